From an optimization exercise on the open Yosys and OpenROAD flow, aimed at small area and a short achievable clock period; shortcuts taken in it are not production practice. RTL that was checked went through simulation tests only; none was proved equivalent to the original. Order is by start time. A run may have started before the one above it ended, and the first run may already hold edits. The series may have gaps, and a smaller design here may also do less where the tests do not look. For run 1, only the layout was checked, not whether the RTL still works. Power and IR drop assume default switching activity.

## config.mk

```make
export PLATFORM = sky130hd
export DESIGN_NAME = IExecute
export DESIGN_NICKNAME = IExecute
export VERILOG_FILES = /design/flow/design.v
export SDC_FILE = /design/flow/constraint.sdc
export NUM_CORES = 4
export LEC_CHECK = 0
export CAP_MARGIN = 20
export CORE_MARGIN = 2
export CORE_UTILIZATION = 40
export SLEW_MARGIN = 20
```

## constraint.sdc

```tcl
create_clock -name core_clock -period 6.0 [get_ports {clk}]
set_input_delay 1.2000 -clock core_clock [delete_from_list [all_inputs] [get_ports {clk}]]
set_output_delay 1.2000 -clock core_clock [all_outputs]
set_load 0.01 [all_outputs]
```

## design.v

```verilog
`timescale 1ns / 1ps
module IExecute(
    input clk,
    input rst,
    input EXEBufEn,
    input [31:0] ALUopr1,
    input [31:0] ALUopr2,
    input [7:0] ALUOp,
    input sgn,
    input isJump,
    input [3:0] branch_type,
    input [31:0] PC_curr,
    input [31:0] Store_src,
    input pc_ins_type,
    output EXEHold,
    output reg [31:0] branch_resolution_address,
    output reg misprediction,
    output reg isJump_reg,
    output reg [31:0] EXE_Result
);
    parameter ALU_PREFIX = 0;    
    parameter PC_PREFIX  = 1;
    wire [31:0] A = ALUopr1;
    wire [31:0] B = ALUopr2;
    wire sub = ALUOp[1];
    assign EXEHold = 1'b0;
    function [31:0] prefix;
        input [31:0] g_in;
        input [31:0] p_in;
        input integer kind;
        reg [31:0] G, P, Gn, Pn;
        integer l, i, j, d;
        begin
            G = g_in; P = p_in;
            if (kind == 0) begin
                for (l = 0; l < 5; l = l + 1) begin
                    Gn = G; Pn = P;
                    for (i = 0; i < 32; i = i + 1)
                        if ((i >> l) & 1) begin
                            j = ((i >> l) << l) - 1;
                            Gn[i] = G[i] | (P[i] & G[j]);
                            Pn[i] = P[i] & P[j];
                        end
                    G = Gn; P = Pn;
                end
            end else if (kind == 2) begin
                for (l = 0; l < 5; l = l + 1) begin
                    Gn = G; Pn = P;
                    for (i = 0; i < 32; i = i + 1)
                        if (i >= (1 << l)) begin
                            j = i - (1 << l);
                            Gn[i] = G[i] | (P[i] & G[j]);
                            Pn[i] = P[i] & P[j];
                        end
                    G = Gn; P = Pn;
                end
            end else begin
                for (l = 0; l < 5; l = l + 1) begin
                    d = 1 << l;
                    Gn = G; Pn = P;
                    for (i = 0; i < 32; i = i + 1)
                        if (((i + 1) % (2 * d)) == 0) begin
                            j = i - d;
                            Gn[i] = G[i] | (P[i] & G[j]);
                            Pn[i] = P[i] & P[j];
                        end
                    G = Gn; P = Pn;
                end
                for (l = 3; l >= 0; l = l - 1) begin
                    d = 1 << l;
                    Gn = G; Pn = P;
                    for (i = 0; i < 32; i = i + 1)
                        if ((((i + 1) % (2 * d)) == d) && (i >= 2 * d)) begin
                            j = i - d;
                            Gn[i] = G[i] | (P[i] & G[j]);
                            Pn[i] = P[i] & P[j];
                        end
                    G = Gn; P = Pn;
                end
            end
            prefix = G;
        end
    endfunction
    wire [31:0] x  = A ^ B;              
    wire [31:0] ap = x ^ {32{sub}};      
    wire [31:0] ag = A & (B ^ {32{sub}});
    wire [31:0] ag0 = {ag[31:1], ag[0] | (ap[0] & sub)};
    wire [31:0] ac = prefix(ag0, ap, ALU_PREFIX);    
    wire [31:0] sum = ap ^ {ac[30:0], sub};
    wire lt = x[31] ? B[31] : (sub ^ ac[30]);
    wire neq = |x;
    wire mis_w = ((branch_type[0] & neq) | (branch_type[1] & lt)) ^ branch_type[2];
    wire [31:0] pp = PC_curr ^ B;
    wire [31:0] pg = PC_curr & B;
    wire [31:0] pc_c = prefix(pg, pp, PC_PREFIX);
    wire [31:0] bra = pp ^ {pc_c[30:0], 1'b0};
    wire right = ALUOp[6];
    wire fill = sgn & right;
    wire [31:0] Arev;
    genvar k;
    generate
        for (k = 0; k < 32; k = k + 1) begin : g_rev
            assign Arev[k] = A[31 - k];
        end
    endgenerate
    wire [31:0] s0 = right ? A : Arev;
    wire [31:0] s1 = B[0] ? {fill, s0[31:1]} : s0;
    wire [31:0] s2 = B[1] ? {{2{fill}}, s1[31:2]} : s1;
    wire [31:0] s3 = B[2] ? {{4{fill}}, s2[31:4]} : s2;
    wire [31:0] s4 = B[3] ? {{8{fill}}, s3[31:8]} : s3;
    wire [31:0] s5 = B[4] ? {{16{fill}}, s4[31:16]} : s4;
    wire [31:0] s5rev;
    generate
        for (k = 0; k < 32; k = k + 1) begin : g_rev2
            assign s5rev[k] = s5[31 - k];
        end
    endgenerate
    wire hi_zero = ~|ALUOp[6:2];
    wire sel_add = ~ALUOp[7] & hi_zero & ALUOp[0];
    wire sel_lt  =  ALUOp[7] & hi_zero & ALUOp[0];
    wire sel_and = ALUOp[6:0] == 7'b0000100;
    wire sel_or  = ALUOp[6:0] == 7'b0001000;
    wire sel_xor = ALUOp[6:0] == 7'b0010000;
    wire sel_sll = ALUOp[6:0] == 7'b0100000;
    wire sel_sr  = ALUOp[6:0] == 7'b1000000;
    wire any_sel = sel_add | sel_lt | sel_and | sel_or | sel_xor | sel_sll | sel_sr;
    wire load = EXEBufEn & ~branch_type[3] & any_sel;
    wire k_and = sel_and | sel_or;
    wire k_xor = sel_xor | sel_or;
    wire [31:0] logic_r = ({32{k_and}} & A & B) | ({32{k_xor}} & x);
    wire [31:0] res = ({32{sel_add}} & sum)
                    | {31'b0, sel_lt & lt}
                    | logic_r
                    | ({32{sel_sll}} & s5rev)
                    | ({32{sel_sr}} & s5);
    always @(posedge clk or negedge rst) begin
        if (rst == 1'b0) begin
            misprediction <= 1'b0;
            branch_resolution_address <= 32'b0;
            isJump_reg <= 1'b0;
        end else begin
            misprediction <= mis_w;
            branch_resolution_address <= bra;
            isJump_reg <= isJump;
        end
    end
    always @(posedge clk or negedge rst) begin
        if (rst == 1'b0)
            EXE_Result <= 32'b0;
        else if (load)
            EXE_Result <= res;
    end
endmodule
```

## run.sh

```bash
#!/bin/bash
# synth_recipe.tcl (not shown) runs the flow's synth.tcl, then flattens the netlist and writes it again
# the make line also repeats each setting of config.mk as NAME=value (left out here)
make -C /OpenROAD-flow-scripts/flow DESIGN_CONFIG=/design/flow/config.mk WORK_HOME=/design/flow/orfs CLKGATE_MAP_FILE= SYNTH_SCRIPT=/design/flow/synth_recipe.tcl finish
```

==> notes.md, run 1 <==
----------------------------------------------------
[Logic synthesis]
  Number of library cell types mapped by synthesis ... a little over 90
  Number of synthesized flops with an enable pin ... 0
  Synthesized cell area ... between 10,000 and 15,000 um^2
  Fraction of the mapped netlist area in simple logic gates ... 0.1808
  Prevailing post-synth register cell ... dfrtp_1
  Parity-gate share of the synthesized area counting xor and xnor cells ... 0.08633
  Multiplexer area fraction after synthesis ... 0.1224
  Adder-cell area share of the yosys netlist ... 0.08645
  Main combinational cell family by area after synthesis ... compound AO/OA/AOI/OAI gates
  Synth Area in Compound Gates ... 0.2847
  Synthesis Warnings ... 1
  Average footprint of a synthesized cell ... approximately 7.6 um^2
  Post-Synthesis Cells ... 1,321
  Post-synth ARST share ... 1.000
  Synthesis-stage register bit count ... 66
  Number of nets in the synthesized netlist ... approximately 1,500
  Sequential share of the synthesized area ... 0.1647

[Timing]
  Setup repair after global routing missed its margin ... no
  Setup-failing EPs final ... 0
  Setup clock skew after layout ... 0 ns
  Worst max-slew margin expressed relative to the limit ... 0.3765
  Worst slack on hold paths ... 0.4949 ns
  Setup_tns ... 0 ns
  Least-Margin Pin Slew ... slightly above 0.9 ns
  Maximum frequency from static timing analysis ... ~0.19 GHz
  Final critical-path required period ... ~5.3 ns
  Number of slew-limit violations in the final report ... 0
  Hold Violations, Final ... 0
  Tcrit/Tclk final ... 0.8796

[Clocking]
  Clock net sink count ... 66
  Clk Tree Root Cell ... clkbuf_16
  Clock latency on the worst-skew pair ... 0.36 ns
  Hold buffer count at CTS ... 0
  Worst-path clk slew ... about 0.07 ns
  CTS tree ... built
  Gates resized, CTS repair ... 0
  Clock buffers created by TritonCTS ... 9
  H-tree depth ... 3
  Clk buf depth ... 2
  # Post-CTS Setup Buffers ... 0

[Route]
  WL per Instance ... approximately 21 um
  Drt initial violations ... ~860
  Post-detailed-route DRC marker count ... 0
  Total Routed Length ... 35,980 um
  DR pass1 iterations ... 5
  Number of vias per cell ... 6.101
  Vias ... about 11,000
  Post-route antenna net violation count ... 0

[Global routing]
  Number of antenna violations at the first check in global routing ... 0
  Maximum number of pins on one net before global-route repair ... 88
  Global-route wire length before repair ... 56,630 um
  Via count of the first global-routing pass ... around 9,900
  Aggregate global routing overflow ... 0
  Total global routing track utilization ... 0.2742

[Floorplanning]
  Die width ... about 160 um
  Top-Level Pins ... 213
  Core Rows ... 57
  Vertical extent of the die ... approximately 160 um
  Placeable core region ... between 20,000 and 25,000 um^2
  Effective utilization at floorplan ... 0.4100
  Full die area ... around 26,000 um^2

[Power and ir drop]
  Net load switching power ... about 0.0009 W
  Leakage dissipation ... 4.735 nW
  Max IR drop VDD ... about 0.00011 V
  Sequential fraction of design power ... 0.250
  Power Internal ... 0.001538 W
  Part of the power in the clock network ... 0.256
  Switching share of total power ... 0.3762
  Total power divided by cell area ... between 200 and 250 nW/um^2
  Combinational share of power ... 0.494

[Critical path]
  Critical register-to-register path endpoint ... EXE_Result[21]$_DFFE_PN0P_
  Kind of end point of the critical path ... flip-flop
  Data arrival time of the worst path ... 5.52 ns
  Top fanout value on the critical path ... 4
  Worst Reg2Reg Path Length in Cells ... 2
  Required time reported for the critical path endpoint ... between 6 and 7 ns
  Crit Path Class ... in2reg
  R2R setup slack ... approximately 5.2 ns
  FF-to-FF Start ... EXE_Result[21]$_DFFE_PN0P_
  Nature of the critical path startpoint ... primary input

[Min path]
  Worst hold stages ... 2
  Startpoint of the worst hold path ... EXE_Result[4]$_DFFE_PN0P_
  Min-Delay Endpoint ... EXE_Result[4]$_DFFE_PN0P_
  Path category of the worst min-delay check ... reg2reg

[Placement]
  Last weighted congestion value of the routability-driven placer ... roughly 0.96
  Port buffer count ... ~180
  HPWL after DPL ... ~27,000 um
  Placed inst area ... 11,900 um^2

[Run status]
  Result of the run ... finished clean

[Finish]
  Synth-to-layout area growth ... 21.98%
  Commonest non-fill, non-tap cell in the layout ... clkdlybuf4s50_1
  Fillers ... between 2,000 and 2,500
  Leading cell types in the layout, fill and taps excluded ... 174 x clkdlybuf4s50_1, 123 x a21oi_1, 122 x nor2_1
  Antenna diodes ... 0
  Top flop regs ... EXE_Result x32, branch_resolution_address x32
  Fraction of the core area covered by cells at the end of the flow ... 0.5001
  Final non-filler cell area ... about 12,000 um^2
  Number of nets in the layout ... roughly 1,600
  Ratio of cells with drive above 1 in the final layout ... 0.08717

[Flow run]
  Number of maximum-capacitance violations ... 0

----------------------------------------------------
==> metrics by stage <==
step                      instances  setup WS [ns]  total power (W)
final                          1735         0.7224         0.002465
after global routing           1735         0.4811         0.002621
after CTS                      1735         0.6309         0.002479
after detailed placement       1719         0.2768         0.001834
after global placement         1719         0.2533         0.001822
after floorplan                1321       0.006988         0.001315
==> critical path: stages <==
cell	delay (ns)
clkdlybuf4s50_1	0.42
ha_1	0.20
fa_1	0.39
a21o_1	0.19
a21o_1	0.21
a31oi_1	0.29
o21ai_0	0.25
a21o_1	0.23
a21o_1	0.21
a211oi_1	0.33
buf_4	0.19
o2bb2ai_1	0.29
o22a_1	0.23
a21oi_1	0.11
a31o_2	0.27
fa_1	0.37
xnor2_1	0.13
==> layer usage <==
layer | part of all wire | up-vias | track usage
met3 | 0.081 | 39 | 0.04482
met2 | 0.46 | 468 | 0.4422
met4 | 0.018 | 0 | 0.06758
met1 | 0.44 | 5090 | 0.3846
met5 | 0 | - | 0
li1 | - | 4989 | -
==> cell families (layout without fill, tap and decap cells) <==
logic type / after synthesis / in the layout
xor gates and xnor gates: 98 / 98
DFF: 66 / 66
muxes: 83 / 83
adders and majority gates: 62 / 62
other: 1 / 1
buffers and inverters: 190 / 280
and+or+nand+nor: 386 / 386
AOI/OAI and AO/OA: 435 / 435
==> cell type report <==
type / count / area (um^2) / share of cell area
timing repair buffer: 203 / 1964 / 0.1606
sequential: 66 / 1652 / 0.1350
clock inverter: 5 / 85.08 / 0.006954
multi-input combinational: 1065 / 7646 / 0.6250
tap: 324 / 405.4 / 0.03314
inverter: 61 / 229.0 / 0.01872
clock buffer: 11 / 252.7 / 0.02066
==> worst max-delay path by stage <==
stage               start                                 endpoint
2_1_floorplan    ALUOp[1]               EXE_Result[17]$_DFFE_PN0P_
3_3_place_gp   PC_curr[0]  branch_resolution_address[31]$_DFF_PN0_
3_5_place_dp   PC_curr[0]  branch_resolution_address[31]$_DFF_PN0_
4_1_cts        PC_curr[0]  branch_resolution_address[31]$_DFF_PN0_
5_1_grt        PC_curr[0]  branch_resolution_address[31]$_DFF_PN0_
6_report       PC_curr[0]  branch_resolution_address[31]$_DFF_PN0_
==> power by group through the flow <==
stage                     Sequential (W)  Combinational [W]  Clock, W
final                           0.000616            0.00122  0.000632
after global routing            0.000631            0.00133  0.000660
after CTS                       0.000618            0.00122  0.000644
after detailed placement        0.000625            0.00121         0
after global placement          0.000623            0.00120         0
after floorplan                 0.000676           0.000639         0
==> cells in the mapped netlist, drive strengths merged, types with 4 or more instances <==
cell type,instances,area share
o2bb2ai,4,0.0035
o21a,26,0.019
o2111ai,6,0.0052
a2111oi,9,0.0087
a221o,4,0.0040
a211oi,16,0.013
nor4,13,0.0087
o22a,4,0.0035
maj3,12,0.012
buf,40,0.018
inv,60,0.022
and3,5,0.0036
or2,7,0.0044
nand2b,15,0.0094
o21bai,5,0.0037
clkbuf,89,0.033
or3,4,0.0030
dfrtp,66,0.16
and2,4,0.0025
fa,16,0.032
or4,5,0.0041
a21oi,123,0.061
nand4,9,0.0056
nor2b,12,0.0075
nand3,30,0.015
a221oi,10,0.0087
ha,34,0.042
nor2,123,0.047
mux2,17,0.019
o211ai,27,0.021
a311oi,4,0.0035
xor2,45,0.040
mux2i,36,0.036
a22oi,6,0.0045
nor3,26,0.013
mux4,30,0.067
o22ai,15,0.0094
o31ai,13,0.011
nand2,119,0.045
o21ai,93,0.047
o221ai,11,0.0096
xnor2,53,0.046
a21o,11,0.0082
a31oi,18,0.011
==> run 2, diff against run 1 <==
--- a/design.v
+++ b/design.v
@@ -19,7 +19,7 @@
     output reg [31:0] EXE_Result
 );
     parameter ALU_PREFIX = 0;    
-    parameter PC_PREFIX  = 1;
+    parameter PC_PREFIX  = 0;
     wire [31:0] A = ALUopr1;
     wire [31:0] B = ALUopr2;
     wire sub = ALUOp[1];
==> flow/run.sh (new file) <==
#!/bin/bash
set -euo pipefail
export BUFFER_PORTS_ARGS="-buffer_cell sky130_fd_sc_hd__buf_1"
bash standard.sh > standard_flow.log 2>&1
==> standard.sh (new file) <==
#!/bin/bash
# synth_recipe.tcl (not shown) runs the flow's synth.tcl, then flattens the netlist and writes it again
# the make line also repeats each setting of config.mk as NAME=value (left out here)
make -C /OpenROAD-flow-scripts/flow DESIGN_CONFIG=/design/flow/config.mk WORK_HOME=/design/flow/orfs CLKGATE_MAP_FILE= SYNTH_SCRIPT=/design/flow/synth_recipe.tcl "${@:-finish}"
--- a/config.mk
+++ b/config.mk
@@ -5,7 +5,9 @@
 export SDC_FILE = /design/flow/constraint.sdc
 export NUM_CORES = 4
 export LEC_CHECK = 0
+export ABC_AREA = 1
 export CAP_MARGIN = 20
 export CORE_MARGIN = 2
 export CORE_UTILIZATION = 40
+export SETUP_SLACK_MARGIN = 2.5
 export SLEW_MARGIN = 20
removed: run.sh
==> run 2 against run 1 <==
Sequential power barely moved; worst setup slack improved by 1.9 ns; die area shrank 8.3%; largest power group unchanged; hold slack worse by 0.0032 ns.
==> notes.md, run 2 <==
----------------------------------------------------
[Clocking]
  CTS tree ... built
  Clock latency on the worst-skew pair ... 0.36 ns (about the same)
  Worst-path clk slew ... 0.07 ns (about the same)
  Clk buf depth ... 2 (unchanged)
  Hold buffer count at CTS ... 0 (unchanged)
  Clock buffers created by TritonCTS ... 9 (unchanged)
  H-tree depth ... 3 (unchanged)
  Clock net sink count ... 66 (unchanged)
  Clk Tree Root Cell ... clkbuf_16

[Floorplanning]
  Vertical extent of the die ... 155.5 um (-4.2%)
  Die width ... 155.5 um (-4.2%)
  Full die area ... 24,160 um^2 (-8.3%)
  Top-Level Pins ... 213 (unchanged)
  Core Rows ... 55 (-3.5%)
  Effective utilization at floorplan ... 0.4065 (-0.003519)
  Placeable core region ... 22,570 um^2 (-7.7%)

[Logic synthesis]
  Main combinational cell family by area after synthesis ... simple AND/OR/NAND/NOR gates
  Synth area leaders ... dfrtp_1 18%, nand2_1 18%, nand3_1 9.4%, nor2_1 6.0%, inv_1 5.9%
  Synthesis-stage register bit count ... 66 (unchanged)
  Synth top area share ... 0.1800 (+0.01534)
  Fraction of the mapped netlist area in simple logic gates ... 0.3941 (+0.2133)
  Adder-cell area share of the yosys netlist ... 0.05864 (-0.02781)
  Post-synth ARST share ... 1.000 (unchanged)
  Number of synthesized flops with an enable pin ... 0 (unchanged)
  Synth cell count leaders ... 433 x nand2_1, 173 x nand3_1, 146 x nor2_1
  Parity-gate share of the synthesized area counting xor and xnor cells ... 0.06464 (-0.02169)
  Synth Area in Compound Gates ... 0.1846 (-0.1000)
  Multiplexer area fraction after synthesis ... 0.01091 (-0.1115)
  Sequential share of the synthesized area ... 0.1800 (+0.01534)
  Post-Synthesis Cells ... 1,540 (+17%)
  Number of library cell types mapped by synthesis ... 56 (-38%)
  Cell with the most instances after synthesis ... nand2_1
  Prevailing post-synth register cell ... dfrtp_1
  Most area-hungry cell type in the Yosys netlist ... dfrtp_1
  Synthesis Warnings ... 1 (unchanged)
  Number of nets in the synthesized netlist ... 1,726 (+14%)
  Average footprint of a synthesized cell ... 5.958 um^2 (-22%)
  Synthesized cell area ... 9175 um^2 (-8.5%)

[Route]
  WL per Instance ... 18.68 um (-9.9%)
  Vias ... 11,000 (+3.9%)
  DR pass1 iterations ... 6 (+1)
  Post-detailed-route DRC marker count ... 0 (unchanged)
  Number of vias per cell ... 5.555 (-9.0%)
  Post-route antenna net violation count ... 0 (unchanged)
  Total Routed Length ... 36,990 um (+2.8%)
  Drt initial violations ... 1,326 (+53%)

[Timing]
  Final critical-path required period ... 3.376 ns (-1.902 ns)
  Worst slack on hold paths ... 0.4917 ns (-0.003183 ns)
  Setup repair after global routing missed its margin ... yes
  Hold Violations, Final ... 0 (unchanged)
  Maximum frequency from static timing analysis ... 0.2962 GHz (+56%)
  Least-Margin Pin Slew ... 0.9427 ns (+0.007469 ns)
  Tcrit/Tclk final ... 0.5626 (-0.3170)
  Setup-failing EPs final ... 0 (unchanged)
  Worst max-slew margin expressed relative to the limit ... 0.3715 (-0.004979)
  Setup_tns ... 0 ns (unchanged)
  Setup clock skew after layout ... 0 ns (unchanged)
  Number of slew-limit violations in the final report ... 0 (unchanged)
  Setup slack of the critical path after layout ... 2.624 ns (+1.902 ns)

[Finish]
  Commonest non-fill, non-tap cell in the layout ... nand2_1
  Number of nets in the layout ... 1,875 (+17%)
  Ratio of cells with drive above 1 in the final layout ... 0.09386 (+0.006688)
  Fillers ... 2,453 (+1.2%)
  Synth-to-layout area growth ... 16.96%
  Leading cell types in the layout, fill and taps excluded ... 421 x nand2_1, 173 x nand3_1, 170 x buf_1
  Top flop regs ... EXE_Result x32, branch_resolution_address x32

[Critical path]
  Logic depth of the worst path, buffers included ... 13 (-4)
  Required time reported for the critical path endpoint ... 6.23 ns (about the same)
  Crit-path leading delay family ... simple AND/OR/NAND/NOR gates
  Top fanout value on the critical path ... 30 (+26)
  Crit Path Class ... in2reg
  Nature of the critical path startpoint ... primary input
  Worst Reg2Reg Path Length in Cells ... 3 (+1)
  Crit path buffers/inverters ... 4 (+2)
  Crit path max-delay cell type ... a211oi_1
  Chain of cells forming the critical path ... buf_1 > nor2_1 > nand2_1 > nor3_2 > buf_4 > inv_2 > nand3_1 > nand3_1 > buf_8 > a211oi_1 > nand2_1 > nor2_1 > a21oi_1
  Kind of end point of the critical path ... flip-flop
  Data arrival time of the worst path ... 3.60 ns (-1.92 ns)
  Delay of the slowest cell on the worst path ... 0.43 ns (about the same)

[Min path]
  Worst hold stages ... 2 (unchanged)
  Path category of the worst min-delay check ... reg2reg

[Power and ir drop]
  Max IR drop VDD ... 0.0001051 V (-1.3%)
  Leakage dissipation ... 5.138 nW (+8.5%)
  Total power divided by cell area ... 201.0 nW/um^2 (-0.25%)

[Placement]
  HPWL after DPL ... 28,790 um (+6.9%)
  Port buffer count ... 178 (unchanged)
  Last weighted congestion value of the routability-driven placer ... 1.039 (+7.7%)
  Pre-CTS WS ... 1.230 ns (+0.9528 ns)

[Global routing]
  Global-route wire length before repair ... 56,060 um (-1.0%)
  Via count of the first global-routing pass ... 9,923 (unchanged)
  Maximum number of pins on one net before global-route repair ... 67 (-24%)
  Total global routing track utilization ... 0.3010 (+0.02677)
  Aggregate global routing overflow ... 0 (unchanged)
  Number of antenna violations at the first check in global routing ... 2 (+2)

[Run status]
  Result of the run ... finished clean

[Flow run]
  Number of maximum-capacitance violations ... 0 (unchanged)

----------------------------------------------------
## run 2: worst register-to-register path, delay by kind of cell, from the launching register on
kind / cells / cell delay [ns]
AND/OR/NAND/NOR: 2 / 0.36
buffers and inverters: 1 / 0.04
flip-flops: 1 / 0.37
## run 2: logic make-up (layout without fill, tap and decap cells)
kind of cell	count (synthesis)	after routing
compound gates	286	286
xor+xnor	66	66
fa+ha+maj	40	40
buf+inv	227	381
flops	66	66
mux	10	10
other cells	1	2
simple gates	844	844
## run 2: worst paths after layout
path | slack, ns | to | start
setup reg to reg | 5.14 | EXE_Result[5]$_DFFE_PN0P_ | EXE_Result[5]$_DFFE_PN0P_
hold / removal | 0.49 | EXE_Result[17]$_DFFE_PN0P_ | EXE_Result[17]$_DFFE_PN0P_
setup / recovery | 2.62 | EXE_Result[18]$_DFFE_PN0P_ | ALUOp[3]
min in group asynchronous | 0.96 | EXE_Result[7]$_DFFE_PN0P_ | rst
max in group asynchronous | 4.39 | branch_resolution_address[9]$_DFF_PN0_ | rst
hold reg to reg | 0.49 | EXE_Result[17]$_DFFE_PN0P_ | EXE_Result[17]$_DFFE_PN0P_
## run 2: cell type report
type | count | area, um^2 | share of cell area
Inverter | 157 | 625.6 | 0.05830
Sequential cell | 66 | 1652 | 0.1539
Antenna cell | 1 | 2.502 | 0.0002332
Clock inverter | 7 | 77.57 | 0.007229
Tap cell | 285 | 356.6 | 0.03323
Clock buffer | 9 | 225.2 | 0.02099
Multi-Input combinational cell | 1247 | 6749 | 0.6289
Timing Repair Buffer | 208 | 1044 | 0.09724
## run 2: power breakdown
group,internal (W),switching [W]
clock,0.000327,0.000270
combinational,0.000325,0.000621
sequential,0.000561,0.0000529
total,0.00121,0.000944
## run 2: what timing repair did
action                     4_1_cts  5_1_grt
pin swaps                        2       10
gates cloned                     1        3
gates resized for setup         34       51
setup endpoints to repair       57       40
buffers inserted                 5        8
## run 2: metal layers
metal / up-vias / global-route usage / routed length, um
li1: 5395 / - / -
met1: 4942 / 0.4315 / 15990
met2: 582 / 0.4517 / 15610
met3: 80 / 0.04708 / 3797
met4: 0 / 0.1184 / 1588
met5: - / 0 / 0
## run 2: metrics by stage
stage | std cells | cell area, um^2 | util | total power [W]
final | 1980 | 10730 | 0.4754 | 0.002157
after global routing | 1979 | 10730 | 0.4753 | 0.002302
after floorplan | 1540 | 9240 | - | 0.001220
after global placement | 1946 | 9966 | 0.4415 | 0.001502
after CTS | 1968 | 10450 | 0.4631 | 0.002126
after detailed placement | 1946 | 9966 | 0.4415 | 0.001517
==> run 3: too many edits to list; what changed since run 2 <==
design.v: 153 -> 1667 lines; modules unchanged: 0
  IExecute: edited, 152 -> 1627 lines, shown in part
  IExecute_c_inv: new, 3 lines
  IExecute_c_nand2: new, 3 lines
  IExecute_c_nor2: new, 3 lines
  IExecute_c_xor2: new, 3 lines
  IExecute_c_xnor2: new, 3 lines
  IExecute_c_a21oi: new, 3 lines
  IExecute_c_o21ai: new, 3 lines
  IExecute_c_mux2i: new, 3 lines
  IExecute_c_mxi: new, 3 lines
  IExecute_c_a222oi: new, 3 lines
  IExecute_c_a2bb2oi: new, 3 lines
  IExecute_c_nand3: new, 3 lines
  IExecute_c_nand4: new, 3 lines
==> module IExecute as of run 3, first 55 of 1627 lines <==
module IExecute(
    input clk,
    input rst,
    input EXEBufEn,
    input [31:0] ALUopr1,
    input [31:0] ALUopr2,
    input [7:0] ALUOp,
    input sgn,
    input isJump,
    input [3:0] branch_type,
    input [31:0] PC_curr,
    input [31:0] Store_src,
    input pc_ins_type,
    output EXEHold,
    output reg [31:0] branch_resolution_address,
    output reg misprediction,
    output reg isJump_reg,
    output reg [31:0] EXE_Result
);
    assign EXEHold = 1'b0;
    wire sub = ALUOp[1];
    wire en2 = EXEBufEn & ~branch_type[3];
    wire hi_zero = ~|ALUOp[6:2];
    wire d_add = ~ALUOp[7] & hi_zero & ALUOp[0];
    wire d_lt  =  ALUOp[7] & hi_zero & ALUOp[0];
    wire d_and = ALUOp[6:0] == 7'b0000100;
    wire d_or  = ALUOp[6:0] == 7'b0001000;
    wire d_xor = ALUOp[6:0] == 7'b0010000;
    wire d_sll = ALUOp[6:0] == 7'b0100000;
    wire d_sr  = ALUOp[6:0] == 7'b1000000;
    wire load = en2 & (d_add | d_lt | d_and | d_or | d_xor | d_sll | d_sr);
    wire hold = ~load;
    wire sel_add = en2 & d_add;
    wire sel_lt  = en2 & d_lt;
    wire k_xor   = en2 & (d_xor | d_or);
    wire k_and_n = ~(en2 & (d_and | d_or));
    wire sel_sr  = en2 & d_sr;
    wire sel_sll = en2 & d_sll;
    wire right = ALUOp[6];
    wire fill = sgn & right;
    wire fill_n = ~fill;
    wire [5:0] ssel = {ALUopr2[4:0], right};
    wire [5:0] ssel_n = ~ssel;
    wire sum31;
    wire lt;
    wire [31:0] x_all, res, bra;
    wire n_1;
    IExecute_c_xor2 u1 (.a(ALUopr1[0]), .b(ALUopr2[0]), .y(n_1));
    wire n_2;
    IExecute_c_xor2 u2 (.a(ALUopr1[1]), .b(ALUopr2[1]), .y(n_2));
    wire n_3;
    IExecute_c_xor2 u3 (.a(ALUopr1[2]), .b(ALUopr2[2]), .y(n_3));
    wire n_4;
    IExecute_c_xor2 u4 (.a(ALUopr1[3]), .b(ALUopr2[3]), .y(n_4));
    wire n_5;
==> module IExecute_c_inv as of run 3 <==
module IExecute_c_inv(input a, output y);
    assign y = ~a;
endmodule
==> module IExecute_c_nand2 as of run 3 <==
module IExecute_c_nand2(input a, b, output y);
    assign y = ~(a & b);
endmodule
==> module IExecute_c_nor2 as of run 3 <==
module IExecute_c_nor2(input a, b, output y);
    assign y = ~(a | b);
endmodule
==> module IExecute_c_xor2 as of run 3 <==
module IExecute_c_xor2(input a, b, output y);
    assign y = a ^ b;
endmodule
==> module IExecute_c_xnor2 as of run 3 <==
module IExecute_c_xnor2(input a, b, output y);
    assign y = ~(a ^ b);
endmodule
==> module IExecute_c_a21oi as of run 3 <==
module IExecute_c_a21oi(input a1, a2, b1, output y);
    assign y = ~((a1 & a2) | b1);
endmodule
==> module IExecute_c_o21ai as of run 3 <==
module IExecute_c_o21ai(input a1, a2, b1, output y);
    assign y = ~((a1 | a2) & b1);
endmodule
==> module IExecute_c_mux2i as of run 3 <==
module IExecute_c_mux2i(input a0, a1, s, output y);
    assign y = ~(s ? a1 : a0);
endmodule
==> module IExecute_c_mxi as of run 3 <==
module IExecute_c_mxi(input a, b, s, sn, output y);
    assign y = ~((a | s) & (b | sn));   
endmodule
==> module IExecute_c_a222oi as of run 3 <==
module IExecute_c_a222oi(input a1, a2, b1, b2, c1, c2, output y);
    assign y = ~((a1 & a2) | (b1 & b2) | (c1 & c2));
endmodule
==> module IExecute_c_a2bb2oi as of run 3 <==
module IExecute_c_a2bb2oi(input a1n, a2n, b1, b2, output y);
    assign y = ~((~a1n & ~a2n) | (b1 & b2));
endmodule
==> module IExecute_c_nand3 as of run 3 <==
module IExecute_c_nand3(input a, b, c, output y);
    assign y = ~(a & b & c);
endmodule
==> module IExecute_c_nand4 as of run 3 <==
module IExecute_c_nand4(input a, b, c, d, output y);
    assign y = ~(a & b & c & d);
endmodule
==> flow/run.sh (replaced) <==
#!/bin/bash
# The standard layout with two changes:
#  - synthesis runs flow/synth_own.tcl: ORFS's synthesis (same passes,
#    flattening and renaming as synth_recipe.tcl) except that the single-gate
#    modules IExecute_c_* are mapped one cell each at the smallest drive;
#  - ports are buffered with buf_1 instead of the default buffer cell.
set -euo pipefail
here=$(pwd)
export BUFFER_PORTS_ARGS="-buffer_cell sky130_fd_sc_hd__buf_1"
sed -e "s#SYNTH_SCRIPT=[^ ]*#SYNTH_SCRIPT=$here/flow/synth_own.tcl#" standard.sh > own_synth.sh
grep -q "SYNTH_SCRIPT=$here/flow/synth_own.tcl" own_synth.sh
bash own_synth.sh synth > synth.log 2>&1
bash standard.sh > layout.log 2>&1
==> flow/synth_own.tcl (new file) <==
proc synth {args} { yosys synth -nofsm -noshare {*}$args }
# ORFS synthesis with one change: hand-built cell modules (IExecute_c_*) are
# technology mapped with ABC's speed script (which maps a single-gate function
# to that gate) and then set to the smallest drive strength, while the rest of
# the design is mapped with the script ABC_AREA selects.
proc own_abc {} {
  global abc_args
  set leaf_args [lreplace $abc_args 0 1 -script $::env(SCRIPTS_DIR)/abc_speed.script]
  set leaves [tee -q -s result.string select -list-mod IExecute_c_*]
  if { [string trim $leaves] ne "" } {
    log_cmd abc {*}$leaf_args IExecute_c_*
    foreach c {inv nand2 nor2 nand3 nor3 nand4 nor4 a21oi o21ai a22oi o22ai a211oi o211ai
               a31oi o31ai a221oi o221ai a222oi xor2 xnor2 mux2i mux2 maj3 and2 or2 a21o o21a
               a2bb2oi o2bb2ai a32oi o32ai nor2b nand2b buf clkinv} {
      foreach s {2 4 8 12 16} {
        chtype -map sky130_fd_sc_hd__${c}_$s sky130_fd_sc_hd__${c}_1 IExecute_c_*
      }
    }
  }
  log_cmd abc {*}$abc_args IExecute
}
set f [open $::env(SCRIPTS_DIR)/synth.tcl]
set txt [read $f]
close $f
if { [regsub {log_cmd abc \{\*\}\$abc_args} $txt {own_abc} txt] != 1 } {
  error "synth_own: abc call not found in synth.tcl"
}
eval $txt
# left out here: clear keep_hierarchy, flatten, clean up, hide names made inside functions, write 1_2_yosys.v
--- a/config.mk
+++ b/config.mk
@@ -9,5 +9,7 @@
 export CAP_MARGIN = 20
 export CORE_MARGIN = 2
 export CORE_UTILIZATION = 40
+export CTS_BUF_LIST = sky130_fd_sc_hd__clkbuf_8
 export SETUP_SLACK_MARGIN = 2.5
 export SLEW_MARGIN = 20
+export SYNTH_HIERARCHICAL = 1
==> run 3 against run 2 <==
Sequential share of layout area rose by 3.2 points; largest cell class unchanged; routed wire length fell by 29%; combinational power rose by 12%; hold slack improved by 0.056 ns; area after synthesis fell by 26%; via count fell by 23%; power fell by 2.7%; non-clock buffer count rose by 3; fmax fell by 3.2%; synthesized cell count fell by 40%; largest power group unchanged; global-route usage fell by 2.3 points.
==> notes.md, run 3 <==
----------------------------------------------------
[Run status]
  Result of the run ... finished clean

[Logic synthesis]
  Average footprint of a synthesized cell ... 7.310 um^2 (+23%)
  Post-synth ARST share ... 1.000 (unchanged)
  Number of synthesized flops with an enable pin ... 0 (unchanged)
  Number of nets in the synthesized netlist ... 1,074 (-38%)
  Number of library cell types mapped by synthesis ... 25 (-55%)
  Synthesized cell area ... 6784 um^2 (-26%)
  Sequential share of the synthesized area ... 0.2435 (+0.06344)
  Synth cell count leaders ... 192 x o22ai_1, 131 x nand2_1, 100 x xnor2_1
  Cell with the most instances after synthesis ... o22ai_1
  Synthesis-stage register bit count ... 66 (unchanged)
  Synth top area share ... 0.2435 (+0.06344)
  Synthesis Warnings ... 7 (+6)
  Synth area leaders ... dfrtp_1 24%, o22ai_1 18%, xnor2_1 13%, xor2_1 7.6%, nand2_1 7.2%
  Prevailing post-synth register cell ... dfrtp_1
  Most area-hungry cell type in the Yosys netlist ... dfrtp_1
  Post-Synthesis Cells ... 928 (-40%)

[Clocking]
  CTS tree ... built
  H-tree depth ... 3 (unchanged)
  Clock buffers created by TritonCTS ... 9 (unchanged)
  Clock latency on the worst-skew pair ... 0.37 ns (about the same)
  Clk Tree Root Cell ... clkbuf_8
  Worst-path clk slew ... 0.08 ns (about the same)
  Clk buf depth ... 2 (unchanged)
  Hold buffer count at CTS ... 0 (unchanged)
  Clock net sink count ... 66 (unchanged)

[Route]
  Post-detailed-route DRC marker count ... 0 (unchanged)
  Number of vias per cell ... 6.119 (+10%)
  WL per Instance ... 19.22 um (+2.9%)
  Vias ... 8,420 (-23%)
  DR pass1 iterations ... 8 (+2)
  Post-route antenna net violation count ... 0 (unchanged)
  Drt initial violations ... 1,326 (unchanged)
  Total Routed Length ... 26,440 um (-29%)

[Global routing]
  Global-route wire length before repair ... 39,600 um (-29%)
  Number of antenna violations at the first check in global routing ... 0 (-2)
  Maximum number of pins on one net before global-route repair ... 67 (unchanged)
  Aggregate global routing overflow ... 0 (unchanged)
  Via count of the first global-routing pass ... 7,387 (-26%)
  Total global routing track utilization ... 0.2781 (-0.02292)

[Critical path]
  Critical Path Source ... ALUopr2[0]
  Chain of cells forming the critical path ... clkbuf_2 > buf_4 > clkinvlp_4 > buf_4 > o22ai_1 > o22ai_1 > o22ai_1 > o22ai_1 > o22ai_1 > nand2_1 > nand3_1
  Capture point of the critical path ... EXE_Result[16]$_DFF_PN0_
  Worst Reg2Reg Path Length in Cells ... 2 (-1)
  Top fanout value on the critical path ... 36 (+20%)
  Critical register-to-register path endpoint ... EXE_Result[3]$_DFF_PN0_
  R2R setup slack ... 4.98 ns (-0.16 ns)
  Critical path's most frequent cell ... o22ai_1
  FF-to-FF Start ... EXE_Result[3]$_DFF_PN0_
  Nature of the critical path startpoint ... primary input
  Kind of end point of the critical path ... flip-flop
  Crit path max-delay cell type ... o22ai_1
  Data arrival time of the worst path ... 3.78 ns (+0.18 ns)
  Delay of the slowest cell on the worst path ... 0.46 ns (+0.03 ns)
  Crit Path Class ... in2reg
  Required time reported for the critical path endpoint ... 6.30 ns (+0.07 ns)

[Placement]
  Last weighted congestion value of the routability-driven placer ... 0.9921 (-4.5%)
  Port buffer count ... 178 (unchanged)
  HPWL after DPL ... 18,890 um (-34%)
  Placed inst area ... 7904 um^2 (-21%)

[Power and ir drop]
  Total power divided by cell area ... 236.4 nW/um^2 (+18%)
  Leakage dissipation ... 3.310 nW (-36%)
  Max IR drop VDD ... 0.0001070 V (+1.8%)

[Timing]
  Final critical-path required period ... 3.486 ns (+0.1105 ns)
  Tcrit/Tclk final ... 0.5810 (+0.01842)
  Worst max-slew margin expressed relative to the limit ... 0.3025 (-0.06903)
  Number of slew-limit violations in the final report ... 0 (unchanged)
  Setup clock skew after layout ... 0 ns (unchanged)
  Hold Violations, Final ... 0 (unchanged)
  Setup repair after global routing missed its margin ... yes
  Setup-failing EPs final ... 0 (unchanged)
  Setup_tns ... 0 ns (unchanged)
  Maximum frequency from static timing analysis ... 0.2868 GHz (-3.2%)
  Least-Margin Pin Slew ... 1.045 ns (+0.1024 ns)

[Floorplanning]
  Core Rows ... 47 (-15%)
  Top-Level Pins ... 213 (unchanged)
  Placeable core region ... 16,580 um^2 (-27%)
  Full die area ... 18,020 um^2 (-25%)
  Vertical extent of the die ... 134.2 um (-14%)
  Effective utilization at floorplan ... 0.4091 (+0.002598)
  Die width ... 134.2 um (-14%)

[Finish]
  Commonest non-fill, non-tap cell in the layout ... o22ai_1
  Ratio of cells with drive above 1 in the final layout ... 0.1202 (+0.02638)
  Leading cell types in the layout, fill and taps excluded ... 187 x o22ai_1, 167 x buf_1, 127 x nand2_1
  Top flop regs ... EXE_Result x32, branch_resolution_address x32
  Antenna diodes ... 0 (-1)
  Number of nets in the layout ... 1,297 (-31%)
  Fillers ... 1,679 (-32%)
  Synth-to-layout area growth ... 30.86%
  Final non-filler cell area ... 8877 um^2 (-17%)

[Flow run]
  Number of maximum-capacitance violations ... 0 (unchanged)

[Min path]
  Startpoint of the worst hold path ... EXE_Result[18]$_DFF_PN0_
  Path category of the worst min-delay check ... reg2reg

----------------------------------------------------
==> run 3: cell types whose count changed after synthesis, moves of 79 or more <==
cell and change:
o22ai_1 +183, xnor2_1 +81, nand2_1 -302, inv_1 -87, o21ai_0 -96, o21ai_1 +79
nand3_1 -139
==> run 3: what timing repair did <==
| item | CTS | global route |
|---|---|---|
| gates resized for setup | 17 | 86 |
| setup endpoints to repair | 39 | 40 |
| setup buffers | 7 | 10 |
| pin swaps | 4 | 13 |
| gates cloned | 1 | 3 |
==> run 3: layout make-up <==
type                       count  area, um^2  share of cell area
clock buffer                  10       137.6             0.01550
clock inverter                 6       88.84             0.01001
inverter                      59       227.7             0.02565
multi-input combinational    802        5418              0.6103
sequential                    66        1652              0.1860
tap                          220       275.3             0.03101
timing repair buffer         211        1066              0.1201
timing repair inverter         2       12.51            0.001409
==> run 3: worst min path at each step <==
stage                                to  slack, ns  depth (start not counted)
2_1_floorplan   EXE_Result[2]$_DFF_PN0_       0.58                          2
4_1_cts        EXE_Result[15]$_DFF_PN0_       0.55                          2
5_1_grt        EXE_Result[22]$_DFF_PN0_       0.58                          2
6_report       EXE_Result[18]$_DFF_PN0_       0.55                          2
3_3_place_gp    EXE_Result[5]$_DFF_PN0_       0.53                          2
3_5_place_dp   EXE_Result[15]$_DFF_PN0_       0.53                          2
==> run 3: per-stage QoR <==
step	utilization	power, W	setup WS [ns]	hold WS [ns]	instances
final	0.5353	0.002098	2.514	0.5474	1376
after global routing	0.5353	0.002227	2.447	0.5833	1376
after CTS	0.4987	0.002021	2.388	0.5517	1363
after detailed placement	0.4766	0.001530	1.522	0.5322	1339
after global placement	0.4766	0.001528	1.519	0.5310	1339
after floorplan	-	0.001229	2.509	0.5796	928
==> run 3: routing by layer <==
metal  global-route usage  vias up  part of all wire
li1                     -     3975                 -
met5                    0        -                 0
met4              0.09942        0             0.042
met2               0.4291      515              0.44
met1               0.3877     3844              0.41
met3              0.05291       86              0.10
==> run 3: cells by family (layout without fill, tap and decap cells) <==
kind of cell | count (synthesis) | count (layout) | synth area share
AO/OA/AOI/OAI | 385 | 385 | 0.3608
AND/OR/NAND/NOR | 255 | 255 | 0.1531
XOR/XNOR | 159 | 159 | 0.2053
flip-flops | 66 | 66 | 0.2435
buffers and inverters | 60 | 288 | 0.03375
multiplexers | 2 | 2 | 0.003135
other | 1 | 1 | 0.0005528
==> run 3: worst max-delay path: cells and delay by family <==
family / cells / cell delay [ns]
AOI/OAI and AO/OA: 5 / 1.31
buffers and inverters: 4 / 1.04
and+or+nand+nor: 2 / 0.22
==> run 3: modules after synthesis, one instance, submodules excluded, excerpt <==
module / times used / flops+latches / cells
IExecute: 1 / 66 / 149
IExecute_c_a21oi: 48 / 0 / 1
IExecute_c_a222oi: 32 / 0 / 1
IExecute_c_mux2i: 1 / 0 / 1
IExecute_c_nand2: 113 / 0 / 1
IExecute_c_nand3: 31 / 0 / 1
IExecute_c_nand4: 1 / 0 / 1
IExecute_c_o21ai: 79 / 0 / 1
IExecute_c_xor2: 59 / 0 / 1
==> run 3: power by group <==
part | internal [W] | switching [W] | leakage, nW
combinational | 0.000426 | 0.000632 | 2.38
sequential | 0.000544 | 0.0000443 | 0.819
clock | 0.000246 | 0.000206 | 0.109
total | 0.00122 | 0.000883 | 3.31
==> run 4, diff against run 3 <==
==> design.v (replaced) <==
`timescale 1ns / 1ps
module IExecute(
    input clk,
    input rst,
    input EXEBufEn,
    input [31:0] ALUopr1,
    input [31:0] ALUopr2,
    input [7:0] ALUOp,
    input sgn,
    input isJump,
    input [3:0] branch_type,
    input [31:0] PC_curr,
    input [31:0] Store_src,
    input pc_ins_type,
    output EXEHold,
    output reg [31:0] branch_resolution_address,
    output reg misprediction,
    output reg isJump_reg,
    output reg [31:0] EXE_Result
);
    assign EXEHold = 1'b0;
    wire sub = ALUOp[1];
    wire en2 = EXEBufEn & ~branch_type[3];
    wire hi_zero = ~|ALUOp[6:2];
    wire d_add = ~ALUOp[7] & hi_zero & ALUOp[0];
    wire d_lt  =  ALUOp[7] & hi_zero & ALUOp[0];
    wire d_and = ALUOp[6:0] == 7'b0000100;
    wire d_or  = ALUOp[6:0] == 7'b0001000;
    wire d_xor = ALUOp[6:0] == 7'b0010000;
    wire d_sll = ALUOp[6:0] == 7'b0100000;
    wire d_sr  = ALUOp[6:0] == 7'b1000000;
    wire load = en2 & (d_add | d_lt | d_and | d_or | d_xor | d_sll | d_sr);
    wire hold = ~load;
    wire sel_add = en2 & d_add;
    wire sel_lt  = en2 & d_lt;
    wire k_xor_n = ~(en2 & (d_xor | d_or));
    wire k_and_n = ~(en2 & (d_and | d_or));
    wire sel_sr  = en2 & d_sr;
    wire sel_sll = en2 & d_sll;
    wire right = ALUOp[6];
    wire fill = sgn & right;
    wire fill_n = ~fill;
    wire sum31;
    wire slt_c0, slt_c1, mis_c0_n, mis_c1_n, mis_w;
    wire [31:0] pn_all, res, bra;
    wire n_1;
    IExecute_c_xor2 u1 (.a(ALUopr2[0]), .b(sub), .y(n_1));
    wire n_2;
    IExecute_c_xor2 u2 (.a(ALUopr2[1]), .b(sub), .y(n_2));
    wire n_3;
    IExecute_c_xor2 u3 (.a(ALUopr2[2]), .b(sub), .y(n_3));
    wire n_4;
    IExecute_c_xor2 u4 (.a(ALUopr2[3]), .b(sub), .y(n_4));
    wire n_5;
    IExecute_c_xor2 u5 (.a(ALUopr2[4]), .b(sub), .y(n_5));
    wire n_6;
    IExecute_c_xor2 u6 (.a(ALUopr2[5]), .b(sub), .y(n_6));
    wire n_7;
    IExecute_c_xor2 u7 (.a(ALUopr2[6]), .b(sub), .y(n_7));
    wire n_8;
    IExecute_c_xor2 u8 (.a(ALUopr2[7]), .b(sub), .y(n_8));
    wire n_9;
    IExecute_c_xor2 u9 (.a(ALUopr2[8]), .b(sub), .y(n_9));
    wire n_10;
    IExecute_c_xor2 u10 (.a(ALUopr2[9]), .b(sub), .y(n_10));
    wire n_11;
    IExecute_c_xor2 u11 (.a(ALUopr2[10]), .b(sub), .y(n_11));
    wire n_12;
    IExecute_c_xor2 u12 (.a(ALUopr2[11]), .b(sub), .y(n_12));
    wire n_13;
    IExecute_c_xor2 u13 (.a(ALUopr2[12]), .b(sub), .y(n_13));
    wire n_14;
    IExecute_c_xor2 u14 (.a(ALUopr2[13]), .b(sub), .y(n_14));
    wire n_15;
    IExecute_c_xor2 u15 (.a(ALUopr2[14]), .b(sub), .y(n_15));
    wire n_16;
    IExecute_c_xor2 u16 (.a(ALUopr2[15]), .b(sub), .y(n_16));
    wire n_17;
    IExecute_c_xor2 u17 (.a(ALUopr2[16]), .b(sub), .y(n_17));
    wire n_18;
    IExecute_c_xor2 u18 (.a(ALUopr2[17]), .b(sub), .y(n_18));
    wire n_19;
    IExecute_c_xor2 u19 (.a(ALUopr2[18]), .b(sub), .y(n_19));
    wire n_20;
    IExecute_c_xor2 u20 (.a(ALUopr2[19]), .b(sub), .y(n_20));
    wire n_21;
    IExecute_c_xor2 u21 (.a(ALUopr2[20]), .b(sub), .y(n_21));
    wire n_22;
    IExecute_c_xor2 u22 (.a(ALUopr2[21]), .b(sub), .y(n_22));
    wire n_23;
    IExecute_c_xor2 u23 (.a(ALUopr2[22]), .b(sub), .y(n_23));
    wire n_24;
    IExecute_c_xor2 u24 (.a(ALUopr2[23]), .b(sub), .y(n_24));
    wire n_25;
    IExecute_c_xor2 u25 (.a(ALUopr2[24]), .b(sub), .y(n_25));
    wire n_26;
    IExecute_c_xor2 u26 (.a(ALUopr2[25]), .b(sub), .y(n_26));
    wire n_27;
    IExecute_c_xor2 u27 (.a(ALUopr2[26]), .b(sub), .y(n_27));
    wire n_28;
    IExecute_c_xor2 u28 (.a(ALUopr2[27]), .b(sub), .y(n_28));
    wire n_29;
    IExecute_c_xor2 u29 (.a(ALUopr2[28]), .b(sub), .y(n_29));
    wire n_30;
    IExecute_c_xor2 u30 (.a(ALUopr2[29]), .b(sub), .y(n_30));
    wire n_31;
    IExecute_c_xor2 u31 (.a(ALUopr2[30]), .b(sub), .y(n_31));
    wire n_32;
    IExecute_c_xor2 u32 (.a(ALUopr2[31]), .b(sub), .y(n_32));
    wire n_33;
    IExecute_c_xnor2 u33 (.a(ALUopr1[0]), .b(n_1), .y(n_33));
    wire n_34;
    IExecute_c_xnor2 u34 (.a(ALUopr1[1]), .b(n_2), .y(n_34));
    wire n_35;
    IExecute_c_xnor2 u35 (.a(ALUopr1[2]), .b(n_3), .y(n_35));
    wire n_36;
    IExecute_c_xnor2 u36 (.a(ALUopr1[3]), .b(n_4), .y(n_36));
    wire n_37;
    IExecute_c_xnor2 u37 (.a(ALUopr1[4]), .b(n_5), .y(n_37));
    wire n_38;
    IExecute_c_xnor2 u38 (.a(ALUopr1[5]), .b(n_6), .y(n_38));
    wire n_39;
    IExecute_c_xnor2 u39 (.a(ALUopr1[6]), .b(n_7), .y(n_39));
    wire n_40;
    IExecute_c_xnor2 u40 (.a(ALUopr1[7]), .b(n_8), .y(n_40));
    wire n_41;
    IExecute_c_xnor2 u41 (.a(ALUopr1[8]), .b(n_9), .y(n_41));
    wire n_42;
    IExecute_c_xnor2 u42 (.a(ALUopr1[9]), .b(n_10), .y(n_42));
    wire n_43;
    IExecute_c_xnor2 u43 (.a(ALUopr1[10]), .b(n_11), .y(n_43));
    wire n_44;
    IExecute_c_xnor2 u44 (.a(ALUopr1[11]), .b(n_12), .y(n_44));
    wire n_45;
    IExecute_c_xnor2 u45 (.a(ALUopr1[12]), .b(n_13), .y(n_45));
    wire n_46;
    IExecute_c_xnor2 u46 (.a(ALUopr1[13]), .b(n_14), .y(n_46));
    wire n_47;
    IExecute_c_xnor2 u47 (.a(ALUopr1[14]), .b(n_15), .y(n_47));
    wire n_48;
    IExecute_c_xnor2 u48 (.a(ALUopr1[15]), .b(n_16), .y(n_48));
    wire n_49;
    IExecute_c_xnor2 u49 (.a(ALUopr1[16]), .b(n_17), .y(n_49));
    wire n_50;
    IExecute_c_xnor2 u50 (.a(ALUopr1[17]), .b(n_18), .y(n_50));
    wire n_51;
    IExecute_c_xnor2 u51 (.a(ALUopr1[18]), .b(n_19), .y(n_51));
    wire n_52;
    IExecute_c_xnor2 u52 (.a(ALUopr1[19]), .b(n_20), .y(n_52));
    wire n_53;
    IExecute_c_xnor2 u53 (.a(ALUopr1[20]), .b(n_21), .y(n_53));
    wire n_54;
    IExecute_c_xnor2 u54 (.a(ALUopr1[21]), .b(n_22), .y(n_54));
    wire n_55;
    IExecute_c_xnor2 u55 (.a(ALUopr1[22]), .b(n_23), .y(n_55));
    wire n_56;
    IExecute_c_xnor2 u56 (.a(ALUopr1[23]), .b(n_24), .y(n_56));
    wire n_57;
    IExecute_c_xnor2 u57 (.a(ALUopr1[24]), .b(n_25), .y(n_57));
    wire n_58;
    IExecute_c_xnor2 u58 (.a(ALUopr1[25]), .b(n_26), .y(n_58));
    wire n_59;
    IExecute_c_xnor2 u59 (.a(ALUopr1[26]), .b(n_27), .y(n_59));
    wire n_60;
    IExecute_c_xnor2 u60 (.a(ALUopr1[27]), .b(n_28), .y(n_60));
    wire n_61;
    IExecute_c_xnor2 u61 (.a(ALUopr1[28]), .b(n_29), .y(n_61));
    wire n_62;
    IExecute_c_xnor2 u62 (.a(ALUopr1[29]), .b(n_30), .y(n_62));
    wire n_63;
    IExecute_c_xnor2 u63 (.a(ALUopr1[30]), .b(n_31), .y(n_63));
    wire n_64;
    IExecute_c_xnor2 u64 (.a(ALUopr1[31]), .b(n_32), .y(n_64));
    wire n_65;
    IExecute_c_nand2 u65 (.a(ALUopr1[0]), .b(n_1), .y(n_65));
    wire n_66;
    IExecute_c_nand2 u66 (.a(ALUopr1[1]), .b(n_2), .y(n_66));
    wire n_67;
    IExecute_c_nand2 u67 (.a(ALUopr1[2]), .b(n_3), .y(n_67));
    wire n_68;
    IExecute_c_nand2 u68 (.a(ALUopr1[3]), .b(n_4), .y(n_68));
    wire n_69;
    IExecute_c_nand2 u69 (.a(ALUopr1[4]), .b(n_5), .y(n_69));
    wire n_70;
    IExecute_c_nand2 u70 (.a(ALUopr1[5]), .b(n_6), .y(n_70));
    wire n_71;
    IExecute_c_nand2 u71 (.a(ALUopr1[6]), .b(n_7), .y(n_71));
    wire n_72;
    IExecute_c_nand2 u72 (.a(ALUopr1[7]), .b(n_8), .y(n_72));
    wire n_73;
    IExecute_c_nand2 u73 (.a(ALUopr1[8]), .b(n_9), .y(n_73));
    wire n_74;
    IExecute_c_nand2 u74 (.a(ALUopr1[9]), .b(n_10), .y(n_74));
    wire n_75;
    IExecute_c_nand2 u75 (.a(ALUopr1[10]), .b(n_11), .y(n_75));
    wire n_76;
    IExecute_c_nand2 u76 (.a(ALUopr1[11]), .b(n_12), .y(n_76));
    wire n_77;
    IExecute_c_nand2 u77 (.a(ALUopr1[12]), .b(n_13), .y(n_77));
    wire n_78;
    IExecute_c_nand2 u78 (.a(ALUopr1[13]), .b(n_14), .y(n_78));
    wire n_79;
    IExecute_c_nand2 u79 (.a(ALUopr1[14]), .b(n_15), .y(n_79));
    wire n_80;
    IExecute_c_nand2 u80 (.a(ALUopr1[15]), .b(n_16), .y(n_80));
    wire n_81;
    IExecute_c_nand2 u81 (.a(ALUopr1[16]), .b(n_17), .y(n_81));
    wire n_82;
    IExecute_c_nand2 u82 (.a(ALUopr1[17]), .b(n_18), .y(n_82));
    wire n_83;
    IExecute_c_nand2 u83 (.a(ALUopr1[18]), .b(n_19), .y(n_83));
    wire n_84;
    IExecute_c_nand2 u84 (.a(ALUopr1[19]), .b(n_20), .y(n_84));
    wire n_85;
    IExecute_c_nand2 u85 (.a(ALUopr1[20]), .b(n_21), .y(n_85));
    wire n_86;
    IExecute_c_nand2 u86 (.a(ALUopr1[21]), .b(n_22), .y(n_86));
    wire n_87;
    IExecute_c_nand2 u87 (.a(ALUopr1[22]), .b(n_23), .y(n_87));
    wire n_88;
    IExecute_c_nand2 u88 (.a(ALUopr1[23]), .b(n_24), .y(n_88));
    wire n_89;
    IExecute_c_nand2 u89 (.a(ALUopr1[24]), .b(n_25), .y(n_89));
    wire n_90;
    IExecute_c_nand2 u90 (.a(ALUopr1[25]), .b(n_26), .y(n_90));
    wire n_91;
    IExecute_c_nand2 u91 (.a(ALUopr1[26]), .b(n_27), .y(n_91));
    wire n_92;
    IExecute_c_nand2 u92 (.a(ALUopr1[27]), .b(n_28), .y(n_92));
    wire n_93;
    IExecute_c_nand2 u93 (.a(ALUopr1[28]), .b(n_29), .y(n_93));
    wire n_94;
    IExecute_c_nand2 u94 (.a(ALUopr1[29]), .b(n_30), .y(n_94));
    wire n_95;
    IExecute_c_nand2 u95 (.a(ALUopr1[30]), .b(n_31), .y(n_95));
    wire n_96;
    IExecute_c_nand2 u96 (.a(ALUopr1[31]), .b(n_32), .y(n_96));
    wire n_97;
    IExecute_c_mux2i u97 (.a0(sub), .a1(ALUopr1[0]), .s(n_33), .y(n_97));
    wire n_98;
    IExecute_c_o21ai u98 (.a1(n_34), .a2(n_97), .b1(n_66), .y(n_98));
    wire n_99;
    IExecute_c_o21ai u99 (.a1(n_36), .a2(n_67), .b1(n_68), .y(n_99));
    wire n_100;
    IExecute_c_nor2 u100 (.a(n_36), .b(n_35), .y(n_100));
    wire n_101;
    IExecute_c_o21ai u101 (.a1(n_38), .a2(n_69), .b1(n_70), .y(n_101));
    wire n_102;
    IExecute_c_nor2 u102 (.a(n_38), .b(n_37), .y(n_102));
    wire n_103;
    IExecute_c_o21ai u103 (.a1(n_40), .a2(n_71), .b1(n_72), .y(n_103));
    wire n_104;
    IExecute_c_nor2 u104 (.a(n_40), .b(n_39), .y(n_104));
    wire n_105;
    IExecute_c_o21ai u105 (.a1(n_42), .a2(n_73), .b1(n_74), .y(n_105));
    wire n_106;
    IExecute_c_nor2 u106 (.a(n_42), .b(n_41), .y(n_106));
    wire n_107;
    IExecute_c_o21ai u107 (.a1(n_44), .a2(n_75), .b1(n_76), .y(n_107));
    wire n_108;
    IExecute_c_nor2 u108 (.a(n_44), .b(n_43), .y(n_108));
    wire n_109;
    IExecute_c_o21ai u109 (.a1(n_46), .a2(n_77), .b1(n_78), .y(n_109));
    wire n_110;
    IExecute_c_nor2 u110 (.a(n_46), .b(n_45), .y(n_110));
    wire n_111;
    IExecute_c_o21ai u111 (.a1(n_48), .a2(n_79), .b1(n_80), .y(n_111));
    wire n_112;
    IExecute_c_nor2 u112 (.a(n_48), .b(n_47), .y(n_112));
    wire n_113;
    IExecute_c_o21ai u113 (.a1(n_50), .a2(n_81), .b1(n_82), .y(n_113));
    wire n_114;
    IExecute_c_nor2 u114 (.a(n_50), .b(n_49), .y(n_114));
    wire n_115;
    IExecute_c_o21ai u115 (.a1(n_52), .a2(n_83), .b1(n_84), .y(n_115));
    wire n_116;
    IExecute_c_nor2 u116 (.a(n_52), .b(n_51), .y(n_116));
    wire n_117;
    IExecute_c_o21ai u117 (.a1(n_54), .a2(n_85), .b1(n_86), .y(n_117));
    wire n_118;
    IExecute_c_nor2 u118 (.a(n_54), .b(n_53), .y(n_118));
    wire n_119;
    IExecute_c_o21ai u119 (.a1(n_56), .a2(n_87), .b1(n_88), .y(n_119));
    wire n_120;
    IExecute_c_nor2 u120 (.a(n_56), .b(n_55), .y(n_120));
    wire n_121;
    IExecute_c_o21ai u121 (.a1(n_58), .a2(n_89), .b1(n_90), .y(n_121));
    wire n_122;
    IExecute_c_nor2 u122 (.a(n_58), .b(n_57), .y(n_122));
    wire n_123;
    IExecute_c_o21ai u123 (.a1(n_60), .a2(n_91), .b1(n_92), .y(n_123));
    wire n_124;
    IExecute_c_nor2 u124 (.a(n_60), .b(n_59), .y(n_124));
    wire n_125;
    IExecute_c_o21ai u125 (.a1(n_62), .a2(n_93), .b1(n_94), .y(n_125));
    wire n_126;
    IExecute_c_nor2 u126 (.a(n_62), .b(n_61), .y(n_126));
    wire n_127;
    IExecute_c_inv u127 (.a(n_98), .y(n_127));
    wire n_128;
    IExecute_c_o21ai u128 (.a1(n_35), .a2(n_127), .b1(n_67), .y(n_128));
    wire n_129;
    IExecute_c_a21oi u129 (.a1(n_100), .a2(n_98), .b1(n_99), .y(n_129));
    wire n_130;
    IExecute_c_inv u130 (.a(n_101), .y(n_130));
    wire n_131;
    IExecute_c_o21ai u131 (.a1(n_39), .a2(n_130), .b1(n_71), .y(n_131));
    wire n_132;
    IExecute_c_nand2b u132 (.an(n_39), .b(n_102), .y(n_132));
    wire n_133;
    IExecute_c_a21oi u133 (.a1(n_104), .a2(n_101), .b1(n_103), .y(n_133));
    wire n_134;
    IExecute_c_nand2 u134 (.a(n_104), .b(n_102), .y(n_134));
    wire n_135;
    IExecute_c_inv u135 (.a(n_105), .y(n_135));
    wire n_136;
    IExecute_c_o21ai u136 (.a1(n_43), .a2(n_135), .b1(n_75), .y(n_136));
    wire n_137;
    IExecute_c_nand2b u137 (.an(n_43), .b(n_106), .y(n_137));
    wire n_138;
    IExecute_c_a21oi u138 (.a1(n_108), .a2(n_105), .b1(n_107), .y(n_138));
    wire n_139;
    IExecute_c_nand2 u139 (.a(n_108), .b(n_106), .y(n_139));
    wire n_140;
    IExecute_c_inv u140 (.a(n_109), .y(n_140));
    wire n_141;
    IExecute_c_o21ai u141 (.a1(n_47), .a2(n_140), .b1(n_79), .y(n_141));
    wire n_142;
    IExecute_c_nand2b u142 (.an(n_47), .b(n_110), .y(n_142));
    wire n_143;
    IExecute_c_a21oi u143 (.a1(n_112), .a2(n_109), .b1(n_111), .y(n_143));
    wire n_144;
    IExecute_c_nand2 u144 (.a(n_112), .b(n_110), .y(n_144));
    wire n_145;
    IExecute_c_inv u145 (.a(n_113), .y(n_145));
    wire n_146;
    IExecute_c_o21ai u146 (.a1(n_51), .a2(n_145), .b1(n_83), .y(n_146));
    wire n_147;
    IExecute_c_nand2b u147 (.an(n_51), .b(n_114), .y(n_147));
    wire n_148;
    IExecute_c_a21oi u148 (.a1(n_116), .a2(n_113), .b1(n_115), .y(n_148));
    wire n_149;
    IExecute_c_nand2 u149 (.a(n_116), .b(n_114), .y(n_149));
    wire n_150;
    IExecute_c_inv u150 (.a(n_117), .y(n_150));
    wire n_151;
    IExecute_c_o21ai u151 (.a1(n_55), .a2(n_150), .b1(n_87), .y(n_151));
    wire n_152;
    IExecute_c_nand2b u152 (.an(n_55), .b(n_118), .y(n_152));
    wire n_153;
    IExecute_c_a21oi u153 (.a1(n_120), .a2(n_117), .b1(n_119), .y(n_153));
    wire n_154;
    IExecute_c_nand2 u154 (.a(n_120), .b(n_118), .y(n_154));
    wire n_155;
    IExecute_c_inv u155 (.a(n_121), .y(n_155));
    wire n_156;
    IExecute_c_o21ai u156 (.a1(n_59), .a2(n_155), .b1(n_91), .y(n_156));
    wire n_157;
    IExecute_c_nand2b u157 (.an(n_59), .b(n_122), .y(n_157));
    wire n_158;
    IExecute_c_a21oi u158 (.a1(n_124), .a2(n_121), .b1(n_123), .y(n_158));
    wire n_159;
    IExecute_c_nand2 u159 (.a(n_124), .b(n_122), .y(n_159));
    wire n_160;
    IExecute_c_inv u160 (.a(n_125), .y(n_160));
    wire n_161;
    IExecute_c_o21ai u161 (.a1(n_63), .a2(n_160), .b1(n_95), .y(n_161));
    wire n_162;
    IExecute_c_nand2b u162 (.an(n_63), .b(n_126), .y(n_162));
    wire n_163;
    IExecute_c_o21ai u163 (.a1(n_37), .a2(n_129), .b1(n_69), .y(n_163));
    wire n_164;
    IExecute_c_inv u164 (.a(n_129), .y(n_164));
    wire n_165;
    IExecute_c_a21oi u165 (.a1(n_102), .a2(n_164), .b1(n_101), .y(n_165));
    wire n_166;
    IExecute_c_o21bai u166 (.a1(n_132), .a2(n_129), .b1n(n_131), .y(n_166));
    wire n_167;
    IExecute_c_o21ai u167 (.a1(n_134), .a2(n_129), .b1(n_133), .y(n_167));
    wire n_168;
    IExecute_c_o21ai u168 (.a1(n_45), .a2(n_138), .b1(n_77), .y(n_168));
    wire n_169;
    IExecute_c_nor2 u169 (.a(n_45), .b(n_139), .y(n_169));
    wire n_170;
    IExecute_c_inv u170 (.a(n_138), .y(n_170));
    wire n_171;
    IExecute_c_a21oi u171 (.a1(n_110), .a2(n_170), .b1(n_109), .y(n_171));
    wire n_172;
    IExecute_c_nand2b u172 (.an(n_139), .b(n_110), .y(n_172));
    wire n_173;
    IExecute_c_o21bai u173 (.a1(n_142), .a2(n_138), .b1n(n_141), .y(n_173));
    wire n_174;
    IExecute_c_nor2 u174 (.a(n_142), .b(n_139), .y(n_174));
    wire n_175;
    IExecute_c_o21ai u175 (.a1(n_144), .a2(n_138), .b1(n_143), .y(n_175));
    wire n_176;
    IExecute_c_nor2 u176 (.a(n_144), .b(n_139), .y(n_176));
    wire n_177;
    IExecute_c_o21ai u177 (.a1(n_53), .a2(n_148), .b1(n_85), .y(n_177));
    wire n_178;
    IExecute_c_nor2 u178 (.a(n_53), .b(n_149), .y(n_178));
    wire n_179;
    IExecute_c_inv u179 (.a(n_148), .y(n_179));
    wire n_180;
    IExecute_c_a21oi u180 (.a1(n_118), .a2(n_179), .b1(n_117), .y(n_180));
    wire n_181;
    IExecute_c_nand2b u181 (.an(n_149), .b(n_118), .y(n_181));
    wire n_182;
    IExecute_c_o21bai u182 (.a1(n_152), .a2(n_148), .b1n(n_151), .y(n_182));
    wire n_183;
    IExecute_c_nor2 u183 (.a(n_152), .b(n_149), .y(n_183));
    wire n_184;
    IExecute_c_o21ai u184 (.a1(n_154), .a2(n_148), .b1(n_153), .y(n_184));
    wire n_185;
    IExecute_c_nor2 u185 (.a(n_154), .b(n_149), .y(n_185));
    wire n_186;
    IExecute_c_o21ai u186 (.a1(n_61), .a2(n_158), .b1(n_93), .y(n_186));
    wire n_187;
    IExecute_c_nor2 u187 (.a(n_61), .b(n_159), .y(n_187));
    wire n_188;
    IExecute_c_inv u188 (.a(n_158), .y(n_188));
    wire n_189;
    IExecute_c_a21oi u189 (.a1(n_126), .a2(n_188), .b1(n_125), .y(n_189));
    wire n_190;
    IExecute_c_nand2b u190 (.an(n_159), .b(n_126), .y(n_190));
    wire n_191;
    IExecute_c_o21bai u191 (.a1(n_162), .a2(n_158), .b1n(n_161), .y(n_191));
    wire n_192;
    IExecute_c_nor2 u192 (.a(n_162), .b(n_159), .y(n_192));
    wire n_193;
    IExecute_c_inv u193 (.a(n_167), .y(n_193));
    wire n_194;
    IExecute_c_o21ai u194 (.a1(n_41), .a2(n_193), .b1(n_73), .y(n_194));
    wire n_195;
    IExecute_c_a21oi u195 (.a1(n_106), .a2(n_167), .b1(n_105), .y(n_195));
    wire n_196;
    IExecute_c_o21bai u196 (.a1(n_137), .a2(n_193), .b1n(n_136), .y(n_196));
    wire n_197;
    IExecute_c_o21ai u197 (.a1(n_139), .a2(n_193), .b1(n_138), .y(n_197));
    wire n_198;
    IExecute_c_a21oi u198 (.a1(n_169), .a2(n_167), .b1(n_168), .y(n_198));
    wire n_199;
    IExecute_c_o21ai u199 (.a1(n_172), .a2(n_193), .b1(n_171), .y(n_199));
    wire n_200;
    IExecute_c_a21oi u200 (.a1(n_174), .a2(n_167), .b1(n_173), .y(n_200));
    wire n_201;
    IExecute_c_a21oi u201 (.a1(n_176), .a2(n_167), .b1(n_175), .y(n_201));
    wire n_202;
    IExecute_c_inv u202 (.a(n_184), .y(n_202));
    wire n_203;
    IExecute_c_o21ai u203 (.a1(n_57), .a2(n_202), .b1(n_89), .y(n_203));
    wire n_204;
    IExecute_c_nand2b u204 (.an(n_57), .b(n_185), .y(n_204));
    wire n_205;
    IExecute_c_a21oi u205 (.a1(n_122), .a2(n_184), .b1(n_121), .y(n_205));
    wire n_206;
    IExecute_c_nand2 u206 (.a(n_122), .b(n_185), .y(n_206));
    wire n_207;
    IExecute_c_o21bai u207 (.a1(n_157), .a2(n_202), .b1n(n_156), .y(n_207));
    wire n_208;
    IExecute_c_nand2b u208 (.an(n_157), .b(n_185), .y(n_208));
    wire n_209;
    IExecute_c_o21ai u209 (.a1(n_159), .a2(n_202), .b1(n_158), .y(n_209));
    wire n_210;
    IExecute_c_nand2b u210 (.an(n_159), .b(n_185), .y(n_210));
    wire n_211;
    IExecute_c_a21oi u211 (.a1(n_187), .a2(n_184), .b1(n_186), .y(n_211));
    wire n_212;
    IExecute_c_nand2 u212 (.a(n_187), .b(n_185), .y(n_212));
    wire n_213;
    IExecute_c_o21ai u213 (.a1(n_190), .a2(n_202), .b1(n_189), .y(n_213));
    wire n_214;
    IExecute_c_nand2b u214 (.an(n_190), .b(n_185), .y(n_214));
    wire n_215;
    IExecute_c_a21oi u215 (.a1(n_192), .a2(n_184), .b1(n_191), .y(n_215));
    wire n_216;
    IExecute_c_nand2 u216 (.a(n_192), .b(n_185), .y(n_216));
    wire n_217;
    IExecute_c_o21ai u217 (.a1(n_49), .a2(n_201), .b1(n_81), .y(n_217));
    wire n_218;
    IExecute_c_inv u218 (.a(n_201), .y(n_218));
    wire n_219;
    IExecute_c_a21oi u219 (.a1(n_114), .a2(n_218), .b1(n_113), .y(n_219));
    wire n_220;
    IExecute_c_o21bai u220 (.a1(n_147), .a2(n_201), .b1n(n_146), .y(n_220));
    wire n_221;
    IExecute_c_o21ai u221 (.a1(n_149), .a2(n_201), .b1(n_148), .y(n_221));
    wire n_222;
    IExecute_c_a21oi u222 (.a1(n_178), .a2(n_218), .b1(n_177), .y(n_222));
    wire n_223;
    IExecute_c_o21ai u223 (.a1(n_181), .a2(n_201), .b1(n_180), .y(n_223));
    wire n_224;
    IExecute_c_a21oi u224 (.a1(n_183), .a2(n_218), .b1(n_182), .y(n_224));
    wire n_225;
    IExecute_c_a21oi u225 (.a1(n_185), .a2(n_218), .b1(n_184), .y(n_225));
    wire n_226;
    IExecute_c_o21bai u226 (.a1(n_204), .a2(n_201), .b1n(n_203), .y(n_226));
    wire n_227;
    IExecute_c_o21ai u227 (.a1(n_206), .a2(n_201), .b1(n_205), .y(n_227));
    wire n_228;
    IExecute_c_o21bai u228 (.a1(n_208), .a2(n_201), .b1n(n_207), .y(n_228));
    wire n_229;
    IExecute_c_o21bai u229 (.a1(n_210), .a2(n_201), .b1n(n_209), .y(n_229));
    wire n_230;
    IExecute_c_o21ai u230 (.a1(n_212), .a2(n_201), .b1(n_211), .y(n_230));
    wire n_231;
    IExecute_c_o21bai u231 (.a1(n_214), .a2(n_201), .b1n(n_213), .y(n_231));
    wire n_232;
    IExecute_c_o21ai u232 (.a1(n_216), .a2(n_201), .b1(n_215), .y(n_232));
    wire n_233;
    IExecute_c_xnor2 u233 (.a(n_33), .b(sub), .y(n_233));
    wire n_234;
    IExecute_c_xor2 u234 (.a(n_34), .b(n_97), .y(n_234));
    wire n_235;
    IExecute_c_xnor2 u235 (.a(n_35), .b(n_98), .y(n_235));
    wire n_236;
    IExecute_c_xnor2 u236 (.a(n_36), .b(n_128), .y(n_236));
    wire n_237;
    IExecute_c_xor2 u237 (.a(n_37), .b(n_129), .y(n_237));
    wire n_238;
    IExecute_c_xnor2 u238 (.a(n_38), .b(n_163), .y(n_238));
    wire n_239;
    IExecute_c_xor2 u239 (.a(n_39), .b(n_165), .y(n_239));
    wire n_240;
    IExecute_c_xnor2 u240 (.a(n_40), .b(n_166), .y(n_240));
    wire n_241;
    IExecute_c_xnor2 u241 (.a(n_41), .b(n_167), .y(n_241));
    wire n_242;
    IExecute_c_xnor2 u242 (.a(n_42), .b(n_194), .y(n_242));
    wire n_243;
    IExecute_c_xor2 u243 (.a(n_43), .b(n_195), .y(n_243));
    wire n_244;
    IExecute_c_xnor2 u244 (.a(n_44), .b(n_196), .y(n_244));
    wire n_245;
    IExecute_c_xnor2 u245 (.a(n_45), .b(n_197), .y(n_245));
    wire n_246;
    IExecute_c_xor2 u246 (.a(n_46), .b(n_198), .y(n_246));
    wire n_247;
    IExecute_c_xnor2 u247 (.a(n_47), .b(n_199), .y(n_247));
    wire n_248;
    IExecute_c_xor2 u248 (.a(n_48), .b(n_200), .y(n_248));
    wire n_249;
    IExecute_c_xor2 u249 (.a(n_49), .b(n_201), .y(n_249));
    wire n_250;
    IExecute_c_xnor2 u250 (.a(n_50), .b(n_217), .y(n_250));
    wire n_251;
    IExecute_c_xor2 u251 (.a(n_51), .b(n_219), .y(n_251));
    wire n_252;
    IExecute_c_xnor2 u252 (.a(n_52), .b(n_220), .y(n_252));
    wire n_253;
    IExecute_c_xnor2 u253 (.a(n_53), .b(n_221), .y(n_253));
    wire n_254;
    IExecute_c_xor2 u254 (.a(n_54), .b(n_222), .y(n_254));
    wire n_255;
    IExecute_c_xnor2 u255 (.a(n_55), .b(n_223), .y(n_255));
    wire n_256;
    IExecute_c_xor2 u256 (.a(n_56), .b(n_224), .y(n_256));
    wire n_257;
    IExecute_c_xor2 u257 (.a(n_57), .b(n_225), .y(n_257));
    wire n_258;
    IExecute_c_xnor2 u258 (.a(n_58), .b(n_226), .y(n_258));
    wire n_259;
    IExecute_c_xnor2 u259 (.a(n_59), .b(n_227), .y(n_259));
    wire n_260;
    IExecute_c_xnor2 u260 (.a(n_60), .b(n_228), .y(n_260));
    wire n_261;
    IExecute_c_xnor2 u261 (.a(n_61), .b(n_229), .y(n_261));
    wire n_262;
    IExecute_c_xnor2 u262 (.a(n_62), .b(n_230), .y(n_262));
    wire n_263;
    IExecute_c_xnor2 u263 (.a(n_63), .b(n_231), .y(n_263));
    wire n_264;
    IExecute_c_xnor2 u264 (.a(n_64), .b(n_232), .y(n_264));
    wire n_265;
    IExecute_c_xnor2 u265 (.a(PC_curr[0]), .b(ALUopr2[0]), .y(n_265));
    wire n_266;
    IExecute_c_xnor2 u266 (.a(PC_curr[1]), .b(ALUopr2[1]), .y(n_266));
    wire n_267;
    IExecute_c_xnor2 u267 (.a(PC_curr[2]), .b(ALUopr2[2]), .y(n_267));
    wire n_268;
    IExecute_c_xnor2 u268 (.a(PC_curr[3]), .b(ALUopr2[3]), .y(n_268));
    wire n_269;
    IExecute_c_xnor2 u269 (.a(PC_curr[4]), .b(ALUopr2[4]), .y(n_269));
    wire n_270;
    IExecute_c_xnor2 u270 (.a(PC_curr[5]), .b(ALUopr2[5]), .y(n_270));
    wire n_271;
    IExecute_c_xnor2 u271 (.a(PC_curr[6]), .b(ALUopr2[6]), .y(n_271));
    wire n_272;
    IExecute_c_xnor2 u272 (.a(PC_curr[7]), .b(ALUopr2[7]), .y(n_272));
    wire n_273;
    IExecute_c_xnor2 u273 (.a(PC_curr[8]), .b(ALUopr2[8]), .y(n_273));
    wire n_274;
    IExecute_c_xnor2 u274 (.a(PC_curr[9]), .b(ALUopr2[9]), .y(n_274));
    wire n_275;
    IExecute_c_xnor2 u275 (.a(PC_curr[10]), .b(ALUopr2[10]), .y(n_275));
    wire n_276;
    IExecute_c_xnor2 u276 (.a(PC_curr[11]), .b(ALUopr2[11]), .y(n_276));
    wire n_277;
    IExecute_c_xnor2 u277 (.a(PC_curr[12]), .b(ALUopr2[12]), .y(n_277));
    wire n_278;
    IExecute_c_xnor2 u278 (.a(PC_curr[13]), .b(ALUopr2[13]), .y(n_278));
    wire n_279;
    IExecute_c_xnor2 u279 (.a(PC_curr[14]), .b(ALUopr2[14]), .y(n_279));
    wire n_280;
    IExecute_c_xnor2 u280 (.a(PC_curr[15]), .b(ALUopr2[15]), .y(n_280));
    wire n_281;
    IExecute_c_xnor2 u281 (.a(PC_curr[16]), .b(ALUopr2[16]), .y(n_281));
    wire n_282;
    IExecute_c_xnor2 u282 (.a(PC_curr[17]), .b(ALUopr2[17]), .y(n_282));
    wire n_283;
    IExecute_c_xnor2 u283 (.a(PC_curr[18]), .b(ALUopr2[18]), .y(n_283));
    wire n_284;
    IExecute_c_xnor2 u284 (.a(PC_curr[19]), .b(ALUopr2[19]), .y(n_284));
    wire n_285;
    IExecute_c_xnor2 u285 (.a(PC_curr[20]), .b(ALUopr2[20]), .y(n_285));
    wire n_286;
    IExecute_c_xnor2 u286 (.a(PC_curr[21]), .b(ALUopr2[21]), .y(n_286));
    wire n_287;
    IExecute_c_xnor2 u287 (.a(PC_curr[22]), .b(ALUopr2[22]), .y(n_287));
    wire n_288;
    IExecute_c_xnor2 u288 (.a(PC_curr[23]), .b(ALUopr2[23]), .y(n_288));
    wire n_289;
    IExecute_c_xnor2 u289 (.a(PC_curr[24]), .b(ALUopr2[24]), .y(n_289));
    wire n_290;
    IExecute_c_xnor2 u290 (.a(PC_curr[25]), .b(ALUopr2[25]), .y(n_290));
    wire n_291;
    IExecute_c_xnor2 u291 (.a(PC_curr[26]), .b(ALUopr2[26]), .y(n_291));
    wire n_292;
    IExecute_c_xnor2 u292 (.a(PC_curr[27]), .b(ALUopr2[27]), .y(n_292));
    wire n_293;
    IExecute_c_xnor2 u293 (.a(PC_curr[28]), .b(ALUopr2[28]), .y(n_293));
    wire n_294;
    IExecute_c_xnor2 u294 (.a(PC_curr[29]), .b(ALUopr2[29]), .y(n_294));
    wire n_295;
    IExecute_c_xnor2 u295 (.a(PC_curr[30]), .b(ALUopr2[30]), .y(n_295));
    wire n_296;
    IExecute_c_xnor2 u296 (.a(PC_curr[31]), .b(ALUopr2[31]), .y(n_296));
    wire n_297;
    IExecute_c_nand2 u297 (.a(PC_curr[0]), .b(ALUopr2[0]), .y(n_297));
    wire n_298;
    IExecute_c_nand2 u298 (.a(PC_curr[1]), .b(ALUopr2[1]), .y(n_298));
    wire n_299;
    IExecute_c_nand2 u299 (.a(PC_curr[2]), .b(ALUopr2[2]), .y(n_299));
    wire n_300;
    IExecute_c_nand2 u300 (.a(PC_curr[3]), .b(ALUopr2[3]), .y(n_300));
    wire n_301;
    IExecute_c_nand2 u301 (.a(PC_curr[4]), .b(ALUopr2[4]), .y(n_301));
    wire n_302;
    IExecute_c_nand2 u302 (.a(PC_curr[5]), .b(ALUopr2[5]), .y(n_302));
    wire n_303;
    IExecute_c_nand2 u303 (.a(PC_curr[6]), .b(ALUopr2[6]), .y(n_303));
    wire n_304;
    IExecute_c_nand2 u304 (.a(PC_curr[7]), .b(ALUopr2[7]), .y(n_304));
    wire n_305;
    IExecute_c_nand2 u305 (.a(PC_curr[8]), .b(ALUopr2[8]), .y(n_305));
    wire n_306;
    IExecute_c_nand2 u306 (.a(PC_curr[9]), .b(ALUopr2[9]), .y(n_306));
    wire n_307;
    IExecute_c_nand2 u307 (.a(PC_curr[10]), .b(ALUopr2[10]), .y(n_307));
    wire n_308;
    IExecute_c_nand2 u308 (.a(PC_curr[11]), .b(ALUopr2[11]), .y(n_308));
    wire n_309;
    IExecute_c_nand2 u309 (.a(PC_curr[12]), .b(ALUopr2[12]), .y(n_309));
    wire n_310;
    IExecute_c_nand2 u310 (.a(PC_curr[13]), .b(ALUopr2[13]), .y(n_310));
    wire n_311;
    IExecute_c_nand2 u311 (.a(PC_curr[14]), .b(ALUopr2[14]), .y(n_311));
    wire n_312;
    IExecute_c_nand2 u312 (.a(PC_curr[15]), .b(ALUopr2[15]), .y(n_312));
    wire n_313;
    IExecute_c_nand2 u313 (.a(PC_curr[16]), .b(ALUopr2[16]), .y(n_313));
    wire n_314;
    IExecute_c_nand2 u314 (.a(PC_curr[17]), .b(ALUopr2[17]), .y(n_314));
    wire n_315;
    IExecute_c_nand2 u315 (.a(PC_curr[18]), .b(ALUopr2[18]), .y(n_315));
    wire n_316;
    IExecute_c_nand2 u316 (.a(PC_curr[19]), .b(ALUopr2[19]), .y(n_316));
    wire n_317;
    IExecute_c_nand2 u317 (.a(PC_curr[20]), .b(ALUopr2[20]), .y(n_317));
    wire n_318;
    IExecute_c_nand2 u318 (.a(PC_curr[21]), .b(ALUopr2[21]), .y(n_318));
    wire n_319;
    IExecute_c_nand2 u319 (.a(PC_curr[22]), .b(ALUopr2[22]), .y(n_319));
    wire n_320;
    IExecute_c_nand2 u320 (.a(PC_curr[23]), .b(ALUopr2[23]), .y(n_320));
    wire n_321;
    IExecute_c_nand2 u321 (.a(PC_curr[24]), .b(ALUopr2[24]), .y(n_321));
    wire n_322;
    IExecute_c_nand2 u322 (.a(PC_curr[25]), .b(ALUopr2[25]), .y(n_322));
    wire n_323;
    IExecute_c_nand2 u323 (.a(PC_curr[26]), .b(ALUopr2[26]), .y(n_323));
    wire n_324;
    IExecute_c_nand2 u324 (.a(PC_curr[27]), .b(ALUopr2[27]), .y(n_324));
    wire n_325;
    IExecute_c_nand2 u325 (.a(PC_curr[28]), .b(ALUopr2[28]), .y(n_325));
    wire n_326;
    IExecute_c_nand2 u326 (.a(PC_curr[29]), .b(ALUopr2[29]), .y(n_326));
    wire n_327;
    IExecute_c_nand2 u327 (.a(PC_curr[30]), .b(ALUopr2[30]), .y(n_327));
    wire n_328;
    IExecute_c_nand2 u328 (.a(PC_curr[31]), .b(ALUopr2[31]), .y(n_328));
    wire n_329;
    IExecute_c_o21ai u329 (.a1(n_266), .a2(n_297), .b1(n_298), .y(n_329));
    wire n_330;
    IExecute_c_o21ai u330 (.a1(n_268), .a2(n_299), .b1(n_300), .y(n_330));
    wire n_331;
    IExecute_c_nor2 u331 (.a(n_268), .b(n_267), .y(n_331));
    wire n_332;
    IExecute_c_o21ai u332 (.a1(n_270), .a2(n_301), .b1(n_302), .y(n_332));
    wire n_333;
    IExecute_c_nor2 u333 (.a(n_270), .b(n_269), .y(n_333));
    wire n_334;
    IExecute_c_o21ai u334 (.a1(n_272), .a2(n_303), .b1(n_304), .y(n_334));
    wire n_335;
    IExecute_c_nor2 u335 (.a(n_272), .b(n_271), .y(n_335));
    wire n_336;
    IExecute_c_o21ai u336 (.a1(n_274), .a2(n_305), .b1(n_306), .y(n_336));
    wire n_337;
    IExecute_c_nor2 u337 (.a(n_274), .b(n_273), .y(n_337));
    wire n_338;
    IExecute_c_o21ai u338 (.a1(n_276), .a2(n_307), .b1(n_308), .y(n_338));
    wire n_339;
    IExecute_c_nor2 u339 (.a(n_276), .b(n_275), .y(n_339));
    wire n_340;
    IExecute_c_o21ai u340 (.a1(n_278), .a2(n_309), .b1(n_310), .y(n_340));
    wire n_341;
    IExecute_c_nor2 u341 (.a(n_278), .b(n_277), .y(n_341));
    wire n_342;
    IExecute_c_o21ai u342 (.a1(n_280), .a2(n_311), .b1(n_312), .y(n_342));
    wire n_343;
    IExecute_c_nor2 u343 (.a(n_280), .b(n_279), .y(n_343));
    wire n_344;
    IExecute_c_o21ai u344 (.a1(n_282), .a2(n_313), .b1(n_314), .y(n_344));
    wire n_345;
    IExecute_c_nor2 u345 (.a(n_282), .b(n_281), .y(n_345));
    wire n_346;
    IExecute_c_o21ai u346 (.a1(n_284), .a2(n_315), .b1(n_316), .y(n_346));
    wire n_347;
    IExecute_c_nor2 u347 (.a(n_284), .b(n_283), .y(n_347));
    wire n_348;
    IExecute_c_o21ai u348 (.a1(n_286), .a2(n_317), .b1(n_318), .y(n_348));
    wire n_349;
    IExecute_c_nor2 u349 (.a(n_286), .b(n_285), .y(n_349));
    wire n_350;
    IExecute_c_o21ai u350 (.a1(n_288), .a2(n_319), .b1(n_320), .y(n_350));
    wire n_351;
    IExecute_c_nor2 u351 (.a(n_288), .b(n_287), .y(n_351));
    wire n_352;
    IExecute_c_o21ai u352 (.a1(n_290), .a2(n_321), .b1(n_322), .y(n_352));
    wire n_353;
    IExecute_c_nor2 u353 (.a(n_290), .b(n_289), .y(n_353));
    wire n_354;
    IExecute_c_o21ai u354 (.a1(n_292), .a2(n_323), .b1(n_324), .y(n_354));
    wire n_355;
    IExecute_c_nor2 u355 (.a(n_292), .b(n_291), .y(n_355));
    wire n_356;
    IExecute_c_o21ai u356 (.a1(n_294), .a2(n_325), .b1(n_326), .y(n_356));
    wire n_357;
    IExecute_c_nor2 u357 (.a(n_294), .b(n_293), .y(n_357));
    wire n_358;
    IExecute_c_a21oi u358 (.a1(n_331), .a2(n_329), .b1(n_330), .y(n_358));
    wire n_359;
    IExecute_c_a21oi u359 (.a1(n_335), .a2(n_332), .b1(n_334), .y(n_359));
    wire n_360;
    IExecute_c_nand2 u360 (.a(n_335), .b(n_333), .y(n_360));
    wire n_361;
    IExecute_c_a21oi u361 (.a1(n_339), .a2(n_336), .b1(n_338), .y(n_361));
    wire n_362;
    IExecute_c_nand2 u362 (.a(n_339), .b(n_337), .y(n_362));
    wire n_363;
    IExecute_c_a21oi u363 (.a1(n_343), .a2(n_340), .b1(n_342), .y(n_363));
    wire n_364;
    IExecute_c_nand2 u364 (.a(n_343), .b(n_341), .y(n_364));
    wire n_365;
    IExecute_c_a21oi u365 (.a1(n_347), .a2(n_344), .b1(n_346), .y(n_365));
    wire n_366;
    IExecute_c_nand2 u366 (.a(n_347), .b(n_345), .y(n_366));
    wire n_367;
    IExecute_c_a21oi u367 (.a1(n_351), .a2(n_348), .b1(n_350), .y(n_367));
    wire n_368;
    IExecute_c_nand2 u368 (.a(n_351), .b(n_349), .y(n_368));
    wire n_369;
    IExecute_c_a21oi u369 (.a1(n_355), .a2(n_352), .b1(n_354), .y(n_369));
    wire n_370;
    IExecute_c_nand2 u370 (.a(n_355), .b(n_353), .y(n_370));
    wire n_371;
    IExecute_c_o21ai u371 (.a1(n_360), .a2(n_358), .b1(n_359), .y(n_371));
    wire n_372;
    IExecute_c_o21ai u372 (.a1(n_364), .a2(n_361), .b1(n_363), .y(n_372));
    wire n_373;
    IExecute_c_nor2 u373 (.a(n_364), .b(n_362), .y(n_373));
    wire n_374;
    IExecute_c_o21ai u374 (.a1(n_368), .a2(n_365), .b1(n_367), .y(n_374));
    wire n_375;
    IExecute_c_nor2 u375 (.a(n_368), .b(n_366), .y(n_375));
    wire n_376;
    IExecute_c_a21oi u376 (.a1(n_373), .a2(n_371), .b1(n_372), .y(n_376));
    wire n_377;
    IExecute_c_inv u377 (.a(n_376), .y(n_377));
    wire n_378;
    IExecute_c_a21oi u378 (.a1(n_375), .a2(n_377), .b1(n_374), .y(n_378));
    wire n_379;
    IExecute_c_inv u379 (.a(n_371), .y(n_379));
    wire n_380;
    IExecute_c_o21ai u380 (.a1(n_362), .a2(n_379), .b1(n_361), .y(n_380));
    wire n_381;
    IExecute_c_o21ai u381 (.a1(n_366), .a2(n_376), .b1(n_365), .y(n_381));
    wire n_382;
    IExecute_c_o21ai u382 (.a1(n_370), .a2(n_378), .b1(n_369), .y(n_382));
    wire n_383;
    IExecute_c_inv u383 (.a(n_358), .y(n_383));
    wire n_384;
    IExecute_c_a21oi u384 (.a1(n_333), .a2(n_383), .b1(n_332), .y(n_384));
    wire n_385;
    IExecute_c_a21oi u385 (.a1(n_337), .a2(n_371), .b1(n_336), .y(n_385));
    wire n_386;
    IExecute_c_a21oi u386 (.a1(n_341), .a2(n_380), .b1(n_340), .y(n_386));
    wire n_387;
    IExecute_c_a21oi u387 (.a1(n_345), .a2(n_377), .b1(n_344), .y(n_387));
    wire n_388;
    IExecute_c_a21oi u388 (.a1(n_349), .a2(n_381), .b1(n_348), .y(n_388));
    wire n_389;
    IExecute_c_inv u389 (.a(n_378), .y(n_389));
    wire n_390;
    IExecute_c_a21oi u390 (.a1(n_353), .a2(n_389), .b1(n_352), .y(n_390));
    wire n_391;
    IExecute_c_a21oi u391 (.a1(n_357), .a2(n_382), .b1(n_356), .y(n_391));
    wire n_392;
    IExecute_c_inv u392 (.a(n_329), .y(n_392));
    wire n_393;
    IExecute_c_o21ai u393 (.a1(n_267), .a2(n_392), .b1(n_299), .y(n_393));
    wire n_394;
    IExecute_c_o21ai u394 (.a1(n_269), .a2(n_358), .b1(n_301), .y(n_394));
    wire n_395;
    IExecute_c_o21ai u395 (.a1(n_271), .a2(n_384), .b1(n_303), .y(n_395));
    wire n_396;
    IExecute_c_o21ai u396 (.a1(n_273), .a2(n_379), .b1(n_305), .y(n_396));
    wire n_397;
    IExecute_c_o21ai u397 (.a1(n_275), .a2(n_385), .b1(n_307), .y(n_397));
    wire n_398;
    IExecute_c_inv u398 (.a(n_380), .y(n_398));
    wire n_399;
    IExecute_c_o21ai u399 (.a1(n_277), .a2(n_398), .b1(n_309), .y(n_399));
    wire n_400;
    IExecute_c_o21ai u400 (.a1(n_279), .a2(n_386), .b1(n_311), .y(n_400));
    wire n_401;
    IExecute_c_o21ai u401 (.a1(n_281), .a2(n_376), .b1(n_313), .y(n_401));
    wire n_402;
    IExecute_c_o21ai u402 (.a1(n_283), .a2(n_387), .b1(n_315), .y(n_402));
    wire n_403;
    IExecute_c_inv u403 (.a(n_381), .y(n_403));
    wire n_404;
    IExecute_c_o21ai u404 (.a1(n_285), .a2(n_403), .b1(n_317), .y(n_404));
    wire n_405;
    IExecute_c_o21ai u405 (.a1(n_287), .a2(n_388), .b1(n_319), .y(n_405));
    wire n_406;
    IExecute_c_o21ai u406 (.a1(n_289), .a2(n_378), .b1(n_321), .y(n_406));
    wire n_407;
    IExecute_c_o21ai u407 (.a1(n_291), .a2(n_390), .b1(n_323), .y(n_407));
    wire n_408;
    IExecute_c_inv u408 (.a(n_382), .y(n_408));
    wire n_409;
    IExecute_c_o21ai u409 (.a1(n_293), .a2(n_408), .b1(n_325), .y(n_409));
    wire n_410;
    IExecute_c_o21ai u410 (.a1(n_295), .a2(n_391), .b1(n_327), .y(n_410));
    wire n_411;
    IExecute_c_inv u411 (.a(n_265), .y(n_411));
    wire n_412;
    IExecute_c_xor2 u412 (.a(n_266), .b(n_297), .y(n_412));
    wire n_413;
    IExecute_c_xnor2 u413 (.a(n_267), .b(n_329), .y(n_413));
    wire n_414;
    IExecute_c_xnor2 u414 (.a(n_268), .b(n_393), .y(n_414));
    wire n_415;
    IExecute_c_xor2 u415 (.a(n_269), .b(n_358), .y(n_415));
    wire n_416;
    IExecute_c_xnor2 u416 (.a(n_270), .b(n_394), .y(n_416));
    wire n_417;
    IExecute_c_xor2 u417 (.a(n_271), .b(n_384), .y(n_417));
    wire n_418;
    IExecute_c_xnor2 u418 (.a(n_272), .b(n_395), .y(n_418));
    wire n_419;
    IExecute_c_xnor2 u419 (.a(n_273), .b(n_371), .y(n_419));
    wire n_420;
    IExecute_c_xnor2 u420 (.a(n_274), .b(n_396), .y(n_420));
    wire n_421;
    IExecute_c_xor2 u421 (.a(n_275), .b(n_385), .y(n_421));
    wire n_422;
    IExecute_c_xnor2 u422 (.a(n_276), .b(n_397), .y(n_422));
    wire n_423;
    IExecute_c_xnor2 u423 (.a(n_277), .b(n_380), .y(n_423));
    wire n_424;
    IExecute_c_xnor2 u424 (.a(n_278), .b(n_399), .y(n_424));
    wire n_425;
    IExecute_c_xor2 u425 (.a(n_279), .b(n_386), .y(n_425));
    wire n_426;
    IExecute_c_xnor2 u426 (.a(n_280), .b(n_400), .y(n_426));
    wire n_427;
    IExecute_c_xor2 u427 (.a(n_281), .b(n_376), .y(n_427));
    wire n_428;
    IExecute_c_xnor2 u428 (.a(n_282), .b(n_401), .y(n_428));
    wire n_429;
    IExecute_c_xor2 u429 (.a(n_283), .b(n_387), .y(n_429));
    wire n_430;
    IExecute_c_xnor2 u430 (.a(n_284), .b(n_402), .y(n_430));
    wire n_431;
    IExecute_c_xnor2 u431 (.a(n_285), .b(n_381), .y(n_431));
    wire n_432;
    IExecute_c_xnor2 u432 (.a(n_286), .b(n_404), .y(n_432));
    wire n_433;
    IExecute_c_xor2 u433 (.a(n_287), .b(n_388), .y(n_433));
    wire n_434;
    IExecute_c_xnor2 u434 (.a(n_288), .b(n_405), .y(n_434));
    wire n_435;
    IExecute_c_xor2 u435 (.a(n_289), .b(n_378), .y(n_435));
    wire n_436;
    IExecute_c_xnor2 u436 (.a(n_290), .b(n_406), .y(n_436));
    wire n_437;
    IExecute_c_xor2 u437 (.a(n_291), .b(n_390), .y(n_437));
    wire n_438;
    IExecute_c_xnor2 u438 (.a(n_292), .b(n_407), .y(n_438));
    wire n_439;
    IExecute_c_xnor2 u439 (.a(n_293), .b(n_382), .y(n_439));
    wire n_440;
    IExecute_c_xnor2 u440 (.a(n_294), .b(n_409), .y(n_440));
    wire n_441;
    IExecute_c_xor2 u441 (.a(n_295), .b(n_391), .y(n_441));
    wire n_442;
    IExecute_c_xnor2 u442 (.a(n_296), .b(n_410), .y(n_442));
    wire n_443;
    IExecute_c_invx u443 (.a(right), .y(n_443));
    wire n_444;
    IExecute_c_invx u444 (.a(ALUopr2[0]), .y(n_444));
    wire n_445;
    IExecute_c_invx u445 (.a(ALUopr2[1]), .y(n_445));
    wire n_446;
    IExecute_c_invx u446 (.a(ALUopr2[2]), .y(n_446));
    wire n_447;
    IExecute_c_invx u447 (.a(ALUopr2[3]), .y(n_447));
    wire n_448;
    IExecute_c_invx u448 (.a(ALUopr2[4]), .y(n_448));
    wire n_449;
    IExecute_c_invx u449 (.a(n_443), .y(n_449));
    wire n_450;
    IExecute_c_invx u450 (.a(n_444), .y(n_450));
    wire n_451;
    IExecute_c_invx u451 (.a(n_445), .y(n_451));
    wire n_452;
    IExecute_c_invx u452 (.a(n_446), .y(n_452));
    wire n_453;
    IExecute_c_invx u453 (.a(n_447), .y(n_453));
    wire n_454;
    IExecute_c_invx u454 (.a(n_448), .y(n_454));
    wire n_455;
    IExecute_c_mxi u455 (.a(ALUopr1[31]), .b(ALUopr1[0]), .s(n_449), .sn(n_443), .y(n_455));
    wire n_456;
    IExecute_c_mxi u456 (.a(ALUopr1[30]), .b(ALUopr1[1]), .s(n_449), .sn(n_443), .y(n_456));
    wire n_457;
    IExecute_c_mxi u457 (.a(ALUopr1[29]), .b(ALUopr1[2]), .s(n_449), .sn(n_443), .y(n_457));
    wire n_458;
    IExecute_c_mxi u458 (.a(ALUopr1[28]), .b(ALUopr1[3]), .s(n_449), .sn(n_443), .y(n_458));
    wire n_459;
    IExecute_c_mxi u459 (.a(ALUopr1[27]), .b(ALUopr1[4]), .s(n_449), .sn(n_443), .y(n_459));
    wire n_460;
    IExecute_c_mxi u460 (.a(ALUopr1[26]), .b(ALUopr1[5]), .s(n_449), .sn(n_443), .y(n_460));
    wire n_461;
    IExecute_c_mxi u461 (.a(ALUopr1[25]), .b(ALUopr1[6]), .s(n_449), .sn(n_443), .y(n_461));
    wire n_462;
    IExecute_c_mxi u462 (.a(ALUopr1[24]), .b(ALUopr1[7]), .s(n_449), .sn(n_443), .y(n_462));
    wire n_463;
    IExecute_c_mxi u463 (.a(ALUopr1[23]), .b(ALUopr1[8]), .s(n_449), .sn(n_443), .y(n_463));
    wire n_464;
    IExecute_c_mxi u464 (.a(ALUopr1[22]), .b(ALUopr1[9]), .s(n_449), .sn(n_443), .y(n_464));
    wire n_465;
    IExecute_c_mxi u465 (.a(ALUopr1[21]), .b(ALUopr1[10]), .s(n_449), .sn(n_443), .y(n_465));
    wire n_466;
    IExecute_c_mxi u466 (.a(ALUopr1[20]), .b(ALUopr1[11]), .s(n_449), .sn(n_443), .y(n_466));
    wire n_467;
    IExecute_c_mxi u467 (.a(ALUopr1[19]), .b(ALUopr1[12]), .s(n_449), .sn(n_443), .y(n_467));
    wire n_468;
    IExecute_c_mxi u468 (.a(ALUopr1[18]), .b(ALUopr1[13]), .s(n_449), .sn(n_443), .y(n_468));
    wire n_469;
    IExecute_c_mxi u469 (.a(ALUopr1[17]), .b(ALUopr1[14]), .s(n_449), .sn(n_443), .y(n_469));
    wire n_470;
    IExecute_c_mxi u470 (.a(ALUopr1[16]), .b(ALUopr1[15]), .s(n_449), .sn(n_443), .y(n_470));
    wire n_471;
    IExecute_c_mxi u471 (.a(ALUopr1[15]), .b(ALUopr1[16]), .s(n_449), .sn(n_443), .y(n_471));
    wire n_472;
    IExecute_c_mxi u472 (.a(ALUopr1[14]), .b(ALUopr1[17]), .s(n_449), .sn(n_443), .y(n_472));
    wire n_473;
    IExecute_c_mxi u473 (.a(ALUopr1[13]), .b(ALUopr1[18]), .s(n_449), .sn(n_443), .y(n_473));
    wire n_474;
    IExecute_c_mxi u474 (.a(ALUopr1[12]), .b(ALUopr1[19]), .s(n_449), .sn(n_443), .y(n_474));
    wire n_475;
    IExecute_c_mxi u475 (.a(ALUopr1[11]), .b(ALUopr1[20]), .s(n_449), .sn(n_443), .y(n_475));
    wire n_476;
    IExecute_c_mxi u476 (.a(ALUopr1[10]), .b(ALUopr1[21]), .s(n_449), .sn(n_443), .y(n_476));
    wire n_477;
    IExecute_c_mxi u477 (.a(ALUopr1[9]), .b(ALUopr1[22]), .s(n_449), .sn(n_443), .y(n_477));
    wire n_478;
    IExecute_c_mxi u478 (.a(ALUopr1[8]), .b(ALUopr1[23]), .s(n_449), .sn(n_443), .y(n_478));
    wire n_479;
    IExecute_c_mxi u479 (.a(ALUopr1[7]), .b(ALUopr1[24]), .s(n_449), .sn(n_443), .y(n_479));
    wire n_480;
    IExecute_c_mxi u480 (.a(ALUopr1[6]), .b(ALUopr1[25]), .s(n_449), .sn(n_443), .y(n_480));
    wire n_481;
    IExecute_c_mxi u481 (.a(ALUopr1[5]), .b(ALUopr1[26]), .s(n_449), .sn(n_443), .y(n_481));
    wire n_482;
    IExecute_c_mxi u482 (.a(ALUopr1[4]), .b(ALUopr1[27]), .s(n_449), .sn(n_443), .y(n_482));
    wire n_483;
    IExecute_c_mxi u483 (.a(ALUopr1[3]), .b(ALUopr1[28]), .s(n_449), .sn(n_443), .y(n_483));
    wire n_484;
    IExecute_c_mxi u484 (.a(ALUopr1[2]), .b(ALUopr1[29]), .s(n_449), .sn(n_443), .y(n_484));
    wire n_485;
    IExecute_c_mxi u485 (.a(ALUopr1[1]), .b(ALUopr1[30]), .s(n_449), .sn(n_443), .y(n_485));
    wire n_486;
    IExecute_c_mxi u486 (.a(ALUopr1[0]), .b(ALUopr1[31]), .s(n_449), .sn(n_443), .y(n_486));
    wire n_487;
    IExecute_c_mxi u487 (.a(n_455), .b(n_456), .s(n_450), .sn(n_444), .y(n_487));
    wire n_488;
    IExecute_c_mxi u488 (.a(n_456), .b(n_457), .s(n_450), .sn(n_444), .y(n_488));
    wire n_489;
    IExecute_c_mxi u489 (.a(n_457), .b(n_458), .s(n_450), .sn(n_444), .y(n_489));
    wire n_490;
    IExecute_c_mxi u490 (.a(n_458), .b(n_459), .s(n_450), .sn(n_444), .y(n_490));
    wire n_491;
    IExecute_c_mxi u491 (.a(n_459), .b(n_460), .s(n_450), .sn(n_444), .y(n_491));
    wire n_492;
    IExecute_c_mxi u492 (.a(n_460), .b(n_461), .s(n_450), .sn(n_444), .y(n_492));
    wire n_493;
    IExecute_c_mxi u493 (.a(n_461), .b(n_462), .s(n_450), .sn(n_444), .y(n_493));
    wire n_494;
    IExecute_c_mxi u494 (.a(n_462), .b(n_463), .s(n_450), .sn(n_444), .y(n_494));
    wire n_495;
    IExecute_c_mxi u495 (.a(n_463), .b(n_464), .s(n_450), .sn(n_444), .y(n_495));
    wire n_496;
    IExecute_c_mxi u496 (.a(n_464), .b(n_465), .s(n_450), .sn(n_444), .y(n_496));
    wire n_497;
    IExecute_c_mxi u497 (.a(n_465), .b(n_466), .s(n_450), .sn(n_444), .y(n_497));
    wire n_498;
    IExecute_c_mxi u498 (.a(n_466), .b(n_467), .s(n_450), .sn(n_444), .y(n_498));
    wire n_499;
    IExecute_c_mxi u499 (.a(n_467), .b(n_468), .s(n_450), .sn(n_444), .y(n_499));
    wire n_500;
    IExecute_c_mxi u500 (.a(n_468), .b(n_469), .s(n_450), .sn(n_444), .y(n_500));
    wire n_501;
    IExecute_c_mxi u501 (.a(n_469), .b(n_470), .s(n_450), .sn(n_444), .y(n_501));
    wire n_502;
    IExecute_c_mxi u502 (.a(n_470), .b(n_471), .s(n_450), .sn(n_444), .y(n_502));
    wire n_503;
    IExecute_c_mxi u503 (.a(n_471), .b(n_472), .s(n_450), .sn(n_444), .y(n_503));
    wire n_504;
    IExecute_c_mxi u504 (.a(n_472), .b(n_473), .s(n_450), .sn(n_444), .y(n_504));
    wire n_505;
    IExecute_c_mxi u505 (.a(n_473), .b(n_474), .s(n_450), .sn(n_444), .y(n_505));
    wire n_506;
    IExecute_c_mxi u506 (.a(n_474), .b(n_475), .s(n_450), .sn(n_444), .y(n_506));
    wire n_507;
    IExecute_c_mxi u507 (.a(n_475), .b(n_476), .s(n_450), .sn(n_444), .y(n_507));
    wire n_508;
    IExecute_c_mxi u508 (.a(n_476), .b(n_477), .s(n_450), .sn(n_444), .y(n_508));
    wire n_509;
    IExecute_c_mxi u509 (.a(n_477), .b(n_478), .s(n_450), .sn(n_444), .y(n_509));
    wire n_510;
    IExecute_c_mxi u510 (.a(n_478), .b(n_479), .s(n_450), .sn(n_444), .y(n_510));
    wire n_511;
    IExecute_c_mxi u511 (.a(n_479), .b(n_480), .s(n_450), .sn(n_444), .y(n_511));
    wire n_512;
    IExecute_c_mxi u512 (.a(n_480), .b(n_481), .s(n_450), .sn(n_444), .y(n_512));
    wire n_513;
    IExecute_c_mxi u513 (.a(n_481), .b(n_482), .s(n_450), .sn(n_444), .y(n_513));
    wire n_514;
    IExecute_c_mxi u514 (.a(n_482), .b(n_483), .s(n_450), .sn(n_444), .y(n_514));
    wire n_515;
    IExecute_c_mxi u515 (.a(n_483), .b(n_484), .s(n_450), .sn(n_444), .y(n_515));
    wire n_516;
    IExecute_c_mxi u516 (.a(n_484), .b(n_485), .s(n_450), .sn(n_444), .y(n_516));
    wire n_517;
    IExecute_c_mxi u517 (.a(n_485), .b(n_486), .s(n_450), .sn(n_444), .y(n_517));
    wire n_518;
    IExecute_c_mxi u518 (.a(n_486), .b(fill_n), .s(n_450), .sn(n_444), .y(n_518));
    wire n_519;
    IExecute_c_mxi u519 (.a(n_487), .b(n_489), .s(n_451), .sn(n_445), .y(n_519));
    wire n_520;
    IExecute_c_mxi u520 (.a(n_488), .b(n_490), .s(n_451), .sn(n_445), .y(n_520));
    wire n_521;
    IExecute_c_mxi u521 (.a(n_489), .b(n_491), .s(n_451), .sn(n_445), .y(n_521));
    wire n_522;
    IExecute_c_mxi u522 (.a(n_490), .b(n_492), .s(n_451), .sn(n_445), .y(n_522));
    wire n_523;
    IExecute_c_mxi u523 (.a(n_491), .b(n_493), .s(n_451), .sn(n_445), .y(n_523));
    wire n_524;
    IExecute_c_mxi u524 (.a(n_492), .b(n_494), .s(n_451), .sn(n_445), .y(n_524));
    wire n_525;
    IExecute_c_mxi u525 (.a(n_493), .b(n_495), .s(n_451), .sn(n_445), .y(n_525));
    wire n_526;
    IExecute_c_mxi u526 (.a(n_494), .b(n_496), .s(n_451), .sn(n_445), .y(n_526));
    wire n_527;
    IExecute_c_mxi u527 (.a(n_495), .b(n_497), .s(n_451), .sn(n_445), .y(n_527));
    wire n_528;
    IExecute_c_mxi u528 (.a(n_496), .b(n_498), .s(n_451), .sn(n_445), .y(n_528));
    wire n_529;
    IExecute_c_mxi u529 (.a(n_497), .b(n_499), .s(n_451), .sn(n_445), .y(n_529));
    wire n_530;
    IExecute_c_mxi u530 (.a(n_498), .b(n_500), .s(n_451), .sn(n_445), .y(n_530));
    wire n_531;
    IExecute_c_mxi u531 (.a(n_499), .b(n_501), .s(n_451), .sn(n_445), .y(n_531));
    wire n_532;
    IExecute_c_mxi u532 (.a(n_500), .b(n_502), .s(n_451), .sn(n_445), .y(n_532));
    wire n_533;
    IExecute_c_mxi u533 (.a(n_501), .b(n_503), .s(n_451), .sn(n_445), .y(n_533));
    wire n_534;
    IExecute_c_mxi u534 (.a(n_502), .b(n_504), .s(n_451), .sn(n_445), .y(n_534));
    wire n_535;
    IExecute_c_mxi u535 (.a(n_503), .b(n_505), .s(n_451), .sn(n_445), .y(n_535));
    wire n_536;
    IExecute_c_mxi u536 (.a(n_504), .b(n_506), .s(n_451), .sn(n_445), .y(n_536));
    wire n_537;
    IExecute_c_mxi u537 (.a(n_505), .b(n_507), .s(n_451), .sn(n_445), .y(n_537));
    wire n_538;
    IExecute_c_mxi u538 (.a(n_506), .b(n_508), .s(n_451), .sn(n_445), .y(n_538));
    wire n_539;
    IExecute_c_mxi u539 (.a(n_507), .b(n_509), .s(n_451), .sn(n_445), .y(n_539));
    wire n_540;
    IExecute_c_mxi u540 (.a(n_508), .b(n_510), .s(n_451), .sn(n_445), .y(n_540));
    wire n_541;
    IExecute_c_mxi u541 (.a(n_509), .b(n_511), .s(n_451), .sn(n_445), .y(n_541));
    wire n_542;
    IExecute_c_mxi u542 (.a(n_510), .b(n_512), .s(n_451), .sn(n_445), .y(n_542));
    wire n_543;
    IExecute_c_mxi u543 (.a(n_511), .b(n_513), .s(n_451), .sn(n_445), .y(n_543));
    wire n_544;
    IExecute_c_mxi u544 (.a(n_512), .b(n_514), .s(n_451), .sn(n_445), .y(n_544));
    wire n_545;
    IExecute_c_mxi u545 (.a(n_513), .b(n_515), .s(n_451), .sn(n_445), .y(n_545));
    wire n_546;
    IExecute_c_mxi u546 (.a(n_514), .b(n_516), .s(n_451), .sn(n_445), .y(n_546));
    wire n_547;
    IExecute_c_mxi u547 (.a(n_515), .b(n_517), .s(n_451), .sn(n_445), .y(n_547));
    wire n_548;
    IExecute_c_mxi u548 (.a(n_516), .b(n_518), .s(n_451), .sn(n_445), .y(n_548));
    wire n_549;
    IExecute_c_mxi u549 (.a(n_517), .b(fill), .s(n_451), .sn(n_445), .y(n_549));
    wire n_550;
    IExecute_c_mxi u550 (.a(n_518), .b(fill), .s(n_451), .sn(n_445), .y(n_550));
    wire n_551;
    IExecute_c_mxi u551 (.a(n_519), .b(n_523), .s(n_452), .sn(n_446), .y(n_551));
    wire n_552;
    IExecute_c_mxi u552 (.a(n_520), .b(n_524), .s(n_452), .sn(n_446), .y(n_552));
    wire n_553;
    IExecute_c_mxi u553 (.a(n_521), .b(n_525), .s(n_452), .sn(n_446), .y(n_553));
    wire n_554;
    IExecute_c_mxi u554 (.a(n_522), .b(n_526), .s(n_452), .sn(n_446), .y(n_554));
    wire n_555;
    IExecute_c_mxi u555 (.a(n_523), .b(n_527), .s(n_452), .sn(n_446), .y(n_555));
    wire n_556;
    IExecute_c_mxi u556 (.a(n_524), .b(n_528), .s(n_452), .sn(n_446), .y(n_556));
    wire n_557;
    IExecute_c_mxi u557 (.a(n_525), .b(n_529), .s(n_452), .sn(n_446), .y(n_557));
    wire n_558;
    IExecute_c_mxi u558 (.a(n_526), .b(n_530), .s(n_452), .sn(n_446), .y(n_558));
    wire n_559;
    IExecute_c_mxi u559 (.a(n_527), .b(n_531), .s(n_452), .sn(n_446), .y(n_559));
    wire n_560;
    IExecute_c_mxi u560 (.a(n_528), .b(n_532), .s(n_452), .sn(n_446), .y(n_560));
    wire n_561;
    IExecute_c_mxi u561 (.a(n_529), .b(n_533), .s(n_452), .sn(n_446), .y(n_561));
    wire n_562;
    IExecute_c_mxi u562 (.a(n_530), .b(n_534), .s(n_452), .sn(n_446), .y(n_562));
    wire n_563;
    IExecute_c_mxi u563 (.a(n_531), .b(n_535), .s(n_452), .sn(n_446), .y(n_563));
    wire n_564;
    IExecute_c_mxi u564 (.a(n_532), .b(n_536), .s(n_452), .sn(n_446), .y(n_564));
    wire n_565;
    IExecute_c_mxi u565 (.a(n_533), .b(n_537), .s(n_452), .sn(n_446), .y(n_565));
    wire n_566;
    IExecute_c_mxi u566 (.a(n_534), .b(n_538), .s(n_452), .sn(n_446), .y(n_566));
    wire n_567;
    IExecute_c_mxi u567 (.a(n_535), .b(n_539), .s(n_452), .sn(n_446), .y(n_567));
    wire n_568;
    IExecute_c_mxi u568 (.a(n_536), .b(n_540), .s(n_452), .sn(n_446), .y(n_568));
    wire n_569;
    IExecute_c_mxi u569 (.a(n_537), .b(n_541), .s(n_452), .sn(n_446), .y(n_569));
    wire n_570;
    IExecute_c_mxi u570 (.a(n_538), .b(n_542), .s(n_452), .sn(n_446), .y(n_570));
    wire n_571;
    IExecute_c_mxi u571 (.a(n_539), .b(n_543), .s(n_452), .sn(n_446), .y(n_571));
    wire n_572;
    IExecute_c_mxi u572 (.a(n_540), .b(n_544), .s(n_452), .sn(n_446), .y(n_572));
    wire n_573;
    IExecute_c_mxi u573 (.a(n_541), .b(n_545), .s(n_452), .sn(n_446), .y(n_573));
    wire n_574;
    IExecute_c_mxi u574 (.a(n_542), .b(n_546), .s(n_452), .sn(n_446), .y(n_574));
    wire n_575;
    IExecute_c_mxi u575 (.a(n_543), .b(n_547), .s(n_452), .sn(n_446), .y(n_575));
    wire n_576;
    IExecute_c_mxi u576 (.a(n_544), .b(n_548), .s(n_452), .sn(n_446), .y(n_576));
    wire n_577;
    IExecute_c_mxi u577 (.a(n_545), .b(n_549), .s(n_452), .sn(n_446), .y(n_577));
    wire n_578;
    IExecute_c_mxi u578 (.a(n_546), .b(n_550), .s(n_452), .sn(n_446), .y(n_578));
    wire n_579;
    IExecute_c_mxi u579 (.a(n_547), .b(fill_n), .s(n_452), .sn(n_446), .y(n_579));
    wire n_580;
    IExecute_c_mxi u580 (.a(n_548), .b(fill_n), .s(n_452), .sn(n_446), .y(n_580));
    wire n_581;
    IExecute_c_mxi u581 (.a(n_549), .b(fill_n), .s(n_452), .sn(n_446), .y(n_581));
    wire n_582;
    IExecute_c_mxi u582 (.a(n_550), .b(fill_n), .s(n_452), .sn(n_446), .y(n_582));
    wire n_583;
    IExecute_c_mxi u583 (.a(n_551), .b(n_559), .s(n_453), .sn(n_447), .y(n_583));
    wire n_584;
    IExecute_c_mxi u584 (.a(n_552), .b(n_560), .s(n_453), .sn(n_447), .y(n_584));
    wire n_585;
    IExecute_c_mxi u585 (.a(n_553), .b(n_561), .s(n_453), .sn(n_447), .y(n_585));
    wire n_586;
    IExecute_c_mxi u586 (.a(n_554), .b(n_562), .s(n_453), .sn(n_447), .y(n_586));
    wire n_587;
    IExecute_c_mxi u587 (.a(n_555), .b(n_563), .s(n_453), .sn(n_447), .y(n_587));
    wire n_588;
    IExecute_c_mxi u588 (.a(n_556), .b(n_564), .s(n_453), .sn(n_447), .y(n_588));
    wire n_589;
    IExecute_c_mxi u589 (.a(n_557), .b(n_565), .s(n_453), .sn(n_447), .y(n_589));
    wire n_590;
    IExecute_c_mxi u590 (.a(n_558), .b(n_566), .s(n_453), .sn(n_447), .y(n_590));
    wire n_591;
    IExecute_c_mxi u591 (.a(n_559), .b(n_567), .s(n_453), .sn(n_447), .y(n_591));
    wire n_592;
    IExecute_c_mxi u592 (.a(n_560), .b(n_568), .s(n_453), .sn(n_447), .y(n_592));
    wire n_593;
    IExecute_c_mxi u593 (.a(n_561), .b(n_569), .s(n_453), .sn(n_447), .y(n_593));
    wire n_594;
    IExecute_c_mxi u594 (.a(n_562), .b(n_570), .s(n_453), .sn(n_447), .y(n_594));
    wire n_595;
    IExecute_c_mxi u595 (.a(n_563), .b(n_571), .s(n_453), .sn(n_447), .y(n_595));
    wire n_596;
    IExecute_c_mxi u596 (.a(n_564), .b(n_572), .s(n_453), .sn(n_447), .y(n_596));
    wire n_597;
    IExecute_c_mxi u597 (.a(n_565), .b(n_573), .s(n_453), .sn(n_447), .y(n_597));
    wire n_598;
    IExecute_c_mxi u598 (.a(n_566), .b(n_574), .s(n_453), .sn(n_447), .y(n_598));
    wire n_599;
    IExecute_c_mxi u599 (.a(n_567), .b(n_575), .s(n_453), .sn(n_447), .y(n_599));
    wire n_600;
    IExecute_c_mxi u600 (.a(n_568), .b(n_576), .s(n_453), .sn(n_447), .y(n_600));
    wire n_601;
    IExecute_c_mxi u601 (.a(n_569), .b(n_577), .s(n_453), .sn(n_447), .y(n_601));
    wire n_602;
    IExecute_c_mxi u602 (.a(n_570), .b(n_578), .s(n_453), .sn(n_447), .y(n_602));
    wire n_603;
    IExecute_c_mxi u603 (.a(n_571), .b(n_579), .s(n_453), .sn(n_447), .y(n_603));
    wire n_604;
    IExecute_c_mxi u604 (.a(n_572), .b(n_580), .s(n_453), .sn(n_447), .y(n_604));
    wire n_605;
    IExecute_c_mxi u605 (.a(n_573), .b(n_581), .s(n_453), .sn(n_447), .y(n_605));
    wire n_606;
    IExecute_c_mxi u606 (.a(n_574), .b(n_582), .s(n_453), .sn(n_447), .y(n_606));
    wire n_607;
    IExecute_c_mxi u607 (.a(n_575), .b(fill), .s(n_453), .sn(n_447), .y(n_607));
    wire n_608;
    IExecute_c_mxi u608 (.a(n_576), .b(fill), .s(n_453), .sn(n_447), .y(n_608));
    wire n_609;
    IExecute_c_mxi u609 (.a(n_577), .b(fill), .s(n_453), .sn(n_447), .y(n_609));
    wire n_610;
    IExecute_c_mxi u610 (.a(n_578), .b(fill), .s(n_453), .sn(n_447), .y(n_610));
    wire n_611;
    IExecute_c_mxi u611 (.a(n_579), .b(fill), .s(n_453), .sn(n_447), .y(n_611));
    wire n_612;
    IExecute_c_mxi u612 (.a(n_580), .b(fill), .s(n_453), .sn(n_447), .y(n_612));
    wire n_613;
    IExecute_c_mxi u613 (.a(n_581), .b(fill), .s(n_453), .sn(n_447), .y(n_613));
    wire n_614;
    IExecute_c_mxi u614 (.a(n_582), .b(fill), .s(n_453), .sn(n_447), .y(n_614));
    wire n_615;
    IExecute_c_mxi u615 (.a(n_583), .b(n_599), .s(n_454), .sn(n_448), .y(n_615));
    wire n_616;
    IExecute_c_mxi u616 (.a(n_584), .b(n_600), .s(n_454), .sn(n_448), .y(n_616));
    wire n_617;
    IExecute_c_mxi u617 (.a(n_585), .b(n_601), .s(n_454), .sn(n_448), .y(n_617));
    wire n_618;
    IExecute_c_mxi u618 (.a(n_586), .b(n_602), .s(n_454), .sn(n_448), .y(n_618));
    wire n_619;
    IExecute_c_mxi u619 (.a(n_587), .b(n_603), .s(n_454), .sn(n_448), .y(n_619));
    wire n_620;
    IExecute_c_mxi u620 (.a(n_588), .b(n_604), .s(n_454), .sn(n_448), .y(n_620));
    wire n_621;
    IExecute_c_mxi u621 (.a(n_589), .b(n_605), .s(n_454), .sn(n_448), .y(n_621));
    wire n_622;
    IExecute_c_mxi u622 (.a(n_590), .b(n_606), .s(n_454), .sn(n_448), .y(n_622));
    wire n_623;
    IExecute_c_mxi u623 (.a(n_591), .b(n_607), .s(n_454), .sn(n_448), .y(n_623));
    wire n_624;
    IExecute_c_mxi u624 (.a(n_592), .b(n_608), .s(n_454), .sn(n_448), .y(n_624));
    wire n_625;
    IExecute_c_mxi u625 (.a(n_593), .b(n_609), .s(n_454), .sn(n_448), .y(n_625));
    wire n_626;
    IExecute_c_mxi u626 (.a(n_594), .b(n_610), .s(n_454), .sn(n_448), .y(n_626));
    wire n_627;
    IExecute_c_mxi u627 (.a(n_595), .b(n_611), .s(n_454), .sn(n_448), .y(n_627));
    wire n_628;
    IExecute_c_mxi u628 (.a(n_596), .b(n_612), .s(n_454), .sn(n_448), .y(n_628));
    wire n_629;
    IExecute_c_mxi u629 (.a(n_597), .b(n_613), .s(n_454), .sn(n_448), .y(n_629));
    wire n_630;
    IExecute_c_mxi u630 (.a(n_598), .b(n_614), .s(n_454), .sn(n_448), .y(n_630));
    wire n_631;
    IExecute_c_mxi u631 (.a(n_599), .b(fill_n), .s(n_454), .sn(n_448), .y(n_631));
    wire n_632;
    IExecute_c_mxi u632 (.a(n_600), .b(fill_n), .s(n_454), .sn(n_448), .y(n_632));
    wire n_633;
    IExecute_c_mxi u633 (.a(n_601), .b(fill_n), .s(n_454), .sn(n_448), .y(n_633));
    wire n_634;
    IExecute_c_mxi u634 (.a(n_602), .b(fill_n), .s(n_454), .sn(n_448), .y(n_634));
    wire n_635;
    IExecute_c_mxi u635 (.a(n_603), .b(fill_n), .s(n_454), .sn(n_448), .y(n_635));
    wire n_636;
    IExecute_c_mxi u636 (.a(n_604), .b(fill_n), .s(n_454), .sn(n_448), .y(n_636));
    wire n_637;
    IExecute_c_mxi u637 (.a(n_605), .b(fill_n), .s(n_454), .sn(n_448), .y(n_637));
    wire n_638;
    IExecute_c_mxi u638 (.a(n_606), .b(fill_n), .s(n_454), .sn(n_448), .y(n_638));
    wire n_639;
    IExecute_c_mxi u639 (.a(n_607), .b(fill_n), .s(n_454), .sn(n_448), .y(n_639));
    wire n_640;
    IExecute_c_mxi u640 (.a(n_608), .b(fill_n), .s(n_454), .sn(n_448), .y(n_640));
    wire n_641;
    IExecute_c_mxi u641 (.a(n_609), .b(fill_n), .s(n_454), .sn(n_448), .y(n_641));
    wire n_642;
    IExecute_c_mxi u642 (.a(n_610), .b(fill_n), .s(n_454), .sn(n_448), .y(n_642));
    wire n_643;
    IExecute_c_mxi u643 (.a(n_611), .b(fill_n), .s(n_454), .sn(n_448), .y(n_643));
    wire n_644;
    IExecute_c_mxi u644 (.a(n_612), .b(fill_n), .s(n_454), .sn(n_448), .y(n_644));
    wire n_645;
    IExecute_c_mxi u645 (.a(n_613), .b(fill_n), .s(n_454), .sn(n_448), .y(n_645));
    wire n_646;
    IExecute_c_mxi u646 (.a(n_614), .b(fill_n), .s(n_454), .sn(n_448), .y(n_646));
    wire n_647;
    IExecute_c_o22ai u647 (.a1(k_and_n), .a2(n_65), .b1(k_xor_n), .b2(n_33), .y(n_647));
    wire n_648;
    IExecute_c_a221oi u648 (.a1(hold), .a2(EXE_Result[0]), .b1(sel_sr), .b2(n_615), .c1(n_647), .y(n_648));
    wire n_649;
    IExecute_c_nand2 u649 (.a(sel_sll), .b(n_646), .y(n_649));
    wire n_650;
    IExecute_c_nand2 u650 (.a(sel_add), .b(n_233), .y(n_650));
    wire n_651;
    IExecute_c_mux2i u651 (.a0(slt_c0), .a1(slt_c1), .s(n_232), .y(n_651));
    wire n_652;
    IExecute_c_nand4 u652 (.a(n_648), .b(n_649), .c(n_650), .d(n_651), .y(n_652));
    wire n_653;
    IExecute_c_o22ai u653 (.a1(k_and_n), .a2(n_66), .b1(k_xor_n), .b2(n_34), .y(n_653));
    wire n_654;
    IExecute_c_a221oi u654 (.a1(hold), .a2(EXE_Result[1]), .b1(sel_sr), .b2(n_616), .c1(n_653), .y(n_654));
    wire n_655;
    IExecute_c_nand2 u655 (.a(sel_sll), .b(n_645), .y(n_655));
    wire n_656;
    IExecute_c_nand2 u656 (.a(sel_add), .b(n_234), .y(n_656));
    wire n_657;
    IExecute_c_nand3 u657 (.a(n_654), .b(n_655), .c(n_656), .y(n_657));
    wire n_658;
    IExecute_c_o22ai u658 (.a1(k_and_n), .a2(n_67), .b1(k_xor_n), .b2(n_35), .y(n_658));
    wire n_659;
    IExecute_c_a221oi u659 (.a1(hold), .a2(EXE_Result[2]), .b1(sel_sr), .b2(n_617), .c1(n_658), .y(n_659));
    wire n_660;
    IExecute_c_nand2 u660 (.a(sel_sll), .b(n_644), .y(n_660));
    wire n_661;
    IExecute_c_nand2 u661 (.a(sel_add), .b(n_235), .y(n_661));
    wire n_662;
    IExecute_c_nand3 u662 (.a(n_659), .b(n_660), .c(n_661), .y(n_662));
    wire n_663;
    IExecute_c_o22ai u663 (.a1(k_and_n), .a2(n_68), .b1(k_xor_n), .b2(n_36), .y(n_663));
    wire n_664;
    IExecute_c_a221oi u664 (.a1(hold), .a2(EXE_Result[3]), .b1(sel_sr), .b2(n_618), .c1(n_663), .y(n_664));
    wire n_665;
    IExecute_c_nand2 u665 (.a(sel_sll), .b(n_643), .y(n_665));
    wire n_666;
    IExecute_c_nand2 u666 (.a(sel_add), .b(n_236), .y(n_666));
    wire n_667;
    IExecute_c_nand3 u667 (.a(n_664), .b(n_665), .c(n_666), .y(n_667));
    wire n_668;
    IExecute_c_o22ai u668 (.a1(k_and_n), .a2(n_69), .b1(k_xor_n), .b2(n_37), .y(n_668));
    wire n_669;
    IExecute_c_a221oi u669 (.a1(hold), .a2(EXE_Result[4]), .b1(sel_sr), .b2(n_619), .c1(n_668), .y(n_669));
    wire n_670;
    IExecute_c_nand2 u670 (.a(sel_sll), .b(n_642), .y(n_670));
    wire n_671;
    IExecute_c_nand2 u671 (.a(sel_add), .b(n_237), .y(n_671));
    wire n_672;
    IExecute_c_nand3 u672 (.a(n_669), .b(n_670), .c(n_671), .y(n_672));
    wire n_673;
    IExecute_c_o22ai u673 (.a1(k_and_n), .a2(n_70), .b1(k_xor_n), .b2(n_38), .y(n_673));
    wire n_674;
    IExecute_c_a221oi u674 (.a1(hold), .a2(EXE_Result[5]), .b1(sel_sr), .b2(n_620), .c1(n_673), .y(n_674));
    wire n_675;
    IExecute_c_nand2 u675 (.a(sel_sll), .b(n_641), .y(n_675));
    wire n_676;
    IExecute_c_nand2 u676 (.a(sel_add), .b(n_238), .y(n_676));
    wire n_677;
    IExecute_c_nand3 u677 (.a(n_674), .b(n_675), .c(n_676), .y(n_677));
    wire n_678;
    IExecute_c_o22ai u678 (.a1(k_and_n), .a2(n_71), .b1(k_xor_n), .b2(n_39), .y(n_678));
    wire n_679;
    IExecute_c_a221oi u679 (.a1(hold), .a2(EXE_Result[6]), .b1(sel_sr), .b2(n_621), .c1(n_678), .y(n_679));
    wire n_680;
    IExecute_c_nand2 u680 (.a(sel_sll), .b(n_640), .y(n_680));
    wire n_681;
    IExecute_c_nand2 u681 (.a(sel_add), .b(n_239), .y(n_681));
    wire n_682;
    IExecute_c_nand3 u682 (.a(n_679), .b(n_680), .c(n_681), .y(n_682));
    wire n_683;
    IExecute_c_o22ai u683 (.a1(k_and_n), .a2(n_72), .b1(k_xor_n), .b2(n_40), .y(n_683));
    wire n_684;
    IExecute_c_a221oi u684 (.a1(hold), .a2(EXE_Result[7]), .b1(sel_sr), .b2(n_622), .c1(n_683), .y(n_684));
    wire n_685;
    IExecute_c_nand2 u685 (.a(sel_sll), .b(n_639), .y(n_685));
    wire n_686;
    IExecute_c_nand2 u686 (.a(sel_add), .b(n_240), .y(n_686));
    wire n_687;
    IExecute_c_nand3 u687 (.a(n_684), .b(n_685), .c(n_686), .y(n_687));
    wire n_688;
    IExecute_c_o22ai u688 (.a1(k_and_n), .a2(n_73), .b1(k_xor_n), .b2(n_41), .y(n_688));
    wire n_689;
    IExecute_c_a221oi u689 (.a1(hold), .a2(EXE_Result[8]), .b1(sel_sr), .b2(n_623), .c1(n_688), .y(n_689));
    wire n_690;
    IExecute_c_nand2 u690 (.a(sel_sll), .b(n_638), .y(n_690));
    wire n_691;
    IExecute_c_nand2 u691 (.a(sel_add), .b(n_241), .y(n_691));
    wire n_692;
    IExecute_c_nand3 u692 (.a(n_689), .b(n_690), .c(n_691), .y(n_692));
    wire n_693;
    IExecute_c_o22ai u693 (.a1(k_and_n), .a2(n_74), .b1(k_xor_n), .b2(n_42), .y(n_693));
    wire n_694;
    IExecute_c_a221oi u694 (.a1(hold), .a2(EXE_Result[9]), .b1(sel_sr), .b2(n_624), .c1(n_693), .y(n_694));
    wire n_695;
    IExecute_c_nand2 u695 (.a(sel_sll), .b(n_637), .y(n_695));
    wire n_696;
    IExecute_c_nand2 u696 (.a(sel_add), .b(n_242), .y(n_696));
    wire n_697;
    IExecute_c_nand3 u697 (.a(n_694), .b(n_695), .c(n_696), .y(n_697));
    wire n_698;
    IExecute_c_o22ai u698 (.a1(k_and_n), .a2(n_75), .b1(k_xor_n), .b2(n_43), .y(n_698));
    wire n_699;
    IExecute_c_a221oi u699 (.a1(hold), .a2(EXE_Result[10]), .b1(sel_sr), .b2(n_625), .c1(n_698), .y(n_699));
    wire n_700;
    IExecute_c_nand2 u700 (.a(sel_sll), .b(n_636), .y(n_700));
    wire n_701;
    IExecute_c_nand2 u701 (.a(sel_add), .b(n_243), .y(n_701));
    wire n_702;
    IExecute_c_nand3 u702 (.a(n_699), .b(n_700), .c(n_701), .y(n_702));
    wire n_703;
    IExecute_c_o22ai u703 (.a1(k_and_n), .a2(n_76), .b1(k_xor_n), .b2(n_44), .y(n_703));
    wire n_704;
    IExecute_c_a221oi u704 (.a1(hold), .a2(EXE_Result[11]), .b1(sel_sr), .b2(n_626), .c1(n_703), .y(n_704));
    wire n_705;
    IExecute_c_nand2 u705 (.a(sel_sll), .b(n_635), .y(n_705));
    wire n_706;
    IExecute_c_nand2 u706 (.a(sel_add), .b(n_244), .y(n_706));
    wire n_707;
    IExecute_c_nand3 u707 (.a(n_704), .b(n_705), .c(n_706), .y(n_707));
    wire n_708;
    IExecute_c_o22ai u708 (.a1(k_and_n), .a2(n_77), .b1(k_xor_n), .b2(n_45), .y(n_708));
    wire n_709;
    IExecute_c_a221oi u709 (.a1(hold), .a2(EXE_Result[12]), .b1(sel_sr), .b2(n_627), .c1(n_708), .y(n_709));
    wire n_710;
    IExecute_c_nand2 u710 (.a(sel_sll), .b(n_634), .y(n_710));
    wire n_711;
    IExecute_c_nand2 u711 (.a(sel_add), .b(n_245), .y(n_711));
    wire n_712;
    IExecute_c_nand3 u712 (.a(n_709), .b(n_710), .c(n_711), .y(n_712));
    wire n_713;
    IExecute_c_o22ai u713 (.a1(k_and_n), .a2(n_78), .b1(k_xor_n), .b2(n_46), .y(n_713));
    wire n_714;
    IExecute_c_a221oi u714 (.a1(hold), .a2(EXE_Result[13]), .b1(sel_sr), .b2(n_628), .c1(n_713), .y(n_714));
    wire n_715;
    IExecute_c_nand2 u715 (.a(sel_sll), .b(n_633), .y(n_715));
    wire n_716;
    IExecute_c_nand2 u716 (.a(sel_add), .b(n_246), .y(n_716));
    wire n_717;
    IExecute_c_nand3 u717 (.a(n_714), .b(n_715), .c(n_716), .y(n_717));
    wire n_718;
    IExecute_c_o22ai u718 (.a1(k_and_n), .a2(n_79), .b1(k_xor_n), .b2(n_47), .y(n_718));
    wire n_719;
    IExecute_c_a221oi u719 (.a1(hold), .a2(EXE_Result[14]), .b1(sel_sr), .b2(n_629), .c1(n_718), .y(n_719));
    wire n_720;
    IExecute_c_nand2 u720 (.a(sel_sll), .b(n_632), .y(n_720));
    wire n_721;
    IExecute_c_nand2 u721 (.a(sel_add), .b(n_247), .y(n_721));
    wire n_722;
    IExecute_c_nand3 u722 (.a(n_719), .b(n_720), .c(n_721), .y(n_722));
    wire n_723;
    IExecute_c_o22ai u723 (.a1(k_and_n), .a2(n_80), .b1(k_xor_n), .b2(n_48), .y(n_723));
    wire n_724;
    IExecute_c_a221oi u724 (.a1(hold), .a2(EXE_Result[15]), .b1(sel_sr), .b2(n_630), .c1(n_723), .y(n_724));
    wire n_725;
    IExecute_c_nand2 u725 (.a(sel_sll), .b(n_631), .y(n_725));
    wire n_726;
    IExecute_c_nand2 u726 (.a(sel_add), .b(n_248), .y(n_726));
    wire n_727;
    IExecute_c_nand3 u727 (.a(n_724), .b(n_725), .c(n_726), .y(n_727));
    wire n_728;
    IExecute_c_o22ai u728 (.a1(k_and_n), .a2(n_81), .b1(k_xor_n), .b2(n_49), .y(n_728));
    wire n_729;
    IExecute_c_a221oi u729 (.a1(hold), .a2(EXE_Result[16]), .b1(sel_sr), .b2(n_631), .c1(n_728), .y(n_729));
    wire n_730;
    IExecute_c_nand2 u730 (.a(sel_sll), .b(n_630), .y(n_730));
    wire n_731;
    IExecute_c_nand2 u731 (.a(sel_add), .b(n_249), .y(n_731));
    wire n_732;
    IExecute_c_nand3 u732 (.a(n_729), .b(n_730), .c(n_731), .y(n_732));
    wire n_733;
    IExecute_c_o22ai u733 (.a1(k_and_n), .a2(n_82), .b1(k_xor_n), .b2(n_50), .y(n_733));
    wire n_734;
    IExecute_c_a221oi u734 (.a1(hold), .a2(EXE_Result[17]), .b1(sel_sr), .b2(n_632), .c1(n_733), .y(n_734));
    wire n_735;
    IExecute_c_nand2 u735 (.a(sel_sll), .b(n_629), .y(n_735));
    wire n_736;
    IExecute_c_nand2 u736 (.a(sel_add), .b(n_250), .y(n_736));
    wire n_737;
    IExecute_c_nand3 u737 (.a(n_734), .b(n_735), .c(n_736), .y(n_737));
    wire n_738;
    IExecute_c_o22ai u738 (.a1(k_and_n), .a2(n_83), .b1(k_xor_n), .b2(n_51), .y(n_738));
    wire n_739;
    IExecute_c_a221oi u739 (.a1(hold), .a2(EXE_Result[18]), .b1(sel_sr), .b2(n_633), .c1(n_738), .y(n_739));
    wire n_740;
    IExecute_c_nand2 u740 (.a(sel_sll), .b(n_628), .y(n_740));
    wire n_741;
    IExecute_c_nand2 u741 (.a(sel_add), .b(n_251), .y(n_741));
    wire n_742;
    IExecute_c_nand3 u742 (.a(n_739), .b(n_740), .c(n_741), .y(n_742));
    wire n_743;
    IExecute_c_o22ai u743 (.a1(k_and_n), .a2(n_84), .b1(k_xor_n), .b2(n_52), .y(n_743));
    wire n_744;
    IExecute_c_a221oi u744 (.a1(hold), .a2(EXE_Result[19]), .b1(sel_sr), .b2(n_634), .c1(n_743), .y(n_744));
    wire n_745;
    IExecute_c_nand2 u745 (.a(sel_sll), .b(n_627), .y(n_745));
    wire n_746;
    IExecute_c_nand2 u746 (.a(sel_add), .b(n_252), .y(n_746));
    wire n_747;
    IExecute_c_nand3 u747 (.a(n_744), .b(n_745), .c(n_746), .y(n_747));
    wire n_748;
    IExecute_c_o22ai u748 (.a1(k_and_n), .a2(n_85), .b1(k_xor_n), .b2(n_53), .y(n_748));
    wire n_749;
    IExecute_c_a221oi u749 (.a1(hold), .a2(EXE_Result[20]), .b1(sel_sr), .b2(n_635), .c1(n_748), .y(n_749));
    wire n_750;
    IExecute_c_nand2 u750 (.a(sel_sll), .b(n_626), .y(n_750));
    wire n_751;
    IExecute_c_nand2 u751 (.a(sel_add), .b(n_253), .y(n_751));
    wire n_752;
    IExecute_c_nand3 u752 (.a(n_749), .b(n_750), .c(n_751), .y(n_752));
    wire n_753;
    IExecute_c_o22ai u753 (.a1(k_and_n), .a2(n_86), .b1(k_xor_n), .b2(n_54), .y(n_753));
    wire n_754;
    IExecute_c_a221oi u754 (.a1(hold), .a2(EXE_Result[21]), .b1(sel_sr), .b2(n_636), .c1(n_753), .y(n_754));
    wire n_755;
    IExecute_c_nand2 u755 (.a(sel_sll), .b(n_625), .y(n_755));
    wire n_756;
    IExecute_c_nand2 u756 (.a(sel_add), .b(n_254), .y(n_756));
    wire n_757;
    IExecute_c_nand3 u757 (.a(n_754), .b(n_755), .c(n_756), .y(n_757));
    wire n_758;
    IExecute_c_o22ai u758 (.a1(k_and_n), .a2(n_87), .b1(k_xor_n), .b2(n_55), .y(n_758));
    wire n_759;
    IExecute_c_a221oi u759 (.a1(hold), .a2(EXE_Result[22]), .b1(sel_sr), .b2(n_637), .c1(n_758), .y(n_759));
    wire n_760;
    IExecute_c_nand2 u760 (.a(sel_sll), .b(n_624), .y(n_760));
    wire n_761;
    IExecute_c_nand2 u761 (.a(sel_add), .b(n_255), .y(n_761));
    wire n_762;
    IExecute_c_nand3 u762 (.a(n_759), .b(n_760), .c(n_761), .y(n_762));
    wire n_763;
    IExecute_c_o22ai u763 (.a1(k_and_n), .a2(n_88), .b1(k_xor_n), .b2(n_56), .y(n_763));
    wire n_764;
    IExecute_c_a221oi u764 (.a1(hold), .a2(EXE_Result[23]), .b1(sel_sr), .b2(n_638), .c1(n_763), .y(n_764));
    wire n_765;
    IExecute_c_nand2 u765 (.a(sel_sll), .b(n_623), .y(n_765));
    wire n_766;
    IExecute_c_nand2 u766 (.a(sel_add), .b(n_256), .y(n_766));
    wire n_767;
    IExecute_c_nand3 u767 (.a(n_764), .b(n_765), .c(n_766), .y(n_767));
    wire n_768;
    IExecute_c_o22ai u768 (.a1(k_and_n), .a2(n_89), .b1(k_xor_n), .b2(n_57), .y(n_768));
    wire n_769;
    IExecute_c_a221oi u769 (.a1(hold), .a2(EXE_Result[24]), .b1(sel_sr), .b2(n_639), .c1(n_768), .y(n_769));
    wire n_770;
    IExecute_c_nand2 u770 (.a(sel_sll), .b(n_622), .y(n_770));
    wire n_771;
    IExecute_c_nand2 u771 (.a(sel_add), .b(n_257), .y(n_771));
    wire n_772;
    IExecute_c_nand3 u772 (.a(n_769), .b(n_770), .c(n_771), .y(n_772));
    wire n_773;
    IExecute_c_o22ai u773 (.a1(k_and_n), .a2(n_90), .b1(k_xor_n), .b2(n_58), .y(n_773));
    wire n_774;
    IExecute_c_a221oi u774 (.a1(hold), .a2(EXE_Result[25]), .b1(sel_sr), .b2(n_640), .c1(n_773), .y(n_774));
    wire n_775;
    IExecute_c_nand2 u775 (.a(sel_sll), .b(n_621), .y(n_775));
    wire n_776;
    IExecute_c_nand2 u776 (.a(sel_add), .b(n_258), .y(n_776));
    wire n_777;
    IExecute_c_nand3 u777 (.a(n_774), .b(n_775), .c(n_776), .y(n_777));
    wire n_778;
    IExecute_c_o22ai u778 (.a1(k_and_n), .a2(n_91), .b1(k_xor_n), .b2(n_59), .y(n_778));
    wire n_779;
    IExecute_c_a221oi u779 (.a1(hold), .a2(EXE_Result[26]), .b1(sel_sr), .b2(n_641), .c1(n_778), .y(n_779));
    wire n_780;
    IExecute_c_nand2 u780 (.a(sel_sll), .b(n_620), .y(n_780));
    wire n_781;
    IExecute_c_nand2 u781 (.a(sel_add), .b(n_259), .y(n_781));
    wire n_782;
    IExecute_c_nand3 u782 (.a(n_779), .b(n_780), .c(n_781), .y(n_782));
    wire n_783;
    IExecute_c_o22ai u783 (.a1(k_and_n), .a2(n_92), .b1(k_xor_n), .b2(n_60), .y(n_783));
    wire n_784;
    IExecute_c_a221oi u784 (.a1(hold), .a2(EXE_Result[27]), .b1(sel_sr), .b2(n_642), .c1(n_783), .y(n_784));
    wire n_785;
    IExecute_c_nand2 u785 (.a(sel_sll), .b(n_619), .y(n_785));
    wire n_786;
    IExecute_c_nand2 u786 (.a(sel_add), .b(n_260), .y(n_786));
    wire n_787;
    IExecute_c_nand3 u787 (.a(n_784), .b(n_785), .c(n_786), .y(n_787));
    wire n_788;
    IExecute_c_o22ai u788 (.a1(k_and_n), .a2(n_93), .b1(k_xor_n), .b2(n_61), .y(n_788));
    wire n_789;
    IExecute_c_a221oi u789 (.a1(hold), .a2(EXE_Result[28]), .b1(sel_sr), .b2(n_643), .c1(n_788), .y(n_789));
    wire n_790;
    IExecute_c_nand2 u790 (.a(sel_sll), .b(n_618), .y(n_790));
    wire n_791;
    IExecute_c_nand2 u791 (.a(sel_add), .b(n_261), .y(n_791));
    wire n_792;
    IExecute_c_nand3 u792 (.a(n_789), .b(n_790), .c(n_791), .y(n_792));
    wire n_793;
    IExecute_c_o22ai u793 (.a1(k_and_n), .a2(n_94), .b1(k_xor_n), .b2(n_62), .y(n_793));
    wire n_794;
    IExecute_c_a221oi u794 (.a1(hold), .a2(EXE_Result[29]), .b1(sel_sr), .b2(n_644), .c1(n_793), .y(n_794));
    wire n_795;
    IExecute_c_nand2 u795 (.a(sel_sll), .b(n_617), .y(n_795));
    wire n_796;
    IExecute_c_nand2 u796 (.a(sel_add), .b(n_262), .y(n_796));
    wire n_797;
    IExecute_c_nand3 u797 (.a(n_794), .b(n_795), .c(n_796), .y(n_797));
    wire n_798;
    IExecute_c_o22ai u798 (.a1(k_and_n), .a2(n_95), .b1(k_xor_n), .b2(n_63), .y(n_798));
    wire n_799;
    IExecute_c_a221oi u799 (.a1(hold), .a2(EXE_Result[30]), .b1(sel_sr), .b2(n_645), .c1(n_798), .y(n_799));
    wire n_800;
    IExecute_c_nand2 u800 (.a(sel_sll), .b(n_616), .y(n_800));
    wire n_801;
    IExecute_c_nand2 u801 (.a(sel_add), .b(n_263), .y(n_801));
    wire n_802;
    IExecute_c_nand3 u802 (.a(n_799), .b(n_800), .c(n_801), .y(n_802));
    wire n_803;
    IExecute_c_o22ai u803 (.a1(k_and_n), .a2(n_96), .b1(k_xor_n), .b2(n_64), .y(n_803));
    wire n_804;
    IExecute_c_a221oi u804 (.a1(hold), .a2(EXE_Result[31]), .b1(sel_sr), .b2(n_646), .c1(n_803), .y(n_804));
    wire n_805;
    IExecute_c_nand2 u805 (.a(sel_sll), .b(n_615), .y(n_805));
    wire n_806;
    IExecute_c_nand2 u806 (.a(sel_add), .b(n_264), .y(n_806));
    wire n_807;
    IExecute_c_nand3 u807 (.a(n_804), .b(n_805), .c(n_806), .y(n_807));
    IExecute_c_mux2i u_mis (.a0(mis_c0_n), .a1(mis_c1_n), .s(n_232), .y(mis_w));
    assign sum31 = n_264;
    assign pn_all = {n_64, n_63, n_62, n_61, n_60, n_59, n_58, n_57, n_56, n_55, n_54, n_53, n_52, n_51, n_50, n_49, n_48, n_47, n_46, n_45, n_44, n_43, n_42, n_41, n_40, n_39, n_38, n_37, n_36, n_35, n_34, n_33};
    assign res = {n_807, n_802, n_797, n_792, n_787, n_782, n_777, n_772, n_767, n_762, n_757, n_752, n_747, n_742, n_737, n_732, n_727, n_722, n_717, n_712, n_707, n_702, n_697, n_692, n_687, n_682, n_677, n_672, n_667, n_662, n_657, n_652};
    assign bra = {n_442, n_441, n_440, n_439, n_438, n_437, n_436, n_435, n_434, n_433, n_432, n_431, n_430, n_429, n_428, n_427, n_426, n_425, n_424, n_423, n_422, n_421, n_420, n_419, n_418, n_417, n_416, n_415, n_414, n_413, n_412, n_411};
    wire neq = sub ? |pn_all : ~&pn_all;
    wire x31 = ALUopr1[31] ^ ALUopr2[31];
    wire lt_c0 = x31 ? ALUopr2[31] : sub;
    wire lt_c1 = x31 ? ALUopr2[31] : ~sub;
    assign slt_c0 = sel_lt & lt_c0;
    assign slt_c1 = sel_lt & lt_c1;
    wire mis_lt0 = (branch_type[0] & neq) ^ branch_type[2];
    wire mis_lt1 = ((branch_type[0] & neq) | branch_type[1]) ^ branch_type[2];
    assign mis_c0_n = ~(lt_c0 ? mis_lt1 : mis_lt0);
    assign mis_c1_n = ~(lt_c1 ? mis_lt1 : mis_lt0);
    always @(posedge clk or negedge rst) begin
        if (rst == 1'b0) begin
            misprediction <= 1'b0;
            branch_resolution_address <= 32'b0;
            isJump_reg <= 1'b0;
            EXE_Result <= 32'b0;
        end else begin
            misprediction <= mis_w;
            branch_resolution_address <= bra;
            isJump_reg <= isJump;
            EXE_Result <= res;
        end
    end
endmodule
module IExecute_c_inv(input a, output y);
    assign y = ~a;
endmodule
module IExecute_c_invx(input a, output y);
    assign y = ~a;   
endmodule
module IExecute_c_nand2(input a, b, output y);
    assign y = ~(a & b);
endmodule
module IExecute_c_nor2(input a, b, output y);
    assign y = ~(a | b);
endmodule
module IExecute_c_xor2(input a, b, output y);
    assign y = a ^ b;
endmodule
module IExecute_c_xnor2(input a, b, output y);
    assign y = ~(a ^ b);
endmodule
module IExecute_c_a21oi(input a1, a2, b1, output y);
    assign y = ~((a1 & a2) | b1);
endmodule
module IExecute_c_a21boi(input a1, a2, b1n, output y);
    assign y = ~((a1 & a2) | ~b1n);
endmodule
module IExecute_c_o21bai(input a1, a2, b1n, output y);
    assign y = ~((a1 | a2) & ~b1n);
endmodule
module IExecute_c_nand2b(input an, b, output y);
    assign y = ~(~an & b);
endmodule
module IExecute_c_o21ai(input a1, a2, b1, output y);
    assign y = ~((a1 | a2) & b1);
endmodule
module IExecute_c_mux2i(input a0, a1, s, output y);
    assign y = ~(s ? a1 : a0);
endmodule
module IExecute_c_mxi(input a, b, s, sn, output y);
    assign y = ~((a | s) & (b | sn));   
endmodule
module IExecute_c_a222oi(input a1, a2, b1, b2, c1, c2, output y);
    assign y = ~((a1 & a2) | (b1 & b2) | (c1 & c2));
endmodule
module IExecute_c_o22ai(input a1, a2, b1, b2, output y);
    assign y = ~((a1 | a2) & (b1 | b2));
endmodule
module IExecute_c_a221oi(input a1, a2, b1, b2, c1, output y);
    assign y = ~((a1 & a2) | (b1 & b2) | c1);
endmodule
module IExecute_c_nand3(input a, b, c, output y);
    assign y = ~(a & b & c);
endmodule
module IExecute_c_nand4(input a, b, c, d, output y);
    assign y = ~(a & b & c & d);
endmodule
--- a/flow/synth_own.tcl
+++ b/flow/synth_own.tcl
@@ -11,11 +11,15 @@
     log_cmd abc {*}$leaf_args IExecute_c_*
     foreach c {inv nand2 nor2 nand3 nor3 nand4 nor4 a21oi o21ai a22oi o22ai a211oi o211ai
                a31oi o31ai a221oi o221ai a222oi xor2 xnor2 mux2i mux2 maj3 and2 or2 a21o o21a
-               a2bb2oi o2bb2ai a32oi o32ai nor2b nand2b buf clkinv} {
+               a2bb2oi o2bb2ai a32oi o32ai nor2b nand2b buf clkinv a21boi o21bai} {
       foreach s {2 4 8 12 16} {
         chtype -map sky130_fd_sc_hd__${c}_$s sky130_fd_sc_hd__${c}_1 IExecute_c_*
       }
     }
+    # inv_2 has the area of inv_1; IExecute_c_invx drives the shifter selects
+    chtype -map sky130_fd_sc_hd__inv_1 sky130_fd_sc_hd__inv_2 IExecute_c_*
+    chtype -map sky130_fd_sc_hd__clkinv_1 sky130_fd_sc_hd__inv_2 IExecute_c_*
+    chtype -map sky130_fd_sc_hd__inv_2 sky130_fd_sc_hd__inv_4 IExecute_c_invx
   }
   log_cmd abc {*}$abc_args IExecute
 }
==> run 4 against run 3 <==
Still clean; via count is 1.8% lower; clock skew stayed put; hold slack worse by 0.0024 ns; cell area is 3.3% lower; synthesized cell count is 7.1% higher; core utilization is 3.7 points lower; flip-flop and latch count stayed put; non-clock buffer count is 18 lower; critical endpoint is now EXE_Result[0]$_DFF_PN0_; largest cell class unchanged; largest power group unchanged.
==> notes.md, run 4 <==
----------------------------------------------------
[Run status]
  Result of the run ... finished clean

[Critical path]
  Delay of the slowest cell on the worst path ... 0.48 ns (+0.02 ns)
  Crit-path leading delay family ... compound AO/OA/AOI/OAI gates
  Crit path buffers/inverters ... 2 (-2)
  Critical path's most frequent cell ... o21ai_2
  Kind of end point of the critical path ... flip-flop
  Logic depth of the worst path, buffers included ... 11 (unchanged)
  Data arrival time of the worst path ... 3.64 ns (-0.14 ns)
  Worst Reg2Reg Path Length in Cells ... 2 (unchanged)
  Nature of the critical path startpoint ... primary input
  FF-to-FF Start ... EXE_Result[6]$_DFF_PN0_
  R2R setup slack ... 5.02 ns (+0.04 ns)
  Required time reported for the critical path endpoint ... 6.24 ns (-0.06 ns)
  Chain of cells forming the critical path ... clkbuf_8 > buf_12 > xor2_1 > xnor2_1 > nor2_1 > a21oi_2 > o21ai_2 > a21oi_1 > o21ai_2 > mux2i_1 > nand4_1
  Critical register-to-register path endpoint ... EXE_Result[6]$_DFF_PN0_
  Crit Path Class ... in2reg
  Crit path max-delay cell type ... xnor2_1
  Top fanout value on the critical path ... 25 (-31%)

[Finish]
  Commonest non-fill, non-tap cell in the layout ... o22ai_1
  Top flop regs ... EXE_Result x32, branch_resolution_address x32
  Leading cell types in the layout, fill and taps excluded ... 224 x o22ai_1, 174 x buf_1, 172 x nand2_1
  Fillers ... 1,811 (+7.9%)
  Synth-to-layout area growth ... 21.90%
  Number of nets in the layout ... 1,343 (+3.5%)
  Ratio of cells with drive above 1 in the final layout ... 0.09484 (-0.02540)
  Number of non-filler instances in the completed layout ... 1,427 (+3.7%)
  Antenna diodes ... 0 (unchanged)

[Timing]
  Worst slack on hold paths ... 0.5450 ns (-0.002363 ns)
  Number of slew-limit violations in the final report ... 0 (unchanged)
  Worst max-slew margin expressed relative to the limit ... 0.3138 (+0.01137)
  Final critical-path required period ... 3.397 ns (-0.08951 ns)
  Tcrit/Tclk final ... 0.5661 (-0.01492)
  Setup slack of the critical path after layout ... 2.603 ns (+0.08951 ns)
  Hold Violations, Final ... 0 (unchanged)
  Setup clock skew after layout ... 0 ns (unchanged)
  Setup_tns ... 0 ns (unchanged)
  Maximum frequency from static timing analysis ... 0.2944 GHz (+2.6%)
  Setup repair after global routing missed its margin ... yes
  Least-Margin Pin Slew ... 1.025 ns (-0.01979 ns)
  Setup-failing EPs final ... 0 (unchanged)

[Min path]
  Worst hold stages ... 2 (unchanged)
  Startpoint of the worst hold path ... EXE_Result[30]$_DFF_PN0_
  Min-Delay Endpoint ... EXE_Result[30]$_DFF_PN0_
  Path category of the worst min-delay check ... reg2reg

[Clocking]
  CTS tree ... built
  Clk buf depth ... 2 (unchanged)
  H-tree depth ... 3 (unchanged)
  Hold buffer count at CTS ... 0 (unchanged)
  Clock latency on the worst-skew pair ... 0.37 ns (about the same)
  Clock net sink count ... 66 (unchanged)
  Clk Tree Root Cell ... clkbuf_8
  Clock buffers created by TritonCTS ... 9 (unchanged)
  Worst-path clk slew ... 0.08 ns (about the same)

[Logic synthesis]
  Number of library cell types mapped by synthesis ... 28 (+12%)
  Synthesis Warnings ... 7 (unchanged)
  Synth area leaders ... dfrtp_1 23%, o22ai_1 20%, xnor2_1 13%, nand2_1 9.2%, xor2_1 6.7%
  Cell with the most instances after synthesis ... o22ai_1
  Number of nets in the synthesized netlist ... 1,140 (+6.1%)
  Post-Synthesis Cells ... 994 (+7.1%)
  Synth top area share ... 0.2344 (-0.009036)
  Post-synth ARST share ... 1.000 (unchanged)
  Synthesis-stage register bit count ... 66 (unchanged)
  Prevailing post-synth register cell ... dfrtp_1
  Sequential share of the synthesized area ... 0.2344 (-0.009036)
  Most area-hungry cell type in the Yosys netlist ... dfrtp_1
  Number of synthesized flops with an enable pin ... 0 (unchanged)
  Synth cell count leaders ... 224 x o22ai_1, 172 x nand2_1, 105 x xnor2_1
  Average footprint of a synthesized cell ... 7.088 um^2 (-3.0%)
  Synthesized cell area ... 7046 um^2 (+3.9%)

[Flow run]
  Number of maximum-capacitance violations ... 0 (unchanged)

[Global routing]
  Via count of the first global-routing pass ... 7,442 (+0.74%)
  Global-route wire length before repair ... 38,220 um (-3.5%)
  Maximum number of pins on one net before global-route repair ... 67 (unchanged)
  Number of antenna violations at the first check in global routing ... 0 (unchanged)
  Total global routing track utilization ... 0.2644 (-0.01367)
  Aggregate global routing overflow ... 0 (unchanged)

[Floorplanning]
  Top-Level Pins ... 213 (unchanged)
  Full die area ... 18,690 um^2 (+3.7%)
  Placeable core region ... 17,240 um^2 (+3.9%)
  Effective utilization at floorplan ... 0.4088 (about the same)
  Core Rows ... 48 (+2.1%)
  Die width ... 136.7 um (+1.9%)
  Vertical extent of the die ... 136.7 um (+1.9%)

[Route]
  Total Routed Length ... 25,380 um (-4.0%)
  Post-route antenna net violation count ... 0 (unchanged)
  Drt initial violations ... 675 (-49%)
  Post-detailed-route DRC marker count ... 0 (unchanged)
  WL per Instance ... 17.79 um (-7.4%)
  Number of vias per cell ... 5.795 (-5.3%)
  DR pass1 iterations ... 5 (-3)
  Vias ... 8,269 (-1.8%)

[Placement]
  Pre-CTS WS ... 1.299 ns (-0.2228 ns)
  Last weighted congestion value of the routability-driven placer ... 0.9118 (-8.1%)
  HPWL after DPL ... 19,250 um (+1.9%)
  Number of placed instances, taps included ... 1,404 (+4.9%)
  Port buffer count ... 178 (unchanged)

[Power and ir drop]
  Combinational share of power ... 0.496 (-0.008)
  Overall Power ... 0.001965 W (-6.4%)
  Leakage dissipation ... 3.148 nW (-4.9%)
  Net load switching power ... 0.0008576 W (-2.8%)
  Switching share of total power ... 0.4364 (+0.01580)
  Total power divided by cell area ... 228.8 nW/um^2 (-3.2%)
  Sequential fraction of design power ... 0.304 (+0.024)
  Part of the power in the clock network ... 0.199 (-0.017)
  Max IR drop VDD ... 0.0001033 V (-3.5%)
  Power Internal ... 0.001108 W (-8.9%)

----------------------------------------------------
==> run 4: cell types whose count changed in the layout (fill, tap and decap cells not counted), sizes merged, moves of 14 or more <==
cell / previous run / this run
nand2: 132 / 175
a221oi: 0 / 32
a222oi: 32 / 0
a2bb2oi: 32 / 0
o22ai: 192 / 224
nand2b: 0 / 14
==> run 4: worst max-delay path by stage <==
stage	start	to	slack (ns)
2_1_floorplan	ALUOp[1]	EXE_Result[0]$_DFF_PN0_	2.56
3_3_place_gp	ALUOp[1]	EXE_Result[0]$_DFF_PN0_	1.34
3_5_place_dp	ALUOp[1]	EXE_Result[0]$_DFF_PN0_	1.30
4_1_cts	ALUOp[1]	EXE_Result[28]$_DFF_PN0_	2.54
5_1_grt	ALUOp[1]	EXE_Result[20]$_DFF_PN0_	2.47
6_report	ALUOp[1]	EXE_Result[0]$_DFF_PN0_	2.60
==> run 4: logic make-up after synthesis <==
| group | count (synthesis) | synth area share |
|---|---|---|
| AOI/OAI and AO/OA | 386 | 0.3349 |
| xor gates and xnor gates | 159 | 0.1977 |
| buffers and inverters | 59 | 0.03623 |
| DFF | 66 | 0.2344 |
| muxes | 3 | 0.004262 |
| other | 1 | 0.0005323 |
| and+or+nand+nor | 320 | 0.1920 |
==> run 4: tightest hold or removal path, cell delays in order, from the launching register on <==
cell and delay [ns]:
dfrtp_1 0.35, a221oi_1 0.08, nand3_1 0.08
==> run 4: per-stage QoR <==
step           cell area [um^2]  utilization
6_report                   8588       0.4983
5_1_grt                    8588       0.4983
4_1_cts                    8434       0.4893
3_5_place_dp               8105       0.4702
3_3_place_gp               8090       0.4694
2_1_floorplan              7077            -
==> run 4: per-module statistics from Yosys (local to each module, per instance), a selection <==
module | cells inside | times used | area [um^2] | flops+latches
IExecute | 187 | 1 | 2188 | 66
IExecute_c_mux2i | 1 | 3 | 10.01 | 0
IExecute_c_xnor2 | 1 | 105 | 8.758 | 0
IExecute_c_o21bai | 1 | 11 | 7.507 | 0
IExecute_c_o22ai | 1 | 32 | 6.256 | 0
IExecute_c_invx | 1 | 12 | 6.256 | 0
IExecute_c_mxi | 1 | 192 | 6.256 | 0
IExecute_c_nand4 | 1 | 1 | 6.256 | 0
IExecute_c_o21ai | 1 | 78 | 5.005 | 0
IExecute_c_nand3 | 1 | 31 | 5.005 | 0
IExecute_c_a21oi | 1 | 38 | 5.005 | 0
IExecute_c_nand2 | 1 | 142 | 3.754 | 0
IExecute_c_inv | 1 | 24 | 3.754 | 0
==> run 4: final cells by class <==
| type | instances | area [um^2] | share of cell area |
|---|---|---|---|
| inverters | 58 | 261.5 | 0.03045 |
| multi-input cells | 869 | 5376 | 0.6260 |
| clock buffers | 9 | 123.9 | 0.01442 |
| repair buffers | 193 | 829.5 | 0.09659 |
| clock inverters | 7 | 63.81 | 0.007430 |
| flip-flops and latches | 66 | 1652 | 0.1923 |
| well taps | 225 | 281.5 | 0.03278 |
==> run 4: power groups by stage <==
stage	Sequential (W)	Combinational, W	Clock, W
floorplan	0.000644	0.000591	0
global placement	0.000607	0.000919	0
detailed placement	0.000605	0.000922	0
CTS	0.000598	0.000950	0.000407
global route	0.000607	0.00107	0.000420
finish	0.000598	0.000976	0.000391
==> run 4: timing repair <==
action / 4_1_cts / 5_1_grt
setup endpoints to repair: 36 / 21
pin swaps: 2 / 3
buffers inserted: 4 / 2
resized for setup: 21 / 22
==> run 4: per-layer routing <==
layer / routed length, um / track usage / vias up / share of wire
met3: 1824 / 0.04815 / 28 / 0.072
li1: - / - / 4128 / -
met4: 536 / 0.08102 / 0 / 0.021
met2: 11590 / 0.4242 / 343 / 0.46
met5: 0 / 0 / - / 0
met1: 11430 / 0.3604 / 3770 / 0.45
==> run 5, diff against run 4 <==
--- a/design.v
+++ b/design.v
@@ -1340,327 +1340,263 @@
     wire n_648;
     IExecute_c_a221oi u648 (.a1(hold), .a2(EXE_Result[0]), .b1(sel_sr), .b2(n_615), .c1(n_647), .y(n_648));
     wire n_649;
-    IExecute_c_nand2 u649 (.a(sel_sll), .b(n_646), .y(n_649));
+    IExecute_c_a22oi u649 (.a1(sel_sll), .a2(n_646), .b1(sel_add), .b2(n_233), .y(n_649));
     wire n_650;
-    IExecute_c_nand2 u650 (.a(sel_add), .b(n_233), .y(n_650));
+    IExecute_c_mux2i u650 (.a0(slt_c0), .a1(slt_c1), .s(n_232), .y(n_650));
     wire n_651;
-    IExecute_c_mux2i u651 (.a0(slt_c0), .a1(slt_c1), .s(n_232), .y(n_651));
+    IExecute_c_nand3 u651 (.a(n_648), .b(n_649), .c(n_650), .y(n_651));
     wire n_652;
-    IExecute_c_nand4 u652 (.a(n_648), .b(n_649), .c(n_650), .d(n_651), .y(n_652));
+    IExecute_c_o22ai u652 (.a1(k_and_n), .a2(n_66), .b1(k_xor_n), .b2(n_34), .y(n_652));
     wire n_653;
-    IExecute_c_o22ai u653 (.a1(k_and_n), .a2(n_66), .b1(k_xor_n), .b2(n_34), .y(n_653));
+    IExecute_c_a221oi u653 (.a1(hold), .a2(EXE_Result[1]), .b1(sel_sr), .b2(n_616), .c1(n_652), .y(n_653));
     wire n_654;
-    IExecute_c_a221oi u654 (.a1(hold), .a2(EXE_Result[1]), .b1(sel_sr), .b2(n_616), .c1(n_653), .y(n_654));
+    IExecute_c_a22oi u654 (.a1(sel_sll), .a2(n_645), .b1(sel_add), .b2(n_234), .y(n_654));
     wire n_655;
-    IExecute_c_nand2 u655 (.a(sel_sll), .b(n_645), .y(n_655));
+    IExecute_c_nand2 u655 (.a(n_653), .b(n_654), .y(n_655));
     wire n_656;
-    IExecute_c_nand2 u656 (.a(sel_add), .b(n_234), .y(n_656));
+    IExecute_c_o22ai u656 (.a1(k_and_n), .a2(n_67), .b1(k_xor_n), .b2(n_35), .y(n_656));
     wire n_657;
-    IExecute_c_nand3 u657 (.a(n_654), .b(n_655), .c(n_656), .y(n_657));
+    IExecute_c_a221oi u657 (.a1(hold), .a2(EXE_Result[2]), .b1(sel_sr), .b2(n_617), .c1(n_656), .y(n_657));
     wire n_658;
-    IExecute_c_o22ai u658 (.a1(k_and_n), .a2(n_67), .b1(k_xor_n), .b2(n_35), .y(n_658));
+    IExecute_c_a22oi u658 (.a1(sel_sll), .a2(n_644), .b1(sel_add), .b2(n_235), .y(n_658));
     wire n_659;
-    IExecute_c_a221oi u659 (.a1(hold), .a2(EXE_Result[2]), .b1(sel_sr), .b2(n_617), .c1(n_658), .y(n_659));
+    IExecute_c_nand2 u659 (.a(n_657), .b(n_658), .y(n_659));
     wire n_660;
-    IExecute_c_nand2 u660 (.a(sel_sll), .b(n_644), .y(n_660));
+    IExecute_c_o22ai u660 (.a1(k_and_n), .a2(n_68), .b1(k_xor_n), .b2(n_36), .y(n_660));
     wire n_661;
-    IExecute_c_nand2 u661 (.a(sel_add), .b(n_235), .y(n_661));
+    IExecute_c_a221oi u661 (.a1(hold), .a2(EXE_Result[3]), .b1(sel_sr), .b2(n_618), .c1(n_660), .y(n_661));
     wire n_662;
-    IExecute_c_nand3 u662 (.a(n_659), .b(n_660), .c(n_661), .y(n_662));
+    IExecute_c_a22oi u662 (.a1(sel_sll), .a2(n_643), .b1(sel_add), .b2(n_236), .y(n_662));
     wire n_663;
-    IExecute_c_o22ai u663 (.a1(k_and_n), .a2(n_68), .b1(k_xor_n), .b2(n_36), .y(n_663));
+    IExecute_c_nand2 u663 (.a(n_661), .b(n_662), .y(n_663));
     wire n_664;
-    IExecute_c_a221oi u664 (.a1(hold), .a2(EXE_Result[3]), .b1(sel_sr), .b2(n_618), .c1(n_663), .y(n_664));
+    IExecute_c_o22ai u664 (.a1(k_and_n), .a2(n_69), .b1(k_xor_n), .b2(n_37), .y(n_664));
     wire n_665;
-    IExecute_c_nand2 u665 (.a(sel_sll), .b(n_643), .y(n_665));
+    IExecute_c_a221oi u665 (.a1(hold), .a2(EXE_Result[4]), .b1(sel_sr), .b2(n_619), .c1(n_664), .y(n_665));
     wire n_666;
-    IExecute_c_nand2 u666 (.a(sel_add), .b(n_236), .y(n_666));
+    IExecute_c_a22oi u666 (.a1(sel_sll), .a2(n_642), .b1(sel_add), .b2(n_237), .y(n_666));
     wire n_667;
-    IExecute_c_nand3 u667 (.a(n_664), .b(n_665), .c(n_666), .y(n_667));
+    IExecute_c_nand2 u667 (.a(n_665), .b(n_666), .y(n_667));
     wire n_668;
-    IExecute_c_o22ai u668 (.a1(k_and_n), .a2(n_69), .b1(k_xor_n), .b2(n_37), .y(n_668));
+    IExecute_c_o22ai u668 (.a1(k_and_n), .a2(n_70), .b1(k_xor_n), .b2(n_38), .y(n_668));
     wire n_669;
-    IExecute_c_a221oi u669 (.a1(hold), .a2(EXE_Result[4]), .b1(sel_sr), .b2(n_619), .c1(n_668), .y(n_669));
+    IExecute_c_a221oi u669 (.a1(hold), .a2(EXE_Result[5]), .b1(sel_sr), .b2(n_620), .c1(n_668), .y(n_669));
     wire n_670;
-    IExecute_c_nand2 u670 (.a(sel_sll), .b(n_642), .y(n_670));
+    IExecute_c_a22oi u670 (.a1(sel_sll), .a2(n_641), .b1(sel_add), .b2(n_238), .y(n_670));
     wire n_671;
-    IExecute_c_nand2 u671 (.a(sel_add), .b(n_237), .y(n_671));
+    IExecute_c_nand2 u671 (.a(n_669), .b(n_670), .y(n_671));
     wire n_672;
-    IExecute_c_nand3 u672 (.a(n_669), .b(n_670), .c(n_671), .y(n_672));
+    IExecute_c_o22ai u672 (.a1(k_and_n), .a2(n_71), .b1(k_xor_n), .b2(n_39), .y(n_672));
     wire n_673;
-    IExecute_c_o22ai u673 (.a1(k_and_n), .a2(n_70), .b1(k_xor_n), .b2(n_38), .y(n_673));
+    IExecute_c_a221oi u673 (.a1(hold), .a2(EXE_Result[6]), .b1(sel_sr), .b2(n_621), .c1(n_672), .y(n_673));
     wire n_674;
-    IExecute_c_a221oi u674 (.a1(hold), .a2(EXE_Result[5]), .b1(sel_sr), .b2(n_620), .c1(n_673), .y(n_674));
+    IExecute_c_a22oi u674 (.a1(sel_sll), .a2(n_640), .b1(sel_add), .b2(n_239), .y(n_674));
     wire n_675;
-    IExecute_c_nand2 u675 (.a(sel_sll), .b(n_641), .y(n_675));
+    IExecute_c_nand2 u675 (.a(n_673), .b(n_674), .y(n_675));
     wire n_676;
-    IExecute_c_nand2 u676 (.a(sel_add), .b(n_238), .y(n_676));
+    IExecute_c_o22ai u676 (.a1(k_and_n), .a2(n_72), .b1(k_xor_n), .b2(n_40), .y(n_676));
     wire n_677;
-    IExecute_c_nand3 u677 (.a(n_674), .b(n_675), .c(n_676), .y(n_677));
+    IExecute_c_a221oi u677 (.a1(hold), .a2(EXE_Result[7]), .b1(sel_sr), .b2(n_622), .c1(n_676), .y(n_677));
     wire n_678;
-    IExecute_c_o22ai u678 (.a1(k_and_n), .a2(n_71), .b1(k_xor_n), .b2(n_39), .y(n_678));
+    IExecute_c_a22oi u678 (.a1(sel_sll), .a2(n_639), .b1(sel_add), .b2(n_240), .y(n_678));
     wire n_679;
-    IExecute_c_a221oi u679 (.a1(hold), .a2(EXE_Result[6]), .b1(sel_sr), .b2(n_621), .c1(n_678), .y(n_679));
+    IExecute_c_nand2 u679 (.a(n_677), .b(n_678), .y(n_679));
     wire n_680;
-    IExecute_c_nand2 u680 (.a(sel_sll), .b(n_640), .y(n_680));
+    IExecute_c_o22ai u680 (.a1(k_and_n), .a2(n_73), .b1(k_xor_n), .b2(n_41), .y(n_680));
     wire n_681;
-    IExecute_c_nand2 u681 (.a(sel_add), .b(n_239), .y(n_681));
+    IExecute_c_a221oi u681 (.a1(hold), .a2(EXE_Result[8]), .b1(sel_sr), .b2(n_623), .c1(n_680), .y(n_681));
     wire n_682;
-    IExecute_c_nand3 u682 (.a(n_679), .b(n_680), .c(n_681), .y(n_682));
+    IExecute_c_a22oi u682 (.a1(sel_sll), .a2(n_638), .b1(sel_add), .b2(n_241), .y(n_682));
     wire n_683;
-    IExecute_c_o22ai u683 (.a1(k_and_n), .a2(n_72), .b1(k_xor_n), .b2(n_40), .y(n_683));
+    IExecute_c_nand2 u683 (.a(n_681), .b(n_682), .y(n_683));
     wire n_684;
-    IExecute_c_a221oi u684 (.a1(hold), .a2(EXE_Result[7]), .b1(sel_sr), .b2(n_622), .c1(n_683), .y(n_684));
+    IExecute_c_o22ai u684 (.a1(k_and_n), .a2(n_74), .b1(k_xor_n), .b2(n_42), .y(n_684));
     wire n_685;
-    IExecute_c_nand2 u685 (.a(sel_sll), .b(n_639), .y(n_685));
+    IExecute_c_a221oi u685 (.a1(hold), .a2(EXE_Result[9]), .b1(sel_sr), .b2(n_624), .c1(n_684), .y(n_685));
     wire n_686;
-    IExecute_c_nand2 u686 (.a(sel_add), .b(n_240), .y(n_686));
+    IExecute_c_a22oi u686 (.a1(sel_sll), .a2(n_637), .b1(sel_add), .b2(n_242), .y(n_686));
     wire n_687;
-    IExecute_c_nand3 u687 (.a(n_684), .b(n_685), .c(n_686), .y(n_687));
+    IExecute_c_nand2 u687 (.a(n_685), .b(n_686), .y(n_687));
     wire n_688;
-    IExecute_c_o22ai u688 (.a1(k_and_n), .a2(n_73), .b1(k_xor_n), .b2(n_41), .y(n_688));
+    IExecute_c_o22ai u688 (.a1(k_and_n), .a2(n_75), .b1(k_xor_n), .b2(n_43), .y(n_688));
     wire n_689;
-    IExecute_c_a221oi u689 (.a1(hold), .a2(EXE_Result[8]), .b1(sel_sr), .b2(n_623), .c1(n_688), .y(n_689));
+    IExecute_c_a221oi u689 (.a1(hold), .a2(EXE_Result[10]), .b1(sel_sr), .b2(n_625), .c1(n_688), .y(n_689));
     wire n_690;
-    IExecute_c_nand2 u690 (.a(sel_sll), .b(n_638), .y(n_690));
+    IExecute_c_a22oi u690 (.a1(sel_sll), .a2(n_636), .b1(sel_add), .b2(n_243), .y(n_690));
     wire n_691;
-    IExecute_c_nand2 u691 (.a(sel_add), .b(n_241), .y(n_691));
+    IExecute_c_nand2 u691 (.a(n_689), .b(n_690), .y(n_691));
     wire n_692;
-    IExecute_c_nand3 u692 (.a(n_689), .b(n_690), .c(n_691), .y(n_692));
+    IExecute_c_o22ai u692 (.a1(k_and_n), .a2(n_76), .b1(k_xor_n), .b2(n_44), .y(n_692));
     wire n_693;
-    IExecute_c_o22ai u693 (.a1(k_and_n), .a2(n_74), .b1(k_xor_n), .b2(n_42), .y(n_693));
+    IExecute_c_a221oi u693 (.a1(hold), .a2(EXE_Result[11]), .b1(sel_sr), .b2(n_626), .c1(n_692), .y(n_693));
     wire n_694;
-    IExecute_c_a221oi u694 (.a1(hold), .a2(EXE_Result[9]), .b1(sel_sr), .b2(n_624), .c1(n_693), .y(n_694));
+    IExecute_c_a22oi u694 (.a1(sel_sll), .a2(n_635), .b1(sel_add), .b2(n_244), .y(n_694));
     wire n_695;
-    IExecute_c_nand2 u695 (.a(sel_sll), .b(n_637), .y(n_695));
+    IExecute_c_nand2 u695 (.a(n_693), .b(n_694), .y(n_695));
     wire n_696;
-    IExecute_c_nand2 u696 (.a(sel_add), .b(n_242), .y(n_696));
+    IExecute_c_o22ai u696 (.a1(k_and_n), .a2(n_77), .b1(k_xor_n), .b2(n_45), .y(n_696));
     wire n_697;
-    IExecute_c_nand3 u697 (.a(n_694), .b(n_695), .c(n_696), .y(n_697));
+    IExecute_c_a221oi u697 (.a1(hold), .a2(EXE_Result[12]), .b1(sel_sr), .b2(n_627), .c1(n_696), .y(n_697));
     wire n_698;
-    IExecute_c_o22ai u698 (.a1(k_and_n), .a2(n_75), .b1(k_xor_n), .b2(n_43), .y(n_698));
+    IExecute_c_a22oi u698 (.a1(sel_sll), .a2(n_634), .b1(sel_add), .b2(n_245), .y(n_698));
     wire n_699;
-    IExecute_c_a221oi u699 (.a1(hold), .a2(EXE_Result[10]), .b1(sel_sr), .b2(n_625), .c1(n_698), .y(n_699));
+    IExecute_c_nand2 u699 (.a(n_697), .b(n_698), .y(n_699));
     wire n_700;
-    IExecute_c_nand2 u700 (.a(sel_sll), .b(n_636), .y(n_700));
+    IExecute_c_o22ai u700 (.a1(k_and_n), .a2(n_78), .b1(k_xor_n), .b2(n_46), .y(n_700));
     wire n_701;
-    IExecute_c_nand2 u701 (.a(sel_add), .b(n_243), .y(n_701));
+    IExecute_c_a221oi u701 (.a1(hold), .a2(EXE_Result[13]), .b1(sel_sr), .b2(n_628), .c1(n_700), .y(n_701));
     wire n_702;
-    IExecute_c_nand3 u702 (.a(n_699), .b(n_700), .c(n_701), .y(n_702));
+    IExecute_c_a22oi u702 (.a1(sel_sll), .a2(n_633), .b1(sel_add), .b2(n_246), .y(n_702));
     wire n_703;
-    IExecute_c_o22ai u703 (.a1(k_and_n), .a2(n_76), .b1(k_xor_n), .b2(n_44), .y(n_703));
+    IExecute_c_nand2 u703 (.a(n_701), .b(n_702), .y(n_703));
     wire n_704;
-    IExecute_c_a221oi u704 (.a1(hold), .a2(EXE_Result[11]), .b1(sel_sr), .b2(n_626), .c1(n_703), .y(n_704));
+    IExecute_c_o22ai u704 (.a1(k_and_n), .a2(n_79), .b1(k_xor_n), .b2(n_47), .y(n_704));
     wire n_705;
-    IExecute_c_nand2 u705 (.a(sel_sll), .b(n_635), .y(n_705));
+    IExecute_c_a221oi u705 (.a1(hold), .a2(EXE_Result[14]), .b1(sel_sr), .b2(n_629), .c1(n_704), .y(n_705));
     wire n_706;
-    IExecute_c_nand2 u706 (.a(sel_add), .b(n_244), .y(n_706));
+    IExecute_c_a22oi u706 (.a1(sel_sll), .a2(n_632), .b1(sel_add), .b2(n_247), .y(n_706));
     wire n_707;
-    IExecute_c_nand3 u707 (.a(n_704), .b(n_705), .c(n_706), .y(n_707));
+    IExecute_c_nand2 u707 (.a(n_705), .b(n_706), .y(n_707));
     wire n_708;
-    IExecute_c_o22ai u708 (.a1(k_and_n), .a2(n_77), .b1(k_xor_n), .b2(n_45), .y(n_708));
+    IExecute_c_o22ai u708 (.a1(k_and_n), .a2(n_80), .b1(k_xor_n), .b2(n_48), .y(n_708));
     wire n_709;
-    IExecute_c_a221oi u709 (.a1(hold), .a2(EXE_Result[12]), .b1(sel_sr), .b2(n_627), .c1(n_708), .y(n_709));
+    IExecute_c_a221oi u709 (.a1(hold), .a2(EXE_Result[15]), .b1(sel_sr), .b2(n_630), .c1(n_708), .y(n_709));
     wire n_710;
-    IExecute_c_nand2 u710 (.a(sel_sll), .b(n_634), .y(n_710));
+    IExecute_c_a22oi u710 (.a1(sel_sll), .a2(n_631), .b1(sel_add), .b2(n_248), .y(n_710));
     wire n_711;
-    IExecute_c_nand2 u711 (.a(sel_add), .b(n_245), .y(n_711));
+    IExecute_c_nand2 u711 (.a(n_709), .b(n_710), .y(n_711));
     wire n_712;
-    IExecute_c_nand3 u712 (.a(n_709), .b(n_710), .c(n_711), .y(n_712));
+    IExecute_c_o22ai u712 (.a1(k_and_n), .a2(n_81), .b1(k_xor_n), .b2(n_49), .y(n_712));
     wire n_713;
-    IExecute_c_o22ai u713 (.a1(k_and_n), .a2(n_78), .b1(k_xor_n), .b2(n_46), .y(n_713));
+    IExecute_c_a221oi u713 (.a1(hold), .a2(EXE_Result[16]), .b1(sel_sr), .b2(n_631), .c1(n_712), .y(n_713));
     wire n_714;
-    IExecute_c_a221oi u714 (.a1(hold), .a2(EXE_Result[13]), .b1(sel_sr), .b2(n_628), .c1(n_713), .y(n_714));
+    IExecute_c_a22oi u714 (.a1(sel_sll), .a2(n_630), .b1(sel_add), .b2(n_249), .y(n_714));
     wire n_715;
-    IExecute_c_nand2 u715 (.a(sel_sll), .b(n_633), .y(n_715));
+    IExecute_c_nand2 u715 (.a(n_713), .b(n_714), .y(n_715));
     wire n_716;
-    IExecute_c_nand2 u716 (.a(sel_add), .b(n_246), .y(n_716));
+    IExecute_c_o22ai u716 (.a1(k_and_n), .a2(n_82), .b1(k_xor_n), .b2(n_50), .y(n_716));
     wire n_717;
-    IExecute_c_nand3 u717 (.a(n_714), .b(n_715), .c(n_716), .y(n_717));
+    IExecute_c_a221oi u717 (.a1(hold), .a2(EXE_Result[17]), .b1(sel_sr), .b2(n_632), .c1(n_716), .y(n_717));
     wire n_718;
-    IExecute_c_o22ai u718 (.a1(k_and_n), .a2(n_79), .b1(k_xor_n), .b2(n_47), .y(n_718));
+    IExecute_c_a22oi u718 (.a1(sel_sll), .a2(n_629), .b1(sel_add), .b2(n_250), .y(n_718));
     wire n_719;
-    IExecute_c_a221oi u719 (.a1(hold), .a2(EXE_Result[14]), .b1(sel_sr), .b2(n_629), .c1(n_718), .y(n_719));
+    IExecute_c_nand2 u719 (.a(n_717), .b(n_718), .y(n_719));
     wire n_720;
-    IExecute_c_nand2 u720 (.a(sel_sll), .b(n_632), .y(n_720));
+    IExecute_c_o22ai u720 (.a1(k_and_n), .a2(n_83), .b1(k_xor_n), .b2(n_51), .y(n_720));
     wire n_721;
-    IExecute_c_nand2 u721 (.a(sel_add), .b(n_247), .y(n_721));
+    IExecute_c_a221oi u721 (.a1(hold), .a2(EXE_Result[18]), .b1(sel_sr), .b2(n_633), .c1(n_720), .y(n_721));
     wire n_722;
-    IExecute_c_nand3 u722 (.a(n_719), .b(n_720), .c(n_721), .y(n_722));
+    IExecute_c_a22oi u722 (.a1(sel_sll), .a2(n_628), .b1(sel_add), .b2(n_251), .y(n_722));
     wire n_723;
-    IExecute_c_o22ai u723 (.a1(k_and_n), .a2(n_80), .b1(k_xor_n), .b2(n_48), .y(n_723));
+    IExecute_c_nand2 u723 (.a(n_721), .b(n_722), .y(n_723));
     wire n_724;
-    IExecute_c_a221oi u724 (.a1(hold), .a2(EXE_Result[15]), .b1(sel_sr), .b2(n_630), .c1(n_723), .y(n_724));
+    IExecute_c_o22ai u724 (.a1(k_and_n), .a2(n_84), .b1(k_xor_n), .b2(n_52), .y(n_724));
     wire n_725;
-    IExecute_c_nand2 u725 (.a(sel_sll), .b(n_631), .y(n_725));
+    IExecute_c_a221oi u725 (.a1(hold), .a2(EXE_Result[19]), .b1(sel_sr), .b2(n_634), .c1(n_724), .y(n_725));
     wire n_726;
-    IExecute_c_nand2 u726 (.a(sel_add), .b(n_248), .y(n_726));
+    IExecute_c_a22oi u726 (.a1(sel_sll), .a2(n_627), .b1(sel_add), .b2(n_252), .y(n_726));
     wire n_727;
-    IExecute_c_nand3 u727 (.a(n_724), .b(n_725), .c(n_726), .y(n_727));
+    IExecute_c_nand2 u727 (.a(n_725), .b(n_726), .y(n_727));
     wire n_728;
-    IExecute_c_o22ai u728 (.a1(k_and_n), .a2(n_81), .b1(k_xor_n), .b2(n_49), .y(n_728));
+    IExecute_c_o22ai u728 (.a1(k_and_n), .a2(n_85), .b1(k_xor_n), .b2(n_53), .y(n_728));
     wire n_729;
-    IExecute_c_a221oi u729 (.a1(hold), .a2(EXE_Result[16]), .b1(sel_sr), .b2(n_631), .c1(n_728), .y(n_729));
+    IExecute_c_a221oi u729 (.a1(hold), .a2(EXE_Result[20]), .b1(sel_sr), .b2(n_635), .c1(n_728), .y(n_729));
     wire n_730;
-    IExecute_c_nand2 u730 (.a(sel_sll), .b(n_630), .y(n_730));
+    IExecute_c_a22oi u730 (.a1(sel_sll), .a2(n_626), .b1(sel_add), .b2(n_253), .y(n_730));
     wire n_731;
-    IExecute_c_nand2 u731 (.a(sel_add), .b(n_249), .y(n_731));
+    IExecute_c_nand2 u731 (.a(n_729), .b(n_730), .y(n_731));
     wire n_732;
-    IExecute_c_nand3 u732 (.a(n_729), .b(n_730), .c(n_731), .y(n_732));
+    IExecute_c_o22ai u732 (.a1(k_and_n), .a2(n_86), .b1(k_xor_n), .b2(n_54), .y(n_732));
     wire n_733;
-    IExecute_c_o22ai u733 (.a1(k_and_n), .a2(n_82), .b1(k_xor_n), .b2(n_50), .y(n_733));
+    IExecute_c_a221oi u733 (.a1(hold), .a2(EXE_Result[21]), .b1(sel_sr), .b2(n_636), .c1(n_732), .y(n_733));
     wire n_734;
-    IExecute_c_a221oi u734 (.a1(hold), .a2(EXE_Result[17]), .b1(sel_sr), .b2(n_632), .c1(n_733), .y(n_734));
+    IExecute_c_a22oi u734 (.a1(sel_sll), .a2(n_625), .b1(sel_add), .b2(n_254), .y(n_734));
     wire n_735;
-    IExecute_c_nand2 u735 (.a(sel_sll), .b(n_629), .y(n_735));
+    IExecute_c_nand2 u735 (.a(n_733), .b(n_734), .y(n_735));
     wire n_736;
-    IExecute_c_nand2 u736 (.a(sel_add), .b(n_250), .y(n_736));
+    IExecute_c_o22ai u736 (.a1(k_and_n), .a2(n_87), .b1(k_xor_n), .b2(n_55), .y(n_736));
     wire n_737;
-    IExecute_c_nand3 u737 (.a(n_734), .b(n_735), .c(n_736), .y(n_737));
+    IExecute_c_a221oi u737 (.a1(hold), .a2(EXE_Result[22]), .b1(sel_sr), .b2(n_637), .c1(n_736), .y(n_737));
     wire n_738;
-    IExecute_c_o22ai u738 (.a1(k_and_n), .a2(n_83), .b1(k_xor_n), .b2(n_51), .y(n_738));
+    IExecute_c_a22oi u738 (.a1(sel_sll), .a2(n_624), .b1(sel_add), .b2(n_255), .y(n_738));
     wire n_739;
-    IExecute_c_a221oi u739 (.a1(hold), .a2(EXE_Result[18]), .b1(sel_sr), .b2(n_633), .c1(n_738), .y(n_739));
+    IExecute_c_nand2 u739 (.a(n_737), .b(n_738), .y(n_739));
     wire n_740;
-    IExecute_c_nand2 u740 (.a(sel_sll), .b(n_628), .y(n_740));
+    IExecute_c_o22ai u740 (.a1(k_and_n), .a2(n_88), .b1(k_xor_n), .b2(n_56), .y(n_740));
     wire n_741;
-    IExecute_c_nand2 u741 (.a(sel_add), .b(n_251), .y(n_741));
+    IExecute_c_a221oi u741 (.a1(hold), .a2(EXE_Result[23]), .b1(sel_sr), .b2(n_638), .c1(n_740), .y(n_741));
     wire n_742;
-    IExecute_c_nand3 u742 (.a(n_739), .b(n_740), .c(n_741), .y(n_742));
+    IExecute_c_a22oi u742 (.a1(sel_sll), .a2(n_623), .b1(sel_add), .b2(n_256), .y(n_742));
     wire n_743;
-    IExecute_c_o22ai u743 (.a1(k_and_n), .a2(n_84), .b1(k_xor_n), .b2(n_52), .y(n_743));
+    IExecute_c_nand2 u743 (.a(n_741), .b(n_742), .y(n_743));
     wire n_744;
-    IExecute_c_a221oi u744 (.a1(hold), .a2(EXE_Result[19]), .b1(sel_sr), .b2(n_634), .c1(n_743), .y(n_744));
+    IExecute_c_o22ai u744 (.a1(k_and_n), .a2(n_89), .b1(k_xor_n), .b2(n_57), .y(n_744));
     wire n_745;
-    IExecute_c_nand2 u745 (.a(sel_sll), .b(n_627), .y(n_745));
+    IExecute_c_a221oi u745 (.a1(hold), .a2(EXE_Result[24]), .b1(sel_sr), .b2(n_639), .c1(n_744), .y(n_745));
     wire n_746;
-    IExecute_c_nand2 u746 (.a(sel_add), .b(n_252), .y(n_746));
+    IExecute_c_a22oi u746 (.a1(sel_sll), .a2(n_622), .b1(sel_add), .b2(n_257), .y(n_746));
     wire n_747;
-    IExecute_c_nand3 u747 (.a(n_744), .b(n_745), .c(n_746), .y(n_747));
+    IExecute_c_nand2 u747 (.a(n_745), .b(n_746), .y(n_747));
     wire n_748;
-    IExecute_c_o22ai u748 (.a1(k_and_n), .a2(n_85), .b1(k_xor_n), .b2(n_53), .y(n_748));
+    IExecute_c_o22ai u748 (.a1(k_and_n), .a2(n_90), .b1(k_xor_n), .b2(n_58), .y(n_748));
     wire n_749;
-    IExecute_c_a221oi u749 (.a1(hold), .a2(EXE_Result[20]), .b1(sel_sr), .b2(n_635), .c1(n_748), .y(n_749));
+    IExecute_c_a221oi u749 (.a1(hold), .a2(EXE_Result[25]), .b1(sel_sr), .b2(n_640), .c1(n_748), .y(n_749));
     wire n_750;
-    IExecute_c_nand2 u750 (.a(sel_sll), .b(n_626), .y(n_750));
+    IExecute_c_a22oi u750 (.a1(sel_sll), .a2(n_621), .b1(sel_add), .b2(n_258), .y(n_750));
     wire n_751;
-    IExecute_c_nand2 u751 (.a(sel_add), .b(n_253), .y(n_751));
+    IExecute_c_nand2 u751 (.a(n_749), .b(n_750), .y(n_751));
     wire n_752;
-    IExecute_c_nand3 u752 (.a(n_749), .b(n_750), .c(n_751), .y(n_752));
+    IExecute_c_o22ai u752 (.a1(k_and_n), .a2(n_91), .b1(k_xor_n), .b2(n_59), .y(n_752));
     wire n_753;
-    IExecute_c_o22ai u753 (.a1(k_and_n), .a2(n_86), .b1(k_xor_n), .b2(n_54), .y(n_753));
+    IExecute_c_a221oi u753 (.a1(hold), .a2(EXE_Result[26]), .b1(sel_sr), .b2(n_641), .c1(n_752), .y(n_753));
     wire n_754;
-    IExecute_c_a221oi u754 (.a1(hold), .a2(EXE_Result[21]), .b1(sel_sr), .b2(n_636), .c1(n_753), .y(n_754));
+    IExecute_c_a22oi u754 (.a1(sel_sll), .a2(n_620), .b1(sel_add), .b2(n_259), .y(n_754));
     wire n_755;
-    IExecute_c_nand2 u755 (.a(sel_sll), .b(n_625), .y(n_755));
+    IExecute_c_nand2 u755 (.a(n_753), .b(n_754), .y(n_755));
     wire n_756;
-    IExecute_c_nand2 u756 (.a(sel_add), .b(n_254), .y(n_756));
+    IExecute_c_o22ai u756 (.a1(k_and_n), .a2(n_92), .b1(k_xor_n), .b2(n_60), .y(n_756));
     wire n_757;
-    IExecute_c_nand3 u757 (.a(n_754), .b(n_755), .c(n_756), .y(n_757));
+    IExecute_c_a221oi u757 (.a1(hold), .a2(EXE_Result[27]), .b1(sel_sr), .b2(n_642), .c1(n_756), .y(n_757));
     wire n_758;
-    IExecute_c_o22ai u758 (.a1(k_and_n), .a2(n_87), .b1(k_xor_n), .b2(n_55), .y(n_758));
+    IExecute_c_a22oi u758 (.a1(sel_sll), .a2(n_619), .b1(sel_add), .b2(n_260), .y(n_758));
     wire n_759;
-    IExecute_c_a221oi u759 (.a1(hold), .a2(EXE_Result[22]), .b1(sel_sr), .b2(n_637), .c1(n_758), .y(n_759));
+    IExecute_c_nand2 u759 (.a(n_757), .b(n_758), .y(n_759));
     wire n_760;
-    IExecute_c_nand2 u760 (.a(sel_sll), .b(n_624), .y(n_760));
+    IExecute_c_o22ai u760 (.a1(k_and_n), .a2(n_93), .b1(k_xor_n), .b2(n_61), .y(n_760));
     wire n_761;
-    IExecute_c_nand2 u761 (.a(sel_add), .b(n_255), .y(n_761));
+    IExecute_c_a221oi u761 (.a1(hold), .a2(EXE_Result[28]), .b1(sel_sr), .b2(n_643), .c1(n_760), .y(n_761));
     wire n_762;
-    IExecute_c_nand3 u762 (.a(n_759), .b(n_760), .c(n_761), .y(n_762));
+    IExecute_c_a22oi u762 (.a1(sel_sll), .a2(n_618), .b1(sel_add), .b2(n_261), .y(n_762));
     wire n_763;
-    IExecute_c_o22ai u763 (.a1(k_and_n), .a2(n_88), .b1(k_xor_n), .b2(n_56), .y(n_763));
+    IExecute_c_nand2 u763 (.a(n_761), .b(n_762), .y(n_763));
     wire n_764;
-    IExecute_c_a221oi u764 (.a1(hold), .a2(EXE_Result[23]), .b1(sel_sr), .b2(n_638), .c1(n_763), .y(n_764));
+    IExecute_c_o22ai u764 (.a1(k_and_n), .a2(n_94), .b1(k_xor_n), .b2(n_62), .y(n_764));
     wire n_765;
-    IExecute_c_nand2 u765 (.a(sel_sll), .b(n_623), .y(n_765));
+    IExecute_c_a221oi u765 (.a1(hold), .a2(EXE_Result[29]), .b1(sel_sr), .b2(n_644), .c1(n_764), .y(n_765));
     wire n_766;
-    IExecute_c_nand2 u766 (.a(sel_add), .b(n_256), .y(n_766));
+    IExecute_c_a22oi u766 (.a1(sel_sll), .a2(n_617), .b1(sel_add), .b2(n_262), .y(n_766));
     wire n_767;
-    IExecute_c_nand3 u767 (.a(n_764), .b(n_765), .c(n_766), .y(n_767));
+    IExecute_c_nand2 u767 (.a(n_765), .b(n_766), .y(n_767));
     wire n_768;
-    IExecute_c_o22ai u768 (.a1(k_and_n), .a2(n_89), .b1(k_xor_n), .b2(n_57), .y(n_768));
+    IExecute_c_o22ai u768 (.a1(k_and_n), .a2(n_95), .b1(k_xor_n), .b2(n_63), .y(n_768));
     wire n_769;
-    IExecute_c_a221oi u769 (.a1(hold), .a2(EXE_Result[24]), .b1(sel_sr), .b2(n_639), .c1(n_768), .y(n_769));
+    IExecute_c_a221oi u769 (.a1(hold), .a2(EXE_Result[30]), .b1(sel_sr), .b2(n_645), .c1(n_768), .y(n_769));
     wire n_770;
-    IExecute_c_nand2 u770 (.a(sel_sll), .b(n_622), .y(n_770));
+    IExecute_c_a22oi u770 (.a1(sel_sll), .a2(n_616), .b1(sel_add), .b2(n_263), .y(n_770));
     wire n_771;
-    IExecute_c_nand2 u771 (.a(sel_add), .b(n_257), .y(n_771));
+    IExecute_c_nand2 u771 (.a(n_769), .b(n_770), .y(n_771));
     wire n_772;
-    IExecute_c_nand3 u772 (.a(n_769), .b(n_770), .c(n_771), .y(n_772));
+    IExecute_c_o22ai u772 (.a1(k_and_n), .a2(n_96), .b1(k_xor_n), .b2(n_64), .y(n_772));
     wire n_773;
-    IExecute_c_o22ai u773 (.a1(k_and_n), .a2(n_90), .b1(k_xor_n), .b2(n_58), .y(n_773));
+    IExecute_c_a221oi u773 (.a1(hold), .a2(EXE_Result[31]), .b1(sel_sr), .b2(n_646), .c1(n_772), .y(n_773));
     wire n_774;
-    IExecute_c_a221oi u774 (.a1(hold), .a2(EXE_Result[25]), .b1(sel_sr), .b2(n_640), .c1(n_773), .y(n_774));
+    IExecute_c_a22oi u774 (.a1(sel_sll), .a2(n_615), .b1(sel_add), .b2(n_264), .y(n_774));
     wire n_775;
-    IExecute_c_nand2 u775 (.a(sel_sll), .b(n_621), .y(n_775));
-    wire n_776;
-    IExecute_c_nand2 u776 (.a(sel_add), .b(n_258), .y(n_776));
-    wire n_777;
-    IExecute_c_nand3 u777 (.a(n_774), .b(n_775), .c(n_776), .y(n_777));
-    wire n_778;
-    IExecute_c_o22ai u778 (.a1(k_and_n), .a2(n_91), .b1(k_xor_n), .b2(n_59), .y(n_778));
-    wire n_779;
-    IExecute_c_a221oi u779 (.a1(hold), .a2(EXE_Result[26]), .b1(sel_sr), .b2(n_641), .c1(n_778), .y(n_779));
-    wire n_780;
-    IExecute_c_nand2 u780 (.a(sel_sll), .b(n_620), .y(n_780));
-    wire n_781;
-    IExecute_c_nand2 u781 (.a(sel_add), .b(n_259), .y(n_781));
-    wire n_782;
-    IExecute_c_nand3 u782 (.a(n_779), .b(n_780), .c(n_781), .y(n_782));
-    wire n_783;
-    IExecute_c_o22ai u783 (.a1(k_and_n), .a2(n_92), .b1(k_xor_n), .b2(n_60), .y(n_783));
-    wire n_784;
-    IExecute_c_a221oi u784 (.a1(hold), .a2(EXE_Result[27]), .b1(sel_sr), .b2(n_642), .c1(n_783), .y(n_784));
-    wire n_785;
-    IExecute_c_nand2 u785 (.a(sel_sll), .b(n_619), .y(n_785));
-    wire n_786;
-    IExecute_c_nand2 u786 (.a(sel_add), .b(n_260), .y(n_786));
-    wire n_787;
-    IExecute_c_nand3 u787 (.a(n_784), .b(n_785), .c(n_786), .y(n_787));
-    wire n_788;
-    IExecute_c_o22ai u788 (.a1(k_and_n), .a2(n_93), .b1(k_xor_n), .b2(n_61), .y(n_788));
-    wire n_789;
-    IExecute_c_a221oi u789 (.a1(hold), .a2(EXE_Result[28]), .b1(sel_sr), .b2(n_643), .c1(n_788), .y(n_789));
-    wire n_790;
-    IExecute_c_nand2 u790 (.a(sel_sll), .b(n_618), .y(n_790));
-    wire n_791;
-    IExecute_c_nand2 u791 (.a(sel_add), .b(n_261), .y(n_791));
-    wire n_792;
-    IExecute_c_nand3 u792 (.a(n_789), .b(n_790), .c(n_791), .y(n_792));
-    wire n_793;
-    IExecute_c_o22ai u793 (.a1(k_and_n), .a2(n_94), .b1(k_xor_n), .b2(n_62), .y(n_793));
-    wire n_794;
-    IExecute_c_a221oi u794 (.a1(hold), .a2(EXE_Result[29]), .b1(sel_sr), .b2(n_644), .c1(n_793), .y(n_794));
-    wire n_795;
-    IExecute_c_nand2 u795 (.a(sel_sll), .b(n_617), .y(n_795));
-    wire n_796;
-    IExecute_c_nand2 u796 (.a(sel_add), .b(n_262), .y(n_796));
-    wire n_797;
-    IExecute_c_nand3 u797 (.a(n_794), .b(n_795), .c(n_796), .y(n_797));
-    wire n_798;
-    IExecute_c_o22ai u798 (.a1(k_and_n), .a2(n_95), .b1(k_xor_n), .b2(n_63), .y(n_798));
-    wire n_799;
-    IExecute_c_a221oi u799 (.a1(hold), .a2(EXE_Result[30]), .b1(sel_sr), .b2(n_645), .c1(n_798), .y(n_799));
-    wire n_800;
-    IExecute_c_nand2 u800 (.a(sel_sll), .b(n_616), .y(n_800));
-    wire n_801;
-    IExecute_c_nand2 u801 (.a(sel_add), .b(n_263), .y(n_801));
-    wire n_802;
-    IExecute_c_nand3 u802 (.a(n_799), .b(n_800), .c(n_801), .y(n_802));
-    wire n_803;
-    IExecute_c_o22ai u803 (.a1(k_and_n), .a2(n_96), .b1(k_xor_n), .b2(n_64), .y(n_803));
-    wire n_804;
-    IExecute_c_a221oi u804 (.a1(hold), .a2(EXE_Result[31]), .b1(sel_sr), .b2(n_646), .c1(n_803), .y(n_804));
-    wire n_805;
-    IExecute_c_nand2 u805 (.a(sel_sll), .b(n_615), .y(n_805));
-    wire n_806;
-    IExecute_c_nand2 u806 (.a(sel_add), .b(n_264), .y(n_806));
-    wire n_807;
-    IExecute_c_nand3 u807 (.a(n_804), .b(n_805), .c(n_806), .y(n_807));
+    IExecute_c_nand2 u775 (.a(n_773), .b(n_774), .y(n_775));
     IExecute_c_mux2i u_mis (.a0(mis_c0_n), .a1(mis_c1_n), .s(n_232), .y(mis_w));
     assign sum31 = n_264;
     assign pn_all = {n_64, n_63, n_62, n_61, n_60, n_59, n_58, n_57, n_56, n_55, n_54, n_53, n_52, n_51, n_50, n_49, n_48, n_47, n_46, n_45, n_44, n_43, n_42, n_41, n_40, n_39, n_38, n_37, n_36, n_35, n_34, n_33};
-    assign res = {n_807, n_802, n_797, n_792, n_787, n_782, n_777, n_772, n_767, n_762, n_757, n_752, n_747, n_742, n_737, n_732, n_727, n_722, n_717, n_712, n_707, n_702, n_697, n_692, n_687, n_682, n_677, n_672, n_667, n_662, n_657, n_652};
+    assign res = {n_775, n_771, n_767, n_763, n_759, n_755, n_751, n_747, n_743, n_739, n_735, n_731, n_727, n_723, n_719, n_715, n_711, n_707, n_703, n_699, n_695, n_691, n_687, n_683, n_679, n_675, n_671, n_667, n_663, n_659, n_655, n_651};
     assign bra = {n_442, n_441, n_440, n_439, n_438, n_437, n_436, n_435, n_434, n_433, n_432, n_431, n_430, n_429, n_428, n_427, n_426, n_425, n_424, n_423, n_422, n_421, n_420, n_419, n_418, n_417, n_416, n_415, n_414, n_413, n_412, n_411};
     wire neq = sub ? |pn_all : ~&pn_all;
     wire x31 = ALUopr1[31] ^ ALUopr2[31];
@@ -1731,6 +1667,9 @@
 module IExecute_c_o22ai(input a1, a2, b1, b2, output y);
     assign y = ~((a1 | a2) & (b1 | b2));
 endmodule
+module IExecute_c_a22oi(input a1, a2, b1, b2, output y);
+    assign y = ~((a1 & a2) | (b1 & b2));
+endmodule
 module IExecute_c_a221oi(input a1, a2, b1, b2, c1, output y);
     assign y = ~((a1 & a2) | (b1 & b2) | c1);
 endmodule
==> run 5 against run 4 <==
Still clean; critical path depth is the same; non-clock buffer count is 2 lower; sequential power is essentially flat; via count is essentially flat; fmax hardly changed; area after synthesis shrank 0.57%; register-to-register slack gained 0.07 ns; clock power down 5%; power fell by 0.93%; combinational power hardly changed; hold slack lost 0.022 ns; critical path type unchanged.
==> notes.md, run 5 <==
----------------------------------------------------
[Logic synthesis]
  Number of library cell types mapped by synthesis ... 29 (+3.6%)
  Post-synth ARST share ... 1.000 (unchanged)
  Number of synthesized flops with an enable pin ... 0 (unchanged)
  Sequential share of the synthesized area ... 0.2358 (+0.001340)
  Average footprint of a synthesized cell ... 7.282 um^2 (+2.7%)
  Most area-hungry cell type in the Yosys netlist ... dfrtp_1
  Synth area leaders ... dfrtp_1 24%, o22ai_1 20%, xnor2_1 13%, nand2_1 7.4%, xor2_1 6.8%
  Synthesized cell area ... 7005 um^2 (-0.57%)
  Synthesis Warnings ... 7 (unchanged)
  Synthesis-stage register bit count ... 66 (unchanged)
  Number of nets in the synthesized netlist ... 1,108 (-2.8%)
  Synth cell count leaders ... 224 x o22ai_1, 139 x nand2_1, 105 x xnor2_1
  Prevailing post-synth register cell ... dfrtp_1
  Cell with the most instances after synthesis ... o22ai_1
  Post-Synthesis Cells ... 962 (-3.2%)
  Synth top area share ... 0.2358 (+0.001340)

[Critical path]
  Kind of end point of the critical path ... flip-flop
  Chain of cells forming the critical path ... buf_1 > inv_6 > inv_4 > o22ai_1 > o22ai_1 > o22ai_1 > o22ai_1 > o22ai_1 > o22ai_1 > a22oi_1 > nand2_1
  Required time reported for the critical path endpoint ... 6.33 ns (+0.09 ns)
  Critical path's most frequent cell ... o22ai_1
  Data arrival time of the worst path ... 3.73 ns (+0.09 ns)
  Crit Path Class ... in2reg
  Nature of the critical path startpoint ... primary input
  Crit path max-delay cell type ... o22ai_1
  Delay of the slowest cell on the worst path ... 0.49 ns (about the same)
  Top fanout value on the critical path ... 33 (+32%)

[Global routing]
  Via count of the first global-routing pass ... 7,077 (-4.9%)
  Maximum number of pins on one net before global-route repair ... 67 (unchanged)
  Aggregate global routing overflow ... 0 (unchanged)
  Total global routing track utilization ... 0.2673 (+0.002921)
  Number of antenna violations at the first check in global routing ... 0 (unchanged)
  Global-route wire length before repair ... 38,230 um (about the same)

[Clocking]
  H-tree depth ... 3 (unchanged)
  Hold buffer count at CTS ... 0 (unchanged)
  CTS tree ... built
  Clk Tree Root Cell ... clkbuf_8
  Clk buf depth ... 2 (unchanged)
  Clock net sink count ... 66 (unchanged)
  Clock buffers created by TritonCTS ... 9 (unchanged)
  Clock latency on the worst-skew pair ... 0.38 ns (about the same)
  Worst-path clk slew ... 0.09 ns (about the same)

[Timing]
  Tcrit/Tclk final ... 0.5663 (about the same)
  Maximum frequency from static timing analysis ... 0.2943 GHz (about the same)
  Least-Margin Pin Slew ... 0.9911 ns (-0.03422 ns)
  Final critical-path required period ... 3.398 ns (+0.001100 ns)
  Setup clock skew after layout ... 0 ns (unchanged)
  Setup repair after global routing missed its margin ... no
  Worst max-slew margin expressed relative to the limit ... 0.3367 (+0.02290)
  Hold Violations, Final ... 0 (unchanged)
  Number of slew-limit violations in the final report ... 0 (unchanged)
  Setup_tns ... 0 ns (unchanged)
  Setup-failing EPs final ... 0 (unchanged)

[Route]
  Drt initial violations ... 831 (+23%)
  DR pass1 iterations ... 5 (unchanged)
  Vias ... 8,261 (-0.097%)
  Total Routed Length ... 25,210 um (-0.70%)
  Number of vias per cell ... 5.930 (+2.3%)
  Post-route antenna net violation count ... 0 (unchanged)
  Post-detailed-route DRC marker count ... 0 (unchanged)
  WL per Instance ... 18.09 um (+1.7%)

[Placement]
  HPWL after DPL ... 18,930 um (-1.7%)
  Placed inst area ... 8053 um^2 (-0.65%)
  Last weighted congestion value of the routability-driven placer ... 0.9013 (-1.2%)
  Port buffer count ... 178 (unchanged)

[Run status]
  Result of the run ... finished clean

[Flow run]
  Number of maximum-capacitance violations ... 0 (unchanged)

[Finish]
  Final non-filler cell area ... 8533 um^2 (-0.64%)
  Commonest non-fill, non-tap cell in the layout ... o22ai_1
  Leading cell types in the layout, fill and taps excluded ... 224 x o22ai_1, 174 x buf_1, 138 x nand2_1
  Number of nets in the layout ... 1,309 (-2.5%)
  Antenna diodes ... 0 (unchanged)
  Synth-to-layout area growth ... 21.81% (about the same)
  Top flop regs ... EXE_Result x32, branch_resolution_address x32
  Ratio of cells with drive above 1 in the final layout ... 0.1053 (+0.01047)

[Floorplanning]
  Effective utilization at floorplan ... 0.4064 (-0.002323)
  Top-Level Pins ... 213 (unchanged)
  Die width ... 136.3 um (-0.27%)
  Vertical extent of the die ... 136.3 um (-0.27%)
  Full die area ... 18,590 um^2 (-0.55%)
  Core Rows ... 48 (unchanged)
  Placeable core region ... 17,240 um^2 (unchanged)

[Power and ir drop]
  Max IR drop VDD ... 0.0001445 V (+40%)
  Total power divided by cell area ... 228.2 nW/um^2 (-0.29%)
  Leakage dissipation ... 3.156 nW (+0.27%)

[Min path]
  Path category of the worst min-delay check ... reg2reg

----------------------------------------------------
run 5: kinds of logic after synthesis:
family	count (synthesis)	synth area share
AOI/OAI and AO/OA	418	0.3711
xor gates and xnor gates	159	0.1988
buffers and inverters	59	0.03643
DFF	66	0.2358
muxes	3	0.004287
other	1	0.0005353
and+or+nand+nor	256	0.1531
run 5: repair_timing:
item	in CTS	in global routing
endpoints found under the setup margin	33	21
gates resized for setup	22	23
pin swaps	2	2
hold endpoints to repair	0	0
buffers inserted	4	2
run 5: stage by stage:
stage | hold slack [ns] | std cells | total power, W | setup WS (ns) | utilization
floorplan | 0.5532 | 962 | 0.001231 | 2.519 | -
global placement | 0.5096 | 1371 | 0.001518 | 1.460 | 0.4672
detailed placement | 0.5052 | 1371 | 0.001521 | 1.437 | 0.4672
CTS | 0.5278 | 1391 | 0.001937 | 2.580 | 0.4869
global route | 0.5610 | 1393 | 0.002084 | 2.505 | 0.4951
finish | 0.5226 | 1393 | 0.001947 | 2.602 | 0.4951
run 5: path summary, 6_finish.rpt:
path / cells after the start / start / slack [ns] / to
max: 11 / ALUOp[6] / 2.60 / EXE_Result[18]$_DFF_PN0_
min: 2 / EXE_Result[18]$_DFF_PN0_ / 0.52 / EXE_Result[18]$_DFF_PN0_
max reg2reg: 2 / EXE_Result[8]$_DFF_PN0_ / 5.09 / EXE_Result[8]$_DFF_PN0_
min reg2reg: 2 / EXE_Result[18]$_DFF_PN0_ / 0.52 / EXE_Result[18]$_DFF_PN0_
max in group asynchronous: 1 / rst / 4.38 / EXE_Result[26]$_DFF_PN0_
min in group asynchronous: 1 / rst / 0.98 / EXE_Result[19]$_DFF_PN0_
run 5: per-module statistics from Yosys, one instance, submodules excluded, excerpt:
module | times used | flip-flops and latches | area [um^2] | cells
IExecute_c_mux2i | 3 | 0 | 10.01 | 1
IExecute_c_xor2 | 54 | 0 | 8.758 | 1
IExecute_c_a221oi | 32 | 0 | 8.758 | 1
IExecute_c_xnor2 | 105 | 0 | 8.758 | 1
IExecute_c_a22oi | 32 | 0 | 7.507 | 1
IExecute_c_o21bai | 11 | 0 | 7.507 | 1
IExecute_c_o22ai | 32 | 0 | 6.256 | 1
IExecute_c_mxi | 192 | 0 | 6.256 | 1
IExecute_c_nand2b | 14 | 0 | 6.256 | 1
IExecute_c_o21ai | 78 | 0 | 5.005 | 1
IExecute_c_a21oi | 38 | 0 | 5.005 | 1
IExecute_c_nand2 | 109 | 0 | 3.754 | 1
IExecute_c_inv | 24 | 0 | 3.754 | 1
run 5: cell type report:
type / count / area [um^2]
Fill cell: 1826 / 8703
Tap cell: 225 / 281.5
Clock inverter: 7 / 51.30
Multi-Input combinational cell: 837 / 5373
Inverter: 58 / 250.2
Timing Repair Buffer: 191 / 802.0
Clock buffer: 9 / 123.9
Sequential cell: 66 / 1652
run 5: critical path: cells and delay by family:
| family | cells | cell delay (ns) |
|---|---|---|
| AOI/OAI and AO/OA | 7 | 1.66 |
| buffers and inverters | 3 | 0.77 |
| and+or+nand+nor | 1 | 0.09 |
run 5: routing by layer:
| layer | up-vias | global-route usage | routed length, um |
|---|---|---|---|
| li1 | 4063 | - | - |
| met4 | 0 | 0.09375 | 703 |
| met5 | - | 0 | 0 |
| met1 | 3794 | 0.3781 | 11360 |
| met2 | 354 | 0.4104 | 11290 |
| met3 | 50 | 0.04400 | 1852 |
run 5: where the power goes:
group | switching (W) | internal, W | total (W) | leakage (nW)
clock network | 0.000220 | 0.000153 | 0.000373 | 0.0864
logic | 0.000606 | 0.000373 | 0.000979 | 2.25
registers | 0.0000508 | 0.000544 | 0.000595 | 0.819
==> run 6, diff against run 5 <==
==> design.v (replaced) <==
`timescale 1ns / 1ps
module IExecute(
    input clk,
    input rst,
    input EXEBufEn,
    input [31:0] ALUopr1,
    input [31:0] ALUopr2,
    input [7:0] ALUOp,
    input sgn,
    input isJump,
    input [3:0] branch_type,
    input [31:0] PC_curr,
    input [31:0] Store_src,
    input pc_ins_type,
    output EXEHold,
    output reg [31:0] branch_resolution_address,
    output reg misprediction,
    output reg isJump_reg,
    output reg [31:0] EXE_Result
);
    assign EXEHold = 1'b0;
    wire sub = ALUOp[1];
    wire en2 = EXEBufEn & ~branch_type[3];
    wire hi_zero = ~|ALUOp[6:2];
    wire d_add = ~ALUOp[7] & hi_zero & ALUOp[0];
    wire d_lt  =  ALUOp[7] & hi_zero & ALUOp[0];
    wire d_and = ALUOp[6:0] == 7'b0000100;
    wire d_or  = ALUOp[6:0] == 7'b0001000;
    wire d_xor = ALUOp[6:0] == 7'b0010000;
    wire d_sll = ALUOp[6:0] == 7'b0100000;
    wire d_sr  = ALUOp[6:0] == 7'b1000000;
    wire load = en2 & (d_add | d_lt | d_and | d_or | d_xor | d_sll | d_sr);
    wire hold = ~load;
    wire sel_add = en2 & d_add;
    wire sel_lt  = en2 & d_lt;
    wire k_xor_n = ~(en2 & (d_xor | d_or));
    wire k_and_n = ~(en2 & (d_and | d_or));
    wire sel_sr  = en2 & d_sr;
    wire sel_sll = en2 & d_sll;
    wire right = ALUOp[6];
    wire fill = sgn & right;
    wire fill_n = ~fill;
    wire sum31;
    wire slt_c0, slt_c1, mis_c0_n, mis_c1_n, mis_w;
    wire [31:0] pn_all, res, bra;
    wire n_1;
    IExecute_c_xor2 u1 (.a(ALUopr2[0]), .b(sub), .y(n_1));
    wire n_2;
    IExecute_c_xor2 u2 (.a(ALUopr2[1]), .b(sub), .y(n_2));
    wire n_3;
    IExecute_c_xor2 u3 (.a(ALUopr2[2]), .b(sub), .y(n_3));
    wire n_4;
    IExecute_c_xor2 u4 (.a(ALUopr2[3]), .b(sub), .y(n_4));
    wire n_5;
    IExecute_c_xor2 u5 (.a(ALUopr2[4]), .b(sub), .y(n_5));
    wire n_6;
    IExecute_c_xor2 u6 (.a(ALUopr2[5]), .b(sub), .y(n_6));
    wire n_7;
    IExecute_c_xor2 u7 (.a(ALUopr2[6]), .b(sub), .y(n_7));
    wire n_8;
    IExecute_c_xor2 u8 (.a(ALUopr2[7]), .b(sub), .y(n_8));
    wire n_9;
    IExecute_c_xor2 u9 (.a(ALUopr2[8]), .b(sub), .y(n_9));
    wire n_10;
    IExecute_c_xor2 u10 (.a(ALUopr2[9]), .b(sub), .y(n_10));
    wire n_11;
    IExecute_c_xor2 u11 (.a(ALUopr2[10]), .b(sub), .y(n_11));
    wire n_12;
    IExecute_c_xor2 u12 (.a(ALUopr2[11]), .b(sub), .y(n_12));
    wire n_13;
    IExecute_c_xor2 u13 (.a(ALUopr2[12]), .b(sub), .y(n_13));
    wire n_14;
    IExecute_c_xor2 u14 (.a(ALUopr2[13]), .b(sub), .y(n_14));
    wire n_15;
    IExecute_c_xor2 u15 (.a(ALUopr2[14]), .b(sub), .y(n_15));
    wire n_16;
    IExecute_c_xor2 u16 (.a(ALUopr2[15]), .b(sub), .y(n_16));
    wire n_17;
    IExecute_c_xor2 u17 (.a(ALUopr2[16]), .b(sub), .y(n_17));
    wire n_18;
    IExecute_c_xor2 u18 (.a(ALUopr2[17]), .b(sub), .y(n_18));
    wire n_19;
    IExecute_c_xor2 u19 (.a(ALUopr2[18]), .b(sub), .y(n_19));
    wire n_20;
    IExecute_c_xor2 u20 (.a(ALUopr2[19]), .b(sub), .y(n_20));
    wire n_21;
    IExecute_c_xor2 u21 (.a(ALUopr2[20]), .b(sub), .y(n_21));
    wire n_22;
    IExecute_c_xor2 u22 (.a(ALUopr2[21]), .b(sub), .y(n_22));
    wire n_23;
    IExecute_c_xor2 u23 (.a(ALUopr2[22]), .b(sub), .y(n_23));
    wire n_24;
    IExecute_c_xor2 u24 (.a(ALUopr2[23]), .b(sub), .y(n_24));
    wire n_25;
    IExecute_c_xor2 u25 (.a(ALUopr2[24]), .b(sub), .y(n_25));
    wire n_26;
    IExecute_c_xor2 u26 (.a(ALUopr2[25]), .b(sub), .y(n_26));
    wire n_27;
    IExecute_c_xor2 u27 (.a(ALUopr2[26]), .b(sub), .y(n_27));
    wire n_28;
    IExecute_c_xor2 u28 (.a(ALUopr2[27]), .b(sub), .y(n_28));
    wire n_29;
    IExecute_c_xor2 u29 (.a(ALUopr2[28]), .b(sub), .y(n_29));
    wire n_30;
    IExecute_c_xor2 u30 (.a(ALUopr2[29]), .b(sub), .y(n_30));
    wire n_31;
    IExecute_c_xor2 u31 (.a(ALUopr2[30]), .b(sub), .y(n_31));
    wire n_32;
    IExecute_c_xor2 u32 (.a(ALUopr2[31]), .b(sub), .y(n_32));
    wire n_33;
    IExecute_c_xnor2 u33 (.a(ALUopr1[0]), .b(n_1), .y(n_33));
    wire n_34;
    IExecute_c_xnor2 u34 (.a(ALUopr1[1]), .b(n_2), .y(n_34));
    wire n_35;
    IExecute_c_xnor2 u35 (.a(ALUopr1[2]), .b(n_3), .y(n_35));
    wire n_36;
    IExecute_c_xnor2 u36 (.a(ALUopr1[3]), .b(n_4), .y(n_36));
    wire n_37;
    IExecute_c_xnor2 u37 (.a(ALUopr1[4]), .b(n_5), .y(n_37));
    wire n_38;
    IExecute_c_xnor2 u38 (.a(ALUopr1[5]), .b(n_6), .y(n_38));
    wire n_39;
    IExecute_c_xnor2 u39 (.a(ALUopr1[6]), .b(n_7), .y(n_39));
    wire n_40;
    IExecute_c_xnor2 u40 (.a(ALUopr1[7]), .b(n_8), .y(n_40));
    wire n_41;
    IExecute_c_xnor2 u41 (.a(ALUopr1[8]), .b(n_9), .y(n_41));
    wire n_42;
    IExecute_c_xnor2 u42 (.a(ALUopr1[9]), .b(n_10), .y(n_42));
    wire n_43;
    IExecute_c_xnor2 u43 (.a(ALUopr1[10]), .b(n_11), .y(n_43));
    wire n_44;
    IExecute_c_xnor2 u44 (.a(ALUopr1[11]), .b(n_12), .y(n_44));
    wire n_45;
    IExecute_c_xnor2 u45 (.a(ALUopr1[12]), .b(n_13), .y(n_45));
    wire n_46;
    IExecute_c_xnor2 u46 (.a(ALUopr1[13]), .b(n_14), .y(n_46));
    wire n_47;
    IExecute_c_xnor2 u47 (.a(ALUopr1[14]), .b(n_15), .y(n_47));
    wire n_48;
    IExecute_c_xnor2 u48 (.a(ALUopr1[15]), .b(n_16), .y(n_48));
    wire n_49;
    IExecute_c_xnor2 u49 (.a(ALUopr1[16]), .b(n_17), .y(n_49));
    wire n_50;
    IExecute_c_xnor2 u50 (.a(ALUopr1[17]), .b(n_18), .y(n_50));
    wire n_51;
    IExecute_c_xnor2 u51 (.a(ALUopr1[18]), .b(n_19), .y(n_51));
    wire n_52;
    IExecute_c_xnor2 u52 (.a(ALUopr1[19]), .b(n_20), .y(n_52));
    wire n_53;
    IExecute_c_xnor2 u53 (.a(ALUopr1[20]), .b(n_21), .y(n_53));
    wire n_54;
    IExecute_c_xnor2 u54 (.a(ALUopr1[21]), .b(n_22), .y(n_54));
    wire n_55;
    IExecute_c_xnor2 u55 (.a(ALUopr1[22]), .b(n_23), .y(n_55));
    wire n_56;
    IExecute_c_xnor2 u56 (.a(ALUopr1[23]), .b(n_24), .y(n_56));
    wire n_57;
    IExecute_c_xnor2 u57 (.a(ALUopr1[24]), .b(n_25), .y(n_57));
    wire n_58;
    IExecute_c_xnor2 u58 (.a(ALUopr1[25]), .b(n_26), .y(n_58));
    wire n_59;
    IExecute_c_xnor2 u59 (.a(ALUopr1[26]), .b(n_27), .y(n_59));
    wire n_60;
    IExecute_c_xnor2 u60 (.a(ALUopr1[27]), .b(n_28), .y(n_60));
    wire n_61;
    IExecute_c_xnor2 u61 (.a(ALUopr1[28]), .b(n_29), .y(n_61));
    wire n_62;
    IExecute_c_xnor2 u62 (.a(ALUopr1[29]), .b(n_30), .y(n_62));
    wire n_63;
    IExecute_c_xnor2 u63 (.a(ALUopr1[30]), .b(n_31), .y(n_63));
    wire n_64;
    IExecute_c_xnor2 u64 (.a(ALUopr1[31]), .b(n_32), .y(n_64));
    wire n_65;
    IExecute_c_nand2 u65 (.a(ALUopr1[0]), .b(n_1), .y(n_65));
    wire n_66;
    IExecute_c_nand2 u66 (.a(ALUopr1[1]), .b(n_2), .y(n_66));
    wire n_67;
    IExecute_c_nand2 u67 (.a(ALUopr1[2]), .b(n_3), .y(n_67));
    wire n_68;
    IExecute_c_nand2 u68 (.a(ALUopr1[3]), .b(n_4), .y(n_68));
    wire n_69;
    IExecute_c_nand2 u69 (.a(ALUopr1[4]), .b(n_5), .y(n_69));
    wire n_70;
    IExecute_c_nand2 u70 (.a(ALUopr1[5]), .b(n_6), .y(n_70));
    wire n_71;
    IExecute_c_nand2 u71 (.a(ALUopr1[6]), .b(n_7), .y(n_71));
    wire n_72;
    IExecute_c_nand2 u72 (.a(ALUopr1[7]), .b(n_8), .y(n_72));
    wire n_73;
    IExecute_c_nand2 u73 (.a(ALUopr1[8]), .b(n_9), .y(n_73));
    wire n_74;
    IExecute_c_nand2 u74 (.a(ALUopr1[9]), .b(n_10), .y(n_74));
    wire n_75;
    IExecute_c_nand2 u75 (.a(ALUopr1[10]), .b(n_11), .y(n_75));
    wire n_76;
    IExecute_c_nand2 u76 (.a(ALUopr1[11]), .b(n_12), .y(n_76));
    wire n_77;
    IExecute_c_nand2 u77 (.a(ALUopr1[12]), .b(n_13), .y(n_77));
    wire n_78;
    IExecute_c_nand2 u78 (.a(ALUopr1[13]), .b(n_14), .y(n_78));
    wire n_79;
    IExecute_c_nand2 u79 (.a(ALUopr1[14]), .b(n_15), .y(n_79));
    wire n_80;
    IExecute_c_nand2 u80 (.a(ALUopr1[15]), .b(n_16), .y(n_80));
    wire n_81;
    IExecute_c_nand2 u81 (.a(ALUopr1[16]), .b(n_17), .y(n_81));
    wire n_82;
    IExecute_c_nand2 u82 (.a(ALUopr1[17]), .b(n_18), .y(n_82));
    wire n_83;
    IExecute_c_nand2 u83 (.a(ALUopr1[18]), .b(n_19), .y(n_83));
    wire n_84;
    IExecute_c_nand2 u84 (.a(ALUopr1[19]), .b(n_20), .y(n_84));
    wire n_85;
    IExecute_c_nand2 u85 (.a(ALUopr1[20]), .b(n_21), .y(n_85));
    wire n_86;
    IExecute_c_nand2 u86 (.a(ALUopr1[21]), .b(n_22), .y(n_86));
    wire n_87;
    IExecute_c_nand2 u87 (.a(ALUopr1[22]), .b(n_23), .y(n_87));
    wire n_88;
    IExecute_c_nand2 u88 (.a(ALUopr1[23]), .b(n_24), .y(n_88));
    wire n_89;
    IExecute_c_nand2 u89 (.a(ALUopr1[24]), .b(n_25), .y(n_89));
    wire n_90;
    IExecute_c_nand2 u90 (.a(ALUopr1[25]), .b(n_26), .y(n_90));
    wire n_91;
    IExecute_c_nand2 u91 (.a(ALUopr1[26]), .b(n_27), .y(n_91));
    wire n_92;
    IExecute_c_nand2 u92 (.a(ALUopr1[27]), .b(n_28), .y(n_92));
    wire n_93;
    IExecute_c_nand2 u93 (.a(ALUopr1[28]), .b(n_29), .y(n_93));
    wire n_94;
    IExecute_c_nand2 u94 (.a(ALUopr1[29]), .b(n_30), .y(n_94));
    wire n_95;
    IExecute_c_nand2 u95 (.a(ALUopr1[30]), .b(n_31), .y(n_95));
    wire n_96;
    IExecute_c_nand2 u96 (.a(ALUopr1[31]), .b(n_32), .y(n_96));
    wire n_97;
    IExecute_c_maj3 u97 (.a(ALUopr1[0]), .b(n_1), .c(sub), .y(n_97));
    wire n_98;
    IExecute_c_inv u98 (.a(n_97), .y(n_98));
    wire n_99;
    IExecute_c_o21ai u99 (.a1(n_34), .a2(n_98), .b1(n_66), .y(n_99));
    wire n_100;
    IExecute_c_o21ai u100 (.a1(n_36), .a2(n_67), .b1(n_68), .y(n_100));
    wire n_101;
    IExecute_c_nor2 u101 (.a(n_36), .b(n_35), .y(n_101));
    wire n_102;
    IExecute_c_o21ai u102 (.a1(n_38), .a2(n_69), .b1(n_70), .y(n_102));
    wire n_103;
    IExecute_c_nor2 u103 (.a(n_38), .b(n_37), .y(n_103));
    wire n_104;
    IExecute_c_o21ai u104 (.a1(n_40), .a2(n_71), .b1(n_72), .y(n_104));
    wire n_105;
    IExecute_c_nor2 u105 (.a(n_40), .b(n_39), .y(n_105));
    wire n_106;
    IExecute_c_o21ai u106 (.a1(n_42), .a2(n_73), .b1(n_74), .y(n_106));
    wire n_107;
    IExecute_c_nor2 u107 (.a(n_42), .b(n_41), .y(n_107));
    wire n_108;
    IExecute_c_o21ai u108 (.a1(n_44), .a2(n_75), .b1(n_76), .y(n_108));
    wire n_109;
    IExecute_c_nor2 u109 (.a(n_44), .b(n_43), .y(n_109));
    wire n_110;
    IExecute_c_o21ai u110 (.a1(n_46), .a2(n_77), .b1(n_78), .y(n_110));
    wire n_111;
    IExecute_c_nor2 u111 (.a(n_46), .b(n_45), .y(n_111));
    wire n_112;
    IExecute_c_o21ai u112 (.a1(n_48), .a2(n_79), .b1(n_80), .y(n_112));
    wire n_113;
    IExecute_c_nor2 u113 (.a(n_48), .b(n_47), .y(n_113));
    wire n_114;
    IExecute_c_o21ai u114 (.a1(n_50), .a2(n_81), .b1(n_82), .y(n_114));
    wire n_115;
    IExecute_c_nor2 u115 (.a(n_50), .b(n_49), .y(n_115));
    wire n_116;
    IExecute_c_o21ai u116 (.a1(n_52), .a2(n_83), .b1(n_84), .y(n_116));
    wire n_117;
    IExecute_c_nor2 u117 (.a(n_52), .b(n_51), .y(n_117));
    wire n_118;
    IExecute_c_o21ai u118 (.a1(n_54), .a2(n_85), .b1(n_86), .y(n_118));
    wire n_119;
    IExecute_c_nor2 u119 (.a(n_54), .b(n_53), .y(n_119));
    wire n_120;
    IExecute_c_o21ai u120 (.a1(n_56), .a2(n_87), .b1(n_88), .y(n_120));
    wire n_121;
    IExecute_c_nor2 u121 (.a(n_56), .b(n_55), .y(n_121));
    wire n_122;
    IExecute_c_o21ai u122 (.a1(n_58), .a2(n_89), .b1(n_90), .y(n_122));
    wire n_123;
    IExecute_c_nor2 u123 (.a(n_58), .b(n_57), .y(n_123));
    wire n_124;
    IExecute_c_o21ai u124 (.a1(n_60), .a2(n_91), .b1(n_92), .y(n_124));
    wire n_125;
    IExecute_c_nor2 u125 (.a(n_60), .b(n_59), .y(n_125));
    wire n_126;
    IExecute_c_o21ai u126 (.a1(n_62), .a2(n_93), .b1(n_94), .y(n_126));
    wire n_127;
    IExecute_c_nor2 u127 (.a(n_62), .b(n_61), .y(n_127));
    wire n_128;
    IExecute_c_inv u128 (.a(n_99), .y(n_128));
    wire n_129;
    IExecute_c_o21ai u129 (.a1(n_35), .a2(n_128), .b1(n_67), .y(n_129));
    wire n_130;
    IExecute_c_a21oi u130 (.a1(n_101), .a2(n_99), .b1(n_100), .y(n_130));
    wire n_131;
    IExecute_c_inv u131 (.a(n_102), .y(n_131));
    wire n_132;
    IExecute_c_o21ai u132 (.a1(n_39), .a2(n_131), .b1(n_71), .y(n_132));
    wire n_133;
    IExecute_c_nand2b u133 (.an(n_39), .b(n_103), .y(n_133));
    wire n_134;
    IExecute_c_a21oi u134 (.a1(n_105), .a2(n_102), .b1(n_104), .y(n_134));
    wire n_135;
    IExecute_c_nand2 u135 (.a(n_105), .b(n_103), .y(n_135));
    wire n_136;
    IExecute_c_inv u136 (.a(n_106), .y(n_136));
    wire n_137;
    IExecute_c_o21ai u137 (.a1(n_43), .a2(n_136), .b1(n_75), .y(n_137));
    wire n_138;
    IExecute_c_nand2b u138 (.an(n_43), .b(n_107), .y(n_138));
    wire n_139;
    IExecute_c_a21oi u139 (.a1(n_109), .a2(n_106), .b1(n_108), .y(n_139));
    wire n_140;
    IExecute_c_nand2 u140 (.a(n_109), .b(n_107), .y(n_140));
    wire n_141;
    IExecute_c_inv u141 (.a(n_110), .y(n_141));
    wire n_142;
    IExecute_c_o21ai u142 (.a1(n_47), .a2(n_141), .b1(n_79), .y(n_142));
    wire n_143;
    IExecute_c_nand2b u143 (.an(n_47), .b(n_111), .y(n_143));
    wire n_144;
    IExecute_c_a21oi u144 (.a1(n_113), .a2(n_110), .b1(n_112), .y(n_144));
    wire n_145;
    IExecute_c_nand2 u145 (.a(n_113), .b(n_111), .y(n_145));
    wire n_146;
    IExecute_c_inv u146 (.a(n_114), .y(n_146));
    wire n_147;
    IExecute_c_o21ai u147 (.a1(n_51), .a2(n_146), .b1(n_83), .y(n_147));
    wire n_148;
    IExecute_c_nand2b u148 (.an(n_51), .b(n_115), .y(n_148));
    wire n_149;
    IExecute_c_a21oi u149 (.a1(n_117), .a2(n_114), .b1(n_116), .y(n_149));
    wire n_150;
    IExecute_c_nand2 u150 (.a(n_117), .b(n_115), .y(n_150));
    wire n_151;
    IExecute_c_inv u151 (.a(n_118), .y(n_151));
    wire n_152;
    IExecute_c_o21ai u152 (.a1(n_55), .a2(n_151), .b1(n_87), .y(n_152));
    wire n_153;
    IExecute_c_nand2b u153 (.an(n_55), .b(n_119), .y(n_153));
    wire n_154;
    IExecute_c_a21oi u154 (.a1(n_121), .a2(n_118), .b1(n_120), .y(n_154));
    wire n_155;
    IExecute_c_nand2 u155 (.a(n_121), .b(n_119), .y(n_155));
    wire n_156;
    IExecute_c_inv u156 (.a(n_122), .y(n_156));
    wire n_157;
    IExecute_c_o21ai u157 (.a1(n_59), .a2(n_156), .b1(n_91), .y(n_157));
    wire n_158;
    IExecute_c_nand2b u158 (.an(n_59), .b(n_123), .y(n_158));
    wire n_159;
    IExecute_c_a21oi u159 (.a1(n_125), .a2(n_122), .b1(n_124), .y(n_159));
    wire n_160;
    IExecute_c_nand2 u160 (.a(n_125), .b(n_123), .y(n_160));
    wire n_161;
    IExecute_c_inv u161 (.a(n_126), .y(n_161));
    wire n_162;
    IExecute_c_o21ai u162 (.a1(n_63), .a2(n_161), .b1(n_95), .y(n_162));
    wire n_163;
    IExecute_c_nand2b u163 (.an(n_63), .b(n_127), .y(n_163));
    wire n_164;
    IExecute_c_o21ai u164 (.a1(n_37), .a2(n_130), .b1(n_69), .y(n_164));
    wire n_165;
    IExecute_c_inv u165 (.a(n_130), .y(n_165));
    wire n_166;
    IExecute_c_a21oi u166 (.a1(n_103), .a2(n_165), .b1(n_102), .y(n_166));
    wire n_167;
    IExecute_c_o21bai u167 (.a1(n_133), .a2(n_130), .b1n(n_132), .y(n_167));
    wire n_168;
    IExecute_c_o21ai u168 (.a1(n_135), .a2(n_130), .b1(n_134), .y(n_168));
    wire n_169;
    IExecute_c_o21ai u169 (.a1(n_45), .a2(n_139), .b1(n_77), .y(n_169));
    wire n_170;
    IExecute_c_nor2 u170 (.a(n_45), .b(n_140), .y(n_170));
    wire n_171;
    IExecute_c_inv u171 (.a(n_139), .y(n_171));
    wire n_172;
    IExecute_c_a21oi u172 (.a1(n_111), .a2(n_171), .b1(n_110), .y(n_172));
    wire n_173;
    IExecute_c_nand2b u173 (.an(n_140), .b(n_111), .y(n_173));
    wire n_174;
    IExecute_c_o21bai u174 (.a1(n_143), .a2(n_139), .b1n(n_142), .y(n_174));
    wire n_175;
    IExecute_c_nor2 u175 (.a(n_143), .b(n_140), .y(n_175));
    wire n_176;
    IExecute_c_o21ai u176 (.a1(n_145), .a2(n_139), .b1(n_144), .y(n_176));
    wire n_177;
    IExecute_c_nor2 u177 (.a(n_145), .b(n_140), .y(n_177));
    wire n_178;
    IExecute_c_o21ai u178 (.a1(n_53), .a2(n_149), .b1(n_85), .y(n_178));
    wire n_179;
    IExecute_c_nor2 u179 (.a(n_53), .b(n_150), .y(n_179));
    wire n_180;
    IExecute_c_inv u180 (.a(n_149), .y(n_180));
    wire n_181;
    IExecute_c_a21oi u181 (.a1(n_119), .a2(n_180), .b1(n_118), .y(n_181));
    wire n_182;
    IExecute_c_nand2b u182 (.an(n_150), .b(n_119), .y(n_182));
    wire n_183;
    IExecute_c_o21bai u183 (.a1(n_153), .a2(n_149), .b1n(n_152), .y(n_183));
    wire n_184;
    IExecute_c_nor2 u184 (.a(n_153), .b(n_150), .y(n_184));
    wire n_185;
    IExecute_c_o21ai u185 (.a1(n_155), .a2(n_149), .b1(n_154), .y(n_185));
    wire n_186;
    IExecute_c_nor2 u186 (.a(n_155), .b(n_150), .y(n_186));
    wire n_187;
    IExecute_c_o21ai u187 (.a1(n_61), .a2(n_159), .b1(n_93), .y(n_187));
    wire n_188;
    IExecute_c_nor2 u188 (.a(n_61), .b(n_160), .y(n_188));
    wire n_189;
    IExecute_c_inv u189 (.a(n_159), .y(n_189));
    wire n_190;
    IExecute_c_a21oi u190 (.a1(n_127), .a2(n_189), .b1(n_126), .y(n_190));
    wire n_191;
    IExecute_c_nand2b u191 (.an(n_160), .b(n_127), .y(n_191));
    wire n_192;
    IExecute_c_o21bai u192 (.a1(n_163), .a2(n_159), .b1n(n_162), .y(n_192));
    wire n_193;
    IExecute_c_nor2 u193 (.a(n_163), .b(n_160), .y(n_193));
    wire n_194;
    IExecute_c_inv u194 (.a(n_168), .y(n_194));
    wire n_195;
    IExecute_c_o21ai u195 (.a1(n_41), .a2(n_194), .b1(n_73), .y(n_195));
    wire n_196;
    IExecute_c_a21oi u196 (.a1(n_107), .a2(n_168), .b1(n_106), .y(n_196));
    wire n_197;
    IExecute_c_o21bai u197 (.a1(n_138), .a2(n_194), .b1n(n_137), .y(n_197));
    wire n_198;
    IExecute_c_o21ai u198 (.a1(n_140), .a2(n_194), .b1(n_139), .y(n_198));
    wire n_199;
    IExecute_c_a21oi u199 (.a1(n_170), .a2(n_168), .b1(n_169), .y(n_199));
    wire n_200;
    IExecute_c_o21ai u200 (.a1(n_173), .a2(n_194), .b1(n_172), .y(n_200));
    wire n_201;
    IExecute_c_a21oi u201 (.a1(n_175), .a2(n_168), .b1(n_174), .y(n_201));
    wire n_202;
    IExecute_c_a21oi u202 (.a1(n_177), .a2(n_168), .b1(n_176), .y(n_202));
    wire n_203;
    IExecute_c_inv u203 (.a(n_185), .y(n_203));
    wire n_204;
    IExecute_c_o21ai u204 (.a1(n_57), .a2(n_203), .b1(n_89), .y(n_204));
    wire n_205;
    IExecute_c_nand2b u205 (.an(n_57), .b(n_186), .y(n_205));
    wire n_206;
    IExecute_c_a21oi u206 (.a1(n_123), .a2(n_185), .b1(n_122), .y(n_206));
    wire n_207;
    IExecute_c_nand2 u207 (.a(n_123), .b(n_186), .y(n_207));
    wire n_208;
    IExecute_c_o21bai u208 (.a1(n_158), .a2(n_203), .b1n(n_157), .y(n_208));
    wire n_209;
    IExecute_c_nand2b u209 (.an(n_158), .b(n_186), .y(n_209));
    wire n_210;
    IExecute_c_o21ai u210 (.a1(n_160), .a2(n_203), .b1(n_159), .y(n_210));
    wire n_211;
    IExecute_c_nand2b u211 (.an(n_160), .b(n_186), .y(n_211));
    wire n_212;
    IExecute_c_a21oi u212 (.a1(n_188), .a2(n_185), .b1(n_187), .y(n_212));
    wire n_213;
    IExecute_c_nand2 u213 (.a(n_188), .b(n_186), .y(n_213));
    wire n_214;
    IExecute_c_o21ai u214 (.a1(n_191), .a2(n_203), .b1(n_190), .y(n_214));
    wire n_215;
    IExecute_c_nand2b u215 (.an(n_191), .b(n_186), .y(n_215));
    wire n_216;
    IExecute_c_a21oi u216 (.a1(n_193), .a2(n_185), .b1(n_192), .y(n_216));
    wire n_217;
    IExecute_c_nand2 u217 (.a(n_193), .b(n_186), .y(n_217));
    wire n_218;
    IExecute_c_o21ai u218 (.a1(n_49), .a2(n_202), .b1(n_81), .y(n_218));
    wire n_219;
    IExecute_c_inv u219 (.a(n_202), .y(n_219));
    wire n_220;
    IExecute_c_a21oi u220 (.a1(n_115), .a2(n_219), .b1(n_114), .y(n_220));
    wire n_221;
    IExecute_c_o21bai u221 (.a1(n_148), .a2(n_202), .b1n(n_147), .y(n_221));
    wire n_222;
    IExecute_c_o21ai u222 (.a1(n_150), .a2(n_202), .b1(n_149), .y(n_222));
    wire n_223;
    IExecute_c_a21oi u223 (.a1(n_179), .a2(n_219), .b1(n_178), .y(n_223));
    wire n_224;
    IExecute_c_o21ai u224 (.a1(n_182), .a2(n_202), .b1(n_181), .y(n_224));
    wire n_225;
    IExecute_c_a21oi u225 (.a1(n_184), .a2(n_219), .b1(n_183), .y(n_225));
    wire n_226;
    IExecute_c_a21oi u226 (.a1(n_186), .a2(n_219), .b1(n_185), .y(n_226));
    wire n_227;
    IExecute_c_o21bai u227 (.a1(n_205), .a2(n_202), .b1n(n_204), .y(n_227));
    wire n_228;
    IExecute_c_o21ai u228 (.a1(n_207), .a2(n_202), .b1(n_206), .y(n_228));
    wire n_229;
    IExecute_c_o21bai u229 (.a1(n_209), .a2(n_202), .b1n(n_208), .y(n_229));
    wire n_230;
    IExecute_c_o21bai u230 (.a1(n_211), .a2(n_202), .b1n(n_210), .y(n_230));
    wire n_231;
    IExecute_c_o21ai u231 (.a1(n_213), .a2(n_202), .b1(n_212), .y(n_231));
    wire n_232;
    IExecute_c_o21bai u232 (.a1(n_215), .a2(n_202), .b1n(n_214), .y(n_232));
    wire n_233;
    IExecute_c_o21ai u233 (.a1(n_217), .a2(n_202), .b1(n_216), .y(n_233));
    wire n_234;
    IExecute_c_xnor2 u234 (.a(n_33), .b(sub), .y(n_234));
    wire n_235;
    IExecute_c_xnor2 u235 (.a(n_34), .b(n_97), .y(n_235));
    wire n_236;
    IExecute_c_xnor2 u236 (.a(n_35), .b(n_99), .y(n_236));
    wire n_237;
    IExecute_c_xnor2 u237 (.a(n_36), .b(n_129), .y(n_237));
    wire n_238;
    IExecute_c_xor2 u238 (.a(n_37), .b(n_130), .y(n_238));
    wire n_239;
    IExecute_c_xnor2 u239 (.a(n_38), .b(n_164), .y(n_239));
    wire n_240;
    IExecute_c_xor2 u240 (.a(n_39), .b(n_166), .y(n_240));
    wire n_241;
    IExecute_c_xnor2 u241 (.a(n_40), .b(n_167), .y(n_241));
    wire n_242;
    IExecute_c_xnor2 u242 (.a(n_41), .b(n_168), .y(n_242));
    wire n_243;
    IExecute_c_xnor2 u243 (.a(n_42), .b(n_195), .y(n_243));
    wire n_244;
    IExecute_c_xor2 u244 (.a(n_43), .b(n_196), .y(n_244));
    wire n_245;
    IExecute_c_xnor2 u245 (.a(n_44), .b(n_197), .y(n_245));
    wire n_246;
    IExecute_c_xnor2 u246 (.a(n_45), .b(n_198), .y(n_246));
    wire n_247;
    IExecute_c_xor2 u247 (.a(n_46), .b(n_199), .y(n_247));
    wire n_248;
    IExecute_c_xnor2 u248 (.a(n_47), .b(n_200), .y(n_248));
    wire n_249;
    IExecute_c_xor2 u249 (.a(n_48), .b(n_201), .y(n_249));
    wire n_250;
    IExecute_c_xor2 u250 (.a(n_49), .b(n_202), .y(n_250));
    wire n_251;
    IExecute_c_xnor2 u251 (.a(n_50), .b(n_218), .y(n_251));
    wire n_252;
    IExecute_c_xor2 u252 (.a(n_51), .b(n_220), .y(n_252));
    wire n_253;
    IExecute_c_xnor2 u253 (.a(n_52), .b(n_221), .y(n_253));
    wire n_254;
    IExecute_c_xnor2 u254 (.a(n_53), .b(n_222), .y(n_254));
    wire n_255;
    IExecute_c_xor2 u255 (.a(n_54), .b(n_223), .y(n_255));
    wire n_256;
    IExecute_c_xnor2 u256 (.a(n_55), .b(n_224), .y(n_256));
    wire n_257;
    IExecute_c_xor2 u257 (.a(n_56), .b(n_225), .y(n_257));
    wire n_258;
    IExecute_c_xor2 u258 (.a(n_57), .b(n_226), .y(n_258));
    wire n_259;
    IExecute_c_xnor2 u259 (.a(n_58), .b(n_227), .y(n_259));
    wire n_260;
    IExecute_c_xnor2 u260 (.a(n_59), .b(n_228), .y(n_260));
    wire n_261;
    IExecute_c_xnor2 u261 (.a(n_60), .b(n_229), .y(n_261));
    wire n_262;
    IExecute_c_xnor2 u262 (.a(n_61), .b(n_230), .y(n_262));
    wire n_263;
    IExecute_c_xnor2 u263 (.a(n_62), .b(n_231), .y(n_263));
    wire n_264;
    IExecute_c_xnor2 u264 (.a(n_63), .b(n_232), .y(n_264));
    wire n_265;
    IExecute_c_xnor2 u265 (.a(n_64), .b(n_233), .y(n_265));
    wire n_266;
    IExecute_c_xnor2 u266 (.a(PC_curr[0]), .b(ALUopr2[0]), .y(n_266));
    wire n_267;
    IExecute_c_xnor2 u267 (.a(PC_curr[1]), .b(ALUopr2[1]), .y(n_267));
    wire n_268;
    IExecute_c_xnor2 u268 (.a(PC_curr[2]), .b(ALUopr2[2]), .y(n_268));
    wire n_269;
    IExecute_c_xnor2 u269 (.a(PC_curr[3]), .b(ALUopr2[3]), .y(n_269));
    wire n_270;
    IExecute_c_xnor2 u270 (.a(PC_curr[4]), .b(ALUopr2[4]), .y(n_270));
    wire n_271;
    IExecute_c_xnor2 u271 (.a(PC_curr[5]), .b(ALUopr2[5]), .y(n_271));
    wire n_272;
    IExecute_c_xnor2 u272 (.a(PC_curr[6]), .b(ALUopr2[6]), .y(n_272));
    wire n_273;
    IExecute_c_xnor2 u273 (.a(PC_curr[7]), .b(ALUopr2[7]), .y(n_273));
    wire n_274;
    IExecute_c_xnor2 u274 (.a(PC_curr[8]), .b(ALUopr2[8]), .y(n_274));
    wire n_275;
    IExecute_c_xnor2 u275 (.a(PC_curr[9]), .b(ALUopr2[9]), .y(n_275));
    wire n_276;
    IExecute_c_xnor2 u276 (.a(PC_curr[10]), .b(ALUopr2[10]), .y(n_276));
    wire n_277;
    IExecute_c_xnor2 u277 (.a(PC_curr[11]), .b(ALUopr2[11]), .y(n_277));
    wire n_278;
    IExecute_c_xnor2 u278 (.a(PC_curr[12]), .b(ALUopr2[12]), .y(n_278));
    wire n_279;
    IExecute_c_xnor2 u279 (.a(PC_curr[13]), .b(ALUopr2[13]), .y(n_279));
    wire n_280;
    IExecute_c_xnor2 u280 (.a(PC_curr[14]), .b(ALUopr2[14]), .y(n_280));
    wire n_281;
    IExecute_c_xnor2 u281 (.a(PC_curr[15]), .b(ALUopr2[15]), .y(n_281));
    wire n_282;
    IExecute_c_xnor2 u282 (.a(PC_curr[16]), .b(ALUopr2[16]), .y(n_282));
    wire n_283;
    IExecute_c_xnor2 u283 (.a(PC_curr[17]), .b(ALUopr2[17]), .y(n_283));
    wire n_284;
    IExecute_c_xnor2 u284 (.a(PC_curr[18]), .b(ALUopr2[18]), .y(n_284));
    wire n_285;
    IExecute_c_xnor2 u285 (.a(PC_curr[19]), .b(ALUopr2[19]), .y(n_285));
    wire n_286;
    IExecute_c_xnor2 u286 (.a(PC_curr[20]), .b(ALUopr2[20]), .y(n_286));
    wire n_287;
    IExecute_c_xnor2 u287 (.a(PC_curr[21]), .b(ALUopr2[21]), .y(n_287));
    wire n_288;
    IExecute_c_xnor2 u288 (.a(PC_curr[22]), .b(ALUopr2[22]), .y(n_288));
    wire n_289;
    IExecute_c_xnor2 u289 (.a(PC_curr[23]), .b(ALUopr2[23]), .y(n_289));
    wire n_290;
    IExecute_c_xnor2 u290 (.a(PC_curr[24]), .b(ALUopr2[24]), .y(n_290));
    wire n_291;
    IExecute_c_xnor2 u291 (.a(PC_curr[25]), .b(ALUopr2[25]), .y(n_291));
    wire n_292;
    IExecute_c_xnor2 u292 (.a(PC_curr[26]), .b(ALUopr2[26]), .y(n_292));
    wire n_293;
    IExecute_c_xnor2 u293 (.a(PC_curr[27]), .b(ALUopr2[27]), .y(n_293));
    wire n_294;
    IExecute_c_xnor2 u294 (.a(PC_curr[28]), .b(ALUopr2[28]), .y(n_294));
    wire n_295;
    IExecute_c_xnor2 u295 (.a(PC_curr[29]), .b(ALUopr2[29]), .y(n_295));
    wire n_296;
    IExecute_c_xnor2 u296 (.a(PC_curr[30]), .b(ALUopr2[30]), .y(n_296));
    wire n_297;
    IExecute_c_xnor2 u297 (.a(PC_curr[31]), .b(ALUopr2[31]), .y(n_297));
    wire n_298;
    IExecute_c_nand2 u298 (.a(PC_curr[0]), .b(ALUopr2[0]), .y(n_298));
    wire n_299;
    IExecute_c_nand2 u299 (.a(PC_curr[1]), .b(ALUopr2[1]), .y(n_299));
    wire n_300;
    IExecute_c_nand2 u300 (.a(PC_curr[2]), .b(ALUopr2[2]), .y(n_300));
    wire n_301;
    IExecute_c_nand2 u301 (.a(PC_curr[3]), .b(ALUopr2[3]), .y(n_301));
    wire n_302;
    IExecute_c_nand2 u302 (.a(PC_curr[4]), .b(ALUopr2[4]), .y(n_302));
    wire n_303;
    IExecute_c_nand2 u303 (.a(PC_curr[5]), .b(ALUopr2[5]), .y(n_303));
    wire n_304;
    IExecute_c_nand2 u304 (.a(PC_curr[6]), .b(ALUopr2[6]), .y(n_304));
    wire n_305;
    IExecute_c_nand2 u305 (.a(PC_curr[7]), .b(ALUopr2[7]), .y(n_305));
    wire n_306;
    IExecute_c_nand2 u306 (.a(PC_curr[8]), .b(ALUopr2[8]), .y(n_306));
    wire n_307;
    IExecute_c_nand2 u307 (.a(PC_curr[9]), .b(ALUopr2[9]), .y(n_307));
    wire n_308;
    IExecute_c_nand2 u308 (.a(PC_curr[10]), .b(ALUopr2[10]), .y(n_308));
    wire n_309;
    IExecute_c_nand2 u309 (.a(PC_curr[11]), .b(ALUopr2[11]), .y(n_309));
    wire n_310;
    IExecute_c_nand2 u310 (.a(PC_curr[12]), .b(ALUopr2[12]), .y(n_310));
    wire n_311;
    IExecute_c_nand2 u311 (.a(PC_curr[13]), .b(ALUopr2[13]), .y(n_311));
    wire n_312;
    IExecute_c_nand2 u312 (.a(PC_curr[14]), .b(ALUopr2[14]), .y(n_312));
    wire n_313;
    IExecute_c_nand2 u313 (.a(PC_curr[15]), .b(ALUopr2[15]), .y(n_313));
    wire n_314;
    IExecute_c_nand2 u314 (.a(PC_curr[16]), .b(ALUopr2[16]), .y(n_314));
    wire n_315;
    IExecute_c_nand2 u315 (.a(PC_curr[17]), .b(ALUopr2[17]), .y(n_315));
    wire n_316;
    IExecute_c_nand2 u316 (.a(PC_curr[18]), .b(ALUopr2[18]), .y(n_316));
    wire n_317;
    IExecute_c_nand2 u317 (.a(PC_curr[19]), .b(ALUopr2[19]), .y(n_317));
    wire n_318;
    IExecute_c_nand2 u318 (.a(PC_curr[20]), .b(ALUopr2[20]), .y(n_318));
    wire n_319;
    IExecute_c_nand2 u319 (.a(PC_curr[21]), .b(ALUopr2[21]), .y(n_319));
    wire n_320;
    IExecute_c_nand2 u320 (.a(PC_curr[22]), .b(ALUopr2[22]), .y(n_320));
    wire n_321;
    IExecute_c_nand2 u321 (.a(PC_curr[23]), .b(ALUopr2[23]), .y(n_321));
    wire n_322;
    IExecute_c_nand2 u322 (.a(PC_curr[24]), .b(ALUopr2[24]), .y(n_322));
    wire n_323;
    IExecute_c_nand2 u323 (.a(PC_curr[25]), .b(ALUopr2[25]), .y(n_323));
    wire n_324;
    IExecute_c_nand2 u324 (.a(PC_curr[26]), .b(ALUopr2[26]), .y(n_324));
    wire n_325;
    IExecute_c_nand2 u325 (.a(PC_curr[27]), .b(ALUopr2[27]), .y(n_325));
    wire n_326;
    IExecute_c_nand2 u326 (.a(PC_curr[28]), .b(ALUopr2[28]), .y(n_326));
    wire n_327;
    IExecute_c_nand2 u327 (.a(PC_curr[29]), .b(ALUopr2[29]), .y(n_327));
    wire n_328;
    IExecute_c_nand2 u328 (.a(PC_curr[30]), .b(ALUopr2[30]), .y(n_328));
    wire n_329;
    IExecute_c_nand2 u329 (.a(PC_curr[31]), .b(ALUopr2[31]), .y(n_329));
    wire n_330;
    IExecute_c_o21ai u330 (.a1(n_267), .a2(n_298), .b1(n_299), .y(n_330));
    wire n_331;
    IExecute_c_o21ai u331 (.a1(n_269), .a2(n_300), .b1(n_301), .y(n_331));
    wire n_332;
    IExecute_c_nor2 u332 (.a(n_269), .b(n_268), .y(n_332));
    wire n_333;
    IExecute_c_o21ai u333 (.a1(n_271), .a2(n_302), .b1(n_303), .y(n_333));
    wire n_334;
    IExecute_c_nor2 u334 (.a(n_271), .b(n_270), .y(n_334));
    wire n_335;
    IExecute_c_o21ai u335 (.a1(n_273), .a2(n_304), .b1(n_305), .y(n_335));
    wire n_336;
    IExecute_c_nor2 u336 (.a(n_273), .b(n_272), .y(n_336));
    wire n_337;
    IExecute_c_o21ai u337 (.a1(n_275), .a2(n_306), .b1(n_307), .y(n_337));
    wire n_338;
    IExecute_c_nor2 u338 (.a(n_275), .b(n_274), .y(n_338));
    wire n_339;
    IExecute_c_o21ai u339 (.a1(n_277), .a2(n_308), .b1(n_309), .y(n_339));
    wire n_340;
    IExecute_c_nor2 u340 (.a(n_277), .b(n_276), .y(n_340));
    wire n_341;
    IExecute_c_o21ai u341 (.a1(n_279), .a2(n_310), .b1(n_311), .y(n_341));
    wire n_342;
    IExecute_c_nor2 u342 (.a(n_279), .b(n_278), .y(n_342));
    wire n_343;
    IExecute_c_o21ai u343 (.a1(n_281), .a2(n_312), .b1(n_313), .y(n_343));
    wire n_344;
    IExecute_c_nor2 u344 (.a(n_281), .b(n_280), .y(n_344));
    wire n_345;
    IExecute_c_o21ai u345 (.a1(n_283), .a2(n_314), .b1(n_315), .y(n_345));
    wire n_346;
    IExecute_c_nor2 u346 (.a(n_283), .b(n_282), .y(n_346));
    wire n_347;
    IExecute_c_o21ai u347 (.a1(n_285), .a2(n_316), .b1(n_317), .y(n_347));
    wire n_348;
    IExecute_c_nor2 u348 (.a(n_285), .b(n_284), .y(n_348));
    wire n_349;
    IExecute_c_o21ai u349 (.a1(n_287), .a2(n_318), .b1(n_319), .y(n_349));
    wire n_350;
    IExecute_c_nor2 u350 (.a(n_287), .b(n_286), .y(n_350));
    wire n_351;
    IExecute_c_o21ai u351 (.a1(n_289), .a2(n_320), .b1(n_321), .y(n_351));
    wire n_352;
    IExecute_c_nor2 u352 (.a(n_289), .b(n_288), .y(n_352));
    wire n_353;
    IExecute_c_o21ai u353 (.a1(n_291), .a2(n_322), .b1(n_323), .y(n_353));
    wire n_354;
    IExecute_c_nor2 u354 (.a(n_291), .b(n_290), .y(n_354));
    wire n_355;
    IExecute_c_o21ai u355 (.a1(n_293), .a2(n_324), .b1(n_325), .y(n_355));
    wire n_356;
    IExecute_c_nor2 u356 (.a(n_293), .b(n_292), .y(n_356));
    wire n_357;
    IExecute_c_o21ai u357 (.a1(n_295), .a2(n_326), .b1(n_327), .y(n_357));
    wire n_358;
    IExecute_c_nor2 u358 (.a(n_295), .b(n_294), .y(n_358));
    wire n_359;
    IExecute_c_a21oi u359 (.a1(n_332), .a2(n_330), .b1(n_331), .y(n_359));
    wire n_360;
    IExecute_c_a21oi u360 (.a1(n_336), .a2(n_333), .b1(n_335), .y(n_360));
    wire n_361;
    IExecute_c_nand2 u361 (.a(n_336), .b(n_334), .y(n_361));
    wire n_362;
    IExecute_c_a21oi u362 (.a1(n_340), .a2(n_337), .b1(n_339), .y(n_362));
    wire n_363;
    IExecute_c_nand2 u363 (.a(n_340), .b(n_338), .y(n_363));
    wire n_364;
    IExecute_c_a21oi u364 (.a1(n_344), .a2(n_341), .b1(n_343), .y(n_364));
    wire n_365;
    IExecute_c_nand2 u365 (.a(n_344), .b(n_342), .y(n_365));
    wire n_366;
    IExecute_c_a21oi u366 (.a1(n_348), .a2(n_345), .b1(n_347), .y(n_366));
    wire n_367;
    IExecute_c_nand2 u367 (.a(n_348), .b(n_346), .y(n_367));
    wire n_368;
    IExecute_c_a21oi u368 (.a1(n_352), .a2(n_349), .b1(n_351), .y(n_368));
    wire n_369;
    IExecute_c_nand2 u369 (.a(n_352), .b(n_350), .y(n_369));
    wire n_370;
    IExecute_c_a21oi u370 (.a1(n_356), .a2(n_353), .b1(n_355), .y(n_370));
    wire n_371;
    IExecute_c_nand2 u371 (.a(n_356), .b(n_354), .y(n_371));
    wire n_372;
    IExecute_c_o21ai u372 (.a1(n_361), .a2(n_359), .b1(n_360), .y(n_372));
    wire n_373;
    IExecute_c_o21ai u373 (.a1(n_365), .a2(n_362), .b1(n_364), .y(n_373));
    wire n_374;
    IExecute_c_nor2 u374 (.a(n_365), .b(n_363), .y(n_374));
    wire n_375;
    IExecute_c_o21ai u375 (.a1(n_369), .a2(n_366), .b1(n_368), .y(n_375));
    wire n_376;
    IExecute_c_nor2 u376 (.a(n_369), .b(n_367), .y(n_376));
    wire n_377;
    IExecute_c_a21oi u377 (.a1(n_374), .a2(n_372), .b1(n_373), .y(n_377));
    wire n_378;
    IExecute_c_inv u378 (.a(n_377), .y(n_378));
    wire n_379;
    IExecute_c_a21oi u379 (.a1(n_376), .a2(n_378), .b1(n_375), .y(n_379));
    wire n_380;
    IExecute_c_inv u380 (.a(n_372), .y(n_380));
    wire n_381;
    IExecute_c_o21ai u381 (.a1(n_363), .a2(n_380), .b1(n_362), .y(n_381));
    wire n_382;
    IExecute_c_o21ai u382 (.a1(n_367), .a2(n_377), .b1(n_366), .y(n_382));
    wire n_383;
    IExecute_c_o21ai u383 (.a1(n_371), .a2(n_379), .b1(n_370), .y(n_383));
    wire n_384;
    IExecute_c_inv u384 (.a(n_359), .y(n_384));
    wire n_385;
    IExecute_c_a21oi u385 (.a1(n_334), .a2(n_384), .b1(n_333), .y(n_385));
    wire n_386;
    IExecute_c_a21oi u386 (.a1(n_338), .a2(n_372), .b1(n_337), .y(n_386));
    wire n_387;
    IExecute_c_a21oi u387 (.a1(n_342), .a2(n_381), .b1(n_341), .y(n_387));
    wire n_388;
    IExecute_c_a21oi u388 (.a1(n_346), .a2(n_378), .b1(n_345), .y(n_388));
    wire n_389;
    IExecute_c_a21oi u389 (.a1(n_350), .a2(n_382), .b1(n_349), .y(n_389));
    wire n_390;
    IExecute_c_inv u390 (.a(n_379), .y(n_390));
    wire n_391;
    IExecute_c_a21oi u391 (.a1(n_354), .a2(n_390), .b1(n_353), .y(n_391));
    wire n_392;
    IExecute_c_a21oi u392 (.a1(n_358), .a2(n_383), .b1(n_357), .y(n_392));
    wire n_393;
    IExecute_c_inv u393 (.a(n_330), .y(n_393));
    wire n_394;
    IExecute_c_o21ai u394 (.a1(n_268), .a2(n_393), .b1(n_300), .y(n_394));
    wire n_395;
    IExecute_c_o21ai u395 (.a1(n_270), .a2(n_359), .b1(n_302), .y(n_395));
    wire n_396;
    IExecute_c_o21ai u396 (.a1(n_272), .a2(n_385), .b1(n_304), .y(n_396));
    wire n_397;
    IExecute_c_o21ai u397 (.a1(n_274), .a2(n_380), .b1(n_306), .y(n_397));
    wire n_398;
    IExecute_c_o21ai u398 (.a1(n_276), .a2(n_386), .b1(n_308), .y(n_398));
    wire n_399;
    IExecute_c_inv u399 (.a(n_381), .y(n_399));
    wire n_400;
    IExecute_c_o21ai u400 (.a1(n_278), .a2(n_399), .b1(n_310), .y(n_400));
    wire n_401;
    IExecute_c_o21ai u401 (.a1(n_280), .a2(n_387), .b1(n_312), .y(n_401));
    wire n_402;
    IExecute_c_o21ai u402 (.a1(n_282), .a2(n_377), .b1(n_314), .y(n_402));
    wire n_403;
    IExecute_c_o21ai u403 (.a1(n_284), .a2(n_388), .b1(n_316), .y(n_403));
    wire n_404;
    IExecute_c_inv u404 (.a(n_382), .y(n_404));
    wire n_405;
    IExecute_c_o21ai u405 (.a1(n_286), .a2(n_404), .b1(n_318), .y(n_405));
    wire n_406;
    IExecute_c_o21ai u406 (.a1(n_288), .a2(n_389), .b1(n_320), .y(n_406));
    wire n_407;
    IExecute_c_o21ai u407 (.a1(n_290), .a2(n_379), .b1(n_322), .y(n_407));
    wire n_408;
    IExecute_c_o21ai u408 (.a1(n_292), .a2(n_391), .b1(n_324), .y(n_408));
    wire n_409;
    IExecute_c_inv u409 (.a(n_383), .y(n_409));
    wire n_410;
    IExecute_c_o21ai u410 (.a1(n_294), .a2(n_409), .b1(n_326), .y(n_410));
    wire n_411;
    IExecute_c_o21ai u411 (.a1(n_296), .a2(n_392), .b1(n_328), .y(n_411));
    wire n_412;
    IExecute_c_inv u412 (.a(n_266), .y(n_412));
    wire n_413;
    IExecute_c_xor2 u413 (.a(n_267), .b(n_298), .y(n_413));
    wire n_414;
    IExecute_c_xnor2 u414 (.a(n_268), .b(n_330), .y(n_414));
    wire n_415;
    IExecute_c_xnor2 u415 (.a(n_269), .b(n_394), .y(n_415));
    wire n_416;
    IExecute_c_xor2 u416 (.a(n_270), .b(n_359), .y(n_416));
    wire n_417;
    IExecute_c_xnor2 u417 (.a(n_271), .b(n_395), .y(n_417));
    wire n_418;
    IExecute_c_xor2 u418 (.a(n_272), .b(n_385), .y(n_418));
    wire n_419;
    IExecute_c_xnor2 u419 (.a(n_273), .b(n_396), .y(n_419));
    wire n_420;
    IExecute_c_xnor2 u420 (.a(n_274), .b(n_372), .y(n_420));
    wire n_421;
    IExecute_c_xnor2 u421 (.a(n_275), .b(n_397), .y(n_421));
    wire n_422;
    IExecute_c_xor2 u422 (.a(n_276), .b(n_386), .y(n_422));
    wire n_423;
    IExecute_c_xnor2 u423 (.a(n_277), .b(n_398), .y(n_423));
    wire n_424;
    IExecute_c_xnor2 u424 (.a(n_278), .b(n_381), .y(n_424));
    wire n_425;
    IExecute_c_xnor2 u425 (.a(n_279), .b(n_400), .y(n_425));
    wire n_426;
    IExecute_c_xor2 u426 (.a(n_280), .b(n_387), .y(n_426));
    wire n_427;
    IExecute_c_xnor2 u427 (.a(n_281), .b(n_401), .y(n_427));
    wire n_428;
    IExecute_c_xor2 u428 (.a(n_282), .b(n_377), .y(n_428));
    wire n_429;
    IExecute_c_xnor2 u429 (.a(n_283), .b(n_402), .y(n_429));
    wire n_430;
    IExecute_c_xor2 u430 (.a(n_284), .b(n_388), .y(n_430));
    wire n_431;
    IExecute_c_xnor2 u431 (.a(n_285), .b(n_403), .y(n_431));
    wire n_432;
    IExecute_c_xnor2 u432 (.a(n_286), .b(n_382), .y(n_432));
    wire n_433;
    IExecute_c_xnor2 u433 (.a(n_287), .b(n_405), .y(n_433));
    wire n_434;
    IExecute_c_xor2 u434 (.a(n_288), .b(n_389), .y(n_434));
    wire n_435;
    IExecute_c_xnor2 u435 (.a(n_289), .b(n_406), .y(n_435));
    wire n_436;
    IExecute_c_xor2 u436 (.a(n_290), .b(n_379), .y(n_436));
    wire n_437;
    IExecute_c_xnor2 u437 (.a(n_291), .b(n_407), .y(n_437));
    wire n_438;
    IExecute_c_xor2 u438 (.a(n_292), .b(n_391), .y(n_438));
    wire n_439;
    IExecute_c_xnor2 u439 (.a(n_293), .b(n_408), .y(n_439));
    wire n_440;
    IExecute_c_xnor2 u440 (.a(n_294), .b(n_383), .y(n_440));
    wire n_441;
    IExecute_c_xnor2 u441 (.a(n_295), .b(n_410), .y(n_441));
    wire n_442;
    IExecute_c_xor2 u442 (.a(n_296), .b(n_392), .y(n_442));
    wire n_443;
    IExecute_c_xnor2 u443 (.a(n_297), .b(n_411), .y(n_443));
    wire n_444;
    IExecute_c_invx u444 (.a(right), .y(n_444));
    wire n_445;
    IExecute_c_invx u445 (.a(ALUopr2[0]), .y(n_445));
    wire n_446;
    IExecute_c_invx u446 (.a(ALUopr2[1]), .y(n_446));
    wire n_447;
    IExecute_c_invx u447 (.a(ALUopr2[2]), .y(n_447));
    wire n_448;
    IExecute_c_invx u448 (.a(ALUopr2[3]), .y(n_448));
    wire n_449;
    IExecute_c_invx u449 (.a(ALUopr2[4]), .y(n_449));
    wire n_450;
    IExecute_c_invx u450 (.a(n_444), .y(n_450));
    wire n_451;
    IExecute_c_invx u451 (.a(n_445), .y(n_451));
    wire n_452;
    IExecute_c_invx u452 (.a(n_446), .y(n_452));
    wire n_453;
    IExecute_c_invx u453 (.a(n_447), .y(n_453));
    wire n_454;
    IExecute_c_invx u454 (.a(n_448), .y(n_454));
    wire n_455;
    IExecute_c_invx u455 (.a(n_449), .y(n_455));
    wire n_456;
    IExecute_c_mxi u456 (.a(ALUopr1[31]), .b(ALUopr1[0]), .s(n_450), .sn(n_444), .y(n_456));
    wire n_457;
    IExecute_c_mxi u457 (.a(ALUopr1[30]), .b(ALUopr1[1]), .s(n_450), .sn(n_444), .y(n_457));
    wire n_458;
    IExecute_c_mxi u458 (.a(ALUopr1[29]), .b(ALUopr1[2]), .s(n_450), .sn(n_444), .y(n_458));
    wire n_459;
    IExecute_c_mxi u459 (.a(ALUopr1[28]), .b(ALUopr1[3]), .s(n_450), .sn(n_444), .y(n_459));
    wire n_460;
    IExecute_c_mxi u460 (.a(ALUopr1[27]), .b(ALUopr1[4]), .s(n_450), .sn(n_444), .y(n_460));
    wire n_461;
    IExecute_c_mxi u461 (.a(ALUopr1[26]), .b(ALUopr1[5]), .s(n_450), .sn(n_444), .y(n_461));
    wire n_462;
    IExecute_c_mxi u462 (.a(ALUopr1[25]), .b(ALUopr1[6]), .s(n_450), .sn(n_444), .y(n_462));
    wire n_463;
    IExecute_c_mxi u463 (.a(ALUopr1[24]), .b(ALUopr1[7]), .s(n_450), .sn(n_444), .y(n_463));
    wire n_464;
    IExecute_c_mxi u464 (.a(ALUopr1[23]), .b(ALUopr1[8]), .s(n_450), .sn(n_444), .y(n_464));
    wire n_465;
    IExecute_c_mxi u465 (.a(ALUopr1[22]), .b(ALUopr1[9]), .s(n_450), .sn(n_444), .y(n_465));
    wire n_466;
    IExecute_c_mxi u466 (.a(ALUopr1[21]), .b(ALUopr1[10]), .s(n_450), .sn(n_444), .y(n_466));
    wire n_467;
    IExecute_c_mxi u467 (.a(ALUopr1[20]), .b(ALUopr1[11]), .s(n_450), .sn(n_444), .y(n_467));
    wire n_468;
    IExecute_c_mxi u468 (.a(ALUopr1[19]), .b(ALUopr1[12]), .s(n_450), .sn(n_444), .y(n_468));
    wire n_469;
    IExecute_c_mxi u469 (.a(ALUopr1[18]), .b(ALUopr1[13]), .s(n_450), .sn(n_444), .y(n_469));
    wire n_470;
    IExecute_c_mxi u470 (.a(ALUopr1[17]), .b(ALUopr1[14]), .s(n_450), .sn(n_444), .y(n_470));
    wire n_471;
    IExecute_c_mxi u471 (.a(ALUopr1[16]), .b(ALUopr1[15]), .s(n_450), .sn(n_444), .y(n_471));
    wire n_472;
    IExecute_c_mxi u472 (.a(ALUopr1[15]), .b(ALUopr1[16]), .s(n_450), .sn(n_444), .y(n_472));
    wire n_473;
    IExecute_c_mxi u473 (.a(ALUopr1[14]), .b(ALUopr1[17]), .s(n_450), .sn(n_444), .y(n_473));
    wire n_474;
    IExecute_c_mxi u474 (.a(ALUopr1[13]), .b(ALUopr1[18]), .s(n_450), .sn(n_444), .y(n_474));
    wire n_475;
    IExecute_c_mxi u475 (.a(ALUopr1[12]), .b(ALUopr1[19]), .s(n_450), .sn(n_444), .y(n_475));
    wire n_476;
    IExecute_c_mxi u476 (.a(ALUopr1[11]), .b(ALUopr1[20]), .s(n_450), .sn(n_444), .y(n_476));
    wire n_477;
    IExecute_c_mxi u477 (.a(ALUopr1[10]), .b(ALUopr1[21]), .s(n_450), .sn(n_444), .y(n_477));
    wire n_478;
    IExecute_c_mxi u478 (.a(ALUopr1[9]), .b(ALUopr1[22]), .s(n_450), .sn(n_444), .y(n_478));
    wire n_479;
    IExecute_c_mxi u479 (.a(ALUopr1[8]), .b(ALUopr1[23]), .s(n_450), .sn(n_444), .y(n_479));
    wire n_480;
    IExecute_c_mxi u480 (.a(ALUopr1[7]), .b(ALUopr1[24]), .s(n_450), .sn(n_444), .y(n_480));
    wire n_481;
    IExecute_c_mxi u481 (.a(ALUopr1[6]), .b(ALUopr1[25]), .s(n_450), .sn(n_444), .y(n_481));
    wire n_482;
    IExecute_c_mxi u482 (.a(ALUopr1[5]), .b(ALUopr1[26]), .s(n_450), .sn(n_444), .y(n_482));
    wire n_483;
    IExecute_c_mxi u483 (.a(ALUopr1[4]), .b(ALUopr1[27]), .s(n_450), .sn(n_444), .y(n_483));
    wire n_484;
    IExecute_c_mxi u484 (.a(ALUopr1[3]), .b(ALUopr1[28]), .s(n_450), .sn(n_444), .y(n_484));
    wire n_485;
    IExecute_c_mxi u485 (.a(ALUopr1[2]), .b(ALUopr1[29]), .s(n_450), .sn(n_444), .y(n_485));
    wire n_486;
    IExecute_c_mxi u486 (.a(ALUopr1[1]), .b(ALUopr1[30]), .s(n_450), .sn(n_444), .y(n_486));
    wire n_487;
    IExecute_c_mxi u487 (.a(ALUopr1[0]), .b(ALUopr1[31]), .s(n_450), .sn(n_444), .y(n_487));
    wire n_488;
    IExecute_c_mxi u488 (.a(n_456), .b(n_457), .s(n_451), .sn(n_445), .y(n_488));
    wire n_489;
    IExecute_c_mxi u489 (.a(n_457), .b(n_458), .s(n_451), .sn(n_445), .y(n_489));
    wire n_490;
    IExecute_c_mxi u490 (.a(n_458), .b(n_459), .s(n_451), .sn(n_445), .y(n_490));
    wire n_491;
    IExecute_c_mxi u491 (.a(n_459), .b(n_460), .s(n_451), .sn(n_445), .y(n_491));
    wire n_492;
    IExecute_c_mxi u492 (.a(n_460), .b(n_461), .s(n_451), .sn(n_445), .y(n_492));
    wire n_493;
    IExecute_c_mxi u493 (.a(n_461), .b(n_462), .s(n_451), .sn(n_445), .y(n_493));
    wire n_494;
    IExecute_c_mxi u494 (.a(n_462), .b(n_463), .s(n_451), .sn(n_445), .y(n_494));
    wire n_495;
    IExecute_c_mxi u495 (.a(n_463), .b(n_464), .s(n_451), .sn(n_445), .y(n_495));
    wire n_496;
    IExecute_c_mxi u496 (.a(n_464), .b(n_465), .s(n_451), .sn(n_445), .y(n_496));
    wire n_497;
    IExecute_c_mxi u497 (.a(n_465), .b(n_466), .s(n_451), .sn(n_445), .y(n_497));
    wire n_498;
    IExecute_c_mxi u498 (.a(n_466), .b(n_467), .s(n_451), .sn(n_445), .y(n_498));
    wire n_499;
    IExecute_c_mxi u499 (.a(n_467), .b(n_468), .s(n_451), .sn(n_445), .y(n_499));
    wire n_500;
    IExecute_c_mxi u500 (.a(n_468), .b(n_469), .s(n_451), .sn(n_445), .y(n_500));
    wire n_501;
    IExecute_c_mxi u501 (.a(n_469), .b(n_470), .s(n_451), .sn(n_445), .y(n_501));
    wire n_502;
    IExecute_c_mxi u502 (.a(n_470), .b(n_471), .s(n_451), .sn(n_445), .y(n_502));
    wire n_503;
    IExecute_c_mxi u503 (.a(n_471), .b(n_472), .s(n_451), .sn(n_445), .y(n_503));
    wire n_504;
    IExecute_c_mxi u504 (.a(n_472), .b(n_473), .s(n_451), .sn(n_445), .y(n_504));
    wire n_505;
    IExecute_c_mxi u505 (.a(n_473), .b(n_474), .s(n_451), .sn(n_445), .y(n_505));
    wire n_506;
    IExecute_c_mxi u506 (.a(n_474), .b(n_475), .s(n_451), .sn(n_445), .y(n_506));
    wire n_507;
    IExecute_c_mxi u507 (.a(n_475), .b(n_476), .s(n_451), .sn(n_445), .y(n_507));
    wire n_508;
    IExecute_c_mxi u508 (.a(n_476), .b(n_477), .s(n_451), .sn(n_445), .y(n_508));
    wire n_509;
    IExecute_c_mxi u509 (.a(n_477), .b(n_478), .s(n_451), .sn(n_445), .y(n_509));
    wire n_510;
    IExecute_c_mxi u510 (.a(n_478), .b(n_479), .s(n_451), .sn(n_445), .y(n_510));
    wire n_511;
    IExecute_c_mxi u511 (.a(n_479), .b(n_480), .s(n_451), .sn(n_445), .y(n_511));
    wire n_512;
    IExecute_c_mxi u512 (.a(n_480), .b(n_481), .s(n_451), .sn(n_445), .y(n_512));
    wire n_513;
    IExecute_c_mxi u513 (.a(n_481), .b(n_482), .s(n_451), .sn(n_445), .y(n_513));
    wire n_514;
    IExecute_c_mxi u514 (.a(n_482), .b(n_483), .s(n_451), .sn(n_445), .y(n_514));
    wire n_515;
    IExecute_c_mxi u515 (.a(n_483), .b(n_484), .s(n_451), .sn(n_445), .y(n_515));
    wire n_516;
    IExecute_c_mxi u516 (.a(n_484), .b(n_485), .s(n_451), .sn(n_445), .y(n_516));
    wire n_517;
    IExecute_c_mxi u517 (.a(n_485), .b(n_486), .s(n_451), .sn(n_445), .y(n_517));
    wire n_518;
    IExecute_c_mxi u518 (.a(n_486), .b(n_487), .s(n_451), .sn(n_445), .y(n_518));
    wire n_519;
    IExecute_c_mxi u519 (.a(n_487), .b(fill_n), .s(n_451), .sn(n_445), .y(n_519));
    wire n_520;
    IExecute_c_mxi u520 (.a(n_488), .b(n_490), .s(n_452), .sn(n_446), .y(n_520));
    wire n_521;
    IExecute_c_mxi u521 (.a(n_489), .b(n_491), .s(n_452), .sn(n_446), .y(n_521));
    wire n_522;
    IExecute_c_mxi u522 (.a(n_490), .b(n_492), .s(n_452), .sn(n_446), .y(n_522));
    wire n_523;
    IExecute_c_mxi u523 (.a(n_491), .b(n_493), .s(n_452), .sn(n_446), .y(n_523));
    wire n_524;
    IExecute_c_mxi u524 (.a(n_492), .b(n_494), .s(n_452), .sn(n_446), .y(n_524));
    wire n_525;
    IExecute_c_mxi u525 (.a(n_493), .b(n_495), .s(n_452), .sn(n_446), .y(n_525));
    wire n_526;
    IExecute_c_mxi u526 (.a(n_494), .b(n_496), .s(n_452), .sn(n_446), .y(n_526));
    wire n_527;
    IExecute_c_mxi u527 (.a(n_495), .b(n_497), .s(n_452), .sn(n_446), .y(n_527));
    wire n_528;
    IExecute_c_mxi u528 (.a(n_496), .b(n_498), .s(n_452), .sn(n_446), .y(n_528));
    wire n_529;
    IExecute_c_mxi u529 (.a(n_497), .b(n_499), .s(n_452), .sn(n_446), .y(n_529));
    wire n_530;
    IExecute_c_mxi u530 (.a(n_498), .b(n_500), .s(n_452), .sn(n_446), .y(n_530));
    wire n_531;
    IExecute_c_mxi u531 (.a(n_499), .b(n_501), .s(n_452), .sn(n_446), .y(n_531));
    wire n_532;
    IExecute_c_mxi u532 (.a(n_500), .b(n_502), .s(n_452), .sn(n_446), .y(n_532));
    wire n_533;
    IExecute_c_mxi u533 (.a(n_501), .b(n_503), .s(n_452), .sn(n_446), .y(n_533));
    wire n_534;
    IExecute_c_mxi u534 (.a(n_502), .b(n_504), .s(n_452), .sn(n_446), .y(n_534));
    wire n_535;
    IExecute_c_mxi u535 (.a(n_503), .b(n_505), .s(n_452), .sn(n_446), .y(n_535));
    wire n_536;
    IExecute_c_mxi u536 (.a(n_504), .b(n_506), .s(n_452), .sn(n_446), .y(n_536));
    wire n_537;
    IExecute_c_mxi u537 (.a(n_505), .b(n_507), .s(n_452), .sn(n_446), .y(n_537));
    wire n_538;
    IExecute_c_mxi u538 (.a(n_506), .b(n_508), .s(n_452), .sn(n_446), .y(n_538));
    wire n_539;
    IExecute_c_mxi u539 (.a(n_507), .b(n_509), .s(n_452), .sn(n_446), .y(n_539));
    wire n_540;
    IExecute_c_mxi u540 (.a(n_508), .b(n_510), .s(n_452), .sn(n_446), .y(n_540));
    wire n_541;
    IExecute_c_mxi u541 (.a(n_509), .b(n_511), .s(n_452), .sn(n_446), .y(n_541));
    wire n_542;
    IExecute_c_mxi u542 (.a(n_510), .b(n_512), .s(n_452), .sn(n_446), .y(n_542));
    wire n_543;
    IExecute_c_mxi u543 (.a(n_511), .b(n_513), .s(n_452), .sn(n_446), .y(n_543));
    wire n_544;
    IExecute_c_mxi u544 (.a(n_512), .b(n_514), .s(n_452), .sn(n_446), .y(n_544));
    wire n_545;
    IExecute_c_mxi u545 (.a(n_513), .b(n_515), .s(n_452), .sn(n_446), .y(n_545));
    wire n_546;
    IExecute_c_mxi u546 (.a(n_514), .b(n_516), .s(n_452), .sn(n_446), .y(n_546));
    wire n_547;
    IExecute_c_mxi u547 (.a(n_515), .b(n_517), .s(n_452), .sn(n_446), .y(n_547));
    wire n_548;
    IExecute_c_mxi u548 (.a(n_516), .b(n_518), .s(n_452), .sn(n_446), .y(n_548));
    wire n_549;
    IExecute_c_mxi u549 (.a(n_517), .b(n_519), .s(n_452), .sn(n_446), .y(n_549));
    wire n_550;
    IExecute_c_mxi u550 (.a(n_518), .b(fill), .s(n_452), .sn(n_446), .y(n_550));
    wire n_551;
    IExecute_c_mxi u551 (.a(n_519), .b(fill), .s(n_452), .sn(n_446), .y(n_551));
    wire n_552;
    IExecute_c_mxi u552 (.a(n_520), .b(n_524), .s(n_453), .sn(n_447), .y(n_552));
    wire n_553;
    IExecute_c_mxi u553 (.a(n_521), .b(n_525), .s(n_453), .sn(n_447), .y(n_553));
    wire n_554;
    IExecute_c_mxi u554 (.a(n_522), .b(n_526), .s(n_453), .sn(n_447), .y(n_554));
    wire n_555;
    IExecute_c_mxi u555 (.a(n_523), .b(n_527), .s(n_453), .sn(n_447), .y(n_555));
    wire n_556;
    IExecute_c_mxi u556 (.a(n_524), .b(n_528), .s(n_453), .sn(n_447), .y(n_556));
    wire n_557;
    IExecute_c_mxi u557 (.a(n_525), .b(n_529), .s(n_453), .sn(n_447), .y(n_557));
    wire n_558;
    IExecute_c_mxi u558 (.a(n_526), .b(n_530), .s(n_453), .sn(n_447), .y(n_558));
    wire n_559;
    IExecute_c_mxi u559 (.a(n_527), .b(n_531), .s(n_453), .sn(n_447), .y(n_559));
    wire n_560;
    IExecute_c_mxi u560 (.a(n_528), .b(n_532), .s(n_453), .sn(n_447), .y(n_560));
    wire n_561;
    IExecute_c_mxi u561 (.a(n_529), .b(n_533), .s(n_453), .sn(n_447), .y(n_561));
    wire n_562;
    IExecute_c_mxi u562 (.a(n_530), .b(n_534), .s(n_453), .sn(n_447), .y(n_562));
    wire n_563;
    IExecute_c_mxi u563 (.a(n_531), .b(n_535), .s(n_453), .sn(n_447), .y(n_563));
    wire n_564;
    IExecute_c_mxi u564 (.a(n_532), .b(n_536), .s(n_453), .sn(n_447), .y(n_564));
    wire n_565;
    IExecute_c_mxi u565 (.a(n_533), .b(n_537), .s(n_453), .sn(n_447), .y(n_565));
    wire n_566;
    IExecute_c_mxi u566 (.a(n_534), .b(n_538), .s(n_453), .sn(n_447), .y(n_566));
    wire n_567;
    IExecute_c_mxi u567 (.a(n_535), .b(n_539), .s(n_453), .sn(n_447), .y(n_567));
    wire n_568;
    IExecute_c_mxi u568 (.a(n_536), .b(n_540), .s(n_453), .sn(n_447), .y(n_568));
    wire n_569;
    IExecute_c_mxi u569 (.a(n_537), .b(n_541), .s(n_453), .sn(n_447), .y(n_569));
    wire n_570;
    IExecute_c_mxi u570 (.a(n_538), .b(n_542), .s(n_453), .sn(n_447), .y(n_570));
    wire n_571;
    IExecute_c_mxi u571 (.a(n_539), .b(n_543), .s(n_453), .sn(n_447), .y(n_571));
    wire n_572;
    IExecute_c_mxi u572 (.a(n_540), .b(n_544), .s(n_453), .sn(n_447), .y(n_572));
    wire n_573;
    IExecute_c_mxi u573 (.a(n_541), .b(n_545), .s(n_453), .sn(n_447), .y(n_573));
    wire n_574;
    IExecute_c_mxi u574 (.a(n_542), .b(n_546), .s(n_453), .sn(n_447), .y(n_574));
    wire n_575;
    IExecute_c_mxi u575 (.a(n_543), .b(n_547), .s(n_453), .sn(n_447), .y(n_575));
    wire n_576;
    IExecute_c_mxi u576 (.a(n_544), .b(n_548), .s(n_453), .sn(n_447), .y(n_576));
    wire n_577;
    IExecute_c_mxi u577 (.a(n_545), .b(n_549), .s(n_453), .sn(n_447), .y(n_577));
    wire n_578;
    IExecute_c_mxi u578 (.a(n_546), .b(n_550), .s(n_453), .sn(n_447), .y(n_578));
    wire n_579;
    IExecute_c_mxi u579 (.a(n_547), .b(n_551), .s(n_453), .sn(n_447), .y(n_579));
    wire n_580;
    IExecute_c_mxi u580 (.a(n_548), .b(fill_n), .s(n_453), .sn(n_447), .y(n_580));
    wire n_581;
    IExecute_c_mxi u581 (.a(n_549), .b(fill_n), .s(n_453), .sn(n_447), .y(n_581));
    wire n_582;
    IExecute_c_mxi u582 (.a(n_550), .b(fill_n), .s(n_453), .sn(n_447), .y(n_582));
    wire n_583;
    IExecute_c_mxi u583 (.a(n_551), .b(fill_n), .s(n_453), .sn(n_447), .y(n_583));
    wire n_584;
    IExecute_c_mxi u584 (.a(n_552), .b(n_560), .s(n_454), .sn(n_448), .y(n_584));
    wire n_585;
    IExecute_c_mxi u585 (.a(n_553), .b(n_561), .s(n_454), .sn(n_448), .y(n_585));
    wire n_586;
    IExecute_c_mxi u586 (.a(n_554), .b(n_562), .s(n_454), .sn(n_448), .y(n_586));
    wire n_587;
    IExecute_c_mxi u587 (.a(n_555), .b(n_563), .s(n_454), .sn(n_448), .y(n_587));
    wire n_588;
    IExecute_c_mxi u588 (.a(n_556), .b(n_564), .s(n_454), .sn(n_448), .y(n_588));
    wire n_589;
    IExecute_c_mxi u589 (.a(n_557), .b(n_565), .s(n_454), .sn(n_448), .y(n_589));
    wire n_590;
    IExecute_c_mxi u590 (.a(n_558), .b(n_566), .s(n_454), .sn(n_448), .y(n_590));
    wire n_591;
    IExecute_c_mxi u591 (.a(n_559), .b(n_567), .s(n_454), .sn(n_448), .y(n_591));
    wire n_592;
    IExecute_c_mxi u592 (.a(n_560), .b(n_568), .s(n_454), .sn(n_448), .y(n_592));
    wire n_593;
    IExecute_c_mxi u593 (.a(n_561), .b(n_569), .s(n_454), .sn(n_448), .y(n_593));
    wire n_594;
    IExecute_c_mxi u594 (.a(n_562), .b(n_570), .s(n_454), .sn(n_448), .y(n_594));
    wire n_595;
    IExecute_c_mxi u595 (.a(n_563), .b(n_571), .s(n_454), .sn(n_448), .y(n_595));
    wire n_596;
    IExecute_c_mxi u596 (.a(n_564), .b(n_572), .s(n_454), .sn(n_448), .y(n_596));
    wire n_597;
    IExecute_c_mxi u597 (.a(n_565), .b(n_573), .s(n_454), .sn(n_448), .y(n_597));
    wire n_598;
    IExecute_c_mxi u598 (.a(n_566), .b(n_574), .s(n_454), .sn(n_448), .y(n_598));
    wire n_599;
    IExecute_c_mxi u599 (.a(n_567), .b(n_575), .s(n_454), .sn(n_448), .y(n_599));
    wire n_600;
    IExecute_c_mxi u600 (.a(n_568), .b(n_576), .s(n_454), .sn(n_448), .y(n_600));
    wire n_601;
    IExecute_c_mxi u601 (.a(n_569), .b(n_577), .s(n_454), .sn(n_448), .y(n_601));
    wire n_602;
    IExecute_c_mxi u602 (.a(n_570), .b(n_578), .s(n_454), .sn(n_448), .y(n_602));
    wire n_603;
    IExecute_c_mxi u603 (.a(n_571), .b(n_579), .s(n_454), .sn(n_448), .y(n_603));
    wire n_604;
    IExecute_c_mxi u604 (.a(n_572), .b(n_580), .s(n_454), .sn(n_448), .y(n_604));
    wire n_605;
    IExecute_c_mxi u605 (.a(n_573), .b(n_581), .s(n_454), .sn(n_448), .y(n_605));
    wire n_606;
    IExecute_c_mxi u606 (.a(n_574), .b(n_582), .s(n_454), .sn(n_448), .y(n_606));
    wire n_607;
    IExecute_c_mxi u607 (.a(n_575), .b(n_583), .s(n_454), .sn(n_448), .y(n_607));
    wire n_608;
    IExecute_c_mxi u608 (.a(n_576), .b(fill), .s(n_454), .sn(n_448), .y(n_608));
    wire n_609;
    IExecute_c_mxi u609 (.a(n_577), .b(fill), .s(n_454), .sn(n_448), .y(n_609));
    wire n_610;
    IExecute_c_mxi u610 (.a(n_578), .b(fill), .s(n_454), .sn(n_448), .y(n_610));
    wire n_611;
    IExecute_c_mxi u611 (.a(n_579), .b(fill), .s(n_454), .sn(n_448), .y(n_611));
    wire n_612;
    IExecute_c_mxi u612 (.a(n_580), .b(fill), .s(n_454), .sn(n_448), .y(n_612));
    wire n_613;
    IExecute_c_mxi u613 (.a(n_581), .b(fill), .s(n_454), .sn(n_448), .y(n_613));
    wire n_614;
    IExecute_c_mxi u614 (.a(n_582), .b(fill), .s(n_454), .sn(n_448), .y(n_614));
    wire n_615;
    IExecute_c_mxi u615 (.a(n_583), .b(fill), .s(n_454), .sn(n_448), .y(n_615));
    wire n_616;
    IExecute_c_mxi u616 (.a(n_584), .b(n_600), .s(n_455), .sn(n_449), .y(n_616));
    wire n_617;
    IExecute_c_mxi u617 (.a(n_585), .b(n_601), .s(n_455), .sn(n_449), .y(n_617));
    wire n_618;
    IExecute_c_mxi u618 (.a(n_586), .b(n_602), .s(n_455), .sn(n_449), .y(n_618));
    wire n_619;
    IExecute_c_mxi u619 (.a(n_587), .b(n_603), .s(n_455), .sn(n_449), .y(n_619));
    wire n_620;
    IExecute_c_mxi u620 (.a(n_588), .b(n_604), .s(n_455), .sn(n_449), .y(n_620));
    wire n_621;
    IExecute_c_mxi u621 (.a(n_589), .b(n_605), .s(n_455), .sn(n_449), .y(n_621));
    wire n_622;
    IExecute_c_mxi u622 (.a(n_590), .b(n_606), .s(n_455), .sn(n_449), .y(n_622));
    wire n_623;
    IExecute_c_mxi u623 (.a(n_591), .b(n_607), .s(n_455), .sn(n_449), .y(n_623));
    wire n_624;
    IExecute_c_mxi u624 (.a(n_592), .b(n_608), .s(n_455), .sn(n_449), .y(n_624));
    wire n_625;
    IExecute_c_mxi u625 (.a(n_593), .b(n_609), .s(n_455), .sn(n_449), .y(n_625));
    wire n_626;
    IExecute_c_mxi u626 (.a(n_594), .b(n_610), .s(n_455), .sn(n_449), .y(n_626));
    wire n_627;
    IExecute_c_mxi u627 (.a(n_595), .b(n_611), .s(n_455), .sn(n_449), .y(n_627));
    wire n_628;
    IExecute_c_mxi u628 (.a(n_596), .b(n_612), .s(n_455), .sn(n_449), .y(n_628));
    wire n_629;
    IExecute_c_mxi u629 (.a(n_597), .b(n_613), .s(n_455), .sn(n_449), .y(n_629));
    wire n_630;
    IExecute_c_mxi u630 (.a(n_598), .b(n_614), .s(n_455), .sn(n_449), .y(n_630));
    wire n_631;
    IExecute_c_mxi u631 (.a(n_599), .b(n_615), .s(n_455), .sn(n_449), .y(n_631));
    wire n_632;
    IExecute_c_mxi u632 (.a(n_600), .b(fill_n), .s(n_455), .sn(n_449), .y(n_632));
    wire n_633;
    IExecute_c_mxi u633 (.a(n_601), .b(fill_n), .s(n_455), .sn(n_449), .y(n_633));
    wire n_634;
    IExecute_c_mxi u634 (.a(n_602), .b(fill_n), .s(n_455), .sn(n_449), .y(n_634));
    wire n_635;
    IExecute_c_mxi u635 (.a(n_603), .b(fill_n), .s(n_455), .sn(n_449), .y(n_635));
    wire n_636;
    IExecute_c_mxi u636 (.a(n_604), .b(fill_n), .s(n_455), .sn(n_449), .y(n_636));
    wire n_637;
    IExecute_c_mxi u637 (.a(n_605), .b(fill_n), .s(n_455), .sn(n_449), .y(n_637));
    wire n_638;
    IExecute_c_mxi u638 (.a(n_606), .b(fill_n), .s(n_455), .sn(n_449), .y(n_638));
    wire n_639;
    IExecute_c_mxi u639 (.a(n_607), .b(fill_n), .s(n_455), .sn(n_449), .y(n_639));
    wire n_640;
    IExecute_c_mxi u640 (.a(n_608), .b(fill_n), .s(n_455), .sn(n_449), .y(n_640));
    wire n_641;
    IExecute_c_mxi u641 (.a(n_609), .b(fill_n), .s(n_455), .sn(n_449), .y(n_641));
    wire n_642;
    IExecute_c_mxi u642 (.a(n_610), .b(fill_n), .s(n_455), .sn(n_449), .y(n_642));
    wire n_643;
    IExecute_c_mxi u643 (.a(n_611), .b(fill_n), .s(n_455), .sn(n_449), .y(n_643));
    wire n_644;
    IExecute_c_mxi u644 (.a(n_612), .b(fill_n), .s(n_455), .sn(n_449), .y(n_644));
    wire n_645;
    IExecute_c_mxi u645 (.a(n_613), .b(fill_n), .s(n_455), .sn(n_449), .y(n_645));
    wire n_646;
    IExecute_c_mxi u646 (.a(n_614), .b(fill_n), .s(n_455), .sn(n_449), .y(n_646));
    wire n_647;
    IExecute_c_mxi u647 (.a(n_615), .b(fill_n), .s(n_455), .sn(n_449), .y(n_647));
    wire n_648;
    IExecute_c_o22ai u648 (.a1(k_and_n), .a2(n_65), .b1(k_xor_n), .b2(n_33), .y(n_648));
    wire n_649;
    IExecute_c_a221oi u649 (.a1(hold), .a2(EXE_Result[0]), .b1(sel_sr), .b2(n_616), .c1(n_648), .y(n_649));
    wire n_650;
    IExecute_c_a22oi u650 (.a1(sel_sll), .a2(n_647), .b1(sel_add), .b2(n_234), .y(n_650));
    wire n_651;
    IExecute_c_mux2i u651 (.a0(slt_c0), .a1(slt_c1), .s(n_233), .y(n_651));
    wire n_652;
    IExecute_c_nand3 u652 (.a(n_649), .b(n_650), .c(n_651), .y(n_652));
    wire n_653;
    IExecute_c_o22ai u653 (.a1(k_and_n), .a2(n_66), .b1(k_xor_n), .b2(n_34), .y(n_653));
    wire n_654;
    IExecute_c_a221oi u654 (.a1(hold), .a2(EXE_Result[1]), .b1(sel_sr), .b2(n_617), .c1(n_653), .y(n_654));
    wire n_655;
    IExecute_c_a22oi u655 (.a1(sel_sll), .a2(n_646), .b1(sel_add), .b2(n_235), .y(n_655));
    wire n_656;
    IExecute_c_nand2 u656 (.a(n_654), .b(n_655), .y(n_656));
    wire n_657;
    IExecute_c_o22ai u657 (.a1(k_and_n), .a2(n_67), .b1(k_xor_n), .b2(n_35), .y(n_657));
    wire n_658;
    IExecute_c_a221oi u658 (.a1(hold), .a2(EXE_Result[2]), .b1(sel_sr), .b2(n_618), .c1(n_657), .y(n_658));
    wire n_659;
    IExecute_c_a22oi u659 (.a1(sel_sll), .a2(n_645), .b1(sel_add), .b2(n_236), .y(n_659));
    wire n_660;
    IExecute_c_nand2 u660 (.a(n_658), .b(n_659), .y(n_660));
    wire n_661;
    IExecute_c_o22ai u661 (.a1(k_and_n), .a2(n_68), .b1(k_xor_n), .b2(n_36), .y(n_661));
    wire n_662;
    IExecute_c_a221oi u662 (.a1(hold), .a2(EXE_Result[3]), .b1(sel_sr), .b2(n_619), .c1(n_661), .y(n_662));
    wire n_663;
    IExecute_c_a22oi u663 (.a1(sel_sll), .a2(n_644), .b1(sel_add), .b2(n_237), .y(n_663));
    wire n_664;
    IExecute_c_nand2 u664 (.a(n_662), .b(n_663), .y(n_664));
    wire n_665;
    IExecute_c_o22ai u665 (.a1(k_and_n), .a2(n_69), .b1(k_xor_n), .b2(n_37), .y(n_665));
    wire n_666;
    IExecute_c_a221oi u666 (.a1(hold), .a2(EXE_Result[4]), .b1(sel_sr), .b2(n_620), .c1(n_665), .y(n_666));
    wire n_667;
    IExecute_c_a22oi u667 (.a1(sel_sll), .a2(n_643), .b1(sel_add), .b2(n_238), .y(n_667));
    wire n_668;
    IExecute_c_nand2 u668 (.a(n_666), .b(n_667), .y(n_668));
    wire n_669;
    IExecute_c_o22ai u669 (.a1(k_and_n), .a2(n_70), .b1(k_xor_n), .b2(n_38), .y(n_669));
    wire n_670;
    IExecute_c_a221oi u670 (.a1(hold), .a2(EXE_Result[5]), .b1(sel_sr), .b2(n_621), .c1(n_669), .y(n_670));
    wire n_671;
    IExecute_c_a22oi u671 (.a1(sel_sll), .a2(n_642), .b1(sel_add), .b2(n_239), .y(n_671));
    wire n_672;
    IExecute_c_nand2 u672 (.a(n_670), .b(n_671), .y(n_672));
    wire n_673;
    IExecute_c_o22ai u673 (.a1(k_and_n), .a2(n_71), .b1(k_xor_n), .b2(n_39), .y(n_673));
    wire n_674;
    IExecute_c_a221oi u674 (.a1(hold), .a2(EXE_Result[6]), .b1(sel_sr), .b2(n_622), .c1(n_673), .y(n_674));
    wire n_675;
    IExecute_c_a22oi u675 (.a1(sel_sll), .a2(n_641), .b1(sel_add), .b2(n_240), .y(n_675));
    wire n_676;
    IExecute_c_nand2 u676 (.a(n_674), .b(n_675), .y(n_676));
    wire n_677;
    IExecute_c_o22ai u677 (.a1(k_and_n), .a2(n_72), .b1(k_xor_n), .b2(n_40), .y(n_677));
    wire n_678;
    IExecute_c_a221oi u678 (.a1(hold), .a2(EXE_Result[7]), .b1(sel_sr), .b2(n_623), .c1(n_677), .y(n_678));
    wire n_679;
    IExecute_c_a22oi u679 (.a1(sel_sll), .a2(n_640), .b1(sel_add), .b2(n_241), .y(n_679));
    wire n_680;
    IExecute_c_nand2 u680 (.a(n_678), .b(n_679), .y(n_680));
    wire n_681;
    IExecute_c_o22ai u681 (.a1(k_and_n), .a2(n_73), .b1(k_xor_n), .b2(n_41), .y(n_681));
    wire n_682;
    IExecute_c_a221oi u682 (.a1(hold), .a2(EXE_Result[8]), .b1(sel_sr), .b2(n_624), .c1(n_681), .y(n_682));
    wire n_683;
    IExecute_c_a22oi u683 (.a1(sel_sll), .a2(n_639), .b1(sel_add), .b2(n_242), .y(n_683));
    wire n_684;
    IExecute_c_nand2 u684 (.a(n_682), .b(n_683), .y(n_684));
    wire n_685;
    IExecute_c_o22ai u685 (.a1(k_and_n), .a2(n_74), .b1(k_xor_n), .b2(n_42), .y(n_685));
    wire n_686;
    IExecute_c_a221oi u686 (.a1(hold), .a2(EXE_Result[9]), .b1(sel_sr), .b2(n_625), .c1(n_685), .y(n_686));
    wire n_687;
    IExecute_c_a22oi u687 (.a1(sel_sll), .a2(n_638), .b1(sel_add), .b2(n_243), .y(n_687));
    wire n_688;
    IExecute_c_nand2 u688 (.a(n_686), .b(n_687), .y(n_688));
    wire n_689;
    IExecute_c_o22ai u689 (.a1(k_and_n), .a2(n_75), .b1(k_xor_n), .b2(n_43), .y(n_689));
    wire n_690;
    IExecute_c_a221oi u690 (.a1(hold), .a2(EXE_Result[10]), .b1(sel_sr), .b2(n_626), .c1(n_689), .y(n_690));
    wire n_691;
    IExecute_c_a22oi u691 (.a1(sel_sll), .a2(n_637), .b1(sel_add), .b2(n_244), .y(n_691));
    wire n_692;
    IExecute_c_nand2 u692 (.a(n_690), .b(n_691), .y(n_692));
    wire n_693;
    IExecute_c_o22ai u693 (.a1(k_and_n), .a2(n_76), .b1(k_xor_n), .b2(n_44), .y(n_693));
    wire n_694;
    IExecute_c_a221oi u694 (.a1(hold), .a2(EXE_Result[11]), .b1(sel_sr), .b2(n_627), .c1(n_693), .y(n_694));
    wire n_695;
    IExecute_c_a22oi u695 (.a1(sel_sll), .a2(n_636), .b1(sel_add), .b2(n_245), .y(n_695));
    wire n_696;
    IExecute_c_nand2 u696 (.a(n_694), .b(n_695), .y(n_696));
    wire n_697;
    IExecute_c_o22ai u697 (.a1(k_and_n), .a2(n_77), .b1(k_xor_n), .b2(n_45), .y(n_697));
    wire n_698;
    IExecute_c_a221oi u698 (.a1(hold), .a2(EXE_Result[12]), .b1(sel_sr), .b2(n_628), .c1(n_697), .y(n_698));
    wire n_699;
    IExecute_c_a22oi u699 (.a1(sel_sll), .a2(n_635), .b1(sel_add), .b2(n_246), .y(n_699));
    wire n_700;
    IExecute_c_nand2 u700 (.a(n_698), .b(n_699), .y(n_700));
    wire n_701;
    IExecute_c_o22ai u701 (.a1(k_and_n), .a2(n_78), .b1(k_xor_n), .b2(n_46), .y(n_701));
    wire n_702;
    IExecute_c_a221oi u702 (.a1(hold), .a2(EXE_Result[13]), .b1(sel_sr), .b2(n_629), .c1(n_701), .y(n_702));
    wire n_703;
    IExecute_c_a22oi u703 (.a1(sel_sll), .a2(n_634), .b1(sel_add), .b2(n_247), .y(n_703));
    wire n_704;
    IExecute_c_nand2 u704 (.a(n_702), .b(n_703), .y(n_704));
    wire n_705;
    IExecute_c_o22ai u705 (.a1(k_and_n), .a2(n_79), .b1(k_xor_n), .b2(n_47), .y(n_705));
    wire n_706;
    IExecute_c_a221oi u706 (.a1(hold), .a2(EXE_Result[14]), .b1(sel_sr), .b2(n_630), .c1(n_705), .y(n_706));
    wire n_707;
    IExecute_c_a22oi u707 (.a1(sel_sll), .a2(n_633), .b1(sel_add), .b2(n_248), .y(n_707));
    wire n_708;
    IExecute_c_nand2 u708 (.a(n_706), .b(n_707), .y(n_708));
    wire n_709;
    IExecute_c_o22ai u709 (.a1(k_and_n), .a2(n_80), .b1(k_xor_n), .b2(n_48), .y(n_709));
    wire n_710;
    IExecute_c_a221oi u710 (.a1(hold), .a2(EXE_Result[15]), .b1(sel_sr), .b2(n_631), .c1(n_709), .y(n_710));
    wire n_711;
    IExecute_c_a22oi u711 (.a1(sel_sll), .a2(n_632), .b1(sel_add), .b2(n_249), .y(n_711));
    wire n_712;
    IExecute_c_nand2 u712 (.a(n_710), .b(n_711), .y(n_712));
    wire n_713;
    IExecute_c_o22ai u713 (.a1(k_and_n), .a2(n_81), .b1(k_xor_n), .b2(n_49), .y(n_713));
    wire n_714;
    IExecute_c_a221oi u714 (.a1(hold), .a2(EXE_Result[16]), .b1(sel_sr), .b2(n_632), .c1(n_713), .y(n_714));
    wire n_715;
    IExecute_c_a22oi u715 (.a1(sel_sll), .a2(n_631), .b1(sel_add), .b2(n_250), .y(n_715));
    wire n_716;
    IExecute_c_nand2 u716 (.a(n_714), .b(n_715), .y(n_716));
    wire n_717;
    IExecute_c_o22ai u717 (.a1(k_and_n), .a2(n_82), .b1(k_xor_n), .b2(n_50), .y(n_717));
    wire n_718;
    IExecute_c_a221oi u718 (.a1(hold), .a2(EXE_Result[17]), .b1(sel_sr), .b2(n_633), .c1(n_717), .y(n_718));
    wire n_719;
    IExecute_c_a22oi u719 (.a1(sel_sll), .a2(n_630), .b1(sel_add), .b2(n_251), .y(n_719));
    wire n_720;
    IExecute_c_nand2 u720 (.a(n_718), .b(n_719), .y(n_720));
    wire n_721;
    IExecute_c_o22ai u721 (.a1(k_and_n), .a2(n_83), .b1(k_xor_n), .b2(n_51), .y(n_721));
    wire n_722;
    IExecute_c_a221oi u722 (.a1(hold), .a2(EXE_Result[18]), .b1(sel_sr), .b2(n_634), .c1(n_721), .y(n_722));
    wire n_723;
    IExecute_c_a22oi u723 (.a1(sel_sll), .a2(n_629), .b1(sel_add), .b2(n_252), .y(n_723));
    wire n_724;
    IExecute_c_nand2 u724 (.a(n_722), .b(n_723), .y(n_724));
    wire n_725;
    IExecute_c_o22ai u725 (.a1(k_and_n), .a2(n_84), .b1(k_xor_n), .b2(n_52), .y(n_725));
    wire n_726;
    IExecute_c_a221oi u726 (.a1(hold), .a2(EXE_Result[19]), .b1(sel_sr), .b2(n_635), .c1(n_725), .y(n_726));
    wire n_727;
    IExecute_c_a22oi u727 (.a1(sel_sll), .a2(n_628), .b1(sel_add), .b2(n_253), .y(n_727));
    wire n_728;
    IExecute_c_nand2 u728 (.a(n_726), .b(n_727), .y(n_728));
    wire n_729;
    IExecute_c_o22ai u729 (.a1(k_and_n), .a2(n_85), .b1(k_xor_n), .b2(n_53), .y(n_729));
    wire n_730;
    IExecute_c_a221oi u730 (.a1(hold), .a2(EXE_Result[20]), .b1(sel_sr), .b2(n_636), .c1(n_729), .y(n_730));
    wire n_731;
    IExecute_c_a22oi u731 (.a1(sel_sll), .a2(n_627), .b1(sel_add), .b2(n_254), .y(n_731));
    wire n_732;
    IExecute_c_nand2 u732 (.a(n_730), .b(n_731), .y(n_732));
    wire n_733;
    IExecute_c_o22ai u733 (.a1(k_and_n), .a2(n_86), .b1(k_xor_n), .b2(n_54), .y(n_733));
    wire n_734;
    IExecute_c_a221oi u734 (.a1(hold), .a2(EXE_Result[21]), .b1(sel_sr), .b2(n_637), .c1(n_733), .y(n_734));
    wire n_735;
    IExecute_c_a22oi u735 (.a1(sel_sll), .a2(n_626), .b1(sel_add), .b2(n_255), .y(n_735));
    wire n_736;
    IExecute_c_nand2 u736 (.a(n_734), .b(n_735), .y(n_736));
    wire n_737;
    IExecute_c_o22ai u737 (.a1(k_and_n), .a2(n_87), .b1(k_xor_n), .b2(n_55), .y(n_737));
    wire n_738;
    IExecute_c_a221oi u738 (.a1(hold), .a2(EXE_Result[22]), .b1(sel_sr), .b2(n_638), .c1(n_737), .y(n_738));
    wire n_739;
    IExecute_c_a22oi u739 (.a1(sel_sll), .a2(n_625), .b1(sel_add), .b2(n_256), .y(n_739));
    wire n_740;
    IExecute_c_nand2 u740 (.a(n_738), .b(n_739), .y(n_740));
    wire n_741;
    IExecute_c_o22ai u741 (.a1(k_and_n), .a2(n_88), .b1(k_xor_n), .b2(n_56), .y(n_741));
    wire n_742;
    IExecute_c_a221oi u742 (.a1(hold), .a2(EXE_Result[23]), .b1(sel_sr), .b2(n_639), .c1(n_741), .y(n_742));
    wire n_743;
    IExecute_c_a22oi u743 (.a1(sel_sll), .a2(n_624), .b1(sel_add), .b2(n_257), .y(n_743));
    wire n_744;
    IExecute_c_nand2 u744 (.a(n_742), .b(n_743), .y(n_744));
    wire n_745;
    IExecute_c_o22ai u745 (.a1(k_and_n), .a2(n_89), .b1(k_xor_n), .b2(n_57), .y(n_745));
    wire n_746;
    IExecute_c_a221oi u746 (.a1(hold), .a2(EXE_Result[24]), .b1(sel_sr), .b2(n_640), .c1(n_745), .y(n_746));
    wire n_747;
    IExecute_c_a22oi u747 (.a1(sel_sll), .a2(n_623), .b1(sel_add), .b2(n_258), .y(n_747));
    wire n_748;
    IExecute_c_nand2 u748 (.a(n_746), .b(n_747), .y(n_748));
    wire n_749;
    IExecute_c_o22ai u749 (.a1(k_and_n), .a2(n_90), .b1(k_xor_n), .b2(n_58), .y(n_749));
    wire n_750;
    IExecute_c_a221oi u750 (.a1(hold), .a2(EXE_Result[25]), .b1(sel_sr), .b2(n_641), .c1(n_749), .y(n_750));
    wire n_751;
    IExecute_c_a22oi u751 (.a1(sel_sll), .a2(n_622), .b1(sel_add), .b2(n_259), .y(n_751));
    wire n_752;
    IExecute_c_nand2 u752 (.a(n_750), .b(n_751), .y(n_752));
    wire n_753;
    IExecute_c_o22ai u753 (.a1(k_and_n), .a2(n_91), .b1(k_xor_n), .b2(n_59), .y(n_753));
    wire n_754;
    IExecute_c_a221oi u754 (.a1(hold), .a2(EXE_Result[26]), .b1(sel_sr), .b2(n_642), .c1(n_753), .y(n_754));
    wire n_755;
    IExecute_c_a22oi u755 (.a1(sel_sll), .a2(n_621), .b1(sel_add), .b2(n_260), .y(n_755));
    wire n_756;
    IExecute_c_nand2 u756 (.a(n_754), .b(n_755), .y(n_756));
    wire n_757;
    IExecute_c_o22ai u757 (.a1(k_and_n), .a2(n_92), .b1(k_xor_n), .b2(n_60), .y(n_757));
    wire n_758;
    IExecute_c_a221oi u758 (.a1(hold), .a2(EXE_Result[27]), .b1(sel_sr), .b2(n_643), .c1(n_757), .y(n_758));
    wire n_759;
    IExecute_c_a22oi u759 (.a1(sel_sll), .a2(n_620), .b1(sel_add), .b2(n_261), .y(n_759));
    wire n_760;
    IExecute_c_nand2 u760 (.a(n_758), .b(n_759), .y(n_760));
    wire n_761;
    IExecute_c_o22ai u761 (.a1(k_and_n), .a2(n_93), .b1(k_xor_n), .b2(n_61), .y(n_761));
    wire n_762;
    IExecute_c_a221oi u762 (.a1(hold), .a2(EXE_Result[28]), .b1(sel_sr), .b2(n_644), .c1(n_761), .y(n_762));
    wire n_763;
    IExecute_c_a22oi u763 (.a1(sel_sll), .a2(n_619), .b1(sel_add), .b2(n_262), .y(n_763));
    wire n_764;
    IExecute_c_nand2 u764 (.a(n_762), .b(n_763), .y(n_764));
    wire n_765;
    IExecute_c_o22ai u765 (.a1(k_and_n), .a2(n_94), .b1(k_xor_n), .b2(n_62), .y(n_765));
    wire n_766;
    IExecute_c_a221oi u766 (.a1(hold), .a2(EXE_Result[29]), .b1(sel_sr), .b2(n_645), .c1(n_765), .y(n_766));
    wire n_767;
    IExecute_c_a22oi u767 (.a1(sel_sll), .a2(n_618), .b1(sel_add), .b2(n_263), .y(n_767));
    wire n_768;
    IExecute_c_nand2 u768 (.a(n_766), .b(n_767), .y(n_768));
    wire n_769;
    IExecute_c_o22ai u769 (.a1(k_and_n), .a2(n_95), .b1(k_xor_n), .b2(n_63), .y(n_769));
    wire n_770;
    IExecute_c_a221oi u770 (.a1(hold), .a2(EXE_Result[30]), .b1(sel_sr), .b2(n_646), .c1(n_769), .y(n_770));
    wire n_771;
    IExecute_c_a22oi u771 (.a1(sel_sll), .a2(n_617), .b1(sel_add), .b2(n_264), .y(n_771));
    wire n_772;
    IExecute_c_nand2 u772 (.a(n_770), .b(n_771), .y(n_772));
    wire n_773;
    IExecute_c_o22ai u773 (.a1(k_and_n), .a2(n_96), .b1(k_xor_n), .b2(n_64), .y(n_773));
    wire n_774;
    IExecute_c_a221oi u774 (.a1(hold), .a2(EXE_Result[31]), .b1(sel_sr), .b2(n_647), .c1(n_773), .y(n_774));
    wire n_775;
    IExecute_c_a22oi u775 (.a1(sel_sll), .a2(n_616), .b1(sel_add), .b2(n_265), .y(n_775));
    wire n_776;
    IExecute_c_nand2 u776 (.a(n_774), .b(n_775), .y(n_776));
    IExecute_c_mux2i u_mis (.a0(mis_c0_n), .a1(mis_c1_n), .s(n_233), .y(mis_w));
    assign sum31 = n_265;
    assign pn_all = {n_64, n_63, n_62, n_61, n_60, n_59, n_58, n_57, n_56, n_55, n_54, n_53, n_52, n_51, n_50, n_49, n_48, n_47, n_46, n_45, n_44, n_43, n_42, n_41, n_40, n_39, n_38, n_37, n_36, n_35, n_34, n_33};
    assign res = {n_776, n_772, n_768, n_764, n_760, n_756, n_752, n_748, n_744, n_740, n_736, n_732, n_728, n_724, n_720, n_716, n_712, n_708, n_704, n_700, n_696, n_692, n_688, n_684, n_680, n_676, n_672, n_668, n_664, n_660, n_656, n_652};
    assign bra = {n_443, n_442, n_441, n_440, n_439, n_438, n_437, n_436, n_435, n_434, n_433, n_432, n_431, n_430, n_429, n_428, n_427, n_426, n_425, n_424, n_423, n_422, n_421, n_420, n_419, n_418, n_417, n_416, n_415, n_414, n_413, n_412};
    wire neq = sub ? |pn_all : ~&pn_all;
    wire x31 = ALUopr1[31] ^ ALUopr2[31];
    wire lt_c0 = x31 ? ALUopr2[31] : sub;
    wire lt_c1 = x31 ? ALUopr2[31] : ~sub;
    assign slt_c0 = sel_lt & lt_c0;
    assign slt_c1 = sel_lt & lt_c1;
    wire mis_lt0 = (branch_type[0] & neq) ^ branch_type[2];
    wire mis_lt1 = ((branch_type[0] & neq) | branch_type[1]) ^ branch_type[2];
    assign mis_c0_n = ~(lt_c0 ? mis_lt1 : mis_lt0);
    assign mis_c1_n = ~(lt_c1 ? mis_lt1 : mis_lt0);
    always @(posedge clk or negedge rst) begin
        if (rst == 1'b0) begin
            misprediction <= 1'b0;
            branch_resolution_address <= 32'b0;
            isJump_reg <= 1'b0;
            EXE_Result <= 32'b0;
        end else begin
            misprediction <= mis_w;
            branch_resolution_address <= bra;
            isJump_reg <= isJump;
            EXE_Result <= res;
        end
    end
endmodule
module IExecute_c_inv(input a, output y);
    assign y = ~a;
endmodule
module IExecute_c_invx(input a, output y);
    assign y = ~a;   
endmodule
module IExecute_c_nand2(input a, b, output y);
    assign y = ~(a & b);
endmodule
module IExecute_c_nor2(input a, b, output y);
    assign y = ~(a | b);
endmodule
module IExecute_c_xor2(input a, b, output y);
    assign y = a ^ b;
endmodule
module IExecute_c_xnor2(input a, b, output y);
    assign y = ~(a ^ b);
endmodule
module IExecute_c_a21oi(input a1, a2, b1, output y);
    assign y = ~((a1 & a2) | b1);
endmodule
module IExecute_c_a21boi(input a1, a2, b1n, output y);
    assign y = ~((a1 & a2) | ~b1n);
endmodule
module IExecute_c_o21bai(input a1, a2, b1n, output y);
    assign y = ~((a1 | a2) & ~b1n);
endmodule
module IExecute_c_nand2b(input an, b, output y);
    assign y = ~(~an & b);
endmodule
module IExecute_c_o21ai(input a1, a2, b1, output y);
    assign y = ~((a1 | a2) & b1);
endmodule
module IExecute_c_mux2i(input a0, a1, s, output y);
    assign y = ~(s ? a1 : a0);
endmodule
module IExecute_c_mxi(input a, b, s, sn, output y);
    assign y = ~((a | s) & (b | sn));   
endmodule
module IExecute_c_a222oi(input a1, a2, b1, b2, c1, c2, output y);
    assign y = ~((a1 & a2) | (b1 & b2) | (c1 & c2));
endmodule
module IExecute_c_o22ai(input a1, a2, b1, b2, output y);
    assign y = ~((a1 | a2) & (b1 | b2));
endmodule
module IExecute_c_a22oi(input a1, a2, b1, b2, output y);
    assign y = ~((a1 & a2) | (b1 & b2));
endmodule
module IExecute_c_a221oi(input a1, a2, b1, b2, c1, output y);
    assign y = ~((a1 & a2) | (b1 & b2) | c1);
endmodule
module IExecute_c_nand3(input a, b, c, output y);
    assign y = ~(a & b & c);
endmodule
module IExecute_c_nand4(input a, b, c, d, output y);
    assign y = ~(a & b & c & d);
endmodule
module IExecute_c_maj3(input a, b, c, output y);
    assign y = (a & b) | (a & c) | (b & c);
endmodule
==> run 6 against run 5 <==
Still clean on timing, DRC and antenna; first-iteration DRC count is 7.1% lower; global-route usage is 0.17 points higher; clock power grew 32%; critical path depth is 3 higher; cell count about the same; combinational power is 0.5% lower; via count increased by 0.42%; largest cell class unchanged.
==> notes.md, run 6 <==
----------------------------------------------------
[Run status]
  Result of the run ... finished clean

[Critical path]
  Top fanout value on the critical path ... 26 (-21%)
  Data arrival time of the worst path ... 3.69 ns (-0.04 ns)
  Nature of the critical path startpoint ... primary input
  FF-to-FF Start ... EXE_Result[5]$_DFF_PN0_
  Crit Path Class ... in2reg
  Delay of the slowest cell on the worst path ... 0.57 ns (+0.08 ns)
  Critical Path Source ... ALUOp[1]
  Crit path buffers/inverters ... 4 (+1)
  Crit path max-delay cell type ... xnor2_1
  Chain of cells forming the critical path ... clkbuf_8 > xor2_1 > xnor2_1 > nor2_1 > nand2_1 > o21ai_1 > buf_4 > a21oi_4 > buf_12 > inv_2 > a21oi_1 > xor2_1 > a22oi_1 > nand2_1
  Crit-path leading delay family ... XOR/XNOR gates
  Kind of end point of the critical path ... flip-flop
  Required time reported for the critical path endpoint ... 6.27 ns (-0.06 ns)

[Clocking]
  H-tree depth ... 3 (unchanged)
  Clk Tree Root Cell ... clkbuf_8
  Clock buffers created by TritonCTS ... 9 (unchanged)
  Clock latency on the worst-skew pair ... 0.38 ns (about the same)
  Clock net sink count ... 66 (unchanged)
  Clk buf depth ... 2 (unchanged)
  Hold buffer count at CTS ... 0 (unchanged)
  Worst-path clk slew ... 0.09 ns (about the same)
  CTS tree ... built

[Power and ir drop]
  Max IR drop VDD ... 0.00009918 V (-31%)
  Total power divided by cell area ... 241.8 nW/um^2 (+6.0%)
  Leakage dissipation ... 3.150 nW (-0.21%)
  Overall Power ... 0.002064 W (+6.0%)

[Finish]
  Antenna diodes ... 0 (unchanged)
  Number of nets in the layout ... 1,310 (+0.076%)
  Top flop regs ... EXE_Result x32, branch_resolution_address x32
  Commonest non-fill, non-tap cell in the layout ... o22ai_1
  Synth-to-layout area growth ... 21.76% (about the same)
  Ratio of cells with drive above 1 in the final layout ... 0.09752 (-0.007789)
  Fillers ... 1,791 (-1.9%)
  Leading cell types in the layout, fill and taps excluded ... 224 x o22ai_1, 176 x buf_1, 138 x nand2_1

[Logic synthesis]
  Synthesis-stage register bit count ... 66 (unchanged)
  Average footprint of a synthesized cell ... 7.279 um^2 (about the same)
  Post-synth ARST share ... 1.000 (unchanged)
  Synth cell count leaders ... 224 x o22ai_1, 139 x nand2_1, 106 x xnor2_1
  Cell with the most instances after synthesis ... o22ai_1
  Synth top area share ... 0.2356 (about the same)
  Synth area leaders ... dfrtp_1 24%, o22ai_1 20%, xnor2_1 13%, nand2_1 7.4%, xor2_1 6.6%
  Sequential share of the synthesized area ... 0.2356 (about the same)
  Post-Synthesis Cells ... 963 (+0.10%)
  Prevailing post-synth register cell ... dfrtp_1
  Number of nets in the synthesized netlist ... 1,109 (+0.090%)
  Number of library cell types mapped by synthesis ... 30 (+3.4%)
  Number of synthesized flops with an enable pin ... 0 (unchanged)
  Most area-hungry cell type in the Yosys netlist ... dfrtp_1
  Synthesized cell area ... 7009 um^2 (about the same)
  Synthesis Warnings ... 7 (unchanged)

[Global routing]
  Global-route wire length before repair ... 38,740 um (+1.3%)
  Aggregate global routing overflow ... 0 (unchanged)
  Number of antenna violations at the first check in global routing ... 0 (unchanged)
  Via count of the first global-routing pass ... 7,298 (+3.1%)
  Maximum number of pins on one net before global-route repair ... 67 (unchanged)
  Total global routing track utilization ... 0.2690 (+0.001667)

[Route]
  Number of vias per cell ... 5.951 (+0.35%)
  Post-detailed-route DRC marker count ... 0 (unchanged)
  Drt initial violations ... 772 (-7.1%)
  Post-route antenna net violation count ... 0 (unchanged)
  DR pass1 iterations ... 5 (unchanged)
  Vias ... 8,296 (+0.42%)
  WL per Instance ... 18.49 um (+2.2%)
  Total Routed Length ... 25,780 um (+2.3%)

[Timing]
  Setup repair after global routing missed its margin ... yes
  Maximum frequency from static timing analysis ... 0.2919 GHz (-0.81%)
  Worst max-slew margin expressed relative to the limit ... 0.3244 (-0.01232)
  Setup-failing EPs final ... 0 (unchanged)
  Least-Margin Pin Slew ... 1.010 ns (+0.01840 ns)
  Tcrit/Tclk final ... 0.5710 (+0.004642)
  Hold Violations, Final ... 0 (unchanged)
  Setup clock skew after layout ... 0 ns (unchanged)
  Final critical-path required period ... 3.426 ns (+0.02785 ns)
  Number of slew-limit violations in the final report ... 0 (unchanged)
  Setup_tns ... 0 ns (unchanged)

[Floorplanning]
  Full die area ... 18,600 um^2 (about the same)
  Placeable core region ... 17,240 um^2 (unchanged)
  Effective utilization at floorplan ... 0.4066 (about the same)
  Top-Level Pins ... 213 (unchanged)
  Die width ... 136.4 um (about the same)
  Core Rows ... 48 (unchanged)
  Vertical extent of the die ... 136.4 um (about the same)

[Placement]
  Port buffer count ... 178 (unchanged)
  HPWL after DPL ... 19,220 um (+1.5%)
  Last weighted congestion value of the routability-driven placer ... 0.9329 (+3.5%)

[Min path]
  Startpoint of the worst hold path ... EXE_Result[23]$_DFF_PN0_
  Path category of the worst min-delay check ... reg2reg

[Flow run]
  Number of maximum-capacitance violations ... 0 (unchanged)

----------------------------------------------------
run 6: tightest hold or removal path: cells and delay by family, from the launching register on:
family / cells / cell delay, ns
compound gates: 1 / 0.08
simple gates: 1 / 0.07
flops: 1 / 0.35
run 6: through the flow:
stage	std cells	setup slack, ns	cell area [um^2]	util	hold slack [ns]
after floorplan	963	2.533	7029	-	0.5532
after global placement	1374	1.326	8060	0.4676	0.5083
after detailed placement	1374	1.321	8060	0.4676	0.5075
after CTS	1393	2.521	8402	0.4874	0.5297
after global routing	1394	2.451	8534	0.4951	0.5506
final	1394	2.574	8534	0.4951	0.5255
run 6: final cells by class:
type | count | area (um^2) | area share
inverters | 59 | 251.5 | 0.02947
flip-flops and latches | 66 | 1652 | 0.1935
well taps | 225 | 281.5 | 0.03299
clock buffers | 9 | 123.9 | 0.01451
repair buffers | 191 | 792.0 | 0.09280
clock inverters | 7 | 125.1 | 0.01466
multi-input cells | 837 | 5309 | 0.6220
run 6: worst paths after layout:
path	end	depth (start not counted)	slack, ns
setup / recovery	EXE_Result[23]$_DFF_PN0_	14	2.57
min in group asynchronous	branch_resolution_address[14]$_DFF_PN0_	2	1.04
hold reg to reg	EXE_Result[23]$_DFF_PN0_	2	0.53
hold / removal	EXE_Result[23]$_DFF_PN0_	2	0.53
setup reg to reg	EXE_Result[5]$_DFF_PN0_	2	5.10
max in group asynchronous	EXE_Result[29]$_DFF_PN0_	2	4.35
run 6: repair_timing:
item / CTS / global route
buffers inserted: 3 / 1
resized for setup: 11 / 21
pin swaps: 3 / 2
setup endpoints to repair: 34 / 18
gates cloned: 0 / 0
run 6: Yosys stat by module (local to each module, per instance), a selection:
module | flops+latches | cells
IExecute_c_nand2b | 0 | 1
IExecute_c_a22oi | 0 | 1
IExecute_c_nor2 | 0 | 1
IExecute_c_o21bai | 0 | 1
IExecute_c_inv | 0 | 1
IExecute_c_mux2i | 0 | 1
IExecute_c_invx | 0 | 1
IExecute_c_nand2 | 0 | 1
IExecute_c_xnor2 | 0 | 1
IExecute_c_a21oi | 0 | 1
IExecute_c_xor2 | 0 | 1
run 6: logic make-up after synthesis:
family          Yosys count  synth area share
flops                    66            0.2356
mux                       2          0.002856
buf+inv                  60           0.03695
fa+ha+maj                 1          0.001428
simple gates            256            0.1530
xor+xnor                159            0.1987
other cells               1         0.0005350
compound gates          418            0.3709
run 6: report_power, final:
group,internal [W],total (W),switching [W]
clock network,0.000280,0.000494,0.000215
logic,0.000368,0.000974,0.000606
registers,0.000544,0.000596,0.0000523
run 6: routing by layer:
| layer | GRT usage | share of wire | up-vias |
|---|---|---|---|
| met5 | 0 | 0 | - |
| met4 | 0.08218 | 0.020 | 0 |
| met3 | 0.03878 | 0.078 | 34 |
| met2 | 0.4235 | 0.46 | 372 |
| met1 | 0.3799 | 0.45 | 3824 |
| li1 | - | - | 4066 |
## Run 7: large edit since run 6, in outline
design.v: 1686 -> 1750 lines; modules unchanged: 20
  IExecute: edited, 1625 -> 1689 lines, shown in part
==> module IExecute, changes in run 7, first 38 of 2093 lines <==
@@ -237,1368 +237,1432 @@
     wire n_97;
     IExecute_c_maj3 u97 (.a(ALUopr1[0]), .b(n_1), .c(sub), .y(n_97));
     wire n_98;
-    IExecute_c_inv u98 (.a(n_97), .y(n_98));
+    IExecute_c_nor2 u98 (.a(ALUopr1[0]), .b(n_1), .y(n_98));
     wire n_99;
-    IExecute_c_o21ai u99 (.a1(n_34), .a2(n_98), .b1(n_66), .y(n_99));
+    IExecute_c_nor2 u99 (.a(ALUopr1[1]), .b(n_2), .y(n_99));
     wire n_100;
-    IExecute_c_o21ai u100 (.a1(n_36), .a2(n_67), .b1(n_68), .y(n_100));
+    IExecute_c_nor2 u100 (.a(ALUopr1[2]), .b(n_3), .y(n_100));
     wire n_101;
-    IExecute_c_nor2 u101 (.a(n_36), .b(n_35), .y(n_101));
+    IExecute_c_nor2 u101 (.a(ALUopr1[3]), .b(n_4), .y(n_101));
     wire n_102;
-    IExecute_c_o21ai u102 (.a1(n_38), .a2(n_69), .b1(n_70), .y(n_102));
+    IExecute_c_nor2 u102 (.a(ALUopr1[4]), .b(n_5), .y(n_102));
     wire n_103;
-    IExecute_c_nor2 u103 (.a(n_38), .b(n_37), .y(n_103));
+    IExecute_c_nor2 u103 (.a(ALUopr1[5]), .b(n_6), .y(n_103));
     wire n_104;
-    IExecute_c_o21ai u104 (.a1(n_40), .a2(n_71), .b1(n_72), .y(n_104));
+    IExecute_c_nor2 u104 (.a(ALUopr1[6]), .b(n_7), .y(n_104));
     wire n_105;
-    IExecute_c_nor2 u105 (.a(n_40), .b(n_39), .y(n_105));
+    IExecute_c_nor2 u105 (.a(ALUopr1[7]), .b(n_8), .y(n_105));
     wire n_106;
-    IExecute_c_o21ai u106 (.a1(n_42), .a2(n_73), .b1(n_74), .y(n_106));
+    IExecute_c_nor2 u106 (.a(ALUopr1[8]), .b(n_9), .y(n_106));
     wire n_107;
-    IExecute_c_nor2 u107 (.a(n_42), .b(n_41), .y(n_107));
+    IExecute_c_nor2 u107 (.a(ALUopr1[9]), .b(n_10), .y(n_107));
     wire n_108;
-    IExecute_c_o21ai u108 (.a1(n_44), .a2(n_75), .b1(n_76), .y(n_108));
+    IExecute_c_nor2 u108 (.a(ALUopr1[10]), .b(n_11), .y(n_108));
     wire n_109;
-    IExecute_c_nor2 u109 (.a(n_44), .b(n_43), .y(n_109));
--- a/config.mk
+++ b/config.mk
@@ -10,6 +10,6 @@
 export CORE_MARGIN = 2
 export CORE_UTILIZATION = 40
 export CTS_BUF_LIST = sky130_fd_sc_hd__clkbuf_8
-export SETUP_SLACK_MARGIN = 2.5
+export SETUP_SLACK_MARGIN = 2.6
 export SLEW_MARGIN = 20
 export SYNTH_HIERARCHICAL = 1
==> run 7 against run 6 <==
Cell count grew 2.2%; clock power shrank 5.7%; die area grew 1.6%; hold slack lost 0.0010 ns; global-route usage grew 0.31 points; power shrank 0.32%; area after synthesis grew 1.6%; first-iteration DRC count grew 1.3%; fmax grew 4.3%; non-clock buffer count is the same; worst setup slack gained 0.14 ns; synthesized cell count grew 3.1%; largest power group unchanged; highest routed layer unchanged.
==> notes.md, run 7 <==
----------------------------------------------------
[Critical path]
  Chain of cells forming the critical path ... buf_1 > bufinv_8 > inv_6 > o22ai_1 > o22ai_1 > o22ai_1 > o22ai_1 > o22ai_1 > o22ai_1 > a22oi_1 > nand2_1
  Critical path's most frequent cell ... o22ai_1
  Top fanout value on the critical path ... 33 (+27%)
  Worst Reg2Reg Path Length in Cells ... 2 (unchanged)
  Crit Path Class ... in2reg
  Data arrival time of the worst path ... 3.62 ns (-0.07 ns)
  Crit path max-delay cell type ... o22ai_1
  Delay of the slowest cell on the worst path ... 0.45 ns (-0.12 ns)
  Nature of the critical path startpoint ... primary input
  Capture point of the critical path ... EXE_Result[18]$_DFF_PN0_
  Critical register-to-register path endpoint ... EXE_Result[26]$_DFF_PN0_
  Kind of end point of the critical path ... flip-flop
  Critical Path Source ... ALUOp[6]
  R2R setup slack ... 5.07 ns (-0.03 ns)
  Required time reported for the critical path endpoint ... 6.33 ns (+0.06 ns)
  FF-to-FF Start ... EXE_Result[26]$_DFF_PN0_

[Clocking]
  Worst-path clk slew ... 0.10 ns (about the same)
  Clock net sink count ... 66 (unchanged)
  Clock buffers created by TritonCTS ... 9 (unchanged)
  Clk Tree Root Cell ... clkbuf_8
  CTS tree ... built
  Clock latency on the worst-skew pair ... 0.38 ns (about the same)
  Hold buffer count at CTS ... 0 (unchanged)
  Clk buf depth ... 2 (unchanged)
  H-tree depth ... 3 (unchanged)

[Logic synthesis]
  Parity-gate share of the synthesized area counting xor and xnor cells ... 0.1955 (-0.003141)
  Fraction of the mapped netlist area in simple logic gates ... 0.1664 (+0.01339)
  Synthesis Warnings ... 7 (unchanged)
  Post-Synthesis Cells ... 993 (+3.1%)
  Average footprint of a synthesized cell ... 7.172 um^2 (-1.5%)
  Cell with the most instances after synthesis ... o22ai_1
  Prevailing post-synth register cell ... dfrtp_1
  Synth cell count leaders ... 224 x o22ai_1, 139 x nand2_1, 106 x xnor2_1
  Number of synthesized flops with an enable pin ... 0 (unchanged)
  Synth area leaders ... dfrtp_1 23%, o22ai_1 20%, xnor2_1 13%, nand2_1 7.3%, xor2_1 6.5%
  Sequential share of the synthesized area ... 0.2319 (-0.003726)
  Multiplexer area fraction after synthesis ... 0.002811 (-0.00004516)
  Synthesized cell area ... 7122 um^2 (+1.6%)
  Synth Area in Compound Gates ... 0.3651 (-0.005865)
  Adder-cell area share of the yosys netlist ... 0.001405 (-0.00002258)
  Number of library cell types mapped by synthesis ... 30 (unchanged)
  Post-synth ARST share ... 1.000 (unchanged)
  Main combinational cell family by area after synthesis ... compound AO/OA/AOI/OAI gates
  Most area-hungry cell type in the Yosys netlist ... dfrtp_1
  Number of nets in the synthesized netlist ... 1,139 (+2.7%)
  Synthesis-stage register bit count ... 66 (unchanged)
  Synth top area share ... 0.2319 (-0.003726)

[Global routing]
  Aggregate global routing overflow ... 0 (unchanged)
  Global-route wire length before repair ... 39,760 um (+2.6%)
  Total global routing track utilization ... 0.2721 (+0.003132)
  Maximum number of pins on one net before global-route repair ... 67 (unchanged)
  Via count of the first global-routing pass ... 7,393 (+1.3%)
  Number of antenna violations at the first check in global routing ... 0 (unchanged)

[Timing]
  Maximum frequency from static timing analysis ... 0.3044 GHz (+4.3%)
  Setup slack of the critical path after layout ... 2.715 ns (+0.1410 ns)
  Final critical-path required period ... 3.285 ns (-0.1410 ns)
  Least-Margin Pin Slew ... 0.9081 ns (-0.1015 ns)
  Number of slew-limit violations in the final report ... 0 (unchanged)
  Setup repair after global routing missed its margin ... yes
  Setup clock skew after layout ... 0 ns (unchanged)
  Tcrit/Tclk final ... 0.5475 (-0.02349)
  Hold Violations, Final ... 0 (unchanged)
  Setup-failing EPs final ... 0 (unchanged)
  Worst max-slew margin expressed relative to the limit ... 0.3946 (+0.07020)
  Setup_tns ... 0 ns (unchanged)

[Finish]
  Antenna diodes ... 0 (unchanged)
  Synth-to-layout area growth ... 21.40%
  Number of nets in the layout ... 1,340 (+2.3%)
  Top flop regs ... EXE_Result x32, branch_resolution_address x32
  Commonest non-fill, non-tap cell in the layout ... o22ai_1
  Leading cell types in the layout, fill and taps excluded ... 221 x o22ai_1, 174 x buf_1, 138 x nand2_1
  Ratio of cells with drive above 1 in the final layout ... 0.09758 (about the same)

[Route]
  Post-route antenna net violation count ... 0 (unchanged)
  Post-detailed-route DRC marker count ... 0 (unchanged)
  Vias ... 8,475 (+2.2%)
  WL per Instance ... 18.50 um (about the same)
  Number of vias per cell ... 5.952 (about the same)
  DR pass1 iterations ... 5 (unchanged)
  Drt initial violations ... 782 (+1.3%)
  Total Routed Length ... 26,350 um (+2.2%)

[Min path]
  Startpoint of the worst hold path ... EXE_Result[13]$_DFF_PN0_
  Path category of the worst min-delay check ... reg2reg

[Placement]
  Port buffer count ... 178 (unchanged)
  Last weighted congestion value of the routability-driven placer ... 0.9772 (+4.7%)
  HPWL after DPL ... 19,970 um (+3.9%)
  Pre-CTS WS ... 1.578 ns (+0.2566 ns)

[Flow run]
  Number of maximum-capacitance violations ... 0 (unchanged)

[Floorplanning]
  Top-Level Pins ... 213 (unchanged)
  Placeable core region ... 17,360 um^2 (+0.70%)
  Core Rows ... 48 (unchanged)
  Die width ... 137.4 um (+0.78%)
  Vertical extent of the die ... 137.4 um (+0.78%)
  Full die area ... 18,890 um^2 (+1.6%)
  Effective utilization at floorplan ... 0.4103 (+0.003674)

[Power and ir drop]
  Leakage dissipation ... 3.214 nW (+2.0%)
  Combinational share of power ... 0.483 (+0.011)
  Switching share of total power ... 0.4393 (+0.01641)
  Power Internal ... 0.001154 W (-3.2%)
  Max IR drop VDD ... 0.0001092 V (+10%)
  Total power divided by cell area ... 237.9 nW/um^2 (-1.6%)
  Net load switching power ... 0.0009037 W (+3.5%)
  Part of the power in the clock network ... 0.226 (-0.013)
  Sequential fraction of design power ... 0.290 (about the same)

[Run status]
  Result of the run ... finished clean

----------------------------------------------------
## run 7: cell types whose count changed in the layout (fill, tap and decap cells not counted), sizes merged
cell,delta
clkbuf,+1
clkinvlp,+2
clkinv,-1
buf,-1
nor2,+30
inv,-1
## run 7: kinds of logic after synthesis
family / Yosys count
flops: 66
fa+ha+maj: 1
xor+xnor: 159
mux: 2
simple gates: 286
compound gates: 418
buf+inv: 60
other cells: 1
## run 7: worst max-delay path, delay by kind of cell
family / cells / cell delay, ns
AO/OA/AOI/OAI: 7 / 1.61
buffers and inverters: 3 / 0.69
AND/OR/NAND/NOR: 1 / 0.09
## run 7: through the flow
stage / cell area [um^2] / power, W / std cells / hold WS [ns] / util
finish: 8646 / 0.002057 / 1424 / 0.5245 / 0.4981
global route: 8646 / 0.002182 / 1424 / 0.5498 / 0.4981
CTS: 8489 / 0.002037 / 1422 / 0.5286 / 0.4891
detailed placement: 8173 / 0.001546 / 1404 / 0.5054 / 0.4709
global placement: 8173 / 0.001545 / 1404 / 0.5087 / 0.4709
floorplan: 7149 / 0.001238 / 993 / 0.5532 / -
## run 7: area by class of cell
type | instances | area (um^2)
timing repair buffer | 191 | 797.0
clock buffer | 9 | 123.9
inverter | 59 | 265.3
fill | 1828 | 8711
multi-input combinational | 867 | 5425
clock inverter | 7 | 101.3
tap | 225 | 281.5
sequential | 66 | 1652
## run 7: worst min path at each step
stage	slack, ns	to	depth (start not counted)
floorplan	0.55	EXE_Result[1]$_DFF_PN0_	2
global placement	0.51	EXE_Result[13]$_DFF_PN0_	2
detailed placement	0.51	EXE_Result[16]$_DFF_PN0_	2
CTS	0.53	EXE_Result[13]$_DFF_PN0_	2
global route	0.55	EXE_Result[16]$_DFF_PN0_	2
finish	0.52	EXE_Result[13]$_DFF_PN0_	2
## run 7: power groups by stage
stage                     clock network (W)  registers, W  logic, W
final                              0.000466      0.000597  0.000995
after global placement                    0      0.000606  0.000939
after CTS                          0.000476      0.000598  0.000964
after global routing               0.000492      0.000607   0.00108
after detailed placement                  0      0.000605  0.000941
after floorplan                           0      0.000644  0.000594
## run 7: metal layers
| metal | global-route usage | part of all wire |
|---|---|---|
| met5 | 0 | 0 |
| met4 | 0.06758 | 0.020 |
| met3 | 0.01987 | 0.081 |
| met2 | 0.4381 | 0.46 |
| met1 | 0.3942 | 0.44 |
## run 7: what timing repair did
| action | 4_1_cts | 5_1_grt |
|---|---|---|
| gates resized for setup | 12 | 29 |
| pin swaps | 3 | 3 |
| endpoints found under the setup margin | 26 | 35 |
| cloned | 0 | 0 |
| setup buffers | 2 | 2 |
## run 7: per-module statistics from Yosys (local to each module, per instance), a selection
module,area [um^2],copies in the design,flops+latches,cells inside
IExecute,2188,1,66,187
IExecute_c_a221oi,8.758,32,0,1
IExecute_c_a22oi,7.507,32,0,1
IExecute_c_maj3,10.01,1,0,1
IExecute_c_mux2i,10.01,2,0,1
IExecute_c_mxi,6.256,192,0,1
IExecute_c_nand2,3.754,109,0,1
IExecute_c_nand2b,6.256,14,0,1
IExecute_c_nand3,5.005,1,0,1
IExecute_c_nor2,3.754,68,0,1
IExecute_c_o21ai,5.005,78,0,1
IExecute_c_o21bai,7.507,11,0,1
IExecute_c_o22ai,6.256,32,0,1
IExecute_c_xor2,8.758,53,0,1

re-timing with driven ports:
The results above use ideal ports. As a check the final layouts listed here were re-extracted and re-timed, cells and wires unchanged. Step 1: set_driving_cell puts a clkbuf_16 on clk and a buf_2 on each other input, an assumption about the parent block. Step 2, shift: input delay + t, output delay - t, t = (earliest + latest rising clock arrival at the registers) / 2. This alone moves slack from input paths to output paths. a / b / c = no drivers / after step 1 / after step 2; a / b = the first two.
run	t, ns	slack for setup (ns)	latest minus earliest clock arrival (ns)	worst data-port slew with drivers (ns)
run 1	0.403	0.722 / 0.747 / 0.344	0.015 / 0.016	0.05
run 2	0.400	2.624 / 2.647 / 2.247	0.024 / 0.024	0.06
run 3	0.404	2.514 / 2.521 / 2.117	0.018 / 0.019	0.05
run 4	0.412	2.603 / 2.614 / 2.201	0.016 / 0.017	0.05
run 5	0.414	2.602 / 2.612 / 2.197	0.013 / 0.013	0.06
run 6	0.410	2.574 / 2.580 / 2.170	0.010 / 0.009	0.06
run 7	0.412	2.715 / 2.726 / 2.314	0.019 / 0.018	0.05
After both steps every run listed still meets setup and hold. The setup slack of run 5, which loses most, moves by +0.010 ns with the drivers and by -0.405 ns with both steps.
